Background: an optimization exercise with open tools, aiming at small area, a short achievable clock period and few clock cycles per item. Do not read the settings as production practice.
Where RTL was checked, it was by simulation tests only, not by an equivalence proof against the original.
Runs are listed by start time; runs that overlapped did not see each other's results, and the first one shown may already differ from the original design.
Not every run is shown, and edits may drop behaviour that the tests do not exercise.
The RTL of runs 8, 10, 18, 19, 22, 29, 33 and 34 was laid out without a check of its function.
No activity file was given, so power comes from the tool's default toggle rates.

[design/flow/config.mk]
export PLATFORM = sky130hd
export DESIGN_NAME = cubroot_add_system
export DESIGN_NICKNAME = cubroot_add_system
export VERILOG_FILES = /design/flow/design.v
export SDC_FILE = /design/flow/constraint.sdc
export NUM_CORES = 4
export LEC_CHECK = 0
export CAP_MARGIN = 20
export CORE_MARGIN = 2
export CORE_UTILIZATION = 40
export SLEW_MARGIN = 20
[design/flow/constraint.sdc]
create_clock -name core_clock -period 5.0 [get_ports {clk_i}]
set_input_delay 1.0000 -clock core_clock [delete_from_list [all_inputs] [get_ports {clk_i}]]
set_output_delay 1.0000 -clock core_clock [all_outputs]
set_load 0.01 [all_outputs]
[design/flow/design.v]
module mult (
    input  [7:0]  x_bi,
    input  [2:0]  c_bi,
    output [15:0] y_bo
);
    assign y_bo = x_bi * x_bi + {13'd0, c_bi};
endmodule
module cubroot (
    input  [7:0] x_bi,
    output [2:0] y_bo
);
    assign y_bo = (x_bi >= 8'd216) ? 3'd6 :
                  (x_bi >= 8'd125) ? 3'd5 :
                  (x_bi >= 8'd64)  ? 3'd4 :
                  (x_bi >= 8'd27)  ? 3'd3 :
                  (x_bi >= 8'd8)   ? 3'd2 :
                  (x_bi >= 8'd1)   ? 3'd1 : 3'd0;
endmodule
module cubroot_add_system (
    input clk_i,
    input rst_i,
    input start_i,
    input [7:0] a_bi,
    input [7:0] b_bi,
    output busy_o,
    output [15:0] result
);
    wire       load = start_i & ~rst_i;
    wire [2:0] cub_result;
    reg  [7:0] a_q;
    reg  [2:0] c_q;
    cubroot cub (.x_bi(b_bi), .y_bo(cub_result));
    always @(posedge clk_i) begin
        if (load) begin
            a_q <= a_bi;
            c_q <= cub_result;
        end
    end
    assign busy_o = 1'b0;
    mult square (.x_bi(a_q), .c_bi(c_q), .y_bo(result));
endmodule
[design/flow/run.sh]
#!/bin/bash
# synth_recipe.tcl (not shown) runs the flow's synth.tcl, then flattens the netlist and writes it again
# the make line also repeats each setting of config.mk as NAME=value (left out here)
make -C /OpenROAD-flow-scripts/flow DESIGN_CONFIG=/design/flow/config.mk WORK_HOME=/design/flow/orfs CLKGATE_MAP_FILE= SYNTH_SCRIPT=/design/flow/synth_recipe.tcl finish
==> metrics.cfg, run 1 <==
[status]
status=complete, but fails checks
violatedChecks=negative setup slack

[die]
start_util=0.407
die_y_um=80.9
dieWidth_um=80.9
rows=28
dieArea_um2=6550
io-pin-count=36
core_um2=5820

[cells_and_area]
area_growth_pct=56.2
drive_gt1_frac=0.412
final_common_cell=buf_4
antenna_cells=0
nFillCells=513
final_util=0.636
layout_common_cells=buf_4, inv_1, fa_1, clkdlybuf4s50_1, ha_1
final_nets=448
design_area_um2=3700
fin_cells=446

[pwr]
p_total_mw=2.06
powerDensity_nw_per_um2=558
p_leak_nw=1.70
vdd.ir_drop.worst_mv=0.365

[setup_path]
cpMaxStageDelayCell=fa_1
worstSetupPathType=reg2out
slowest_delay_ps=540
required_ps=4000
crit_start=a_q[3]
crit_fanout=5
cpMostUsedCell=fa_1
crit_chain=buf_4, nand2_1, fa_1, fa_1, fa_1, inv_1, fa_1, ha_4, nand2_2, o21ai_2, a221o_1, a31oi_1, xor2_1, buf_2
crit_path_end_kind=output port
path_buf_inv=3
cp_top_family=adder cells
critPathArrivalTime_ps=4290
startpoint_type=register

[clock_tree]
cts_inserted_buffers=3
max-clock-path-buffers=2
cts-root-buf=clkbuf_8
clk_pin_slew_worst_paths_ps=50
clock_sinks=11
holdBufCountCts=0
htreeDepth=1
cts_tree=built

[sta]
period_needed_ps=5290
relSlewSlack=0.378
worstMarginPinSlew_ps=931
fin_ws_ps=-291
whs_ps=1300
rsz0062_at_grt=true
finalHoldViolations=0
fin_crit_sh=1.06
finalSetupViolCount=9
slew_violations=0
max_freq_mhz=189

[yosys]
synth_area_um2=2370
synthMuxAreaShare=0.0153
synth.largest_area_cell=fa_1
synth_cells=267
yosysTopAreaCellShare=0.211
synthSimpleGateAreaFrac=0.159
synth_ff_type=edfxtp_1
yosysWarningCount=1
synth_top_family_by_area=adder cells
synth_fa_ha_area_frac=0.381
synth_cell_types=43
synth-seq-cells=11
synth_edf_count=11
synth-compound-area-share=0.144
avgSynthCellArea_um2=8.87
yosysSeqAreaShare=0.140
synthArstFlopShare=0
synth_xor_area_frac=0.0777
yosys-top-cells-area=fa_1, ha_1, edfxtp_1

[routing]
post_drt_wl_per_cell_um=13.7
drc=0
antenna_left=0
via_count=2170
drt_pass1_iterations=4
drt_iter0_drc=47
via_per_inst=4.87
routed_wl_mm=6.11

[placed_design]
io_buffer_count=34
placedCellCount=424
hpwl_mm=4.69
gp_congestion=0.839
placed_area_um2=3190

[global_route]
grt_use_total=0.199
grt_pass1_wl_mm=10.2
grt_max_degree=12
grt_pass1_vias=2337
grt_overflow=0
antenna_found_initial=0

[hold_path]
hold_class=in2reg
holdCritStartpoint=a_bi[6]
hold-path-cell-count=1
whs_endpoint=a_q[6]

[run]
maxCapViolCount=0

how the worst max path moves through the flow:
| stage | endpoint | slack, ps | depth (start not counted) |
|---|---|---|---|
| 6_report | result[15] | -290 | 14 |
| 5_1_grt | result[15] | -460 | 14 |
| 4_1_cts | result[14] | -260 | 15 |
| 3_5_place_dp | result[15] | -640 | 16 |
| 3_3_place_gp | result[15] | -570 | 16 |
| 2_1_floorplan | result[15] | 1 | 13 |
cells by family after synthesis:
family                   Yosys count
AO/OA/AOI/OAI                     48
XOR/XNOR                          21
adder cells (fa/ha/maj)           57
buffers and inverters             51
flip-flops                        11
multiplexers                       3
other                              1
AND/OR/NAND/NOR                   75
metrics by stage:
step	setup TNS [ps]	setup WS, ps
after floorplan	0	1.03
after global placement	-3890	-573
after detailed placement	-4400	-636
after CTS	-1030	-263
after global routing	-2880	-463
final	-1400	-291
cells in the mapped netlist, types with 2 or more instances:
cell,n
xor2_1,8
nand2_1,23
o21a_1,2
clkbuf_1,2
a211oi_1,2
nor2_1,14
or2_2,2
nand2b_1,4
and2_1,15
nor2b_1,2
edfxtp_1,11
nand3_1,3
a221o_1,2
o21ai_0,10
a21o_1,2
nor4_1,3
a22oi_1,2
a21oi_1,17
xnor2_1,13
inv_1,48
fa_1,25
a31oi_1,3
nor3_1,3
ha_1,32
report_power, final:
part / total (mW) / leakage, nW / internal, mW / switching, mW
registers: 0.116 / 0.103 / 0.109 / 0.00654
clock network: 0.0916 / 0.0255 / 0.0550 / 0.0366
logic: 1.86 / 1.57 / 0.948 / 0.909
layout make-up:
cell class | count | area, µm² | share of cell area
Clock buffer | 3 | 41.3 | 0.0112
Clock inverter | 1 | 5.00 | 0.00135
Multi-Input combinational cell | 206 | 2220 | 0.601
Sequential cell | 11 | 330 | 0.0893
Timing Repair Buffer | 102 | 822 | 0.222
Inverter | 48 | 183 | 0.0494
Tap cell | 75 | 93.8 | 0.0254
registers in the layout, summed over array words and instances (netlist names):
| signal | cells |
|---|---|
| a_q | 8 |
| c_q | 3 |
what timing repair did:
| item | 4_1_cts | 5_1_grt |
|---|---|---|
| endpoints found under the setup margin | 11 | 11 |
| buffers inserted | 11 | 7 |
| gates resized for setup | 79 | 47 |
| pin swaps | 28 | 15 |
per-layer routing:
| layer | wire, µm | vias up | part of all wire | global-route usage |
|---|---|---|---|---|
| met5 | 0 | - | 0 | 0 |
| met4 | 74 | 0 | 0.012 | 0.0508 |
| met3 | 81 | 7 | 0.013 | 0.0122 |
| met2 | 3310 | 25 | 0.54 | 0.380 |
| met1 | 2640 | 1045 | 0.43 | 0.240 |
| li1 | - | 1093 | - | - |
Testbench counts, summed over its fixed seeds: cycles 2,048, items 2,048.
==> inputs of run 2 (changes only) <==
==> design/flow/design.v (replaced) <==
module mult (
    input  [7:0]  x,
    input  [2:0]  c,
    output [15:0] y
);
    wire t1 = x[0];
    wire t2 = c[0];
    wire t3 = c[1];
    wire t4 = (x[1] & ~x[0]);
    wire t5 = c[2];
    wire t6 = (x[0] & x[2]);
    wire t7 = (x[0] & x[1]);
    wire t8 = (x[0] & x[3]);
    wire t9 = (x[2] & ~x[1]);
    wire t10 = (x[0] & x[4]);
    wire t11 = (x[1] & x[3]);
    wire t12 = (x[1] & x[2]);
    wire t13 = (x[0] & x[5]);
    wire t14 = (x[1] & x[4]);
    wire t15 = (x[3] & ~x[2]);
    wire t16 = (x[0] & x[6]);
    wire t17 = (x[1] & x[5]);
    wire t18 = (x[2] & x[4]);
    wire t19 = (x[2] & x[3]);
    wire t20 = (x[0] & x[7]);
    wire t21 = (x[1] & x[6]);
    wire t22 = (x[2] & x[5]);
    wire t23 = (x[4] & ~x[3]);
    wire t24 = (x[1] & x[7]);
    wire t25 = (x[2] & x[6]);
    wire t26 = (x[3] & x[5]);
    wire t27 = (x[3] & x[4]);
    wire t28 = (x[2] & x[7]);
    wire t29 = (x[3] & x[6]);
    wire t30 = (x[5] & ~x[4]);
    wire t31 = (x[3] & x[7]);
    wire t32 = (x[4] & x[6]);
    wire t33 = (x[4] & x[5]);
    wire t34 = (x[4] & x[7]);
    wire t35 = (x[6] & ~x[5]);
    wire t36 = (x[5] & x[7]);
    wire t37 = (x[5] & x[6]);
    wire t38 = (x[7] & ~x[6]);
    wire t39 = (x[6] & x[7]);
    wire t40 = t16 ^ t17;
    wire t41 = t16 & t17;
    wire t42 = t20 ^ t21;
    wire t43 = t42 ^ t22;
    wire t44 = t42 ? t22 : t20;
    wire t45 = t24 ^ t25;
    wire t46 = t45 ^ t26;
    wire t47 = t45 ? t26 : t24;
    wire t48 = t28 ^ t29;
    wire t49 = t28 & t29;
    wire t50 = t31 ^ t32;
    wire t51 = t31 & t32;
    wire t52 = t10 ^ t11;
    wire t53 = t10 & t11;
    wire t54 = t13 ^ t14;
    wire t55 = t54 ^ t15;
    wire t56 = t54 ? t15 : t13;
    wire t57 = t40 ^ t18;
    wire t58 = t57 ^ t19;
    wire t59 = t57 ? t19 : t40;
    wire t60 = t43 ^ t23;
    wire t61 = t60 ^ t41;
    wire t62 = t60 ? t41 : t43;
    wire t63 = t46 ^ t27;
    wire t64 = t63 ^ t44;
    wire t65 = t63 ? t44 : t46;
    wire t66 = t48 ^ t30;
    wire t67 = t66 ^ t47;
    wire t68 = t66 ? t47 : t48;
    wire t69 = t50 ^ t33;
    wire t70 = t69 ^ t49;
    wire t71 = t69 ? t49 : t50;
    wire t72 = t34 ^ t35;
    wire t73 = t72 ^ t51;
    wire t74 = t72 ? t51 : t34;
    wire t75 = t36 ^ t37;
    wire t76 = t36 & t37;
    wire t77 = t1 & t2;
    wire t78 = t3 & 1'b0;
    wire t79 = t4 & t5;
    wire t80 = t6 & t7;
    wire t81 = t8 & t9;
    wire t82 = t52 & t12;
    wire t83 = t55 & t53;
    wire t84 = t58 & t56;
    wire t85 = t61 & t59;
    wire t86 = t64 & t62;
    wire t87 = t67 & t65;
    wire t88 = t70 & t68;
    wire t89 = t73 & t71;
    wire t90 = t75 & t74;
    wire t91 = t38 & t76;
    wire t92 = t39 & 1'b0;
    wire t93 = t1 ^ t2;
    wire t94 = t3 ^ 1'b0;
    wire t95 = t4 ^ t5;
    wire t96 = t6 ^ t7;
    wire t97 = t8 ^ t9;
    wire t98 = t52 ^ t12;
    wire t99 = t55 ^ t53;
    wire t100 = t58 ^ t56;
    wire t101 = t61 ^ t59;
    wire t102 = t64 ^ t62;
    wire t103 = t67 ^ t65;
    wire t104 = t70 ^ t68;
    wire t105 = t73 ^ t71;
    wire t106 = t75 ^ t74;
    wire t107 = t38 ^ t76;
    wire t108 = t39 ^ 1'b0;
    wire t109 = t78 | (t94 & t77);
    wire t110 = t94 & t93;
    wire t111 = t80 | (t96 & t79);
    wire t112 = t96 & t95;
    wire t113 = t82 | (t98 & t81);
    wire t114 = t98 & t97;
    wire t115 = t84 | (t100 & t83);
    wire t116 = t100 & t99;
    wire t117 = t86 | (t102 & t85);
    wire t118 = t102 & t101;
    wire t119 = t88 | (t104 & t87);
    wire t120 = t104 & t103;
    wire t121 = t90 | (t106 & t89);
    wire t122 = t106 & t105;
    wire t123 = t92 | (t108 & t91);
    wire t124 = t108 & t107;
    wire t125 = t79 | (t95 & t109);
    wire t126 = t95 & t110;
    wire t127 = t111 | (t112 & t109);
    wire t128 = t112 & t110;
    wire t129 = t83 | (t99 & t113);
    wire t130 = t99 & t114;
    wire t131 = t115 | (t116 & t113);
    wire t132 = t116 & t114;
    wire t133 = t87 | (t103 & t117);
    wire t134 = t103 & t118;
    wire t135 = t119 | (t120 & t117);
    wire t136 = t120 & t118;
    wire t137 = t91 | (t107 & t121);
    wire t138 = t107 & t122;
    wire t139 = t123 | (t124 & t121);
    wire t140 = t124 & t122;
    wire t141 = t81 | (t97 & t127);
    wire t142 = t97 & t128;
    wire t143 = t113 | (t114 & t127);
    wire t144 = t114 & t128;
    wire t145 = t129 | (t130 & t127);
    wire t146 = t130 & t128;
    wire t147 = t131 | (t132 & t127);
    wire t148 = t132 & t128;
    wire t149 = t89 | (t105 & t135);
    wire t150 = t105 & t136;
    wire t151 = t121 | (t122 & t135);
    wire t152 = t122 & t136;
    wire t153 = t137 | (t138 & t135);
    wire t154 = t138 & t136;
    wire t155 = t139 | (t140 & t135);
    wire t156 = t140 & t136;
    wire t157 = t85 | (t101 & t147);
    wire t158 = t101 & t148;
    wire t159 = t117 | (t118 & t147);
    wire t160 = t118 & t148;
    wire t161 = t133 | (t134 & t147);
    wire t162 = t134 & t148;
    wire t163 = t135 | (t136 & t147);
    wire t164 = t136 & t148;
    wire t165 = t149 | (t150 & t147);
    wire t166 = t150 & t148;
    wire t167 = t151 | (t152 & t147);
    wire t168 = t152 & t148;
    wire t169 = t153 | (t154 & t147);
    wire t170 = t154 & t148;
    wire t171 = t155 | (t156 & t147);
    wire t172 = t156 & t148;
    wire t173 = t94 ^ t77;
    wire t174 = t95 ^ t109;
    wire t175 = t96 ^ t125;
    wire t176 = t97 ^ t127;
    wire t177 = t98 ^ t141;
    wire t178 = t99 ^ t143;
    wire t179 = t100 ^ t145;
    wire t180 = t101 ^ t147;
    wire t181 = t102 ^ t157;
    wire t182 = t103 ^ t159;
    wire t183 = t104 ^ t161;
    wire t184 = t105 ^ t163;
    wire t185 = t106 ^ t165;
    wire t186 = t107 ^ t167;
    wire t187 = t108 ^ t169;
    assign y = {t187, t186, t185, t184, t183, t182, t181, t180, t179, t178, t177, t176, t175, t174, t173, t93};
endmodule
module cubroot (
    input  [7:0] x_bi,
    output [2:0] y_bo
);
    wire [7:0] x = x_bi;
    wire ge1   = |x;
    wire ge8   = |x[7:3];
    wire ge27  = |x[7:5] | (x[4] & x[3] & (x[2] | (x[1] & x[0])));
    wire ge64  = x[7] | x[6];
    wire ge125 = x[7] | (x[6] & x[5] & x[4] & x[3] & x[2] & (x[1] | x[0]));
    wire ge216 = x[7] & x[6] & (x[5] | (x[4] & x[3]));
    assign y_bo[2] = ge64;
    assign y_bo[1] = (ge8 & ~ge64) | ge216;
    assign y_bo[0] = (ge1 & ~ge8) | (ge27 & ~ge64) | (ge125 & ~ge216);
endmodule
module cubroot_add_system (
    input clk_i,
    input rst_i,
    input start_i,
    input [7:0] a_bi,
    input [7:0] b_bi,
    output busy_o,
    output reg [15:0] result
);
    wire        load = start_i & ~rst_i;
    wire [2:0]  cub_result;
    wire [15:0] sum;
    cubroot cub (.x_bi(b_bi), .y_bo(cub_result));
    mult square (.x(a_bi), .c(cub_result), .y(sum));
    always @(posedge clk_i) begin
        if (load)
            result <= sum;
    end
    assign busy_o = 1'b0;
endmodule
==> metrics.cfg, run 2 <==
[yosys]
synth_edf_count=16  ; was 11
synth_cell_types=40  ; was 43
yosysSeqAreaShare=0.270  ; was 0.140
avgSynthCellArea_um2=9.17  ; was 8.87 µm²
synthArstFlopShare=0  ; unchanged
synthMuxAreaShare=0  ; was 0.0153
synth_area_um2=1780  ; was 2370 µm²
synth-compound-area-share=0.169  ; was 0.144
synth_top_family_by_area=simple AND/OR/NAND/NOR gates  ; was adder cells
yosysWarningCount=1  ; unchanged
synth.largest_area_cell=edfxtp_1  ; was fa_1
synth_cells=194  ; was 267
synth_xor_area_frac=0.128  ; was 0.0777
yosysTopAreaCellShare=0.270  ; was 0.211
synthSimpleGateAreaFrac=0.205  ; was 0.159
synth-seq-cells=16  ; was 11
synthTopCellsByCount=ha_1, nand2_1, xnor2_1, edfxtp_1, and2_1  ; was inv_1, ha_1, fa_1, nand2_1, a21oi_1
synth_fa_ha_area_frac=0.197  ; was 0.381
synth_ff_type=edfxtp_1  ; unchanged
yosys-top-cells-area=edfxtp_1, ha_1, xnor2_1  ; was fa_1, ha_1, edfxtp_1

[die]
start_util=0.411  ; was 0.407
core_um2=4320  ; was 5820 µm²
io-pin-count=36  ; unchanged
dieArea_um2=5000  ; was 6550 µm²
rows=24  ; was 28
die_y_um=70.7  ; was 80.9 µm
dieWidth_um=70.7  ; was 80.9 µm

[clock_tree]
cts_setup_buffers=0  ; was 11
holdBufCountCts=0  ; unchanged
max-clock-path-buffers=2  ; unchanged
cts_tree=built  ; unchanged
cts_inserted_buffers=3  ; unchanged
htreeDepth=1  ; unchanged
clock_sinks=16  ; was 11
cts_resized=0  ; was 79
clk_pin_slew_worst_paths_ps=60  ; was 50 ps
cts-root-buf=clkbuf_8  ; unchanged

[routing]
met3_length_um=129  ; was 81 µm
drt_pass1_iterations=4  ; unchanged
via_count=1427  ; was 2170
via_per_inst=5.08  ; was 4.87
antenna_left=0  ; unchanged
top_layer=met4  ; unchanged
routed_wl_mm=3.24  ; was 6.11 mm
post_drt_wl_per_cell_um=11.5  ; was 13.7 µm
drc=0  ; unchanged
wl_met2_mm=1.39  ; was 3.31 mm
drt-met1-wl_mm=1.67  ; was 2.64 mm
drt_iter0_drc=70  ; was 47

[setup_path]
crit_start=a_bi[0]  ; was a_q[3]
slowest_delay_ps=700  ; was 540 ps
crit_path_end_kind=register  ; was output port
critPathArrivalTime_ps=3960  ; was 4290 ps
worstSetupPathType=in2reg  ; was reg2out
crit_end=result[15]  ; unchanged
cpMaxStageDelayCell=clkdlybuf4s50_1  ; was fa_1
startpoint_type=input port  ; was register
crit_fanout=11  ; was 5
crit_chain=clkdlybuf4s50_1, nand2_1, xor2_1, xnor2_1, maj3_1, ha_1, a21o_1, a21oi_2, a2bb2oi_1, a21oi_1, a211o_1  ; was buf_4, nand2_1, fa_1, fa_1, fa_1, inv_1, fa_1, ha_4, nand2_2, o21ai_2, a221o_1, a31oi_1, xor2_1, buf_2
required_ps=4990  ; was 4000 ps

[sta]
slew_violations=0  ; unchanged
finalSetupViolCount=0  ; was 9
fin_tns_setup_ps=0  ; was -1400 ps
period_needed_ps=3970  ; was 5290 ps
fin_crit_sh=0.794  ; was 1.06
finalHoldViolations=0  ; unchanged
max_freq_mhz=252  ; was 189 MHz
rsz0062_at_grt=false  ; was true

[pwr]
seqPwrFrac=0.356  ; was 0.056
vdd.ir_drop.worst_mv=0.0927  ; was 0.365 mV
power.share.clock=0.191  ; was 0.044
p_total_mw=0.502  ; was 2.06 mW
swShare=0.315  ; was 0.461
powerDensity_nw_per_um2=226  ; was 558 nW/µm²
p_leak_nw=0.914  ; was 1.70 nW
pwr-share-comb=0.453  ; was 0.899
p_int_mw=0.344  ; was 1.11 mW
power.switching_mw=0.158  ; was 0.952 mW

[placed_design]
gp_congestion=0.738  ; was 0.839
io_buffer_count=34  ; unchanged
hpwl_mm=2.69  ; was 4.69 mm

[cells_and_area]
ff_latch_area_um2=480  ; was 330 µm²
area_growth_pct=24.8  ; was 56.2%
multiInputGateArea_um2=1250  ; was 2220 µm²
final_nets=272  ; was 448
reg_top3=result: 16 flops  ; was a_q: 8 flops, c_q: 3 flops
layout_common_cells=clkdlybuf4s50_1, nand2_1, ha_1, xnor2_1, edfxtp_1  ; was buf_4, inv_1, fa_1, clkdlybuf4s50_1, ha_1
nFillCells=431  ; was 513
largest_register=result  ; was a_q
antenna_cells=0  ; unchanged
final_common_cell=clkdlybuf4s50_1  ; was buf_4
largest_reg_flops=16  ; was 8
drive_gt1_frac=0.0655  ; was 0.412

[status]
status=finished clean  ; was complete, but fails checks

[global_route]
grt_pass1_wl_mm=5.72  ; was 10.2 mm
grt_max_degree=17  ; was 12
antenna_found_initial=0  ; unchanged
grt_pass1_vias=1268  ; was 2337
grt_use_total=0.138  ; was 0.199
grt_overflow=0  ; unchanged

[run]
maxCapViolCount=0  ; unchanged

[hold_path]
hold_class=in2reg  ; unchanged

==> run 2: cell types whose count changed after synthesis, sizes merged, moves of 5 or more <==
cell	delta
inv	-41
nor2b	+7
edfxtp	+5
fa	-22
ha	-12
==> run 2: power by group through the flow <==
stage | Clock (mW) | Sequential [mW] | Combinational, mW
3_3_place_gp | 0 | 0.181 | 0.227
2_1_floorplan | 0 | 0.191 | 0.144
5_1_grt | 0.105 | 0.180 | 0.255
6_report | 0.0959 | 0.178 | 0.227
4_1_cts | 0.0983 | 0.179 | 0.229
3_5_place_dp | 0 | 0.182 | 0.228
==> run 2: per-stage QoR <==
stage / setup slack [ps] / utilization / hold WS (ps) / instances / area (µm²)
after global placement: 819 / 0.503 / 1810 / 277 / 2170
after floorplan: 1600 / - / 1210 / 194 / 1780
after detailed placement: 762 / 0.503 / 1810 / 277 / 2170
final: 1030 / 0.513 / 1630 / 281 / 2220
after CTS: 1020 / 0.513 / 1640 / 281 / 2220
after global routing: 840 / 0.513 / 1660 / 281 / 2220
==> run 2: kinds of logic (layout without fill, tap and decap cells) <==
kind of cell,after synthesis,after routing
simple gates,69,69
fa+ha+maj,27,27
flops,16,16
xor+xnor,26,26
other cells,1,1
compound gates,43,43
buf+inv,12,47
==> run 2: metal layers <==
metal	up-vias	track usage
met5	-	0
met1	637	0.209
met3	5	0.0157
met4	0	0.0503
li1	756	-
met2	29	0.204
==> run 2: final cells by class <==
cell class              instances  area share
multi-input cells             166       0.562
flip-flops and latches         16       0.216
clock inverters                 1     0.00169
inverters                       7      0.0118
clock buffers                   3      0.0186
well taps                      52      0.0293
repair buffers                 36       0.160
==> run 2: worst min path at each step <==
stage	from	end	cells past startpoint	slack (ps)
2_1_floorplan	a_bi[0]	result[0]	1	1210
3_3_place_gp	result[10]	result[10]	1	1810
3_5_place_dp	result[12]	result[12]	1	1810
4_1_cts	rst_i	result[13]	3	1640
5_1_grt	rst_i	result[14]	3	1660
6_report	rst_i	result[13]	3	1630
==> run 2: critical path: cells and delay by family <==
| kind | cells | cell delay [ps] |
|---|---|---|
| compound gates | 5 | 1060 |
| xor+xnor | 2 | 350 |
| simple gates | 1 | 170 |
| buf+inv | 1 | 700 |
| fa+ha+maj | 2 | 690 |
Testbench counts for the RTL of run 2, summed over its fixed seeds: cycles 2,048, items 2,048.
==> inputs of run 3 (changes only) <==
--- a/design/flow/config.mk
+++ b/design/flow/config.mk
@@ -8,4 +8,5 @@
 export CAP_MARGIN = 20
 export CORE_MARGIN = 2
 export CORE_UTILIZATION = 40
+export SETUP_SLACK_MARGIN = 2.5
 export SLEW_MARGIN = 20
==> metrics.cfg, run 3 <==
[global_route]
grt_max_degree=17  ; unchanged
grt_overflow=0  ; unchanged
grt_pass1_vias=1588  ; was 1268
grt_use_total=0.175  ; was 0.138
antenna_found_initial=0  ; unchanged
grt_pass1_wl_mm=7.24  ; was 5.72 mm

[routing]
via_per_inst=5.08  ; about the same
drt_iter0_drc=57  ; was 70
drc=0  ; unchanged
routed_wl_mm=4.05  ; was 3.24 mm
drt_pass1_iterations=4  ; unchanged
via_count=1538  ; was 1427
antenna_left=0  ; unchanged
post_drt_wl_per_cell_um=13.4  ; was 11.5 µm

[sta]
fin_ws_ps=1830  ; was 1030 ps
fin_crit_sh=0.635  ; was 0.794
rsz0062_at_grt=true  ; was false
fin_tns_setup_ps=0  ; unchanged
whs_ps=1290  ; was 1630 ps
slew_violations=0  ; unchanged
finalSetupViolCount=0  ; unchanged
period_needed_ps=3170  ; was 3970 ps
max_freq_mhz=315  ; was 252 MHz
finalHoldViolations=0  ; unchanged

[yosys]
synth_edf_count=16  ; unchanged
synth-seq-cells=16  ; unchanged
yosysTopAreaCellShare=0.270  ; unchanged
yosysWarningCount=1  ; unchanged
yosysSeqAreaShare=0.270  ; unchanged
synth_ff_type=edfxtp_1  ; unchanged
synth_cells=194  ; unchanged
synthTopCellsByCount=ha_1, nand2_1, xnor2_1, edfxtp_1, and2_1  ; unchanged
synth_cell_types=40  ; unchanged
synthArstFlopShare=0  ; unchanged
yosys-top-cells-area=edfxtp_1, ha_1, xnor2_1  ; unchanged
avgSynthCellArea_um2=9.17  ; unchanged
synth_area_um2=1780  ; unchanged
synth.largest_area_cell=edfxtp_1  ; unchanged

[setup_path]
crit_fanout=3  ; was 11
worstSetupPathType=in2reg  ; unchanged
startpoint_type=input port  ; unchanged
required_ps=5000  ; was 4990 ps
critPathArrivalTime_ps=3170  ; was 3960 ps
crit_path_end_kind=register  ; unchanged

[pwr]
vdd.ir_drop.worst_mv=0.0813  ; was 0.0927 mV
p_int_mw=0.402  ; was 0.344 mW
power.switching_mw=0.189  ; was 0.158 mW
p_total_mw=0.590  ; was 0.502 mW
powerDensity_nw_per_um2=216  ; was 226 nW/µm²
seqPwrFrac=0.302  ; was 0.356
pwr-share-comb=0.540  ; was 0.453
p_leak_nw=1.12  ; was 0.914 nW
swShare=0.320  ; was 0.315
power.share.clock=0.158  ; was 0.191

[die]
rows=24  ; unchanged
start_util=0.411  ; unchanged
core_um2=4320  ; unchanged
dieArea_um2=5000  ; unchanged
dieWidth_um=70.7  ; unchanged
die_y_um=70.7  ; unchanged
io-pin-count=36  ; unchanged

[clock_tree]
cts-root-buf=clkbuf_8  ; unchanged
cts_inserted_buffers=3  ; unchanged
holdBufCountCts=0  ; unchanged
max-clock-path-buffers=2  ; unchanged
clock_sinks=16  ; unchanged
htreeDepth=1  ; unchanged
cts_tree=built  ; unchanged
clk_pin_slew_worst_paths_ps=60  ; about the same

[cells_and_area]
fin_cells=303  ; was 281
final_util=0.633  ; was 0.513
antenna_cells=0  ; unchanged
reg_top3=result: 16 flops  ; unchanged
largest_reg_flops=16  ; unchanged
final_common_cell=buf_4  ; was clkdlybuf4s50_1
nFillCells=370  ; was 431
layout_common_cells=buf_4, clkdlybuf4s50_1, edfxtp_1, nand2_1, xnor2_1  ; was clkdlybuf4s50_1, nand2_1, ha_1, xnor2_1, edfxtp_1
design_area_um2=2740  ; was 2220 µm²
drive_gt1_frac=0.390  ; was 0.0655
largest_register=result  ; unchanged
final_nets=294  ; was 272
area_growth_pct=53.9  ; was 24.8%

[hold_path]
hold_class=in2reg  ; unchanged

[placed_design]
placed_area_um2=2370  ; was 2170 µm²
io_buffer_count=34  ; unchanged
gp_congestion=0.787  ; was 0.738
placedCellCount=276  ; was 277
pre_cts_slack_ps=933  ; was 762 ps
hpwl_mm=3.01  ; was 2.69 mm

[run]
maxCapViolCount=0  ; unchanged

[status]
status=finished clean  ; unchanged

run 3: cells by family (layout without fill, tap and decap cells):
| kind of cell | Yosys count | in the layout | synth area share |
|---|---|---|---|
| AND/OR/NAND/NOR | 69 | 69 | 0.205 |
| AO/OA/AOI/OAI | 43 | 43 | 0.169 |
| adder cells (fa/ha/maj) | 27 | 27 | 0.197 |
| XOR/XNOR | 26 | 26 | 0.128 |
| flip-flops | 16 | 16 | 0.270 |
| buffers and inverters | 12 | 69 | 0.0288 |
| other | 1 | 1 | 0.00211 |
run 3: per-layer routing:
layer  up-vias  GRT usage  part of all wire
met1       703      0.243              0.48
met5         -          0                 0
li1        796          -                 -
met2        35      0.290              0.48
met4         0     0.0545            0.0099
met3         4     0.0142             0.033
run 3: cell type report:
type / instances / area, µm² / area share
clock buffer: 3 / 41.3 / 0.0151
clock inverter: 1 / 3.75 / 0.00137
inverter: 7 / 26.3 / 0.00960
multi-input combinational: 166 / 1550 / 0.565
sequential: 16 / 480 / 0.176
tap: 52 / 65.1 / 0.0238
timing repair buffer: 58 / 574 / 0.210
run 3: worst max-delay path, cell delays in order:
cell      delay, ps
buf_6            90
and2_4          150
o22a_1          200
nor2_1           80
o21ai_1          80
ha_2            200
ha_4            160
a211oi_4        220
o21a_1          210
nor2b_2          60
o21ai_1         110
nand2b_1         80
fa_2            350
xor2_1          160
run 3: path summary, 6_finish.rpt:
check  cells after the start    start   endpoint
min                        4  a_bi[0]  result[0]
max                       14  b_bi[4]  result[9]
run 3: power by group through the flow:
stage               Combinational [mW]  Clock (mW)  Sequential (mW)
floorplan                        0.179           0            0.191
global placement                 0.263           0            0.181
detailed placement               0.268           0            0.182
CTS                              0.299      0.0965            0.179
global route                     0.350       0.101            0.180
finish                           0.319      0.0932            0.178
run 3: what timing repair did:
item	4_1_cts	5_1_grt
buffers inserted	15	8
setup endpoints to repair	14	14
pin swaps	17	35
gates cloned	0	0
resized for setup	106	17
==> inputs of run 4 (changes only) <==
--- a/design/flow/config.mk
+++ b/design/flow/config.mk
@@ -8,5 +8,5 @@
 export CAP_MARGIN = 20
 export CORE_MARGIN = 2
 export CORE_UTILIZATION = 40
-export SETUP_SLACK_MARGIN = 2.5
+export SETUP_SLACK_MARGIN = 1.5
 export SLEW_MARGIN = 20
==> metrics.cfg, run 4 <==
[cells_and_area]
area_growth_pct=36.7  ; was 53.9%
layout_common_cells=clkdlybuf4s50_1, nand2_1, xnor2_1, edfxtp_1, ha_1  ; was buf_4, clkdlybuf4s50_1, edfxtp_1, nand2_1, xnor2_1
final_common_cell=clkdlybuf4s50_1  ; was buf_4
final_nets=279  ; was 294
largest_reg_flops=16  ; unchanged
drive_gt1_frac=0.220  ; was 0.390
largest_register=result  ; unchanged
multiInputGateArea_um2=1420  ; was 1550 µm²
nFillCells=409  ; was 370
antenna_cells=0  ; unchanged
reg_top3=result: 16 flops  ; unchanged
ff_latch_area_um2=480  ; unchanged

[setup_path]
crit_fanout=6  ; was 3
path_buf_inv=2  ; was 1
slowest_delay_ps=410  ; was 350 ps
cp_top_family=adder cells  ; was compound AO/OA/AOI/OAI gates
crit_path_end_kind=register  ; unchanged
critPathArrivalTime_ps=3420  ; was 3170 ps
cpMaxStageDelayCell=clkdlybuf4s50_1  ; was fa_2
worstSetupPathType=in2reg  ; unchanged
crit_chain=clkdlybuf4s50_1, buf_6, and2_1, ha_1, xor2_1, xnor2_1, ha_2, nand2_1, a2bb2oi_2, and2_4, a211o_1  ; was buf_6, and2_4, o22a_1, nor2_1, o21ai_1, ha_2, ha_4, a211oi_4, o21a_1, nor2b_2, o21ai_1, nand2b_1, fa_2, xor2_1
required_ps=4990  ; was 5000 ps
startpoint_type=input port  ; unchanged

[yosys]
synth_ff_type=edfxtp_1  ; unchanged
synth_cells=194  ; unchanged
synth-compound-area-share=0.169  ; unchanged
synth_cell_types=40  ; unchanged
synth_edf_count=16  ; unchanged
yosysTopAreaCellShare=0.270  ; unchanged
yosysWarningCount=1  ; unchanged
synthArstFlopShare=0  ; unchanged
synth.largest_area_cell=edfxtp_1  ; unchanged
synth-seq-cells=16  ; unchanged
synthSimpleGateAreaFrac=0.205  ; unchanged
synth_area_um2=1780  ; unchanged
synth_xor_area_frac=0.128  ; unchanged
synth_top_family_by_area=simple AND/OR/NAND/NOR gates  ; unchanged
yosys-top-cells-area=edfxtp_1, ha_1, xnor2_1  ; unchanged
avgSynthCellArea_um2=9.17  ; unchanged
synthTopCellsByCount=ha_1, nand2_1, xnor2_1, edfxtp_1, and2_1  ; unchanged
synthMuxAreaShare=0  ; unchanged
synth_fa_ha_area_frac=0.197  ; unchanged
yosysSeqAreaShare=0.270  ; unchanged

[placed_design]
io_buffer_count=34  ; unchanged
hpwl_mm=2.69  ; was 3.01 mm
gp_congestion=0.738  ; was 0.787

[pwr]
powerDensity_nw_per_um2=224  ; was 216 nW/µm²
vdd.ir_drop.worst_mv=0.0946  ; was 0.0813 mV
p_total_mw=0.545  ; was 0.590 mW
p_leak_nw=1.03  ; was 1.12 nW

[global_route]
antenna_found_initial=0  ; unchanged
grt_max_degree=17  ; unchanged
grt_overflow=0  ; unchanged
grt_pass1_vias=1343  ; was 1588
grt_pass1_wl_mm=6.05  ; was 7.24 mm
grt_use_total=0.147  ; was 0.175

[run]
maxCapViolCount=0  ; unchanged

[clock_tree]
cts-root-buf=clkbuf_8  ; unchanged
htreeDepth=1  ; unchanged
max-clock-path-buffers=2  ; unchanged
cts_tree=built  ; unchanged
clk_pin_slew_worst_paths_ps=60  ; about the same
clock_sinks=16  ; unchanged
cts_inserted_buffers=3  ; unchanged

[die]
dieArea_um2=5000  ; unchanged
rows=24  ; unchanged
dieWidth_um=70.7  ; unchanged
core_um2=4320  ; unchanged
start_util=0.411  ; unchanged
die_y_um=70.7  ; unchanged
io-pin-count=36  ; unchanged

[hold_path]
hold_class=in2reg  ; unchanged
whs_endpoint=result[0]  ; unchanged
hold-path-cell-count=2  ; was 4
holdCritStartpoint=a_bi[0]  ; unchanged

[routing]
routed_wl_mm=3.64  ; was 4.05 mm
post_drt_wl_per_cell_um=12.6  ; was 13.4 µm
via_count=1468  ; was 1538
antenna_left=0  ; unchanged
via_per_inst=5.10  ; was 5.08
drc=0  ; unchanged
drt_pass1_iterations=4  ; unchanged
drt_iter0_drc=57  ; unchanged

[sta]
slew_violations=0  ; unchanged
max_freq_mhz=292  ; was 315 MHz
fin_tns_setup_ps=0  ; unchanged
finalSetupViolCount=0  ; unchanged
fin_crit_sh=0.684  ; was 0.635
finalHoldViolations=0  ; unchanged
rsz0062_at_grt=false  ; was true
period_needed_ps=3420  ; was 3170 ps

[status]
status=finished clean  ; unchanged

run 4: cell count changes in the layout (fill, tap and decap cells not counted), sizes merged:
cell | previous run | this run
buf | 36 | 10
dlymetal6s2s | 0 | 6
clkbuf | 6 | 9
clkdlybuf4s15 | 1 | 2
clkdlybuf4s50 | 18 | 19
run 4: repair_timing:
action / in CTS / in global routing
endpoints found under the setup margin: 8 / 6
hold buffers: 0 / 0
resized for setup: 25 / 49
setup buffers: 3 / 4
pin swaps: 2 / 17
gates cloned: 0 / 0
run 4: metal layers:
layer	vias up	wire, µm	global-route usage
li1	769	-	-
met1	661	1760	0.210
met2	33	1680	0.231
met3	5	144	0.0171
met4	0	56	0.0524
met5	-	0	0
run 4: cell type report:
class                           count  area share
Inverter                            7      0.0108
Tap cell                           52      0.0267
Timing Repair Buffer               43       0.162
Clock buffer                        3      0.0170
Sequential cell                    16       0.198
Clock inverter                      1     0.00154
Multi-Input combinational cell    166       0.584
run 4: worst max path at each step:
stage	startpoint	to	slack (ps)	cells past startpoint
after detailed placement	a_bi[0]	result[15]	760	11
after floorplan	a_bi[0]	result[15]	1600	11
final	a_bi[4]	result[15]	1580	11
after global routing	a_bi[4]	result[15]	1450	12
after global placement	a_bi[0]	result[15]	820	11
after CTS	a_bi[4]	result[15]	1500	11
run 4: per-stage QoR:
step	util	worst slack [ps]	hold slack, ps	cell area, µm²	instances
6_report	0.563	1580	1220	2430	288
4_1_cts	0.527	1500	1340	2280	284
5_1_grt	0.563	1450	1240	2430	288
3_3_place_gp	0.503	819	1810	2170	277
2_1_floorplan	-	1600	1210	1780	194
3_5_place_dp	0.503	762	1810	2170	277
run 4: cell families after synthesis:
kind of cell    Yosys count
flops                    16
simple gates             69
other cells               1
fa+ha+maj                27
xor+xnor                 26
compound gates           43
buf+inv                  12
run 4: power breakdown:
group / switching [mW] / internal (mW) / leakage [nW] / total (mW)
logic: 0.134 / 0.136 / 0.861 / 0.270
clock network: 0.0426 / 0.0544 / 0.0231 / 0.0970
registers: 0.00357 / 0.175 / 0.149 / 0.178
total: 0.180 / 0.365 / 1.03 / 0.545
==> inputs of run 5 (changes only) <==
==> design/flow/flow/run.sh (new file) <==
#!/bin/bash
# The standard layout, with every port buffered by sky130_fd_sc_hd__buf_2.
set -euo pipefail
export BUFFER_PORTS_ARGS="-buffer_cell sky130_fd_sc_hd__buf_2"
bash standard.sh > standard.log 2>&1
==> design/flow/standard.sh (new file) <==
#!/bin/bash
# synth_recipe.tcl (not shown) runs the flow's synth.tcl, then flattens the netlist and writes it again
# the make line also repeats each setting of config.mk as NAME=value (left out here)
make -C /OpenROAD-flow-scripts/flow DESIGN_CONFIG=/design/flow/config.mk WORK_HOME=/design/flow/orfs CLKGATE_MAP_FILE= SYNTH_SCRIPT=/design/flow/synth_recipe.tcl "${@:-finish}"
removed: design/flow/run.sh
==> metrics.cfg, run 5 <==
[pwr]
seqPwrFrac=0.371  ; was 0.327
powerDensity_nw_per_um2=232  ; was 224 nW/µm²
power.share.clock=0.197  ; was 0.178
pwr-share-comb=0.432  ; was 0.495
p_total_mw=0.479  ; was 0.545 mW
p_int_mw=0.323  ; was 0.365 mW
power.switching_mw=0.156  ; was 0.180 mW
swShare=0.326  ; was 0.330
p_leak_nw=0.919  ; was 1.03 nW
vdd.ir_drop.worst_mv=0.0871  ; was 0.0946 mV

[global_route]
grt_max_degree=17  ; unchanged
antenna_found_initial=0  ; unchanged
grt_overflow=0  ; unchanged
grt_pass1_vias=1322  ; was 1343
grt_pass1_wl_mm=5.64  ; was 6.05 mm
grt_use_total=0.136  ; was 0.147

[cells_and_area]
reg_top3=result: 16 flops  ; unchanged
layout_common_cells=buf_2, nand2_1, ha_1, xnor2_1, edfxtp_1  ; was clkdlybuf4s50_1, nand2_1, xnor2_1, edfxtp_1, ha_1
multiInputGateArea_um2=1250  ; was 1420 µm²
largest_register=result  ; unchanged
final_nets=273  ; was 279
area_growth_pct=16.0  ; was 36.7%
final_util=0.477  ; was 0.563
nFillCells=437  ; was 409
fin_cells=282  ; was 288
ff_latch_area_um2=480  ; unchanged
largest_reg_flops=16  ; unchanged
antenna_cells=0  ; unchanged
drive_gt1_frac=0.222  ; was 0.220
design_area_um2=2060  ; was 2430 µm²
final_common_cell=buf_2  ; was clkdlybuf4s50_1

[yosys]
avgSynthCellArea_um2=9.17  ; unchanged
synth_cells=194  ; unchanged
synthArstFlopShare=0  ; unchanged
synth.largest_area_cell=edfxtp_1  ; unchanged
synth-seq-cells=16  ; unchanged
synth_ff_type=edfxtp_1  ; unchanged
yosysWarningCount=1  ; unchanged
synth_area_um2=1780  ; unchanged
synth_cell_types=40  ; unchanged
synthTopCellsByCount=ha_1, nand2_1, xnor2_1, edfxtp_1, and2_1  ; unchanged
yosysTopAreaCellShare=0.270  ; unchanged
yosysSeqAreaShare=0.270  ; unchanged
synth_edf_count=16  ; unchanged
yosys-top-cells-area=edfxtp_1, ha_1, xnor2_1  ; unchanged

[routing]
via_per_inst=4.99  ; was 5.10
post_drt_wl_per_cell_um=11.4  ; was 12.6 µm
antenna_left=0  ; unchanged
via_count=1406  ; was 1468
drc=0  ; unchanged
routed_wl_mm=3.20  ; was 3.64 mm
drt_iter0_drc=51  ; was 57
drt_pass1_iterations=4  ; unchanged

[placed_design]
gp_congestion=0.798  ; was 0.738
placed_area_um2=2000  ; was 2170 µm²
hpwl_mm=2.64  ; was 2.69 mm
pre_cts_slack_ps=1220  ; was 762 ps
placedCellCount=276  ; was 277
io_buffer_count=34  ; unchanged

[setup_path]
slowest_delay_ps=380  ; was 410 ps
critPathArrivalTime_ps=3330  ; was 3420 ps
startpoint_type=input port  ; unchanged
crit_cells=15  ; was 11
cp_top_family=compound AO/OA/AOI/OAI gates  ; was adder cells
required_ps=5000  ; was 4990 ps
path_buf_inv=1  ; was 2
crit_fanout=3  ; was 6
cpMaxStageDelayCell=fa_1  ; was clkdlybuf4s50_1
worstSetupPathType=in2reg  ; unchanged
crit_chain=buf_2, nor2_1, a21oi_1, o22a_1, nor2_1, o21ai_0, ha_1, ha_1, a211oi_2, o21a_1, nor2b_1, o21ai_0, nand2b_1, fa_1, xor2_1  ; was clkdlybuf4s50_1, buf_6, and2_1, ha_1, xor2_1, xnor2_1, ha_2, nand2_1, a2bb2oi_2, and2_4, a211o_1
crit_path_end_kind=register  ; unchanged

[run]
maxCapViolCount=0  ; unchanged

[sta]
slew_violations=0  ; unchanged
fin_ws_ps=1660  ; was 1580 ps
finalSetupViolCount=0  ; unchanged
whs_ps=1230  ; was 1220 ps
period_needed_ps=3340  ; was 3420 ps
rsz0062_at_grt=true  ; was false
fin_tns_setup_ps=0  ; unchanged
fin_crit_sh=0.667  ; was 0.684
max_freq_mhz=300  ; was 292 MHz
finalHoldViolations=0  ; unchanged

[die]
dieWidth_um=70.7  ; unchanged
dieArea_um2=5000  ; unchanged
io-pin-count=36  ; unchanged
rows=24  ; unchanged
start_util=0.411  ; unchanged
core_um2=4320  ; unchanged
die_y_um=70.7  ; unchanged

[clock_tree]
holdBufCountCts=0  ; unchanged
clock_sinks=16  ; unchanged
cts_inserted_buffers=3  ; unchanged
clk_pin_slew_worst_paths_ps=60  ; about the same
cts-root-buf=clkbuf_8  ; unchanged
cts_tree=built  ; unchanged
htreeDepth=1  ; unchanged
max-clock-path-buffers=2  ; unchanged

[status]
status=finished clean  ; unchanged

[hold_path]
hold-path-cell-count=2  ; unchanged
hold_class=in2reg  ; unchanged

==> run 5: changes by cell type in the layout (fill, tap and decap cells not counted), moves of 5 or more <==
| cell | before | now |
|---|---|---|
| clkdlybuf4s50_1 | 19 | 0 |
| clkbuf_2 | 5 | 0 |
| dlymetal6s2s_1 | 6 | 0 |
| buf_2 | 1 | 34 |
| ha_1 | 13 | 20 |
| buf_4 | 8 | 3 |
==> run 5: metal layers <==
| metal | vias to the layer above | GRT usage | routed length [µm] |
|---|---|---|---|
| met4 | 0 | 0.0503 | 36 |
| met1 | 618 | 0.197 | 1710 |
| met3 | 2 | 0.00570 | 132 |
| li1 | 752 | - | - |
| met2 | 34 | 0.215 | 1320 |
| met5 | - | 0 | 0 |
==> run 5: what timing repair did <==
item / in CTS / in global routing
resized for setup: 0 / 1
buffers inserted: 1 / 1
setup endpoints to repair: 1 / 2
cloned: 0 / 0
pin swaps: 0 / 1
==> run 5: path summary, 6_finish.rpt <==
| kind | start | to | slack (ps) |
|---|---|---|---|
| hold / removal | a_bi[0] | result[0] | 1230 |
| setup / recovery | b_bi[1] | result[9] | 1660 |
==> run 5: power by group through the flow <==
stage | Clock [mW] | Combinational [mW] | Sequential (mW)
2_1_floorplan | 0 | 0.144 | 0.191
3_3_place_gp | 0 | 0.203 | 0.180
3_5_place_dp | 0 | 0.203 | 0.181
4_1_cts | 0.0989 | 0.206 | 0.178
5_1_grt | 0.102 | 0.235 | 0.179
6_report | 0.0947 | 0.207 | 0.178
==> run 5: cell type report <==
type                    instances  share of cell area
inverters                       7              0.0127
clock inverters                 1             0.00182
multi-input cells             166               0.608
clock buffers                   3              0.0200
repair buffers                 37              0.0934
well taps                      52              0.0315
flip-flops and latches         16               0.233
==> run 5: kinds of logic after synthesis <==
| logic type | share of synthesized area |
|---|---|
| flip-flops | 0.270 |
| XOR/XNOR | 0.128 |
| AND/OR/NAND/NOR | 0.205 |
| adder cells (fa/ha/maj) | 0.197 |
| other | 0.00211 |
| AO/OA/AOI/OAI | 0.169 |
| buffers and inverters | 0.0288 |
==> inputs of run 6 (changes only) <==
==> design/flow/flow/run.sh (replaced) <==
#!/bin/bash
# The standard layout, with every port buffered by sky130_fd_sc_hd__buf_1.
set -euo pipefail
export BUFFER_PORTS_ARGS="-buffer_cell sky130_fd_sc_hd__buf_1"
bash standard.sh > standard.log 2>&1
==> metrics.cfg, run 6 <==
[status]
status=finished clean  ; unchanged

[yosys]
yosys-top-cells-area=edfxtp_1, ha_1, xnor2_1  ; unchanged
synth.largest_area_cell=edfxtp_1  ; unchanged
yosysSeqAreaShare=0.270  ; unchanged
synth_area_um2=1780  ; unchanged
synth_ff_type=edfxtp_1  ; unchanged
synth_cells=194  ; unchanged
avgSynthCellArea_um2=9.17  ; unchanged
yosysWarningCount=1  ; unchanged
synthTopCellsByCount=ha_1, nand2_1, xnor2_1, edfxtp_1, and2_1  ; unchanged
synth-seq-cells=16  ; unchanged
yosysTopAreaCellShare=0.270  ; unchanged
synth_edf_count=16  ; unchanged
synth_cell_types=40  ; unchanged
synthArstFlopShare=0  ; unchanged

[pwr]
swShare=0.333  ; was 0.326
vdd.ir_drop.worst_mv=0.0863  ; was 0.0871 mV
power.share.clock=0.195  ; was 0.197
powerDensity_nw_per_um2=235  ; was 232 nW/µm²
p_leak_nw=0.844  ; was 0.919 nW
p_int_mw=0.316  ; was 0.323 mW
seqPwrFrac=0.377  ; was 0.371
pwr-share-comb=0.428  ; was 0.432
power.switching_mw=0.158  ; was 0.156 mW

[setup_path]
required_ps=4990  ; was 5000 ps
critPathArrivalTime_ps=3300  ; was 3330 ps
worstSetupPathType=in2reg  ; unchanged
crit_path_end_kind=register  ; unchanged
startpoint_type=input port  ; unchanged
crit_fanout=4  ; was 3

[die]
core_um2=4320  ; unchanged
rows=24  ; unchanged
dieArea_um2=5000  ; unchanged
die_y_um=70.7  ; unchanged
dieWidth_um=70.7  ; unchanged
start_util=0.411  ; unchanged
io-pin-count=36  ; unchanged

[global_route]
grt_use_total=0.137  ; was 0.136
grt_pass1_wl_mm=5.70  ; was 5.64 mm
grt_overflow=0  ; unchanged
antenna_found_initial=0  ; unchanged
grt_max_degree=17  ; unchanged
grt_pass1_vias=1334  ; was 1322

[sta]
max_freq_mhz=302  ; was 300 MHz
period_needed_ps=3310  ; was 3340 ps
fin_crit_sh=0.662  ; was 0.667
fin_ws_ps=1690  ; was 1660 ps
slew_violations=0  ; unchanged
rsz0062_at_grt=false  ; was true
fin_tns_setup_ps=0  ; unchanged
finalHoldViolations=0  ; unchanged
finalSetupViolCount=0  ; unchanged

[cells_and_area]
drive_gt1_frac=0.105  ; was 0.222
largest_reg_flops=16  ; unchanged
layout_common_cells=buf_1, nand2_1, ha_1, xnor2_1, edfxtp_1  ; was buf_2, nand2_1, ha_1, xnor2_1, edfxtp_1
largest_register=result  ; unchanged
final_nets=272  ; was 273
reg_top3=result: 16 flops  ; unchanged
antenna_cells=0  ; unchanged
final_common_cell=buf_1  ; was buf_2
area_growth_pct=13.5  ; was 16.0%

[clock_tree]
clk_pin_slew_worst_paths_ps=60  ; about the same
holdBufCountCts=0  ; unchanged
cts_inserted_buffers=3  ; unchanged
htreeDepth=1  ; unchanged
max-clock-path-buffers=2  ; unchanged
cts_tree=built  ; unchanged
cts-root-buf=clkbuf_8  ; unchanged
clock_sinks=16  ; unchanged

[placed_design]
hpwl_mm=2.67  ; was 2.64 mm
pre_cts_slack_ps=1170  ; was 1220 ps
io_buffer_count=34  ; unchanged
gp_congestion=0.754  ; was 0.798

[routing]
via_per_inst=5.08  ; was 4.99
routed_wl_mm=3.25  ; was 3.20 mm
via_count=1421  ; was 1406
antenna_left=0  ; unchanged
drt_pass1_iterations=4  ; unchanged
drc=0  ; unchanged
post_drt_wl_per_cell_um=11.6  ; was 11.4 µm
drt_iter0_drc=37  ; was 51

[hold_path]
hold_class=in2reg  ; unchanged

[run]
maxCapViolCount=0  ; unchanged

[run 6: cell counts after synthesis]
No cell type changed its count.
[run 6: kinds of logic after synthesis]
kind of cell             synth area share
AND/OR/NAND/NOR                     0.205
other                             0.00211
AO/OA/AOI/OAI                       0.169
adder cells (fa/ha/maj)             0.197
flip-flops                          0.270
XOR/XNOR                            0.128
buffers and inverters              0.0288
[run 6: power groups by stage]
stage	Sequential [mW]	Clock (mW)	Combinational, mW
2_1_floorplan	0.191	0	0.144
4_1_cts	0.179	0.0969	0.201
3_3_place_gp	0.181	0	0.197
5_1_grt	0.180	0.101	0.231
3_5_place_dp	0.182	0	0.199
6_report	0.178	0.0926	0.203
[run 6: per-layer routing]
| metal | GRT usage | vias to the layer above | share of wire |
|---|---|---|---|
| met5 | 0 | - | 0 |
| met4 | 0.0440 | 0 | 0 |
| met3 | 0.0114 | 0 | 0.032 |
| met2 | 0.231 | 29 | 0.46 |
| met1 | 0.187 | 638 | 0.51 |
| li1 | - | 754 | - |
[run 6: timing repair]
item                       CTS  global route
cloned                       0             0
setup buffers                0             1
pin swaps                    0             1
setup endpoints to repair    2             6
resized for setup            3             7
[run 6: metrics by stage]
stage               total power [mW]  hold WS [ps]  area, µm²  cells   util
detailed placement             0.380          1440       1950    276  0.452
global placement               0.378          1440       1950    276  0.452
CTS                            0.477          1210       2000    279  0.462
global route                   0.512          1240       2020    280  0.467
floorplan                      0.335          1210       1780    194      -
finish                         0.474          1210       2020    280  0.467
[run 6: layout make-up]
| cell class | count | area, µm² |
|---|---|---|
| Tap cell | 52 | 65.1 |
| Fill cell | 420 | 2300 |
| Clock buffer | 3 | 41.3 |
| Timing Repair Buffer | 36 | 153 |
| Multi-Input combinational cell | 166 | 1250 |
| Sequential cell | 16 | 480 |
| Inverter | 7 | 26.3 |
[run 6: critical path: stages]
cell and delay (ps):
buf_1 100, and2_1 160, o22a_1 190, nor2_1 80, o21ai_0 80, ha_1 190, ha_1 230, a211oi_2 240
o21a_1 170, nor2b_1 60, o21ai_0 150, nand2b_1 90, fa_1 380, xor2_1 170
[run 6: worst paths after layout]
path | startpoint | to | slack, ps | cells after the start
worst max-delay path | b_bi[3] | result[9] | 1690 | 14
worst min-delay path | a_bi[0] | result[0] | 1210 | 2
==> inputs of run 7 (changes only) <==
==> design/flow/design.v (replaced) <==
module mult (
    input  [7:0]  x,
    input  [2:0]  c,
    output [15:0] y
);
    wire t1 = x[0] & x[2];
    wire t2 = x[1] & (x[0] | c[2]);
    wire t3 = x[0] & x[3];
    wire t4 = x[2] & ~x[1];
    wire t5 = x[0] & x[4];
    wire t6 = x[1] & x[3];
    wire t7 = x[1] & x[2];
    wire t8 = x[0] & x[5];
    wire t9 = x[1] & x[4];
    wire t10 = x[3] & ~x[2];
    wire t11 = x[0] & x[6];
    wire t12 = x[1] & x[5];
    wire t13 = x[2] & x[4];
    wire t14 = x[2] & x[3];
    wire t15 = x[0] & x[7];
    wire t16 = x[1] & x[6];
    wire t17 = x[2] & x[5];
    wire t18 = x[4] & ~x[3];
    wire t19 = x[1] & x[7];
    wire t20 = x[2] & x[6];
    wire t21 = x[3] & x[5];
    wire t22 = x[3] & x[4];
    wire t23 = x[2] & x[7];
    wire t24 = x[3] & x[6];
    wire t25 = x[5] & ~x[4];
    wire t26 = x[3] & x[7];
    wire t27 = x[4] & x[6];
    wire t28 = x[4] & x[5];
    wire t29 = x[4] & x[7];
    wire t30 = x[6] & ~x[5];
    wire t31 = x[5] & x[7];
    wire t32 = x[5] & x[6];
    wire t33 = x[7] & ~x[6];
    wire t34 = x[6] & x[7];
    wire t35 = t11 ^ t12;
    wire t36 = t11 & t12;
    wire t37 = t15 ^ t16;
    wire t38 = t37 ^ t17;
    wire t39 = t37 ? t17 : t15;
    wire t40 = t19 ^ t20;
    wire t41 = t40 ^ t21;
    wire t42 = t40 ? t21 : t19;
    wire t43 = t23 ^ t24;
    wire t44 = t23 & t24;
    wire t45 = t26 ^ t27;
    wire t46 = t26 & t27;
    wire t47 = t5 ^ t6;
    wire t48 = t5 & t6;
    wire t49 = t8 ^ t9;
    wire t50 = t49 ^ t10;
    wire t51 = t49 ? t10 : t8;
    wire t52 = t35 ^ t13;
    wire t53 = t52 ^ t14;
    wire t54 = t52 ? t14 : t35;
    wire t55 = t38 ^ t18;
    wire t56 = t55 ^ t36;
    wire t57 = t55 ? t36 : t38;
    wire t58 = t41 ^ t22;
    wire t59 = t58 ^ t39;
    wire t60 = t58 ? t39 : t41;
    wire t61 = t43 ^ t25;
    wire t62 = t61 ^ t42;
    wire t63 = t61 ? t42 : t43;
    wire t64 = t45 ^ t28;
    wire t65 = t64 ^ t44;
    wire t66 = t64 ? t44 : t45;
    wire t67 = t29 ^ t30;
    wire t68 = t67 ^ t46;
    wire t69 = t67 ? t46 : t29;
    wire t70 = t31 ^ t32;
    wire t71 = t31 & t32;
    wire [2:0] lo = {x[1] & ~x[0], 1'b0, x[0]} + c;
    wire [12:0] ra = {t34, t33, t70, t68, t65, t62, t59, t56, t53, t50, t47, t3, t1};
    wire [12:0] rb = {1'b0, t71, t69, t66, t63, t60, t57, t54, t51, t48, t7, t4, t2};
    wire [12:0] hi = ra + rb;
    assign y = {hi, lo};
endmodule
module cubroot (
    input  [7:0] x_bi,
    output [2:0] y_bo
);
    wire [7:0] x = x_bi;
    wire ge1   = |x;
    wire ge8   = |x[7:3];
    wire ge27  = |x[7:5] | (x[4] & x[3] & (x[2] | (x[1] & x[0])));
    wire ge64  = x[7] | x[6];
    wire ge125 = x[7] | (x[6] & x[5] & x[4] & x[3] & x[2] & (x[1] | x[0]));
    wire ge216 = x[7] & x[6] & (x[5] | (x[4] & x[3]));
    assign y_bo[2] = ge64;
    assign y_bo[1] = (ge8 & ~ge64) | ge216;
    assign y_bo[0] = (ge1 & ~ge8) | (ge27 & ~ge64) | (ge125 & ~ge216);
endmodule
module cubroot_add_system (
    input clk_i,
    input rst_i,
    input start_i,
    input [7:0] a_bi,
    input [7:0] b_bi,
    output busy_o,
    output reg [15:0] result
);
    wire        load = start_i & ~rst_i;
    wire [2:0]  cub_result;
    wire [15:0] sum;
    cubroot cub (.x_bi(b_bi), .y_bo(cub_result));
    mult square (.x(a_bi), .c(cub_result), .y(sum));
    always @(posedge clk_i) begin
        if (load)
            result <= sum;
    end
    assign busy_o = 1'b0;
endmodule
==> metrics.cfg, run 7 <==
[status]
status=finished clean  ; unchanged

[sta]
finalSetupViolCount=0  ; unchanged
max_freq_mhz=301  ; was 302 MHz
finalHoldViolations=0  ; unchanged
fin_crit_sh=0.664  ; was 0.662
period_needed_ps=3320  ; was 3310 ps
fin_tns_setup_ps=0  ; unchanged
slew_violations=0  ; unchanged
whs_ps=1240  ; was 1210 ps
rsz0062_at_grt=false  ; unchanged

[yosys]
synth_cell_types=38  ; was 40
synth_ff_type=edfxtp_1  ; unchanged
yosysWarningCount=1  ; unchanged
synth-seq-cells=16  ; unchanged
synth.largest_area_cell=edfxtp_1  ; unchanged
yosysMostFrequentCell=xnor2_1
yosysTopAreaCellShare=0.283  ; was 0.270
synth_cells=179  ; was 194
yosysSeqAreaShare=0.283  ; was 0.270
synth_area_um2=1700  ; was 1780 µm²
synth_edf_count=16  ; unchanged
yosys-top-cells-area=edfxtp_1, ha_1, xnor2_1  ; unchanged
synthTopCellsByCount=xnor2_1, ha_1, and2_1, edfxtp_1, nand2_1  ; was ha_1, nand2_1, xnor2_1, edfxtp_1, and2_1
synthArstFlopShare=0  ; unchanged
avgSynthCellArea_um2=9.48  ; was 9.17 µm²

[cells_and_area]
reg_top3=result: 16 flops  ; unchanged
drive_gt1_frac=0.0660  ; was 0.105
final_nets=253  ; was 272
antenna_cells=0  ; unchanged
nFillCells=402  ; was 420
final_common_cell=buf_1  ; unchanged
final_util=0.476  ; was 0.467
layout_common_cells=buf_1, xnor2_1, ha_1, and2_1  ; was buf_1, nand2_1, ha_1, xnor2_1, edfxtp_1
largest_reg_flops=16  ; unchanged
largest_register=result  ; unchanged
area_growth_pct=13.1  ; was 13.5%

[routing]
drt_iter0_drc=41  ; was 37
drc=0  ; unchanged
via_count=1310  ; was 1421
post_drt_wl_per_cell_um=11.2  ; was 11.6 µm
antenna_left=0  ; unchanged
routed_wl_mm=2.92  ; was 3.25 mm
via_per_inst=5.00  ; was 5.08
drt_pass1_iterations=4  ; unchanged

[die]
rows=23  ; was 24
io-pin-count=36  ; unchanged
dieWidth_um=69.1  ; was 70.7 µm
start_util=0.421  ; was 0.411
dieArea_um2=4780  ; was 5000 µm²
core_um2=4030  ; was 4320 µm²
die_y_um=69.1  ; was 70.7 µm

[clock_tree]
cts-root-buf=clkbuf_8  ; unchanged
cts_tree=built  ; unchanged
clock_sinks=16  ; unchanged
cts_setup_buffers=0  ; unchanged
clk_pin_slew_worst_paths_ps=50  ; was 60 ps
htreeDepth=1  ; unchanged
max-clock-path-buffers=2  ; unchanged
cts_inserted_buffers=3  ; unchanged

[global_route]
antenna_found_initial=0  ; unchanged
grt_pass1_wl_mm=5.44  ; was 5.70 mm
grt_use_total=0.133  ; was 0.137
grt_pass1_vias=1234  ; was 1334
grt_overflow=0  ; unchanged
grt_max_degree=17  ; unchanged

[hold_path]
hold_class=in2reg  ; unchanged
hold-path-cell-count=3  ; was 2

[pwr]
seqPwrFrac=0.382  ; was 0.377
pwr-share-comb=0.423  ; was 0.428
power.share.clock=0.195  ; about the same
swShare=0.324  ; was 0.333
p_int_mw=0.313  ; was 0.316 mW
power.switching_mw=0.150  ; was 0.158 mW
powerDensity_nw_per_um2=241  ; was 235 nW/µm²
vdd.ir_drop.worst_mv=0.0839  ; was 0.0863 mV
p_leak_nw=0.781  ; was 0.844 nW

[setup_path]
crit_chain=clkbuf_2, nand2_1, xor2_1, xnor2_1, maj3_1, ha_1, a21o_1, a221oi_2, a21bo_1, a21oi_2, xor2_1  ; was buf_1, and2_1, o22a_1, nor2_1, o21ai_0, ha_1, ha_1, a211oi_2, o21a_1, nor2b_1, o21ai_0, nand2b_1, fa_1, xor2_1
slowest_delay_ps=390  ; was 380 ps
crit_path_end_kind=register  ; unchanged
worstSetupPathType=in2reg  ; unchanged
crit_fanout=11  ; was 4
cpMostUsedCell=xor2_1
startpoint_type=input port  ; unchanged
required_ps=5000  ; was 4990 ps
cpMaxStageDelayCell=ha_1  ; was fa_1
critPathArrivalTime_ps=3310  ; was 3300 ps

[placed_design]
hpwl_mm=2.43  ; was 2.67 mm
gp_congestion=0.774  ; was 0.754
io_buffer_count=34  ; unchanged

[run]
maxCapViolCount=0  ; unchanged

==> run 7: path summary, 6_finish.rpt <==
kind / from / endpoint / slack [ps]
hold / removal: rst_i / result[3] / 1240
setup / recovery: a_bi[5] / result[15] / 1680
==> run 7: metrics by stage <==
stage	std cells	area (µm²)	power [mW]	setup slack [ps]
2_1_floorplan	179	1700	0.331	1610
3_3_place_gp	259	1870	0.374	1340
3_5_place_dp	259	1870	0.374	1270
4_1_cts	262	1910	0.466	1520
5_1_grt	262	1920	0.502	1510
6_report	262	1920	0.463	1680
==> run 7: cells by family after synthesis <==
kind of cell,share of synthesized area
other,0.00221
and+or+nand+nor,0.185
DFF,0.283
AOI/OAI and AO/OA,0.176
xor gates and xnor gates,0.155
buffers and inverters,0.0170
adders and majority gates,0.181
==> run 7: area by class of cell <==
cell class	instances	area, µm²	area share
multi-input combinational	157	1190	0.619
sequential	16	480	0.250
timing repair buffer	35	143	0.0744
tap	50	62.6	0.0326
clock buffer	3	41.3	0.0215
inverter	1	3.75	0.00196
==> run 7: critical path: cells and delay by family <==
family | cells | cell delay (ps)
compound gates | 4 | 880
fa+ha+maj | 2 | 750
xor+xnor | 3 | 380
buf+inv | 1 | 190
simple gates | 1 | 110
==> run 7: routing by layer <==
metal / part of all wire / up-vias / GRT usage
met5: 0 / - / 0
met1: 0.54 / 568 / 0.200
li1: - / 706 / -
met3: 0.043 / 5 / 0.0117
met2: 0.40 / 31 / 0.196
met4: 0.021 / 0 / 0.0523
==> run 7: power groups by stage <==
| stage | Combinational [mW] | Sequential [mW] | Clock [mW] |
|---|---|---|---|
| after floorplan | 0.141 | 0.189 | 0 |
| after global placement | 0.194 | 0.180 | 0 |
| after detailed placement | 0.195 | 0.180 | 0 |
| after CTS | 0.196 | 0.177 | 0.0928 |
| after global routing | 0.224 | 0.179 | 0.0987 |
| final | 0.196 | 0.177 | 0.0904 |
==> run 7: timing repair <==
action / 4_1_cts / 5_1_grt
setup endpoints to repair: 0 / 5
gates resized for setup: 0 / 6
hold buffers: 0 / 0
Testbench counts for the RTL of run 7, summed over its fixed seeds: cycles 2,048, items 2,048.
==> inputs of run 8 (changes only) <==
--- a/design/flow/design.v
+++ b/design/flow/design.v
@@ -74,11 +74,90 @@
     wire t69 = t67 ? t46 : t29;
     wire t70 = t31 ^ t32;
     wire t71 = t31 & t32;
+    wire t72 = t1 & t2;
+    wire t73 = t3 & t4;
+    wire t74 = t47 & t7;
+    wire t75 = t50 & t48;
+    wire t76 = t53 & t51;
+    wire t77 = t56 & t54;
+    wire t78 = t59 & t57;
+    wire t79 = t62 & t60;
+    wire t80 = t65 & t63;
+    wire t81 = t68 & t66;
+    wire t82 = t70 & t69;
+    wire t83 = t33 & t71;
+    wire t84 = t34 & 1'b0;
+    wire t85 = t1 ^ t2;
+    wire t86 = t3 ^ t4;
+    wire t87 = t47 ^ t7;
+    wire t88 = t50 ^ t48;
+    wire t89 = t53 ^ t51;
+    wire t90 = t56 ^ t54;
+    wire t91 = t59 ^ t57;
+    wire t92 = t62 ^ t60;
+    wire t93 = t65 ^ t63;
+    wire t94 = t68 ^ t66;
+    wire t95 = t70 ^ t69;
+    wire t96 = t33 ^ t71;
+    wire t97 = t34 ^ 1'b0;
+    wire t98 = t73 | (t86 & t72);
+    wire t99 = t86 & t85;
+    wire t100 = t75 | (t88 & t74);
+    wire t101 = t88 & t87;
+    wire t102 = t77 | (t90 & t76);
+    wire t103 = t90 & t89;
+    wire t104 = t79 | (t92 & t78);
+    wire t105 = t92 & t91;
+    wire t106 = t81 | (t94 & t80);
+    wire t107 = t94 & t93;
+    wire t108 = t83 | (t96 & t82);
+    wire t109 = t96 & t95;
+    wire t110 = t74 | (t87 & t98);
+    wire t111 = t87 & t99;
+    wire t112 = t100 | (t101 & t98);
+    wire t113 = t101 & t99;
+    wire t114 = t78 | (t91 & t102);
+    wire t115 = t91 & t103;
+    wire t116 = t104 | (t105 & t102);
+    wire t117 = t105 & t103;
+    wire t118 = t82 | (t95 & t106);
+    wire t119 = t95 & t107;
+    wire t120 = t108 | (t109 & t106);
+    wire t121 = t109 & t107;
+    wire t122 = t76 | (t89 & t112);
+    wire t123 = t89 & t113;
+    wire t124 = t102 | (t103 & t112);
+    wire t125 = t103 & t113;
+    wire t126 = t114 | (t115 & t112);
+    wire t127 = t115 & t113;
+    wire t128 = t116 | (t117 & t112);
+    wire t129 = t117 & t113;
+    wire t130 = t84 | (t97 & t120);
+    wire t131 = t97 & t121;
+    wire t132 = t80 | (t93 & t128);
+    wire t133 = t93 & t129;
+    wire t134 = t106 | (t107 & t128);
+    wire t135 = t107 & t129;
+    wire t136 = t118 | (t119 & t128);
+    wire t137 = t119 & t129;
+    wire t138 = t120 | (t121 & t128);
+    wire t139 = t121 & t129;
+    wire t140 = t130 | (t131 & t128);
+    wire t141 = t131 & t129;
+    wire t142 = t86 ^ t72;
+    wire t143 = t87 ^ t98;
+    wire t144 = t88 ^ t110;
+    wire t145 = t89 ^ t112;
+    wire t146 = t90 ^ t122;
+    wire t147 = t91 ^ t124;
+    wire t148 = t92 ^ t126;
+    wire t149 = t93 ^ t128;
+    wire t150 = t94 ^ t132;
+    wire t151 = t95 ^ t134;
+    wire t152 = t96 ^ t136;
+    wire t153 = t97 ^ t138;
     wire [2:0] lo = {x[1] & ~x[0], 1'b0, x[0]} + c;
-    wire [12:0] ra = {t34, t33, t70, t68, t65, t62, t59, t56, t53, t50, t47, t3, t1};
-    wire [12:0] rb = {1'b0, t71, t69, t66, t63, t60, t57, t54, t51, t48, t7, t4, t2};
-    wire [12:0] hi = ra + rb;
-    assign y = {hi, lo};
+    assign y = {t153, t152, t151, t150, t149, t148, t147, t146, t145, t144, t143, t142, t85, lo};
 endmodule
 module cubroot (
     input  [7:0] x_bi,
==> metrics.cfg, run 8 <==
[clock_tree]
holdBufCountCts=0  ; unchanged
cts_inserted_buffers=3  ; unchanged
cts_tree=built  ; unchanged
clock_sinks=16  ; unchanged
htreeDepth=1  ; unchanged
cts-root-buf=clkbuf_8  ; unchanged
clk_pin_slew_worst_paths_ps=60  ; was 50 ps
max-clock-path-buffers=2  ; unchanged

[yosys]
synthTopCellsByCount=xnor2_1, ha_1, edfxtp_1, inv_1, and2_1  ; was xnor2_1, ha_1, and2_1, edfxtp_1, nand2_1
synth-compound-area-share=0.166  ; was 0.176
synth_cell_types=49  ; was 38
synth_fa_ha_area_frac=0.206  ; was 0.181
yosysSeqAreaShare=0.276  ; was 0.283
synth_top_family_by_area=adder cells  ; was simple AND/OR/NAND/NOR gates
yosysMostFrequentCell=xnor2_1  ; unchanged
yosysTopAreaCellShare=0.276  ; was 0.283
synth_edf_count=16  ; unchanged
synth_xor_area_frac=0.126  ; was 0.155
yosys-top-cells-area=edfxtp_1, ha_1, xnor2_1  ; unchanged
synth.largest_area_cell=edfxtp_1  ; unchanged
synthMuxAreaShare=0.00647  ; was 0
synthSimpleGateAreaFrac=0.168  ; was 0.185
yosysWarningCount=1  ; unchanged
avgSynthCellArea_um2=9.46  ; was 9.48 µm²
synth-seq-cells=16  ; unchanged
synth_area_um2=1740  ; was 1700 µm²
synthArstFlopShare=0  ; unchanged
synth_cells=184  ; was 179
synth_ff_type=edfxtp_1  ; unchanged

[global_route]
grt_pass1_wl_mm=5.22  ; was 5.44 mm
grt_pass1_vias=1186  ; was 1234
grt_overflow=0  ; unchanged
antenna_found_initial=0  ; unchanged
grt_use_total=0.128  ; was 0.133
grt_max_degree=17  ; unchanged

[die]
dieWidth_um=70.0  ; was 69.1 µm
start_util=0.426  ; was 0.421
rows=23  ; unchanged
io-pin-count=36  ; unchanged
dieArea_um2=4890  ; was 4780 µm²
core_um2=4090  ; was 4030 µm²
die_y_um=70.0  ; was 69.1 µm

[cells_and_area]
drive_gt1_frac=0.110  ; was 0.0660
area_growth_pct=13.3  ; was 13.1%
antenna_cells=0  ; unchanged
reg_top3=result: 16 flops  ; unchanged
largest_register=result  ; unchanged
final_nets=260  ; was 253
final_common_cell=buf_1  ; unchanged
layout_common_cells=buf_1, xnor2_1, ha_1, edfxtp_1, inv_1  ; was buf_1, xnor2_1, ha_1, and2_1
final_util=0.483  ; was 0.476
largest_reg_flops=16  ; unchanged

[routing]
via_per_inst=5.13  ; was 5.00
drt_pass1_iterations=4  ; unchanged
drt_iter0_drc=42  ; was 41
via_count=1375  ; was 1310
post_drt_wl_per_cell_um=12.0  ; was 11.2 µm
routed_wl_mm=3.22  ; was 2.92 mm
antenna_left=0  ; unchanged
drc=0  ; unchanged

[setup_path]
crit_fanout=13  ; was 11
worstSetupPathType=in2reg  ; unchanged
critPathArrivalTime_ps=3330  ; was 3310 ps
cpMaxStageDelayCell=fa_1  ; was ha_1
cpMostUsedCell=ha_1  ; was xor2_1
startpoint_type=input port  ; unchanged
crit_chain=buf_2, and2_2, ha_1, o21ai_0, a21boi_0, ha_1, o211ai_1, o21ai_2, a31oi_1, fa_1, xnor2_1  ; was clkbuf_2, nand2_1, xor2_1, xnor2_1, maj3_1, ha_1, a21o_1, a221oi_2, a21bo_1, a21oi_2, xor2_1
crit_path_end_kind=register  ; unchanged
required_ps=5000  ; about the same
slowest_delay_ps=400  ; was 390 ps

[pwr]
p_leak_nw=0.775  ; was 0.781 nW
powerDensity_nw_per_um2=240  ; was 241 nW/µm²
vdd.ir_drop.worst_mv=0.0851  ; was 0.0839 mV

[run]
maxCapViolCount=0  ; unchanged

[sta]
whs_ps=1220  ; was 1240 ps
finalSetupViolCount=0  ; unchanged
rsz0062_at_grt=false  ; unchanged
fin_crit_sh=0.666  ; was 0.664
fin_tns_setup_ps=0  ; unchanged
finalHoldViolations=0  ; unchanged
max_freq_mhz=300  ; was 301 MHz
period_needed_ps=3330  ; was 3320 ps
slew_violations=0  ; unchanged

[placed_design]
io_buffer_count=34  ; unchanged
gp_congestion=0.825  ; was 0.774
hpwl_mm=2.61  ; was 2.43 mm

[hold_path]
holdCritStartpoint=a_bi[0]  ; was rst_i
hold-path-cell-count=2  ; was 3
hold_class=in2reg  ; unchanged
whs_endpoint=result[0]  ; was result[3]

[status]
status=finished clean  ; unchanged

==> run 8: cell count changes after synthesis, moves of 3 or more <==
cell	before	now
inv_1	1	15
and2_1	18	13
and2_2	0	3
o211ai_1	0	3
nand2_2	0	3
nand2_1	16	10
nor2b_1	9	6
xor2_1	8	3
fa_1	1	4
==> run 8: cells by family after synthesis <==
kind of cell	count (synthesis)
DFF	16
muxes	1
and+or+nand+nor	52
buffers and inverters	21
AOI/OAI and AO/OA	41
adders and majority gates	27
xor gates and xnor gates	25
other	1
==> run 8: cell type report <==
cell class / count / area (µm²)
clock buffers: 3 / 41.3
inverters: 15 / 56.3
clock inverters: 1 / 3.75
multi-input cells: 147 / 1180
well taps: 50 / 62.6
repair buffers: 36 / 150
flip-flops and latches: 16 / 480
fillers: 402 / 2110
==> run 8: worst max-delay path by stage <==
stage	from	endpoint	slack (ps)	depth (start not counted)
floorplan	a_bi[5]	result[12]	1540	11
global placement	a_bi[5]	result[12]	1250	11
detailed placement	a_bi[5]	result[12]	1160	11
CTS	a_bi[6]	result[12]	1500	11
global route	a_bi[6]	result[12]	1510	11
finish	a_bi[5]	result[12]	1670	11
==> run 8: repair_timing <==
action / in CTS / in global routing
pin swaps: 0 / 1
buffers inserted: 0 / 1
endpoints found under the setup margin: 2 / 2
gates resized for setup: 4 / 3
==> run 8: report_power, final <==
group | switching (mW) | total (mW) | internal [mW]
clock | 0.0426 | 0.0970 | 0.0544
combinational | 0.112 | 0.198 | 0.0863
sequential | 0.00346 | 0.178 | 0.174
==> run 8: critical path: cells and delay by family <==
family | cells | cell delay [ps]
XOR/XNOR | 1 | 130
AO/OA/AOI/OAI | 5 | 760
AND/OR/NAND/NOR | 1 | 210
buffers and inverters | 1 | 170
adder cells (fa/ha/maj) | 3 | 1050
==> run 8: per-layer routing <==
metal  vias up  routed length [µm]  track usage
li1        721                   -            -
met1       626                1620        0.184
met2        26                1470        0.203
met3         2                  93      0.00433
met4         0                  32       0.0513
met5         -                   0            0
==> run 8: per-stage QoR <==
| stage | setup slack [ps] | instances | power [mW] | area [µm²] |
|---|---|---|---|---|
| finish | 1670 | 268 | 0.473 | 1970 |
| detailed placement | 1160 | 263 | 0.376 | 1910 |
| floorplan | 1540 | 184 | 0.331 | 1740 |
| global placement | 1250 | 263 | 0.374 | 1910 |
| CTS | 1500 | 267 | 0.475 | 1960 |
| global route | 1510 | 268 | 0.508 | 1970 |
==> inputs of run 9 (changes only) <==
==> design/flow/design.v: back to that of run 7 <==
--- a/design/flow/config.mk
+++ b/design/flow/config.mk
@@ -8,5 +8,5 @@
 export CAP_MARGIN = 20
 export CORE_MARGIN = 2
 export CORE_UTILIZATION = 40
-export SETUP_SLACK_MARGIN = 1.5
+export SETUP_SLACK_MARGIN = 2.0
 export SLEW_MARGIN = 20
==> metrics.cfg, run 9 <==
[status]
status=finished clean  ; unchanged

[global_route]
grt_pass1_wl_mm=6.44  ; was 5.22 mm
grt_overflow=0  ; unchanged
grt_pass1_vias=1458  ; was 1186
antenna_found_initial=0  ; unchanged
grt_use_total=0.159  ; was 0.128
grt_max_degree=17  ; unchanged

[pwr]
powerDensity_nw_per_um2=232  ; was 240 nW/µm²
vdd.ir_drop.worst_mv=0.112  ; was 0.0851 mV
p_total_mw=0.530  ; was 0.473 mW
p_leak_nw=0.884  ; was 0.775 nW

[yosys]
avgSynthCellArea_um2=9.48  ; was 9.46 µm²
synth_ff_type=edfxtp_1  ; unchanged
synthTopCellsByCount=xnor2_1, ha_1, and2_1, edfxtp_1, nand2_1  ; was xnor2_1, ha_1, edfxtp_1, inv_1, and2_1
synth_area_um2=1700  ; was 1740 µm²
synthArstFlopShare=0  ; unchanged
yosys-top-cells-area=edfxtp_1, ha_1, xnor2_1  ; unchanged
yosysMostFrequentCell=xnor2_1  ; unchanged
yosysSeqAreaShare=0.283  ; was 0.276
synth-seq-cells=16  ; unchanged
synth_cell_types=38  ; was 49
synth_cells=179  ; was 184
yosysWarningCount=1  ; unchanged
yosysTopAreaCellShare=0.283  ; was 0.276
synth_edf_count=16  ; unchanged
synth.largest_area_cell=edfxtp_1  ; unchanged

[setup_path]
crit_fanout=5  ; was 13
required_ps=4990  ; was 5000 ps
crit_chain=buf_8, and2_4, ha_4, xor2_2, xnor2_2, ha_4, a21o_4, buf_4, a211oi_2, o31ai_2, xor2_1  ; was buf_2, and2_2, ha_1, o21ai_0, a21boi_0, ha_1, o211ai_1, o21ai_2, a31oi_1, fa_1, xnor2_1
worstSetupPathType=in2reg  ; unchanged
cpMostUsedCell=ha_4  ; was ha_1
crit_start=a_bi[7]  ; was a_bi[5]
cpMaxStageDelayCell=a211oi_2  ; was fa_1
startpoint_type=input port  ; unchanged
slowest_delay_ps=280  ; was 400 ps
critPathArrivalTime_ps=3020  ; was 3330 ps
crit_path_end_kind=register  ; unchanged

[placed_design]
gp_congestion=0.779  ; was 0.825
io_buffer_count=34  ; unchanged
placed_area_um2=1960  ; was 1910 µm²
hpwl_mm=2.76  ; was 2.61 mm
placedCellCount=259  ; was 263

[sta]
rsz0062_at_grt=true  ; was false
max_freq_mhz=330  ; was 300 MHz
fin_tns_setup_ps=0  ; unchanged
finalHoldViolations=0  ; unchanged
slew_violations=0  ; unchanged
period_needed_ps=3030  ; was 3330 ps
finalSetupViolCount=0  ; unchanged
fin_crit_sh=0.606  ; was 0.666

[routing]
routed_wl_mm=3.63  ; was 3.22 mm
drc=0  ; unchanged
drt_pass1_iterations=4  ; unchanged
antenna_left=0  ; unchanged
via_per_inst=5.15  ; was 5.13
post_drt_wl_per_cell_um=13.2  ; was 12.0 µm
via_count=1412  ; was 1375
drt_iter0_drc=99  ; was 42

[cells_and_area]
largest_register=result  ; unchanged
area_growth_pct=34.4  ; was 13.3%
design_area_um2=2280  ; was 1970 µm²
final_nets=264  ; was 260
largest_reg_flops=16  ; unchanged
layout_common_cells=buf_1, xnor2_1, edfxtp_1  ; was buf_1, xnor2_1, ha_1, edfxtp_1, inv_1
antenna_cells=0  ; unchanged
reg_top3=result: 16 flops  ; unchanged
final_common_cell=buf_1  ; unchanged
drive_gt1_frac=0.290  ; was 0.110
nFillCells=371  ; was 402
fin_cells=274  ; was 268

[run]
maxCapViolCount=0  ; unchanged

[die]
die_y_um=69.1  ; was 70.0 µm
dieWidth_um=69.1  ; was 70.0 µm
rows=23  ; unchanged
core_um2=4030  ; was 4090 µm²
dieArea_um2=4780  ; was 4890 µm²
start_util=0.421  ; was 0.426
io-pin-count=36  ; unchanged

[clock_tree]
clock_sinks=16  ; unchanged
htreeDepth=1  ; unchanged
clk_pin_slew_worst_paths_ps=60  ; about the same
max-clock-path-buffers=2  ; unchanged
cts_tree=built  ; unchanged
cts-root-buf=clkbuf_8  ; unchanged
cts_inserted_buffers=3  ; unchanged

[hold_path]
hold-path-cell-count=2  ; unchanged
whs_endpoint=result[0]  ; unchanged
hold_class=in2reg  ; unchanged
holdCritStartpoint=a_bi[0]  ; unchanged

run 9: cell count changes in the layout (fill, tap and decap cells not counted), moves of 4 or more:
| cell | before | now |
|---|---|---|
| ha_4 | 0 | 6 |
| and2_4 | 0 | 6 |
| fa_1 | 4 | 0 |
| buf_4 | 2 | 12 |
| buf_6 | 0 | 4 |
| ha_1 | 18 | 10 |
| inv_1 | 15 | 1 |
run 9: worst max path at each step:
| stage | endpoint | cells after the start |
|---|---|---|
| global placement | result[15] | 11 |
| floorplan | result[15] | 11 |
| global route | result[15] | 11 |
| detailed placement | result[15] | 11 |
| finish | result[13] | 11 |
| CTS | result[15] | 11 |
run 9: routing by layer:
layer	up-vias	global-route usage	wire [µm]	part of all wire
li1	733	-	-	-
met1	641	0.199	1640	0.45
met2	36	0.274	1810	0.50
met3	2	0.0219	141	0.039
met4	0	0.0697	30	0.0083
met5	-	0	0	0
run 9: cell type report:
| class | instances | area (µm²) | share of cell area |
|---|---|---|---|
| inverter | 1 | 3.75 | 0.00165 |
| clock inverter | 1 | 3.75 | 0.00165 |
| timing repair buffer | 46 | 288 | 0.126 |
| multi-input combinational | 157 | 1400 | 0.614 |
| tap | 50 | 62.6 | 0.0274 |
| clock buffer | 3 | 41.3 | 0.0181 |
| sequential | 16 | 480 | 0.211 |
run 9: logic make-up (layout without fill, tap and decap cells):
logic type,Yosys count,after routing,synth area share
and+or+nand+nor,59,59,0.185
AOI/OAI and AO/OA,42,42,0.176
xor gates and xnor gates,30,30,0.155
adders and majority gates,25,25,0.181
DFF,16,16,0.283
buffers and inverters,6,51,0.0170
other,1,1,0.00221
run 9: where the power goes:
group          switching [mW]  leakage (nW)  internal [mW]
combinational           0.133         0.713          0.126
sequential            0.00324         0.148          0.174
clock                  0.0389        0.0231         0.0543
total                   0.175         0.884          0.354
run 9: worst max-delay path, delay by kind of cell:
kind / cells / cell delay, ps
XOR/XNOR: 3 / 510
buffers and inverters: 2 / 230
AO/OA/AOI/OAI: 3 / 620
adder cells (fa/ha/maj): 2 / 480
AND/OR/NAND/NOR: 1 / 160
run 9: timing repair:
item                       CTS  global route
setup endpoints to repair    8             6
setup buffers                9             2
pin swaps                   19             7
resized for setup           47             7
hold buffers                 0             0
run 9: metrics by stage:
step	utilization	setup slack, ps	hold WS [ps]
after floorplan	-	1730	1210
after global placement	0.485	1400	1440
after detailed placement	0.485	1300	1440
after CTS	0.551	1990	1160
after global routing	0.566	1900	1180
final	0.566	1970	1170
Testbench counts for the RTL of run 9, summed over its fixed seeds: cycles 2,048, items 2,048.
==> inputs of run 10 (changes only) <==
--- a/design/flow/design.v
+++ b/design/flow/design.v
@@ -102,16 +102,19 @@
     input [7:0] a_bi,
     input [7:0] b_bi,
     output busy_o,
-    output reg [15:0] result
+    output [15:0] result
 );
-    wire        load = start_i & ~rst_i;
-    wire [2:0]  cub_result;
-    wire [15:0] sum;
+    wire       load = start_i & ~rst_i;
+    wire [2:0] cub_result;
+    reg  [7:0] a_q;
+    reg  [2:0] c_q;
     cubroot cub (.x_bi(b_bi), .y_bo(cub_result));
-    mult square (.x(a_bi), .c(cub_result), .y(sum));
     always @(posedge clk_i) begin
-        if (load)
-            result <= sum;
+        if (load) begin
+            a_q <= a_bi;
+            c_q <= cub_result;
+        end
     end
     assign busy_o = 1'b0;
+    mult square (.x(a_q), .c(c_q), .y(result));
 endmodule
--- a/design/flow/config.mk
+++ b/design/flow/config.mk
@@ -8,5 +8,5 @@
 export CAP_MARGIN = 20
 export CORE_MARGIN = 2
 export CORE_UTILIZATION = 40
-export SETUP_SLACK_MARGIN = 2.0
+export SETUP_SLACK_MARGIN = 1.5
 export SLEW_MARGIN = 20
==> metrics.cfg, run 10 <==
[status]
status=finished clean  ; unchanged

[yosys]
synth_edf_count=11  ; was 16
synthSimpleGateAreaFrac=0.245  ; was 0.185
synth_cells=198  ; was 179
synth-seq-cells=11  ; was 16
avgSynthCellArea_um2=8.13  ; was 9.48 µm²
synth_ff_type=edfxtp_1  ; unchanged
synthMuxAreaShare=0  ; unchanged
synth_cell_types=40  ; was 38
synth_fa_ha_area_frac=0.185  ; was 0.181
yosysMostFrequentCell=nand2_1  ; was xnor2_1
synth_top_family_by_area=simple AND/OR/NAND/NOR gates  ; unchanged
synth.largest_area_cell=edfxtp_1  ; unchanged
yosysTopAreaCellShare=0.205  ; was 0.283
yosys-top-cells-area=edfxtp_1, ha_1, xnor2_1  ; unchanged
synth_xor_area_frac=0.131  ; was 0.155
synth-compound-area-share=0.204  ; was 0.176
yosysWarningCount=1  ; unchanged
synthArstFlopShare=0  ; unchanged
yosysSeqAreaShare=0.205  ; was 0.283
synth_area_um2=1610  ; was 1700 µm²
synthTopCellsByCount=nand2_1, ha_1, and2_1, xnor2_1, nor2_1  ; was xnor2_1, ha_1, and2_1, edfxtp_1, nand2_1

[cells_and_area]
largest_reg_flops=8  ; was 16
drive_gt1_frac=0.341  ; was 0.290
final_common_cell=buf_1  ; unchanged
final_nets=301  ; was 264
antenna_cells=0  ; unchanged
reg_top3=a_q: 8 flops, c_q: 3 flops  ; was result: 16 flops
layout_common_cells=buf_1, buf_4, nand2_1, nor2_1, and2_1  ; was buf_1, xnor2_1, edfxtp_1
largest_register=a_q  ; was result
area_growth_pct=45.6  ; was 34.4%

[setup_path]
required_ps=4000  ; was 4990 ps
crit_fanout=9  ; was 5
path_buf_inv=1  ; was 2
critPathArrivalTime_ps=2730  ; was 3020 ps
crit_path_end_kind=output port  ; was register
cp_top_family=compound AO/OA/AOI/OAI gates  ; unchanged
startpoint_type=register  ; was input port
worstSetupPathType=reg2out  ; was in2reg
cpMaxStageDelayCell=edfxtp_1  ; was a211oi_2
slowest_delay_ps=490  ; was 280 ps
crit_chain=and2_1, ha_4, a31oi_1, nor2_1, ha_2, a21oi_2, o21ai_2, a2111oi_2, o21ai_1, o311ai_2, buf_2  ; was buf_8, and2_4, ha_4, xor2_2, xnor2_2, ha_4, a21o_4, buf_4, a211oi_2, o31ai_2, xor2_1

[die]
dieArea_um2=4550  ; was 4780 µm²
rows=23  ; unchanged
dieWidth_um=67.4  ; was 69.1 µm
core_um2=3940  ; was 4030 µm²
die_y_um=67.4  ; was 69.1 µm
start_util=0.408  ; was 0.421
io-pin-count=36  ; unchanged

[clock_tree]
max-clock-path-buffers=2  ; unchanged
clock_sinks=11  ; was 16
clk_pin_slew_worst_paths_ps=50  ; was 60 ps
cts-root-buf=clkbuf_8  ; unchanged
cts_tree=built  ; unchanged
cts_inserted_buffers=3  ; unchanged
htreeDepth=1  ; unchanged

[hold_path]
hold_class=in2reg  ; unchanged

[global_route]
grt_overflow=0  ; unchanged
antenna_found_initial=0  ; unchanged
grt_use_total=0.158  ; was 0.159
grt_max_degree=12  ; was 17
grt_pass1_wl_mm=5.69  ; was 6.44 mm
grt_pass1_vias=1369  ; was 1458

[sta]
period_needed_ps=3730  ; was 3030 ps
finalSetupViolCount=0  ; unchanged
fin_tns_setup_ps=0  ; unchanged
fin_ws_ps=1270  ; was 1970 ps
rsz0062_at_grt=true  ; unchanged
relSlewSlack=0.421
fin_crit_sh=0.746  ; was 0.606
slew_violations=0  ; unchanged
max_freq_mhz=268  ; was 330 MHz
finalHoldViolations=0  ; unchanged
worstMarginPinSlew_ps=867

[placed_design]
io_buffer_count=34  ; unchanged
pre_cts_slack_ps=1190  ; was 1300 ps
hpwl_mm=2.41  ; was 2.76 mm
gp_congestion=0.761  ; was 0.779

[routing]
via_count=1601  ; was 1412
drc=0  ; unchanged
via_per_inst=5.15  ; about the same
routed_wl_mm=3.85  ; was 3.63 mm
drt_pass1_iterations=4  ; unchanged
post_drt_wl_per_cell_um=12.4  ; was 13.2 µm
antenna_left=0  ; unchanged
drt_iter0_drc=64  ; was 99

[pwr]
p_leak_nw=0.967  ; was 0.884 nW
powerDensity_nw_per_um2=251  ; was 232 nW/µm²
vdd.ir_drop.worst_mv=0.170  ; was 0.112 mV
p_total_mw=0.589  ; was 0.530 mW

[run]
maxCapViolCount=0  ; unchanged

[run 10: cell count changes after synthesis, sizes merged, moves of 3 or more]
cell,before,now
nand2,16,23
o21ai,8,15
edfxtp,16,11
xnor2,22,17
nor2,7,16
and3,3,0
nand4,0,3
[run 10: cells by family after synthesis]
kind of cell    after synthesis
other cells                   1
compound gates               51
flops                        11
buf+inv                       9
xor+xnor                     24
fa+ha+maj                    24
simple gates                 78
[run 10: path summary, 6_finish.rpt]
path	from	endpoint	depth (start not counted)
hold / removal	a_bi[0]	a_q[0]	1
setup / recovery	a_q[6]	result[15]	11
[run 10: metrics by stage]
stage	area (µm²)	instances	util	hold slack (ps)
after global routing	2340	311	0.594	929
after floorplan	1620	198	-	1100
after global placement	1770	275	0.449	1170
after detailed placement	1770	275	0.449	1170
after CTS	2160	309	0.549	931
final	2340	311	0.594	937
[run 10: power breakdown]
| part | leakage, nW | total (mW) | internal, mW | switching, mW |
|---|---|---|---|---|
| clock | 0.0228 | 0.0843 | 0.0556 | 0.0287 |
| combinational | 0.840 | 0.389 | 0.194 | 0.195 |
| sequential | 0.104 | 0.115 | 0.110 | 0.00586 |
| total | 0.967 | 0.589 | 0.359 | 0.230 |
[run 10: what timing repair did]
action	in CTS	in global routing
gates resized for setup	39	32
pin swaps	25	20
hold buffers	0	0
buffers inserted	30	2
setup endpoints to repair	8	8
[run 10: metal layers]
| metal | track usage | part of all wire | vias to the layer above |
|---|---|---|---|
| li1 | - | - | 824 |
| met1 | 0.201 | 0.42 | 748 |
| met2 | 0.296 | 0.54 | 27 |
| met3 | 0.00667 | 0.030 | 2 |
| met4 | 0.0332 | 0.0018 | 0 |
| met5 | 0 | 0 | - |
[run 10: final cells by class]
type                    instances  area (µm²)
fillers                       350        1600
flip-flops and latches         11         330
multi-input cells             178        1510
clock buffers                   4        45.0
inverters                       2        7.51
repair buffers                 66         388
well taps                      50        62.6
==> inputs of run 11 (changes only) <==
--- a/design/flow/design.v
+++ b/design/flow/design.v
@@ -102,19 +102,16 @@
     input [7:0] a_bi,
     input [7:0] b_bi,
     output busy_o,
-    output [15:0] result
+    output reg [15:0] result
 );
-    wire       load = start_i & ~rst_i;
-    wire [2:0] cub_result;
-    reg  [7:0] a_q;
-    reg  [2:0] c_q;
+    wire        load = start_i & ~rst_i;
+    wire [2:0]  cub_result;
+    wire [15:0] sum;
     cubroot cub (.x_bi(b_bi), .y_bo(cub_result));
+    mult square (.x(a_bi), .c(cub_result), .y(sum));
     always @(posedge clk_i) begin
-        if (load) begin
-            a_q <= a_bi;
-            c_q <= cub_result;
-        end
+        if (load)
+            result <= sum;
     end
     assign busy_o = 1'b0;
-    mult square (.x(a_q), .c(c_q), .y(result));
 endmodule
==> design/flow/flow/run.sh (replaced) <==
#!/bin/bash
# The standard layout with two changes: synthesis leaves full and half adders
# as plain logic for ABC (no adder cells), and every port is buffered by
# sky130_fd_sc_hd__buf_1.
set -euo pipefail
export ADDER_MAP_FILE=
export BUFFER_PORTS_ARGS="-buffer_cell sky130_fd_sc_hd__buf_1"
bash standard.sh > standard.log 2>&1
--- a/design/flow/config.mk
+++ b/design/flow/config.mk
@@ -5,6 +5,7 @@
 export SDC_FILE = /design/flow/constraint.sdc
 export NUM_CORES = 4
 export LEC_CHECK = 0
+export ABC_AREA = 0
 export CAP_MARGIN = 20
 export CORE_MARGIN = 2
 export CORE_UTILIZATION = 40
==> metrics.cfg, run 11 <==
[sta]
period_needed_ps=3330  ; was 3730 ps
finalSetupViolCount=0  ; unchanged
relSlewSlack=0.585  ; was 0.421
finalHoldViolations=0  ; unchanged
worstMarginPinSlew_ps=615  ; was 867 ps
slew_violations=0  ; unchanged
fin_tns_setup_ps=0  ; unchanged
fin_crit_sh=0.667  ; was 0.746
max_freq_mhz=300  ; was 268 MHz
rsz0062_at_grt=false  ; was true

[clock_tree]
htreeDepth=1  ; unchanged
holdBufCountCts=0  ; unchanged
cts_tree=built  ; unchanged
clock_sinks=16  ; was 11
cts_inserted_buffers=3  ; unchanged
cts-root-buf=clkbuf_8  ; unchanged
cts_resized=12  ; was 39
max-clock-path-buffers=2  ; unchanged
cts_setup_buffers=0  ; was 30
clk_pin_slew_worst_paths_ps=60  ; was 50 ps

[routing]
via_count=1522  ; was 1601
drt_pass1_iterations=4  ; unchanged
routed_wl_mm=3.60  ; was 3.85 mm
post_drt_wl_per_cell_um=13.0  ; was 12.4 µm
via_per_inst=5.49  ; was 5.15
drc=0  ; unchanged
drt_iter0_drc=86  ; was 64
antenna_left=0  ; unchanged

[pwr]
vdd.ir_drop.worst_mv=0.0680  ; was 0.170 mV
p_total_mw=0.426  ; was 0.589 mW
seqPwrFrac=0.402  ; was 0.196
pwr-share-comb=0.389  ; was 0.661
powerDensity_nw_per_um2=228  ; was 251 nW/µm²
swShare=0.318  ; was 0.390
p_leak_nw=0.672  ; was 0.967 nW
power.share.clock=0.210  ; was 0.143
power.switching_mw=0.136  ; was 0.230 mW
p_int_mw=0.291  ; was 0.359 mW

[placed_design]
gp_congestion=0.914  ; was 0.761
io_buffer_count=34  ; unchanged
hpwl_mm=2.66  ; was 2.41 mm

[cells_and_area]
multiInputGateArea_um2=1090  ; was 1510 µm²
layout_common_cells=nand2_1, buf_1, edfxtp_1  ; was buf_1, buf_4, nand2_1, nor2_1, and2_1
antenna_cells=0  ; unchanged
largest_register=result  ; was a_q
nFillCells=407  ; was 350
final_common_cell=nand2_1  ; was buf_1
final_nets=248  ; was 301
area_growth_pct=9.63  ; was 45.6%
ff_latch_area_um2=480  ; was 330 µm²
largest_reg_flops=16  ; was 8
drive_gt1_frac=0.0925  ; was 0.341
reg_top3=result: 16 flops  ; was a_q: 8 flops, c_q: 3 flops

[setup_path]
startpoint_type=input port  ; was register
crit_start=a_bi[2]  ; was a_q[6]
crit_chain=buf_2, nand2b_1, a221o_1, and3_4, a211o_1, a211o_1, a31oi_4, nor3b_2, o31a_1  ; was and2_1, ha_4, a31oi_1, nor2_1, ha_2, a21oi_2, o21ai_2, a2111oi_2, o21ai_1, o311ai_2, buf_2
slowest_delay_ps=380  ; was 490 ps
worstSetupPathType=in2reg  ; was reg2out
critPathArrivalTime_ps=3320  ; was 2730 ps
crit_path_end_kind=register  ; was output port
required_ps=4990  ; was 4000 ps
crit_fanout=23  ; was 9
cpMostUsedCell=a211o_1
cpMaxStageDelayCell=a221o_1  ; was edfxtp_1

[yosys]
synthArstFlopShare=0  ; unchanged
yosysSeqAreaShare=0.282  ; was 0.205
synth.largest_area_cell=edfxtp_1  ; unchanged
yosys-top-cells-area=edfxtp_1, xnor2_1, nand2_1  ; was edfxtp_1, ha_1, xnor2_1
synth_cells=206  ; was 198
yosysWarningCount=1  ; unchanged
synth-seq-cells=16  ; was 11
avgSynthCellArea_um2=8.27  ; was 8.13 µm²
yosysMostFrequentCell=nand2_1  ; unchanged
synthTopCellsByCount=nand2_1, edfxtp_1, a21oi_1, o21ai_0, xnor2_1  ; was nand2_1, ha_1, and2_1, xnor2_1, nor2_1
synth_area_um2=1700  ; was 1610 µm²
synth_cell_types=56  ; was 40
yosysTopAreaCellShare=0.282  ; was 0.205
synth_ff_type=edfxtp_1  ; unchanged
synth_edf_count=16  ; was 11

[global_route]
grt_overflow=0  ; unchanged
grt_pass1_wl_mm=6.28  ; was 5.69 mm
grt_max_degree=28  ; was 12
grt_use_total=0.156  ; was 0.158
antenna_found_initial=0  ; unchanged
grt_pass1_vias=1386  ; was 1369

[die]
core_um2=4060  ; was 3940 µm²
dieArea_um2=4790  ; was 4550 µm²
io-pin-count=36  ; unchanged
start_util=0.420  ; was 0.408
die_y_um=69.2  ; was 67.4 µm
dieWidth_um=69.2  ; was 67.4 µm
rows=23  ; unchanged

[hold_path]
holdCritStartpoint=rst_i  ; was a_bi[0]
hold_class=in2reg  ; unchanged

[status]
status=finished clean  ; unchanged

[run]
maxCapViolCount=0  ; unchanged

-- run 11: power groups by stage --
| stage | combinational, mW | sequential [mW] | clock (mW) |
|---|---|---|---|
| 6_report | 0.166 | 0.171 | 0.0893 |
| 4_1_cts | 0.166 | 0.171 | 0.0945 |
| 3_5_place_dp | 0.164 | 0.174 | 0 |
| 5_1_grt | 0.186 | 0.173 | 0.0981 |
| 2_1_floorplan | 0.124 | 0.182 | 0 |
| 3_3_place_gp | 0.163 | 0.174 | 0 |
-- run 11: routing by layer --
layer | GRT usage | part of all wire
met2 | 0.233 | 0.43
met3 | 0.0102 | 0.045
met4 | 0.0632 | 0.014
met5 | 0 | 0
met1 | 0.233 | 0.51
-- run 11: cells by family after synthesis --
family / count (synthesis) / share of synthesized area
DFF: 16 / 0.282
muxes: 2 / 0.0118
adders and majority gates: 5 / 0.0301
buffers and inverters: 27 / 0.0786
other: 1 / 0.00220
xor gates and xnor gates: 25 / 0.137
AOI/OAI and AO/OA: 65 / 0.269
and+or+nand+nor: 65 / 0.190
-- run 11: path summary, 6_finish.rpt --
kind	to	slack (ps)	depth (start not counted)
setup / recovery	result[15]	1670	9
hold / removal	result[8]	1240	3
-- run 11: layout make-up --
cell class | instances | share of cell area
clock buffers | 3 | 0.0221
inverters | 8 | 0.0161
multi-input cells | 163 | 0.584
flip-flops and latches | 16 | 0.257
well taps | 50 | 0.0335
repair buffers | 37 | 0.0865
-- run 11: worst max-delay path, delay by kind of cell --
kind	cells	cell delay [ps]
compound gates	5	1570
buf+inv	1	240
simple gates	3	520
-- run 11: stage by stage --
step / area [µm²] / hold slack, ps / instances / setup slack, ps / utilization
final: 1870 / 1240 / 277 / 1670 / 0.460
after global routing: 1870 / 1260 / 277 / 1500 / 0.460
after CTS: 1870 / 1250 / 277 / 1500 / 0.462
after detailed placement: 1810 / 1440 / 274 / 946 / 0.447
after global placement: 1810 / 1440 / 274 / 1010 / 0.447
after floorplan: 1700 / 1330 / 206 / 1820 / -
Testbench counts for the RTL of run 11, summed over its fixed seeds: cycles 2,048, items 2,048.
==> inputs of run 12 (changes only) <==
--- a/design/flow/config.mk
+++ b/design/flow/config.mk
@@ -5,7 +5,7 @@
 export SDC_FILE = /design/flow/constraint.sdc
 export NUM_CORES = 4
 export LEC_CHECK = 0
-export ABC_AREA = 0
+export ABC_AREA = 1
 export CAP_MARGIN = 20
 export CORE_MARGIN = 2
 export CORE_UTILIZATION = 40
==> metrics.cfg, run 12 <==
[status]
status=finished clean  ; unchanged

[setup_path]
required_ps=4990  ; about the same
worstSetupPathType=in2reg  ; unchanged
crit_fanout=8  ; was 23
crit_path_end_kind=register  ; unchanged
startpoint_type=input port  ; unchanged
critPathArrivalTime_ps=2780  ; was 3320 ps

[clock_tree]
cts-root-buf=clkbuf_8  ; unchanged
cts_inserted_buffers=3  ; unchanged
cts_tree=built  ; unchanged
holdBufCountCts=0  ; unchanged
cts_resized=0  ; was 12
clk_pin_slew_worst_paths_ps=50  ; was 60 ps
htreeDepth=1  ; unchanged
max-clock-path-buffers=2  ; unchanged
clock_sinks=16  ; unchanged
cts_setup_buffers=0  ; unchanged

[hold_path]
hold-path-cell-count=3  ; unchanged
holdCritStartpoint=rst_i  ; unchanged
whs_endpoint=result[0]  ; was result[8]
hold_class=in2reg  ; unchanged

[yosys]
synth_edf_count=16  ; unchanged
synth_cell_types=35  ; was 56
synth.largest_area_cell=edfxtp_1  ; unchanged
synth_area_um2=1900  ; was 1700 µm²
synth-seq-cells=16  ; unchanged
yosysTopAreaCellShare=0.253  ; was 0.282
yosys-top-cells-area=edfxtp_1, nand2_1, inv_1  ; was edfxtp_1, xnor2_1, nand2_1
synthArstFlopShare=0  ; unchanged
synth_ff_type=edfxtp_1  ; unchanged
synth_cells=296  ; was 206
yosysMostFrequentCell=nand2_1  ; unchanged
avgSynthCellArea_um2=6.42  ; was 8.27 µm²
yosysSeqAreaShare=0.253  ; was 0.282
synthTopCellsByCount=nand2_1, inv_1, nand3_1, nand2_2, edfxtp_1  ; was nand2_1, edfxtp_1, a21oi_1, o21ai_0, xnor2_1
yosysWarningCount=1  ; unchanged

[cells_and_area]
largest_reg_flops=16  ; unchanged
layout_common_cells=nand2_1, inv_1, buf_1, nand3_1, nand2_2  ; was nand2_1, buf_1, edfxtp_1
reg_top3=result: 16 flops  ; unchanged
antenna_cells=0  ; unchanged
largest_register=result  ; unchanged
design_area_um2=2080  ; was 1870 µm²
final_common_cell=nand2_1  ; unchanged
drive_gt1_frac=0.153  ; was 0.0925
area_growth_pct=9.68  ; was 9.63%
final_nets=348  ; was 248

[sta]
fin_crit_sh=0.558  ; was 0.667
finalHoldViolations=0  ; unchanged
finalSetupViolCount=0  ; unchanged
period_needed_ps=2790  ; was 3330 ps
max_freq_mhz=358  ; was 300 MHz
rsz0062_at_grt=false  ; unchanged
fin_tns_setup_ps=0  ; unchanged
whs_ps=1240  ; about the same
fin_ws_ps=2210  ; was 1670 ps
slew_violations=0  ; unchanged

[pwr]
p_total_mw=0.467  ; was 0.426 mW
p_leak_nw=1.13  ; was 0.672 nW
powerDensity_nw_per_um2=224  ; was 228 nW/µm²
vdd.ir_drop.worst_mv=0.0754  ; was 0.0680 mV

[placed_design]
gp_congestion=0.803  ; was 0.914
io_buffer_count=34  ; unchanged
hpwl_mm=3.35  ; was 2.66 mm
placed_area_um2=2040  ; was 1810 µm²
pre_cts_slack_ps=1960  ; was 946 ps

[routing]
antenna_left=0  ; unchanged
drc=0  ; unchanged
post_drt_wl_per_cell_um=10.1  ; was 13.0 µm
routed_wl_mm=3.85  ; was 3.60 mm
via_count=1797  ; was 1522
drt_iter0_drc=64  ; was 86
drt_pass1_iterations=4  ; unchanged
via_per_inst=4.72  ; was 5.49

[global_route]
grt_pass1_wl_mm=6.98  ; was 6.28 mm
grt_pass1_vias=1643  ; was 1386
grt_max_degree=17  ; was 28
antenna_found_initial=0  ; unchanged
grt_use_total=0.161  ; was 0.156
grt_overflow=0  ; unchanged

[die]
start_util=0.408  ; was 0.420
dieArea_um2=5320  ; was 4790 µm²
core_um2=4660  ; was 4060 µm²
io-pin-count=36  ; unchanged
die_y_um=72.9  ; was 69.2 µm
dieWidth_um=72.9  ; was 69.2 µm
rows=25  ; was 23

[run]
maxCapViolCount=0  ; unchanged

[run 12: worst max path at each step]
| stage | from | end | depth (start not counted) |
|---|---|---|---|
| 6_report | a_bi[6] | result[15] | 16 |
| 4_1_cts | a_bi[2] | result[15] | 16 |
| 2_1_floorplan | a_bi[1] | result[15] | 17 |
| 5_1_grt | a_bi[2] | result[15] | 16 |
| 3_5_place_dp | a_bi[2] | result[15] | 16 |
| 3_3_place_gp | a_bi[2] | result[15] | 16 |
[run 12: kinds of logic after synthesis]
group	count (synthesis)	synth area share
xor gates and xnor gates	12	0.0593
and+or+nand+nor	194	0.485
DFF	16	0.253
buffers and inverters	51	0.119
other	1	0.00197
AOI/OAI and AO/OA	22	0.0823
[run 12: stage by stage]
stage          utilization  instances
2_1_floorplan            -        296
3_3_place_gp         0.438        378
3_5_place_dp         0.438        378
4_1_cts              0.447        381
5_1_grt              0.447        381
6_report             0.447        381
[run 12: critical path: stages]
cell	delay, ps
buf_1	340
nand2_1	170
nand2_2	130
nand2_1	70
nand2_1	70
nand3_2	130
nand2_1	120
nand2_1	50
nand2_1	90
nand2_1	100
a21oi_1	150
nand2_1	60
nand2_1	70
nand2_1	60
nand2_1	70
nand2_1	70
[run 12: final cells by class]
type,instances,area [µm²]
repair buffers,35,135
fillers,517,2580
flip-flops and latches,16,480
multi-input cells,229,1190
well taps,54,67.6
inverters,44,166
clock buffers,3,41.3
[run 12: power breakdown]
group          internal (mW)  switching (mW)
logic                 0.0702           0.133
registers              0.170         0.00296
clock network         0.0533          0.0376
total                  0.294           0.174
[run 12: metal layers]
layer,vias up,wire (µm),GRT usage
met1,758,2010,0.241
li1,1000,-,-
met5,-,0,0
met4,0,65,0.0617
met2,32,1650,0.244
met3,7,121,0.00414
==> inputs of run 13 (changes only) <==
--- a/design/flow/config.mk
+++ b/design/flow/config.mk
@@ -9,5 +9,5 @@
 export CAP_MARGIN = 20
 export CORE_MARGIN = 2
 export CORE_UTILIZATION = 40
-export SETUP_SLACK_MARGIN = 1.5
+export SETUP_SLACK_MARGIN = 2.6
 export SLEW_MARGIN = 20
==> metrics.cfg, run 13 <==
[cells_and_area]
drive_gt1_frac=0.452  ; was 0.153
layout_common_cells=nand2_1, nand2_2, inv_1, nand2_4, buf_1  ; was nand2_1, inv_1, buf_1, nand3_1, nand2_2
design_area_um2=2900  ; was 2080 µm²
largest_reg_flops=16  ; unchanged
largest_register=result  ; unchanged
final_nets=364  ; was 348
antenna_cells=0  ; unchanged
reg_top3=result: 16 flops  ; unchanged
final_common_cell=nand2_1  ; unchanged
area_growth_pct=52.8  ; was 9.68%

[clock_tree]
clk_pin_slew_worst_paths_ps=60  ; was 50 ps
max-clock-path-buffers=2  ; unchanged
cts-root-buf=clkbuf_8  ; unchanged
clock_sinks=16  ; unchanged
htreeDepth=1  ; unchanged
cts_inserted_buffers=3  ; unchanged
holdBufCountCts=0  ; unchanged
cts_tree=built  ; unchanged

[placed_design]
io_buffer_count=34  ; unchanged
gp_congestion=0.834  ; was 0.803
hpwl_mm=3.27  ; was 3.35 mm
pre_cts_slack_ps=1870  ; was 1960 ps
placed_area_um2=2120  ; was 2040 µm²

[setup_path]
crit_fanout=8  ; unchanged
crit_path_end_kind=register  ; unchanged
worstSetupPathType=in2reg  ; unchanged
startpoint_type=input port  ; unchanged
critPathArrivalTime_ps=2400  ; was 2780 ps
required_ps=5000  ; was 4990 ps

[routing]
routed_wl_mm=4.58  ; was 3.85 mm
drc=0  ; unchanged
via_per_inst=4.97  ; was 4.72
post_drt_wl_per_cell_um=11.5  ; was 10.1 µm
drt_pass1_iterations=4  ; unchanged
via_count=1975  ; was 1797
drt_iter0_drc=94  ; was 64
antenna_left=0  ; unchanged

[sta]
rsz0062_at_grt=true  ; was false
max_freq_mhz=417  ; was 358 MHz
period_needed_ps=2400  ; was 2790 ps
finalSetupViolCount=0  ; unchanged
fin_ws_ps=2600  ; was 2210 ps
fin_crit_sh=0.479  ; was 0.558
finalHoldViolations=0  ; unchanged
fin_tns_setup_ps=0  ; unchanged
slew_violations=0  ; unchanged

[pwr]
vdd.ir_drop.worst_mv=0.0798  ; was 0.0754 mV
powerDensity_nw_per_um2=199  ; was 224 nW/µm²
p_total_mw=0.577  ; was 0.467 mW
p_leak_nw=1.41  ; was 1.13 nW

[yosys]
synthTopCellsByCount=nand2_1, inv_1, nand3_1, nand2_2, edfxtp_1  ; unchanged
yosysWarningCount=1  ; unchanged
yosys-top-cells-area=edfxtp_1, nand2_1, inv_1  ; unchanged
synth_edf_count=16  ; unchanged
yosysSeqAreaShare=0.253  ; unchanged
synth_ff_type=edfxtp_1  ; unchanged
synth_area_um2=1900  ; unchanged
synth-seq-cells=16  ; unchanged
avgSynthCellArea_um2=6.42  ; unchanged
yosysMostFrequentCell=nand2_1  ; unchanged
yosysTopAreaCellShare=0.253  ; unchanged
synth.largest_area_cell=edfxtp_1  ; unchanged
synth_cell_types=35  ; unchanged
synthArstFlopShare=0  ; unchanged
synth_cells=296  ; unchanged

[global_route]
grt_pass1_vias=1653  ; was 1643
antenna_found_initial=0  ; unchanged
grt_pass1_wl_mm=7.16  ; was 6.98 mm
grt_use_total=0.166  ; was 0.161
grt_max_degree=17  ; unchanged
grt_overflow=0  ; unchanged

[die]
die_y_um=72.9  ; unchanged
dieArea_um2=5320  ; unchanged
core_um2=4660  ; unchanged
io-pin-count=36  ; unchanged
rows=25  ; unchanged
dieWidth_um=72.9  ; unchanged
start_util=0.408  ; unchanged

[run]
maxCapViolCount=0  ; unchanged

[status]
status=finished clean  ; unchanged

[hold_path]
hold_class=in2reg  ; unchanged

==> run 13: cell counts after synthesis <==
No cell type changed its count.
==> run 13: power breakdown <==
part           switching (mW)  internal, mW
clock network          0.0396        0.0533
registers             0.00280         0.170
logic                   0.185         0.126
total                   0.227         0.349
==> run 13: through the flow <==
step / hold slack [ps] / instances / util
finish: 1180 / 397 / 0.623
CTS: 1220 / 386 / 0.489
floorplan: 1280 / 296 / -
detailed placement: 1440 / 378 / 0.455
global route: 1210 / 397 / 0.623
global placement: 1440 / 378 / 0.455
==> run 13: path summary, 6_finish.rpt <==
check	startpoint	endpoint	slack [ps]	depth (start not counted)
max	a_bi[7]	result[12]	2600	15
min	a_bi[2]	result[4]	1180	3
==> run 13: layout make-up <==
cell class	instances	area, µm²
clock buffer	3	41.3
multi-input combinational	229	1730
fill	424	1760
timing repair buffer	51	398
tap	54	67.6
inverter	44	190
sequential	16	480
==> run 13: repair_timing <==
item / in CTS / in global routing
gates cloned: 0 / 1
resized for setup: 31 / 134
endpoints found under the setup margin: 9 / 7
setup buffers: 5 / 10
pin swaps: 12 / 50
==> run 13: layer usage <==
metal | GRT usage | vias up | part of all wire
met1 | 0.251 | 894 | 0.47
li1 | - | 1034 | -
met2 | 0.259 | 41 | 0.50
met5 | 0 | - | 0
met4 | 0.0370 | 0 | 0.012
met3 | 0.00829 | 6 | 0.022
==> run 13: worst max-delay path, cell delays in order <==
cell	delay, ps
buf_12	110
nand2_1	70
nand2_2	70
inv_2	50
nor2_2	110
nand3_2	140
nand3_4	140
nand2_2	60
nand3_2	90
nand2_2	90
inv_2	70
nand2_2	40
nand3b_1	200
nand3_1	110
nand2_1	50
==> run 13: cells by family after synthesis <==
| kind of cell | after synthesis | synth area share |
|---|---|---|
| other | 1 | 0.00197 |
| XOR/XNOR | 12 | 0.0593 |
| flip-flops | 16 | 0.253 |
| buffers and inverters | 51 | 0.119 |
| AND/OR/NAND/NOR | 194 | 0.485 |
| AO/OA/AOI/OAI | 22 | 0.0823 |
==> inputs of run 14 (changes only) <==
--- a/design/flow/config.mk
+++ b/design/flow/config.mk
@@ -9,5 +9,5 @@
 export CAP_MARGIN = 20
 export CORE_MARGIN = 2
 export CORE_UTILIZATION = 40
-export SETUP_SLACK_MARGIN = 2.6
+export SETUP_SLACK_MARGIN = 2.2
 export SLEW_MARGIN = 20
==> metrics.cfg, run 14 <==
[die]
dieArea_um2=5320  ; unchanged
die_y_um=72.9  ; unchanged
start_util=0.408  ; unchanged
rows=25  ; unchanged
io-pin-count=36  ; unchanged
dieWidth_um=72.9  ; unchanged
core_um2=4660  ; unchanged

[sta]
max_freq_mhz=388  ; was 417 MHz
finalSetupViolCount=0  ; unchanged
fin_crit_sh=0.516  ; was 0.479
slew_violations=0  ; unchanged
finalHoldViolations=0  ; unchanged
rsz0062_at_grt=false  ; was true
fin_tns_setup_ps=0  ; unchanged
period_needed_ps=2580  ; was 2400 ps
fin_ws_ps=2420  ; was 2600 ps

[cells_and_area]
final_nets=348  ; was 364
final_common_cell=nand2_1  ; unchanged
largest_register=result  ; unchanged
antenna_cells=0  ; unchanged
layout_common_cells=nand2_1, inv_1, buf_1, nand3_1, nand2_2  ; was nand2_1, nand2_2, inv_1, nand2_4, buf_1
drive_gt1_frac=0.180  ; was 0.452
area_growth_pct=11.0  ; was 52.8%
reg_top3=result: 16 flops  ; unchanged
largest_reg_flops=16  ; unchanged

[status]
status=finished clean  ; unchanged

[setup_path]
crit_path_end_kind=register  ; unchanged
worstSetupPathType=in2reg  ; unchanged
required_ps=4990  ; was 5000 ps
startpoint_type=input port  ; unchanged
slowest_delay_ps=230  ; was 200 ps
crit_fanout=7  ; was 8
crit_end=result[15]  ; was result[12]
crit_start=a_bi[5]  ; was a_bi[7]
crit_chain=clkbuf_2, nand2_2, clkinv_2, nand2_4, nand2_2, nand2_2, a21boi_1, nand3_2, nand2_1, inv_2, nand3_1, nand2_1, nand2_1, nand2_1, nand2_1, nand2_1  ; was buf_12, nand2_1, nand2_2, inv_2, nor2_2, nand3_2, nand3_4, nand2_2, nand3_2, nand2_2, inv_2, nand2_2, nand3b_1, nand3_1, nand2_1
critPathArrivalTime_ps=2560  ; was 2400 ps
cpMostUsedCell=nand2_1  ; was nand2_2
cpMaxStageDelayCell=a21boi_1  ; was nand3b_1

[yosys]
yosysWarningCount=1  ; unchanged
avgSynthCellArea_um2=6.42  ; unchanged
synthMuxAreaShare=0  ; unchanged
yosysSeqAreaShare=0.253  ; unchanged
yosys-top-cells-area=edfxtp_1, nand2_1, inv_1  ; unchanged
synthArstFlopShare=0  ; unchanged
synth_fa_ha_area_frac=0  ; unchanged
synth-seq-cells=16  ; unchanged
synth_xor_area_frac=0.0592  ; unchanged
synth-compound-area-share=0.0823  ; unchanged
yosysMostFrequentCell=nand2_1  ; unchanged
synthTopCellsByCount=nand2_1, inv_1, nand3_1, nand2_2, edfxtp_1  ; unchanged
synth_cell_types=35  ; unchanged
synth_ff_type=edfxtp_1  ; unchanged
synth_top_family_by_area=simple AND/OR/NAND/NOR gates  ; unchanged
synth_cells=296  ; unchanged
yosysTopAreaCellShare=0.253  ; unchanged
synthSimpleGateAreaFrac=0.485  ; unchanged
synth_area_um2=1900  ; unchanged
synth.largest_area_cell=edfxtp_1  ; unchanged
synth_edf_count=16  ; unchanged

[placed_design]
hpwl_mm=3.35  ; was 3.27 mm
pre_cts_slack_ps=1960  ; was 1870 ps
io_buffer_count=34  ; unchanged
gp_congestion=0.803  ; was 0.834

[clock_tree]
cts_resized=0  ; was 31
holdBufCountCts=0  ; unchanged
cts_tree=built  ; unchanged
clk_pin_slew_worst_paths_ps=50  ; was 60 ps
clock_sinks=16  ; unchanged
cts_inserted_buffers=3  ; unchanged
max-clock-path-buffers=2  ; unchanged
cts-root-buf=clkbuf_8  ; unchanged
htreeDepth=1  ; unchanged
cts_setup_buffers=0  ; was 5

[routing]
drt_pass1_iterations=4  ; unchanged
via_per_inst=4.75  ; was 4.97
drc=0  ; unchanged
drt_iter0_drc=55  ; was 94
post_drt_wl_per_cell_um=10.1  ; was 11.5 µm
antenna_left=0  ; unchanged
via_count=1808  ; was 1975
routed_wl_mm=3.84  ; was 4.58 mm

[run]
maxCapViolCount=0  ; unchanged

[global_route]
grt_overflow=0  ; unchanged
grt_use_total=0.161  ; was 0.166
grt_pass1_wl_mm=6.98  ; was 7.16 mm
grt_pass1_vias=1643  ; was 1653
grt_max_degree=17  ; unchanged
antenna_found_initial=0  ; unchanged

[pwr]
vdd.ir_drop.worst_mv=0.0755  ; was 0.0798 mV
p_leak_nw=1.16  ; was 1.41 nW
powerDensity_nw_per_um2=223  ; was 199 nW/µm²

[hold_path]
hold_class=in2reg  ; unchanged

run 14: cell count changes in the layout (fill, tap and decap cells not counted), sizes merged:
cell	previous run	this run
inv	44	43
buf	50	28
clkbuf	4	10
clkinv	0	1
run 14: cell type report:
type,instances,area (µm²)
Sequential cell,16,480
Fill cell,512,2550
Multi-Input combinational cell,229,1200
Clock buffer,3,41.3
Tap cell,54,67.6
Inverter,44,166
Timing Repair Buffer,35,150
run 14: power by group:
group,internal (mW),switching (mW),total [mW]
clock network,0.0533,0.0376,0.0909
logic,0.0722,0.134,0.206
registers,0.170,0.00296,0.173
run 14: how the worst min path moves through the flow:
stage / start / to / slack [ps] / depth (start not counted)
floorplan: a_bi[0] / result[4] / 1280 / 2
global placement: result[8] / result[8] / 1440 / 1
detailed placement: result[7] / result[7] / 1440 / 1
CTS: rst_i / result[1] / 1250 / 3
global route: a_bi[0] / result[4] / 1270 / 3
finish: rst_i / result[0] / 1240 / 3
run 14: cells by family after synthesis:
logic type / Yosys count
simple gates: 194
buf+inv: 51
compound gates: 22
flops: 16
xor+xnor: 12
other cells: 1
run 14: per-stage QoR:
stage                     instance area [µm²]  power [mW]  cells  hold WS [ps]   util
after global routing                     2110       0.511    381          1270  0.453
after global placement                   2040       0.377    378          1440  0.438
final                                    2110       0.470    381          1240  0.453
after floorplan                          1900       0.340    296          1280      -
after CTS                                2080       0.472    381          1250  0.447
after detailed placement                 2040       0.380    378          1440  0.438
run 14: critical path, delay by kind of cell:
| family | cells | cell delay, ps |
|---|---|---|
| compound gates | 1 | 230 |
| buf+inv | 3 | 290 |
| simple gates | 12 | 1040 |
run 14: routing by layer:
layer / track usage / share of wire / vias up
met1: 0.241 / 0.53 / 772
met4: 0.0617 / 0.017 / 0
li1: - / - / 1001
met2: 0.244 / 0.43 / 28
met3: 0.00414 / 0.020 / 7
met5: 0 / 0 / -
==> inputs of run 15 (changes only) <==
--- a/design/flow/design.v
+++ b/design/flow/design.v
@@ -74,11 +74,84 @@
     wire t69 = t67 ? t46 : t29;
     wire t70 = t31 ^ t32;
     wire t71 = t31 & t32;
+    wire t72 = t1 & t2;
+    wire t73 = t3 & t4;
+    wire t74 = t47 & t7;
+    wire t75 = t50 & t48;
+    wire t76 = t53 & t51;
+    wire t77 = t56 & t54;
+    wire t78 = t59 & t57;
+    wire t79 = t62 & t60;
+    wire t80 = t65 & t63;
+    wire t81 = t68 & t66;
+    wire t82 = t70 & t69;
+    wire t83 = t33 & t71;
+    wire t84 = t34 & 1'b0;
+    wire t85 = t1 ^ t2;
+    wire t86 = t3 ^ t4;
+    wire t87 = t47 ^ t7;
+    wire t88 = t50 ^ t48;
+    wire t89 = t53 ^ t51;
+    wire t90 = t56 ^ t54;
+    wire t91 = t59 ^ t57;
+    wire t92 = t62 ^ t60;
+    wire t93 = t65 ^ t63;
+    wire t94 = t68 ^ t66;
+    wire t95 = t70 ^ t69;
+    wire t96 = t33 ^ t71;
+    wire t97 = t34 ^ 1'b0;
+    wire t98 = t73 | (t86 & t72);
+    wire t99 = t86 & t85;
+    wire t100 = t75 | (t88 & t74);
+    wire t101 = t88 & t87;
+    wire t102 = t77 | (t90 & t76);
+    wire t103 = t90 & t89;
+    wire t104 = t79 | (t92 & t78);
+    wire t105 = t92 & t91;
+    wire t106 = t81 | (t94 & t80);
+    wire t107 = t94 & t93;
+    wire t108 = t83 | (t96 & t82);
+    wire t109 = t96 & t95;
+    wire t110 = t100 | (t101 & t98);
+    wire t111 = t101 & t99;
+    wire t112 = t104 | (t105 & t102);
+    wire t113 = t105 & t103;
+    wire t114 = t108 | (t109 & t106);
+    wire t115 = t109 & t107;
+    wire t116 = t112 | (t113 & t110);
+    wire t117 = t113 & t111;
+    wire t118 = t114 | (t115 & t116);
+    wire t119 = t115 & t117;
+    wire t120 = t102 | (t103 & t110);
+    wire t121 = t103 & t111;
+    wire t122 = t106 | (t107 & t116);
+    wire t123 = t107 & t117;
+    wire t124 = t74 | (t87 & t98);
+    wire t125 = t87 & t99;
+    wire t126 = t76 | (t89 & t110);
+    wire t127 = t89 & t111;
+    wire t128 = t78 | (t91 & t120);
+    wire t129 = t91 & t121;
+    wire t130 = t80 | (t93 & t116);
+    wire t131 = t93 & t117;
+    wire t132 = t82 | (t95 & t122);
+    wire t133 = t95 & t123;
+    wire t134 = t84 | (t97 & t118);
+    wire t135 = t97 & t119;
+    wire t136 = t86 ^ t72;
+    wire t137 = t87 ^ t98;
+    wire t138 = t88 ^ t124;
+    wire t139 = t89 ^ t110;
+    wire t140 = t90 ^ t126;
+    wire t141 = t91 ^ t120;
+    wire t142 = t92 ^ t128;
+    wire t143 = t93 ^ t116;
+    wire t144 = t94 ^ t130;
+    wire t145 = t95 ^ t122;
+    wire t146 = t96 ^ t132;
+    wire t147 = t97 ^ t118;
     wire [2:0] lo = {x[1] & ~x[0], 1'b0, x[0]} + c;
-    wire [12:0] ra = {t34, t33, t70, t68, t65, t62, t59, t56, t53, t50, t47, t3, t1};
-    wire [12:0] rb = {1'b0, t71, t69, t66, t63, t60, t57, t54, t51, t48, t7, t4, t2};
-    wire [12:0] hi = ra + rb;
-    assign y = {hi, lo};
+    assign y = {t147, t146, t145, t144, t143, t142, t141, t140, t139, t138, t137, t136, t85, lo};
 endmodule
 module cubroot (
     input  [7:0] x_bi,
==> design/flow/flow/run.sh (replaced) <==
#!/bin/bash
# The standard layout (standard.sh) with three changes:
#  - synthesis leaves full and half adders as plain logic for ABC (no adder
#    cells from ADDER_MAP_FILE),
#  - the final ABC mapping runs flow/abc.script when that file exists,
#  - every port is buffered by sky130_fd_sc_hd__buf_1.
# Each tool's output goes to the ORFS logs under orfs/logs; make's own output
# goes to standard.log here.
set -euo pipefail
here=$(pwd)
export ADDER_MAP_FILE=
export BUFFER_PORTS_ARGS="-buffer_cell sky130_fd_sc_hd__buf_1"
export FLOW_SYNTH_TCL="$here/synth_recipe.tcl"
if [[ -f "$here/flow/abc.script" ]]; then
  export MY_ABC_SCRIPT="$here/flow/abc.script"
  sed "s#SYNTH_SCRIPT=[^ ]*#SYNTH_SCRIPT=$here/flow/synth.tcl#" standard.sh > my_standard.sh
else
  cp standard.sh my_standard.sh
fi
bash my_standard.sh > standard.log 2>&1
==> design/flow/flow/abc.script (new file) <==
strash
 dch
 map -D 1600
 topo
 stime -c
 buffer -c
 upsize -D 1600
 dnsize -D 1600
==> design/flow/flow/synth.tcl (new file) <==
# The standard flow's synthesis script (synth_recipe.tcl, unchanged) with the final ABC
# mapping run on MY_ABC_SCRIPT instead of ORFS's abc_speed/abc_area script.
proc abc {args} {
  set i [lsearch -exact $args -script]
  if {$i >= 0} { lset args [expr {$i + 1}] $::env(MY_ABC_SCRIPT) }
  yosys abc {*}$args
}
source $::env(FLOW_SYNTH_TCL)
--- a/design/flow/config.mk
+++ b/design/flow/config.mk
@@ -5,7 +5,6 @@
 export SDC_FILE = /design/flow/constraint.sdc
 export NUM_CORES = 4
 export LEC_CHECK = 0
-export ABC_AREA = 1
 export CAP_MARGIN = 20
 export CORE_MARGIN = 2
 export CORE_UTILIZATION = 40
==> metrics.cfg, run 15 <==
[yosys]
synth_ff_type=edfxtp_1  ; unchanged
yosysTopAreaCellShare=0.321  ; was 0.253
synth_edf_count=16  ; unchanged
synth_area_um2=1500  ; was 1900 µm²
synth_cell_types=40  ; was 35
synth_cells=201  ; was 296
synthArstFlopShare=0  ; unchanged
yosys-top-cells-area=edfxtp_1, nand2_1, nor2_1  ; was edfxtp_1, nand2_1, inv_1
yosysWarningCount=1  ; unchanged
synthTopCellsByCount=nand2_1, nor2_1, edfxtp_1, inv_1, nand3_1  ; was nand2_1, inv_1, nand3_1, nand2_2, edfxtp_1
synth.largest_area_cell=edfxtp_1  ; unchanged
synth-seq-cells=16  ; unchanged
yosysMostFrequentCell=nand2_1  ; unchanged
yosysSeqAreaShare=0.321  ; was 0.253
avgSynthCellArea_um2=7.45  ; was 6.42 µm²

[cells_and_area]
ff_latch_area_um2=480  ; unchanged
largest_register=result  ; unchanged
antenna_cells=0  ; unchanged
final_util=0.638  ; was 0.453
reg_top3=result: 16 flops  ; unchanged
drive_gt1_frac=0.363  ; was 0.180
largest_reg_flops=16  ; unchanged
nFillCells=308  ; was 512
final_nets=288  ; was 348
design_area_um2=2320  ; was 2110 µm²
fin_cells=315  ; was 381
area_growth_pct=54.8  ; was 11.0%
final_common_cell=nand2_1  ; unchanged
layout_common_cells=nand2_1, buf_4, buf_1, nor2_1, edfxtp_1  ; was nand2_1, inv_1, buf_1, nand3_1, nand2_2
multiInputGateArea_um2=1140  ; was 1200 µm²

[global_route]
grt_overflow=0  ; unchanged
grt_max_degree=17  ; unchanged
grt_pass1_wl_mm=6.83  ; was 6.98 mm
grt_use_total=0.205  ; was 0.161
antenna_found_initial=0  ; unchanged
grt_pass1_vias=1532  ; was 1643

[die]
core_um2=3630  ; was 4660 µm²
dieArea_um2=4250  ; was 5320 µm²
io-pin-count=36  ; unchanged
dieWidth_um=65.2  ; was 72.9 µm
start_util=0.412  ; was 0.408
die_y_um=65.2  ; was 72.9 µm
rows=22  ; was 25

[sta]
finalSetupViolCount=0  ; unchanged
max_freq_mhz=337  ; was 388 MHz
period_needed_ps=2960  ; was 2580 ps
finalHoldViolations=0  ; unchanged
rsz0062_at_grt=true  ; was false
fin_tns_setup_ps=0  ; unchanged
fin_crit_sh=0.593  ; was 0.516
worstMarginPinSlew_ps=752
slew_violations=0  ; unchanged
relSlewSlack=0.486

[clock_tree]
htreeDepth=1  ; unchanged
max-clock-path-buffers=2  ; unchanged
clock_sinks=16  ; unchanged
holdBufCountCts=0  ; unchanged
clk_pin_slew_worst_paths_ps=60  ; was 50 ps
cts-root-buf=clkbuf_8  ; unchanged
cts_tree=built  ; unchanged
cts_inserted_buffers=3  ; unchanged

[run]
maxCapViolCount=0  ; unchanged

[routing]
routed_wl_mm=4.43  ; was 3.84 mm
antenna_left=0  ; unchanged
via_count=1670  ; was 1808
drt_pass1_iterations=4  ; unchanged
drc=0  ; unchanged
drt_iter0_drc=77  ; was 55
via_per_inst=5.30  ; was 4.75
post_drt_wl_per_cell_um=14.1  ; was 10.1 µm

[setup_path]
crit_fanout=7  ; unchanged
required_ps=5000  ; was 4990 ps
startpoint_type=input port  ; unchanged
critPathArrivalTime_ps=2960  ; was 2560 ps
crit_path_end_kind=register  ; unchanged
worstSetupPathType=in2reg  ; unchanged

[pwr]
powerDensity_nw_per_um2=232  ; was 223 nW/µm²
p_leak_nw=0.967  ; was 1.16 nW
vdd.ir_drop.worst_mv=0.104  ; was 0.0755 mV

[status]
status=finished clean  ; unchanged

[placed_design]
placedCellCount=281  ; was 378
io_buffer_count=34  ; unchanged
placed_area_um2=1700  ; was 2040 µm²
gp_congestion=0.819  ; was 0.803
hpwl_mm=2.79  ; was 3.35 mm

[hold_path]
hold_class=in2reg  ; unchanged

run 15: cell count changes after synthesis, sizes merged, moves of 5 or more:
cell   delta
inv      -20
nand2    -95
nand3    -24
nor2     +11
o22ai     +8
xor2      +5
run 15: area by class of cell:
class | count | area share
multi-input combinational | 159 | 0.490
inverter | 23 | 0.0534
clock buffer | 3 | 0.0178
tap | 48 | 0.0259
sequential | 16 | 0.207
timing repair buffer | 66 | 0.206
run 15: critical path, stage by stage:
cell and delay (ps):
buf_8 110, inv_6 50, o22ai_4 180, nand2_2 100, o21ai_4 90, nand2_1 100
nor2_2 130, o21bai_1 90, buf_4 140, buf_4 120, o21a_1 120, nand2_2 110
nand4_1 120, a21oi_2 230, o22ai_2 100, nand2_1 110, nand2_1 70
run 15: worst paths after layout:
kind	start	endpoint	slack [ps]	cells past startpoint
hold / removal	a_bi[0]	result[0]	1170	3
setup / recovery	a_bi[5]	result[14]	2040	17
run 15: layer usage:
metal  up-vias  share of wire  global-route usage  wire length, µm
li1        825              -                   -                -
met1       784           0.42               0.252             1850
met2        53           0.53               0.385             2350
met3         8          0.038              0.0137              167
met4         0          0.016              0.0495               70
met5         -              0                   0                0
run 15: what timing repair did:
action                                 CTS  global route
setup endpoints to repair                7             6
endpoints found under the hold margin    0             0
gates resized for setup                 68            23
pin swaps                               25            19
buffers inserted                        23             8
run 15: through the flow:
stage	setup WS [ps]	power (mW)	hold slack (ps)
6_report	2040	0.538	1170
5_1_grt	1900	0.566	1150
4_1_cts	2110	0.503	1170
2_1_floorplan	2100	0.307	1220
3_5_place_dp	1420	0.347	1420
3_3_place_gp	1490	0.345	1440
run 15: cells by family after synthesis:
family                    synth area share
AOI/OAI and AO/OA                    0.197
xor gates and xnor gates             0.109
buffers and inverters               0.0727
DFF                                  0.321
other                              0.00250
and+or+nand+nor                      0.297
run 15: power breakdown:
group / switching, mW / internal (mW)
Sequential: 0.00370 / 0.171
Combinational: 0.145 / 0.122
Clock: 0.0436 / 0.0534
Total: 0.192 / 0.346
Testbench counts for the RTL of run 15, summed over its fixed seeds: cycles 2,048, items 2,048.
==> inputs of run 16 (changes only) <==
==> design/flow/design.v: back to that of run 7 <==
--- a/design/flow/config.mk
+++ b/design/flow/config.mk
@@ -5,8 +5,10 @@
 export SDC_FILE = /design/flow/constraint.sdc
 export NUM_CORES = 4
 export LEC_CHECK = 0
+export ABC_AREA = 1
 export CAP_MARGIN = 20
 export CORE_MARGIN = 2
-export CORE_UTILIZATION = 40
+export CORE_UTILIZATION = 60
+export CTS_BUF_LIST = sky130_fd_sc_hd__clkbuf_4
 export SETUP_SLACK_MARGIN = 2.2
 export SLEW_MARGIN = 20
removed: design/flow/flow/abc.script
==> metrics.cfg, run 16 <==
[status]
status=finished clean  ; unchanged

[placed_design]
hpwl_mm=3.02  ; was 2.79 mm
io_buffer_count=34  ; unchanged
gp_congestion=0.876  ; was 0.819

[yosys]
yosysTopAreaCellShare=0.253  ; was 0.321
synth.largest_area_cell=edfxtp_1  ; unchanged
synth_cell_types=35  ; was 40
avgSynthCellArea_um2=6.42  ; was 7.45 µm²
synth_edf_count=16  ; unchanged
synth_area_um2=1900  ; was 1500 µm²
synth_cells=296  ; was 201
yosysSeqAreaShare=0.253  ; was 0.321
yosys-top-cells-area=edfxtp_1, nand2_1, inv_1  ; was edfxtp_1, nand2_1, nor2_1
synthArstFlopShare=0  ; unchanged
yosysWarningCount=1  ; unchanged
synthTopCellsByCount=nand2_1, inv_1, nand3_1, nand2_2, edfxtp_1  ; was nand2_1, nor2_1, edfxtp_1, inv_1, nand3_1
synth-seq-cells=16  ; unchanged
synth_ff_type=edfxtp_1  ; unchanged
yosysMostFrequentCell=nand2_1  ; unchanged

[clock_tree]
cts_inserted_buffers=3  ; unchanged
max-clock-path-buffers=2  ; unchanged
htreeDepth=1  ; unchanged
cts_tree=built  ; unchanged
clock_sinks=16  ; unchanged
holdBufCountCts=0  ; unchanged
cts_setup_buffers=0  ; was 23
clk_pin_slew_worst_paths_ps=90  ; was 60 ps
cts-root-buf=clkbuf_4  ; was clkbuf_8

[hold_path]
whs_endpoint=result[13]  ; was result[0]
hold_class=in2reg  ; unchanged
holdCritStartpoint=rst_i  ; was a_bi[0]
hold-path-cell-count=3  ; unchanged

[die]
dieWidth_um=60.3  ; was 65.2 µm
core_um2=3030  ; was 3630 µm²
rows=20  ; was 22
dieArea_um2=3630  ; was 4250 µm²
io-pin-count=36  ; unchanged
die_y_um=60.3  ; was 65.2 µm
start_util=0.628  ; was 0.412

[cells_and_area]
drive_gt1_frac=0.174  ; was 0.363
nFillCells=302  ; was 308
final_nets=348  ; was 288
antenna_cells=0  ; unchanged
reg_top3=result: 16 flops  ; unchanged
layout_common_cells=nand2_1, inv_1, buf_1, nand3_1, nand2_2  ; was nand2_1, buf_4, buf_1, nor2_1, edfxtp_1
area_growth_pct=8.69  ; was 54.8%
largest_reg_flops=16  ; unchanged
largest_register=result  ; unchanged
final_common_cell=nand2_1  ; unchanged

[global_route]
grt_use_total=0.224  ; was 0.205
antenna_found_initial=0  ; unchanged
grt_pass1_wl_mm=6.33  ; was 6.83 mm
grt_max_degree=17  ; unchanged
grt_overflow=0  ; unchanged
grt_pass1_vias=1573  ; was 1532

[routing]
via_count=1795  ; was 1670
post_drt_wl_per_cell_um=9.71  ; was 14.1 µm
drt_iter0_drc=59  ; was 77
routed_wl_mm=3.61  ; was 4.43 mm
drc=0  ; unchanged
via_per_inst=4.83  ; was 5.30
drt_pass1_iterations=7  ; was 4
antenna_left=0  ; unchanged

[pwr]
powerDensity_nw_per_um2=215  ; was 232 nW/µm²
p_leak_nw=1.15  ; was 0.967 nW
vdd.ir_drop.worst_mv=0.0833  ; was 0.104 mV
p_total_mw=0.443  ; was 0.538 mW

[sta]
slew_violations=0  ; unchanged
fin_tns_setup_ps=0  ; unchanged
fin_crit_sh=0.504  ; was 0.593
rsz0062_at_grt=false  ; was true
max_freq_mhz=397  ; was 337 MHz
period_needed_ps=2520  ; was 2960 ps
finalSetupViolCount=0  ; unchanged
finalHoldViolations=0  ; unchanged

[setup_path]
critPathArrivalTime_ps=2560  ; was 2960 ps
worstSetupPathType=in2reg  ; unchanged
crit_fanout=10  ; was 7
startpoint_type=input port  ; unchanged
crit_path_end_kind=register  ; unchanged
required_ps=5040  ; was 5000 ps

[run]
maxCapViolCount=0  ; unchanged

run 16: cell types whose count changed after synthesis, sizes merged, moves of 4 or more:
cell   change
buf        +4
xor2       -5
nor2      -11
o22ai      -8
nand4      -4
o21ai      -4
nand2     +95
inv       +20
nand3     +24
run 16: through the flow:
stage,area [µm²],utilization,std cells,setup slack [ps],hold WS [ps]
after detailed placement,2030,0.671,368,2000,1440
after global routing,2070,0.682,372,2230,1210
after global placement,2030,0.671,368,1980,1440
after floorplan,1900,-,296,2500,1280
final,2070,0.682,372,2480,1190
after CTS,2060,0.679,372,2310,1190
run 16: how the worst max path moves through the flow:
stage / endpoint / startpoint / slack [ps]
after floorplan: result[15] / a_bi[1] / 2500
after global placement: result[15] / a_bi[2] / 1980
after detailed placement: result[15] / a_bi[2] / 2000
after CTS: result[15] / a_bi[2] / 2310
after global routing: result[15] / a_bi[2] / 2230
final: result[15] / a_bi[2] / 2480
run 16: area by class of cell:
| cell class | count | area [µm²] | area share |
|---|---|---|---|
| Clock buffer | 3 | 22.5 | 0.0109 |
| Clock inverter | 1 | 3.75 | 0.00182 |
| Inverter | 44 | 166 | 0.0806 |
| Multi-Input combinational cell | 229 | 1190 | 0.578 |
| Sequential cell | 16 | 480 | 0.233 |
| Tap cell | 44 | 55.1 | 0.0267 |
| Timing Repair Buffer | 35 | 144 | 0.0697 |
run 16: worst max-delay path: stages:
cell	delay, ps
clkbuf_2	200
nand2_1	130
nand2_2	120
nand2_1	70
nand2_1	70
nand3_2	120
nand2_1	100
nand2_1	50
nand2_1	90
nand2_1	90
a21oi_1	150
nand2_1	70
nand2_1	70
nand2_1	70
nand2_1	80
nand2_1	80
run 16: cells by family (layout without fill, tap and decap cells):
group,after synthesis,count (layout),synth area share
buffers and inverters,51,83,0.119
xor gates and xnor gates,12,12,0.0593
AOI/OAI and AO/OA,22,22,0.0823
other,1,1,0.00197
DFF,16,16,0.253
and+or+nand+nor,194,194,0.485
run 16: timing repair:
item	4_1_cts	5_1_grt
endpoints found under the setup margin	0	6
hold endpoints to repair	0	0
gates resized for setup	0	7
run 16: where the power goes:
group | switching, mW | internal, mW | total, mW
clock network | 0.0389 | 0.0290 | 0.0679
logic | 0.132 | 0.0710 | 0.203
registers | 0.00293 | 0.170 | 0.173
total | 0.173 | 0.270 | 0.443
run 16: layer usage:
metal	global-route usage	vias up	wire [µm]
li1	-	999	-
met1	0.308	761	1880
met2	0.379	31	1610
met3	0.0152	4	80
met4	0.0603	0	34
met5	0	-	0
Testbench counts for the RTL of run 16, summed over its fixed seeds: cycles 2,048, items 2,048.
==> inputs of run 17 (changes only) <==
==> design/flow/design.v: back to that of run 15 <==
--- a/design/flow/config.mk
+++ b/design/flow/config.mk
@@ -8,7 +8,6 @@
 export ABC_AREA = 1
 export CAP_MARGIN = 20
 export CORE_MARGIN = 2
-export CORE_UTILIZATION = 60
-export CTS_BUF_LIST = sky130_fd_sc_hd__clkbuf_4
+export CORE_UTILIZATION = 40
 export SETUP_SLACK_MARGIN = 2.2
 export SLEW_MARGIN = 20
==> metrics.cfg, run 17 <==
[cells_and_area]
antenna_cells=0  ; unchanged
final_nets=309  ; was 348
final_common_cell=nand2_1  ; unchanged
final_util=0.487  ; was 0.682
largest_register=result  ; unchanged
reg_top3=result: 16 flops  ; unchanged
layout_common_cells=nand2_1, inv_1, buf_1, nand2_2, nand3_1  ; was nand2_1, inv_1, buf_1, nand3_1, nand2_2
drive_gt1_frac=0.194  ; was 0.174
largest_reg_flops=16  ; unchanged
fin_cells=339  ; was 372
area_growth_pct=17.4  ; was 8.69%

[placed_design]
pre_cts_slack_ps=1850  ; was 2000 ps
io_buffer_count=34  ; unchanged
gp_congestion=0.784  ; was 0.876
hpwl_mm=2.65  ; was 3.02 mm
placedCellCount=334  ; was 368

[die]
dieArea_um2=4680  ; was 3630 µm²
dieWidth_um=68.4  ; was 60.3 µm
io-pin-count=36  ; unchanged
rows=23  ; was 20
start_util=0.415  ; was 0.628
core_um2=4000  ; was 3030 µm²
die_y_um=68.4  ; was 60.3 µm

[yosys]
synth-seq-cells=16  ; unchanged
synthArstFlopShare=0  ; unchanged
synth_ff_type=edfxtp_1  ; unchanged
synthTopCellsByCount=nand2_1, inv_1, nand3_1, edfxtp_1, nor2_1  ; was nand2_1, inv_1, nand3_1, nand2_2, edfxtp_1
yosysMostFrequentCell=nand2_1  ; unchanged
avgSynthCellArea_um2=6.49  ; was 6.42 µm²
synth.largest_area_cell=edfxtp_1  ; unchanged
yosysTopAreaCellShare=0.289  ; was 0.253
synth_cells=256  ; was 296
yosys-top-cells-area=edfxtp_1, nand2_1, inv_1  ; unchanged
yosysSeqAreaShare=0.289  ; was 0.253
synth_area_um2=1660  ; was 1900 µm²
yosysWarningCount=1  ; unchanged
synth_edf_count=16  ; unchanged
synth_cell_types=30  ; was 35

[global_route]
grt_overflow=0  ; unchanged
grt_max_degree=17  ; unchanged
grt_pass1_vias=1353  ; was 1573
grt_use_total=0.157  ; was 0.224
grt_pass1_wl_mm=5.64  ; was 6.33 mm
antenna_found_initial=0  ; unchanged

[clock_tree]
clock_sinks=16  ; unchanged
cts-root-buf=clkbuf_8  ; was clkbuf_4
cts_inserted_buffers=3  ; unchanged
holdBufCountCts=0  ; unchanged
clk_pin_slew_worst_paths_ps=60  ; was 90 ps
cts_tree=built  ; unchanged
htreeDepth=1  ; unchanged
max-clock-path-buffers=2  ; unchanged

[sta]
fin_ws_ps=2430  ; was 2480 ps
finalSetupViolCount=0  ; unchanged
period_needed_ps=2570  ; was 2520 ps
max_freq_mhz=388  ; was 397 MHz
fin_crit_sh=0.515  ; was 0.504
rsz0062_at_grt=false  ; unchanged
fin_tns_setup_ps=0  ; unchanged
whs_ps=1190  ; about the same
finalHoldViolations=0  ; unchanged
slew_violations=0  ; unchanged

[run]
maxCapViolCount=0  ; unchanged

[routing]
drc=0  ; unchanged
via_count=1569  ; was 1795
routed_wl_mm=3.26  ; was 3.61 mm
antenna_left=0  ; unchanged
drt_pass1_iterations=4  ; was 7
drt_iter0_drc=56  ; was 59
via_per_inst=4.63  ; was 4.83
post_drt_wl_per_cell_um=9.63  ; was 9.71 µm

[pwr]
p_leak_nw=0.994  ; was 1.15 nW
powerDensity_nw_per_um2=225  ; was 215 nW/µm²
vdd.ir_drop.worst_mv=0.0756  ; was 0.0833 mV

[setup_path]
worstSetupPathType=in2reg  ; unchanged
cp_top_family=simple AND/OR/NAND/NOR gates  ; unchanged
crit_path_end_kind=register  ; unchanged
path_buf_inv=2  ; was 1
crit_chain=clkbuf_2, nand2_1, nand2_1, o21ai_1, nand2_1, nand3_1, nand3_2, nand2_1, inv_1, nand2_1, nand3_1, nand4_1, nand2_2, nand2_2, nand2_2, nand2_1, nand2_1, nand2_1  ; was clkbuf_2, nand2_1, nand2_2, nand2_1, nand2_1, nand3_2, nand2_1, nand2_1, nand2_1, nand2_1, a21oi_1, nand2_1, nand2_1, nand2_1, nand2_1, nand2_1
critPathArrivalTime_ps=2580  ; was 2560 ps
crit_fanout=9  ; was 10
cpMostUsedCell=nand2_1  ; unchanged
required_ps=5010  ; was 5040 ps
slowest_delay_ps=180  ; was 200 ps
startpoint_type=input port  ; unchanged
cpMaxStageDelayCell=clkbuf_2  ; unchanged

[hold_path]
hold_class=in2reg  ; unchanged

[status]
status=finished clean  ; unchanged

[run 17: path summary, 6_finish.rpt]
check / cells after the start / slack (ps) / to / from
worst max-delay path: 18 / 2430 / result[14] / a_bi[0]
worst min-delay path: 3 / 1190 / result[15] / a_bi[7]
[run 17: per-stage QoR]
step / power, mW / area, µm²
2_1_floorplan: 0.302 / 1660
3_5_place_dp: 0.335 / 1810
3_3_place_gp: 0.333 / 1810
4_1_cts: 0.431 / 1860
6_report: 0.439 / 1950
5_1_grt: 0.475 / 1950
[run 17: repair_timing]
| action | CTS | global route |
|---|---|---|
| setup endpoints to repair | 4 | 6 |
| cloned | 0 | 0 |
| setup buffers | 0 | 1 |
| pin swaps | 0 | 2 |
| endpoints found under the hold margin | 0 | 0 |
| gates resized for setup | 4 | 31 |
[run 17: metal layers]
| layer | GRT usage | vias up | part of all wire |
|---|---|---|---|
| met1 | 0.221 | 643 | 0.52 |
| met5 | 0 | - | 0 |
| met3 | 0 | 5 | 0.040 |
| met2 | 0.254 | 38 | 0.42 |
| li1 | - | 883 | - |
| met4 | 0.0675 | 0 | 0.020 |
[run 17: cell type report]
class	count	area, µm²
fill	432	2050
multi-input combinational	194	1050
sequential	16	480
timing repair buffer	36	168
inverter	39	146
tap	50	62.6
clock buffer	3	41.3
clock inverter	1	3.75
[run 17: kinds of logic (layout without fill, tap and decap cells)]
family / Yosys count / after routing / share of synthesized area
flops: 16 / 16 / 0.289
buf+inv: 46 / 79 / 0.117
xor+xnor: 12 / 12 / 0.0633
simple gates: 160 / 160 / 0.450
compound gates: 21 / 21 / 0.0784
other cells: 1 / 1 / 0.00226
[run 17: power by group]
group / leakage [nW] / switching [mW] / internal, mW
logic: 0.821 / 0.108 / 0.0634
registers: 0.150 / 0.00253 / 0.169
clock network: 0.0231 / 0.0416 / 0.0545
total: 0.994 / 0.152 / 0.287
Testbench counts for the RTL of run 17, summed over its fixed seeds: cycles 2,048, items 2,048.
==> inputs of run 18 (changes only) <==
--- a/design/flow/design.v
+++ b/design/flow/design.v
@@ -101,57 +101,31 @@
     wire t96 = t33 ^ t71;
     wire t97 = t34 ^ 1'b0;
     wire t98 = t73 | (t86 & t72);
-    wire t99 = t86 & t85;
-    wire t100 = t75 | (t88 & t74);
-    wire t101 = t88 & t87;
-    wire t102 = t77 | (t90 & t76);
-    wire t103 = t90 & t89;
-    wire t104 = t79 | (t92 & t78);
-    wire t105 = t92 & t91;
-    wire t106 = t81 | (t94 & t80);
-    wire t107 = t94 & t93;
-    wire t108 = t83 | (t96 & t82);
-    wire t109 = t96 & t95;
-    wire t110 = t100 | (t101 & t98);
-    wire t111 = t101 & t99;
-    wire t112 = t104 | (t105 & t102);
-    wire t113 = t105 & t103;
-    wire t114 = t108 | (t109 & t106);
-    wire t115 = t109 & t107;
-    wire t116 = t112 | (t113 & t110);
-    wire t117 = t113 & t111;
-    wire t118 = t114 | (t115 & t116);
-    wire t119 = t115 & t117;
-    wire t120 = t102 | (t103 & t110);
-    wire t121 = t103 & t111;
-    wire t122 = t106 | (t107 & t116);
-    wire t123 = t107 & t117;
-    wire t124 = t74 | (t87 & t98);
-    wire t125 = t87 & t99;
-    wire t126 = t76 | (t89 & t110);
-    wire t127 = t89 & t111;
-    wire t128 = t78 | (t91 & t120);
-    wire t129 = t91 & t121;
-    wire t130 = t80 | (t93 & t116);
-    wire t131 = t93 & t117;
-    wire t132 = t82 | (t95 & t122);
-    wire t133 = t95 & t123;
-    wire t134 = t84 | (t97 & t118);
-    wire t135 = t97 & t119;
-    wire t136 = t86 ^ t72;
-    wire t137 = t87 ^ t98;
-    wire t138 = t88 ^ t124;
-    wire t139 = t89 ^ t110;
-    wire t140 = t90 ^ t126;
-    wire t141 = t91 ^ t120;
-    wire t142 = t92 ^ t128;
-    wire t143 = t93 ^ t116;
-    wire t144 = t94 ^ t130;
-    wire t145 = t95 ^ t122;
-    wire t146 = t96 ^ t132;
-    wire t147 = t97 ^ t118;
+    wire t99 = t74 | (t87 & t98);
+    wire t100 = t75 | (t88 & t99);
+    wire t101 = t76 | (t89 & t100);
+    wire t102 = t77 | (t90 & t101);
+    wire t103 = t78 | (t91 & t102);
+    wire t104 = t79 | (t92 & t103);
+    wire t105 = t80 | (t93 & t104);
+    wire t106 = t81 | (t94 & t105);
+    wire t107 = t82 | (t95 & t106);
+    wire t108 = t83 | (t96 & t107);
+    wire t109 = t84 | (t97 & t108);
+    wire t110 = t86 ^ t72;
+    wire t111 = t87 ^ t98;
+    wire t112 = t88 ^ t99;
+    wire t113 = t89 ^ t100;
+    wire t114 = t90 ^ t101;
+    wire t115 = t91 ^ t102;
+    wire t116 = t92 ^ t103;
+    wire t117 = t93 ^ t104;
+    wire t118 = t94 ^ t105;
+    wire t119 = t95 ^ t106;
+    wire t120 = t96 ^ t107;
+    wire t121 = t97 ^ t108;
     wire [2:0] lo = {x[1] & ~x[0], 1'b0, x[0]} + c;
-    assign y = {t147, t146, t145, t144, t143, t142, t141, t140, t139, t138, t137, t136, t85, lo};
+    assign y = {t121, t120, t119, t118, t117, t116, t115, t114, t113, t112, t111, t110, t85, lo};
 endmodule
 module cubroot (
     input  [7:0] x_bi,
==> metrics.cfg, run 18 <==
[cells_and_area]
final_nets=300  ; was 309
area_growth_pct=31.8  ; was 17.4%
largest_register=result  ; unchanged
layout_common_cells=nand2_1, nand2_2, inv_1, buf_1, edfxtp_1  ; was nand2_1, inv_1, buf_1, nand2_2, nand3_1
largest_reg_flops=16  ; unchanged
antenna_cells=0  ; unchanged
reg_top3=result: 16 flops  ; unchanged
drive_gt1_frac=0.375  ; was 0.194
fin_cells=330  ; was 339
final_common_cell=nand2_1  ; unchanged

[die]
dieWidth_um=68.9  ; was 68.4 µm
io-pin-count=36  ; unchanged
rows=23  ; unchanged
start_util=0.418  ; was 0.415
core_um2=4030  ; was 4000 µm²
die_y_um=68.9  ; was 68.4 µm
dieArea_um2=4750  ; was 4680 µm²

[sta]
period_needed_ps=2660  ; was 2570 ps
max_freq_mhz=376  ; was 388 MHz
finalHoldViolations=0  ; unchanged
finalSetupViolCount=0  ; unchanged
fin_ws_ps=2340  ; was 2430 ps
slew_violations=0  ; unchanged
fin_tns_setup_ps=0  ; unchanged
rsz0062_at_grt=false  ; unchanged
fin_crit_sh=0.532  ; was 0.515

[yosys]
synth_cell_types=34  ; was 30
synth-seq-cells=16  ; unchanged
synth_area_um2=1680  ; was 1660 µm²
yosys-top-cells-area=edfxtp_1, nand2_1, inv_1  ; unchanged
yosysWarningCount=1  ; unchanged
yosysMostFrequentCell=nand2_1  ; unchanged
synth_edf_count=16  ; unchanged
synthArstFlopShare=0  ; unchanged
yosysTopAreaCellShare=0.285  ; was 0.289
synthTopCellsByCount=nand2_1, inv_1, nand3_1, nand2_2, edfxtp_1  ; was nand2_1, inv_1, nand3_1, edfxtp_1, nor2_1
yosysSeqAreaShare=0.285  ; was 0.289
synth_ff_type=edfxtp_1  ; unchanged
synth.largest_area_cell=edfxtp_1  ; unchanged
avgSynthCellArea_um2=6.93  ; was 6.49 µm²
synth_cells=243  ; was 256

[clock_tree]
cts_tree=built  ; unchanged
cts-root-buf=clkbuf_8  ; unchanged
holdBufCountCts=0  ; unchanged
clock_sinks=16  ; unchanged
clk_pin_slew_worst_paths_ps=60  ; about the same
max-clock-path-buffers=2  ; unchanged
cts_inserted_buffers=3  ; unchanged
htreeDepth=1  ; unchanged

[global_route]
use_met1=0.212  ; was 0.221
grt-busiest-layer=met2  ; unchanged
grt_use_met2=0.246  ; was 0.254
grt_pass1_vias=1374  ; was 1353
grt_use_total=0.155  ; was 0.157
grt_overflow=0  ; unchanged
antenna_found_initial=0  ; unchanged
met3_usage=0.00974  ; was 0
grt_pass1_wl_mm=5.62  ; was 5.64 mm
grt_max_degree=17  ; unchanged

[pwr]
power.share.clock=0.192  ; was 0.219
swShare=0.361  ; was 0.347
power.switching_mw=0.179  ; was 0.152 mW
p_int_mw=0.318  ; was 0.287 mW
p_leak_nw=1.06  ; was 0.994 nW
pwr-share-comb=0.454  ; was 0.390
vdd.ir_drop.worst_mv=0.0788  ; was 0.0756 mV
p_total_mw=0.497  ; was 0.439 mW
powerDensity_nw_per_um2=224  ; was 225 nW/µm²
seqPwrFrac=0.354  ; was 0.391

[setup_path]
critPathArrivalTime_ps=2670  ; was 2580 ps
worstSetupPathType=in2reg  ; unchanged
crit_chain=buf_6, nand2_1, inv_1, nand3_4, nand2_2, nand2_2, nand3_2, nand2_2, inv_2, nand2_2, nand2_2, nand2_2, nand2_2, nand2_2, nand2_2, nand2_2, nand2_2, nand2_2, nand2_4, nand2_4, nand2_4, nand2_2, nand2_2, nand2_1  ; was clkbuf_2, nand2_1, nand2_1, o21ai_1, nand2_1, nand3_1, nand3_2, nand2_1, inv_1, nand2_1, nand3_1, nand4_1, nand2_2, nand2_2, nand2_2, nand2_1, nand2_1, nand2_1
crit_path_end_kind=register  ; unchanged
required_ps=5010  ; about the same
cpMostUsedCell=nand2_2  ; was nand2_1
startpoint_type=input port  ; unchanged
slowest_delay_ps=120  ; was 180 ps
cpMaxStageDelayCell=buf_6  ; was clkbuf_2
path_buf_inv=3  ; was 2
cp_top_family=simple AND/OR/NAND/NOR gates  ; unchanged
crit_fanout=10  ; was 9

[run]
maxCapViolCount=0  ; unchanged

[placed_design]
placedCellCount=320  ; was 334
gp_congestion=0.788  ; was 0.784
pre_cts_slack_ps=1630  ; was 1850 ps
hpwl_mm=2.60  ; was 2.65 mm
io_buffer_count=34  ; unchanged

[hold_path]
hold_class=in2reg  ; unchanged
whs_endpoint=result[2]  ; was result[15]
holdCritStartpoint=a_bi[0]  ; was a_bi[7]
hold-path-cell-count=3  ; unchanged

[routing]
routed_wl_mm=3.45  ; was 3.26 mm
via_count=1582  ; was 1569
drt_pass1_iterations=4  ; unchanged
post_drt_wl_per_cell_um=10.4  ; was 9.63 µm
via_per_inst=4.79  ; was 4.63
drt_iter0_drc=19  ; was 56
drc=0  ; unchanged
antenna_left=0  ; unchanged

[status]
status=finished clean  ; unchanged

## run 18: cell count changes after synthesis, sizes merged, moves of 2 or more
cell	previous run	this run
nor2	17	14
a21boi	4	0
inv	37	35
nand2	105	98
a21oi	5	2
o211ai	1	3
xor2	7	9
and2	2	0
## run 18: cell type report
class | count | area [µm²]
timing repair buffer | 41 | 274
fill | 392 | 1810
sequential | 16 | 480
multi-input combinational | 182 | 1210
clock buffer | 3 | 41.3
tap | 50 | 62.6
clock inverter | 1 | 3.75
inverter | 37 | 144
## run 18: cell families (layout without fill, tap and decap cells)
| group | after synthesis | count (layout) | synth area share |
|---|---|---|---|
| DFF | 16 | 16 | 0.285 |
| xor gates and xnor gates | 15 | 15 | 0.0825 |
| and+or+nand+nor | 149 | 149 | 0.446 |
| buffers and inverters | 45 | 82 | 0.114 |
| AOI/OAI and AO/OA | 17 | 17 | 0.0706 |
| other | 1 | 1 | 0.00223 |
## run 18: worst min-delay path: stages
cell and delay, ps:
buf_12 110, nand3_1 80, nand2_1 60
## run 18: worst max-delay path by stage
stage | slack (ps) | depth (start not counted) | to | from
floorplan | 2160 | 25 | result[14] | a_bi[1]
global placement | 1650 | 22 | result[14] | a_bi[4]
detailed placement | 1630 | 24 | result[14] | a_bi[0]
CTS | 2220 | 17 | result[14] | a_bi[2]
global route | 2160 | 24 | result[14] | a_bi[2]
finish | 2340 | 24 | result[14] | a_bi[2]
## run 18: metal layers
metal / wire (µm) / vias to the layer above
li1: - / 847
met1: 1620 / 704
met4: 66 / 0
met2: 1680 / 26
met5: 0 / -
met3: 71 / 5
## run 18: stage by stage
stage / utilization / instance area, µm² / hold WS, ps
after floorplan: - / 1760 / 1270
after global placement: 0.465 / 1870 / 1440
after detailed placement: 0.465 / 1870 / 1440
after CTS: 0.482 / 1940 / 1170
after global routing: 0.551 / 2220 / 1130
final: 0.551 / 2220 / 1100
## run 18: power groups by stage
| stage | clock, mW | combinational, mW | sequential [mW] |
|---|---|---|---|
| after CTS | 0.0996 | 0.193 | 0.176 |
| after global placement | 0 | 0.188 | 0.179 |
| after detailed placement | 0 | 0.190 | 0.179 |
| after global routing | 0.105 | 0.253 | 0.178 |
| after floorplan | 0 | 0.149 | 0.188 |
| final | 0.0956 | 0.226 | 0.176 |
## run 18: what timing repair did
| item | 4_1_cts | 5_1_grt |
|---|---|---|
| setup buffers | 0 | 6 |
| gates resized for setup | 14 | 65 |
| pin swaps | 0 | 28 |
| setup endpoints to repair | 5 | 4 |
==> inputs of run 19 (changes only) <==
==> design/flow/design.v: back to that of run 8 <==
==> metrics.cfg, run 19 <==
[yosys]
yosysMostFrequentCell=nand2_1  ; unchanged
synthArstFlopShare=0  ; unchanged
synth_cell_types=28  ; was 34
synth-seq-cells=16  ; unchanged
yosys-top-cells-area=edfxtp_1, nand2_1, inv_1  ; unchanged
synth_area_um2=1670  ; was 1680 µm²
avgSynthCellArea_um2=6.36  ; was 6.93 µm²
yosysWarningCount=1  ; unchanged
yosysTopAreaCellShare=0.287  ; was 0.285
synth_ff_type=edfxtp_1  ; unchanged
synthTopCellsByCount=nand2_1, inv_1, nand3_1, nor2_1, edfxtp_1  ; was nand2_1, inv_1, nand3_1, nand2_2, edfxtp_1
synth.largest_area_cell=edfxtp_1  ; unchanged
synth_cells=263  ; was 243
yosysSeqAreaShare=0.287  ; was 0.285
synth_edf_count=16  ; unchanged

[routing]
routed_wl_mm=3.49  ; was 3.45 mm
antenna_left=0  ; unchanged
drt_pass1_iterations=4  ; unchanged
drt_iter0_drc=66  ; was 19
via_per_inst=4.85  ; was 4.79
drc=0  ; unchanged
post_drt_wl_per_cell_um=10.1  ; was 10.4 µm
via_count=1679  ; was 1582

[status]
status=finished clean  ; unchanged

[cells_and_area]
antenna_cells=0  ; unchanged
drive_gt1_frac=0.166  ; was 0.375
largest_register=result  ; unchanged
fin_cells=346  ; was 330
reg_top3=result: 16 flops  ; unchanged
area_growth_pct=16.0  ; was 31.8%
final_nets=316  ; was 300
final_common_cell=nand2_1  ; unchanged
largest_reg_flops=16  ; unchanged
layout_common_cells=nand2_1, inv_1, buf_1, nand3_1  ; was nand2_1, nand2_2, inv_1, buf_1, edfxtp_1

[clock_tree]
max-clock-path-buffers=2  ; unchanged
cts_setup_buffers=0  ; unchanged
cts_tree=built  ; unchanged
cts-root-buf=clkbuf_8  ; unchanged
cts_inserted_buffers=3  ; unchanged
clk_pin_slew_worst_paths_ps=60  ; about the same
clock_sinks=16  ; unchanged
htreeDepth=1  ; unchanged

[hold_path]
whs_endpoint=result[3]  ; was result[2]
holdCritStartpoint=a_bi[0]  ; unchanged
hold_class=in2reg  ; unchanged
hold-path-cell-count=3  ; unchanged

[sta]
rsz0062_at_grt=false  ; unchanged
finalHoldViolations=0  ; unchanged
finalSetupViolCount=0  ; unchanged
max_freq_mhz=380  ; was 376 MHz
fin_crit_sh=0.526  ; was 0.532
period_needed_ps=2630  ; was 2660 ps
slew_violations=0  ; unchanged
whs_ps=1170  ; was 1100 ps
fin_tns_setup_ps=0  ; unchanged

[die]
dieArea_um2=4720  ; was 4750 µm²
rows=23  ; unchanged
die_y_um=68.7  ; was 68.9 µm
dieWidth_um=68.7  ; was 68.9 µm
core_um2=4000  ; was 4030 µm²
start_util=0.418  ; about the same
io-pin-count=36  ; unchanged

[global_route]
grt_max_degree=17  ; unchanged
antenna_found_initial=0  ; unchanged
grt_use_total=0.170  ; was 0.155
grt_overflow=0  ; unchanged
grt_pass1_vias=1482  ; was 1374
grt_pass1_wl_mm=6.06  ; was 5.62 mm

[placed_design]
gp_congestion=0.836  ; was 0.788
io_buffer_count=34  ; unchanged
hpwl_mm=2.81  ; was 2.60 mm
placedCellCount=342  ; was 320

[pwr]
p_leak_nw=0.991  ; was 1.06 nW
vdd.ir_drop.worst_mv=0.0830  ; was 0.0788 mV
powerDensity_nw_per_um2=233  ; was 224 nW/µm²

[setup_path]
startpoint_type=input port  ; unchanged
critPathArrivalTime_ps=2650  ; was 2670 ps
worstSetupPathType=in2reg  ; unchanged
crit_fanout=8  ; was 10
crit_path_end_kind=register  ; unchanged
required_ps=5010  ; about the same

[run]
maxCapViolCount=0  ; unchanged

==> run 19: per-layer routing <==
layer / share of wire / global-route usage / vias to the layer above
li1: - / - / 914
met1: 0.48 / 0.228 / 723
met2: 0.45 / 0.273 / 37
met3: 0.044 / 0.0195 / 5
met4: 0.021 / 0.0750 / 0
met5: 0 / 0 / -
==> run 19: power by group <==
group | internal, mW | switching [mW] | total, mW
clock | 0.0547 | 0.0462 | 0.101
sequential | 0.169 | 0.00313 | 0.172
combinational | 0.0631 | 0.116 | 0.179
total | 0.287 | 0.165 | 0.452
==> run 19: logic make-up (layout without fill, tap and decap cells) <==
family	Yosys count	after routing	synth area share
other cells	1	1	0.00224
flops	16	16	0.287
buf+inv	45	78	0.115
xor+xnor	12	12	0.0628
simple gates	165	165	0.443
compound gates	24	24	0.0898
==> run 19: worst max path at each step <==
stage	start	end	cells past startpoint
6_report	a_bi[4]	result[12]	14
2_1_floorplan	a_bi[2]	result[12]	16
3_3_place_gp	a_bi[6]	result[12]	17
4_1_cts	a_bi[7]	result[12]	15
5_1_grt	a_bi[6]	result[12]	17
3_5_place_dp	a_bi[5]	result[12]	13
==> run 19: metrics by stage <==
step / util / setup WS [ps] / instance area (µm²) / power [mW]
3_5_place_dp: 0.456 / 1840 / 1820 / 0.344
5_1_grt: 0.485 / 2160 / 1940 / 0.492
2_1_floorplan: - / 2380 / 1670 / 0.309
6_report: 0.485 / 2370 / 1940 / 0.452
4_1_cts: 0.469 / 2210 / 1880 / 0.447
3_3_place_gp: 0.456 / 1840 / 1820 / 0.343
==> run 19: final cells by class <==
cell class                 count  area, µm²
sequential                    16        480
multi-input combinational    202       1050
timing repair buffer          35        153
clock buffer                   3       41.3
tap                           50       62.6
fill                         404       2060
inverter                      39        146
clock inverter                 1       3.75
==> run 19: repair_timing <==
| action | in CTS | in global routing |
|---|---|---|
| setup endpoints to repair | 3 | 6 |
| pin swaps | 0 | 0 |
| hold buffers | 0 | 0 |
| endpoints found under the hold margin | 0 | 0 |
| resized for setup | 4 | 22 |
==> run 19: worst max-delay path, cell delays in order <==
cell	delay, ps
clkbuf_2	180
inv_1	160
nor2_1	180
nand3_1	170
nand2_1	120
nand2_1	60
nand3_1	110
nand2_2	80
nor2_1	120
nand3_1	140
nand3_4	120
nand2_2	60
nand3_1	60
nand2_1	60
==> inputs of run 20 (changes only) <==
==> design/flow/design.v: back to that of run 15 <==
--- a/design/flow/config.mk
+++ b/design/flow/config.mk
@@ -8,6 +8,7 @@
 export ABC_AREA = 1
 export CAP_MARGIN = 20
 export CORE_MARGIN = 2
-export CORE_UTILIZATION = 40
-export SETUP_SLACK_MARGIN = 2.2
+export CORE_UTILIZATION = 60
+export CTS_BUF_LIST = sky130_fd_sc_hd__clkbuf_4
+export SETUP_SLACK_MARGIN = 2.4
 export SLEW_MARGIN = 20
==> metrics.cfg, run 20 <==
[clock_tree]
cts_tree=built  ; unchanged
cts_inserted_buffers=3  ; unchanged
max-clock-path-buffers=2  ; unchanged
clk_pin_slew_worst_paths_ps=80  ; was 60 ps
cts-root-buf=clkbuf_4  ; was clkbuf_8
htreeDepth=1  ; unchanged
clock_sinks=16  ; unchanged
holdBufCountCts=0  ; unchanged

[die]
core_um2=2690  ; was 4000 µm²
rows=19  ; was 23
io-pin-count=36  ; unchanged
dieWidth_um=56.6  ; was 68.7 µm
die_y_um=56.6  ; was 68.7 µm
dieArea_um2=3200  ; was 4720 µm²
start_util=0.618  ; was 0.418

[routing]
drt_iter0_drc=32  ; was 66
via_per_inst=5.11  ; was 4.85
drc=0  ; unchanged
routed_wl_mm=3.41  ; was 3.49 mm
post_drt_wl_per_cell_um=10.7  ; was 10.1 µm
antenna_left=0  ; unchanged
drt_pass1_iterations=4  ; unchanged
via_count=1636  ; was 1679

[cells_and_area]
largest_register=result  ; unchanged
drive_gt1_frac=0.270  ; was 0.166
antenna_cells=0  ; unchanged
reg_top3=result: 16 flops  ; unchanged
area_growth_pct=22.5  ; was 16.0%
largest_reg_flops=16  ; unchanged
final_util=0.757  ; was 0.485
layout_common_cells=nand2_1, inv_1, buf_1, nand2_2, edfxtp_1  ; was nand2_1, inv_1, buf_1, nand3_1
final_common_cell=nand2_1  ; unchanged
final_nets=310  ; was 316

[setup_path]
worstSetupPathType=in2reg  ; unchanged
crit_fanout=9  ; was 8
slowest_delay_ps=160  ; was 180 ps
cpMostUsedCell=nand2_1  ; was nand3_1
cpMaxStageDelayCell=o21ai_1  ; was clkbuf_2
crit_chain=buf_4, nand2_2, o21ai_1, nand2_1, nand2_1, nand2_1, nand3_2, nand2_2, inv_1, nand2_1, nand3_2, nand4_1, nand2_2, nand2_2, nand2_2, nand2_1, nand2_1, nand2_1  ; was clkbuf_2, inv_1, nor2_1, nand3_1, nand2_1, nand2_1, nand3_1, nand2_2, nor2_1, nand3_1, nand3_4, nand2_2, nand3_1, nand2_1
critPathArrivalTime_ps=2530  ; was 2650 ps
required_ps=5040  ; was 5010 ps
crit_path_end_kind=register  ; unchanged
startpoint_type=input port  ; unchanged

[yosys]
synth_cells=256  ; was 263
synth_ff_type=edfxtp_1  ; unchanged
avgSynthCellArea_um2=6.49  ; was 6.36 µm²
synth.largest_area_cell=edfxtp_1  ; unchanged
yosysSeqAreaShare=0.289  ; was 0.287
synth_edf_count=16  ; unchanged
synthArstFlopShare=0  ; unchanged
yosys-top-cells-area=edfxtp_1, nand2_1, inv_1  ; unchanged
synth-seq-cells=16  ; unchanged
synth_area_um2=1660  ; was 1670 µm²
synthTopCellsByCount=nand2_1, inv_1, nand3_1, edfxtp_1, nor2_1  ; was nand2_1, inv_1, nand3_1, nor2_1, edfxtp_1
yosysMostFrequentCell=nand2_1  ; unchanged
yosysWarningCount=1  ; unchanged
yosysTopAreaCellShare=0.289  ; was 0.287
synth_cell_types=30  ; was 28

[sta]
relSlewSlack=0.496
finalHoldViolations=0  ; unchanged
rsz0062_at_grt=false  ; unchanged
fin_tns_setup_ps=0  ; unchanged
slew_violations=0  ; unchanged
max_freq_mhz=403  ; was 380 MHz
period_needed_ps=2480  ; was 2630 ps
fin_crit_sh=0.497  ; was 0.526
worstMarginPinSlew_ps=756
finalSetupViolCount=0  ; unchanged

[pwr]
p_leak_nw=1.05  ; was 0.991 nW
vdd.ir_drop.worst_mv=0.237  ; was 0.0830 mV
powerDensity_nw_per_um2=208  ; was 233 nW/µm²

[global_route]
grt_pass1_vias=1346  ; was 1482
antenna_found_initial=0  ; unchanged
grt_max_degree=17  ; unchanged
grt_use_total=0.211  ; was 0.170
grt_overflow=0  ; unchanged
grt_pass1_wl_mm=5.47  ; was 6.06 mm

[run]
maxCapViolCount=0  ; unchanged

[status]
status=finished clean  ; unchanged

[placed_design]
hpwl_mm=2.66  ; was 2.81 mm
gp_congestion=0.859  ; was 0.836
io_buffer_count=34  ; unchanged

[hold_path]
hold_class=in2reg  ; unchanged

==> run 20: cell families (layout without fill, tap and decap cells) <==
group	count (synthesis)	after routing	synth area share
buffers and inverters	46	79	0.117
DFF	16	16	0.289
and+or+nand+nor	160	160	0.450
other	1	1	0.00226
AOI/OAI and AO/OA	21	21	0.0784
xor gates and xnor gates	12	12	0.0633
==> run 20: worst max-delay path: cells and delay by family <==
family          cells  cell delay [ps]
simple gates       15             1150
compound gates      1              160
buf+inv             2              190
==> run 20: final cells by class <==
class	count	area (µm²)
Timing Repair Buffer	37	206
Fill cell	220	653
Clock buffer	3	22.5
Sequential cell	16	480
Inverter	39	148
Tap cell	31	38.8
Multi-Input combinational cell	194	1140
==> run 20: what timing repair did <==
action,CTS,global route
setup buffers,0,3
endpoints found under the hold margin,0,0
gates resized for setup,8,48
endpoints found under the setup margin,7,6
pin swaps,0,17
==> run 20: path summary, 6_finish.rpt <==
kind	start	endpoint	slack [ps]	cells past startpoint
hold / removal	a_bi[7]	result[15]	1080	3
setup / recovery	a_bi[5]	result[14]	2520	18
==> run 20: power breakdown <==
part / total, mW / switching [mW] / internal (mW)
Clock: 0.0629 / 0.0350 / 0.0279
Combinational: 0.188 / 0.116 / 0.0714
Sequential: 0.171 / 0.00286 / 0.169
==> run 20: per-layer routing <==
layer,vias to the layer above,track usage,share of wire
li1,879,-,-
met2,43,0.384,0.50
met4,0,0.0714,0.023
met5,-,0,0
met1,706,0.260,0.43
met3,8,0.0161,0.046
==> run 20: stage by stage <==
stage / hold WS (ps) / instances / setup slack, ps / total power, mW / cell area, µm²
after floorplan: 1230 / 256 / 2400 / 0.308 / 1720
after global placement: 1440 / 314 / 1850 / 0.338 / 1830
after detailed placement: 1440 / 314 / 1880 / 0.341 / 1830
after CTS: 1160 / 317 / 2410 / 0.404 / 1870
after global routing: 1090 / 320 / 2360 / 0.453 / 2030
final: 1080 / 320 / 2520 / 0.422 / 2030
Testbench counts for the RTL of run 20, summed over its fixed seeds: cycles 2,048, items 2,048.
==> inputs of run 21 (changes only) <==
--- a/design/flow/config.mk
+++ b/design/flow/config.mk
@@ -10,5 +10,5 @@
 export CORE_MARGIN = 2
 export CORE_UTILIZATION = 60
 export CTS_BUF_LIST = sky130_fd_sc_hd__clkbuf_4
-export SETUP_SLACK_MARGIN = 2.4
+export SETUP_SLACK_MARGIN = 2.0
 export SLEW_MARGIN = 20
==> metrics.cfg, run 21 <==
[status]
status=finished clean  ; unchanged

[global_route]
grt_use_met2=0.414  ; was 0.384
grt_use_total=0.226  ; was 0.211
grt_pass1_vias=1458  ; was 1346
use_met1=0.268  ; was 0.260
antenna_found_initial=0  ; unchanged
grt_overflow=0  ; unchanged
grt_pass1_wl_mm=5.79  ; was 5.47 mm
met3_usage=0.0138  ; was 0.0161
grt_max_degree=17  ; unchanged
grt-busiest-layer=met2  ; unchanged

[pwr]
powerDensity_nw_per_um2=220  ; was 208 nW/µm²
p_total_mw=0.399  ; was 0.422 mW
vdd.ir_drop.worst_mv=0.240  ; was 0.237 mV
p_leak_nw=0.952  ; was 1.05 nW

[setup_path]
required_ps=5050  ; was 5040 ps
crit_fanout=7  ; was 9
critPathArrivalTime_ps=2770  ; was 2530 ps
worstSetupPathType=in2reg  ; unchanged
startpoint_type=input port  ; unchanged
crit_end=result[14]  ; unchanged
crit_start=a_bi[6]  ; was a_bi[5]
crit_path_end_kind=register  ; unchanged

[die]
dieArea_um2=3200  ; unchanged
start_util=0.618  ; unchanged
io-pin-count=36  ; unchanged
core_um2=2690  ; unchanged
die_y_um=56.6  ; unchanged
rows=19  ; unchanged
dieWidth_um=56.6  ; unchanged

[placed_design]
pre_cts_slack_ps=1820  ; was 1880 ps
io_buffer_count=34  ; unchanged
placed_area_um2=1780  ; was 1830 µm²
hpwl_mm=2.74  ; was 2.66 mm
gp_congestion=0.850  ; was 0.859

[clock_tree]
cts_tree=built  ; unchanged
max-clock-path-buffers=2  ; unchanged
clk_pin_slew_worst_paths_ps=80  ; about the same
clock_sinks=16  ; unchanged
cts_inserted_buffers=3  ; unchanged
holdBufCountCts=0  ; unchanged
cts-root-buf=clkbuf_4  ; unchanged
htreeDepth=1  ; unchanged

[sta]
period_needed_ps=2720  ; was 2480 ps
max_freq_mhz=367  ; was 403 MHz
rsz0062_at_grt=false  ; unchanged
worstMarginPinSlew_ps=744  ; was 756 ps
fin_tns_setup_ps=0  ; unchanged
relSlewSlack=0.503  ; was 0.496
fin_ws_ps=2280  ; was 2520 ps
finalHoldViolations=0  ; unchanged
slew_violations=0  ; unchanged
whs_ps=1150  ; was 1080 ps
fin_crit_sh=0.545  ; was 0.497
finalSetupViolCount=0  ; unchanged

[routing]
via_per_inst=5.02  ; was 5.11
drt_iter0_drc=70  ; was 32
drt_pass1_iterations=5  ; was 4
drc=0  ; unchanged
post_drt_wl_per_cell_um=10.2  ; was 10.7 µm
via_count=1596  ; was 1636
antenna_left=0  ; unchanged
routed_wl_mm=3.23  ; was 3.41 mm

[yosys]
synth_edf_count=16  ; unchanged
synth_area_um2=1660  ; unchanged
yosysMostFrequentCell=nand2_1  ; unchanged
synthTopCellsByCount=nand2_1, inv_1, nand3_1, edfxtp_1, nor2_1  ; unchanged
yosysWarningCount=1  ; unchanged
synth.largest_area_cell=edfxtp_1  ; unchanged
avgSynthCellArea_um2=6.49  ; unchanged
synth_cells=256  ; unchanged
synthArstFlopShare=0  ; unchanged
synth_ff_type=edfxtp_1  ; unchanged
yosysTopAreaCellShare=0.289  ; unchanged
synth_cell_types=30  ; unchanged
synth-seq-cells=16  ; unchanged
yosysSeqAreaShare=0.289  ; unchanged
yosys-top-cells-area=edfxtp_1, nand2_1, inv_1  ; unchanged

[hold_path]
hold_class=in2reg  ; unchanged

[run]
maxCapViolCount=0  ; unchanged

[cells_and_area]
largest_reg_flops=16  ; unchanged
final_nets=307  ; was 310
nFillCells=269  ; was 220
reg_top3=result: 16 flops  ; unchanged
design_area_um2=1820  ; was 2030 µm²
largest_register=result  ; unchanged
layout_common_cells=nand2_1, inv_1, buf_1, nand3_1, edfxtp_1  ; was nand2_1, inv_1, buf_1, nand2_2, edfxtp_1
area_growth_pct=9.34  ; was 22.5%
final_common_cell=nand2_1  ; unchanged
drive_gt1_frac=0.132  ; was 0.270
antenna_cells=0  ; unchanged

-- run 21: cell count changes in the layout (fill, tap and decap cells not counted), sizes merged --
| cell | change |
|---|---|
| inv | -1 |
| buf | -9 |
| clkinv | +2 |
| clkbuf | +6 |
-- run 21: layout make-up --
cell class,count,area [µm²],area share
multi-input combinational,194,988,0.544
sequential,16,480,0.265
inverter,39,146,0.0806
timing repair buffer,34,135,0.0744
tap,31,38.8,0.0214
clock buffer,3,22.5,0.0124
clock inverter,1,3.75,0.00207
-- run 21: per-layer routing --
metal	vias to the layer above	routed length, µm
li1	881	-
met1	667	1420
met2	40	1580
met3	8	147
met4	0	84
met5	-	0
-- run 21: timing repair --
| item | CTS | global route |
|---|---|---|
| gates resized for setup | 0 | 6 |
| endpoints found under the setup margin | 0 | 4 |
| buffers inserted | 0 | 0 |
-- run 21: kinds of logic after synthesis --
group,count (synthesis),synth area share
other,1,0.00226
xor gates and xnor gates,12,0.0633
AOI/OAI and AO/OA,21,0.0784
buffers and inverters,46,0.117
DFF,16,0.289
and+or+nand+nor,160,0.450
-- run 21: critical path, cell delays in order --
cell      delay [ps]
buf_1            300
nand2_2          180
clkinv_1         100
nand2_2           70
nand4_1          150
nand3_1          130
nand2_1           90
nor2_1            60
nor2_2           140
nand4_1          120
nand2_2          110
nand2_2           70
nand2_2           80
nand2_1           50
nand2_1           50
nand2_1           50
-- run 21: metrics by stage --
stage                      util  instances
after floorplan               -        256
after global placement    0.662        314
after detailed placement  0.663        314
after CTS                 0.673        318
after global routing      0.676        318
final                     0.676        318
-- run 21: how the worst min path moves through the flow --
| stage | to | start | cells past startpoint |
|---|---|---|---|
| floorplan | result[15] | a_bi[6] | 2 |
| global placement | result[15] | result[15] | 1 |
| detailed placement | result[10] | result[10] | 1 |
| CTS | result[10] | rst_i | 2 |
| global route | result[5] | rst_i | 2 |
| finish | result[2] | rst_i | 2 |
-- run 21: report_power, final --
group | internal [mW] | switching, mW | total (mW) | leakage (nW)
Sequential | 0.169 | 0.00311 | 0.172 | 0.150
Combinational | 0.0567 | 0.104 | 0.160 | 0.787
Clock | 0.0290 | 0.0374 | 0.0665 | 0.0154
==> inputs of run 22 (changes only) <==
--- a/design/flow/design.v
+++ b/design/flow/design.v
@@ -37,67 +37,67 @@
     wire t32 = x[5] & x[6];
     wire t33 = x[7] & ~x[6];
     wire t34 = x[6] & x[7];
-    wire t35 = t11 ^ t12;
-    wire t36 = t11 & t12;
-    wire t37 = t15 ^ t16;
-    wire t38 = t37 ^ t17;
-    wire t39 = t37 ? t17 : t15;
-    wire t40 = t19 ^ t20;
-    wire t41 = t40 ^ t21;
-    wire t42 = t40 ? t21 : t19;
-    wire t43 = t23 ^ t24;
-    wire t44 = t23 & t24;
-    wire t45 = t26 ^ t27;
-    wire t46 = t26 & t27;
-    wire t47 = t5 ^ t6;
-    wire t48 = t5 & t6;
-    wire t49 = t8 ^ t9;
-    wire t50 = t49 ^ t10;
-    wire t51 = t49 ? t10 : t8;
-    wire t52 = t35 ^ t13;
-    wire t53 = t52 ^ t14;
-    wire t54 = t52 ? t14 : t35;
-    wire t55 = t38 ^ t18;
-    wire t56 = t55 ^ t36;
-    wire t57 = t55 ? t36 : t38;
-    wire t58 = t41 ^ t22;
-    wire t59 = t58 ^ t39;
-    wire t60 = t58 ? t39 : t41;
-    wire t61 = t43 ^ t25;
-    wire t62 = t61 ^ t42;
-    wire t63 = t61 ? t42 : t43;
-    wire t64 = t45 ^ t28;
-    wire t65 = t64 ^ t44;
-    wire t66 = t64 ? t44 : t45;
+    wire t35 = t5 ^ t6;
+    wire t36 = t5 & t6;
+    wire t37 = t8 ^ t9;
+    wire t38 = t37 ^ t10;
+    wire t39 = t37 ? t10 : t8;
+    wire t40 = t11 ^ t12;
+    wire t41 = t40 ^ t13;
+    wire t42 = t40 ? t13 : t11;
+    wire t43 = t14 ^ t39;
+    wire t44 = t14 & t39;
+    wire t45 = t15 ^ t16;
+    wire t46 = t45 ^ t17;
+    wire t47 = t45 ? t17 : t15;
+    wire t48 = t18 ^ t42;
+    wire t49 = t48 ^ t46;
+    wire t50 = t48 ? t46 : t18;
+    wire t51 = t19 ^ t20;
+    wire t52 = t51 ^ t21;
+    wire t53 = t51 ? t21 : t19;
+    wire t54 = t22 ^ t47;
+    wire t55 = t54 ^ t52;
+    wire t56 = t54 ? t52 : t22;
+    wire t57 = t23 ^ t24;
+    wire t58 = t57 ^ t25;
+    wire t59 = t57 ? t25 : t23;
+    wire t60 = t53 ^ t58;
+    wire t61 = t53 & t58;
+    wire t62 = t26 ^ t27;
+    wire t63 = t62 ^ t28;
+    wire t64 = t62 ? t28 : t26;
+    wire t65 = t59 ^ t63;
+    wire t66 = t59 & t63;
     wire t67 = t29 ^ t30;
-    wire t68 = t67 ^ t46;
-    wire t69 = t67 ? t46 : t29;
+    wire t68 = t67 ^ t64;
+    wire t69 = t67 ? t64 : t29;
     wire t70 = t31 ^ t32;
     wire t71 = t31 & t32;
     wire t72 = t1 & t2;
     wire t73 = t3 & t4;
-    wire t74 = t47 & t7;
-    wire t75 = t50 & t48;
-    wire t76 = t53 & t51;
-    wire t77 = t56 & t54;
-    wire t78 = t59 & t57;
-    wire t79 = t62 & t60;
-    wire t80 = t65 & t63;
-    wire t81 = t68 & t66;
-    wire t82 = t70 & t69;
+    wire t74 = t7 & t35;
+    wire t75 = t36 & t38;
+    wire t76 = t41 & t43;
+    wire t77 = t44 & t49;
+    wire t78 = t50 & t55;
+    wire t79 = t56 & t60;
+    wire t80 = t61 & t65;
+    wire t81 = t66 & t68;
+    wire t82 = t69 & t70;
     wire t83 = t33 & t71;
     wire t84 = t34 & 1'b0;
     wire t85 = t1 ^ t2;
     wire t86 = t3 ^ t4;
-    wire t87 = t47 ^ t7;
-    wire t88 = t50 ^ t48;
-    wire t89 = t53 ^ t51;
-    wire t90 = t56 ^ t54;
-    wire t91 = t59 ^ t57;
-    wire t92 = t62 ^ t60;
-    wire t93 = t65 ^ t63;
-    wire t94 = t68 ^ t66;
-    wire t95 = t70 ^ t69;
+    wire t87 = t7 ^ t35;
+    wire t88 = t36 ^ t38;
+    wire t89 = t41 ^ t43;
+    wire t90 = t44 ^ t49;
+    wire t91 = t50 ^ t55;
+    wire t92 = t56 ^ t60;
+    wire t93 = t61 ^ t65;
+    wire t94 = t66 ^ t68;
+    wire t95 = t69 ^ t70;
     wire t96 = t33 ^ t71;
     wire t97 = t34 ^ 1'b0;
     wire t98 = t73 | (t86 & t72);
--- a/design/flow/config.mk
+++ b/design/flow/config.mk
@@ -10,5 +10,5 @@
 export CORE_MARGIN = 2
 export CORE_UTILIZATION = 60
 export CTS_BUF_LIST = sky130_fd_sc_hd__clkbuf_4
-export SETUP_SLACK_MARGIN = 2.0
+export SETUP_SLACK_MARGIN = 2.2
 export SLEW_MARGIN = 20
==> metrics.cfg, run 22 <==
[routing]
drc=0  ; unchanged
post_drt_wl_per_cell_um=9.93  ; was 10.2 µm
antenna_left=0  ; unchanged
routed_wl_mm=3.14  ; was 3.23 mm
via_count=1568  ; was 1596
drt_iter0_drc=37  ; was 70
drt_pass1_iterations=5  ; unchanged
via_per_inst=4.96  ; was 5.02

[cells_and_area]
antenna_cells=0  ; unchanged
reg_top3=result: 16 flops  ; unchanged
final_util=0.680  ; was 0.676
drive_gt1_frac=0.182  ; was 0.132
multiInputGateArea_um2=1020  ; was 988 µm²
nFillCells=264  ; was 269
area_growth_pct=7.76  ; was 9.34%
final_common_cell=nand2_1  ; unchanged
final_nets=305  ; was 307
largest_reg_flops=16  ; unchanged
ff_latch_area_um2=480  ; unchanged
layout_common_cells=nand2_1, inv_1, buf_1, nor2_1, nand2_2  ; was nand2_1, inv_1, buf_1, nand3_1, edfxtp_1
largest_register=result  ; unchanged

[setup_path]
crit_path_end_kind=register  ; unchanged
slowest_delay_ps=230  ; was 300 ps
worstSetupPathType=in2reg  ; unchanged
crit_chain=buf_1, nand2_1, nand2_2, nand3_2, nand3_2, a21boi_1, nand2_2, nand2_2, nor2_2, nand2_1, nand3_2, nand2_2, nand2_2, xor2_1  ; was buf_1, nand2_2, clkinv_1, nand2_2, nand4_1, nand3_1, nand2_1, nor2_1, nor2_2, nand4_1, nand2_2, nand2_2, nand2_2, nand2_1, nand2_1, nand2_1
crit_fanout=6  ; was 7
cpMaxStageDelayCell=buf_1  ; unchanged
startpoint_type=input port  ; unchanged
cpMostUsedCell=nand2_2  ; unchanged
required_ps=5050  ; about the same
critPathArrivalTime_ps=2680  ; was 2770 ps

[run]
maxCapViolCount=0  ; unchanged

[clock_tree]
cts_inserted_buffers=3  ; unchanged
cts_tree=built  ; unchanged
clk_pin_slew_worst_paths_ps=90  ; was 80 ps
clock_sinks=16  ; unchanged
max-clock-path-buffers=2  ; unchanged
cts-root-buf=clkbuf_4  ; unchanged
cts_resized=0  ; unchanged
htreeDepth=1  ; unchanged
cts_setup_buffers=0  ; unchanged
holdBufCountCts=0  ; unchanged

[yosys]
yosysWarningCount=1  ; unchanged
synthTopCellsByCount=nand2_1, inv_1, nor2_1, nand2_2, edfxtp_1  ; was nand2_1, inv_1, nand3_1, edfxtp_1, nor2_1
yosysSeqAreaShare=0.278  ; was 0.289
synth-compound-area-share=0.0986  ; was 0.0784
synth_xor_area_frac=0.0761  ; was 0.0633
yosysTopAreaCellShare=0.278  ; was 0.289
yosys-top-cells-area=edfxtp_1, nand2_1, inv_1  ; unchanged
synth_area_um2=1730  ; was 1660 µm²
synth_fa_ha_area_frac=0  ; unchanged
synth_top_family_by_area=simple AND/OR/NAND/NOR gates  ; unchanged
synth_edf_count=16  ; unchanged
synthMuxAreaShare=0  ; unchanged
yosysMostFrequentCell=nand2_1  ; unchanged
synth.largest_area_cell=edfxtp_1  ; unchanged
synth-seq-cells=16  ; unchanged
synthArstFlopShare=0  ; unchanged
synth_ff_type=edfxtp_1  ; unchanged
synth_cell_types=34  ; was 30
synth_cells=253  ; was 256
avgSynthCellArea_um2=6.82  ; was 6.49 µm²
synthSimpleGateAreaFrac=0.416  ; was 0.450

[hold_path]
hold_class=in2reg  ; unchanged

[global_route]
grt_overflow=0  ; unchanged
grt_pass1_wl_mm=5.49  ; was 5.79 mm
antenna_found_initial=0  ; unchanged
grt_use_total=0.209  ; was 0.226
grt_max_degree=17  ; unchanged
grt_pass1_vias=1352  ; was 1458

[status]
status=finished clean  ; unchanged

[sta]
rsz0062_at_grt=false  ; unchanged
finalHoldViolations=0  ; unchanged
fin_crit_sh=0.525  ; was 0.545
period_needed_ps=2620  ; was 2720 ps
fin_tns_setup_ps=0  ; unchanged
max_freq_mhz=381  ; was 367 MHz
slew_violations=0  ; unchanged
finalSetupViolCount=0  ; unchanged

[pwr]
seqPwrFrac=0.426  ; was 0.431
power.share.clock=0.175  ; was 0.167
power.switching_mw=0.148  ; was 0.144 mW
powerDensity_nw_per_um2=217  ; was 220 nW/µm²
p_int_mw=0.255  ; was 0.254 mW
vdd.ir_drop.worst_mv=0.192  ; was 0.240 mV
swShare=0.367  ; was 0.362
p_leak_nw=0.955  ; was 0.952 nW
pwr-share-comb=0.399  ; was 0.402

[die]
dieWidth_um=57.6  ; was 56.6 µm
start_util=0.631  ; was 0.618
io-pin-count=36  ; unchanged
core_um2=2730  ; was 2690 µm²
dieArea_um2=3320  ; was 3200 µm²
die_y_um=57.6  ; was 56.6 µm
rows=19  ; unchanged

[placed_design]
hpwl_mm=2.64  ; was 2.74 mm
gp_congestion=0.813  ; was 0.850
io_buffer_count=34  ; unchanged

-- run 22: cell types whose count changed after synthesis, sizes merged, moves of 2 or more --
| cell | before | now |
|---|---|---|
| a21boi | 4 | 2 |
| clkinv | 2 | 0 |
| inv | 37 | 39 |
| nand2 | 105 | 97 |
| nand3 | 27 | 16 |
| nand3b | 0 | 3 |
| nand4 | 6 | 3 |
| nor2 | 17 | 27 |
| o21ai | 6 | 13 |
| or2 | 2 | 0 |
| xor2 | 7 | 10 |
-- run 22: kinds of logic after synthesis --
group	after synthesis
AOI/OAI and AO/OA	26
xor gates and xnor gates	15
buffers and inverters	46
DFF	16
other	1
and+or+nand+nor	149
-- run 22: worst max-delay path, delay by kind of cell --
family / cells / cell delay, ps
AO/OA/AOI/OAI: 1 / 210
AND/OR/NAND/NOR: 11 / 1100
XOR/XNOR: 1 / 140
buffers and inverters: 1 / 230
-- run 22: per-stage QoR --
stage / power, mW / std cells / hold slack (ps) / setup slack [ps] / area (µm²)
global placement: 0.332 / 312 / 1440 / 2000 / 1820
global route: 0.433 / 316 / 1200 / 2200 / 1860
CTS: 0.404 / 316 / 1190 / 2280 / 1850
detailed placement: 0.336 / 312 / 1440 / 1970 / 1820
floorplan: 0.306 / 253 / 1220 / 2410 / 1730
finish: 0.403 / 316 / 1190 / 2380 / 1860
-- run 22: power groups by stage --
stage / Combinational [mW] / Sequential [mW] / Clock (mW)
floorplan: 0.123 / 0.183 / 0
finish: 0.161 / 0.172 / 0.0705
global route: 0.184 / 0.173 / 0.0758
detailed placement: 0.161 / 0.175 / 0
global placement: 0.158 / 0.175 / 0
CTS: 0.161 / 0.172 / 0.0714
-- run 22: cell type report --
type	instances	share of cell area
multi-input cells	191	0.550
repair buffers	35	0.0774
inverters	39	0.0787
clock buffers	3	0.0121
clock inverters	1	0.00202
well taps	31	0.0209
flip-flops and latches	16	0.258
-- run 22: final timing paths --
| path | from | to | slack (ps) | cells after the start |
|---|---|---|---|---|
| hold / removal | rst_i | result[9] | 1190 | 3 |
| setup / recovery | a_bi[0] | result[13] | 2380 | 14 |
-- run 22: per-layer routing --
| layer | track usage | part of all wire |
|---|---|---|
| met1 | 0.287 | 0.48 |
| met3 | 0.00893 | 0.037 |
| met2 | 0.349 | 0.47 |
| met5 | 0 | 0 |
| met4 | 0.0797 | 0.016 |
==> inputs of run 23 (changes only) <==
==> design/flow/design.v: back to that of run 15 <==
--- a/design/flow/config.mk
+++ b/design/flow/config.mk
@@ -7,8 +7,8 @@
 export LEC_CHECK = 0
 export ABC_AREA = 1
 export CAP_MARGIN = 20
-export CORE_MARGIN = 2
-export CORE_UTILIZATION = 60
+export CORE_AREA = 2 2 60 60
 export CTS_BUF_LIST = sky130_fd_sc_hd__clkbuf_4
+export DIE_AREA = 0 0 62 62
 export SETUP_SLACK_MARGIN = 2.2
 export SLEW_MARGIN = 20
==> metrics.cfg, run 23 <==
[cells_and_area]
drive_gt1_frac=0.149  ; was 0.182
design_area_um2=1860  ; about the same
layout_common_cells=nand2_1, inv_1, buf_1, nand3_1, edfxtp_1  ; was nand2_1, inv_1, buf_1, nor2_1, nand2_2
final_nets=308  ; was 305
antenna_cells=0  ; unchanged
reg_top3=result: 16 flops  ; unchanged
largest_reg_flops=16  ; unchanged
largest_register=result  ; unchanged
final_common_cell=nand2_1  ; unchanged
final_util=0.567  ; was 0.680
area_growth_pct=12.1  ; was 7.76%

[sta]
period_needed_ps=2580  ; was 2620 ps
finalHoldViolations=0  ; unchanged
rsz0062_at_grt=false  ; unchanged
max_freq_mhz=388  ; was 381 MHz
fin_crit_sh=0.516  ; was 0.525
fin_tns_setup_ps=0  ; unchanged
finalSetupViolCount=0  ; unchanged
slew_violations=0  ; unchanged

[setup_path]
crit_start=a_bi[2]  ; was a_bi[0]
crit_path_end_kind=register  ; unchanged
startpoint_type=input port  ; unchanged
worstSetupPathType=in2reg  ; unchanged
required_ps=5050  ; about the same
crit_fanout=9  ; was 6
critPathArrivalTime_ps=2630  ; was 2680 ps

[clock_tree]
cts_resized=1  ; was 0
cts_inserted_buffers=3  ; unchanged
cts-root-buf=clkbuf_4  ; unchanged
clk_pin_slew_worst_paths_ps=80  ; was 90 ps
holdBufCountCts=0  ; unchanged
max-clock-path-buffers=2  ; unchanged
htreeDepth=1  ; unchanged
clock_sinks=16  ; unchanged
cts_tree=built  ; unchanged
cts_setup_buffers=0  ; unchanged

[routing]
post_drt_wl_per_cell_um=9.90  ; was 9.93 µm
drt_pass1_iterations=5  ; unchanged
via_count=1619  ; was 1568
via_per_inst=4.85  ; was 4.96
drc=0  ; unchanged
drt_iter0_drc=61  ; was 37
routed_wl_mm=3.31  ; was 3.14 mm
antenna_left=0  ; unchanged

[pwr]
vdd.ir_drop.worst_mv=0.0776  ; was 0.192 mV
pwr-share-comb=0.405  ; was 0.399
p_int_mw=0.256  ; was 0.255 mW
seqPwrFrac=0.426  ; about the same
power.share.clock=0.169  ; was 0.175
powerDensity_nw_per_um2=216  ; was 217 nW/µm²
power.switching_mw=0.146  ; was 0.148 mW
p_leak_nw=0.971  ; was 0.955 nW
swShare=0.364  ; was 0.367

[yosys]
synth_ff_type=edfxtp_1  ; unchanged
avgSynthCellArea_um2=6.49  ; was 6.82 µm²
synthTopCellsByCount=nand2_1, inv_1, nand3_1, edfxtp_1, nor2_1  ; was nand2_1, inv_1, nor2_1, nand2_2, edfxtp_1
synth.largest_area_cell=edfxtp_1  ; unchanged
synth_cells=256  ; was 253
yosysSeqAreaShare=0.289  ; was 0.278
yosysTopAreaCellShare=0.289  ; was 0.278
synth_area_um2=1660  ; was 1730 µm²
synthArstFlopShare=0  ; unchanged
synth-seq-cells=16  ; unchanged
yosys-top-cells-area=edfxtp_1, nand2_1, inv_1  ; unchanged
synth_edf_count=16  ; unchanged
synth_cell_types=30  ; was 34
yosysWarningCount=1  ; unchanged
yosysMostFrequentCell=nand2_1  ; unchanged

[global_route]
antenna_found_initial=0  ; unchanged
grt_pass1_wl_mm=5.24  ; was 5.49 mm
grt_overflow=0  ; unchanged
grt_pass1_vias=1286  ; was 1352
grt_max_degree=17  ; unchanged
grt_use_total=0.185  ; was 0.209

[hold_path]
hold-path-cell-count=3  ; unchanged
whs_endpoint=result[15]  ; was result[9]
holdCritStartpoint=a_bi[7]  ; was rst_i
hold_class=in2reg  ; unchanged

[die]
dieWidth_um=62  ; was 57.6 µm
die_y_um=62  ; was 57.6 µm
start_util=0.506  ; was 0.631
dieArea_um2=3840  ; was 3320 µm²
rows=21  ; was 19
io-pin-count=36  ; unchanged
core_um2=3280  ; was 2730 µm²

[placed_design]
gp_congestion=0.793  ; was 0.813
io_buffer_count=34  ; unchanged
hpwl_mm=2.69  ; was 2.64 mm
placed_area_um2=1810  ; was 1820 µm²

[run]
maxCapViolCount=0  ; unchanged

[status]
status=finished clean  ; unchanged

-- run 23: changes by cell type after synthesis, moves of 4 or more --
cell	change
nand2_1	+13
nand3_1	+11
buf_4	+4
buf_6	-6
nor2_1	-9
nand2_2	-4
o21ai_0	-6
-- run 23: logic make-up (layout without fill, tap and decap cells) --
family | Yosys count | count (layout) | share of synthesized area
AND/OR/NAND/NOR | 160 | 160 | 0.450
buffers and inverters | 46 | 78 | 0.117
AO/OA/AOI/OAI | 21 | 21 | 0.0784
flip-flops | 16 | 16 | 0.289
XOR/XNOR | 12 | 12 | 0.0633
other | 1 | 1 | 0.00226
-- run 23: worst max path at each step --
stage / to / slack, ps / cells past startpoint
3_3_place_gp: result[14] / 1900 / 15
2_1_floorplan: result[14] / 2350 / 17
4_1_cts: result[14] / 2230 / 15
5_1_grt: result[14] / 2200 / 17
6_report: result[14] / 2420 / 17
3_5_place_dp: result[14] / 1910 / 20
-- run 23: power groups by stage --
stage,registers [mW],clock network [mW],logic [mW]
detailed placement,0.175,0,0.161
global placement,0.175,0,0.160
global route,0.174,0.0765,0.190
CTS,0.172,0.0696,0.161
finish,0.171,0.0680,0.163
floorplan,0.183,0,0.119
-- run 23: critical path, stage by stage --
cell and delay [ps]:
clkbuf_2 160, nand2_1 160, inv_1 100, nand2_2 80, nand2_1 70, o21ai_2 100
nand3_1 140, nand2_1 90, nor2_1 60, nor2_2 140, nand4_1 120, nand2_2 100
nand2_2 70, nand2_2 80, nand2_1 50, nand2_1 50, nand2_1 40
-- run 23: per-stage QoR --
step | setup slack, ps | cells | hold WS [ps] | power, mW
2_1_floorplan | 2350 | 256 | 1230 | 0.302
3_3_place_gp | 1900 | 330 | 1440 | 0.335
3_5_place_dp | 1910 | 330 | 1430 | 0.335
4_1_cts | 2230 | 334 | 1200 | 0.402
5_1_grt | 2200 | 334 | 1160 | 0.440
6_report | 2420 | 334 | 1150 | 0.402
-- run 23: cell type report --
| cell class | count | area [µm²] |
|---|---|---|
| inverters | 39 | 146 |
| fillers | 340 | 1420 |
| flip-flops and latches | 16 | 480 |
| clock buffers | 3 | 22.5 |
| well taps | 46 | 57.6 |
| clock inverters | 1 | 3.75 |
| repair buffers | 35 | 148 |
| multi-input cells | 194 | 1000 |
-- run 23: per-layer routing --
layer | vias up | track usage | share of wire
li1 | 886 | - | -
met1 | 692 | 0.230 | 0.48
met3 | 5 | 0.0186 | 0.023
met4 | 0 | 0.0729 | 0.015
met2 | 36 | 0.326 | 0.49
met5 | - | 0 | 0
Testbench counts for the RTL of run 23, summed over its fixed seeds: cycles 2,048, items 2,048.
==> inputs of run 24 (changes only) <==
--- a/design/flow/config.mk
+++ b/design/flow/config.mk
@@ -12,3 +12,4 @@
 export DIE_AREA = 0 0 62 62
 export SETUP_SLACK_MARGIN = 2.2
 export SLEW_MARGIN = 20
+export TNS_END_PERCENT = 0
==> metrics.cfg, run 24 <==
[die]
core_um2=3280  ; unchanged
dieWidth_um=62  ; unchanged
start_util=0.506  ; unchanged
io-pin-count=36  ; unchanged
die_y_um=62  ; unchanged
rows=21  ; unchanged
dieArea_um2=3840  ; unchanged

[yosys]
synth_area_um2=1660  ; unchanged
yosys-top-cells-area=edfxtp_1, nand2_1, inv_1  ; unchanged
synth.largest_area_cell=edfxtp_1  ; unchanged
synth_edf_count=16  ; unchanged
yosysSeqAreaShare=0.289  ; unchanged
synth-seq-cells=16  ; unchanged
avgSynthCellArea_um2=6.49  ; unchanged
yosysWarningCount=1  ; unchanged
synth_cell_types=30  ; unchanged
synthTopCellsByCount=nand2_1, inv_1, nand3_1, edfxtp_1, nor2_1  ; unchanged
yosysTopAreaCellShare=0.289  ; unchanged
synth_cells=256  ; unchanged
synthArstFlopShare=0  ; unchanged
synth_ff_type=edfxtp_1  ; unchanged
yosysMostFrequentCell=nand2_1  ; unchanged

[global_route]
antenna_found_initial=0  ; unchanged
grt_pass1_wl_mm=5.24  ; unchanged
grt_pass1_vias=1286  ; unchanged
grt_overflow=0  ; unchanged
grt_max_degree=17  ; unchanged
grt_use_total=0.185  ; unchanged

[cells_and_area]
nFillCells=340  ; unchanged
largest_register=result  ; unchanged
final_nets=308  ; unchanged
drive_gt1_frac=0.149  ; unchanged
reg_top3=result: 16 flops  ; unchanged
area_growth_pct=12.1  ; unchanged
antenna_cells=0  ; unchanged
layout_common_cells=nand2_1, inv_1, buf_1, nand3_1, edfxtp_1  ; unchanged
fin_cells=334  ; unchanged
ff_latch_area_um2=480  ; unchanged
multiInputGateArea_um2=1000  ; unchanged
largest_reg_flops=16  ; unchanged
design_area_um2=1860  ; unchanged
final_common_cell=nand2_1  ; unchanged
final_util=0.567  ; unchanged

[clock_tree]
cts_tree=built  ; unchanged
htreeDepth=1  ; unchanged
clock_sinks=16  ; unchanged
clk_pin_slew_worst_paths_ps=80  ; about the same
cts_setup_buffers=0  ; unchanged
holdBufCountCts=0  ; unchanged
max-clock-path-buffers=2  ; unchanged
cts-root-buf=clkbuf_4  ; unchanged
cts_inserted_buffers=3  ; unchanged

[routing]
via_per_inst=4.85  ; unchanged
drt_iter0_drc=61  ; unchanged
drt-met1-wl_mm=1.58  ; unchanged
via_count=1619  ; unchanged
routed_wl_mm=3.31  ; unchanged
top_layer=met4  ; unchanged
post_drt_wl_per_cell_um=9.90  ; unchanged
antenna_left=0  ; unchanged
drc=0  ; unchanged
met3_length_um=77  ; unchanged
drt_pass1_iterations=5  ; unchanged
wl_met2_mm=1.60  ; unchanged

[pwr]
p_total_mw=0.402  ; unchanged
seqPwrFrac=0.426  ; about the same
swShare=0.364  ; unchanged
powerDensity_nw_per_um2=216  ; unchanged
pwr-share-comb=0.405  ; about the same
vdd.ir_drop.worst_mv=0.0776  ; unchanged
p_int_mw=0.256  ; unchanged
power.share.clock=0.169  ; about the same
power.switching_mw=0.146  ; unchanged
p_leak_nw=0.971  ; unchanged

[setup_path]
required_ps=5050  ; about the same
crit_fanout=9  ; unchanged
worstSetupPathType=in2reg  ; unchanged
cpMostUsedCell=nand2_1  ; unchanged
crit_path_end_kind=register  ; unchanged
startpoint_type=input port  ; unchanged
slowest_delay_ps=160  ; about the same
critPathArrivalTime_ps=2630  ; about the same
cpMaxStageDelayCell=clkbuf_2  ; unchanged
crit_chain=clkbuf_2, nand2_1, inv_1, nand2_2, nand2_1, o21ai_2, nand3_1, nand2_1, nor2_1, nor2_2, nand4_1, nand2_2, nand2_2, nand2_2, nand2_1, nand2_1, nand2_1  ; unchanged

[run]
maxCapViolCount=0  ; unchanged

[sta]
whs_ps=1150  ; unchanged
finalHoldViolations=0  ; unchanged
fin_tns_setup_ps=0  ; unchanged
period_needed_ps=2580  ; unchanged
rsz0062_at_grt=false  ; unchanged
fin_crit_sh=0.516  ; unchanged
max_freq_mhz=388  ; unchanged
slew_violations=0  ; unchanged
finalSetupViolCount=0  ; unchanged
fin_ws_ps=2420  ; unchanged

[placed_design]
io_buffer_count=34  ; unchanged
pre_cts_slack_ps=1910  ; unchanged
gp_congestion=0.793  ; unchanged
placed_area_um2=1810  ; unchanged
placedCellCount=330  ; unchanged
hpwl_mm=2.69  ; unchanged

[hold_path]
hold-path-cell-count=3  ; unchanged
whs_endpoint=result[15]  ; unchanged
holdCritStartpoint=a_bi[7]  ; unchanged
hold_class=in2reg  ; unchanged

[status]
status=finished clean  ; unchanged

==> run 24: cell counts after synthesis <==
Identical to the previous run, type by type.
==> run 24: timing repair <==
action | CTS | global route
setup endpoints to repair | 1 | 7
hold endpoints to repair | 0 | 0
pin swaps | 0 | 0
gates resized for setup | 1 | 12
==> run 24: layout make-up <==
type,count,area share
clock buffers,3,0.0121
repair buffers,35,0.0793
inverters,39,0.0786
multi-input cells,194,0.539
clock inverters,1,0.00202
well taps,46,0.0309
flip-flops and latches,16,0.258
==> run 24: how the worst max path moves through the flow <==
stage	start	end	slack, ps
3_3_place_gp	a_bi[4]	result[14]	1900
3_5_place_dp	a_bi[1]	result[14]	1910
2_1_floorplan	a_bi[2]	result[14]	2350
6_report	a_bi[2]	result[14]	2420
4_1_cts	a_bi[4]	result[14]	2230
5_1_grt	a_bi[2]	result[14]	2200
==> run 24: worst max-delay path: cells and delay by family <==
family                 cells  cell delay [ps]
AO/OA/AOI/OAI              1              100
buffers and inverters      2              260
AND/OR/NAND/NOR           14             1250
==> run 24: cell families after synthesis <==
family | Yosys count | synth area share
buf+inv | 46 | 0.117
compound gates | 21 | 0.0784
xor+xnor | 12 | 0.0633
flops | 16 | 0.289
other cells | 1 | 0.00226
simple gates | 160 | 0.450
==> run 24: power by group through the flow <==
| stage | Clock [mW] | Sequential [mW] | Combinational [mW] |
|---|---|---|---|
| after floorplan | 0 | 0.183 | 0.119 |
| after global placement | 0 | 0.175 | 0.160 |
| after detailed placement | 0 | 0.175 | 0.161 |
| after CTS | 0.0696 | 0.172 | 0.161 |
| after global routing | 0.0765 | 0.174 | 0.190 |
| final | 0.0680 | 0.171 | 0.163 |
==> run 24: metal layers <==
layer | vias to the layer above | GRT usage
li1 | 886 | -
met1 | 692 | 0.230
met2 | 36 | 0.326
met3 | 5 | 0.0186
met4 | 0 | 0.0729
met5 | - | 0
==> inputs of run 25 (changes only) <==
==> design/flow/flow/abc.script (new file) <==
strash
 dch
 map -B 0.5 -G 150
 topo
 stime -c
 buffer -c
 upsize -c
 dnsize -c
--- a/design/flow/config.mk
+++ b/design/flow/config.mk
@@ -5,11 +5,9 @@
 export SDC_FILE = /design/flow/constraint.sdc
 export NUM_CORES = 4
 export LEC_CHECK = 0
-export ABC_AREA = 1
 export CAP_MARGIN = 20
 export CORE_AREA = 2 2 60 60
 export CTS_BUF_LIST = sky130_fd_sc_hd__clkbuf_4
 export DIE_AREA = 0 0 62 62
 export SETUP_SLACK_MARGIN = 2.2
 export SLEW_MARGIN = 20
-export TNS_END_PERCENT = 0
==> metrics.cfg, run 25 <==
[routing]
drt_iter0_drc=66  ; was 61
met3_length_um=96  ; was 77 µm
via_per_inst=4.86  ; was 4.85
drt_pass1_iterations=5  ; unchanged
routed_wl_mm=3.11  ; was 3.31 mm
drc=0  ; unchanged
post_drt_wl_per_cell_um=9.69  ; was 9.90 µm
antenna_left=0  ; unchanged
wl_met2_mm=1.32  ; was 1.60 mm
via_count=1560  ; was 1619
drt-met1-wl_mm=1.68  ; was 1.58 mm
top_layer=met4  ; unchanged

[yosys]
yosys-top-cells-area=edfxtp_1, nand2_1, inv_1  ; unchanged
synth.largest_area_cell=edfxtp_1  ; unchanged
avgSynthCellArea_um2=6.53  ; was 6.49 µm²
yosysTopAreaCellShare=0.301  ; was 0.289
synth-seq-cells=16  ; unchanged
yosysWarningCount=1  ; unchanged
synthArstFlopShare=0  ; unchanged
synth_ff_type=edfxtp_1  ; unchanged
yosysSeqAreaShare=0.301  ; was 0.289
yosysMostFrequentCell=nand2_1  ; unchanged
synthTopCellsByCount=nand2_1, inv_1, nand3_1, nor2_1, edfxtp_1  ; was nand2_1, inv_1, nand3_1, edfxtp_1, nor2_1
synth_cells=244  ; was 256
synth_edf_count=16  ; unchanged
synth_area_um2=1590  ; was 1660 µm²
synth_cell_types=29  ; was 30

[placed_design]
placed_area_um2=1720  ; was 1810 µm²
io_buffer_count=34  ; unchanged
hpwl_mm=2.54  ; was 2.69 mm
placedCellCount=316  ; was 330
gp_congestion=0.768  ; was 0.793

[pwr]
vdd.ir_drop.worst_mv=0.0779  ; was 0.0776 mV
seqPwrFrac=0.419  ; was 0.426
power.share.clock=0.157  ; was 0.169
p_leak_nw=0.877  ; was 0.971 nW
power.switching_mw=0.149  ; was 0.146 mW
powerDensity_nw_per_um2=226  ; was 216 nW/µm²
pwr-share-comb=0.424  ; was 0.405
swShare=0.361  ; was 0.364
p_int_mw=0.263  ; was 0.256 mW

[global_route]
antenna_found_initial=0  ; unchanged
grt_pass1_vias=1218  ; was 1286
grt_use_total=0.174  ; was 0.185
grt_overflow=0  ; unchanged
grt_pass1_wl_mm=5.06  ; was 5.24 mm
grt_max_degree=17  ; unchanged

[setup_path]
crit_path_end_kind=register  ; unchanged
crit_end=result[14]  ; unchanged
crit_start=a_bi[3]  ; was a_bi[2]
worstSetupPathType=in2reg  ; unchanged
critPathArrivalTime_ps=2630  ; about the same
required_ps=5040  ; was 5050 ps
startpoint_type=input port  ; unchanged
crit_fanout=11  ; was 9

[cells_and_area]
design_area_um2=1820  ; was 1860 µm²
nFillCells=339  ; was 340
reg_top3=result: 16 flops  ; unchanged
fin_cells=321  ; was 334
final_common_cell=nand2_1  ; unchanged
layout_common_cells=nand2_1, inv_1, buf_1, nand3_1, edfxtp_1  ; unchanged
antenna_cells=0  ; unchanged
largest_reg_flops=16  ; unchanged
drive_gt1_frac=0.127  ; was 0.149
largest_register=result  ; unchanged
area_growth_pct=14.3  ; was 12.1%
final_nets=295  ; was 308

[status]
status=finished clean  ; unchanged

[die]
dieWidth_um=62  ; unchanged
start_util=0.485  ; was 0.506
rows=21  ; unchanged
io-pin-count=36  ; unchanged
die_y_um=62  ; unchanged
dieArea_um2=3840  ; unchanged
core_um2=3280  ; unchanged

[sta]
slew_violations=0  ; unchanged
whs_ps=1140  ; was 1150 ps
fin_crit_sh=0.516  ; about the same
rsz0062_at_grt=false  ; unchanged
period_needed_ps=2580  ; about the same
fin_tns_setup_ps=0  ; unchanged
finalHoldViolations=0  ; unchanged
max_freq_mhz=387  ; was 388 MHz
finalSetupViolCount=0  ; unchanged

[clock_tree]
max-clock-path-buffers=2  ; unchanged
cts_tree=built  ; unchanged
clock_sinks=16  ; unchanged
htreeDepth=1  ; unchanged
clk_pin_slew_worst_paths_ps=90  ; was 80 ps
cts_inserted_buffers=3  ; unchanged
cts-root-buf=clkbuf_4  ; unchanged
holdBufCountCts=0  ; unchanged

[hold_path]
hold_class=in2reg  ; unchanged

[run]
maxCapViolCount=0  ; unchanged

run 25: cell count changes in the layout (fill, tap and decap cells not counted), sizes merged, moves of 2 or more:
cell,before,now
xor2,7,4
inv,37,29
clkinv,3,1
nand3,27,20
nand4,6,9
xnor2,5,9
nand2,105,96
clkbuf,11,9
a21oi,5,13
a21boi,4,1
nand3b,0,4
buf,27,30
run 25: worst max-delay path, stage by stage:
cell      delay (ps)
clkbuf_4         180
nand2_1           90
inv_1             90
nand2_1          110
nand3b_1         180
nand2_1           90
nand2_1           60
nand2_1           80
nor2_4           150
nor2_4            60
a21oi_1          160
nand2_2          100
nand2_2           80
nand2_2           70
nand3_1           70
nand2_1           50
run 25: power groups by stage:
stage | Sequential (mW) | Combinational (mW) | Clock [mW]
finish | 0.173 | 0.175 | 0.0648
CTS | 0.173 | 0.165 | 0.0672
global placement | 0.176 | 0.163 | 0
global route | 0.175 | 0.204 | 0.0737
detailed placement | 0.176 | 0.164 | 0
floorplan | 0.185 | 0.124 | 0
run 25: how the worst min path moves through the flow:
stage	to	slack [ps]	startpoint	cells after the start
2_1_floorplan	result[3]	1330	b_bi[6]	2
3_3_place_gp	result[4]	1440	result[4]	1
3_5_place_dp	result[6]	1440	result[6]	1
4_1_cts	result[15]	1170	a_bi[7]	3
5_1_grt	result[15]	1180	a_bi[7]	3
6_report	result[15]	1140	a_bi[7]	3
run 25: cells by family (layout without fill, tap and decap cells):
logic type                after synthesis  in the layout  synth area share
AOI/OAI and AO/OA                      25             25            0.0942
buffers and inverters                  38             69             0.108
other                                   1              1           0.00235
xor gates and xnor gates               13             13            0.0714
and+or+nand+nor                       151            151             0.423
DFF                                    16             16             0.301
run 25: final cells by class:
cell class	count	area, µm²	share of cell area
multi-input combinational	190	981	0.538
sequential	16	480	0.264
timing repair buffer	36	168	0.0920
inverter	29	109	0.0598
tap	46	57.6	0.0316
clock buffer	3	22.5	0.0124
clock inverter	1	3.75	0.00206
run 25: stage by stage:
step	total power, mW	utilization	setup WS, ps
finish	0.413	0.555	2420
detailed placement	0.340	0.525	1740
floorplan	0.308	-	2320
global route	0.452	0.555	2210
CTS	0.405	0.536	2270
global placement	0.338	0.525	1750
run 25: layer usage:
metal,global-route usage,vias to the layer above
met4,0.0638,0
met2,0.259,37
li1,-,858
met5,0,-
met3,0.0124,2
met1,0.261,663
run 25: repair_timing:
item,4_1_cts,5_1_grt
resized for setup,8,18
pin swaps,0,3
hold endpoints to repair,0,0
setup buffers,0,1
setup endpoints to repair,4,4
==> inputs of run 26 (changes only) <==
==> design/flow/flow/abc.script (replaced) <==
strash
dch
map -B 0.5 -G 100
topo
stime -c
buffer -c
upsize -c
dnsize -c
==> metrics.cfg, run 26 <==
[status]
status=finished clean  ; unchanged

[cells_and_area]
largest_register=result  ; unchanged
final_util=0.565  ; was 0.555
largest_reg_flops=16  ; unchanged
final_common_cell=nand2_1  ; unchanged
layout_common_cells=nand2_1, inv_1, buf_1, nor2_1  ; was nand2_1, inv_1, buf_1, nand3_1, edfxtp_1
reg_top3=result: 16 flops  ; unchanged
area_growth_pct=11.8  ; was 14.3%
final_nets=293  ; was 295
fin_cells=318  ; was 321
antenna_cells=0  ; unchanged
drive_gt1_frac=0.169  ; was 0.127

[sta]
worstMarginPinSlew_ps=467
finalSetupViolCount=0  ; unchanged
fin_crit_sh=0.510  ; was 0.516
max_freq_mhz=392  ; was 387 MHz
relSlewSlack=0.681
finalHoldViolations=0  ; unchanged
period_needed_ps=2550  ; was 2580 ps
rsz0062_at_grt=false  ; unchanged
slew_violations=0  ; unchanged
fin_tns_setup_ps=0  ; unchanged

[setup_path]
critPathArrivalTime_ps=2570  ; was 2630 ps
cp_top_family=simple AND/OR/NAND/NOR gates  ; unchanged
startpoint_type=input port  ; unchanged
crit_fanout=9  ; was 11
path_buf_inv=2  ; unchanged
required_ps=5020  ; was 5040 ps
crit_path_end_kind=register  ; unchanged
worstSetupPathType=in2reg  ; unchanged
cpMaxStageDelayCell=buf_2  ; was clkbuf_4
crit_chain=buf_2, inv_2, o21ai_1, nand2_1, nand2_2, nand2_1, nand2_1, nand2_1, nor2_2, nor2_2, a21oi_1, nand2_2, nand2_2, nand2_2, xnor2_1  ; was clkbuf_4, nand2_1, inv_1, nand2_1, nand3b_1, nand2_1, nand2_1, nand2_1, nor2_4, nor2_4, a21oi_1, nand2_2, nand2_2, nand2_2, nand3_1, nand2_1
slowest_delay_ps=200  ; was 180 ps

[placed_design]
hpwl_mm=2.59  ; was 2.54 mm
gp_congestion=0.769  ; was 0.768
placedCellCount=315  ; was 316
io_buffer_count=34  ; unchanged

[yosys]
synthArstFlopShare=0  ; unchanged
synth-seq-cells=16  ; unchanged
synth_edf_count=16  ; unchanged
synth_area_um2=1660  ; was 1590 µm²
avgSynthCellArea_um2=6.83  ; was 6.53 µm²
yosysWarningCount=1  ; unchanged
yosysTopAreaCellShare=0.289  ; was 0.301
yosysMostFrequentCell=nand2_1  ; unchanged
synth_cells=243  ; was 244
synth_cell_types=33  ; was 29
synth.largest_area_cell=edfxtp_1  ; unchanged
synthTopCellsByCount=nand2_1, inv_1, nand3_1, nor2_1, edfxtp_1  ; unchanged
yosysSeqAreaShare=0.289  ; was 0.301
synth_ff_type=edfxtp_1  ; unchanged
yosys-top-cells-area=edfxtp_1, nand2_1, inv_1  ; unchanged

[routing]
drt_iter0_drc=50  ; was 66
routed_wl_mm=3.05  ; was 3.11 mm
antenna_left=0  ; unchanged
via_per_inst=4.84  ; was 4.86
post_drt_wl_per_cell_um=9.60  ; was 9.69 µm
drt_pass1_iterations=4  ; was 5
via_count=1539  ; was 1560
drc=0  ; unchanged

[die]
core_um2=3280  ; unchanged
io-pin-count=36  ; unchanged
start_util=0.506  ; was 0.485
rows=21  ; unchanged
dieWidth_um=62  ; unchanged
dieArea_um2=3840  ; unchanged
die_y_um=62  ; unchanged

[pwr]
p_leak_nw=0.878  ; was 0.877 nW
vdd.ir_drop.worst_mv=0.0625  ; was 0.0779 mV
powerDensity_nw_per_um2=220  ; was 226 nW/µm²

[clock_tree]
cts-root-buf=clkbuf_4  ; unchanged
max-clock-path-buffers=2  ; unchanged
cts_tree=built  ; unchanged
cts_inserted_buffers=3  ; unchanged
clock_sinks=16  ; unchanged
htreeDepth=1  ; unchanged
clk_pin_slew_worst_paths_ps=80  ; was 90 ps
cts_setup_buffers=0  ; unchanged

[global_route]
antenna_found_initial=0  ; unchanged
grt_overflow=0  ; unchanged
grt_pass1_wl_mm=4.94  ; was 5.06 mm
grt_pass1_vias=1170  ; was 1218
grt_use_total=0.168  ; was 0.174
grt_max_degree=17  ; unchanged

[run]
maxCapViolCount=0  ; unchanged

[hold_path]
hold_class=in2reg  ; unchanged

## run 26: cell count changes after synthesis, moves of 3 or more
cell / before / now
buf_6: 0 / 3
nand2_1: 90 / 81
nand2_2: 6 / 10
nor2_2: 1 / 4
## run 26: kinds of logic (layout without fill, tap and decap cells)
group | count (synthesis) | after routing | share of synthesized area
xor gates and xnor gates | 12 | 12 | 0.0633
other | 1 | 1 | 0.00226
AOI/OAI and AO/OA | 29 | 29 | 0.112
and+or+nand+nor | 147 | 147 | 0.422
buffers and inverters | 38 | 67 | 0.112
DFF | 16 | 16 | 0.289
## run 26: final timing paths
path | cells past startpoint | startpoint | endpoint
max | 15 | a_bi[2] | result[13]
min | 3 | a_bi[0] | result[0]
## run 26: report_power, final
group / internal [mW] / leakage [nW] / switching (mW)
clock network: 0.0279 / 0.0138 / 0.0342
registers: 0.170 / 0.150 / 0.00285
logic: 0.0646 / 0.715 / 0.110
total: 0.262 / 0.878 / 0.147
## run 26: final cells by class
class,instances,area [µm²]
Fill cell,324,1430
Multi-Input combinational cell,189,1020
Timing Repair Buffer,35,166
Tap cell,46,57.6
Sequential cell,16,480
Clock buffer,3,22.5
Inverter,29,109
## run 26: tightest hold or removal path, stage by stage
cell and delay (ps):
buf_4 170, nor2_1 70, nor2_1 100
## run 26: metrics by stage
stage	setup WS [ps]	cell area (µm²)	hold slack (ps)	total power, mW
finish	2450	1860	1170	0.409
floorplan	2370	1660	1230	0.313
global route	2200	1860	1180	0.446
global placement	1780	1780	1440	0.343
CTS	2210	1800	1200	0.406
detailed placement	1770	1780	1440	0.343
## run 26: repair_timing
item	in CTS	in global routing
resized for setup	4	25
pin swaps	0	2
setup endpoints to repair	5	6
hold buffers	0	0
## run 26: per-layer routing
layer  vias to the layer above  share of wire  track usage
li1                        856              -            -
met1                       646           0.53        0.258
met2                        33           0.42        0.247
met3                         4          0.037      0.00828
met4                         0          0.012       0.0638
met5                         -              0            0
==> inputs of run 27 (changes only) <==
==> design/flow/flow/abc.script (replaced) <==
strash
dch
map -B 0.4 -G 120
topo
stime -c
buffer -c
upsize -c
dnsize -c
==> metrics.cfg, run 27 <==
[yosys]
yosysSeqAreaShare=0.283  ; was 0.289
yosys-top-cells-area=edfxtp_1, nand2_1, inv_1  ; unchanged
avgSynthCellArea_um2=6.76  ; was 6.83 µm²
yosysTopAreaCellShare=0.283  ; was 0.289
synth_cell_types=38  ; was 33
yosysWarningCount=1  ; unchanged
synth-seq-cells=16  ; unchanged
synth_area_um2=1700  ; was 1660 µm²
synth_ff_type=edfxtp_1  ; unchanged
synthArstFlopShare=0  ; unchanged
synth_cells=251  ; was 243
yosysMostFrequentCell=nand2_1  ; unchanged
synth.largest_area_cell=edfxtp_1  ; unchanged
synthTopCellsByCount=nand2_1, inv_1, nor2_1, edfxtp_1, nand3_1  ; was nand2_1, inv_1, nand3_1, nor2_1, edfxtp_1
synth_edf_count=16  ; unchanged

[sta]
finalSetupViolCount=0  ; unchanged
max_freq_mhz=384  ; was 392 MHz
rsz0062_at_grt=false  ; unchanged
fin_crit_sh=0.521  ; was 0.510
slew_violations=0  ; unchanged
fin_tns_setup_ps=0  ; unchanged
whs_ps=1200  ; was 1170 ps
finalHoldViolations=0  ; unchanged
period_needed_ps=2610  ; was 2550 ps

[cells_and_area]
largest_reg_flops=16  ; unchanged
largest_register=result  ; unchanged
final_nets=301  ; was 293
drive_gt1_frac=0.154  ; was 0.169
area_growth_pct=9.44  ; was 11.8%
layout_common_cells=nand2_1, inv_1, buf_1, nor2_1, edfxtp_1  ; was nand2_1, inv_1, buf_1, nor2_1
fin_cells=326  ; was 318
design_area_um2=1860  ; about the same
antenna_cells=0  ; unchanged
reg_top3=result: 16 flops  ; unchanged
final_common_cell=nand2_1  ; unchanged

[pwr]
p_leak_nw=0.885  ; was 0.878 nW
powerDensity_nw_per_um2=217  ; was 220 nW/µm²
p_total_mw=0.402  ; was 0.409 mW
vdd.ir_drop.worst_mv=0.0708  ; was 0.0625 mV

[die]
die_y_um=62  ; unchanged
io-pin-count=36  ; unchanged
start_util=0.517  ; was 0.506
rows=21  ; unchanged
core_um2=3280  ; unchanged
dieArea_um2=3840  ; unchanged
dieWidth_um=62  ; unchanged

[routing]
antenna_left=0  ; unchanged
via_count=1584  ; was 1539
drc=0  ; unchanged
drt_iter0_drc=55  ; was 50
via_per_inst=4.86  ; was 4.84
drt_pass1_iterations=4  ; unchanged
post_drt_wl_per_cell_um=10.3  ; was 9.60 µm
routed_wl_mm=3.35  ; was 3.05 mm

[global_route]
grt_overflow=0  ; unchanged
antenna_found_initial=0  ; unchanged
grt_max_degree=17  ; unchanged
grt_use_total=0.191  ; was 0.168
grt_pass1_wl_mm=5.60  ; was 4.94 mm
grt_pass1_vias=1343  ; was 1170

[placed_design]
gp_congestion=0.766  ; was 0.769
io_buffer_count=34  ; unchanged
placedCellCount=323  ; was 315
placed_area_um2=1820  ; was 1780 µm²
hpwl_mm=2.77  ; was 2.59 mm

[hold_path]
hold-path-cell-count=3  ; unchanged
holdCritStartpoint=rst_i  ; was a_bi[0]
hold_class=in2reg  ; unchanged
whs_endpoint=result[12]  ; was result[0]

[run]
maxCapViolCount=0  ; unchanged

[clock_tree]
cts_setup_buffers=0  ; unchanged
holdBufCountCts=0  ; unchanged
clk_pin_slew_worst_paths_ps=80  ; about the same
cts_inserted_buffers=3  ; unchanged
htreeDepth=1  ; unchanged
cts-root-buf=clkbuf_4  ; unchanged
cts_tree=built  ; unchanged
clock_sinks=16  ; unchanged
max-clock-path-buffers=2  ; unchanged

[setup_path]
required_ps=5040  ; was 5020 ps
crit_fanout=11  ; was 9
critPathArrivalTime_ps=2640  ; was 2570 ps
startpoint_type=input port  ; unchanged
crit_path_end_kind=register  ; unchanged
worstSetupPathType=in2reg  ; unchanged

[status]
status=finished clean  ; unchanged

==> run 27: worst max-delay path, stage by stage <==
cell and delay, ps:
clkbuf_4 190, nand2_1 140, inv_1 70, nand2_2 90, nand4_1 130, nand3_1 160
nand2_1 60, nor2_1 170, nor2_4 80, a21oi_2 170, nand2_2 110, nand2_1 70
nand2_1 70, nand3_1 70, nand2_1 50
==> run 27: kinds of logic after synthesis <==
kind of cell / count (synthesis) / share of synthesized area
buffers and inverters: 39 / 0.109
AOI/OAI and AO/OA: 32 / 0.127
DFF: 16 / 0.283
xor gates and xnor gates: 9 / 0.0465
other: 1 / 0.00221
and+or+nand+nor: 154 / 0.432
==> run 27: stage by stage <==
step | util | setup slack [ps]
CTS | 0.563 | 2210
global route | 0.565 | 2200
global placement | 0.553 | 1790
detailed placement | 0.553 | 1740
finish | 0.565 | 2390
floorplan | - | 2360
==> run 27: worst max-delay path by stage <==
stage                       start         end  slack [ps]  depth (start not counted)
final                     a_bi[7]  result[14]        2390                         15
after global routing      a_bi[1]  result[14]        2200                         16
after CTS                 a_bi[2]  result[14]        2210                         16
after detailed placement  a_bi[7]  result[14]        1740                         14
after global placement    a_bi[6]  result[14]        1790                         14
after floorplan           a_bi[3]  result[14]        2360                         13
==> run 27: repair_timing <==
item,CTS,global route
cloned,0,0
setup endpoints to repair,5,6
pin swaps,0,0
resized for setup,7,4
==> run 27: final cells by class <==
| cell class | count | area [µm²] |
|---|---|---|
| Fill cell | 329 | 1430 |
| Multi-Input combinational cell | 196 | 1030 |
| Sequential cell | 16 | 480 |
| Timing Repair Buffer | 35 | 150 |
| Inverter | 30 | 113 |
| Tap cell | 46 | 57.6 |
| Clock buffer | 3 | 22.5 |
==> run 27: power breakdown <==
group	switching, mW	total (mW)	internal (mW)
clock	0.0350	0.0629	0.0279
sequential	0.00297	0.171	0.168
combinational	0.110	0.169	0.0588
==> run 27: metal layers <==
| metal | vias to the layer above | global-route usage | wire, µm |
|---|---|---|---|
| met5 | - | 0 | 0 |
| met4 | 0 | 0.0456 | 0 |
| met3 | 0 | 0.0145 | 102 |
| met2 | 28 | 0.335 | 1560 |
| met1 | 674 | 0.255 | 1690 |
| li1 | 882 | - | - |
==> inputs of run 28 (changes only) <==
==> design/flow/flow/abc.script (replaced) <==
strash
 dch
 map -B 0.5 -G 120
 topo
 stime -c
 buffer -c
 upsize -c
 dnsize -c
--- a/design/flow/config.mk
+++ b/design/flow/config.mk
@@ -9,5 +9,5 @@
 export CORE_AREA = 2 2 60 60
 export CTS_BUF_LIST = sky130_fd_sc_hd__clkbuf_4
 export DIE_AREA = 0 0 62 62
-export SETUP_SLACK_MARGIN = 2.2
+export SETUP_SLACK_MARGIN = 2.3
 export SLEW_MARGIN = 20
==> metrics.cfg, run 28 <==
[status]
status=finished clean  ; unchanged

[clock_tree]
cts_tree=built  ; unchanged
max-clock-path-buffers=2  ; unchanged
htreeDepth=1  ; unchanged
cts-root-buf=clkbuf_4  ; unchanged
cts_inserted_buffers=3  ; unchanged
holdBufCountCts=0  ; unchanged
cts_setup_buffers=0  ; unchanged
clk_pin_slew_worst_paths_ps=70  ; was 80 ps
clock_sinks=16  ; unchanged

[global_route]
grt_max_degree=17  ; unchanged
grt_pass1_wl_mm=4.82  ; was 5.60 mm
grt_use_met2=0.259  ; was 0.335
grt_pass1_vias=1119  ; was 1343
met3_usage=0.00828  ; was 0.0145
use_met1=0.248  ; was 0.255
grt_overflow=0  ; unchanged
antenna_found_initial=0  ; unchanged
grt_use_total=0.166  ; was 0.191
grt-busiest-layer=met2  ; unchanged

[yosys]
yosysTopAreaCellShare=0.301  ; was 0.283
synthArstFlopShare=0  ; unchanged
synth_ff_type=edfxtp_1  ; unchanged
avgSynthCellArea_um2=6.58  ; was 6.76 µm²
synth_area_um2=1600  ; was 1700 µm²
synthTopCellsByCount=nand2_1, inv_1, nor2_1, nand3_1, edfxtp_1  ; was nand2_1, inv_1, nor2_1, edfxtp_1, nand3_1
yosysMostFrequentCell=nand2_1  ; unchanged
yosys-top-cells-area=edfxtp_1, nand2_1, inv_1  ; unchanged
yosysSeqAreaShare=0.301  ; was 0.283
synth.largest_area_cell=edfxtp_1  ; unchanged
synth_edf_count=16  ; unchanged
synth_cells=243  ; was 251
yosysWarningCount=1  ; unchanged
synth-seq-cells=16  ; unchanged
synth_cell_types=31  ; was 38

[sta]
finalHoldViolations=0  ; unchanged
period_needed_ps=2520  ; was 2610 ps
fin_crit_sh=0.505  ; was 0.521
worstMarginPinSlew_ps=707
max_freq_mhz=396  ; was 384 MHz
finalSetupViolCount=0  ; unchanged
rsz0062_at_grt=false  ; unchanged
fin_tns_setup_ps=0  ; unchanged
relSlewSlack=0.528
slew_violations=0  ; unchanged

[die]
dieWidth_um=62  ; unchanged
rows=21  ; unchanged
start_util=0.486  ; was 0.517
dieArea_um2=3840  ; unchanged
die_y_um=62  ; unchanged
io-pin-count=36  ; unchanged
core_um2=3280  ; unchanged

[pwr]
powerDensity_nw_per_um2=220  ; was 217 nW/µm²
power.share.clock=0.142  ; was 0.156
vdd.ir_drop.worst_mv=0.0716  ; was 0.0708 mV
seqPwrFrac=0.421  ; was 0.424
power.switching_mw=0.147  ; was 0.148 mW
p_int_mw=0.263  ; was 0.254 mW
swShare=0.358  ; was 0.368
p_leak_nw=0.865  ; was 0.885 nW
pwr-share-comb=0.436  ; was 0.419

[setup_path]
startpoint_type=input port  ; unchanged
critPathArrivalTime_ps=2530  ; was 2640 ps
crit_path_end_kind=register  ; unchanged
crit_chain=clkbuf_4, nand4_4, nand4_1, nand2_1, nand2_1, nand3_1, a21oi_2, nand2_2, nand4_1, nand2_2, nand2_2, nand2_2, xnor2_1  ; was clkbuf_4, nand2_1, inv_1, nand2_2, nand4_1, nand3_1, nand2_1, nor2_1, nor2_4, a21oi_2, nand2_2, nand2_1, nand2_1, nand3_1, nand2_1
cpMostUsedCell=nand2_2  ; was nand2_1
worstSetupPathType=in2reg  ; unchanged
slowest_delay_ps=210  ; was 190 ps
required_ps=5010  ; was 5040 ps
cpMaxStageDelayCell=a21oi_2  ; was clkbuf_4
crit_fanout=11  ; unchanged

[routing]
antenna_left=0  ; unchanged
via_per_inst=4.76  ; was 4.86
routed_wl_mm=3.06  ; was 3.35 mm
drt_pass1_iterations=4  ; unchanged
drc=0  ; unchanged
post_drt_wl_per_cell_um=9.67  ; was 10.3 µm
via_count=1509  ; was 1584
drt_iter0_drc=34  ; was 55

[cells_and_area]
fin_cells=317  ; was 326
final_nets=292  ; was 301
area_growth_pct=16.7  ; was 9.44%
reg_top3=result: 16 flops  ; unchanged
antenna_cells=0  ; unchanged
drive_gt1_frac=0.185  ; was 0.154
final_common_cell=nand2_1  ; unchanged
largest_reg_flops=16  ; unchanged
largest_register=result  ; unchanged
layout_common_cells=nand2_1, inv_1, buf_1, nand3_1, edfxtp_1  ; was nand2_1, inv_1, buf_1, nor2_1, edfxtp_1

[run]
maxCapViolCount=0  ; unchanged

[placed_design]
placedCellCount=314  ; was 323
hpwl_mm=2.52  ; was 2.77 mm
gp_congestion=0.768  ; was 0.766
io_buffer_count=34  ; unchanged

[hold_path]
hold_class=in2reg  ; unchanged

[run 28: changes by cell type in the layout (fill, tap and decap cells not counted), sizes merged, moves of 2 or more]
cell and change:
nand2 -6, a21oi -4, nand3 +3, buf -2
nand4 -2, xor2 +2
[run 28: per-layer routing]
layer,vias to the layer above,share of wire
li1,847,-
met1,631,0.54
met2,29,0.43
met3,2,0.025
met4,0,0.0069
met5,-,0
[run 28: power by group through the flow]
| stage | clock [mW] | combinational, mW | sequential, mW |
|---|---|---|---|
| 6_report | 0.0585 | 0.179 | 0.173 |
| 5_1_grt | 0.0649 | 0.205 | 0.175 |
| 4_1_cts | 0.0600 | 0.162 | 0.173 |
| 3_5_place_dp | 0 | 0.161 | 0.176 |
| 3_3_place_gp | 0 | 0.160 | 0.176 |
| 2_1_floorplan | 0 | 0.121 | 0.184 |
[run 28: path summary, 6_finish.rpt]
path,startpoint,slack (ps),end,cells after the start
setup / recovery,a_bi[5],2480,result[13],13
hold / removal,a_bi[6],1160,result[15],3
[run 28: layout make-up]
| cell class | count | area, µm² |
|---|---|---|
| inverter | 30 | 115 |
| multi-input combinational | 188 | 1030 |
| timing repair buffer | 34 | 158 |
| fill | 316 | 1420 |
| clock buffer | 3 | 22.5 |
| tap | 46 | 57.6 |
| sequential | 16 | 480 |
[run 28: kinds of logic after synthesis]
logic type                Yosys count  synth area share
AOI/OAI and AO/OA                  27             0.108
xor gates and xnor gates           12            0.0658
buffers and inverters              39             0.110
DFF                                16             0.301
other                               1           0.00235
and+or+nand+nor                   148             0.413
[run 28: per-stage QoR]
step / hold slack, ps / worst slack [ps] / cell area (µm²) / util / total power, mW
global route: 1200 / 2290 / 1860 / 0.568 / 0.445
detailed placement: 1440 / 1830 / 1720 / 0.524 / 0.337
global placement: 1440 / 1850 / 1720 / 0.523 / 0.336
CTS: 1170 / 2330 / 1750 / 0.534 / 0.395
finish: 1160 / 2480 / 1860 / 0.568 / 0.410
floorplan: 1330 / 2350 / 1600 / - / 0.305
[run 28: repair_timing]
item	4_1_cts	5_1_grt
setup endpoints to repair	6	6
pin swaps	0	7
resized for setup	8	39
[run 28: worst max-delay path: cells and delay by family]
| family | cells | cell delay, ps |
|---|---|---|
| xor+xnor | 1 | 120 |
| compound gates | 1 | 210 |
| buf+inv | 1 | 200 |
| simple gates | 10 | 990 |
==> inputs of run 29 (changes only) <==
==> design/flow/design.v (replaced) <==
module mult (
    input  [7:0]  x,
    input  [2:0]  c,
    output [15:0] y
);
    wire t1 = x[0] & x[2];
    wire t2 = x[1] & (x[0] | c[2]);
    wire t3 = x[0] & x[3];
    wire t4 = x[2] & ~x[1];
    wire t5 = x[0] & x[4];
    wire t6 = x[1] & x[3];
    wire t7 = x[1] & x[2];
    wire t8 = x[0] & x[5];
    wire t9 = x[1] & x[4];
    wire t10 = x[3] & ~x[2];
    wire t11 = x[0] & x[6];
    wire t12 = x[1] & x[5];
    wire t13 = x[2] & x[4];
    wire t14 = x[2] & x[3];
    wire t15 = x[0] & x[7];
    wire t16 = x[1] & x[6];
    wire t17 = x[2] & x[5];
    wire t18 = x[4] & ~x[3];
    wire t19 = x[1] & x[7];
    wire t20 = x[2] & x[6];
    wire t21 = x[3] & x[5];
    wire t22 = x[3] & x[4];
    wire t23 = x[2] & x[7];
    wire t24 = x[3] & x[6];
    wire t25 = x[5] & ~x[4];
    wire t26 = x[3] & x[7];
    wire t27 = x[4] & x[6];
    wire t28 = x[4] & x[5];
    wire t29 = x[4] & x[7];
    wire t30 = x[6] & ~x[5];
    wire t31 = x[5] & x[7];
    wire t32 = x[5] & x[6];
    wire t33 = x[7] & ~x[6];
    wire t34 = x[6] & x[7];
    wire t35 = t5 ^ t6;
    wire t36 = t5 & t6;
    wire t37 = t8 ^ t9;
    wire t38 = t37 ^ t10;
    wire t39 = t37 ? t10 : t8;
    wire t40 = t11 ^ t12;
    wire t41 = t40 ^ t13;
    wire t42 = t40 ? t13 : t11;
    wire t43 = t14 ^ t39;
    wire t44 = t14 & t39;
    wire t45 = t15 ^ t16;
    wire t46 = t45 ^ t17;
    wire t47 = t45 ? t17 : t15;
    wire t48 = t18 ^ t42;
    wire t49 = t48 ^ t46;
    wire t50 = t48 ? t46 : t18;
    wire t51 = t19 ^ t20;
    wire t52 = t51 ^ t21;
    wire t53 = t51 ? t21 : t19;
    wire t54 = t22 ^ t47;
    wire t55 = t54 ^ t52;
    wire t56 = t54 ? t52 : t22;
    wire t57 = t23 ^ t24;
    wire t58 = t57 ^ t25;
    wire t59 = t57 ? t25 : t23;
    wire t60 = t53 ^ t58;
    wire t61 = t53 & t58;
    wire t62 = t26 ^ t27;
    wire t63 = t62 ^ t28;
    wire t64 = t62 ? t28 : t26;
    wire t65 = t59 ^ t63;
    wire t66 = t59 & t63;
    wire t67 = t29 ^ t30;
    wire t68 = t67 ^ t64;
    wire t69 = t67 ? t64 : t29;
    wire t70 = t31 ^ t32;
    wire t71 = t31 & t32;
    wire t72 = t1 & t2;
    wire t73 = t3 & t4;
    wire t74 = t7 & t35;
    wire t75 = t36 & t38;
    wire t76 = t41 & t43;
    wire t77 = t44 & t49;
    wire t78 = t50 & t55;
    wire t79 = t56 & t60;
    wire t80 = t61 & t65;
    wire t81 = t66 & t68;
    wire t82 = t69 & t70;
    wire t83 = t33 & t71;
    wire t84 = t34 & 1'b0;
    wire t85 = t1 ^ t2;
    wire t86 = t3 ^ t4;
    wire t87 = t7 ^ t35;
    wire t88 = t36 ^ t38;
    wire t89 = t41 ^ t43;
    wire t90 = t44 ^ t49;
    wire t91 = t50 ^ t55;
    wire t92 = t56 ^ t60;
    wire t93 = t61 ^ t65;
    wire t94 = t66 ^ t68;
    wire t95 = t69 ^ t70;
    wire t96 = t33 ^ t71;
    wire t97 = t34 ^ 1'b0;
    wire t98 = t73 | (t86 & t72);
    wire t99 = t86 & t85;
    wire t100 = t75 | (t88 & t74);
    wire t101 = t88 & t87;
    wire t102 = t77 | (t90 & t76);
    wire t103 = t90 & t89;
    wire t104 = t79 | (t92 & t78);
    wire t105 = t92 & t91;
    wire t106 = t81 | (t94 & t80);
    wire t107 = t94 & t93;
    wire t108 = t83 | (t96 & t82);
    wire t109 = t96 & t95;
    wire t110 = t74 | (t87 & t98);
    wire t111 = t87 & t99;
    wire t112 = t100 | (t101 & t98);
    wire t113 = t101 & t99;
    wire t114 = t78 | (t91 & t102);
    wire t115 = t91 & t103;
    wire t116 = t104 | (t105 & t102);
    wire t117 = t105 & t103;
    wire t118 = t82 | (t95 & t106);
    wire t119 = t95 & t107;
    wire t120 = t108 | (t109 & t106);
    wire t121 = t109 & t107;
    wire t122 = t76 | (t89 & t112);
    wire t123 = t89 & t113;
    wire t124 = t102 | (t103 & t112);
    wire t125 = t103 & t113;
    wire t126 = t114 | (t115 & t112);
    wire t127 = t115 & t113;
    wire t128 = t116 | (t117 & t112);
    wire t129 = t117 & t113;
    wire t130 = t84 | (t97 & t120);
    wire t131 = t97 & t121;
    wire t132 = t80 | (t93 & t128);
    wire t133 = t93 & t129;
    wire t134 = t106 | (t107 & t128);
    wire t135 = t107 & t129;
    wire t136 = t118 | (t119 & t128);
    wire t137 = t119 & t129;
    wire t138 = t120 | (t121 & t128);
    wire t139 = t121 & t129;
    wire t140 = t130 | (t131 & t128);
    wire t141 = t131 & t129;
    wire t142 = t86 ^ t72;
    wire t143 = t87 ^ t98;
    wire t144 = t88 ^ t110;
    wire t145 = t89 ^ t112;
    wire t146 = t90 ^ t122;
    wire t147 = t91 ^ t124;
    wire t148 = t92 ^ t126;
    wire t149 = t93 ^ t128;
    wire t150 = t94 ^ t132;
    wire t151 = t95 ^ t134;
    wire t152 = t96 ^ t136;
    wire t153 = t97 ^ t138;
    wire [2:0] lo = {x[1] & ~x[0], 1'b0, x[0]} + c;
    assign y = {t153, t152, t151, t150, t149, t148, t147, t146, t145, t144, t143, t142, t85, lo};
endmodule
module cubroot (
    input  [7:0] x_bi,
    output [2:0] y_bo
);
    wire [7:0] x = x_bi;
    wire ge1   = |x;
    wire ge8   = |x[7:3];
    wire ge27  = |x[7:5] | (x[4] & x[3] & (x[2] | (x[1] & x[0])));
    wire ge64  = x[7] | x[6];
    wire ge125 = x[7] | (x[6] & x[5] & x[4] & x[3] & x[2] & (x[1] | x[0]));
    wire ge216 = x[7] & x[6] & (x[5] | (x[4] & x[3]));
    assign y_bo[2] = ge64;
    assign y_bo[1] = (ge8 & ~ge64) | ge216;
    assign y_bo[0] = (ge1 & ~ge8) | (ge27 & ~ge64) | (ge125 & ~ge216);
endmodule
module cubroot_add_system (
    input clk_i,
    input rst_i,
    input start_i,
    input [7:0] a_bi,
    input [7:0] b_bi,
    output busy_o,
    output reg [15:0] result
);
    wire        load = start_i & ~rst_i;
    wire [2:0]  cub_result;
    wire [15:0] sum;
    cubroot cub (.x_bi(b_bi), .y_bo(cub_result));
    mult square (.x(a_bi), .c(cub_result), .y(sum));
    always @(posedge clk_i) begin
        if (load)
            result <= sum;
    end
    assign busy_o = 1'b0;
endmodule
--- a/design/flow/config.mk
+++ b/design/flow/config.mk
@@ -9,5 +9,5 @@
 export CORE_AREA = 2 2 60 60
 export CTS_BUF_LIST = sky130_fd_sc_hd__clkbuf_4
 export DIE_AREA = 0 0 62 62
-export SETUP_SLACK_MARGIN = 2.3
+export SETUP_SLACK_MARGIN = 2.2
 export SLEW_MARGIN = 20
==> metrics.cfg, run 29 <==
[status]
status=finished clean  ; unchanged

[yosys]
yosysMostFrequentCell=nand2_1  ; unchanged
avgSynthCellArea_um2=6.57  ; was 6.58 µm²
synth_cell_types=32  ; was 31
yosys-top-cells-area=edfxtp_1, nand2_1, inv_1  ; unchanged
yosysWarningCount=1  ; unchanged
synthTopCellsByCount=nand2_1, inv_1, nor2_1, edfxtp_1, nand3_1  ; was nand2_1, inv_1, nor2_1, nand3_1, edfxtp_1
synth_ff_type=edfxtp_1  ; unchanged
synth_area_um2=1710  ; was 1600 µm²
synth_cells=260  ; was 243
synth-seq-cells=16  ; unchanged
synth_edf_count=16  ; unchanged
yosysTopAreaCellShare=0.281  ; was 0.301
synthArstFlopShare=0  ; unchanged
yosysSeqAreaShare=0.281  ; was 0.301
synth.largest_area_cell=edfxtp_1  ; unchanged

[global_route]
grt_use_total=0.186  ; was 0.166
antenna_found_initial=0  ; unchanged
grt_pass1_vias=1301  ; was 1119
grt_overflow=0  ; unchanged
grt_pass1_wl_mm=5.48  ; was 4.82 mm
grt_max_degree=17  ; unchanged

[cells_and_area]
largest_register=result  ; unchanged
reg_top3=result: 16 flops  ; unchanged
design_area_um2=1900  ; was 1860 µm²
final_common_cell=nand2_1  ; unchanged
largest_reg_flops=16  ; unchanged
nFillCells=346  ; was 316
antenna_cells=0  ; unchanged
layout_common_cells=nand2_1, inv_1, buf_1, nor2_1, edfxtp_1  ; was nand2_1, inv_1, buf_1, nand3_1, edfxtp_1
final_nets=310  ; was 292
area_growth_pct=11.4  ; was 16.7%
drive_gt1_frac=0.145  ; was 0.185

[routing]
drc=0  ; unchanged
via_per_inst=4.80  ; was 4.76
drt_iter0_drc=37  ; was 34
routed_wl_mm=3.33  ; was 3.06 mm
post_drt_wl_per_cell_um=9.92  ; was 9.67 µm
via_count=1612  ; was 1509
drt_pass1_iterations=4  ; unchanged
antenna_left=0  ; unchanged

[setup_path]
startpoint_type=input port  ; unchanged
required_ps=5030  ; was 5010 ps
crit_fanout=9  ; was 11
critPathArrivalTime_ps=2610  ; was 2530 ps
cpMostUsedCell=nand2_1  ; was nand2_2
crit_path_end_kind=register  ; unchanged
crit_chain=buf_2, nand2_4, inv_1, nand3_1, nand2_1, o21ai_1, nand4_1, nand2_2, o21ai_4, nand3_1, nand3_2, nand2_1, nand3b_1, nand2_1  ; was clkbuf_4, nand4_4, nand4_1, nand2_1, nand2_1, nand3_1, a21oi_2, nand2_2, nand4_1, nand2_2, nand2_2, nand2_2, xnor2_1
slowest_delay_ps=220  ; was 210 ps
worstSetupPathType=in2reg  ; unchanged
cpMaxStageDelayCell=buf_2  ; was a21oi_2

[clock_tree]
clk_pin_slew_worst_paths_ps=80  ; was 70 ps
max-clock-path-buffers=2  ; unchanged
clock_sinks=16  ; unchanged
holdBufCountCts=0  ; unchanged
cts-root-buf=clkbuf_4  ; unchanged
htreeDepth=1  ; unchanged
cts_tree=built  ; unchanged
cts_inserted_buffers=3  ; unchanged

[sta]
rsz0062_at_grt=true  ; was false
worstMarginPinSlew_ps=695  ; was 707 ps
fin_crit_sh=0.517  ; was 0.505
fin_tns_setup_ps=0  ; unchanged
finalSetupViolCount=0  ; unchanged
finalHoldViolations=0  ; unchanged
period_needed_ps=2580  ; was 2520 ps
slew_violations=0  ; unchanged
relSlewSlack=0.536  ; was 0.528
max_freq_mhz=387  ; was 396 MHz

[die]
start_util=0.520  ; was 0.486
die_y_um=62  ; unchanged
dieArea_um2=3840  ; unchanged
dieWidth_um=62  ; unchanged
rows=21  ; unchanged
core_um2=3280  ; unchanged
io-pin-count=36  ; unchanged

[hold_path]
hold_class=in2reg  ; unchanged
holdCritStartpoint=rst_i  ; was a_bi[6]
hold-path-cell-count=2  ; was 3
whs_endpoint=result[7]  ; was result[15]

[placed_design]
placed_area_um2=1820  ; was 1720 µm²
io_buffer_count=34  ; unchanged
hpwl_mm=2.72  ; was 2.52 mm
gp_congestion=0.790  ; was 0.768

[pwr]
swShare=0.358  ; about the same
seqPwrFrac=0.430  ; was 0.421
power.share.clock=0.155  ; was 0.142
p_int_mw=0.254  ; was 0.263 mW
powerDensity_nw_per_um2=208  ; was 220 nW/µm²
vdd.ir_drop.worst_mv=0.0681  ; was 0.0716 mV
power.switching_mw=0.142  ; was 0.147 mW
pwr-share-comb=0.415  ; was 0.436
p_leak_nw=0.957  ; was 0.865 nW
p_total_mw=0.396  ; was 0.410 mW

[run]
maxCapViolCount=0  ; unchanged

run 29: cell count changes after synthesis, sizes merged, moves of 2 or more:
cell    before  now
nand2       90  103
nor2        21   25
a21oi       15    8
a21boi       1    3
nor3         0    2
xnor2        8    6
o21ai        5   15
run 29: kinds of logic (layout without fill, tap and decap cells):
logic type / after synthesis / count (layout) / synth area share
and+or+nand+nor: 165 / 165 / 0.451
buffers and inverters: 38 / 68 / 0.111
AOI/OAI and AO/OA: 31 / 31 / 0.109
DFF: 16 / 16 / 0.281
xor gates and xnor gates: 9 / 9 / 0.0461
other: 1 / 1 / 0.00219
run 29: timing repair:
action                     in CTS  in global routing
buffers inserted                0                  1
setup endpoints to repair       5                  6
pin swaps                       0                  1
gates cloned                    0                  0
resized for setup               7                 16
run 29: per-stage QoR:
step / util / cells / worst slack, ps / hold WS [ps]
final: 0.580 / 336 / 2420 / 1160
after global routing: 0.580 / 336 / 2200 / 1190
after CTS: 0.564 / 335 / 2200 / 1160
after detailed placement: 0.553 / 331 / 1840 / 1440
after global placement: 0.552 / 331 / 1790 / 1440
after floorplan: - / 260 / 2420 / 1330
run 29: final cells by class:
type,instances,area [µm²],area share
Timing Repair Buffer,35,158,0.0828
Clock inverter,1,3.75,0.00197
Inverter,29,109,0.0572
Multi-Input combinational cell,206,1070,0.564
Sequential cell,16,480,0.252
Clock buffer,3,22.5,0.0118
Tap cell,46,57.6,0.0302
run 29: power groups by stage:
stage,Clock (mW),Sequential [mW],Combinational (mW)
finish,0.0615,0.170,0.164
global route,0.0684,0.173,0.190
CTS,0.0638,0.170,0.159
detailed placement,0,0.173,0.158
global placement,0,0.173,0.157
floorplan,0,0.182,0.121
run 29: worst max-delay path by stage:
stage | endpoint | depth (start not counted) | slack (ps) | start
3_3_place_gp | result[14] | 10 | 1790 | a_bi[4]
6_report | result[13] | 14 | 2420 | a_bi[4]
5_1_grt | result[14] | 14 | 2200 | a_bi[4]
4_1_cts | result[14] | 12 | 2200 | a_bi[7]
2_1_floorplan | result[14] | 12 | 2420 | a_bi[7]
3_5_place_dp | result[12] | 16 | 1840 | a_bi[6]
run 29: critical path: cells and delay by family:
family | cells | cell delay (ps)
and+or+nand+nor | 10 | 1020
buffers and inverters | 2 | 310
AOI/OAI and AO/OA | 2 | 270
run 29: routing by layer:
layer	wire length [µm]	up-vias	GRT usage
li1	-	908	-
met1	1730	675	0.277
met2	1470	27	0.293
met3	109	2	0.00621
met4	24	0	0.0547
met5	0	-	0
==> inputs of run 30 (changes only) <==
==> design/flow/design.v: back to that of run 15 <==
==> metrics.cfg, run 30 <==
[yosys]
synth-seq-cells=16  ; unchanged
synth_ff_type=edfxtp_1  ; unchanged
synthTopCellsByCount=nand2_1, inv_1, nor2_1, nand3_1, edfxtp_1  ; was nand2_1, inv_1, nor2_1, edfxtp_1, nand3_1
yosysTopAreaCellShare=0.301  ; was 0.281
synth_cell_types=31  ; was 32
avgSynthCellArea_um2=6.58  ; was 6.57 µm²
yosysMostFrequentCell=nand2_1  ; unchanged
yosysSeqAreaShare=0.301  ; was 0.281
yosys-top-cells-area=edfxtp_1, nand2_1, inv_1  ; unchanged
yosysWarningCount=1  ; unchanged
synth_edf_count=16  ; unchanged
synth.largest_area_cell=edfxtp_1  ; unchanged
synth_area_um2=1600  ; was 1710 µm²
synthArstFlopShare=0  ; unchanged
synth_cells=243  ; was 260

[routing]
drt-met1-wl_mm=1.65  ; was 1.73 mm
drc=0  ; unchanged
wl_met2_mm=1.27  ; was 1.47 mm
met3_length_um=74  ; was 109 µm
via_count=1492  ; was 1612
via_per_inst=4.71  ; was 4.80
post_drt_wl_per_cell_um=9.51  ; was 9.92 µm
drt_iter0_drc=30  ; was 37
drt_pass1_iterations=4  ; unchanged
antenna_left=0  ; unchanged
routed_wl_mm=3.01  ; was 3.33 mm
top_layer=met4  ; unchanged

[cells_and_area]
layout_common_cells=nand2_1, inv_1, buf_1, nand3_1  ; was nand2_1, inv_1, buf_1, nor2_1, edfxtp_1
drive_gt1_frac=0.133  ; was 0.145
design_area_um2=1790  ; was 1900 µm²
nFillCells=322  ; was 346
final_common_cell=nand2_1  ; unchanged
largest_reg_flops=16  ; unchanged
antenna_cells=0  ; unchanged
final_nets=292  ; was 310
fin_cells=317  ; was 336
largest_register=result  ; unchanged
reg_top3=result: 16 flops  ; unchanged
area_growth_pct=12.1  ; was 11.4%
final_util=0.545  ; was 0.580

[hold_path]
hold-path-cell-count=2  ; unchanged
holdCritStartpoint=rst_i  ; unchanged
hold_class=in2reg  ; unchanged
whs_endpoint=result[7]  ; unchanged

[placed_design]
gp_congestion=0.768  ; was 0.790
placed_area_um2=1720  ; was 1820 µm²
pre_cts_slack_ps=1830  ; was 1840 ps
io_buffer_count=34  ; unchanged
hpwl_mm=2.52  ; was 2.72 mm
placedCellCount=314  ; was 331

[run]
maxCapViolCount=0  ; unchanged

[global_route]
grt_max_degree=17  ; unchanged
grt_pass1_wl_mm=4.82  ; was 5.48 mm
grt_use_total=0.166  ; was 0.186
grt_overflow=0  ; unchanged
antenna_found_initial=0  ; unchanged
grt_pass1_vias=1119  ; was 1301

[setup_path]
crit_start=a_bi[7]  ; was a_bi[4]
critPathArrivalTime_ps=2620  ; was 2610 ps
startpoint_type=input port  ; unchanged
worstSetupPathType=in2reg  ; unchanged
required_ps=5030  ; about the same
crit_fanout=9  ; unchanged
crit_path_end_kind=register  ; unchanged

[sta]
slew_violations=0  ; unchanged
fin_crit_sh=0.519  ; was 0.517
period_needed_ps=2600  ; was 2580 ps
relSlewSlack=0.528  ; was 0.536
fin_ws_ps=2400  ; was 2420 ps
finalHoldViolations=0  ; unchanged
finalSetupViolCount=0  ; unchanged
fin_tns_setup_ps=0  ; unchanged
worstMarginPinSlew_ps=707  ; was 695 ps
max_freq_mhz=385  ; was 387 MHz
rsz0062_at_grt=true  ; unchanged

[pwr]
vdd.ir_drop.worst_mv=0.0711  ; was 0.0681 mV
powerDensity_nw_per_um2=222  ; was 208 nW/µm²
p_leak_nw=0.862  ; was 0.957 nW

[clock_tree]
clock_sinks=16  ; unchanged
cts-root-buf=clkbuf_4  ; unchanged
cts_inserted_buffers=3  ; unchanged
max-clock-path-buffers=2  ; unchanged
htreeDepth=1  ; unchanged
cts_tree=built  ; unchanged
clk_pin_slew_worst_paths_ps=80  ; about the same
holdBufCountCts=0  ; unchanged

[status]
status=finished clean  ; unchanged

[die]
start_util=0.486  ; was 0.520
core_um2=3280  ; unchanged
die_y_um=62  ; unchanged
dieWidth_um=62  ; unchanged
dieArea_um2=3840  ; unchanged
rows=21  ; unchanged
io-pin-count=36  ; unchanged

## run 30: changes by cell type after synthesis, sizes merged, moves of 2 or more
cell    previous run  this run
a21boi             3         1
a21oi              8        15
nand2            103        90
nor2              25        21
nor3               2         0
o21ai             15         5
xnor2              6         8
## run 30: critical path: stages
cell and delay, ps:
clkbuf_2 180, nand2_1 70, nand2_1 130, nand2_1 90
nand2_1 60, nand3_1 140, nand2_1 90, nand2_1 60
nand2_1 80, nor2_2 50, nor2_1 140, nand4_1 120
nand2_2 110, nand2_2 60, nand2_2 90, nand2_1 50
nand2_1 50, nand2_1 40
## run 30: logic make-up after synthesis
logic type	synth area share
xor gates and xnor gates	0.0658
buffers and inverters	0.110
DFF	0.301
other	0.00235
and+or+nand+nor	0.413
AOI/OAI and AO/OA	0.108
## run 30: cell type report
| cell class | count | area, µm² | area share |
|---|---|---|---|
| Clock buffer | 3 | 22.5 | 0.0126 |
| Inverter | 30 | 113 | 0.0629 |
| Multi-Input combinational cell | 188 | 970 | 0.542 |
| Sequential cell | 16 | 480 | 0.268 |
| Tap cell | 46 | 57.6 | 0.0321 |
| Timing Repair Buffer | 34 | 148 | 0.0825 |
## run 30: timing repair
action                     CTS  global route
pin swaps                    0             0
gates resized for setup      6            14
setup endpoints to repair    5             6
buffers inserted             0             0
gates cloned                 0             0
## run 30: power by group
part / leakage (nW) / internal (mW) / switching, mW / total [mW]
Clock: 0.0138 / 0.0278 / 0.0307 / 0.0585
Combinational: 0.699 / 0.0607 / 0.106 / 0.166
Sequential: 0.149 / 0.170 / 0.00317 / 0.173
Total: 0.862 / 0.258 / 0.139 / 0.397
## run 30: layer usage
metal,vias to the layer above,GRT usage
met5,-,0
met4,0,0.0456
met3,2,0.00828
met2,25,0.259
met1,616,0.248
li1,849,-
## run 30: worst max path at each step
stage / end / slack (ps) / cells after the start
after floorplan: result[14] / 2350 / 17
final: result[14] / 2400 / 18
after global placement: result[14] / 1850 / 16
after CTS: result[14] / 2210 / 15
after detailed placement: result[14] / 1830 / 16
after global routing: result[14] / 2160 / 18
## run 30: stage by stage
step	hold slack, ps	total power, mW
2_1_floorplan	1330	0.305
5_1_grt	1200	0.433
6_report	1170	0.397
3_3_place_gp	1440	0.336
4_1_cts	1170	0.395
3_5_place_dp	1440	0.337
Testbench counts for the RTL of run 30, summed over its fixed seeds: cycles 2,048, items 2,048.
==> inputs of run 31 (changes only) <==
--- a/design/flow/config.mk
+++ b/design/flow/config.mk
@@ -8,6 +8,8 @@
 export CAP_MARGIN = 20
 export CORE_AREA = 2 2 60 60
 export CTS_BUF_LIST = sky130_fd_sc_hd__clkbuf_4
+export CTS_CLUSTER_DIAMETER = 200
+export CTS_CLUSTER_SIZE = 32
 export DIE_AREA = 0 0 62 62
 export SETUP_SLACK_MARGIN = 2.2
 export SLEW_MARGIN = 20
==> metrics.cfg, run 31 <==
[yosys]
synth_area_um2=1600  ; unchanged
synth_ff_type=edfxtp_1  ; unchanged
synth_cells=243  ; unchanged
yosysMostFrequentCell=nand2_1  ; unchanged
synth_fa_ha_area_frac=0  ; unchanged
synth_top_family_by_area=simple AND/OR/NAND/NOR gates  ; unchanged
synth_edf_count=16  ; unchanged
synthMuxAreaShare=0  ; unchanged
yosysSeqAreaShare=0.301  ; unchanged
yosysWarningCount=1  ; unchanged
yosysTopAreaCellShare=0.301  ; unchanged
avgSynthCellArea_um2=6.58  ; unchanged
synth_xor_area_frac=0.0658  ; unchanged
synth-seq-cells=16  ; unchanged
synthSimpleGateAreaFrac=0.413  ; unchanged
synthTopCellsByCount=nand2_1, inv_1, nor2_1, nand3_1, edfxtp_1  ; unchanged
yosys-top-cells-area=edfxtp_1, nand2_1, inv_1  ; unchanged
synth.largest_area_cell=edfxtp_1  ; unchanged
synthArstFlopShare=0  ; unchanged
synth_cell_types=31  ; unchanged
synth-compound-area-share=0.108  ; unchanged

[routing]
via_count=1492  ; unchanged
post_drt_wl_per_cell_um=9.51  ; unchanged
drc=0  ; unchanged
top_layer=met4  ; unchanged
met3_length_um=74  ; unchanged
via_per_inst=4.71  ; unchanged
drt_pass1_iterations=4  ; unchanged
routed_wl_mm=3.01  ; unchanged
drt_iter0_drc=30  ; unchanged
antenna_left=0  ; unchanged
wl_met2_mm=1.27  ; unchanged
drt-met1-wl_mm=1.65  ; unchanged

[die]
rows=21  ; unchanged
start_util=0.486  ; unchanged
dieWidth_um=62  ; unchanged
io-pin-count=36  ; unchanged
core_um2=3280  ; unchanged
dieArea_um2=3840  ; unchanged
die_y_um=62  ; unchanged

[sta]
fin_tns_setup_ps=0  ; unchanged
finalHoldViolations=0  ; unchanged
max_freq_mhz=385  ; unchanged
finalSetupViolCount=0  ; unchanged
rsz0062_at_grt=true  ; unchanged
worstMarginPinSlew_ps=707  ; unchanged
fin_ws_ps=2400  ; unchanged
fin_crit_sh=0.519  ; unchanged
period_needed_ps=2600  ; unchanged
slew_violations=0  ; unchanged
relSlewSlack=0.528  ; unchanged

[placed_design]
pre_cts_slack_ps=1830  ; unchanged
gp_congestion=0.768  ; unchanged
io_buffer_count=34  ; unchanged
hpwl_mm=2.52  ; unchanged

[global_route]
grt_max_degree=17  ; unchanged
antenna_found_initial=0  ; unchanged
grt_pass1_vias=1119  ; unchanged
grt_use_total=0.166  ; unchanged
grt_overflow=0  ; unchanged
grt_pass1_wl_mm=4.82  ; unchanged

[clock_tree]
max-clock-path-buffers=2  ; unchanged
cts-root-buf=clkbuf_4  ; unchanged
cts_setup_buffers=0  ; unchanged
clock_sinks=16  ; unchanged
cts_inserted_buffers=3  ; unchanged
cts_tree=built  ; unchanged
holdBufCountCts=0  ; unchanged
clk_pin_slew_worst_paths_ps=80  ; about the same
htreeDepth=1  ; unchanged

[cells_and_area]
largest_register=result  ; unchanged
reg_top3=result: 16 flops  ; unchanged
antenna_cells=0  ; unchanged
area_growth_pct=12.1  ; unchanged
largest_reg_flops=16  ; unchanged
nFillCells=322  ; unchanged
layout_common_cells=nand2_1, inv_1, buf_1, nand3_1  ; unchanged
drive_gt1_frac=0.133  ; unchanged
final_common_cell=nand2_1  ; unchanged
final_nets=292  ; unchanged

[setup_path]
startpoint_type=input port  ; unchanged
crit_chain=clkbuf_2, nand2_1, nand2_1, nand2_1, nand2_1, nand3_1, nand2_1, nand2_1, nand2_1, nor2_2, nor2_1, nand4_1, nand2_2, nand2_2, nand2_2, nand2_1, nand2_1, nand2_1  ; unchanged
slowest_delay_ps=180  ; about the same
worstSetupPathType=in2reg  ; unchanged
crit_path_end_kind=register  ; unchanged
required_ps=5030  ; about the same
critPathArrivalTime_ps=2620  ; about the same
cpMostUsedCell=nand2_1  ; unchanged
cpMaxStageDelayCell=clkbuf_2  ; unchanged
crit_fanout=9  ; unchanged

[pwr]
powerDensity_nw_per_um2=222  ; unchanged
p_leak_nw=0.862  ; unchanged
pwr-share-comb=0.418  ; about the same
power.switching_mw=0.139  ; unchanged
p_int_mw=0.258  ; unchanged
swShare=0.351  ; unchanged
power.share.clock=0.147  ; about the same
vdd.ir_drop.worst_mv=0.0711  ; unchanged
seqPwrFrac=0.435  ; about the same

[run]
maxCapViolCount=0  ; unchanged

[status]
status=finished clean  ; unchanged

[hold_path]
hold_class=in2reg  ; unchanged

==> run 31: cell counts after synthesis <==
Identical to the previous run, type by type.
==> run 31: path summary, 6_finish.rpt <==
kind,depth (start not counted),startpoint,endpoint
min,2,rst_i,result[7]
max,18,a_bi[7],result[14]
==> run 31: cell families (layout without fill, tap and decap cells) <==
group	count (synthesis)	after routing
AO/OA/AOI/OAI	27	27
XOR/XNOR	12	12
buffers and inverters	39	67
flip-flops	16	16
other	1	1
AND/OR/NAND/NOR	148	148
==> run 31: final cells by class <==
class | instances | area [µm²] | area share
multi-input cells | 188 | 970 | 0.542
flip-flops and latches | 16 | 480 | 0.268
repair buffers | 34 | 148 | 0.0825
inverters | 30 | 113 | 0.0629
well taps | 46 | 57.6 | 0.0321
clock buffers | 3 | 22.5 | 0.0126
==> run 31: stage by stage <==
| stage | cells | total power, mW | utilization | instance area, µm² | hold WS [ps] |
|---|---|---|---|---|---|
| 2_1_floorplan | 243 | 0.305 | - | 1600 | 1330 |
| 3_3_place_gp | 314 | 0.336 | 0.523 | 1720 | 1440 |
| 3_5_place_dp | 314 | 0.337 | 0.524 | 1720 | 1440 |
| 4_1_cts | 317 | 0.395 | 0.533 | 1750 | 1170 |
| 5_1_grt | 317 | 0.433 | 0.545 | 1790 | 1200 |
| 6_report | 317 | 0.397 | 0.545 | 1790 | 1170 |
==> run 31: worst max-delay path: cells and delay by family <==
family	cells	cell delay, ps
buffers and inverters	1	180
and+or+nand+nor	17	1430
==> run 31: power by group through the flow <==
stage	clock network (mW)	registers [mW]	logic, mW
final	0.0585	0.173	0.166
after global routing	0.0649	0.175	0.193
after CTS	0.0600	0.173	0.162
after detailed placement	0	0.176	0.161
after global placement	0	0.176	0.160
after floorplan	0	0.184	0.121
==> run 31: routing by layer <==
| layer | up-vias | global-route usage |
|---|---|---|
| li1 | 849 | - |
| met1 | 616 | 0.248 |
| met2 | 25 | 0.259 |
| met3 | 2 | 0.00828 |
| met4 | 0 | 0.0456 |
| met5 | - | 0 |
==> run 31: repair_timing <==
item                                   4_1_cts  5_1_grt
gates resized for setup                      6       14
endpoints found under the hold margin        0        0
setup endpoints to repair                    5        6
pin swaps                                    0        0
==> inputs of run 32 (changes only) <==
--- a/design/flow/config.mk
+++ b/design/flow/config.mk
@@ -7,9 +7,7 @@
 export LEC_CHECK = 0
 export CAP_MARGIN = 20
 export CORE_AREA = 2 2 60 60
-export CTS_BUF_LIST = sky130_fd_sc_hd__clkbuf_4
-export CTS_CLUSTER_DIAMETER = 200
-export CTS_CLUSTER_SIZE = 32
+export CTS_BUF_LIST = sky130_fd_sc_hd__clkbuf_2
 export DIE_AREA = 0 0 62 62
 export SETUP_SLACK_MARGIN = 2.2
 export SLEW_MARGIN = 20
==> metrics.cfg, run 32 <==
[status]
status=finished clean  ; unchanged

[yosys]
yosys-top-cells-area=edfxtp_1, nand2_1, inv_1  ; unchanged
synthTopCellsByCount=nand2_1, inv_1, nor2_1, nand3_1, edfxtp_1  ; unchanged
synth_cell_types=31  ; unchanged
avgSynthCellArea_um2=6.58  ; unchanged
synth-seq-cells=16  ; unchanged
yosysSeqAreaShare=0.301  ; unchanged
yosysTopAreaCellShare=0.301  ; unchanged
yosysWarningCount=1  ; unchanged
yosysMostFrequentCell=nand2_1  ; unchanged
synth_edf_count=16  ; unchanged
synth_area_um2=1600  ; unchanged
synth_cells=243  ; unchanged
synth_ff_type=edfxtp_1  ; unchanged
synth.largest_area_cell=edfxtp_1  ; unchanged
synthArstFlopShare=0  ; unchanged

[setup_path]
path_buf_inv=1  ; unchanged
cp_top_family=simple AND/OR/NAND/NOR gates  ; unchanged
crit_chain=clkbuf_2, nand2_1, nand2_1, nand2_1, nand2_1, nand3_1, nand2_1, nand2_1, nand2_1, nor2_2, nor2_1, nand4_1, nand2_2, nand2_2, nand2_2, nand2_1, nand2_1, nand2_1  ; unchanged
required_ps=5030  ; about the same
cpMostUsedCell=nand2_1  ; unchanged
startpoint_type=input port  ; unchanged
crit_path_end_kind=register  ; unchanged
critPathArrivalTime_ps=2630  ; was 2620 ps
crit_fanout=9  ; unchanged
cpMaxStageDelayCell=clkbuf_2  ; unchanged
slowest_delay_ps=190  ; was 180 ps
worstSetupPathType=in2reg  ; unchanged

[die]
dieWidth_um=62  ; unchanged
rows=21  ; unchanged
io-pin-count=36  ; unchanged
dieArea_um2=3840  ; unchanged
die_y_um=62  ; unchanged
start_util=0.486  ; unchanged
core_um2=3280  ; unchanged

[clock_tree]
holdBufCountCts=0  ; unchanged
cts_tree=built  ; unchanged
cts-root-buf=clkbuf_2  ; was clkbuf_4
cts_resized=5  ; was 6
cts_inserted_buffers=3  ; unchanged
clock_sinks=16  ; unchanged
clk_pin_slew_worst_paths_ps=120  ; was 80 ps
max-clock-path-buffers=2  ; unchanged
htreeDepth=1  ; unchanged
cts_setup_buffers=0  ; unchanged

[routing]
post_drt_wl_per_cell_um=9.58  ; was 9.51 µm
via_count=1490  ; was 1492
drc=0  ; unchanged
routed_wl_mm=3.04  ; was 3.01 mm
drt_pass1_iterations=4  ; unchanged
drt_iter0_drc=27  ; was 30
antenna_left=0  ; unchanged
via_per_inst=4.70  ; was 4.71

[sta]
fin_tns_setup_ps=0  ; unchanged
max_freq_mhz=385  ; about the same
whs_ps=1170  ; about the same
fin_crit_sh=0.519  ; about the same
finalHoldViolations=0  ; unchanged
slew_violations=0  ; unchanged
finalSetupViolCount=0  ; unchanged
fin_ws_ps=2400  ; about the same
relSlewSlack=0.527  ; was 0.528
worstMarginPinSlew_ps=708  ; was 707 ps
period_needed_ps=2600  ; about the same
rsz0062_at_grt=true  ; unchanged

[hold_path]
whs_endpoint=result[7]  ; unchanged
hold-path-cell-count=2  ; unchanged
holdCritStartpoint=rst_i  ; unchanged
hold_class=in2reg  ; unchanged

[placed_design]
placedCellCount=314  ; unchanged
hpwl_mm=2.52  ; unchanged
gp_congestion=0.768  ; unchanged
pre_cts_slack_ps=1830  ; unchanged
io_buffer_count=34  ; unchanged

[cells_and_area]
antenna_cells=0  ; unchanged
fin_cells=317  ; unchanged
largest_register=result  ; unchanged
final_common_cell=nand2_1  ; unchanged
reg_top3=result: 16 flops  ; unchanged
drive_gt1_frac=0.133  ; unchanged
layout_common_cells=nand2_1, inv_1, buf_1, nand3_1  ; unchanged
largest_reg_flops=16  ; unchanged
area_growth_pct=11.6  ; was 12.1%
final_nets=292  ; unchanged

[pwr]
powerDensity_nw_per_um2=217  ; was 222 nW/µm²
vdd.ir_drop.worst_mv=0.0646  ; was 0.0711 mV
p_leak_nw=0.861  ; was 0.862 nW

[global_route]
grt_overflow=0  ; unchanged
antenna_found_initial=0  ; unchanged
grt_pass1_wl_mm=4.83  ; was 4.82 mm
grt_use_total=0.167  ; was 0.166
grt_max_degree=17  ; unchanged
grt_pass1_vias=1119  ; unchanged

[run]
maxCapViolCount=0  ; unchanged

==> run 32: how the worst max path moves through the flow <==
stage	start	to	slack [ps]	depth (start not counted)
floorplan	a_bi[7]	result[14]	2350	17
global placement	a_bi[1]	result[14]	1850	16
detailed placement	a_bi[1]	result[14]	1830	16
CTS	a_bi[5]	result[13]	2210	15
global route	a_bi[6]	result[14]	2180	18
finish	a_bi[7]	result[14]	2400	18
==> run 32: cell families after synthesis <==
| group | count (synthesis) | share of synthesized area |
|---|---|---|
| AND/OR/NAND/NOR | 148 | 0.413 |
| buffers and inverters | 39 | 0.110 |
| AO/OA/AOI/OAI | 27 | 0.108 |
| flip-flops | 16 | 0.301 |
| XOR/XNOR | 12 | 0.0658 |
| other | 1 | 0.00235 |
==> run 32: where the power goes <==
group	switching, mW	total (mW)	internal [mW]
logic	0.106	0.166	0.0606
clock network	0.0317	0.0480	0.0164
registers	0.00317	0.173	0.170
==> run 32: per-layer routing <==
layer | GRT usage | wire [µm]
met2 | 0.259 | 1280
met3 | 0.00828 | 73
met5 | 0 | 0
met4 | 0.0547 | 21
met1 | 0.248 | 1670
==> run 32: area by class of cell <==
class | count | area [µm²]
repair buffers | 34 | 148
multi-input cells | 188 | 970
flip-flops and latches | 16 | 480
fillers | 324 | 1500
inverters | 30 | 113
well taps | 46 | 57.6
clock buffers | 3 | 15.0
==> run 32: stage by stage <==
| step | cell area [µm²] | power (mW) | util |
|---|---|---|---|
| after floorplan | 1600 | 0.305 | - |
| after global placement | 1720 | 0.336 | 0.523 |
| after detailed placement | 1720 | 0.337 | 0.524 |
| after CTS | 1740 | 0.385 | 0.531 |
| after global routing | 1780 | 0.423 | 0.543 |
| final | 1780 | 0.387 | 0.543 |
==> inputs of run 33 (changes only) <==
==> design/flow/design.v (replaced) <==
module mult (
    input  [7:0]  x,
    input  [2:0]  c,
    output [15:0] y
);
    wire t1 = x[0] & x[2];
    wire t2 = x[1] & (x[0] | c[2]);
    wire t3 = x[0] & x[3];
    wire t4 = x[2] & ~x[1];
    wire t5 = x[0] & x[4];
    wire t6 = x[1] & x[3];
    wire t7 = x[1] & x[2];
    wire t8 = x[0] & x[5];
    wire t9 = x[1] & x[4];
    wire t10 = x[3] & ~x[2];
    wire t11 = x[0] & x[6];
    wire t12 = x[1] & x[5];
    wire t13 = x[2] & x[4];
    wire t14 = x[2] & x[3];
    wire t15 = x[0] & x[7];
    wire t16 = x[1] & x[6];
    wire t17 = x[2] & x[5];
    wire t18 = x[4] & ~x[3];
    wire t19 = x[1] & x[7];
    wire t20 = x[2] & x[6];
    wire t21 = x[3] & x[5];
    wire t22 = x[3] & x[4];
    wire t23 = x[2] & x[7];
    wire t24 = x[3] & x[6];
    wire t25 = x[5] & ~x[4];
    wire t26 = x[3] & x[7];
    wire t27 = x[4] & x[6];
    wire t28 = x[4] & x[5];
    wire t29 = x[4] & x[7];
    wire t30 = x[6] & ~x[5];
    wire t31 = x[5] & x[7];
    wire t32 = x[5] & x[6];
    wire t33 = x[7] & ~x[6];
    wire t34 = x[6] & x[7];
    wire t35 = (t1 & t2) | (1'b0 & (t1 ^ t2));
    wire t36 = t1 ^ t2 ^ 1'b0;
    wire t37 = (t1 ^ t2) ^ (1'b0 ^ 1'b0);
    wire t38 = t37 ^ 1'b0;
    wire t39 = t37 ? 1'b0 : 1'b0;
    wire t40 = (t3 & t4) | (1'b0 & (t3 ^ t4));
    wire t41 = t3 ^ t4 ^ 1'b0;
    wire t42 = (t3 ^ t4) ^ (1'b0 ^ 1'b0);
    wire t43 = t42 ^ t35;
    wire t44 = t42 ? t35 : 1'b0;
    wire t45 = (t5 & t6) | (t7 & (t5 ^ t6));
    wire t46 = t5 ^ t6 ^ t7;
    wire t47 = (t5 ^ t6) ^ (t7 ^ 1'b0);
    wire t48 = t47 ^ t40;
    wire t49 = t47 ? t40 : 1'b0;
    wire t50 = (t8 & t9) | (t10 & (t8 ^ t9));
    wire t51 = t8 ^ t9 ^ t10;
    wire t52 = (t8 ^ t9) ^ (t10 ^ 1'b0);
    wire t53 = t52 ^ t45;
    wire t54 = t52 ? t45 : 1'b0;
    wire t55 = (t11 & t12) | (t13 & (t11 ^ t12));
    wire t56 = t11 ^ t12 ^ t13;
    wire t57 = (t11 ^ t12) ^ (t13 ^ t14);
    wire t58 = t57 ^ t50;
    wire t59 = t57 ? t50 : t14;
    wire t60 = (t15 & t16) | (t17 & (t15 ^ t16));
    wire t61 = t15 ^ t16 ^ t17;
    wire t62 = (t15 ^ t16) ^ (t17 ^ t18);
    wire t63 = t62 ^ t55;
    wire t64 = t62 ? t55 : t18;
    wire t65 = (t19 & t20) | (t21 & (t19 ^ t20));
    wire t66 = t19 ^ t20 ^ t21;
    wire t67 = (t19 ^ t20) ^ (t21 ^ t22);
    wire t68 = t67 ^ t60;
    wire t69 = t67 ? t60 : t22;
    wire t70 = (t23 & t24) | (t25 & (t23 ^ t24));
    wire t71 = t23 ^ t24 ^ t25;
    wire t72 = (t23 ^ t24) ^ (t25 ^ 1'b0);
    wire t73 = t72 ^ t65;
    wire t74 = t72 ? t65 : 1'b0;
    wire t75 = (t26 & t27) | (t28 & (t26 ^ t27));
    wire t76 = t26 ^ t27 ^ t28;
    wire t77 = (t26 ^ t27) ^ (t28 ^ 1'b0);
    wire t78 = t77 ^ t70;
    wire t79 = t77 ? t70 : 1'b0;
    wire t80 = (t29 & t30) | (1'b0 & (t29 ^ t30));
    wire t81 = t29 ^ t30 ^ 1'b0;
    wire t82 = (t29 ^ t30) ^ (1'b0 ^ 1'b0);
    wire t83 = t82 ^ t75;
    wire t84 = t82 ? t75 : 1'b0;
    wire t85 = (t31 & t32) | (1'b0 & (t31 ^ t32));
    wire t86 = t31 ^ t32 ^ 1'b0;
    wire t87 = (t31 ^ t32) ^ (1'b0 ^ 1'b0);
    wire t88 = t87 ^ t80;
    wire t89 = t87 ? t80 : 1'b0;
    wire t90 = (t33 & 1'b0) | (1'b0 & (t33 ^ 1'b0));
    wire t91 = t33 ^ 1'b0 ^ 1'b0;
    wire t92 = (t33 ^ 1'b0) ^ (1'b0 ^ 1'b0);
    wire t93 = t92 ^ t85;
    wire t94 = t92 ? t85 : 1'b0;
    wire t95 = (t34 & 1'b0) | (1'b0 & (t34 ^ 1'b0));
    wire t96 = t34 ^ 1'b0 ^ 1'b0;
    wire t97 = (t34 ^ 1'b0) ^ (1'b0 ^ 1'b0);
    wire t98 = t97 ^ t90;
    wire t99 = t38 & 1'b0;
    wire t100 = t39 & t43;
    wire t101 = t44 & t48;
    wire t102 = t49 & t53;
    wire t103 = t54 & t58;
    wire t104 = t59 & t63;
    wire t105 = t64 & t68;
    wire t106 = t69 & t73;
    wire t107 = t74 & t78;
    wire t108 = t79 & t83;
    wire t109 = t84 & t88;
    wire t110 = t89 & t93;
    wire t111 = t94 & t98;
    wire t112 = t38 ^ 1'b0;
    wire t113 = t39 ^ t43;
    wire t114 = t44 ^ t48;
    wire t115 = t49 ^ t53;
    wire t116 = t54 ^ t58;
    wire t117 = t59 ^ t63;
    wire t118 = t64 ^ t68;
    wire t119 = t69 ^ t73;
    wire t120 = t74 ^ t78;
    wire t121 = t79 ^ t83;
    wire t122 = t84 ^ t88;
    wire t123 = t89 ^ t93;
    wire t124 = t94 ^ t98;
    wire t125 = t100 | (t113 & t99);
    wire t126 = t113 & t112;
    wire t127 = t102 | (t115 & t101);
    wire t128 = t115 & t114;
    wire t129 = t104 | (t117 & t103);
    wire t130 = t117 & t116;
    wire t131 = t106 | (t119 & t105);
    wire t132 = t119 & t118;
    wire t133 = t108 | (t121 & t107);
    wire t134 = t121 & t120;
    wire t135 = t110 | (t123 & t109);
    wire t136 = t123 & t122;
    wire t137 = t101 | (t114 & t125);
    wire t138 = t114 & t126;
    wire t139 = t127 | (t128 & t125);
    wire t140 = t128 & t126;
    wire t141 = t105 | (t118 & t129);
    wire t142 = t118 & t130;
    wire t143 = t131 | (t132 & t129);
    wire t144 = t132 & t130;
    wire t145 = t109 | (t122 & t133);
    wire t146 = t122 & t134;
    wire t147 = t135 | (t136 & t133);
    wire t148 = t136 & t134;
    wire t149 = t103 | (t116 & t139);
    wire t150 = t116 & t140;
    wire t151 = t129 | (t130 & t139);
    wire t152 = t130 & t140;
    wire t153 = t141 | (t142 & t139);
    wire t154 = t142 & t140;
    wire t155 = t143 | (t144 & t139);
    wire t156 = t144 & t140;
    wire t157 = t111 | (t124 & t147);
    wire t158 = t124 & t148;
    wire t159 = t107 | (t120 & t155);
    wire t160 = t120 & t156;
    wire t161 = t133 | (t134 & t155);
    wire t162 = t134 & t156;
    wire t163 = t145 | (t146 & t155);
    wire t164 = t146 & t156;
    wire t165 = t147 | (t148 & t155);
    wire t166 = t148 & t156;
    wire t167 = t157 | (t158 & t155);
    wire t168 = t158 & t156;
    wire t169 = t113 ^ t99;
    wire t170 = t114 ^ t125;
    wire t171 = t115 ^ t137;
    wire t172 = t116 ^ t139;
    wire t173 = t117 ^ t149;
    wire t174 = t118 ^ t151;
    wire t175 = t119 ^ t153;
    wire t176 = t120 ^ t155;
    wire t177 = t121 ^ t159;
    wire t178 = t122 ^ t161;
    wire t179 = t123 ^ t163;
    wire t180 = t124 ^ t165;
    wire [2:0] lo = {x[1] & ~x[0], 1'b0, x[0]} + c;
    assign y = {t180, t179, t178, t177, t176, t175, t174, t173, t172, t171, t170, t169, t112, lo};
endmodule
module cubroot (
    input  [7:0] x_bi,
    output [2:0] y_bo
);
    wire [7:0] x = x_bi;
    wire ge1   = |x;
    wire ge8   = |x[7:3];
    wire ge27  = |x[7:5] | (x[4] & x[3] & (x[2] | (x[1] & x[0])));
    wire ge64  = x[7] | x[6];
    wire ge125 = x[7] | (x[6] & x[5] & x[4] & x[3] & x[2] & (x[1] | x[0]));
    wire ge216 = x[7] & x[6] & (x[5] | (x[4] & x[3]));
    assign y_bo[2] = ge64;
    assign y_bo[1] = (ge8 & ~ge64) | ge216;
    assign y_bo[0] = (ge1 & ~ge8) | (ge27 & ~ge64) | (ge125 & ~ge216);
endmodule
module cubroot_add_system (
    input clk_i,
    input rst_i,
    input start_i,
    input [7:0] a_bi,
    input [7:0] b_bi,
    output busy_o,
    output reg [15:0] result
);
    wire        load = start_i & ~rst_i;
    wire [2:0]  cub_result;
    wire [15:0] sum;
    cubroot cub (.x_bi(b_bi), .y_bo(cub_result));
    mult square (.x(a_bi), .c(cub_result), .y(sum));
    always @(posedge clk_i) begin
        if (load)
            result <= sum;
    end
    assign busy_o = 1'b0;
endmodule
--- a/design/flow/config.mk
+++ b/design/flow/config.mk
@@ -7,7 +7,7 @@
 export LEC_CHECK = 0
 export CAP_MARGIN = 20
 export CORE_AREA = 2 2 60 60
-export CTS_BUF_LIST = sky130_fd_sc_hd__clkbuf_2
+export CTS_BUF_LIST = sky130_fd_sc_hd__clkbuf_4
 export DIE_AREA = 0 0 62 62
 export SETUP_SLACK_MARGIN = 2.2
 export SLEW_MARGIN = 20
==> metrics.cfg, run 33 <==
[sta]
finalSetupViolCount=0  ; unchanged
period_needed_ps=2590  ; was 2600 ps
rsz0062_at_grt=false  ; was true
finalHoldViolations=0  ; unchanged
fin_tns_setup_ps=0  ; unchanged
fin_crit_sh=0.517  ; was 0.519
whs_ps=1200  ; was 1170 ps
slew_violations=0  ; unchanged
max_freq_mhz=387  ; was 385 MHz

[clock_tree]
clock_sinks=16  ; unchanged
clk_pin_slew_worst_paths_ps=80  ; was 120 ps
cts-root-buf=clkbuf_4  ; was clkbuf_2
htreeDepth=1  ; unchanged
max-clock-path-buffers=2  ; unchanged
cts_tree=built  ; unchanged
cts_setup_buffers=0  ; unchanged
cts_inserted_buffers=3  ; unchanged

[global_route]
grt_pass1_vias=1500  ; was 1119
antenna_found_initial=0  ; unchanged
grt_max_degree=19  ; was 17
grt_use_total=0.203  ; was 0.167
grt_overflow=0  ; unchanged
grt_pass1_wl_mm=5.98  ; was 4.83 mm

[yosys]
synth.largest_area_cell=edfxtp_1  ; unchanged
synthTopCellsByCount=nand2_1, nand3_1, inv_1, nor2_1, edfxtp_1  ; was nand2_1, inv_1, nor2_1, nand3_1, edfxtp_1
synthArstFlopShare=0  ; unchanged
yosysWarningCount=1  ; unchanged
yosys-top-cells-area=edfxtp_1, nand2_1, nand3_1  ; was edfxtp_1, nand2_1, inv_1
synth_area_um2=1810  ; was 1600 µm²
yosysTopAreaCellShare=0.266  ; was 0.301
synth_edf_count=16  ; unchanged
yosysSeqAreaShare=0.266  ; was 0.301
synth_ff_type=edfxtp_1  ; unchanged
avgSynthCellArea_um2=6.32  ; was 6.58 µm²
synth_cells=286  ; was 243
synth_cell_types=37  ; was 31
synth-seq-cells=16  ; unchanged
yosysMostFrequentCell=nand2_1  ; unchanged

[routing]
post_drt_wl_per_cell_um=10.3  ; was 9.58 µm
via_count=1844  ; was 1490
routed_wl_mm=3.70  ; was 3.04 mm
drt_pass1_iterations=5  ; was 4
drc=0  ; unchanged
antenna_left=0  ; unchanged
drt_iter0_drc=49  ; was 27
via_per_inst=5.12  ; was 4.70

[setup_path]
worstSetupPathType=in2reg  ; unchanged
cpMostUsedCell=nand2_1  ; unchanged
crit_path_end_kind=register  ; unchanged
crit_chain=buf_2, inv_1, nor2_2, inv_1, nand2_1, o2111ai_2, a21oi_2, nand2_1, nand2_1, nand2_2, nand2_4, nand2_1, nand3b_1, nand2_1  ; was clkbuf_2, nand2_1, nand2_1, nand2_1, nand2_1, nand3_1, nand2_1, nand2_1, nand2_1, nor2_2, nor2_1, nand4_1, nand2_2, nand2_2, nand2_2, nand2_1, nand2_1, nand2_1
slowest_delay_ps=220  ; was 190 ps
crit_start=a_bi[3]  ; was a_bi[7]
cpMaxStageDelayCell=buf_2  ; was clkbuf_2
required_ps=5030  ; about the same
crit_fanout=11  ; was 9
critPathArrivalTime_ps=2620  ; was 2630 ps
startpoint_type=input port  ; unchanged

[placed_design]
io_buffer_count=34  ; unchanged
hpwl_mm=3.08  ; was 2.52 mm
placedCellCount=356  ; was 314
gp_congestion=0.828  ; was 0.768

[cells_and_area]
area_growth_pct=8.44  ; was 11.6%
largest_reg_flops=16  ; unchanged
fin_cells=360  ; was 317
final_common_cell=nand2_1  ; unchanged
final_nets=334  ; was 292
largest_register=result  ; unchanged
layout_common_cells=nand2_1, nand3_1, buf_1, inv_1, nor2_1  ; was nand2_1, inv_1, buf_1, nand3_1
reg_top3=result: 16 flops  ; unchanged
drive_gt1_frac=0.102  ; was 0.133
antenna_cells=0  ; unchanged

[pwr]
seqPwrFrac=0.417  ; was 0.446
p_leak_nw=0.975  ; was 0.861 nW
p_int_mw=0.259  ; was 0.247 mW
powerDensity_nw_per_um2=210  ; was 217 nW/µm²
p_total_mw=0.412  ; was 0.387 mW
swShare=0.371  ; was 0.363
vdd.ir_drop.worst_mv=0.0809  ; was 0.0646 mV
power.switching_mw=0.153  ; was 0.140 mW
pwr-share-comb=0.425  ; was 0.429
power.share.clock=0.158  ; was 0.124

[die]
dieWidth_um=62  ; unchanged
core_um2=3280  ; unchanged
rows=21  ; unchanged
dieArea_um2=3840  ; unchanged
start_util=0.550  ; was 0.486
die_y_um=62  ; unchanged
io-pin-count=36  ; unchanged

[status]
status=finished clean  ; unchanged

[hold_path]
hold-path-cell-count=3  ; was 2
whs_endpoint=result[8]  ; was result[7]
holdCritStartpoint=rst_i  ; unchanged
hold_class=in2reg  ; unchanged

[run]
maxCapViolCount=0  ; unchanged

==> run 33: what timing repair did <==
action / CTS / global route
resized for setup: 5 / 5
endpoints found under the setup margin: 5 / 7
hold buffers: 0 / 0
==> run 33: cell type report <==
| type | instances | area [µm²] |
|---|---|---|
| flip-flops and latches | 16 | 480 |
| inverters | 26 | 97.6 |
| well taps | 46 | 57.6 |
| repair buffers | 35 | 145 |
| clock buffers | 3 | 22.5 |
| clock inverters | 1 | 3.75 |
| multi-input cells | 233 | 1150 |
| fillers | 329 | 1320 |
==> run 33: critical path, delay by kind of cell <==
family,cells,cell delay (ps)
and+or+nand+nor,9,820
buffers and inverters,3,460
AOI/OAI and AO/OA,2,340
==> run 33: through the flow <==
| stage | worst slack [ps] | util | instance area [µm²] |
|---|---|---|---|
| final | 2410 | 0.597 | 1960 |
| after global routing | 2200 | 0.597 | 1960 |
| after floorplan | 2470 | - | 1810 |
| after CTS | 2260 | 0.594 | 1950 |
| after detailed placement | 1840 | 0.584 | 1920 |
| after global placement | 1850 | 0.584 | 1920 |
==> run 33: power groups by stage <==
stage          Sequential [mW]  Clock (mW)  Combinational [mW]
6_report                 0.172      0.0649               0.175
5_1_grt                  0.173      0.0695               0.203
4_1_cts                  0.172      0.0655               0.175
3_5_place_dp             0.175           0               0.174
3_3_place_gp             0.175           0               0.172
2_1_floorplan            0.183           0               0.132
==> run 33: worst max path at each step <==
stage,endpoint,slack [ps],cells past startpoint
2_1_floorplan,result[14],2470,13
5_1_grt,result[13],2200,14
3_5_place_dp,result[12],1840,16
6_report,result[13],2410,14
3_3_place_gp,result[14],1850,14
4_1_cts,result[13],2260,14
==> run 33: layer usage <==
metal / up-vias / wire [µm] / global-route usage
li1: 991 / - / -
met1: 798 / 1790 / 0.267
met2: 51 / 1710 / 0.363
met3: 4 / 171 / 0.0124
met4: 0 / 23 / 0.0456
met5: - / 0 / 0
==> run 33: logic make-up (layout without fill, tap and decap cells) <==
group	after synthesis	after routing	share of synthesized area
xor gates and xnor gates	11	11	0.0533
and+or+nand+nor	198	198	0.494
other	1	1	0.00207
buffers and inverters	37	65	0.100
AOI/OAI and AO/OA	23	23	0.0844
DFF	16	16	0.266
==> inputs of run 34 (changes only) <==
--- a/design/flow/design.v
+++ b/design/flow/design.v
@@ -139,52 +139,46 @@
     wire t134 = t121 & t120;
     wire t135 = t110 | (t123 & t109);
     wire t136 = t123 & t122;
-    wire t137 = t101 | (t114 & t125);
-    wire t138 = t114 & t126;
-    wire t139 = t127 | (t128 & t125);
-    wire t140 = t128 & t126;
-    wire t141 = t105 | (t118 & t129);
-    wire t142 = t118 & t130;
-    wire t143 = t131 | (t132 & t129);
-    wire t144 = t132 & t130;
-    wire t145 = t109 | (t122 & t133);
-    wire t146 = t122 & t134;
-    wire t147 = t135 | (t136 & t133);
-    wire t148 = t136 & t134;
-    wire t149 = t103 | (t116 & t139);
-    wire t150 = t116 & t140;
-    wire t151 = t129 | (t130 & t139);
-    wire t152 = t130 & t140;
-    wire t153 = t141 | (t142 & t139);
-    wire t154 = t142 & t140;
-    wire t155 = t143 | (t144 & t139);
-    wire t156 = t144 & t140;
-    wire t157 = t111 | (t124 & t147);
-    wire t158 = t124 & t148;
-    wire t159 = t107 | (t120 & t155);
-    wire t160 = t120 & t156;
-    wire t161 = t133 | (t134 & t155);
-    wire t162 = t134 & t156;
-    wire t163 = t145 | (t146 & t155);
-    wire t164 = t146 & t156;
-    wire t165 = t147 | (t148 & t155);
-    wire t166 = t148 & t156;
-    wire t167 = t157 | (t158 & t155);
-    wire t168 = t158 & t156;
-    wire t169 = t113 ^ t99;
-    wire t170 = t114 ^ t125;
-    wire t171 = t115 ^ t137;
-    wire t172 = t116 ^ t139;
-    wire t173 = t117 ^ t149;
-    wire t174 = t118 ^ t151;
-    wire t175 = t119 ^ t153;
-    wire t176 = t120 ^ t155;
-    wire t177 = t121 ^ t159;
-    wire t178 = t122 ^ t161;
-    wire t179 = t123 ^ t163;
-    wire t180 = t124 ^ t165;
+    wire t137 = t127 | (t128 & t125);
+    wire t138 = t128 & t126;
+    wire t139 = t131 | (t132 & t129);
+    wire t140 = t132 & t130;
+    wire t141 = t135 | (t136 & t133);
+    wire t142 = t136 & t134;
+    wire t143 = t139 | (t140 & t137);
+    wire t144 = t140 & t138;
+    wire t145 = t141 | (t142 & t143);
+    wire t146 = t142 & t144;
+    wire t147 = t129 | (t130 & t137);
+    wire t148 = t130 & t138;
+    wire t149 = t133 | (t134 & t143);
+    wire t150 = t134 & t144;
+    wire t151 = t101 | (t114 & t125);
+    wire t152 = t114 & t126;
+    wire t153 = t103 | (t116 & t137);
+    wire t154 = t116 & t138;
+    wire t155 = t105 | (t118 & t147);
+    wire t156 = t118 & t148;
+    wire t157 = t107 | (t120 & t143);
+    wire t158 = t120 & t144;
+    wire t159 = t109 | (t122 & t149);
+    wire t160 = t122 & t150;
+    wire t161 = t111 | (t124 & t145);
+    wire t162 = t124 & t146;
+    wire t163 = t113 ^ t99;
+    wire t164 = t114 ^ t125;
+    wire t165 = t115 ^ t151;
+    wire t166 = t116 ^ t137;
+    wire t167 = t117 ^ t153;
+    wire t168 = t118 ^ t147;
+    wire t169 = t119 ^ t155;
+    wire t170 = t120 ^ t143;
+    wire t171 = t121 ^ t157;
+    wire t172 = t122 ^ t149;
+    wire t173 = t123 ^ t159;
+    wire t174 = t124 ^ t145;
     wire [2:0] lo = {x[1] & ~x[0], 1'b0, x[0]} + c;
-    assign y = {t180, t179, t178, t177, t176, t175, t174, t173, t172, t171, t170, t169, t112, lo};
+    assign y = {t174, t173, t172, t171, t170, t169, t168, t167, t166, t165, t164, t163, t112, lo};
 endmodule
 module cubroot (
     input  [7:0] x_bi,
==> metrics.cfg, run 34 <==
[placed_design]
io_buffer_count=34  ; unchanged
placed_area_um2=1970  ; was 1920 µm²
hpwl_mm=2.95  ; was 3.08 mm
gp_congestion=0.818  ; was 0.828

[sta]
rsz0062_at_grt=false  ; unchanged
whs_ps=1200  ; about the same
finalSetupViolCount=0  ; unchanged
period_needed_ps=2570  ; was 2590 ps
max_freq_mhz=389  ; was 387 MHz
slew_violations=0  ; unchanged
finalHoldViolations=0  ; unchanged
fin_crit_sh=0.514  ; was 0.517
fin_tns_setup_ps=0  ; unchanged

[pwr]
p_leak_nw=1.00  ; was 0.975 nW
p_int_mw=0.259  ; about the same
power.share.clock=0.151  ; was 0.158
p_total_mw=0.414  ; was 0.412 mW
vdd.ir_drop.worst_mv=0.0748  ; was 0.0809 mV
swShare=0.375  ; was 0.371
seqPwrFrac=0.413  ; was 0.417
powerDensity_nw_per_um2=206  ; was 210 nW/µm²
power.switching_mw=0.155  ; was 0.153 mW
pwr-share-comb=0.436  ; was 0.425

[yosys]
synthArstFlopShare=0  ; unchanged
yosysSeqAreaShare=0.256  ; was 0.266
synth_edf_count=16  ; unchanged
synth_area_um2=1880  ; was 1810 µm²
yosysWarningCount=1  ; unchanged
synth.largest_area_cell=edfxtp_1  ; unchanged
synth_cell_types=31  ; was 37
yosys-top-cells-area=edfxtp_1, nand2_1, nand3_1  ; unchanged
yosysTopAreaCellShare=0.256  ; was 0.266
avgSynthCellArea_um2=6.36  ; was 6.32 µm²
synthTopCellsByCount=nand2_1, nand3_1, inv_1, nor2_1, edfxtp_1  ; unchanged
synth_cells=295  ; was 286
yosysMostFrequentCell=nand2_1  ; unchanged
synth_ff_type=edfxtp_1  ; unchanged
synth-seq-cells=16  ; unchanged

[clock_tree]
cts_resized=5  ; unchanged
cts-root-buf=clkbuf_4  ; unchanged
clk_pin_slew_worst_paths_ps=80  ; about the same
max-clock-path-buffers=2  ; unchanged
holdBufCountCts=0  ; unchanged
cts_inserted_buffers=3  ; unchanged
htreeDepth=1  ; unchanged
cts_tree=built  ; unchanged
cts_setup_buffers=0  ; unchanged
clock_sinks=16  ; unchanged

[cells_and_area]
reg_top3=result: 16 flops  ; unchanged
final_util=0.612  ; was 0.597
drive_gt1_frac=0.140  ; was 0.102
largest_reg_flops=16  ; unchanged
layout_common_cells=nand2_1, nand3_1, buf_1, inv_1, nor2_1  ; unchanged
final_nets=342  ; was 334
design_area_um2=2010  ; was 1960 µm²
area_growth_pct=7.13  ; was 8.44%
largest_register=result  ; unchanged
antenna_cells=0  ; unchanged
final_common_cell=nand2_1  ; unchanged

[routing]
drt_iter0_drc=87  ; was 49
drt_pass1_iterations=4  ; was 5
drc=0  ; unchanged
via_count=1867  ; was 1844
post_drt_wl_per_cell_um=10.0  ; was 10.3 µm
via_per_inst=5.09  ; was 5.12
routed_wl_mm=3.68  ; was 3.70 mm
antenna_left=0  ; unchanged

[die]
io-pin-count=36  ; unchanged
core_um2=3280  ; unchanged
start_util=0.571  ; was 0.550
die_y_um=62  ; unchanged
dieArea_um2=3840  ; unchanged
dieWidth_um=62  ; unchanged
rows=21  ; unchanged

[setup_path]
required_ps=5020  ; was 5030 ps
crit_fanout=16  ; was 11
critPathArrivalTime_ps=2590  ; was 2620 ps
crit_path_end_kind=register  ; unchanged
worstSetupPathType=in2reg  ; unchanged
startpoint_type=input port  ; unchanged

[hold_path]
hold-path-cell-count=3  ; unchanged
hold_class=in2reg  ; unchanged

[global_route]
grt_max_degree=20  ; was 19
grt_pass1_wl_mm=6.11  ; was 5.98 mm
grt_pass1_vias=1485  ; was 1500
antenna_found_initial=0  ; unchanged
grt_overflow=0  ; unchanged
grt_use_total=0.209  ; was 0.203

[status]
status=finished clean  ; unchanged

[run]
maxCapViolCount=0  ; unchanged

-- run 34: changes by cell type in the layout (fill, tap and decap cells not counted), moves of 2 or more --
cell and change:
nand3_2 +4, nor2_1 +4, nor2_2 +2, nand3_1 -6, nand2_2 +6, xor2_1 -3, a21oi_1 +4, nand4_1 +2
clkbuf_4 +2, clkinv_1 -2, buf_2 -2, inv_2 +2, nand3b_1 -2
-- run 34: final timing paths --
kind | start | end | slack, ps
worst max-delay path | a_bi[1] | result[13] | 2430
worst min-delay path | rst_i | result[0] | 1200
-- run 34: routing by layer --
layer | GRT usage | routed length [µm]
met3 | 0.0207 | 145
met4 | 0.0881 | 70
met2 | 0.327 | 1570
met5 | 0 | 0
met1 | 0.292 | 1900
-- run 34: layout make-up --
| type | instances | area (µm²) |
|---|---|---|
| flip-flops and latches | 16 | 480 |
| repair buffers | 35 | 150 |
| multi-input cells | 240 | 1200 |
| inverters | 27 | 101 |
| well taps | 46 | 57.6 |
| clock buffers | 3 | 22.5 |
| fillers | 351 | 1270 |
-- run 34: cells by family (layout without fill, tap and decap cells) --
group | count (synthesis) | after routing | share of synthesized area
compound gates | 23 | 23 | 0.0707
simple gates | 207 | 207 | 0.524
xor+xnor | 9 | 9 | 0.0420
buf+inv | 39 | 65 | 0.105
other cells | 1 | 1 | 0.00200
flops | 16 | 16 | 0.256
-- run 34: power by group through the flow --
stage          clock [mW]  combinational (mW)  sequential (mW)
2_1_floorplan           0               0.140            0.182
3_3_place_gp            0               0.177            0.174
3_5_place_dp            0               0.179            0.174
4_1_cts            0.0640               0.180            0.171
5_1_grt            0.0683               0.210            0.173
6_report           0.0624               0.181            0.171
-- run 34: through the flow --
stage               setup slack, ps  std cells
floorplan                      2440        295
global placement               1790        364
detailed placement             1750        364
CTS                            2210        367
global route                   2210        367
finish                         2430        367
-- run 34: critical path, cell delays in order --
cell,delay [ps]
buf_2,270
nand2_1,130
nand2_1,130
nand2_1,70
o21ai_1,110
nand4_2,200
nor2_2,170
nand2_1,60
nand2_1,70
nand2_2,70
nand2_4,80
and2_4,140
a21oi_1,60
==> inputs of run 35 (changes only) <==
==> design/flow/design.v: back to that of run 15 <==
--- a/design/flow/config.mk
+++ b/design/flow/config.mk
@@ -9,5 +9,6 @@
 export CORE_AREA = 2 2 60 60
 export CTS_BUF_LIST = sky130_fd_sc_hd__clkbuf_4
 export DIE_AREA = 0 0 62 62
+export PLACE_DENSITY = 0.8
 export SETUP_SLACK_MARGIN = 2.2
 export SLEW_MARGIN = 20
==> metrics.cfg, run 35 <==
[cells_and_area]
final_common_cell=nand2_1  ; unchanged
area_growth_pct=11.7  ; was 7.13%
final_util=0.543  ; was 0.612
design_area_um2=1780  ; was 2010 µm²
final_nets=293  ; was 342
layout_common_cells=nand2_1, inv_1, buf_1, nand3_1, nor2_1  ; was nand2_1, nand3_1, buf_1, inv_1, nor2_1
drive_gt1_frac=0.125  ; was 0.140
largest_reg_flops=16  ; unchanged
largest_register=result  ; unchanged
reg_top3=result: 16 flops  ; unchanged
antenna_cells=0  ; unchanged

[yosys]
yosysMostFrequentCell=nand2_1  ; unchanged
synth_cells=243  ; was 295
synth-seq-cells=16  ; unchanged
synthSimpleGateAreaFrac=0.413  ; was 0.524
yosysTopAreaCellShare=0.301  ; was 0.256
yosys-top-cells-area=edfxtp_1, nand2_1, inv_1  ; was edfxtp_1, nand2_1, nand3_1
yosysSeqAreaShare=0.301  ; was 0.256
synth-compound-area-share=0.108  ; was 0.0707
avgSynthCellArea_um2=6.58  ; was 6.36 µm²
synth_xor_area_frac=0.0658  ; was 0.0420
synth_cell_types=31  ; unchanged
synth_top_family_by_area=simple AND/OR/NAND/NOR gates  ; unchanged
synthTopCellsByCount=nand2_1, inv_1, nor2_1, nand3_1, edfxtp_1  ; was nand2_1, nand3_1, inv_1, nor2_1, edfxtp_1
yosysWarningCount=1  ; unchanged
synthMuxAreaShare=0  ; unchanged
synthArstFlopShare=0  ; unchanged
synth.largest_area_cell=edfxtp_1  ; unchanged
synth_fa_ha_area_frac=0  ; unchanged
synth_ff_type=edfxtp_1  ; unchanged
synth_area_um2=1600  ; was 1880 µm²
synth_edf_count=16  ; unchanged

[routing]
post_drt_wl_per_cell_um=9.27  ; was 10.0 µm
via_count=1566  ; was 1867
drt_iter0_drc=37  ; was 87
antenna_left=0  ; unchanged
via_per_inst=4.91  ; was 5.09
drt_pass1_iterations=4  ; unchanged
routed_wl_mm=2.96  ; was 3.68 mm
drc=0  ; unchanged

[die]
rows=21  ; unchanged
die_y_um=62  ; unchanged
io-pin-count=36  ; unchanged
dieArea_um2=3840  ; unchanged
core_um2=3280  ; unchanged
start_util=0.486  ; was 0.571
dieWidth_um=62  ; unchanged

[sta]
finalHoldViolations=0  ; unchanged
max_freq_mhz=383  ; was 389 MHz
whs_ps=1180  ; was 1200 ps
fin_tns_setup_ps=0  ; unchanged
rsz0062_at_grt=false  ; unchanged
fin_ws_ps=2390  ; was 2430 ps
fin_crit_sh=0.523  ; was 0.514
slew_violations=0  ; unchanged
period_needed_ps=2610  ; was 2570 ps
finalSetupViolCount=0  ; unchanged

[run]
maxCapViolCount=0  ; unchanged

[setup_path]
cpMaxStageDelayCell=clkbuf_2  ; was buf_2
critPathArrivalTime_ps=2650  ; was 2590 ps
worstSetupPathType=in2reg  ; unchanged
crit_fanout=9  ; was 16
startpoint_type=input port  ; unchanged
required_ps=5030  ; was 5020 ps
slowest_delay_ps=160  ; was 270 ps
crit_chain=clkbuf_2, nand2_1, inv_1, nand2_1, nand2_1, nand2_1, nand2_1, nand2_1, nand2_1, nor2_2, nor2_2, a21oi_1, nand2_2, nand2_2, nand2_2, xnor2_1  ; was buf_2, nand2_1, nand2_1, nand2_1, o21ai_1, nand4_2, nor2_2, nand2_1, nand2_1, nand2_2, nand2_4, and2_4, a21oi_1
crit_path_end_kind=register  ; unchanged
cpMostUsedCell=nand2_1  ; unchanged

[global_route]
grt_pass1_vias=1264  ; was 1485
grt_use_total=0.175  ; was 0.209
antenna_found_initial=0  ; unchanged
grt_max_degree=17  ; was 20
grt_pass1_wl_mm=5.18  ; was 6.11 mm
grt_overflow=0  ; unchanged

[placed_design]
io_buffer_count=34  ; unchanged
placed_area_um2=1730  ; was 1970 µm²
gp_congestion=0.887  ; was 0.818
hpwl_mm=2.39  ; was 2.95 mm
pre_cts_slack_ps=1810  ; was 1750 ps

[clock_tree]
clk_pin_slew_worst_paths_ps=80  ; about the same
cts-root-buf=clkbuf_4  ; unchanged
cts_tree=built  ; unchanged
htreeDepth=1  ; unchanged
max-clock-path-buffers=2  ; unchanged
cts_setup_buffers=0  ; unchanged
cts_inserted_buffers=3  ; unchanged
clock_sinks=16  ; unchanged

[hold_path]
hold_class=in2reg  ; unchanged
hold-path-cell-count=3  ; unchanged

[pwr]
powerDensity_nw_per_um2=226  ; was 206 nW/µm²
vdd.ir_drop.worst_mv=0.0635  ; was 0.0748 mV
p_leak_nw=0.862  ; was 1.00 nW

[status]
status=finished clean  ; unchanged

==> run 35: path summary, 6_finish.rpt <==
path         end    start  slack (ps)
max   result[13]  a_bi[7]        2390
min    result[0]  a_bi[0]        1180
==> run 35: power by group <==
group	total [mW]	switching (mW)	leakage [nW]	internal (mW)
Clock	0.0653	0.0364	0.0154	0.0289
Combinational	0.165	0.105	0.697	0.0608
Sequential	0.172	0.00269	0.149	0.169
==> run 35: critical path: cells and delay by family <==
| family | cells | cell delay (ps) |
|---|---|---|
| simple gates | 12 | 1130 |
| buf+inv | 2 | 230 |
| compound gates | 1 | 160 |
| xor+xnor | 1 | 120 |
==> run 35: cells by family after synthesis <==
family                 after synthesis
AND/OR/NAND/NOR                    148
buffers and inverters               39
flip-flops                          16
AO/OA/AOI/OAI                       27
XOR/XNOR                            12
other                                1
==> run 35: timing repair <==
action / 4_1_cts / 5_1_grt
endpoints found under the setup margin: 4 / 6
hold buffers: 0 / 0
resized for setup: 4 / 14
==> run 35: final cells by class <==
| type | count | area (µm²) |
|---|---|---|
| fillers | 333 | 1500 |
| multi-input cells | 188 | 955 |
| clock inverters | 1 | 3.75 |
| inverters | 30 | 113 |
| flip-flops and latches | 16 | 480 |
| well taps | 46 | 57.6 |
| repair buffers | 35 | 153 |
| clock buffers | 3 | 22.5 |
==> run 35: layer usage <==
metal  part of all wire  vias to the layer above  track usage
li1                   -                      851            -
met1               0.50                      656        0.247
met2               0.43                       50        0.272
met3              0.051                        9       0.0207
met4              0.022                        0       0.0669
met5                  0                        -            0
==> run 35: through the flow <==
step	total power, mW	cells
finish	0.403	319
global route	0.438	319
floorplan	0.305	243
global placement	0.332	315
CTS	0.401	319
detailed placement	0.335	315
Testbench counts for the RTL of run 35, summed over its fixed seeds: cycles 2,048, items 2,048.
==> inputs of run 36 (changes only) <==
==> design/flow/flow/abc.script (replaced) <==
strash
dch
map -B 0.5 -G 120
topo
stime -c
--- a/design/flow/config.mk
+++ b/design/flow/config.mk
@@ -9,6 +9,6 @@
 export CORE_AREA = 2 2 60 60
 export CTS_BUF_LIST = sky130_fd_sc_hd__clkbuf_4
 export DIE_AREA = 0 0 62 62
-export PLACE_DENSITY = 0.8
+export PLACE_DENSITY = 0.5
 export SETUP_SLACK_MARGIN = 2.2
 export SLEW_MARGIN = 20
==> metrics.cfg, run 36 <==
[status]
status=finished clean  ; unchanged

[clock_tree]
clock_sinks=16  ; unchanged
cts_inserted_buffers=3  ; unchanged
max-clock-path-buffers=2  ; unchanged
htreeDepth=1  ; unchanged
cts_tree=built  ; unchanged
cts-root-buf=clkbuf_4  ; unchanged
clk_pin_slew_worst_paths_ps=80  ; about the same

[sta]
slew_violations=0  ; unchanged
period_needed_ps=2590  ; was 2610 ps
finalHoldViolations=0  ; unchanged
whs_ps=1080  ; was 1180 ps
fin_crit_sh=0.517  ; was 0.523
finalSetupViolCount=0  ; unchanged
max_freq_mhz=387  ; was 383 MHz
fin_tns_setup_ps=0  ; unchanged
rsz0062_at_grt=false  ; unchanged

[die]
io-pin-count=36  ; unchanged
dieWidth_um=62  ; unchanged
dieArea_um2=3840  ; unchanged
die_y_um=62  ; unchanged
rows=21  ; unchanged
core_um2=3280  ; unchanged
start_util=0.453  ; was 0.486

[yosys]
yosysMostFrequentCell=nand2_1  ; unchanged
synth_edf_count=16  ; unchanged
yosysWarningCount=1  ; unchanged
yosys-top-cells-area=edfxtp_1, nand2_1, clkinv_1  ; was edfxtp_1, nand2_1, inv_1
yosysTopAreaCellShare=0.323  ; was 0.301
synth_cells=235  ; was 243
avgSynthCellArea_um2=6.33  ; was 6.58 µm²
synth_cell_types=22  ; was 31
synth_ff_type=edfxtp_1  ; unchanged
yosysSeqAreaShare=0.323  ; was 0.301
synth-seq-cells=16  ; unchanged
synth_area_um2=1490  ; was 1600 µm²
synthTopCellsByCount=nand2_1, clkinv_1, nand3_1, nor2_1, edfxtp_1  ; was nand2_1, inv_1, nor2_1, nand3_1, edfxtp_1
synth.largest_area_cell=edfxtp_1  ; unchanged
synthArstFlopShare=0  ; unchanged

[pwr]
pwr-share-comb=0.449  ; was 0.411
p_int_mw=0.271  ; was 0.259 mW
swShare=0.363  ; was 0.357
p_leak_nw=0.782  ; was 0.862 nW
seqPwrFrac=0.404  ; was 0.427
powerDensity_nw_per_um2=218  ; was 226 nW/µm²
vdd.ir_drop.worst_mv=0.0793  ; was 0.0635 mV
power.share.clock=0.147  ; was 0.162
power.switching_mw=0.155  ; was 0.144 mW

[routing]
drt_pass1_iterations=4  ; unchanged
routed_wl_mm=3.27  ; was 2.96 mm
drc=0  ; unchanged
via_per_inst=4.90  ; was 4.91
antenna_left=0  ; unchanged
via_count=1582  ; was 1566
post_drt_wl_per_cell_um=10.1  ; was 9.27 µm
drt_iter0_drc=58  ; was 37

[cells_and_area]
final_common_cell=nand2_1  ; unchanged
largest_register=result  ; unchanged
reg_top3=result: 16 flops  ; unchanged
nFillCells=318  ; was 333
drive_gt1_frac=0.227  ; was 0.125
antenna_cells=0  ; unchanged
area_growth_pct=31.3  ; was 11.7%
final_util=0.595  ; was 0.543
final_nets=298  ; was 293
largest_reg_flops=16  ; unchanged
layout_common_cells=nand2_1, clkinv_1, buf_1, nand2_2, edfxtp_1  ; was nand2_1, inv_1, buf_1, nand3_1, nor2_1

[placed_design]
hpwl_mm=2.51  ; was 2.39 mm
io_buffer_count=34  ; unchanged
gp_congestion=0.798  ; was 0.887

[setup_path]
critPathArrivalTime_ps=2630  ; was 2650 ps
crit_fanout=9  ; unchanged
crit_path_end_kind=register  ; unchanged
worstSetupPathType=in2reg  ; unchanged
required_ps=5040  ; was 5030 ps
startpoint_type=input port  ; unchanged

[hold_path]
hold-path-cell-count=3  ; unchanged
hold_class=in2reg  ; unchanged

[global_route]
grt_use_total=0.177  ; was 0.175
grt_pass1_vias=1243  ; was 1264
grt_max_degree=17  ; unchanged
antenna_found_initial=0  ; unchanged
grt_pass1_wl_mm=5.15  ; was 5.18 mm
grt_overflow=0  ; unchanged

[run]
maxCapViolCount=0  ; unchanged

run 36: cell count changes after synthesis, sizes merged:
| cell | delta |
|---|---|
| clkinv | +30 |
| inv | -30 |
| buf | -8 |
run 36: per-stage QoR:
stage | instances | cell area, µm² | worst slack (ps) | power, mW
detailed placement | 315 | 1670 | 1620 | 0.330
global placement | 315 | 1670 | 1650 | 0.330
floorplan | 235 | 1490 | 2380 | 0.290
CTS | 318 | 1710 | 2210 | 0.394
finish | 323 | 1950 | 2410 | 0.426
global route | 323 | 1950 | 2190 | 0.463
run 36: repair_timing:
action,4_1_cts,5_1_grt
hold buffers,0,0
gates resized for setup,10,69
endpoints found under the setup margin,6,6
pin swaps,1,13
buffers inserted,0,5
run 36: logic make-up (layout without fill, tap and decap cells):
group	Yosys count	count (layout)	synth area share
compound gates	27	27	0.101
xor+xnor	12	12	0.0706
buf+inv	31	73	0.0807
flops	16	16	0.323
other cells	1	1	0.00252
simple gates	148	148	0.422
run 36: final cells by class:
type,instances,area (µm²),share of cell area
Timing Repair Buffer,40,214,0.110
Sequential cell,16,480,0.246
Inverter,30,120,0.0615
Multi-Input combinational cell,188,1060,0.542
Clock buffer,3,22.5,0.0115
Tap cell,46,57.6,0.0295
run 36: worst paths after layout:
| check | startpoint | to | slack (ps) |
|---|---|---|---|
| hold / removal | a_bi[6] | result[15] | 1080 |
| setup / recovery | a_bi[2] | result[14] | 2410 |
run 36: critical path, cell delays in order:
cell and delay [ps]:
buf_4 150, clkinvlp_4 120, buf_4 160, nor2_2 170, a21oi_2 100, a21oi_2 210, a21oi_2 100, nand2_2 90
nand4_1 100, nand2_2 110, nand2_1 80, nand2_2 100, nand2_1 50, nand2_1 50, nand2_1 40
run 36: power by group through the flow:
| stage | combinational (mW) | clock (mW) | sequential [mW] |
|---|---|---|---|
| after detailed placement | 0.154 | 0 | 0.176 |
| after global routing | 0.220 | 0.0681 | 0.175 |
| after floorplan | 0.105 | 0 | 0.184 |
| after CTS | 0.157 | 0.0646 | 0.173 |
| after global placement | 0.154 | 0 | 0.176 |
| final | 0.191 | 0.0626 | 0.172 |
run 36: per-layer routing:
layer	up-vias	GRT usage	wire length, µm
li1	862	-	-
met1	680	0.242	1560
met2	36	0.293	1590
met3	4	0.0186	89
met4	0	0.0547	29
met5	-	0	0
==> inputs of run 37 (changes only) <==
==> design/flow/flow/abc.script (replaced) <==
strash
dch
map -B 0.5 -G 120
topo
stime -c
upsize -c
dnsize -c
==> metrics.cfg, run 37 <==
[cells_and_area]
nFillCells=356  ; was 318
ff_latch_area_um2=480  ; unchanged
largest_reg_flops=16  ; unchanged
final_common_cell=nand2_1  ; unchanged
largest_register=result  ; unchanged
final_nets=293  ; was 298
drive_gt1_frac=0.210  ; was 0.227
area_growth_pct=15.5  ; was 31.3%
layout_common_cells=nand2_1, buf_1, clkinv_1, nor2_1, edfxtp_1  ; was nand2_1, clkinv_1, buf_1, nand2_2, edfxtp_1
reg_top3=result: 16 flops  ; unchanged
fin_cells=318  ; was 323
antenna_cells=0  ; unchanged
multiInputGateArea_um2=1040  ; was 1060 µm²

[setup_path]
cpMostUsedCell=nand2_1  ; unchanged
path_buf_inv=1  ; was 3
crit_start=a_bi[0]  ; was a_bi[2]
crit_fanout=13  ; was 9
slowest_delay_ps=230  ; was 210 ps
worstSetupPathType=in2reg  ; unchanged
crit_chain=buf_2, nand2_1, nand2_1, nand2_1, nand2_1, nand3_2, a21oi_1, a21oi_1, nor2_2, nand4_1, nand2_2, nand2_2, nand2_4, nand2_1, nand2_1, nand2_1  ; was buf_4, clkinvlp_4, buf_4, nor2_2, a21oi_2, a21oi_2, a21oi_2, nand2_2, nand4_1, nand2_2, nand2_1, nand2_2, nand2_1, nand2_1, nand2_1
critPathArrivalTime_ps=2660  ; was 2630 ps
startpoint_type=input port  ; unchanged
crit_cells=16  ; was 15
required_ps=5030  ; was 5040 ps
crit_path_end_kind=register  ; unchanged
cpMaxStageDelayCell=buf_2  ; was a21oi_2
cp_top_family=simple AND/OR/NAND/NOR gates  ; unchanged

[yosys]
synth.largest_area_cell=edfxtp_1  ; unchanged
yosys-top-cells-area=edfxtp_1, nand2_1, clkinv_1  ; unchanged
synthTopCellsByCount=nand2_1, clkinv_1, nor2_1, edfxtp_1, nand3_1  ; was nand2_1, clkinv_1, nand3_1, nor2_1, edfxtp_1
synth_cell_types=33  ; was 22
synth_area_um2=1620  ; was 1490 µm²
yosysWarningCount=1  ; unchanged
synth_cells=235  ; unchanged
yosysTopAreaCellShare=0.297  ; was 0.323
synth-seq-cells=16  ; unchanged
synth_edf_count=16  ; unchanged
synthArstFlopShare=0  ; unchanged
yosysMostFrequentCell=nand2_1  ; unchanged
synth_ff_type=edfxtp_1  ; unchanged
yosysSeqAreaShare=0.297  ; was 0.323
avgSynthCellArea_um2=6.88  ; was 6.33 µm²

[routing]
via_per_inst=4.75  ; was 4.90
drt_iter0_drc=41  ; was 58
wl_met2_mm=1.29  ; was 1.59 mm
post_drt_wl_per_cell_um=9.61  ; was 10.1 µm
drc=0  ; unchanged
drt_pass1_iterations=4  ; unchanged
via_count=1512  ; was 1582
top_layer=met4  ; unchanged
drt-met1-wl_mm=1.65  ; was 1.56 mm
antenna_left=0  ; unchanged
met3_length_um=86  ; was 89 µm
routed_wl_mm=3.06  ; was 3.27 mm

[sta]
max_freq_mhz=380  ; was 387 MHz
rsz0062_at_grt=false  ; unchanged
slew_violations=0  ; unchanged
fin_crit_sh=0.526  ; was 0.517
fin_tns_setup_ps=0  ; unchanged
finalSetupViolCount=0  ; unchanged
finalHoldViolations=0  ; unchanged
period_needed_ps=2630  ; was 2590 ps
fin_ws_ps=2370  ; was 2410 ps

[placed_design]
pre_cts_slack_ps=1840  ; was 1620 ps
io_buffer_count=34  ; unchanged
placedCellCount=315  ; unchanged
gp_congestion=0.821  ; was 0.798
hpwl_mm=2.55  ; was 2.51 mm

[pwr]
p_leak_nw=0.800  ; was 0.782 nW
vdd.ir_drop.worst_mv=0.0715  ; was 0.0793 mV
p_total_mw=0.412  ; was 0.426 mW
powerDensity_nw_per_um2=220  ; was 218 nW/µm²

[clock_tree]
holdBufCountCts=0  ; unchanged
clock_sinks=16  ; unchanged
cts_setup_buffers=0  ; unchanged
cts_inserted_buffers=3  ; unchanged
max-clock-path-buffers=2  ; unchanged
clk_pin_slew_worst_paths_ps=80  ; about the same
cts_tree=built  ; unchanged
htreeDepth=1  ; unchanged
cts-root-buf=clkbuf_4  ; unchanged

[die]
die_y_um=62  ; unchanged
start_util=0.492  ; was 0.453
rows=21  ; unchanged
io-pin-count=36  ; unchanged
core_um2=3280  ; unchanged
dieArea_um2=3840  ; unchanged
dieWidth_um=62  ; unchanged

[hold_path]
hold_class=in2reg  ; unchanged
holdCritStartpoint=a_bi[7]  ; was a_bi[6]
hold-path-cell-count=3  ; unchanged

[global_route]
grt_use_total=0.177  ; about the same
grt_max_degree=17  ; unchanged
antenna_found_initial=0  ; unchanged
grt_pass1_wl_mm=5.18  ; was 5.15 mm
grt_pass1_vias=1219  ; was 1243
grt_overflow=0  ; unchanged

[run]
maxCapViolCount=0  ; unchanged

[status]
status=finished clean  ; unchanged

==> run 37: cell types whose count changed in the layout (fill, tap and decap cells not counted), moves of 4 or more <==
cell	previous run	this run
buf_2	0	6
buf_4	10	1
clkinv_1	28	22
inv_2	0	5
nand2_2	17	13
==> run 37: metrics by stage <==
step	cell area [µm²]	hold slack [ps]	util
2_1_floorplan	1620	1210	-
3_3_place_gp	1800	1440	0.549
3_5_place_dp	1800	1440	0.549
4_1_cts	1830	1210	0.558
5_1_grt	1870	1210	0.568
6_report	1870	1200	0.568
==> run 37: kinds of logic after synthesis <==
kind of cell	count (synthesis)	share of synthesized area
XOR/XNOR	12	0.0650
AO/OA/AOI/OAI	27	0.109
flip-flops	16	0.297
other	1	0.00232
buffers and inverters	31	0.0743
AND/OR/NAND/NOR	148	0.452
==> run 37: layer usage <==
| layer | vias to the layer above | global-route usage |
|---|---|---|
| met5 | - | 0 |
| li1 | 858 | - |
| met2 | 31 | 0.257 |
| met3 | 2 | 0.0248 |
| met1 | 621 | 0.277 |
| met4 | 0 | 0.0365 |
==> run 37: where the power goes <==
group,internal (mW),total (mW),switching [mW]
sequential,0.169,0.172,0.00271
combinational,0.0655,0.178,0.113
clock,0.0278,0.0613,0.0335
==> run 37: cell type report <==
type | instances | share of cell area
Timing Repair Buffer | 35 | 0.0804
Inverter | 30 | 0.0603
Sequential cell | 16 | 0.257
Multi-Input combinational cell | 188 | 0.559
Tap cell | 46 | 0.0308
Clock buffer | 3 | 0.0121
==> run 37: repair_timing <==
action	CTS	global route
resized for setup	6	17
pin swaps	0	1
setup endpoints to repair	4	6
==> run 37: final timing paths <==
kind	slack, ps	to
setup / recovery	2370	result[14]
hold / removal	1200	result[15]
==> inputs of run 38 (changes only) <==
==> design/flow/flow/abc.script (replaced) <==
strash
 dch
 map -B 0.5 -G 120
 topo
 stime -c
 buffer -c
 upsize -c
 dnsize -c
==> metrics.cfg, run 38 <==
[cells_and_area]
final_nets=294  ; was 293
reg_top3=result: 16 flops  ; unchanged
layout_common_cells=nand2_1, inv_1, buf_1, nor2_1, nand3_1  ; was nand2_1, buf_1, clkinv_1, nor2_1, edfxtp_1
fin_cells=320  ; was 318
ff_latch_area_um2=480  ; unchanged
drive_gt1_frac=0.146  ; was 0.210
nFillCells=352  ; was 356
largest_register=result  ; unchanged
multiInputGateArea_um2=975  ; was 1040 µm²
antenna_cells=0  ; unchanged
final_common_cell=nand2_1  ; unchanged
largest_reg_flops=16  ; unchanged
area_growth_pct=14.0  ; was 15.5%

[clock_tree]
cts-root-buf=clkbuf_4  ; unchanged
cts_tree=built  ; unchanged
htreeDepth=1  ; unchanged
holdBufCountCts=0  ; unchanged
cts_inserted_buffers=3  ; unchanged
clk_pin_slew_worst_paths_ps=80  ; about the same
clock_sinks=16  ; unchanged
max-clock-path-buffers=2  ; unchanged

[sta]
fin_crit_sh=0.507  ; was 0.526
rsz0062_at_grt=false  ; unchanged
slew_violations=0  ; unchanged
fin_tns_setup_ps=0  ; unchanged
finalSetupViolCount=0  ; unchanged
fin_ws_ps=2470  ; was 2370 ps
period_needed_ps=2530  ; was 2630 ps
finalHoldViolations=0  ; unchanged
max_freq_mhz=395  ; was 380 MHz

[setup_path]
cpMostUsedCell=nand2_1  ; unchanged
worstSetupPathType=in2reg  ; unchanged
slowest_delay_ps=230  ; about the same
startpoint_type=input port  ; unchanged
crit_chain=buf_2, nand2_1, nand2_2, nand2_1, nand2_1, nand3_1, a21oi_2, a21oi_2, nand2_2, nand4_1, nand2_2, nand2_2, nand2_2, nand2_1, nand2_1, nand2_1  ; was buf_2, nand2_1, nand2_1, nand2_1, nand2_1, nand3_2, a21oi_1, a21oi_1, nor2_2, nand4_1, nand2_2, nand2_2, nand2_4, nand2_1, nand2_1, nand2_1
cpMaxStageDelayCell=a21oi_2  ; was buf_2
crit_fanout=11  ; was 13
critPathArrivalTime_ps=2580  ; was 2660 ps
crit_path_end_kind=register  ; unchanged
required_ps=5040  ; was 5030 ps

[routing]
antenna_left=0  ; unchanged
post_drt_wl_per_cell_um=9.79  ; was 9.61 µm
drt_iter0_drc=43  ; was 41
via_count=1552  ; was 1512
routed_wl_mm=3.13  ; was 3.06 mm
drt_pass1_iterations=6  ; was 4
via_per_inst=4.85  ; was 4.75
drc=0  ; unchanged

[yosys]
synthTopCellsByCount=nand2_1, inv_1, nor2_1, nand3_1, edfxtp_1  ; was nand2_1, clkinv_1, nor2_1, edfxtp_1, nand3_1
synth_cell_types=31  ; was 33
synth.largest_area_cell=edfxtp_1  ; unchanged
yosys-top-cells-area=edfxtp_1, nand2_1, inv_1  ; was edfxtp_1, nand2_1, clkinv_1
synthArstFlopShare=0  ; unchanged
avgSynthCellArea_um2=6.58  ; was 6.88 µm²
yosysSeqAreaShare=0.301  ; was 0.297
synth_edf_count=16  ; unchanged
synth_ff_type=edfxtp_1  ; unchanged
synth_area_um2=1600  ; was 1620 µm²
yosysMostFrequentCell=nand2_1  ; unchanged
yosysWarningCount=1  ; unchanged
synth-seq-cells=16  ; unchanged
synth_cells=243  ; was 235
yosysTopAreaCellShare=0.301  ; was 0.297

[global_route]
grt_max_degree=17  ; unchanged
grt_overflow=0  ; unchanged
antenna_found_initial=0  ; unchanged
grt_pass1_vias=1370  ; was 1219
grt_use_total=0.188  ; was 0.177
grt_pass1_wl_mm=5.52  ; was 5.18 mm

[pwr]
vdd.ir_drop.worst_mv=0.0717  ; was 0.0715 mV
powerDensity_nw_per_um2=223  ; was 220 nW/µm²
p_leak_nw=0.878  ; was 0.800 nW

[die]
die_y_um=62  ; unchanged
core_um2=3280  ; unchanged
io-pin-count=36  ; unchanged
dieArea_um2=3840  ; unchanged
start_util=0.486  ; was 0.492
rows=21  ; unchanged
dieWidth_um=62  ; unchanged

[run]
maxCapViolCount=0  ; unchanged

[status]
status=finished clean  ; unchanged

[placed_design]
io_buffer_count=34  ; unchanged
gp_congestion=0.777  ; was 0.821
hpwl_mm=2.56  ; was 2.55 mm
pre_cts_slack_ps=1800  ; was 1840 ps
placedCellCount=315  ; unchanged

[hold_path]
hold_class=in2reg  ; unchanged

## run 38: cell types whose count changed after synthesis, sizes merged
cell / previous run / this run
clkinv: 24 / 0
buf: 1 / 9
inv: 6 / 30
## run 38: cell type report
cell class	instances	area share
clock buffer	3	0.0124
tap	46	0.0316
clock inverter	1	0.00206
inverter	30	0.0618
sequential	16	0.264
multi-input combinational	188	0.535
timing repair buffer	36	0.0934
## run 38: timing repair
item	4_1_cts	5_1_grt
pin swaps	0	4
gates resized for setup	5	28
setup endpoints to repair	4	6
buffers inserted	0	1
## run 38: cells by family (layout without fill, tap and decap cells)
kind of cell	after synthesis	after routing	share of synthesized area
flops	16	16	0.301
simple gates	148	148	0.413
compound gates	27	27	0.108
xor+xnor	12	12	0.0658
buf+inv	39	70	0.110
other cells	1	1	0.00235
## run 38: path summary, 6_finish.rpt
check	start	to	slack (ps)	cells after the start
worst min-delay path	a_bi[6]	result[15]	1140	3
worst max-delay path	a_bi[5]	result[14]	2470	16
## run 38: where the power goes
group | switching [mW] | total, mW | internal, mW | leakage, nW
Clock | 0.0359 | 0.0648 | 0.0289 | 0.0154
Sequential | 0.00300 | 0.173 | 0.170 | 0.149
Combinational | 0.106 | 0.169 | 0.0634 | 0.713
Total | 0.145 | 0.407 | 0.262 | 0.878
## run 38: routing by layer
layer  wire length [µm]  track usage  vias to the layer above
met5                  0            0                        -
met4                 21       0.0456                        0
met3                100       0.0186                        2
met2               1440        0.330                       35
met1               1570        0.246                      660
li1                   -            -                      855
## run 38: critical path: cells and delay by family
family / cells / cell delay, ps
buf+inv: 1 / 210
compound gates: 2 / 330
simple gates: 13 / 1050
## run 38: per-stage QoR
stage	hold slack [ps]	cell area (µm²)	total power, mW	utilization
4_1_cts	1170	1760	0.404	0.536
6_report	1140	1820	0.407	0.555
3_3_place_gp	1440	1730	0.337	0.526
5_1_grt	1160	1820	0.447	0.555
3_5_place_dp	1440	1730	0.337	0.526
2_1_floorplan	1330	1600	0.305	-
==> inputs of run 39 (changes only) <==
==> design/flow/flow/abc.script (replaced) <==
strash
 dch
 map -B 0.3 -G 150
 topo
 stime -c
 buffer -c
 upsize -c
 dnsize -c
==> metrics.cfg, run 39 <==
[setup_path]
slowest_delay_ps=190  ; was 230 ps
critPathArrivalTime_ps=2580  ; about the same
startpoint_type=input port  ; unchanged
path_buf_inv=1  ; unchanged
crit_fanout=13  ; was 11
crit_chain=buf_4, nand4_1, nand2_1, nand2_1, nand3_2, nand3_2, a22oi_1, nor2_2, a21oi_1, nand2_2, a21oi_2, o21ai_1  ; was buf_2, nand2_1, nand2_2, nand2_1, nand2_1, nand3_1, a21oi_2, a21oi_2, nand2_2, nand4_1, nand2_2, nand2_2, nand2_2, nand2_1, nand2_1, nand2_1
crit_path_end_kind=register  ; unchanged
worstSetupPathType=in2reg  ; unchanged
cp_top_family=simple AND/OR/NAND/NOR gates  ; unchanged
cpMaxStageDelayCell=a21oi_2  ; unchanged
required_ps=5020  ; was 5040 ps

[yosys]
synth_edf_count=16  ; unchanged
avgSynthCellArea_um2=6.95  ; was 6.58 µm²
yosysSeqAreaShare=0.296  ; was 0.301
synth_area_um2=1630  ; was 1600 µm²
synth-seq-cells=16  ; unchanged
yosysTopAreaCellShare=0.296  ; was 0.301
yosys-top-cells-area=edfxtp_1, nand2_1, nand3_1  ; was edfxtp_1, nand2_1, inv_1
yosysMostFrequentCell=nand2_1  ; unchanged
synth_ff_type=edfxtp_1  ; unchanged
synthArstFlopShare=0  ; unchanged
synth_cells=234  ; was 243
synth_cell_types=34  ; was 31
synth.largest_area_cell=edfxtp_1  ; unchanged
yosysWarningCount=1  ; unchanged
synthTopCellsByCount=nand2_1, nand3_1, inv_1, edfxtp_1, nor2_1  ; was nand2_1, inv_1, nor2_1, nand3_1, edfxtp_1

[routing]
via_per_inst=4.89  ; was 4.85
drt_pass1_iterations=4  ; was 6
drt_iter0_drc=32  ; was 43
routed_wl_mm=3.29  ; was 3.13 mm
post_drt_wl_per_cell_um=10.5  ; was 9.79 µm
antenna_left=0  ; unchanged
drc=0  ; unchanged
via_count=1530  ; was 1552

[cells_and_area]
final_common_cell=nand2_1  ; unchanged
drive_gt1_frac=0.172  ; was 0.146
final_util=0.568  ; was 0.555
design_area_um2=1870  ; was 1820 µm²
reg_top3=result: 16 flops  ; unchanged
antenna_cells=0  ; unchanged
final_nets=287  ; was 294
largest_register=result  ; unchanged
area_growth_pct=14.9  ; was 14.0%
layout_common_cells=nand2_1, buf_1, inv_1, nand3_1, edfxtp_1  ; was nand2_1, inv_1, buf_1, nor2_1, nand3_1
largest_reg_flops=16  ; unchanged

[global_route]
grt_pass1_vias=1297  ; was 1370
grt_pass1_wl_mm=5.60  ; was 5.52 mm
grt_overflow=0  ; unchanged
antenna_found_initial=0  ; unchanged
grt_max_degree=17  ; unchanged
grt_use_total=0.190  ; was 0.188

[clock_tree]
cts_inserted_buffers=3  ; unchanged
cts-root-buf=clkbuf_4  ; unchanged
holdBufCountCts=0  ; unchanged
cts_tree=built  ; unchanged
max-clock-path-buffers=2  ; unchanged
clk_pin_slew_worst_paths_ps=80  ; about the same
htreeDepth=1  ; unchanged
clock_sinks=16  ; unchanged

[pwr]
seqPwrFrac=0.419  ; was 0.424
vdd.ir_drop.worst_mv=0.0937  ; was 0.0717 mV
p_int_mw=0.264  ; was 0.262 mW
powerDensity_nw_per_um2=221  ; was 223 nW/µm²
pwr-share-comb=0.425  ; was 0.416
power.switching_mw=0.148  ; was 0.145 mW
p_total_mw=0.412  ; was 0.407 mW
power.share.clock=0.156  ; was 0.159
p_leak_nw=0.854  ; was 0.878 nW
swShare=0.359  ; was 0.356

[placed_design]
io_buffer_count=34  ; unchanged
hpwl_mm=2.66  ; was 2.56 mm
placed_area_um2=1740  ; was 1730 µm²
gp_congestion=0.835  ; was 0.777

[die]
rows=21  ; unchanged
start_util=0.495  ; was 0.486
die_y_um=62  ; unchanged
core_um2=3280  ; unchanged
dieWidth_um=62  ; unchanged
dieArea_um2=3840  ; unchanged
io-pin-count=36  ; unchanged

[sta]
max_freq_mhz=390  ; was 395 MHz
fin_crit_sh=0.513  ; was 0.507
slew_violations=0  ; unchanged
finalHoldViolations=0  ; unchanged
whs_ps=1200  ; was 1140 ps
rsz0062_at_grt=false  ; unchanged
finalSetupViolCount=0  ; unchanged
fin_tns_setup_ps=0  ; unchanged
period_needed_ps=2560  ; was 2530 ps

[run]
maxCapViolCount=0  ; unchanged

[hold_path]
hold_class=in2reg  ; unchanged

[status]
status=finished clean  ; unchanged

[run 39: changes by cell type after synthesis, sizes merged, moves of 3 or more]
cell,change
nor2,-7
inv,-7
nand4,+3
nand3,+7
a21oi,-6
nand2,-3
[run 39: cells by family after synthesis]
logic type,share of synthesized area
AO/OA/AOI/OAI,0.118
AND/OR/NAND/NOR,0.416
buffers and inverters,0.104
XOR/XNOR,0.0647
other,0.00231
flip-flops,0.296
[run 39: layout make-up]
cell class	instances	area (µm²)
repair buffers	38	191
fillers	337	1420
clock inverters	1	3.75
flip-flops and latches	16	480
clock buffers	3	22.5
inverters	24	90.1
multi-input cells	185	1020
well taps	46	57.6
[run 39: timing repair]
| action | in CTS | in global routing |
|---|---|---|
| pin swaps | 0 | 8 |
| buffers inserted | 0 | 3 |
| gates resized for setup | 8 | 29 |
| endpoints found under the setup margin | 5 | 6 |
[run 39: routing by layer]
layer	GRT usage	up-vias	part of all wire
li1	-	850	-
met1	0.275	632	0.52
met2	0.311	46	0.42
met3	0.0145	2	0.057
met4	0.0365	0	0.0030
met5	0	-	0
[run 39: power by group through the flow]
stage,combinational [mW],clock [mW],sequential (mW)
final,0.175,0.0643,0.173
after global routing,0.204,0.0683,0.175
after CTS,0.165,0.0647,0.173
after detailed placement,0.164,0,0.176
after global placement,0.164,0,0.176
after floorplan,0.124,0,0.184
[run 39: stage by stage]
step | setup slack, ps | instances
floorplan | 2370 | 234
global placement | 1730 | 306
detailed placement | 1690 | 306
CTS | 2300 | 310
global route | 2210 | 313
finish | 2440 | 313
[run 39: path summary, 6_finish.rpt]
| path | startpoint | to | cells past startpoint |
|---|---|---|---|
| worst min-delay path | a_bi[6] | result[15] | 3 |
| worst max-delay path | a_bi[1] | result[15] | 12 |
==> inputs of run 40 (changes only) <==
==> design/flow/flow/abc.script (replaced) <==
strash
 dch
 map -B 0.5 -G 120
 topo
 stime -c
 buffer -c
 upsize -c
 dnsize -c
--- a/design/flow/config.mk
+++ b/design/flow/config.mk
@@ -9,6 +9,7 @@
 export CORE_AREA = 2 2 60 60
 export CTS_BUF_LIST = sky130_fd_sc_hd__clkbuf_4
 export DIE_AREA = 0 0 62 62
+export GPL_TIMING_DRIVEN = 0
 export PLACE_DENSITY = 0.5
 export SETUP_SLACK_MARGIN = 2.2
 export SLEW_MARGIN = 20
==> metrics.cfg, run 40 <==
[status]
status=finished clean  ; unchanged

[routing]
via_count=1633  ; was 1530
drc=0  ; unchanged
antenna_left=0  ; unchanged
drt_iter0_drc=55  ; was 32
drt_pass1_iterations=5  ; was 4
via_per_inst=4.89  ; about the same
post_drt_wl_per_cell_um=10.1  ; was 10.5 µm
routed_wl_mm=3.37  ; was 3.29 mm

[yosys]
yosysSeqAreaShare=0.301  ; was 0.296
yosysMostFrequentCell=nand2_1  ; unchanged
avgSynthCellArea_um2=6.58  ; was 6.95 µm²
synthArstFlopShare=0  ; unchanged
yosys-top-cells-area=edfxtp_1, nand2_1, inv_1  ; was edfxtp_1, nand2_1, nand3_1
synth-seq-cells=16  ; unchanged
yosysTopAreaCellShare=0.301  ; was 0.296
synth_edf_count=16  ; unchanged
synth_cells=243  ; was 234
yosysWarningCount=1  ; unchanged
synth.largest_area_cell=edfxtp_1  ; unchanged
synthTopCellsByCount=nand2_1, inv_1, nor2_1, nand3_1, edfxtp_1  ; was nand2_1, nand3_1, inv_1, edfxtp_1, nor2_1
synth_area_um2=1600  ; was 1630 µm²
synth_cell_types=31  ; was 34
synth_ff_type=edfxtp_1  ; unchanged

[cells_and_area]
area_growth_pct=27.9  ; was 14.9%
largest_register=result  ; unchanged
drive_gt1_frac=0.233  ; was 0.172
layout_common_cells=nand2_1, inv_1, buf_1, edfxtp_1, nand3_1  ; was nand2_1, buf_1, inv_1, nand3_1, edfxtp_1
final_nets=308  ; was 287
largest_reg_flops=16  ; unchanged
reg_top3=result: 16 flops  ; unchanged
final_util=0.622  ; was 0.568
final_common_cell=nand2_1  ; unchanged
nFillCells=315  ; was 337
antenna_cells=0  ; unchanged

[hold_path]
hold_class=in2reg  ; unchanged

[sta]
max_freq_mhz=378  ; was 390 MHz
fin_crit_sh=0.529  ; was 0.513
finalHoldViolations=0  ; unchanged
fin_tns_setup_ps=0  ; unchanged
slew_violations=0  ; unchanged
finalSetupViolCount=0  ; unchanged
relSlewSlack=0.517
period_needed_ps=2650  ; was 2560 ps
rsz0062_at_grt=true  ; was false
worstMarginPinSlew_ps=724

[global_route]
grt_pass1_wl_mm=5.41  ; was 5.60 mm
grt_use_met2=0.324  ; was 0.311
met3_usage=0.0186  ; was 0.0145
use_met1=0.241  ; was 0.275
grt_max_degree=17  ; unchanged
grt_pass1_vias=1342  ; was 1297
antenna_found_initial=0  ; unchanged
grt_overflow=0  ; unchanged
grt-busiest-layer=met2  ; unchanged
grt_use_total=0.183  ; was 0.190

[die]
rows=21  ; unchanged
dieWidth_um=62  ; unchanged
start_util=0.486  ; was 0.495
dieArea_um2=3840  ; unchanged
core_um2=3280  ; unchanged
die_y_um=62  ; unchanged
io-pin-count=36  ; unchanged

[clock_tree]
cts-root-buf=clkbuf_4  ; unchanged
cts_inserted_buffers=3  ; unchanged
htreeDepth=1  ; unchanged
cts_tree=built  ; unchanged
clk_pin_slew_worst_paths_ps=80  ; about the same
max-clock-path-buffers=2  ; unchanged
clock_sinks=16  ; unchanged

[setup_path]
crit_path_end_kind=register  ; unchanged
slowest_delay_ps=190  ; about the same
cpMostUsedCell=nand2_2
crit_chain=clkbuf_2, buf_6, nand4_1, nand2_1, nand2_1, a21oi_2, a21oi_2, a21oi_2, nand2_2, nand4_1, nand2_2, nand2_2, nand2_2, xnor2_1  ; was buf_4, nand4_1, nand2_1, nand2_1, nand3_2, nand3_2, a22oi_1, nor2_2, a21oi_1, nand2_2, a21oi_2, o21ai_1
crit_fanout=10  ; was 13
startpoint_type=input port  ; unchanged
critPathArrivalTime_ps=2670  ; was 2580 ps
required_ps=5020  ; about the same
cpMaxStageDelayCell=a21oi_2  ; unchanged
worstSetupPathType=in2reg  ; unchanged

[placed_design]
io_buffer_count=31  ; was 34
hpwl_mm=2.54  ; was 2.66 mm
gp_congestion=0.786  ; was 0.835

[pwr]
powerDensity_nw_per_um2=214  ; was 221 nW/µm²
p_leak_nw=0.967  ; was 0.854 nW
vdd.ir_drop.worst_mv=0.0885  ; was 0.0937 mV

[run]
maxCapViolCount=0  ; unchanged

## run 40: cell types whose count changed in the layout (fill, tap and decap cells not counted), sizes merged, moves of 3 or more
cell,previous run,this run
nor2,14,21
nand2,87,90
nand3,28,21
inv,23,30
buf,36,48
a21oi,9,15
nand4,12,9
## run 40: worst paths after layout
| kind | depth (start not counted) | start | to | slack, ps |
|---|---|---|---|---|
| setup / recovery | 14 | a_bi[0] | result[13] | 2350 |
| hold / removal | 3 | a_bi[7] | result[15] | 1130 |
## run 40: worst max-delay path: cells and delay by family
kind | cells | cell delay [ps]
compound gates | 3 | 430
xor+xnor | 1 | 120
buf+inv | 2 | 310
simple gates | 8 | 800
## run 40: stage by stage
| step | area (µm²) | setup slack (ps) | total power, mW | instances | hold slack [ps] |
|---|---|---|---|---|---|
| floorplan | 1600 | 2350 | 0.305 | 243 | 1330 |
| global placement | 1770 | 2030 | 0.339 | 320 | 1430 |
| detailed placement | 1770 | 2010 | 0.340 | 320 | 1430 |
| CTS | 1800 | 2300 | 0.403 | 324 | 1150 |
| global route | 2040 | 2150 | 0.476 | 334 | 1150 |
| finish | 2040 | 2350 | 0.437 | 334 | 1130 |
## run 40: report_power, final
part	internal [mW]	switching (mW)	leakage, nW	total (mW)
clock	0.0288	0.0354	0.0154	0.0642
sequential	0.170	0.00302	0.149	0.173
combinational	0.0799	0.120	0.802	0.200
## run 40: per-layer routing
metal / vias up / part of all wire / wire, µm
met5: - / 0 / 0
met4: 0 / 0.012 / 40
met3: 4 / 0.042 / 143
met2: 39 / 0.46 / 1560
met1: 705 / 0.48 / 1630
li1: 885 / - / -
## run 40: what timing repair did
action                                  CTS  global route
endpoints found under the setup margin    0             6
resized for setup                         0            49
buffers inserted                          0            10
hold buffers                              0             0
## run 40: logic make-up after synthesis
group | synth area share
XOR/XNOR | 0.0658
buffers and inverters | 0.110
AND/OR/NAND/NOR | 0.413
other | 0.00235
flip-flops | 0.301
AO/OA/AOI/OAI | 0.108
## run 40: final cells by class
class / instances / area, µm² / area share
clock buffers: 3 / 22.5 / 0.0110
multi-input cells: 188 / 1060 / 0.517
well taps: 46 / 57.6 / 0.0282
inverters: 30 / 113 / 0.0551
repair buffers: 41 / 225 / 0.110
flip-flops and latches: 16 / 480 / 0.235
clock inverters: 1 / 3.75 / 0.00184
plain buffers: 9 / 83.8 / 0.0410
==> inputs of run 41 (changes only) <==
--- a/design/flow/config.mk
+++ b/design/flow/config.mk
@@ -9,7 +9,7 @@
 export CORE_AREA = 2 2 60 60
 export CTS_BUF_LIST = sky130_fd_sc_hd__clkbuf_4
 export DIE_AREA = 0 0 62 62
-export GPL_TIMING_DRIVEN = 0
+export GPL_ROUTABILITY_DRIVEN = 0
 export PLACE_DENSITY = 0.5
 export SETUP_SLACK_MARGIN = 2.2
 export SLEW_MARGIN = 20
==> metrics.cfg, run 41 <==
[status]
status=finished clean  ; unchanged

[yosys]
synth.largest_area_cell=edfxtp_1  ; unchanged
yosysMostFrequentCell=nand2_1  ; unchanged
synth_cells=243  ; unchanged
synth-seq-cells=16  ; unchanged
synth-compound-area-share=0.108  ; unchanged
synthArstFlopShare=0  ; unchanged
yosysSeqAreaShare=0.301  ; unchanged
synth_xor_area_frac=0.0658  ; unchanged
synthTopCellsByCount=nand2_1, inv_1, nor2_1, nand3_1, edfxtp_1  ; unchanged
synthMuxAreaShare=0  ; unchanged
synthSimpleGateAreaFrac=0.413  ; unchanged
synth_cell_types=31  ; unchanged
yosys-top-cells-area=edfxtp_1, nand2_1, inv_1  ; unchanged
synth_area_um2=1600  ; unchanged
synth_top_family_by_area=simple AND/OR/NAND/NOR gates  ; unchanged
yosysTopAreaCellShare=0.301  ; unchanged
yosysWarningCount=1  ; unchanged
synth_fa_ha_area_frac=0  ; unchanged
avgSynthCellArea_um2=6.58  ; unchanged
synth_edf_count=16  ; unchanged
synth_ff_type=edfxtp_1  ; unchanged

[routing]
post_drt_wl_per_cell_um=9.79  ; was 10.1 µm
drt_pass1_iterations=6  ; was 5
antenna_left=0  ; unchanged
via_per_inst=4.85  ; was 4.89
routed_wl_mm=3.13  ; was 3.37 mm
drt_iter0_drc=43  ; was 55
drc=0  ; unchanged
via_count=1552  ; was 1633

[global_route]
grt_use_total=0.188  ; was 0.183
grt_pass1_wl_mm=5.52  ; was 5.41 mm
grt_max_degree=17  ; unchanged
antenna_found_initial=0  ; unchanged
grt_pass1_vias=1370  ; was 1342
grt_overflow=0  ; unchanged

[clock_tree]
clock_sinks=16  ; unchanged
clk_pin_slew_worst_paths_ps=80  ; about the same
htreeDepth=1  ; unchanged
max-clock-path-buffers=2  ; unchanged
cts_tree=built  ; unchanged
cts-root-buf=clkbuf_4  ; unchanged
cts_inserted_buffers=3  ; unchanged

[hold_path]
whs_endpoint=result[15]  ; unchanged
holdCritStartpoint=a_bi[6]  ; was a_bi[7]
hold-path-cell-count=3  ; unchanged
hold_class=in2reg  ; unchanged

[sta]
fin_crit_sh=0.507  ; was 0.529
finalHoldViolations=0  ; unchanged
period_needed_ps=2530  ; was 2650 ps
fin_tns_setup_ps=0  ; unchanged
fin_ws_ps=2470  ; was 2350 ps
finalSetupViolCount=0  ; unchanged
rsz0062_at_grt=false  ; was true
slew_violations=0  ; unchanged
max_freq_mhz=395  ; was 378 MHz

[cells_and_area]
antenna_cells=0  ; unchanged
nFillCells=352  ; was 315
area_growth_pct=14.0  ; was 27.9%
fin_cells=320  ; was 334
layout_common_cells=nand2_1, inv_1, buf_1, nor2_1, nand3_1  ; was nand2_1, inv_1, buf_1, edfxtp_1, nand3_1
largest_register=result  ; unchanged
drive_gt1_frac=0.146  ; was 0.233
ff_latch_area_um2=480  ; unchanged
final_nets=294  ; was 308
reg_top3=result: 16 flops  ; unchanged
final_common_cell=nand2_1  ; unchanged
largest_reg_flops=16  ; unchanged
multiInputGateArea_um2=975  ; was 1060 µm²

[die]
dieWidth_um=62  ; unchanged
die_y_um=62  ; unchanged
core_um2=3280  ; unchanged
start_util=0.486  ; unchanged
rows=21  ; unchanged
dieArea_um2=3840  ; unchanged
io-pin-count=36  ; unchanged

[setup_path]
worstSetupPathType=in2reg  ; unchanged
critPathArrivalTime_ps=2580  ; was 2670 ps
startpoint_type=input port  ; unchanged
required_ps=5040  ; was 5020 ps
crit_path_end_kind=register  ; unchanged
crit_fanout=11  ; was 10

[placed_design]
io_buffer_count=34  ; was 31
hpwl_mm=2.56  ; was 2.54 mm
pre_cts_slack_ps=1800  ; was 2010 ps
placedCellCount=315  ; was 320

[run]
maxCapViolCount=0  ; unchanged

[pwr]
vdd.ir_drop.worst_mv=0.0717  ; was 0.0885 mV
p_total_mw=0.407  ; was 0.437 mW
powerDensity_nw_per_um2=223  ; was 214 nW/µm²
p_leak_nw=0.878  ; was 0.967 nW

run 41: changes by cell type in the layout (fill, tap and decap cells not counted), moves of 4 or more:
cell,delta
buf_4,-7
buf_6,-4
nand2_1,+8
nand2_2,-7
nor2_1,+4
nor2_4,-4
run 41: kinds of logic (layout without fill, tap and decap cells):
family,count (synthesis),after routing
AO/OA/AOI/OAI,27,27
flip-flops,16,16
XOR/XNOR,12,12
other,1,1
buffers and inverters,39,70
AND/OR/NAND/NOR,148,148
run 41: worst max path at each step:
stage          slack (ps)         end    start
6_report             2470  result[14]  a_bi[5]
5_1_grt              2200  result[14]  a_bi[4]
4_1_cts              2210  result[14]  a_bi[7]
3_5_place_dp         1800  result[14]  a_bi[6]
3_3_place_gp         1830  result[14]  a_bi[1]
2_1_floorplan        2350  result[14]  a_bi[7]
run 41: what timing repair did:
| item | CTS | global route |
|---|---|---|
| gates resized for setup | 5 | 28 |
| endpoints found under the setup margin | 4 | 6 |
| hold buffers | 0 | 0 |
| setup buffers | 0 | 1 |
| pin swaps | 0 | 4 |
run 41: area by class of cell:
type / count / share of cell area
inverter: 30 / 0.0618
sequential: 16 / 0.264
multi-input combinational: 188 / 0.535
timing repair buffer: 36 / 0.0934
tap: 46 / 0.0316
clock buffer: 3 / 0.0124
clock inverter: 1 / 0.00206
run 41: power by group:
part	internal, mW	switching [mW]
sequential	0.170	0.00300
clock	0.0289	0.0359
combinational	0.0634	0.106
total	0.262	0.145
run 41: metal layers:
layer	track usage	wire (µm)
met3	0.0186	100
met2	0.330	1440
met1	0.246	1570
met5	0	0
met4	0.0456	21
run 41: per-stage QoR:
| step | instance area [µm²] | util | hold slack, ps |
|---|---|---|---|
| finish | 1820 | 0.555 | 1140 |
| global route | 1820 | 0.555 | 1160 |
| detailed placement | 1730 | 0.526 | 1440 |
| global placement | 1730 | 0.526 | 1440 |
| CTS | 1760 | 0.536 | 1170 |
| floorplan | 1600 | - | 1330 |
run 41: worst max-delay path, stage by stage:
cell	delay, ps
buf_2	210
nand2_1	100
nand2_2	100
nand2_1	60
nand2_1	90
nand3_1	120
a21oi_2	230
a21oi_2	100
nand2_2	80
nand4_1	90
nand2_2	110
nand2_2	60
nand2_2	90
nand2_1	60
nand2_1	50
nand2_1	40
==> inputs of run 42 (changes only) <==
--- a/design/flow/config.mk
+++ b/design/flow/config.mk
@@ -9,7 +9,6 @@
 export CORE_AREA = 2 2 60 60
 export CTS_BUF_LIST = sky130_fd_sc_hd__clkbuf_4
 export DIE_AREA = 0 0 62 62
-export GPL_ROUTABILITY_DRIVEN = 0
 export PLACE_DENSITY = 0.5
-export SETUP_SLACK_MARGIN = 2.2
+export SETUP_SLACK_MARGIN = 2.1
 export SLEW_MARGIN = 20
==> metrics.cfg, run 42 <==
[pwr]
seqPwrFrac=0.431  ; was 0.424
p_int_mw=0.258  ; was 0.262 mW
p_total_mw=0.401  ; was 0.407 mW
vdd.ir_drop.worst_mv=0.0731  ; was 0.0717 mV
swShare=0.355  ; was 0.356
powerDensity_nw_per_um2=225  ; was 223 nW/µm²
power.share.clock=0.162  ; was 0.159
pwr-share-comb=0.408  ; was 0.416
p_leak_nw=0.865  ; was 0.878 nW
power.switching_mw=0.142  ; was 0.145 mW

[yosys]
synth_fa_ha_area_frac=0  ; unchanged
synth_ff_type=edfxtp_1  ; unchanged
synth_area_um2=1600  ; unchanged
synthSimpleGateAreaFrac=0.413  ; unchanged
synth_top_family_by_area=simple AND/OR/NAND/NOR gates  ; unchanged
synthMuxAreaShare=0  ; unchanged
yosysWarningCount=1  ; unchanged
yosysMostFrequentCell=nand2_1  ; unchanged
synthArstFlopShare=0  ; unchanged
synth_xor_area_frac=0.0658  ; unchanged
avgSynthCellArea_um2=6.58  ; unchanged
synth.largest_area_cell=edfxtp_1  ; unchanged
yosysTopAreaCellShare=0.301  ; unchanged
synth_edf_count=16  ; unchanged
yosys-top-cells-area=edfxtp_1, nand2_1, inv_1  ; unchanged
yosysSeqAreaShare=0.301  ; unchanged
synthTopCellsByCount=nand2_1, inv_1, nor2_1, nand3_1, edfxtp_1  ; unchanged
synth_cell_types=31  ; unchanged
synth-seq-cells=16  ; unchanged
synth_cells=243  ; unchanged
synth-compound-area-share=0.108  ; unchanged

[cells_and_area]
layout_common_cells=nand2_1, inv_1, buf_1, nor2_1, nand3_1  ; unchanged
final_util=0.541  ; was 0.555
final_common_cell=nand2_1  ; unchanged
largest_register=result  ; unchanged
final_nets=293  ; was 294
largest_reg_flops=16  ; unchanged
reg_top3=result: 16 flops  ; unchanged
nFillCells=351  ; was 352
design_area_um2=1780  ; was 1820 µm²
antenna_cells=0  ; unchanged
area_growth_pct=11.3  ; was 14.0%
fin_cells=319  ; was 320
drive_gt1_frac=0.110  ; was 0.146

[setup_path]
cpMaxStageDelayCell=o21ai_1  ; was a21oi_2
critPathArrivalTime_ps=2650  ; was 2580 ps
crit_path_end_kind=register  ; unchanged
cpMostUsedCell=nand2_1  ; unchanged
crit_fanout=9  ; was 11
startpoint_type=input port  ; unchanged
crit_chain=clkbuf_2, inv_1, o21ai_1, nand2_1, nand2_1, nand2_1, nand2_1, nand2_1, nor2_2, nor2_2, a21oi_1, nand2_2, nand2_2, nand2_2, xnor2_1  ; was buf_2, nand2_1, nand2_2, nand2_1, nand2_1, nand3_1, a21oi_2, a21oi_2, nand2_2, nand4_1, nand2_2, nand2_2, nand2_2, nand2_1, nand2_1, nand2_1
required_ps=5030  ; was 5040 ps
worstSetupPathType=in2reg  ; unchanged
slowest_delay_ps=200  ; was 230 ps

[routing]
antenna_left=0  ; unchanged
drc=0  ; unchanged
via_per_inst=4.86  ; was 4.85
post_drt_wl_per_cell_um=9.67  ; was 9.79 µm
via_count=1550  ; was 1552
routed_wl_mm=3.09  ; was 3.13 mm
drt_pass1_iterations=6  ; unchanged
drt_iter0_drc=31  ; was 43

[sta]
max_freq_mhz=381  ; was 395 MHz
fin_ws_ps=2380  ; was 2470 ps
rsz0062_at_grt=false  ; unchanged
slew_violations=0  ; unchanged
period_needed_ps=2620  ; was 2530 ps
fin_tns_setup_ps=0  ; unchanged
whs_ps=1190  ; was 1140 ps
fin_crit_sh=0.525  ; was 0.507
finalHoldViolations=0  ; unchanged
finalSetupViolCount=0  ; unchanged

[placed_design]
placed_area_um2=1730  ; unchanged
pre_cts_slack_ps=1800  ; unchanged
hpwl_mm=2.56  ; unchanged
io_buffer_count=34  ; unchanged
gp_congestion=0.777
placedCellCount=315  ; unchanged

[clock_tree]
holdBufCountCts=0  ; unchanged
cts_inserted_buffers=3  ; unchanged
cts_tree=built  ; unchanged
htreeDepth=1  ; unchanged
clk_pin_slew_worst_paths_ps=80  ; about the same
clock_sinks=16  ; unchanged
cts-root-buf=clkbuf_4  ; unchanged
max-clock-path-buffers=2  ; unchanged

[die]
dieWidth_um=62  ; unchanged
start_util=0.486  ; unchanged
io-pin-count=36  ; unchanged
core_um2=3280  ; unchanged
dieArea_um2=3840  ; unchanged
die_y_um=62  ; unchanged
rows=21  ; unchanged

[global_route]
grt_pass1_vias=1370  ; unchanged
grt_max_degree=17  ; unchanged
grt_use_total=0.188  ; unchanged
grt_overflow=0  ; unchanged
antenna_found_initial=0  ; unchanged
grt_pass1_wl_mm=5.52  ; unchanged

[run]
maxCapViolCount=0  ; unchanged

[hold_path]
hold_class=in2reg  ; unchanged

[status]
status=finished clean  ; unchanged

run 42: cell types whose count changed in the layout (fill, tap and decap cells not counted), moves of 2 or more:
cell	delta
buf_4	-5
clkbuf_2	+4
nand2_1	+2
nand2_2	-2
nor2_1	+2
nor2_2	-2
run 42: what timing repair did:
item	in CTS	in global routing
gates resized for setup	0	18
hold endpoints to repair	0	0
setup endpoints to repair	0	6
setup buffers	0	0
run 42: area by class of cell:
type	count	area [µm²]	area share
multi-input combinational	188	946	0.532
sequential	16	480	0.270
timing repair buffer	35	155	0.0873
inverter	30	113	0.0633
tap	46	57.6	0.0324
clock buffer	3	22.5	0.0127
clock inverter	1	3.75	0.00211
run 42: worst max-delay path, delay by kind of cell:
kind / cells / cell delay [ps]
AO/OA/AOI/OAI: 2 / 360
XOR/XNOR: 1 / 120
buffers and inverters: 2 / 340
AND/OR/NAND/NOR: 10 / 820
run 42: cells by family (layout without fill, tap and decap cells):
logic type,after synthesis,after routing
simple gates,148,148
xor+xnor,12,12
compound gates,27,27
other cells,1,1
flops,16,16
buf+inv,39,69
run 42: per-layer routing:
layer  track usage  up-vias  share of wire
met1         0.246      659           0.51
met3        0.0186        0          0.037
met2         0.330       38           0.46
met5             0        -              0
li1              -      853              -
met4        0.0456        0              0
run 42: worst paths after layout:
check    endpoint  cells after the start  slack, ps  startpoint
max    result[13]                     15       2380     a_bi[2]
min     result[0]                      3       1190     a_bi[0]
run 42: power groups by stage:
stage	combinational (mW)	sequential [mW]	clock, mW
6_report	0.163	0.173	0.0647
5_1_grt	0.193	0.175	0.0723
4_1_cts	0.162	0.173	0.0686
3_5_place_dp	0.161	0.176	0
3_3_place_gp	0.161	0.176	0
2_1_floorplan	0.121	0.184	0
==> inputs of run 43 (changes only) <==
--- a/design/flow/config.mk
+++ b/design/flow/config.mk
@@ -10,5 +10,5 @@
 export CTS_BUF_LIST = sky130_fd_sc_hd__clkbuf_4
 export DIE_AREA = 0 0 62 62
 export PLACE_DENSITY = 0.5
-export SETUP_SLACK_MARGIN = 2.1
+export SETUP_SLACK_MARGIN = 2.3
 export SLEW_MARGIN = 20
==> metrics.cfg, run 43 <==
[routing]
post_drt_wl_per_cell_um=10.2  ; was 9.67 µm
drc=0  ; unchanged
routed_wl_mm=3.36  ; was 3.09 mm
antenna_left=0  ; unchanged
drt_pass1_iterations=4  ; was 6
drt_iter0_drc=39  ; was 31
via_per_inst=4.93  ; was 4.86
via_count=1616  ; was 1550

[global_route]
grt-busiest-layer=met2  ; unchanged
grt_max_degree=17  ; unchanged
use_met1=0.246  ; unchanged
met3_usage=0.0186  ; unchanged
grt_use_met2=0.330  ; unchanged
grt_use_total=0.188  ; unchanged
grt_overflow=0  ; unchanged
grt_pass1_wl_mm=5.52  ; unchanged
grt_pass1_vias=1370  ; unchanged
antenna_found_initial=0  ; unchanged

[setup_path]
required_ps=5030  ; about the same
startpoint_type=input port  ; unchanged
critPathArrivalTime_ps=2580  ; was 2650 ps
path_buf_inv=1  ; was 2
slowest_delay_ps=200  ; about the same
crit_end=result[13]  ; unchanged
crit_fanout=11  ; was 9
cp_top_family=simple AND/OR/NAND/NOR gates  ; unchanged
crit_start=a_bi[5]  ; was a_bi[2]
crit_path_end_kind=register  ; unchanged
crit_cells=13  ; was 15
worstSetupPathType=in2reg  ; unchanged
cpMostUsedCell=nand2_2  ; was nand2_1
crit_chain=clkbuf_4, nand4_2, nand4_1, nand2_1, nand2_1, nand3_1, a21oi_2, nand2_2, nand4_1, nand2_2, nand2_2, nand2_4, xnor2_1  ; was clkbuf_2, inv_1, o21ai_1, nand2_1, nand2_1, nand2_1, nand2_1, nand2_1, nor2_2, nor2_2, a21oi_1, nand2_2, nand2_2, nand2_2, xnor2_1
cpMaxStageDelayCell=a21oi_2  ; was o21ai_1

[die]
dieArea_um2=3840  ; unchanged
start_util=0.486  ; unchanged
io-pin-count=36  ; unchanged
die_y_um=62  ; unchanged
core_um2=3280  ; unchanged
dieWidth_um=62  ; unchanged
rows=21  ; unchanged

[cells_and_area]
layout_common_cells=nand2_1, inv_1, buf_1, nand2_2  ; was nand2_1, inv_1, buf_1, nor2_1, nand3_1
largest_reg_flops=16  ; unchanged
final_nets=302  ; was 293
drive_gt1_frac=0.241  ; was 0.110
area_growth_pct=24.7  ; was 11.3%
nFillCells=334  ; was 351
largest_register=result  ; unchanged
reg_top3=result: 16 flops  ; unchanged
final_common_cell=nand2_1  ; unchanged
fin_cells=328  ; was 319
antenna_cells=0  ; unchanged

[yosys]
synth_ff_type=edfxtp_1  ; unchanged
synth_cells=243  ; unchanged
synth_cell_types=31  ; unchanged
yosys-top-cells-area=edfxtp_1, nand2_1, inv_1  ; unchanged
yosysWarningCount=1  ; unchanged
yosysTopAreaCellShare=0.301  ; unchanged
synthArstFlopShare=0  ; unchanged
synth.largest_area_cell=edfxtp_1  ; unchanged
synth_edf_count=16  ; unchanged
synth-seq-cells=16  ; unchanged
avgSynthCellArea_um2=6.58  ; unchanged
synthTopCellsByCount=nand2_1, inv_1, nor2_1, nand3_1, edfxtp_1  ; unchanged
synth_area_um2=1600  ; unchanged
yosysSeqAreaShare=0.301  ; unchanged
yosysMostFrequentCell=nand2_1  ; unchanged

[sta]
finalHoldViolations=0  ; unchanged
slew_violations=0  ; unchanged
rsz0062_at_grt=false  ; unchanged
fin_crit_sh=0.510  ; was 0.525
fin_tns_setup_ps=0  ; unchanged
finalSetupViolCount=0  ; unchanged
fin_ws_ps=2450  ; was 2380 ps
period_needed_ps=2550  ; was 2620 ps
max_freq_mhz=392  ; was 381 MHz

[clock_tree]
htreeDepth=1  ; unchanged
clock_sinks=16  ; unchanged
cts_inserted_buffers=3  ; unchanged
cts_tree=built  ; unchanged
max-clock-path-buffers=2  ; unchanged
cts-root-buf=clkbuf_4  ; unchanged
clk_pin_slew_worst_paths_ps=80  ; about the same

[pwr]
vdd.ir_drop.worst_mv=0.0719  ; was 0.0731 mV
p_leak_nw=0.943  ; was 0.865 nW
powerDensity_nw_per_um2=217  ; was 225 nW/µm²

[placed_design]
placedCellCount=315  ; unchanged
pre_cts_slack_ps=1800  ; unchanged
hpwl_mm=2.56  ; unchanged
gp_congestion=0.777  ; unchanged
io_buffer_count=34  ; unchanged

[hold_path]
hold_class=in2reg  ; unchanged
hold-path-cell-count=3  ; unchanged

[status]
status=finished clean  ; unchanged

[run]
maxCapViolCount=0  ; unchanged

run 43: cell count changes in the layout (fill, tap and decap cells not counted), sizes merged:
| cell | delta |
|---|---|
| buf | +14 |
| clkbuf | -5 |
run 43: cell type report:
type	count	area (µm²)	area share
Tap cell	46	57.6	0.0289
Clock buffer	3	22.5	0.0113
Timing Repair Buffer	44	278	0.139
Clock inverter	1	3.75	0.00188
Multi-Input combinational cell	188	1040	0.520
Sequential cell	16	480	0.241
Inverter	30	115	0.0578
run 43: worst min-delay path by stage:
stage | from | to
2_1_floorplan | b_bi[6] | result[3]
3_3_place_gp | result[15] | result[15]
3_5_place_dp | result[0] | result[0]
4_1_cts | a_bi[2] | result[4]
6_report | a_bi[6] | result[15]
5_1_grt | a_bi[6] | result[15]
run 43: metrics by stage:
step / area, µm² / total power [mW] / hold WS, ps / utilization
final: 1990 / 0.432 / 1070 / 0.607
after global routing: 1990 / 0.471 / 1070 / 0.607
after detailed placement: 1730 / 0.337 / 1440 / 0.526
after global placement: 1730 / 0.337 / 1440 / 0.526
after floorplan: 1600 / 0.305 / 1330 / -
after CTS: 1760 / 0.404 / 1170 / 0.537
run 43: report_power, final:
| group | leakage [nW] | total [mW] | switching (mW) | internal [mW] |
|---|---|---|---|---|
| registers | 0.149 | 0.173 | 0.00300 | 0.170 |
| logic | 0.778 | 0.194 | 0.114 | 0.0798 |
| clock network | 0.0154 | 0.0654 | 0.0365 | 0.0289 |
run 43: kinds of logic (layout without fill, tap and decap cells):
group,Yosys count,count (layout),share of synthesized area
compound gates,27,27,0.108
xor+xnor,12,12,0.0658
buf+inv,39,78,0.110
flops,16,16,0.301
other cells,1,1,0.00235
simple gates,148,148,0.413
run 43: per-layer routing:
| metal | vias to the layer above | share of wire |
|---|---|---|
| met1 | 700 | 0.48 |
| met4 | 0 | 0.0027 |
| li1 | 872 | - |
| met3 | 2 | 0.038 |
| met2 | 42 | 0.48 |
| met5 | - | 0 |
run 43: repair_timing:
action                                  4_1_cts  5_1_grt
endpoints found under the setup margin        5        5
hold buffers                                  0        0
pin swaps                                     0       21
buffers inserted                              0        9
gates resized for setup                       8       58
cloned                                        0        0
run 43: worst min-delay path: stages:
cell and delay [ps]:
buf_12 100, nand2_2 70, nand2_1 70

## what the ideal ports hide
The results above use ideal ports. As a check the final layouts listed here were re-extracted and re-timed, cells and wires unchanged.
Step 1 sets driving cells, clkbuf_16 on the clock port and buf_2 on the other inputs (assumed; they add their load-dependent delay and slew).
Step 2 times the ports against the registers' clock, not the clock port: input delays grow and output delays shrink by t, the midpoint of the rising clock arrivals with the driver on.
Slacks: ideal / step 1 / step 2; pairs: ideal / step 1.
run	shift t [ns]	setup slack, ns	clock arrival spread, ns	worst register clock-pin slew, ns	pins driven straight from the clock port
run 1	0.263	-0.291 / -0.310 / -0.047	0.003 / 0.004	0.05 / 0.05	1
run 2	0.270	1.030 / 1.034 / 0.765	0.003 / 0.003	0.06 / 0.06	1
run 3	0.265	1.827 / 1.817 / 1.552	0.003 / 0.002	0.06 / 0.06	1
run 4	0.272	1.578 / 1.583 / 1.311	0.001 / 0.001	0.06 / 0.06	1
run 5	0.266	1.663 / 1.668 / 1.402	0.003 / 0.003	0.06 / 0.06	1
run 6	0.262	1.690 / 1.691 / 1.429	0.002 / 0.002	0.06 / 0.06	1
run 7	0.266	1.682 / 1.683 / 1.418	0.001 / 0.001	0.05 / 0.05	1
run 8	0.269	1.668 / 1.673 / 1.405	0.003 / 0.003	0.06 / 0.06	1
run 9	0.265	1.968 / 1.953 / 1.688	0.002 / 0.002	0.06 / 0.06	1
run 10	0.246	1.270 / 1.252 / 1.498	0.001 / 0.002	0.05 / 0.05	1
run 11	0.263	1.667 / 1.673 / 1.410	0.002 / 0.002	0.06 / 0.06	1
run 12	0.265	2.209 / 2.210 / 1.946	0.001 / 0.001	0.05 / 0.05	1
run 13	0.265	2.604 / 2.523 / 2.258	0.002 / 0.003	0.06 / 0.06	1
run 14	0.265	2.422 / 2.423 / 2.158	0.001 / 0.001	0.05 / 0.05	1
run 15	0.271	2.036 / 2.003 / 1.732	0.004 / 0.004	0.06 / 0.06	1
run 16	0.305	2.481 / 2.480 / 2.175	0.005 / 0.004	0.09 / 0.09	1
run 17	0.270	2.426 / 2.425 / 2.156	0.001 / 0.001	0.06 / 0.06	1
run 18	0.271	2.338 / 2.323 / 2.052	0.002 / 0.001	0.06 / 0.06	1
run 19	0.281	2.368 / 2.366 / 2.086	0.001 / 0.001	0.06 / 0.06	1
run 20	0.291	2.516 / 2.511 / 2.220	0.004 / 0.004	0.08 / 0.08	1
run 21	0.303	2.276 / 2.274 / 1.970	0.002 / 0.001	0.08 / 0.08	1
run 22	0.308	2.375 / 2.373 / 2.065	0.002 / 0.002	0.09 / 0.09	1
run 23	0.304	2.421 / 2.422 / 2.117	0.007 / 0.007	0.09 / 0.09	1
run 24	0.304	2.421 / 2.422 / 2.117	0.007 / 0.007	0.09 / 0.09	1
run 25	0.294	2.418 / 2.417 / 2.123	0.004 / 0.004	0.09 / 0.09	1
run 26	0.292	2.449 / 2.451 / 2.159	0.006 / 0.006	0.08 / 0.08	1
run 27	0.289	2.395 / 2.391 / 2.102	0.002 / 0.002	0.08 / 0.08	1
run 28	0.281	2.476 / 2.474 / 2.193	0.003 / 0.003	0.08 / 0.08	1
run 29	0.286	2.415 / 2.414 / 2.128	0.005 / 0.005	0.08 / 0.08	1
run 30	0.281	2.404 / 2.403 / 2.121	0.003 / 0.003	0.08 / 0.08	1
run 31	0.281	2.404 / 2.403 / 2.121	0.003 / 0.003	0.08 / 0.08	1
run 32	0.275	2.403 / 2.401 / 2.127	0.005 / 0.005	0.12 / 0.12	1
run 33	0.295	2.414 / 2.415 / 2.120	0.002 / 0.002	0.08 / 0.08	1
run 34	0.296	2.428 / 2.431 / 2.135	0.009 / 0.010	0.08 / 0.08	1
run 35	0.297	2.386 / 2.386 / 2.089	0.001 / 0.002	0.08 / 0.08	1
run 36	0.292	2.414 / 2.409 / 2.117	0.004 / 0.004	0.08 / 0.08	1
run 37	0.286	2.369 / 2.370 / 2.084	0.007 / 0.007	0.08 / 0.08	1
run 38	0.295	2.465 / 2.466 / 2.171	0.002 / 0.002	0.08 / 0.08	1
run 39	0.289	2.437 / 2.434 / 2.145	0.008 / 0.008	0.09 / 0.09	1
run 40	0.289	2.354 / 2.350 / 2.061	0.001 / 0.001	0.08 / 0.08	1
run 41	0.295	2.465 / 2.466 / 2.171	0.002 / 0.002	0.08 / 0.08	1
run 42	0.293	2.377 / 2.375 / 2.082	0.002 / 0.001	0.08 / 0.08	1
run 43	0.298	2.449 / 2.436 / 2.138	0.003 / 0.002	0.08 / 0.08	1
The setup slack of run 13, which loses most, moves by -0.081 ns with the drivers and by -0.346 ns with both steps.
